What follows belongs to an exercise in optimizing a design on an open flow for small area, a short achievable clock period and few clock cycles per item; a production flow would make more cautious choices. Where RTL was checked, it was by simulation tests only, not by an equivalence proof against the original. Order is by start time. A run may have started before the one above it ended, and the first run may already hold edits. The series may have gaps, and a smaller design here may also do less where the tests do not look. No functional check of the RTL was part of runs 3 to 5, 7 to 20, 23 to 37, 48 to 50, 52, 57, 58, 61 and 62.

`flow/config.mk`:
```
export PLATFORM = sky130hd
export DESIGN_NAME = top
export DESIGN_NICKNAME = top
export VERILOG_FILES = /design/flow/design.v
export SDC_FILE = /design/flow/constraint.sdc
export NUM_CORES = 4
export LEC_CHECK = 0
export CAP_MARGIN = 20
export CORE_MARGIN = 2
export CORE_UTILIZATION = 40
export PLACE_DENSITY = 0.6
export SLEW_MARGIN = 20
```
`flow/constraint.sdc`:
```
create_clock -name core_clock -period 5.0 [get_ports {clk}]
set_input_delay 1.0000 -clock core_clock [delete_from_list [all_inputs] [get_ports {clk}]]
set_output_delay 1.0000 -clock core_clock [all_outputs]
set_load 0.01 [all_outputs]
```
`flow/design.v`:
```
module top(clk, rst, start,i, socin1
  ,socin2
  ,socin3
  ,socin4,
  socout1
  ,socout2
  ,socout3
  ,socout4
  ,outReady);
  input i;
  input start;
  input clk;
  input rst;
  input socin1;
  input socin2;
  input socin3;
  input socin4;
  output socout1;
  output socout2;
  output socout3;
  output socout4;
  output outReady;
wire loadOut1
  ,loadOut2
  ,loadOut3
  ,loadOut4
  ,shft
  ,clrCount1
  ,loadDivide1
  ,loadDivide2
  ,loadMultiply
  ,divideDone1
  ,divideDone2
  ,multiplyDone
  ,ngtv
  ,loaded
  ,outDone;
  wire [1:0] sel2;
  CONTROLPATH z0 (
   loadOut1
  ,loadOut2
  ,loadOut3
  ,loadOut4
  ,shft
  ,clrCount1
  ,sel2
  ,loadDivide1
  ,loadDivide2
  ,loadMultiply
  ,divideDone1
  ,divideDone2
  ,multiplyDone
  ,ngtv
  ,loaded
  ,start
  ,clk
  ,rst
  ,outDone
);
 DATAPATH z1 (
   i
  ,clk
  ,rst
  ,socin1
  ,socin2
  ,socin3
  ,socin4
  ,shft
  ,loadOut1
  ,loadOut2
  ,loadOut3
  ,loadOut4
  ,clrCount1
  ,sel2
  ,loadDivide1
  ,loadDivide2
  ,loadMultiply
  ,socout1
  ,socout2
  ,socout3
  ,socout4
  ,divideDone1
  ,divideDone2
  ,multiplyDone
  ,outDone
  ,outReady
  ,loaded
  ,ngtv
);
endmodule
module CONTROLPATH(
   loadOut1
  ,loadOut2
  ,loadOut3
  ,loadOut4
  ,shft
  ,clrCount1
  ,sel2
  ,loadDivide1
  ,loadDivide2
  ,loadMultiply
  ,divideDone1
  ,divideDone2
  ,multiplyDone
  ,ngtv
  ,loaded
  ,start
  ,clk
  ,rst
  ,outDone
);
  input clk;
  input rst;
  input divideDone1;
  input divideDone2;
  input loaded;
  input multiplyDone;
  input ngtv;
  input start;
  input outDone;
  output reg loadOut1;
  output reg loadOut2;
  output reg loadOut3;
  output reg loadOut4;
  output reg clrCount1;
  output reg [1:0] sel2;
  output reg shft;
  output reg loadDivide1;
  output reg loadDivide2;
  output reg loadMultiply;
  reg [4:0] state;
  parameter S0=5'b00000,S1=5'b00001,S2=5'b00010,S3=5'b00011,S4=5'b00100,S5=5'b00101,S6=5'b00110,S7=5'b00111,S8=5'b01000,S9=5'b01001, S10=5'b01010,S11=5'b01011,S12=5'b01100,S13=5'b01101,S14=5'b01110,S15=5'b01111,S16=5'b10000,S17=5'b10001,S18=5'b10010,S19=5'b10011, S20=5'b10100,S21=5'b10101,S22=5'b10110,S23=5'b10111,S24=5'b11000,S25=5'b11001;
  always@(posedge clk)
    if(rst) state <= S0;
    else
    case(state)
      S0: if(start == 1) state <= S1;
      S1: state <= S2;  
      S2: if(loaded) begin if(!ngtv) state <= S3; else state <= S24; end  
      S3: state <= S4;  
      S4: if(divideDone2) state <= S5;  
      S5: state <= S6;  
      S6: if(multiplyDone) state <= S7;  
      S7: state <= S8;  
      S8: state <= S9;  
      S9: if(divideDone2) state <= S10;  
      S10: state <= S11;  
      S11: if(multiplyDone) state <= S12;  
      S12: state <= S13;  
      S13: state <= S14;  
      S14: if(divideDone2) state <= S15;  
      S15: state <= S16;  
      S16: if(multiplyDone) state <= S17;  
      S17: state <= S18;  
      S18: state <= S19;  
      S19: if(divideDone2) state <= S20;  
      S20: state <= S21;  
      S21: if(multiplyDone) state <= S22;  
      S22: state <= S23;  
      S23: if(outDone) state <= S0;
      S24: state <= S25;  
      S25: if(divideDone1) state <= S3;
  default: state <= S0;
    endcase
  always@(*)
    begin
      clrCount1    = (state==S1);
      loadDivide2  = (state==S3)|(state==S8)|(state==S13)|(state==S18);
      loadMultiply = (state==S5)|(state==S10)|(state==S15)|(state==S20);
      loadOut1     = (state==S7);
      loadOut2     = (state==S12);
      loadOut3     = (state==S17);
      loadOut4     = (state==S22);
      shft         = (state==S23);
      loadDivide1  = (state==S24);
      if(state>=S8 && state<=S12) sel2 = 2'd1;
      else if(state>=S13 && state<=S17) sel2 = 2'd2;
      else if(state>=S18 && state<=S23) sel2 = 2'd3;
      else sel2 = 2'd0;
    end
endmodule
module DATAPATH(
   i
  ,clk
  ,rst
  ,socin1
  ,socin2
  ,socin3
  ,socin4
  ,shft
  ,loadOut1
  ,loadOut2
  ,loadOut3
  ,loadOut4
  ,clrCount1
  ,sel2
  ,loadDivide1
  ,loadDivide2
  ,loadMultiply
  ,socout1
  ,socout2
  ,socout3
  ,socout4
  ,divideDone1
  ,divideDone2
  ,multiplyDone
  ,outDone
  ,outReady
  ,loaded
  ,ngtv
);
  input i;
  input clk;
  input rst;
  input socin1;
  input socin2;
  input socin3;
  input socin4;
  input loadOut1;
  input loadOut2;
  input loadOut3;
  input loadOut4;
  input shft;
  input clrCount1;
  input loadMultiply;
  input loadDivide1;
  input loadDivide2;
  input [1:0] sel2;
  output socout1;
  output ngtv;
  output loaded;
  output socout2;
  output socout3;
  output socout4;
  output divideDone1;
  output divideDone2;
  output outDone;
  output outReady;
  output multiplyDone;
  wire ld1;
  wire ld2;
  wire [12:0] current;
  wire [9:0] soc1;
  wire [9:0] soc2;
  wire [9:0] soc3;
  wire [9:0] soc4;
  wire [3:0] count;
  wire [10:0] soc_1;
  wire [10:0] soc_2;
  wire [10:0] soc_3;
  wire [10:0] soc_4;
  wire [43:0] mux_out;
  wire [12:0] sum_out;
  wire [25:0] multiplyOut;
  wire outDone1;
  wire outDone2;
  wire outDone3;
  wire outDone4;
  wire outReady1;
  wire outReady2;
  wire outReady3;
  wire outReady4;
  assign outReady = outReady1&outReady2&outReady3&outReady4;
  assign outDone  = outDone1&outDone2&outDone3&outDone4;
  assign loaded = !ld1;
  wire sel;
  assign sel = current[12];
  assign ngtv = current[12];
  wire [12:0] divideOut;
  wire [12:0] divideIn;
  wire divideDone11;
  wire divideDone12;
  wire divideDone13;
  wire divideDone14;
  wire s1;
  wire s2;
  wire s3;
  wire s4;
  wire [10:0] soc_11;
  wire [10:0] soc_22;
  wire [10:0] soc_33;
  wire [10:0] soc_44;
  assign s1 = |{1'b0,soc1};
  assign s2 = |{1'b0,soc2};
  assign s3 = |{1'b0,soc3};
  assign s4 = |{1'b0,soc4};
  assign divideDone1 = divideDone11&divideDone12&divideDone13&divideDone14;
  SIPO13     S1(current,i,clk,ld1);
  SIPO10     S2(soc1,socin1,clk,ld2);
  SIPO10     S3(soc2,socin2,clk,ld2);
  SIPO10     S4(soc3,socin3,clk,ld2);
  SIPO10     S5(soc4,socin4,clk,ld2);
  COUNTER1   A1(count,clk,clrCount1,rst);
  COMPARATOR C1(count,ld1,ld2);
  DIVIDER1    A2(soc_1,divideDone11,10'd1,soc1,loadDivide1,clk);
  DIVIDER1    A3(soc_2,divideDone12,10'd1,soc2,loadDivide1,clk);
  DIVIDER1    A4(soc_3,divideDone13,10'd1,soc3,loadDivide1,clk);
  DIVIDER1    A5(soc_4,divideDone14,10'd1,soc4,loadDivide1,clk);
  DIVIDER2    A6(divideIn,sum_out,divideOut,loadDivide2,clk,divideDone2);
  MUX1       M1({1'b0,soc1},{1'b0,soc2},{1'b0,soc3},{1'b0,soc4},soc_11,soc_22,soc_33,soc_44,mux_out,sel);
  MUX2       M2(mux_out[43:33],mux_out[32:22],mux_out[21:11],mux_out[10:0],divideIn[10:0],sel2);
  assign divideIn[12:11] = 2'b00;
  MUX3       M3(11'b0,soc_1,s1,soc_11);
  MUX3       M4(11'b0,soc_2,s2,soc_22);
  MUX3       M5(11'b0,soc_3,s3,soc_33);
  MUX3       M6(11'b0,soc_4,s4,soc_44);
  ADDER      W1(mux_out[43:33],mux_out[32:22],mux_out[21:11],mux_out[10:0],sum_out);
  BOOTH      B1(current,{1'b0,divideOut[12:1]},multiplyOut,loadMultiply,clk,multiplyDone);
  PISO       P1(multiplyOut[23:11],socout1,clk,rst,loadOut1,outDone1,outReady1,shft);
  PISO       P2(multiplyOut[23:11],socout2,clk,rst,loadOut2,outDone2,outReady2,shft);
  PISO       P3(multiplyOut[23:11],socout3,clk,rst,loadOut3,outDone3,outReady3,shft);
  PISO       P4(multiplyOut[23:11],socout4,clk,rst,loadOut4,outDone4,outReady4,shft);
endmodule
module SIPO13(d_out,d_in,clk,en);
  input d_in,clk,en;
  output [12:0] d_out;
  reg [12:0] out;
  assign d_out = out;
  always@(posedge clk)
    if(en)
    begin
      out[12] <= d_in;
      out[11:0] <= out[12:1];
    end
endmodule
module SIPO10(d_out,d_in,clk,en);  
  input d_in,clk,en;
  output [9:0] d_out;
  reg [9:0] out;
  assign d_out = out;
  always@(posedge clk)
    if(en)
    begin
      out[9] <= d_in;
      out[8:0] <= out[9:1];
    end
endmodule
module COUNTER1(d_out,clk,clr,rst);
  input clk,clr,rst;
  output reg [3:0] d_out;
  always@(posedge clk)
    begin
      if(rst)
        d_out <= 13;
      else if(clr)
        d_out <= 0;
      else if(d_out < 13)
        d_out <= d_out + 1;
    end
endmodule
module COMPARATOR(din,ld1,ld2);
  input [3:0] din;
  output ld1,ld2;
  assign ld1 = din<13;
  assign ld2 = din<10;
endmodule
module DIVIDER1(d_out,divideDone,numerator,denominator,load,clk);
  input [9:0] numerator,denominator;
  input load,clk;
  output divideDone;
  output [10:0] d_out;  
  reg [3:0] count;  
  reg [10:0] A;  
  reg [10:0] Q; 
  reg [9:0] M;  
  wire [10:0]AM;
  assign AM = A-M;
  assign d_out = Q;
  assign divideDone = (count==10);
  always@(posedge clk)
    begin
      if(load==1)
        begin
          count <= 0;
          A <= {1'b0,numerator};
          M <= denominator;
          Q <= 0;
        end
      else if(count < 11)
        begin
          count <= count +1 ;
          if(A<M)
            begin 
             Q <= Q << 1;
             A <= A << 1;
            end
          else
            begin
              Q <= {Q[9:0],1'b1};
              A <= {AM[9:0],1'b0};
            end
        end
    end
endmodule
module DIVIDER2(numerator,denominator,d_out,load,clk,divideDone);
  input [12:0] numerator,denominator;
  input load,clk;
  output [12:0] d_out;
  output divideDone;
  reg [12:0] Q;
  reg[13:0] A;
  reg [12:0] M;
  reg [3:0] count;
  wire [13:0] AM;
  assign AM = A-M;
  assign d_out = Q;
  assign divideDone = (count==13);
  always@(posedge clk)
    begin
      if(load)
        begin
          count <= 0;
          Q <= 0;
          M <= denominator;
          A <= {1'b0,numerator};
        end
      else if(count < 13)
        begin
          count <= count+1;
          if(A < M)
            begin
              Q <= Q << 1;
              A <= A << 1;
            end
          else 
            begin
              A <= {AM[12:0],1'b0};
              Q <= {Q[12:0],1'b1};
            end
         end
    end
endmodule
module ADDER(in1,in2,in3,in4,out);
  input [10:0] in1;
  input [10:0] in2;
  input [10:0] in3;
  input [10:0] in4;
  output reg [12:0] out;
  always@(*)
    out = {2'b00,in1}+{2'b00,in2}+{2'b00,in3}+{2'b00,in4};
endmodule
module MUX1(in1,in2,in3,in4,in5,in6,in7,in8,out,sel);
  input [10:0] in1;
  input [10:0] in2;
  input [10:0] in3;
  input [10:0] in4;
  input [10:0] in5;
  input [10:0] in6;
  input [10:0] in7;
  input [10:0] in8;
  input sel;
  output reg [43:0] out;
  always@(*)
    out = sel ? {in5,in6,in7,in8}:{in1,in2,in3,in4};
endmodule
module MUX2(in1,in2,in3,in4,out,sel);
  input [10:0] in1;
  input [10:0] in2;
  input [10:0] in3;
  input [10:0] in4;
  input [1:0] sel;
  output reg [10:0] out;
  always@(*)
    case(sel)
      2'b00: out[10:0] = in1[10:0];
      2'b01: out[10:0] = in2[10:0];
      2'b10: out[10:0] = in3[10:0];
      2'b11: out[10:0] = in4[10:0];
    endcase
endmodule
module MUX3(in1,in2,sel,out);
  input [10:0] in1;
  input [10:0] in2;
  input sel;
  output reg [10:0] out;
  always@(*)
    out = sel ? in2:in1;
endmodule
module BOOTH(in1,in2,out,load,clk,done);
  input [12:0] in1,in2;
  input clk,load;
  output [25:0] out;
  output done;
  reg [12:0] A;
  reg [12:0] Q;
  reg [12:0] M;
  wire [13:0] AM1;
  wire [13:0] AM2;
  assign AM1 = {A[12],A}+{M[12],M};
  assign AM2 = {A[12],A}-{M[12],M};
  assign out = {A,Q};
  reg [3:0] count;
  reg Q_1;
  assign done = (count==13);
  always@(posedge clk)
    begin
      if(load)
        begin
          count <= 0;
          A <= 0;
          M <= in1;
          Q <= in2;
          Q_1 <= 0;
        end
      else if(count < 13)
        begin
          count <= count + 1;
          if(in2 == 4096)
            begin
            A<= 0;
          	Q <= in1;
            end
          else if({Q[0],Q_1} == 2'b00 | {Q[0],Q_1} == 2'b11)
             begin
               A <= {A[12],A[12:1]};
               Q <= {A[0],Q[12:1]};
               Q_1 <= Q[0];
             end
          else if({Q[0],Q_1} == 2'b01)
            begin
              A <= AM1[13:1];
              Q <= {AM1[0],Q[12:1]};
              Q_1 <= Q[0];
            end
          else
            begin
              A <= AM2[13:1];
              Q <= {AM2[0],Q[12:1]};
              Q_1 <= Q[0];
            end
        end 
    end
endmodule
module PISO(d_in,d_out,clk,rst,load,done,ready,shft);
  input [12:0] d_in;
  input clk;
  input rst;
  input load;
  input shft;
  output d_out;
  output done;
  output ready;
  reg [12:0] out;
  reg [4:0] count;
  assign d_out = out[0];
  assign done = count==13;
  assign ready = !done;
  always@(posedge clk)
    begin
      if(rst)
        count <= 13;
      else if(load)
        begin
          out <= d_in;
          count <= 1;
        end
      else if(count < 13 & shft)
        begin
        count <= count+1;
          out <= out >>1;
        end
    end
endmodule
```
`flow/run.sh`:
```
#!/bin/bash
# synth_recipe.tcl (not shown) runs the flow's synth.tcl, then flattens the netlist and writes it again
# the make line also repeats each setting of config.mk as NAME=value (left out here)
make -C /OpenROAD-flow-scripts/flow DESIGN_CONFIG=/design/flow/config.mk WORK_HOME=/design/flow/orfs CLKGATE_MAP_FILE= SYNTH_SCRIPT=/design/flow/synth_recipe.tcl finish
```
==> out/results.txt, run 1 <==
Total negative slack - 0 ns
1st-pass router iterations - 5
Clock latency on the worst-skew pair - 0.57 ns
Port buffer count - 12
Final WS setup - 0.160 ns
Crit start category - register
Layout cells sized above 1 - 0.109
Final Critical Period - 4.84 ns
Syn avg cell area - 9.69 µm²
Setup crit end kind - register
Pre-CTS setup slack - -0.0734 ns
Boundary Pins - 13
Die Width - 228 µm
Critical Path AT - 5.13 ns
Antenna viol nets, final - 0
Cell variety after synth - 82
First-pass GRT wire length - 73.2 mm
Maxcap violations - 0
Worst slew margin relative to its limit - 0.276
Worst Setup Path Type - register to register
Number of synthesized flops with an enable pin - 194
Worst Path Required - 5.29 ns
Worst Hold Launch - z1.S1.out[0]
Vias in the first global route - 14539
P&R area growth vs syn - 13.6%
Layout Utilization - 0.457
YS warnings - 12
DP HPWL - 30.2 mm
Worst min-delay path class - register to register
Worst r2r src - z1.S2.out[7]
Worst path max stage delay - 0.54 ns
Routed wire length - 43.6 mm
Clock skew - 0.0294 ns
Worst path bufs/invs - 2
WL per Instance - 15.7 µm
Slowest cell on the critical path - fa_1
CTS Buffer Depth - 3
Die height - 228 µm
Clk root buf - clkbuf_16
Fin nets - 2233
DRC Markers - 0
Full die area - 0.0519 mm²
Status - complete, no violations
Cell family with most CP delay - adder cells
Yosys reg bits - 366
Initial drt markers - 1108
Initial Util - 0.402
GP Congestion - 0.927
Cell Rows - 82
Crit-path max FO - 5
Final count of pins violating max slew - 0
H-tree depth - 2
CP cell instances - nor4_2, nand4_1, buf_4, nand3_1, o21ai_1, ha_2, fa_2, a21o_1, a21oi_2, o21bai_1, a2111o_1, nand2_1, xor2_1, fa_1, inv_1, ha_1, and3_1, a2111oi_2, xnor2_1
Post-DR vias/cell - 5.34
Sequential area share after synthesis - 0.462
Antenna violations before repair - 0
Most used DFF post-synth - edfxtp_1
Gr usage total - 0.168
Post-Syn Instances - 2069
Via count - 14887
CTS tree - built
Clock transition at the registers of the reported paths - 0.06 ns
Hold Violations, Final - 0
Ys async rst share - 0
Max Clk Rate - 207 MHz
Final Setup Violations - 0
Synth Cell Area - 0.0200 mm²
N_diodes - 0
Crit share post-route - 0.968
GRT overflow - 0
Core Region - 0.0499 mm²
CTS Sinks - 366
Num CTS Buffers - 44
Slew @ Worst Pin - 1.09 ns
Critical Path Source - z1.S2.out[7]
Largest net degree at the start of global routing - 62
worst paths after layout:
path	to	slack, ns	cells after the start
max	z1.A6.M[10]	0.16	19
min	z1.B1.M[0]	0.42	0
max reg2reg	z1.A6.M[10]	0.16	19
min reg2reg	z1.B1.M[0]	0.42	0
final cells by class:
type	count	area, µm²
clock inverter	24	368
fill	4729	27100
clock buffer	58	1280
timing repair buffer	57	474
sequential	366	9270
inverter	163	613
multi-input combinational	1447	9920
tap	672	841
worst register-to-register path: cells and delay by family, from the launching register on:
family | cells | cell delay (ns)
xor+xnor | 2 | 0.20
buf+inv | 2 | 0.25
compound gates | 6 | 1.32
simple gates | 5 | 0.93
fa+ha+maj | 4 | 1.47
flops | 1 | 0.40
synthesized netlist by cell type (8+ instances only):
library cell  instances  share of area
nand3_1              48          0.012
a2111oi_0            11         0.0048
mux2i_1              32          0.016
or2_2                12         0.0037
a31oi_1              26         0.0081
o22ai_1              14         0.0044
a211oi_1             19         0.0071
and3_1               14         0.0044
nand2_1             236          0.044
nor4_1               14         0.0044
xnor2_1              57          0.025
nor2b_1              46          0.014
mux2_2               55          0.031
edfxtp_1            194           0.29
clkbuf_1             65          0.012
or3_1                 8         0.0025
xor2_1               22         0.0096
buf_2                24         0.0060
a21o_1               23         0.0086
nor3b_1               8         0.0030
a21oi_1             167          0.042
o21bai_1             14         0.0052
nor3_1               30         0.0075
inv_1               159          0.030
o21a_1               17         0.0064
dfxtp_1             172           0.17
o21ai_0             125          0.031
a41oi_1               8         0.0035
nand2b_1             23         0.0072
fa_1                 20          0.020
nor2_1              139          0.026
ha_1                126          0.079
kinds of logic (layout without fill, tap and decap cells):
| logic type | after synthesis | after routing | synth area share |
|---|---|---|---|
| multiplexers | 87 | 87 | 0.0469 |
| AO/OA/AOI/OAI | 516 | 516 | 0.163 |
| adder cells (fa/ha/maj) | 146 | 146 | 0.0986 |
| AND/OR/NAND/NOR | 619 | 619 | 0.145 |
| buffers and inverters | 256 | 302 | 0.0494 |
| flip-flops | 366 | 366 | 0.462 |
| XOR/XNOR | 79 | 79 | 0.0345 |
registers in the layout, summed over array words and instances, names as in the netlist, 13 cells and up:
name / count
z1.B1.Q: 13
z1.A6.A: 14
z1.P4.out: 13
z1.P3.out: 13
z1.A6.Q: 13
z1.B1.A: 13
z1.P1.out: 13
z1.B1.M: 13
z1.S1.out: 13
z1.A6.M: 13
z1.P2.out: 13
layout by cell type (no fill, tap or decap), types with 21 or more instances in the layout:
| cell | netlist | final |
|---|---|---|
| mux2_2 | 55 | 55 |
| nand2_1 | 236 | 236 |
| nor3_1 | 30 | 30 |
| buf_4 | 0 | 43 |
| dfxtp_1 | 172 | 172 |
| nor2b_1 | 46 | 46 |
| nor2_1 | 139 | 139 |
| o21ai_0 | 125 | 117 |
| ha_1 | 126 | 123 |
| xor2_1 | 22 | 21 |
| xnor2_1 | 57 | 57 |
| a21oi_1 | 167 | 163 |
| a31oi_1 | 26 | 26 |
| mux2i_1 | 32 | 32 |
| clkbuf_16 | 0 | 47 |
| edfxtp_1 | 194 | 194 |
| inv_1 | 159 | 158 |
| nand3_1 | 48 | 48 |
| a21o_1 | 23 | 23 |
| nand2b_1 | 23 | 23 |
repair_timing:
| action | in CTS | in global routing |
|---|---|---|
| setup endpoints to repair | 2 | 4 |
| pin swaps | 1 | 7 |
| hold buffers | 0 | 0 |
| gates resized for setup | 3 | 16 |
| setup buffers | 0 | 1 |
through the flow:
step                      hold slack [ns]  cells  cell area, µm²
after CTS                           0.426   2785           22700
after detailed placement            0.412   2703           21000
after global routing                0.453   2787           22800
final                               0.425   2787           22800
after floorplan                     0.400   2069           20000
after global placement              0.407   2703           21000
layer usage:
metal,routed length [µm],part of all wire,global-route usage
met1,21000,0.48,0.231
met3,1680,0.038,0.0226
met5,0,0,0
met4,867,0.020,0.0492
met2,20100,0.46,0.275
Testbench counts, summed over its fixed seeds: cycles 80,824, items 512.
Power of run 1 is not shown: the default activity estimate is doubtful for this run.
==> run 2, diff against run 1 <==
==> flow/design.v (replaced) <==
module top(clk, rst, start, i, socin1, socin2, socin3, socin4,
           socout1, socout2, socout3, socout4, outReady);
  input clk, rst, start, i;
  input socin1, socin2, socin3, socin4;
  output socout1, socout2, socout3, socout4;
  output reg outReady;
  localparam IDLE = 2'd0, INP = 2'd1, REC = 2'd2, MAIN = 2'd3;
  reg [1:0] state;
  reg       outp;           
  reg [4:0] cnt;
  reg [12:0] c;             
  reg [9:0]  tpos_lo;       
  reg [1:0]  tpos_hi;
  reg [1:0]  tcar;
  reg [12:0] tneg;          
  wire ng = c[12];
  wire inp       = (state == INP);
  wire sh_c      = inp & (cnt >= 5'd2) & (cnt <= 5'd14);
  wire sh_s      = inp & (cnt >= 5'd2) & (cnt <= 5'd11);
  wire tpos_acc  = inp & (cnt >= 5'd3) & (cnt <= 5'd12);
  wire a_pre     = inp & (cnt <= 5'd11);
  wire rec_it    = (inp & (cnt >= 5'd12) & ((cnt != 5'd15) | ng)) |
                   ((state == REC) & (cnt <= 5'd22));
  wire tneg_acc  = (inp & (cnt >= 5'd13)) | (state == REC);
  wire main_init = (inp & (cnt == 5'd15) & !ng) | ((state == REC) & (cnt == 5'd23));
  wire main_run  = (state == MAIN) & !outp;
  wire main_it   = main_run & (cnt <= 5'd11);
  wire out_sh    = (state == MAIN) & outp & (cnt <= 5'd11);
  always @(posedge clk) begin
    if (rst) begin
      state <= IDLE;
      outp <= 1'b0;
      outReady <= 1'b0;
      cnt <= 5'd0;
    end else begin
      case (state)
        IDLE: if (start) begin state <= INP; cnt <= 5'd1; end
        INP: begin
          cnt <= cnt + 5'd1;
          if (cnt == 5'd15) begin
            if (!ng) begin state <= MAIN; cnt <= 5'd0; end
            else state <= REC;
          end
        end
        REC: begin
          cnt <= cnt + 5'd1;
          if (cnt == 5'd23) begin state <= MAIN; cnt <= 5'd0; end
        end
        MAIN: begin
          cnt <= cnt + 5'd1;
          if (!outp) begin
            if (cnt == 5'd12) begin outp <= 1'b1; outReady <= 1'b1; cnt <= 5'd0; end
          end else begin
            if (cnt == 5'd11) outReady <= 1'b0;
            if (cnt == 5'd12) begin state <= IDLE; outp <= 1'b0; end
          end
        end
      endcase
    end
  end
  always @(posedge clk) begin
    if (sh_c) c <= {i, c[12:1]};
  end
  wire [24:0] P1, P2, P3, P4;
  wire q1, q2, q3, q4;    
  assign q1 = P1[0]; assign q2 = P2[0]; assign q3 = P3[0]; assign q4 = P4[0];
  wire [2:0] ssum = P1[24] + P2[24] + P3[24] + P4[24] + tcar;
  always @(posedge clk) begin
    if (inp & (cnt <= 5'd2)) tcar <= 2'd0;
    else if (tpos_acc) begin
      tcar <= ssum[2:1];
      tpos_lo <= {ssum[0], tpos_lo[9:1]};
      if (cnt == 5'd12) tpos_hi <= ssum[2:1];
    end
  end
  wire [2:0] pc = q1 + q2 + q3 + q4;
  always @(posedge clk) begin
    if (inp & (cnt == 5'd12)) tneg <= 13'd0;
    else if (tneg_acc) tneg <= {tneg[11:0], 1'b0} + pc;
  end
  wire [12:0] T = ng ? tneg : {1'b0, tpos_hi, tpos_lo};
  UNIT u1(clk, socin1, sh_s, a_pre, rec_it, main_init, main_it, main_run, out_sh, ng, c, T, P1);
  UNIT u2(clk, socin2, sh_s, a_pre, rec_it, main_init, main_it, main_run, out_sh, ng, c, T, P2);
  UNIT u3(clk, socin3, sh_s, a_pre, rec_it, main_init, main_it, main_run, out_sh, ng, c, T, P3);
  UNIT u4(clk, socin4, sh_s, a_pre, rec_it, main_init, main_it, main_run, out_sh, ng, c, T, P4);
  assign socout1 = P1[11];
  assign socout2 = P2[11];
  assign socout3 = P3[11];
  assign socout4 = P4[11];
endmodule
module UNIT(clk, sin, sh_s, a_pre, rec_it, main_init, main_it, main_run, out_sh, ng, c, T, P);
  input clk, sin, sh_s, a_pre, rec_it, main_init, main_it, main_run, out_sh, ng;
  input [12:0] c;
  input [12:0] T;
  output reg [24:0] P;
  reg [12:0] A;
  reg        qd;
  wire [9:0] s  = P[24:15];
  wire       nz = |s;
  wire [12:0] M = rec_it ? {3'b000, s} : T;
  wire [13:0] D = {1'b0, A} - {1'b0, M};
  wire ge = !D[13];
  always @(posedge clk) begin
    if (a_pre) A <= 13'd1;
    else if (main_init) A <= ng ? {2'b00, P[10:0]} : {3'b000, s};
    else if (rec_it | main_it) A <= ge ? {D[11:0], 1'b0} : {A[11:0], 1'b0};
  end
  always @(posedge clk) begin
    if (main_init) qd <= 1'b0;
    else if (main_it) qd <= ge;
    else qd <= 1'b0;
  end
  always @(posedge clk) begin
    if (sh_s) P[24:15] <= {sin, P[24:16]};
    else if (rec_it) P[10:0] <= {P[9:0], ge & nz};
    else if (main_init) P <= 25'd0;
    else if (main_run) P <= {P[23:0], 1'b0} + (qd ? {{12{c[12]}}, c} : 25'd0);
    else if (out_sh) P <= {P[24], P[24:1]};
  end
endmodule
==> run 2 against run 1 <==
Critical path type unchanged. Hold slack better by 0.029 ns. Global-route usage is 7.7 points higher. First-iteration DRC count is 37% higher. Still clean. Maximum frequency is 3.9% higher. Area after synthesis is 13% lower. Die area is 12% lower.
==> out/results.txt, run 2 <==
Cell family with most CP delay - compound AO/OA/AOI/OAI gates
Antenna violations before repair - 0 (unchanged)
Full die area - 0.0455 mm² (-12%)
R2r worst-path depth - 17 (-2)
Setup Fix Bufs, Post-CTS - 0 (unchanged)
GP Congestion - 0.930 (+0.35%)
Gr usage total - 0.245 (+0.0772)
Num CTS Buffers - 26 (-41%)
Worst Hold Launch - tpos_lo[7]
Crit start category - register
Worst r2r src - cnt[0]
Post-Syn Instances - 2020 (-2.4%)
Port buffer count - 12 (unchanged)
DRC Markers - 0 (unchanged)
Die Width - 213 µm (-6.4%)
Max Clk Rate - 215 MHz (+3.9%)
H-tree depth - 1 (-1)
YS warnings - 2 (-10)
Worst Setup Path Type - register to register
Worst Path Required - 5.39 ns (+0.10 ns)
Die height - 213 µm (-6.4%)
Final Setup Violations - 0 (unchanged)
Via count - 15961 (+7.2%)
Ys async rst share - 0 (unchanged)
Final instance area - 0.0192 mm² (-16%)
Clock skew - 0.0174 ns (-0.0119 ns)
P&R area growth vs syn - 9.46%
Worst slew margin relative to its limit - 0.318 (+0.0417)
DP HPWL - 40.7 mm (+35%)
Vias in the first global route - 15281 (+5.1%)
Fin nets - 2185 (-2.1%)
Post-synth top area share - 0.214 (-0.0762)
Clk root buf - clkbuf_16
Initial drt markers - 1523 (+37%)
Number of synthesized flops with an enable pin - 125 (-36%)
Commonest non-fill, non-tap cell in the layout - a21oi_1
Synth Cell Area - 0.0175 mm² (-13%)
Largest net degree at the start of global routing - 76 (+23%)
Synth cell count leaders - a21oi_1, nand2_1, ha_1, nor2_1, edfxtp_1
Crit-path max FO - 17 (+12)
Total negative slack - 0 ns (unchanged)
Critical path depth - 17 (-2)
Top cells by area, synth - edfxtp_1, ha_1, dfxtp_1, mux2i_1, a21oi_1
Worst path bufs/invs - 2 (unchanged)
CP cell instances - ha_1, and3_1, ha_1, inv_1, o21ai_1, o21a_4, nand2_1, o21ai_0, ha_1, nor2b_1, o31a_1, nor3_2, o41ai_2, o41ai_4, buf_4, mux2i_1, o22ai_1
CTS Sinks - 205 (-44%)
CTS tree - built
Status - complete, no violations
Worst path max stage delay - 0.45 ns (-0.09 ns)
CTS Buffer Depth - 3 (unchanged)
Cell Rows - 76 (-7.3%)
Yosys reg bits - 205 (-44%)
Most used DFF post-synth - edfxtp_1
Slowest cell on the critical path - o41ai_4
Initial Util - 0.405 (+0.00345)
Boundary Pins - 13 (unchanged)
Slew @ Worst Pin - 1.02 ns (-0.0671 ns)
Final count of pins violating max slew - 0 (unchanged)
Final Critical Period - 4.66 ns (-0.183 ns)
Critical Path Sink - u3.A[4]
Sequential area share after synthesis - 0.306 (-0.156)
Syn avg cell area - 8.67 µm² (-11%)
Routed wire length - 55.8 mm (+28%)
Clock latency on the worst-skew pair - 0.55 ns (-0.02 ns)
Post-DR vias/cell - 6.11 (+14%)
Cell variety after synth - 77 (-6.1%)
Setup slack, reg-to-reg - 0.34 ns (+0.18 ns)
1st-pass router iterations - 6 (+1)
GRT overflow - 0 (unchanged)
Critical Path Source - cnt[0]
DP Area - 0.0184 mm² (-13%)
-- run 2: cell families (layout without fill, tap and decap cells) --
group / after synthesis / count (layout) / share of synthesized area
flops: 205 / 205 / 0.306
simple gates: 578 / 578 / 0.159
xor+xnor: 114 / 114 / 0.0570
buf+inv: 150 / 158 / 0.0337
mux: 106 / 106 / 0.0615
other cells: 0 / 1 / 0
compound gates: 698 / 698 / 0.257
fa+ha+maj: 169 / 169 / 0.126
-- run 2: through the flow --
step	setup WS [ns]	cells	hold slack (ns)	utilization
5_1_grt	-0.0198	2613	0.461	0.444
2_1_floorplan	0.611	2020	0.426	-
3_5_place_dp	0.346	2565	0.437	0.426
6_report	0.343	2614	0.454	0.444
3_3_place_gp	0.561	2565	0.436	0.426
4_1_cts	0.306	2613	0.446	0.444
-- run 2: worst min path at each step --
| stage | cells past startpoint | endpoint | slack, ns |
|---|---|---|---|
| final | 0 | tpos_lo[6] | 0.45 |
| after global routing | 0 | tpos_lo[6] | 0.46 |
| after CTS | 0 | tpos_lo[6] | 0.45 |
| after detailed placement | 0 | tpos_lo[6] | 0.44 |
| after global placement | 0 | tpos_lo[2] | 0.44 |
| after floorplan | 0 | tpos_lo[0] | 0.43 |
-- run 2: metal layers --
layer	vias up	track usage	share of wire	wire (µm)
li1	7573	-	-	-
met1	7747	0.335	0.46	25400
met2	543	0.407	0.46	25600
met3	98	0.0234	0.056	3140
met4	0	0.0797	0.030	1670
met5	-	0	0	0
-- run 2: cell type report --
type / count / area [µm²]
sequential: 205 / 5360
clock inverter: 18 / 91.3
fill: 4230 / 24000
clock buffer: 30 / 687
tap: 585 / 732
multi-input combinational: 1665 / 11600
antenna: 1 / 2.50
inverter: 58 / 218
timing repair buffer: 52 / 445
-- run 2: repair_timing --
item / in CTS / in global routing
gates resized for setup: 0 / 2
hold endpoints to repair: 0 / 0
hold buffers: 0 / 0
setup endpoints to repair: 0 / 11
Testbench counts for the RTL of run 2, summed over its fixed seeds: cycles 22,992, items 512.
Power of run 2 is not shown: the default activity estimate is doubtful for this run.
==> run 3, diff against run 2 <==
==> flow/design.v (replaced) <==
module top(clk, rst, start, i, socin1, socin2, socin3, socin4,
           socout1, socout2, socout3, socout4, outReady);
  input clk, rst, start, i;
  input socin1, socin2, socin3, socin4;
  output socout1, socout2, socout3, socout4;
  output reg outReady;
  reg [5:0] cnt;            
  reg [12:0] c;             
  reg [9:0]  tpos_lo;       
  reg [1:0]  tpos_hi;
  reg [1:0]  tcar;
  reg [12:0] tneg;          
  wire ng = c[12];
  reg sh_c, sh_s, tpos_acc, tpos_fin, a_pre, rec, tneg_clr, tneg_acc;
  reg at15, at23, main_it, horner, out_sh;
  wire main_init = at23 | (at15 & !ng);
  wire [12:0] c_n = sh_c ? {i, c[12:1]} : c;
  wire [5:0] cnt_n = rst ? 6'd0 :
                     (cnt == 6'd0) ? {5'd0, start} :
                     (cnt == 6'd15 && !ng) ? 6'd24 :
                     (cnt == 6'd49) ? 6'd0 : cnt + 6'd1;
  always @(posedge clk) begin
    cnt      <= cnt_n;
    sh_c     <= (cnt_n >= 6'd2)  & (cnt_n <= 6'd14);
    sh_s     <= (cnt_n >= 6'd2)  & (cnt_n <= 6'd11);
    tpos_acc <= (cnt_n >= 6'd3)  & (cnt_n <= 6'd12);
    tpos_fin <= (cnt_n == 6'd12);
    a_pre    <= (cnt_n >= 6'd1)  & (cnt_n <= 6'd11);
    rec      <= (cnt_n >= 6'd12) & (cnt_n <= 6'd22);
    tneg_clr <= (cnt_n == 6'd12);
    tneg_acc <= (cnt_n >= 6'd13) & (cnt_n <= 6'd23);
    at15     <= (cnt_n == 6'd15);
    at23     <= (cnt_n == 6'd23);
    main_it  <= (cnt_n >= 6'd24) & (cnt_n <= 6'd35);
    horner   <= (cnt_n >= 6'd24) & (cnt_n <= 6'd36);
    out_sh   <= (cnt_n >= 6'd37) & (cnt_n <= 6'd48);
    outReady <= (cnt_n >= 6'd37) & (cnt_n <= 6'd48);
  end
  always @(posedge clk) c <= c_n;
  wire [24:0] P1, P2, P3, P4;
  wire [2:0] ssum = P1[24] + P2[24] + P3[24] + P4[24] + tcar;
  always @(posedge clk) begin
    if (a_pre & !tpos_acc) tcar <= 2'd0;
    else if (tpos_acc) begin
      tcar <= ssum[2:1];
      tpos_lo <= {ssum[0], tpos_lo[9:1]};
      if (tpos_fin) tpos_hi <= ssum[2:1];
    end
  end
  wire [2:0] pc = P1[0] + P2[0] + P3[0] + P4[0];
  always @(posedge clk) begin
    if (tneg_clr) tneg <= 13'd0;
    else if (tneg_acc) tneg <= {tneg[11:0], 1'b0} + pc;
  end
  wire [12:0] T = ng ? tneg : {1'b0, tpos_hi, tpos_lo};
  UNIT u1(clk, socin1, sh_s, a_pre, rec, main_init, main_it, horner, out_sh, ng, c, T, P1);
  UNIT u2(clk, socin2, sh_s, a_pre, rec, main_init, main_it, horner, out_sh, ng, c, T, P2);
  UNIT u3(clk, socin3, sh_s, a_pre, rec, main_init, main_it, horner, out_sh, ng, c, T, P3);
  UNIT u4(clk, socin4, sh_s, a_pre, rec, main_init, main_it, horner, out_sh, ng, c, T, P4);
  assign socout1 = P1[11];
  assign socout2 = P2[11];
  assign socout3 = P3[11];
  assign socout4 = P4[11];
endmodule
module UNIT(clk, sin, sh_s, a_pre, rec, main_init, main_it, horner, out_sh, ng, c, T, P);
  input clk, sin, sh_s, a_pre, rec, main_init, main_it, horner, out_sh, ng;
  input [12:0] c;
  input [12:0] T;
  output reg [24:0] P;
  reg [12:0] A;
  reg        qd;
  wire [9:0] s  = P[24:15];
  wire       nz = |s;
  wire [12:0] M = rec ? {3'b000, s} : T;
  wire [13:0] D = {1'b0, A} - {1'b0, M};
  wire ge = !D[13];
  always @(posedge clk) begin
    if (a_pre) A <= 13'd1;
    else if (main_init) A <= ng ? {2'b00, P[10:0]} : {3'b000, s};
    else if (rec | main_it) A <= ge ? {D[11:0], 1'b0} : {A[11:0], 1'b0};
  end
  always @(posedge clk) qd <= main_it & ge;
  always @(posedge clk) begin
    if (sh_s) P[24:15] <= {sin, P[24:16]};
    else if (main_init) P <= 25'd0;
    else if (rec) P[10:0] <= {P[9:0], ge & nz};
    else if (horner) P <= {P[23:0], 1'b0} + (qd ? {{12{c[12]}}, c} : 25'd0);
    else if (out_sh) P <= {P[24], P[24:1]};
  end
endmodule
==> run 3 against run 2 <==
Clock skew is 0.0016 ns lower. Cell count increased by 1.2%. Synthesized cell count increased by 4.0%. Cell area shrank 0.44%. Global-route usage up 0.38 points. Maximum frequency is 4.3% higher. Hold slack worse by 0.0046 ns. Sequential cell count increased by 9. Sequential share of layout area up 1.1 points. Area after synthesis is 0.62% higher.
==> out/results.txt, run 3 <==
Most used DFF post-synth - edfxtp_1
DRC Markers - 0 (unchanged)
Largest net degree at the start of global routing - 64 (-16%)
Worst Path Required - 5.39 ns (about the same)
GRT overflow - 0 (unchanged)
Gr usage total - 0.249 (+0.00378)
Routed wire length - 56.9 mm (+1.8%)
Met3 usage in global routing - 0.0376 (+0.0143)
Commonest non-fill, non-tap cell in the layout - nand2_1
Final Setup Violations - 0 (unchanged)
Clock latency on the worst-skew pair - 0.58 ns (+0.03 ns)
Clock skew - 0.0158 ns (-0.00161 ns)
Hold buffers post-CTS - 0 (unchanged)
CTS Buffer Depth - 3 (unchanged)
Dpl cells - 2596 (+1.2%)
H-tree depth - 1 (unchanged)
Port buffer count - 12 (unchanged)
Clk root buf - clkbuf_16
Syn avg cell area - 8.38 µm² (-3.3%)
YS warnings - 2 (unchanged)
Synth Cell Area - 0.0176 mm² (+0.62%)
Status - complete, no violations
Boundary Pins - 13 (unchanged)
Sequential area share after synthesis - 0.314 (+0.00834)
Antenna violations before repair - 1 (+1)
Total negative slack - 0 ns (unchanged)
Full die area - 0.0457 mm² (+0.61%)
Final count of pins violating max slew - 0 (unchanged)
Met2 GRT Util - 0.405 (-0.00155)
CTS Sinks - 214 (+4.4%)
Via count - 16237 (+1.7%)
Count leader, synth - nand2_1
Ys async rst share - 0 (unchanged)
Post-DR vias/cell - 6.14 (+0.50%)
Synth Area in XOR/XNOR - 0.0537 (-0.00334)
Yosys reg bits - 214 (+4.4%)
Layout filler cell count - 4330 (+2.4%)
Num CTS Buffers - 27 (+3.8%)
Crit start category - register
Compound-Gate Fraction of Synth Area - 0.232 (-0.0245)
1st-pass router iterations - 7 (+1)
N_diodes - 0 (-1)
Sequential Area - 0.00554 mm² (+3.4%)
WL met2 - 26.0 mm (+1.4%)
Initial Util - 0.407 (+0.00162)
Max Clk Rate - 224 MHz (+4.3%)
Cell variety after synth - 99 (+29%)
P&R area growth vs syn - 8.30%
Number of synthesized flops with an enable pin - 125 (unchanged)
Final Non-Filler Cells - 2646 (+1.2%)
Top Metal Used - met5
GP Congestion - 0.936 (+0.68%)
Global routing's busiest layer - met2
Setup Fix Bufs, Post-CTS - 0 (unchanged)
Main combinational cell family by area after synthesis - compound AO/OA/AOI/OAI gates
CTS tree - built
Initial drt markers - 1403 (-7.9%)
Final Critical Period - 4.46 ns (-0.193 ns)
Met1 usage - 0.335 (about the same)
Die height - 214 µm (+0.30%)
CTS resizes - 0 (unchanged)
Multi-input logic area - 0.0113 mm² (-2.6%)
Adder-cell area share of the yosys netlist - 0.0877 (-0.0387)
Synth cell count leaders - nand2_1, nor2_1, o21ai_0, a21oi_1, edfxtp_1
Post-synth top area share - 0.213 (-0.00133)
WL met3 - 3.63 mm (+16%)
DP HPWL - 40.8 mm (+0.27%)
Fin nets - 2162 (-1.1%)
Worst Setup Path Type - register to register
Vias in the first global route - 15599 (+2.1%)
Die Width - 214 µm (+0.30%)
## run 3: cell count changes after synthesis, moves of 21 or more
cell,before,now
o21ai_0,113,168
clkbuf_1,62,97
a21o_1,54,27
a21oi_1,182,160
o21ai_1,82,9
nor3_1,33,54
a211oi_1,26,52
nor2_1,144,170
a22o_1,29,5
ha_1,156,101
## run 3: critical path: stages, from the launching register on
cell	delay (ns)
edfxtp_1	0.89
inv_1	0.24
a211oi_1	0.60
a21oi_1	0.09
ha_1	0.25
nor2b_1	0.16
o2111ai_1	0.18
a311oi_1	0.39
a41oi_1	0.24
a21oi_2	0.78
o31ai_1	0.17
a211oi_1	0.28
## run 3: layout make-up
class,instances,share of cell area
Clock buffer,40,0.0422
Clock inverter,10,0.00361
Inverter,72,0.0142
Multi-Input combinational cell,1684,0.594
Sequential cell,214,0.290
Tap cell,585,0.0384
Timing Repair Buffer,41,0.0177
## run 3: stage by stage
stage               setup slack (ns)  hold WS (ns)  cell area [µm²]   util
floorplan                       1.38         0.418            17600      -
global placement               0.815         0.435            18200  0.421
detailed placement             0.610         0.439            18200  0.421
CTS                            0.561         0.454            19100  0.441
global route                   0.340         0.456            19100  0.441
finish                         0.536         0.449            19100  0.441
## run 3: worst paths after layout
kind                    from         end  slack, ns  cells past startpoint
setup / recovery       c[12]     u3.P[0]       0.54                     11
hold / removal    tpos_lo[1]  tpos_lo[0]       0.45                      0
hold reg to reg   tpos_lo[1]  tpos_lo[0]       0.45                      0
setup reg to reg       c[12]     u3.P[0]       0.54                     11
## run 3: cells by family (layout without fill, tap and decap cells)
kind of cell | Yosys count | in the layout
buffers and inverters | 203 | 163
adders and majority gates | 116 | 116
muxes | 111 | 111
AOI/OAI and AO/OA | 635 | 635
DFF | 214 | 214
xor gates and xnor gates | 108 | 108
and+or+nand+nor | 714 | 714
Power of run 3 is not shown: the default activity estimate is doubtful for this run.
==> run 4, diff against run 3 <==
--- a/flow/config.mk
+++ b/flow/config.mk
@@ -5,8 +5,10 @@
 export SDC_FILE = /design/flow/constraint.sdc
 export NUM_CORES = 4
 export LEC_CHECK = 0
+export ABC_CLOCK_PERIOD_IN_PS = 2500
 export CAP_MARGIN = 20
 export CORE_MARGIN = 2
 export CORE_UTILIZATION = 40
 export PLACE_DENSITY = 0.6
+export SETUP_SLACK_MARGIN = 2.2
 export SLEW_MARGIN = 20
==> run 4 against run 3 <==
Synthesized cell count unchanged. Critical path type unchanged. Wire length up 13%. Non-clock buffer count up 195. Cell count up 7.4%. Critical path depth down 1. Global-route usage up 2.2 points. Hold slack better by 0.011 ns. Die area unchanged. Register-to-register slack better by 1.3 ns.
==> out/results.txt, run 4 <==
Hold slack - 0.461 ns (+0.0113 ns)
Clock transition at the registers of the reported paths - 0.06 ns
1st-pass router iterations - 5 (-2)
Via count - 17575 (+8.2%)
Final Setup Violations - 0 (unchanged)
Synth Cell Area - 0.0176 mm² (unchanged)
Clock skew - 0.0202 ns (+0.00437 ns)
Boundary Pins - 13 (unchanged)
Most frequent cells in the layout - nand2_1, nor2_1, buf_4, a21oi_1, edfxtp_1
GP Congestion - 0.951 (+1.6%)
Critical Path AT - 3.64 ns
Synth area leader - edfxtp_1
Sequential area share after synthesis - 0.314 (unchanged)
Initial drt markers - 1705 (+22%)
Fin nets - 2359 (+9.1%)
CTS Sinks - 214 (unchanged)
GRT overflow - 0 (unchanged)
Hold Violations, Final - 0
Die Width - 214 µm (unchanged)
Total negative slack - 0 ns (unchanged)
DRC Markers - 0 (unchanged)
Slew @ Worst Pin - 0.908 ns
Yosys reg bits - 214 (unchanged)
Setup crit end kind - register
Worst slew margin relative to its limit - 0.391
DP HPWL - 41.2 mm (+1.0%)
Max Clk Rate - 315 MHz (+41%)
Worst min-delay path class - register to register
Final WS setup - 1.83 ns (+1.29 ns)
Number of synthesized flops with an enable pin - 125 (unchanged)
Worst Path Required - 5.47 ns (+0.08 ns)
Antenna violations before repair - 0 (-1)
Crit share post-route - 0.634
Gr usage total - 0.271 (+0.0221)
Vias in the first global route - 16882 (+8.2%)
Crit-path max FO - 10
Post-Syn Instances - 2101
Cell variety after synth - 99 (unchanged)
Full die area - 0.0457 mm² (unchanged)
Most used DFF post-synth - edfxtp_1
P&R area growth vs syn - 29.0%
CTS tree - built
Crit start category - register
Count leader, synth - nand2_1
Initial Util - 0.407 (unchanged)
Clock latency on the worst-skew pair - 0.58 ns (about the same)
Post-DR vias/cell - 6.18 (+0.74%)
Final count of pins violating max slew - 0 (unchanged)
RSZ-0062 raised after global routing - true
Cell Rows - 76
Layout cells sized above 1 - 0.250
Maxcap violations - 0
Post-synth top area share - 0.213 (unchanged)
Largest net degree at the start of global routing - 47 (-27%)
WL per Instance - 22.6 µm
Port buffer count - 12 (unchanged)
Routed wire length - 64.3 mm (+13%)
N_diodes - 0 (unchanged)
Clk root buf - clkbuf_16
Antenna viol nets, final - 0
Core Region - 0.0433 mm²
Commonest non-fill, non-tap cell in the layout - nand2_1
Worst Setup Path Type - register to register
Die height - 214 µm (unchanged)
H-tree depth - 1 (unchanged)
Num CTS Buffers - 27 (unchanged)
CTS Buffer Depth - 3 (unchanged)
DP Area - 0.0184 mm² (+1.1%)
Status - complete, no violations
Final Critical Period - 3.17 ns (-1.29 ns)
Top cells by area, synth - edfxtp_1, dfxtp_1, ha_1, mux2i_1, o21ai_0
First-pass GRT wire length - 96.7 mm
Synth cell count leaders - nand2_1, nor2_1, o21ai_0, a21oi_1, edfxtp_1
Final instance area - 0.0227 mm² (+19%)
Syn avg cell area - 8.38 µm² (unchanged)
Ys async rst share - 0 (unchanged)
Pre-CTS setup slack - 1.16 ns (+0.552 ns)
Setup slack, reg-to-reg - 1.83 ns (+1.29 ns)
YS warnings - 2 (unchanged)
run 4: path summary, 6_finish.rpt:
kind,start,end,cells after the start
worst min register to register,tpos_lo[5],tpos_lo[4],0
worst max register to register,c[12],u4.A[4],10
worst min-delay path,tpos_lo[5],tpos_lo[4],0
worst max-delay path,c[12],u4.A[4],10
run 4: timing repair:
item	CTS	global route
setup endpoints to repair	202	125
pin swaps	102	98
setup buffers	120	64
gates resized for setup	241	186
gates cloned	3	3
hold buffers	0	0
run 4: area by class of cell:
cell class | instances | area (µm²)
Tap cell | 585 | 732
Inverter | 72 | 278
Sequential cell | 214 | 5550
Timing Repair Buffer | 236 | 2190
Multi-Input combinational cell | 1686 | 13000
Clock inverter | 10 | 131
Fill cell | 3859 | 20600
Clock buffer | 40 | 787
run 4: logic make-up after synthesis:
logic type / share of synthesized area
and+or+nand+nor: 0.203
AOI/OAI and AO/OA: 0.232
DFF: 0.314
buffers and inverters: 0.0450
adders and majority gates: 0.0877
muxes: 0.0641
xor gates and xnor gates: 0.0537
run 4: worst max-delay path, stage by stage, from the launching register on:
cell and delay [ns]:
edfxtp_1 0.48, buf_6 0.18, buf_4 0.14, mux2_2 0.21, nand2_1 0.22, ha_1 0.40
nor3_1 0.06, nor2_1 0.64, and2_4 0.33, o211ai_1 0.10, a32o_1 0.30
run 4: through the flow:
step                      utilization  cells
final                           0.525   2843
after global routing            0.525   2843
after CTS                       0.494   2776
after detailed placement        0.425   2603
after global placement          0.425   2603
after floorplan                     -   2101
run 4: per-layer routing:
metal | wire length, µm | track usage
met3 | 4960 | 0.0422
met2 | 29500 | 0.442
met5 | 0 | 0
met1 | 27200 | 0.358
met4 | 2670 | 0.112
Power of run 4 is not shown: the default activity estimate is doubtful for this run.
==> run 5, diff against run 4 <==
==> flow/config.mk (replaced) <==
export PLATFORM = sky130hd
export DESIGN_NAME = top
export DESIGN_NICKNAME = top
export VERILOG_FILES = /design/flow/design.v
export SDC_FILE = /design/flow/constraint.sdc
export NUM_CORES = 4
export LEC_CHECK = 0
export ABC_CLOCK_PERIOD_IN_PS = 2000
export CAP_MARGIN = 20
export CORE_MARGIN = 2
export CORE_UTILIZATION = 40
export PLACE_DENSITY = 0.6
export SLEW_MARGIN = 20
==> run 5 against run 4 <==
Still clean on timing, DRC and antenna. Critical path depth is 1 higher. Global-route usage is 2.2 points lower. Count of clock-buffer cells in the layout stayed put. Maximum frequency is 29% lower. Wire length is 12% lower. First-iteration DRC count is 18% lower. Cell count is 6.9% lower. Die area stayed put. Non-clock buffer count is 195 lower. Synthesized cell count stayed put. Largest cell class unchanged. Highest routed layer is now met5.
==> out/results.txt, run 5 <==
Routed wire length - 56.9 mm (-12%)
YS warnings - 2 (unchanged)
GRT overflow - 0 (unchanged)
GP Congestion - 0.936 (-1.6%)
Top cells by area, synth - edfxtp_1, dfxtp_1, ha_1, mux2i_1, o21ai_0
Cell variety after synth - 99 (unchanged)
First-pass GRT wire length - 88.7 mm (-8.3%)
Die Width - 214 µm (unchanged)
Final count of pins violating max slew - 0 (unchanged)
Synth Cell Area - 0.0176 mm² (unchanged)
Number of synthesized flops with an enable pin - 125 (unchanged)
Count leader, synth - nand2_1
Most used DFF post-synth - edfxtp_1
Worst r2r src - c[12]
Layout Utilization - 0.441 (-0.0841)
Crit start category - register
Largest net degree at the start of global routing - 64 (+36%)
Pre-CTS setup slack - 0.610 ns (-0.552 ns)
Gr usage total - 0.249 (-0.0221)
Worst Setup Path Type - register to register
N_diodes - 0 (unchanged)
Via count - 16237 (-7.6%)
Boundary Pins - 13 (unchanged)
Clock transition at the registers of the reported paths - 0.06 ns (about the same)
Worst Hold End - tpos_lo[0]
Fin nets - 2162 (-8.4%)
Clk root buf - clkbuf_16
Final Critical Period - 4.46 ns (+1.29 ns)
Synth area leader - edfxtp_1
P&R area growth vs syn - 8.30%
Antenna violations before repair - 1 (+1)
Post-DR vias/cell - 6.14 (-0.73%)
Slew @ Worst Pin - 1.04 ns (+0.127 ns)
Critical Path AT - 4.86 ns (+1.22 ns)
Hold Path Depth - 0 (unchanged)
Max Clk Rate - 224 MHz (-29%)
Full die area - 0.0457 mm² (unchanged)
DRC Markers - 0 (unchanged)
CTS Sinks - 214 (unchanged)
Dpl cells - 2596 (-0.27%)
Worst slew margin relative to its limit - 0.310 (-0.0815)
WL per Instance - 21.5 µm (-5.0%)
Setup slack, reg-to-reg - 0.54 ns (-1.29 ns)
Commonest non-fill, non-tap cell in the layout - nand2_1
Worst min-delay path class - register to register
Worst Hold Launch - tpos_lo[1]
Setup crit end kind - register
CTS tree - built
Hold Violations, Final - 0 (unchanged)
Core Region - 0.0433 mm² (unchanged)
Status - complete, no violations
Num CTS Buffers - 27 (unchanged)
DP HPWL - 40.8 mm (-1.0%)
Crit-path max FO - 19 (+9)
Most frequent cells in the layout - nand2_1, nor2_1, o21ai_0, a21oi_1, edfxtp_1
Synth cell count leaders - nand2_1, nor2_1, o21ai_0, a21oi_1, edfxtp_1
Hold buffers post-CTS - 0 (unchanged)
Initial Util - 0.407 (unchanged)
RSZ-0062 raised after global routing - false
Final WS setup - 0.536 ns (-1.29 ns)
Ys async rst share - 0 (unchanged)
Post-synth top area share - 0.213 (unchanged)
Port buffer count - 12 (unchanged)
Crit share post-route - 0.893 (+0.258)
Worst Path Required - 5.39 ns (-0.08 ns)
H-tree depth - 1 (unchanged)
Sequential area share after synthesis - 0.314 (unchanged)
Reg-to-Reg End - u3.P[0]
Clock skew - 0.0158 ns (-0.00437 ns)
Final Setup Violations - 0 (unchanged)
Maxcap violations - 0 (unchanged)
run 5: critical path, cell delays in order (launching register included):
cell and delay, ns:
edfxtp_1 0.89, inv_1 0.24, a211oi_1 0.60, a21oi_1 0.09
ha_1 0.25, nor2b_1 0.16, o2111ai_1 0.18, a311oi_1 0.39
a41oi_1 0.24, a21oi_2 0.78, o31ai_1 0.17, a211oi_1 0.28
run 5: per-layer routing:
| layer | share of wire | GRT usage |
|---|---|---|
| met5 | 0.00019 | 0 |
| met4 | 0.037 | 0.0886 |
| met3 | 0.064 | 0.0376 |
| met2 | 0.46 | 0.405 |
| met1 | 0.44 | 0.335 |
run 5: how the worst max path moves through the flow:
stage,startpoint,endpoint,slack (ns),cells after the start
after floorplan,rec,u1.P[0],1.38,4
after global routing,c[12],u3.A[1],0.34,11
after global placement,c[12],u3.A[1],0.82,11
after detailed placement,c[12],u3.P[0],0.61,11
final,c[12],u3.P[0],0.54,11
after CTS,c[12],u3.P[0],0.56,11
run 5: cells by family after synthesis:
family,count (synthesis),share of synthesized area
AOI/OAI and AO/OA,635,0.232
xor gates and xnor gates,108,0.0537
adders and majority gates,116,0.0877
buffers and inverters,203,0.0450
DFF,214,0.314
muxes,111,0.0641
and+or+nand+nor,714,0.203
run 5: final cells by class:
type	instances	area (µm²)
inverters	72	270
clock inverters	10	68.8
multi-input cells	1684	11300
flip-flops and latches	214	5540
repair buffers	41	338
fillers	4330	24200
well taps	585	732
clock buffers	40	806
run 5: metrics by stage:
step                instance area (µm²)  hold WS [ns]
finish                            19100         0.449
global route                      19100         0.456
CTS                               19100         0.454
detailed placement                18200         0.439
global placement                  18200         0.435
floorplan                         17600         0.418
Power of run 5 is not shown: the default activity estimate is doubtful for this run.
==> run 6, diff against run 5 <==
--- a/flow/design.v
+++ b/flow/design.v
@@ -9,7 +9,7 @@
   reg [9:0]  tpos_lo;       
   reg [1:0]  tpos_hi;
   reg [1:0]  tcar;
-  reg [12:0] tneg;          
+  reg [12:0] T;             
   wire ng = c[12];
   reg sh_c, sh_s, tpos_acc, tpos_fin, a_pre, rec, tneg_clr, tneg_acc;
   reg at15, at23, main_it, horner, out_sh;
@@ -49,10 +49,10 @@
   end
   wire [2:0] pc = P1[0] + P2[0] + P3[0] + P4[0];
   always @(posedge clk) begin
-    if (tneg_clr) tneg <= 13'd0;
-    else if (tneg_acc) tneg <= {tneg[11:0], 1'b0} + pc;
+    if (tneg_clr) T <= 13'd0;
+    else if (at15 & !ng) T <= {1'b0, tpos_hi, tpos_lo};
+    else if (tneg_acc) T <= {T[11:0], 1'b0} + pc;
   end
-  wire [12:0] T = ng ? tneg : {1'b0, tpos_hi, tpos_lo};
   UNIT u1(clk, socin1, sh_s, a_pre, rec, main_init, main_it, horner, out_sh, ng, c, T, P1);
   UNIT u2(clk, socin2, sh_s, a_pre, rec, main_init, main_it, horner, out_sh, ng, c, T, P2);
   UNIT u3(clk, socin3, sh_s, a_pre, rec, main_init, main_it, horner, out_sh, ng, c, T, P3);
--- a/flow/config.mk
+++ b/flow/config.mk
@@ -5,9 +5,9 @@
 export SDC_FILE = /design/flow/constraint.sdc
 export NUM_CORES = 4
 export LEC_CHECK = 0
-export ABC_CLOCK_PERIOD_IN_PS = 2000
 export CAP_MARGIN = 20
 export CORE_MARGIN = 2
 export CORE_UTILIZATION = 40
 export PLACE_DENSITY = 0.6
+export SETUP_SLACK_MARGIN = 2.7
 export SLEW_MARGIN = 20
==> run 6 against run 5 <==
Still clean. Global-route usage grew 1.9 points. Sequential share of layout area shrank 5.4 points. Hold slack gained 0.0094 ns. Die area shrank 3.4%. Cell count grew 5.7%. Area after synthesis shrank 3.5%. Count of clock-buffer cells in the layout grew 5. Wire length grew 11%. Sequential cell count is the same. Cell area grew 23%. First-iteration DRC count grew 27%. Worst setup slack gained 1.3 ns. Critical path type unchanged. Critical endpoint is now u3.A[10]. Highest routed layer is now met4.
==> out/results.txt, run 6 <==
YS warnings - 2 (unchanged)
Worst Hold End - tpos_lo[4]
Antenna violations before repair - 1 (unchanged)
Via count - 17152 (+5.6%)
Critical Path Sink - u3.A[10]
Largest net degree at the start of global routing - 72 (+13%)
Met1 usage - 0.365 (+0.0304)
Crit start category - register
Final instance area - 0.0235 mm² (+23%)
RSZ-0062 raised after global routing - true
Worst Setup Path Type - register to register
Worst Path Required - 5.41 ns (+0.02 ns)
Sequential area share after synthesis - 0.325 (+0.0112)
Pre-CTS setup slack - 0.934 ns (+0.324 ns)
Synth cell count leaders - a21oi_1, nor2_1, nand2_1, o21ai_0, edfxtp_1
Setup slack, reg-to-reg - 1.86 ns (+1.32 ns)
Count leader, synth - a21oi_1
Max Clk Rate - 318 MHz (+42%)
Synth area leader - edfxtp_1
Yosys reg bits - 214
Ys async rst share - 0 (unchanged)
Final Critical Period - 3.14 ns (-1.32 ns)
Gr usage total - 0.268 (+0.0191)
H-tree depth - 1 (unchanged)
DRC Markers - 0 (unchanged)
Final WS setup - 1.86 ns (+1.32 ns)
Die Width - 210 µm (-1.7%)
Most frequent cells in the layout - a21oi_1, nor2_1, buf_4, nand2_1, edfxtp_1
Clock skew - 0.0212 ns (+0.00531 ns)
GP Congestion - 0.880 (-6.0%)
Worst min-delay path class - register to register
P&R area growth vs syn - 38.2%
Met3 usage in global routing - 0.0398 (+0.00214)
Maxcap violations - 0 (unchanged)
Cell variety after synth - 89 (-10%)
Worst slew margin relative to its limit - 0.345 (+0.0353)
Synth Cell Area - 0.0170 mm² (-3.5%)
Worst Hold Launch - tpos_lo[5]
Boundary Pins - 13 (unchanged)
Layout filler cell count - 3589 (-17%)
Post-synth top area share - 0.221 (+0.00762)
Setup crit end kind - register
Hold Violations, Final - 0 (unchanged)
Initial Util - 0.405 (-0.00169)
WL met3 - 4.99 mm (+38%)
Worst r2r src - rec
Num CTS Buffers - 28 (+3.7%)
Met2 GRT Util - 0.427 (+0.0214)
Top Metal Used - met4
Slew @ Worst Pin - 0.981 ns (-0.0544 ns)
Crit-path max FO - 8 (-11)
Fin nets - 2358 (+9.1%)
Full die area - 0.0442 mm² (-3.4%)
First-pass GRT wire length - 93.2 mm (+5.0%)
Core Region - 0.0419 mm² (-3.1%)
Most used DFF post-synth - edfxtp_1
CTS Sinks - 214 (unchanged)
Post-DR vias/cell - 6.13 (about the same)
Hold Path Depth - 0 (unchanged)
Clk root buf - clkbuf_16
Critical Path AT - 3.56 ns (-1.30 ns)
WL met2 - 28.7 mm (+11%)
DP HPWL - 37.5 mm (-8.1%)
Reg-to-Reg End - u3.A[10]
DP Area - 0.0181 mm² (-0.56%)
Number of synthesized flops with an enable pin - 125 (unchanged)
Crit share post-route - 0.629 (-0.264)
CTS tree - built
Critical Path Source - rec
Status - complete, no violations
Met1 wire length - 26.7 mm (+6.2%)
[run 6: cell count changes in the layout (fill, tap and decap cells not counted), sizes merged, moves of 15 or more]
| cell | change |
|---|---|
| buf | +248 |
| a21oi | +72 |
| nor2 | +28 |
| nand3 | -21 |
| inv | -18 |
| xor2 | +18 |
| a211oi | -17 |
| mux2i | -15 |
[run 6: metrics by stage]
stage	hold slack [ns]	cells	util
after floorplan	0.427	2042	-
after global placement	0.436	2489	0.431
after detailed placement	0.448	2489	0.431
after CTS	0.460	2734	0.527
after global routing	0.482	2797	0.560
final	0.459	2797	0.560
[run 6: worst max-delay path, cell delays in order (launching register included)]
cell and delay [ns]:
dfxtp_4 0.37, buf_12 0.15, buf_12 0.14, buf_12 0.15, nor2b_4 0.24, a21oi_2 0.06
ha_1 0.33, nand2_2 0.09, a211oi_4 0.27, nor4_2 0.06, buf_4 0.15, o31ai_4 0.27
buf_12 0.17, mux2_4 0.30, a32oi_2 0.16, a211oi_2 0.08
[run 6: area by class of cell]
type,instances,area (µm²),share of cell area
Clock buffer,45,908,0.0386
Clock inverter,7,82.6,0.00351
Inverter,56,220,0.00937
Multi-Input combinational cell,1642,13100,0.555
Sequential cell,214,5560,0.237
Tap cell,539,674,0.0287
Timing Repair Buffer,294,3000,0.128
[run 6: repair_timing]
item | in CTS | in global routing
cloned | 6 | 3
gates resized for setup | 311 | 198
pin swaps | 165 | 136
endpoints found under the setup margin | 262 | 249
buffers inserted | 187 | 60
[run 6: cell families after synthesis]
| group | count (synthesis) | synth area share |
|---|---|---|
| AO/OA/AOI/OAI | 614 | 0.222 |
| XOR/XNOR | 119 | 0.0613 |
| adder cells (fa/ha/maj) | 114 | 0.0896 |
| buffers and inverters | 188 | 0.0426 |
| flip-flops | 214 | 0.325 |
| multiplexers | 104 | 0.0625 |
| AND/OR/NAND/NOR | 689 | 0.196 |
Testbench counts for the RTL of run 6, summed over its fixed seeds: cycles 22,992, items 512.
Power of run 6 is not shown: the default activity estimate is doubtful for this run.
==> run 7, diff against run 6 <==
==> flow/design.v (replaced) <==
module top(clk, rst, start, i, socin1, socin2, socin3, socin4,
           socout1, socout2, socout3, socout4, outReady);
  input clk, rst, start, i;
  input socin1, socin2, socin3, socin4;
  output socout1, socout2, socout3, socout4;
  output reg outReady;
  reg [5:0] cnt;            
  reg [12:0] c;             
  reg [9:0]  tpos_lo;       
  reg [1:0]  tpos_hi;
  reg [1:0]  tcar;
  reg [12:0] T;             
  wire ng = c[12];
  reg sh_c, sh_s, tpos_acc, tpos_fin, a_pre, rec, t_init, t_acc;
  reg at15, at22, main_it, horner, ser, res;
  wire main_init = at22 | (at15 & !ng);
  wire [5:0] cnt_n = rst ? 6'd0 :
                     (cnt == 6'd0) ? {5'd0, start} :
                     (cnt == 6'd15 && !ng) ? 6'd23 :
                     (cnt == 6'd49) ? 6'd0 : cnt + 6'd1;
  always @(posedge clk) begin
    cnt      <= cnt_n;
    sh_c     <= (cnt_n >= 6'd2)  & (cnt_n <= 6'd14);
    sh_s     <= (cnt_n >= 6'd2)  & (cnt_n <= 6'd11);
    tpos_acc <= (cnt_n >= 6'd3)  & (cnt_n <= 6'd12);
    tpos_fin <= (cnt_n == 6'd12);
    a_pre    <= (cnt_n >= 6'd1)  & (cnt_n <= 6'd11);
    rec      <= (cnt_n >= 6'd12) & (cnt_n <= 6'd21);
    t_init   <= (cnt_n == 6'd12);
    t_acc    <= (cnt_n >= 6'd13) & (cnt_n <= 6'd22);
    at15     <= (cnt_n == 6'd15);
    at22     <= (cnt_n == 6'd22);
    main_it  <= (cnt_n >= 6'd23) & (cnt_n <= 6'd34);
    horner   <= (cnt_n >= 6'd23) & (cnt_n <= 6'd35);
    res      <= (cnt_n == 6'd36);
    ser      <= (cnt_n >= 6'd36) & (cnt_n <= 6'd48);
    outReady <= (cnt_n >= 6'd37) & (cnt_n <= 6'd48);
  end
  always @(posedge clk) if (sh_c) c <= {i, c[12:1]};
  wire s24_1, s24_2, s24_3, s24_4;    
  wire q1, q2, q3, q4;                
  wire o1, o2, o3, o4;                
  wire [2:0] ssum = s24_1 + s24_2 + s24_3 + s24_4 + tcar;
  always @(posedge clk) begin
    if (a_pre & !tpos_acc) tcar <= 2'd0;
    else if (tpos_acc) begin
      tcar <= ssum[2:1];
      tpos_lo <= {ssum[0], tpos_lo[9:1]};
      if (tpos_fin) tpos_hi <= ssum[2:1];
    end
  end
  wire [2:0] pc  = q1 + q2 + q3 + q4;
  wire [2:0] pco = o1 + o2 + o3 + o4;
  always @(posedge clk) begin
    if (t_init) T <= {10'd0, pco};
    else if (at15 & !ng) T <= {1'b0, tpos_hi, tpos_lo};
    else if (t_acc) T <= {T[11:0], 1'b0} + pc;
  end
  UNIT u1(clk, socin1, sh_s, a_pre, rec, main_init, main_it, horner, ser, res, ng, c, T, s24_1, q1, o1, socout1);
  UNIT u2(clk, socin2, sh_s, a_pre, rec, main_init, main_it, horner, ser, res, ng, c, T, s24_2, q2, o2, socout2);
  UNIT u3(clk, socin3, sh_s, a_pre, rec, main_init, main_it, horner, ser, res, ng, c, T, s24_3, q3, o3, socout3);
  UNIT u4(clk, socin4, sh_s, a_pre, rec, main_init, main_it, horner, ser, res, ng, c, T, s24_4, q4, o4, socout4);
endmodule
module UNIT(clk, sin, sh_s, a_pre, rec, main_init, main_it, horner, ser, res, ng, c, T,
            s24, q0, one, out);
  input clk, sin, sh_s, a_pre, rec, main_init, main_it, horner, ser, res, ng;
  input [12:0] c;
  input [12:0] T;
  output s24, q0, one;
  output reg out;
  reg [24:0] S;             
  reg [24:0] C;             
  reg [12:0] A;             
  reg        qd;            
  reg        cy;            
  wire [9:0] s  = S[24:15];
  wire       nz = |s;
  assign one = (s == 10'd1);
  assign s24 = S[24];
  assign q0  = S[0];
  wire [12:0] M = rec ? {3'b000, s} : T;
  wire [13:0] D = {1'b0, A} - {1'b0, M};
  wire ge = !D[13];
  always @(posedge clk) begin
    if (a_pre) A <= 13'd2;
    else if (main_init) A <= ng ? {2'b00, one, S[9:0]} : {3'b000, s};
    else if (rec | main_it) A <= ge ? {D[11:0], 1'b0} : {A[11:0], 1'b0};
  end
  always @(posedge clk) qd <= main_it & ge;
  wire [24:0] y  = qd ? {{12{c[12]}}, c} : 25'd0;
  wire [24:0] S2 = {S[23:0], 1'b0};
  wire [24:0] C2 = {C[23:0], 1'b0};
  wire [24:0] hs = S2 ^ C2 ^ y;
  wire [24:0] hc = (S2 & C2) | (S2 & y) | (C2 & y);
  wire [11:0] lo = {1'b0, S[10:0]} + {1'b0, C[10:0]};
  wire cyin = res ? lo[11] : cy;
  always @(posedge clk) begin
    if (sh_s) S[24:15] <= {sin, S[24:16]};
    else if (main_init) S <= 25'd0;
    else if (rec) S[9:0] <= {S[8:0], ge & nz & !one};
    else if (horner) S <= hs;
    else if (ser) S <= {1'b0, S[24:1]};
  end
  always @(posedge clk) begin
    if (main_init) C <= 25'd0;
    else if (horner) C <= {hc[23:0], 1'b0};
    else if (ser) C <= {1'b0, C[24:1]};
  end
  always @(posedge clk) begin
    if (ser) begin
      out <= S[11] ^ C[11] ^ cyin;
      cy  <= (S[11] & C[11]) | (S[11] & cyin) | (C[11] & cyin);
    end
  end
endmodule
--- a/flow/config.mk
+++ b/flow/config.mk
@@ -9,5 +9,5 @@
 export CORE_MARGIN = 2
 export CORE_UTILIZATION = 40
 export PLACE_DENSITY = 0.6
-export SETUP_SLACK_MARGIN = 2.7
+export SETUP_SLACK_MARGIN = 2.6
 export SLEW_MARGIN = 20
==> run 7 against run 6 <==
Count of clock-buffer cells in the layout rose by 10. Global-route usage fell by 3.1 points. Sequential share of layout area rose by 6.3 points. Register-to-register slack improved by 0.28 ns. Wire length rose by 6.1%. Clock skew rose by 0.018 ns. Hold slack got worse by 0.010 ns. Synthesized cell count rose by 15%. Core utilization fell by 6.3 points. First-iteration DRC count fell by 19%. Worst setup slack improved by 0.28 ns. Area after synthesis rose by 26%. Still clean.
==> out/results.txt, run 7 <==
Initial Util - 0.406 (+0.000875)
First-pass GRT wire length - 104 mm (+11%)
Gr usage total - 0.237 (-0.0311)
Worst path bufs/invs - 3 (-2)
Post-DR vias/cell - 5.87 (-4.4%)
Worst Hold Launch - tpos_lo[7]
Yosys reg bits - 324 (+51%)
DRC Markers - 0 (unchanged)
Layout Utilization - 0.497 (-0.0630)
DP HPWL - 43.2 mm (+15%)
Die Width - 236 µm (+12%)
Status - complete, no violations
Layout filler cell count - 4864 (+36%)
Crit share post-route - 0.573 (-0.0556)
Post-synth top area share - 0.191 (-0.0302)
Worst Setup Path Type - register to register
H-tree depth - 2 (+1)
Hold Path Depth - 0 (unchanged)
Final instance area - 0.0262 mm² (+12%)
Crit-path max FO - 7 (-1)
Cell variety after synth - 79 (-11%)
Critical Path Source - T[1]
Most used DFF post-synth - dfxtp_1
Synth Cell Area - 0.0214 mm² (+26%)
Worst Path Required - 5.42 ns (about the same)
Cell family with most CP delay - compound AO/OA/AOI/OAI gates
Largest net degree at the start of global routing - 218 (+200%)
Num CTS Buffers - 40 (+43%)
Ys async rst share - 0 (unchanged)
Clock skew - 0.0396 ns (+0.0184 ns)
Crit start category - register
Worst min-delay path class - register to register
Core Region - 0.0528 mm² (+26%)
Sequential area share after synthesis - 0.366 (+0.0406)
DP Area - 0.0222 mm² (+23%)
Critical Path AT - 3.29 ns (-0.27 ns)
Clock transition at the registers of the reported paths - 0.06 ns
Worst path max stage delay - 0.48 ns (+0.11 ns)
YS warnings - 2 (unchanged)
Setup slack, reg-to-reg - 2.13 ns (+0.28 ns)
Synth area leader - edfxtp_1
WL per Instance - 21.4 µm
Worst r2r src - T[1]
CTS Sinks - 324 (+51%)
Via count - 18406 (+7.3%)
Synth cell count leaders - nor2_1, a211oi_1, inv_1, dfxtp_1, a21oi_1
Fin nets - 2636 (+12%)
1st-pass router iterations - 5
Hold Violations, Final - 0 (unchanged)
Full die area - 0.0555 mm² (+26%)
CTS tree - built
Number of synthesized flops with an enable pin - 136 (+8.8%)
Reg-to-Reg End - u3.A[9]
GP Congestion - 0.898 (+2.1%)
Antenna violations before repair - 0 (-1)
Setup crit end kind - register
Worst Hold End - tpos_lo[6]
Clk root buf - clkbuf_16
Worst slew margin relative to its limit - 0.164 (-0.181)
Post-Syn Instances - 2340
Slowest cell on the critical path - edfxtp_1
RSZ-0062 raised after global routing - true
Max Clk Rate - 349 MHz (+9.7%)
Boundary Pins - 13 (unchanged)
N_diodes - 0
Most frequent cells in the layout - nor2_1, inv_1, a211oi_1, dfxtp_1, nand2_1
Final Critical Period - 2.87 ns (-0.278 ns)
CP cell instances - nor2b_4, a21oi_2, ha_1, nor2b_4, o31a_1, o31a_1, o41ai_4, buf_4, buf_12, buf_6, mux2i_1, a21oi_1
Count leader, synth - nor2_1
Slew @ Worst Pin - 1.25 ns (+0.271 ns)
Maxcap violations - 0 (unchanged)
-- run 7: cell type report --
class	count	area, µm²	area share
Multi-Input combinational cell	1679	13700	0.520
Clock inverter	18	278	0.0106
Clock buffer	55	1130	0.0430
Tap cell	688	861	0.0328
Inverter	199	759	0.0289
Sequential cell	324	7870	0.300
Timing Repair Buffer	175	1690	0.0646
-- run 7: worst max path at each step --
stage	endpoint	slack (ns)	cells past startpoint
after detailed placement	u2.A[2]	1.09	10
after global routing	u3.A[9]	2.03	12
after floorplan	u3.S[0]	2.28	12
after CTS	u3.A[1]	2.13	11
final	u3.A[9]	2.13	12
after global placement	u2.A[2]	1.20	10
-- run 7: cells by family (layout without fill, tap and decap cells) --
logic type,count (synthesis),count (layout),synth area share
AOI/OAI and AO/OA,654,655,0.204
xor gates and xnor gates,37,37,0.0151
adders and majority gates,209,209,0.159
buffers and inverters,343,447,0.0617
DFF,324,324,0.366
muxes,118,118,0.0559
and+or+nand+nor,655,660,0.138
-- run 7: routing by layer --
layer  global-route usage  routed length, µm  vias to the layer above
met2                0.371              29900                      630
met5                    0                  0                        -
met4               0.0766               2300                        0
li1                     -                  -                     8544
met3               0.0359               4360                      142
met1                0.335              30600                     9090
-- run 7: repair_timing --
item / 4_1_cts / 5_1_grt
resized for setup: 223 / 80
setup buffers: 114 / 29
pin swaps: 90 / 55
hold buffers: 0 / 0
cloned: 8 / 1
setup endpoints to repair: 342 / 124
-- run 7: per-stage QoR --
stage | setup WS (ns) | instances | hold WS [ns]
final | 2.13 | 3138 | 0.448
after global routing | 2.03 | 3138 | 0.457
after CTS | 2.13 | 3108 | 0.448
after detailed placement | 1.09 | 2913 | 0.437
after global placement | 1.20 | 2913 | 0.432
after floorplan | 2.28 | 2340 | 0.421
Power of run 7 is not shown: the default activity estimate is doubtful for this run.
==> run 8, diff against run 7 <==
--- a/flow/config.mk
+++ b/flow/config.mk
@@ -9,5 +9,5 @@
 export CORE_MARGIN = 2
 export CORE_UTILIZATION = 40
 export PLACE_DENSITY = 0.6
-export SETUP_SLACK_MARGIN = 2.6
+export SETUP_SLACK_MARGIN = 2.3
 export SLEW_MARGIN = 20
==> run 8 against run 7 <==
Sequential share of layout area increased by 1.3 points. Core utilization decreased by 2.1 points. Register-to-register slack got worse by 0.03 ns. Hold slack improved by 0.00053 ns. Sequential cell count unchanged. Wire length decreased by 3.7%. Maximum frequency decreased by 1.1%. Die area unchanged. Area after synthesis unchanged. Non-clock buffer count decreased by 36. Still clean on timing, DRC and antenna.
==> out/results.txt, run 8 <==
Post-DR vias/cell - 5.81 (-0.99%)
N_diodes - 0 (unchanged)
Hold Violations, Final - 0 (unchanged)
DRC Markers - 0 (unchanged)
Ys async rst share - 0 (unchanged)
Hold slack - 0.449 ns (+0.000527 ns)
Gr usage total - 0.230 (-0.00628)
Multi-input logic area - 0.0131 mm² (-4.3%)
H-tree depth - 2 (unchanged)
Core Region - 0.0528 mm² (unchanged)
Critical path depth - 12 (unchanged)
WL per Instance - 20.9 µm (-2.3%)
Sequential Area - 0.00786 mm² (about the same)
Worst Path Required - 5.27 ns (-0.15 ns)
GP Congestion - 0.917 (+2.0%)
Largest net degree at the start of global routing - 113 (-48%)
Count leader, synth - nor2_1
Clk root buf - clkbuf_16
Yosys reg bits - 324 (unchanged)
Worst path max stage delay - 0.51 ns (+0.03 ns)
Critical Path Source - T[1]
Post-synth top area share - 0.191 (unchanged)
YS warnings - 2 (unchanged)
Hold Path Depth - 0 (unchanged)
Most used DFF post-synth - dfxtp_1
Setup slack, reg-to-reg - 2.10 ns (-0.03 ns)
CTS Sinks - 324 (unchanged)
Number of synthesized flops with an enable pin - 136 (unchanged)
Worst slew margin relative to its limit - 0.233 (+0.0688)
Slowest cell on the critical path - edfxtp_1
Initial Util - 0.406 (unchanged)
WL met3 - 3.61 mm (-17%)
Full die area - 0.0555 mm² (unchanged)
Met1 wire length - 29.7 mm (-3.0%)
Via count - 17963 (-2.4%)
Fin nets - 2596 (-1.5%)
Die Width - 236 µm (unchanged)
Most frequent cells in the layout - nor2_1, inv_1, a211oi_1, dfxtp_1, nand2_1
Clock transition at the registers of the reported paths - 0.06 ns (about the same)
Synth area leader - edfxtp_1
Crit share post-route - 0.579 (+0.00624)
Crit-path max FO - 8 (+1)
1st-pass router iterations - 5 (unchanged)
Status - complete, no violations
Critical Path AT - 3.17 ns (-0.12 ns)
Num CTS Buffers - 40 (unchanged)
First-pass GRT wire length - 101 mm (-2.5%)
Worst r2r src - T[1]
Setup crit end kind - register
Critical Path Sink - u1.S[0]
Final Critical Period - 2.90 ns (+0.0312 ns)
Antenna violations before repair - 0 (unchanged)
Boundary Pins - 13 (unchanged)
Sequential area share after synthesis - 0.366 (unchanged)
Crit start category - register
Slew @ Worst Pin - 1.14 ns (-0.111 ns)
Cell family with most CP delay - compound AO/OA/AOI/OAI gates
Worst Setup Path Type - register to register
Cell variety after synth - 79 (unchanged)
CP cell instances - nor2b_4, buf_4, a21oi_2, ha_1, nor2b_4, o311a_4, o32ai_4, o21ai_4, buf_12, buf_12, a31oi_1, nor2_1
Clock skew - 0.0189 ns (-0.0207 ns)
Synth Cell Area - 0.0214 mm² (unchanged)
RSZ-0062 raised after global routing - true
Max Clk Rate - 345 MHz (-1.1%)
Layout filler cell count - 4995 (+2.7%)
Worst min-delay path class - register to register
Reg-to-Reg End - u1.S[0]
Maxcap violations - 0 (unchanged)
Post-Syn Instances - 2340 (unchanged)
DP HPWL - 42.6 mm (-1.4%)
Top Metal Used - met4
==> run 8: worst min path at each step <==
stage          startpoint          to  slack, ns
6_report       tpos_lo[8]  tpos_lo[7]       0.45
5_1_grt        tpos_lo[8]  tpos_lo[7]       0.46
2_1_floorplan       c[12]       c[11]       0.42
3_3_place_gp   tpos_lo[8]  tpos_lo[7]       0.43
3_5_place_dp   tpos_lo[8]  tpos_lo[7]       0.43
4_1_cts        tpos_lo[8]  tpos_lo[7]       0.45
==> run 8: repair_timing <==
action / 4_1_cts / 5_1_grt
setup buffers: 78 / 23
hold buffers: 0 / 0
gates resized for setup: 124 / 64
cloned: 6 / 0
endpoints found under the setup margin: 171 / 80
pin swaps: 44 / 34
==> run 8: kinds of logic after synthesis <==
group                    after synthesis  synth area share
AO/OA/AOI/OAI                        654             0.204
XOR/XNOR                              37            0.0151
adder cells (fa/ha/maj)              209             0.159
buffers and inverters                343            0.0617
flip-flops                           324             0.366
multiplexers                         118            0.0559
AND/OR/NAND/NOR                      655             0.138
==> run 8: cell type report <==
| cell class | count | area share |
|---|---|---|
| multi-input combinational | 1675 | 0.519 |
| tap | 688 | 0.0342 |
| timing repair buffer | 139 | 0.0559 |
| clock inverter | 8 | 0.00144 |
| inverter | 199 | 0.0300 |
| clock buffer | 60 | 0.0464 |
| sequential | 324 | 0.313 |
==> run 8: through the flow <==
step / utilization / instance area (µm²) / setup slack (ns) / instances
finish: 0.477 / 25200 / 2.10 / 3093
global placement: 0.419 / 22100 / 1.21 / 2918
global route: 0.477 / 25200 / 2.05 / 3093
floorplan: - / 21600 / 2.23 / 2340
CTS: 0.468 / 24700 / 2.10 / 3070
detailed placement: 0.419 / 22100 / 1.13 / 2918
==> run 8: per-layer routing <==
layer / track usage / up-vias
met5: 0 / -
met4: 0.0903 / 0
met3: 0.0328 / 133
met2: 0.358 / 541
met1: 0.324 / 8829
li1: - / 8460
Power of run 8 is not shown: the default activity estimate is doubtful for this run.
==> run 9, diff against run 8 <==
==> flow/design.v (replaced) <==
module top(clk, rst, start, i, socin1, socin2, socin3, socin4,
           socout1, socout2, socout3, socout4, outReady);
  input clk, rst, start, i;
  input socin1, socin2, socin3, socin4;
  output socout1, socout2, socout3, socout4;
  output reg outReady;
  reg [5:0] cnt;            
  reg [12:0] c;             
  reg [9:0]  tpos_lo;       
  reg [1:0]  tpos_hi;
  reg [1:0]  tcar;
  reg [12:0] tneg;          
  reg sh_c, sh_s, tpos_acc, tpos_fin, r_pre, r_it, r_init, qcol, t_init, t_acc;
  reg m_s, m_n, m_p, p_clr, horner, out_sh;
  wire [12:0] c_n  = sh_c ? {i, c[12:1]} : c;
  wire        ng   = c[12];
  wire        ng_n = c_n[12];
  wire [5:0] cnt_n = rst ? 6'd0 :
                     (cnt == 6'd0) ? {5'd0, start} :
                     (cnt == 6'd15 && !ng) ? 6'd24 :
                     (cnt == 6'd48) ? 6'd0 : cnt + 6'd1;
  wire pos15_n = (cnt_n == 6'd15) & !ng_n;
  always @(posedge clk) begin
    cnt      <= cnt_n;
    sh_c     <= (cnt_n >= 6'd2)  & (cnt_n <= 6'd14);
    sh_s     <= (cnt_n >= 6'd2)  & (cnt_n <= 6'd11);
    tpos_acc <= (cnt_n >= 6'd3)  & (cnt_n <= 6'd12);
    tpos_fin <= (cnt_n == 6'd12);
    r_pre    <= (cnt_n >= 6'd1)  & (cnt_n <= 6'd11);
    r_it     <= (((cnt_n >= 6'd12) & (cnt_n <= 6'd21)) & !pos15_n) |
                ((cnt_n >= 6'd24) & (cnt_n <= 6'd34));
    r_init   <= pos15_n | (cnt_n == 6'd23);
    qcol     <= (cnt_n >= 6'd13) & (cnt_n <= 6'd22);
    t_init   <= (cnt_n == 6'd12);
    t_acc    <= (cnt_n >= 6'd13) & (cnt_n <= 6'd22);
    m_s      <= (cnt_n >= 6'd12) & (cnt_n <= 6'd22) & !pos15_n;
    m_n      <= ng_n & (cnt_n >= 6'd23);
    m_p      <= !ng_n & (cnt_n >= 6'd15);
    p_clr    <= pos15_n | (cnt_n == 6'd23);
    horner   <= (cnt_n >= 6'd24) & (cnt_n <= 6'd35);
    out_sh   <= (cnt_n >= 6'd36) & (cnt_n <= 6'd47);
    outReady <= (cnt_n >= 6'd36) & (cnt_n <= 6'd47);
  end
  always @(posedge clk) c <= c_n;
  wire s24_1, s24_2, s24_3, s24_4;    
  wire q1, q2, q3, q4;                
  wire o1, o2, o3, o4;                
  wire [2:0] ssum = s24_1 + s24_2 + s24_3 + s24_4 + tcar;
  always @(posedge clk) begin
    if (r_pre & !tpos_acc) tcar <= 2'd0;
    else if (tpos_acc) begin
      tcar <= ssum[2:1];
      tpos_lo <= {ssum[0], tpos_lo[9:1]};
      if (tpos_fin) tpos_hi <= ssum[2:1];
    end
  end
  wire [2:0] pc  = q1 + q2 + q3 + q4;
  wire [2:0] pco = o1 + o2 + o3 + o4;
  always @(posedge clk) begin
    if (t_init) tneg <= {10'd0, pco};
    else if (t_acc) tneg <= {tneg[11:0], 1'b0} + pc;
  end
  wire [12:0] T = ({13{m_n}} & tneg) | ({13{m_p}} & {1'b0, tpos_hi, tpos_lo});
  UNIT u1(clk, socin1, sh_s, r_pre, r_it, r_init, qcol, m_s, p_clr, horner, out_sh, ng, c, T, s24_1, q1, o1, socout1);
  UNIT u2(clk, socin2, sh_s, r_pre, r_it, r_init, qcol, m_s, p_clr, horner, out_sh, ng, c, T, s24_2, q2, o2, socout2);
  UNIT u3(clk, socin3, sh_s, r_pre, r_it, r_init, qcol, m_s, p_clr, horner, out_sh, ng, c, T, s24_3, q3, o3, socout3);
  UNIT u4(clk, socin4, sh_s, r_pre, r_it, r_init, qcol, m_s, p_clr, horner, out_sh, ng, c, T, s24_4, q4, o4, socout4);
endmodule
module UNIT(clk, sin, sh_s, r_pre, r_it, r_init, qcol, m_s, p_clr, horner, out_sh, ng, c, T,
            s24, qr, one, out);
  input clk, sin, sh_s, r_pre, r_it, r_init, qcol, m_s, p_clr, horner, out_sh, ng;
  input [12:0] c;
  input [12:0] T;
  output s24, qr, one, out;
  reg [24:0] S;             
  reg [13:0] R;             
  wire [9:0] s  = S[24:15];
  wire       nz = |s;
  assign one = (s == 10'd1);
  assign s24 = S[24];
  assign out = S[11];
  wire q  = !R[13];                   
  assign qr = q & nz & !one;
  wire [12:0] M   = m_s ? {3'b000, s} : T;
  wire [10:0] w   = ng ? {one, S[9:0]} : {1'b0, s};
  wire [13:0] X   = r_init ? {3'b000, w} : {R[12:0], 1'b0};
  wire        sub = r_init | q;
  wire [13:0] Rn  = X + ({1'b0, M} ^ {14{sub}}) + sub;
  always @(posedge clk) begin
    if (r_pre) R <= 14'd1;
    else if (r_it | r_init) R <= Rn;
  end
  wire [13:0] lo = {1'b0, S[11:0], 1'b0} + (q ? {1'b0, c} : 14'd0);
  wire        sc = q & c[12];
  wire [11:0] hi = S[23:12] + {{11{sc & !lo[13]}}, sc ^ lo[13]};
  always @(posedge clk) begin
    if (sh_s) S[24:15] <= {sin, S[24:16]};
    else if (p_clr) S <= 25'd0;
    else if (qcol) S[9:0] <= {S[8:0], qr};
    else if (horner) S <= {hi, lo[12:0]};
    else if (out_sh) S <= {S[24], S[24:1]};
  end
endmodule
--- a/flow/config.mk
+++ b/flow/config.mk
@@ -9,5 +9,5 @@
 export CORE_MARGIN = 2
 export CORE_UTILIZATION = 40
 export PLACE_DENSITY = 0.6
-export SETUP_SLACK_MARGIN = 2.3
+export SETUP_SLACK_MARGIN = 2.8
 export SLEW_MARGIN = 20
==> run 9 against run 8 <==
Now fails the layout checks on negative setup slack. Register-to-register slack worse by 2.2 ns. Sequential share of layout area shrank 8.0 points. Global-route usage increased by 1.7 points. Die area down 20%. Highest routed layer unchanged.
==> out/results.txt, run 9 <==
GP Congestion - 0.880 (-3.9%)
Slew @ Worst Pin - 1.07 ns (-0.0703 ns)
Clock transition at the registers of the reported paths - 0.06 ns (about the same)
First-pass GRT wire length - 87.1 mm (-14%)
Initial Util - 0.406 (about the same)
Crit share post-route - 1.02 (+0.444)
Failed Checks - negative setup slack
Worst Setup Path Type - register to register
Met1 wire length - 24.8 mm (-16%)
Synth Cell Area - 0.0171 mm² (-20%)
Worst slew margin relative to its limit - 0.285 (+0.0516)
Crit start category - register
Syn avg cell area - 8.52 µm²
Number of synthesized flops with an enable pin - 127 (-6.6%)
Maxcap violations - 0 (unchanged)
Post-DR vias/cell - 5.69 (-2.1%)
1st-pass router iterations - 5 (unchanged)
Compound-Gate Fraction of Synth Area - 0.198 (-0.00690)
Top Metal Used - met4
Synth cell count leaders - a21oi_1, nor2_1, nand2_1, ha_1, edfxtp_1
Mux share of post-synthesis cell area - 0.0433 (-0.0126)
Clock skew - 0.0127 ns (-0.00620 ns)
Die Width - 211 µm (-11%)
DRC Markers - 0 (unchanged)
Cell variety after synth - 77 (-2.5%)
Crit-path max FO - 2 (-6)
Final WS setup - -0.117 ns (-2.22 ns)
Gr usage total - 0.248 (+0.0173)
Final Critical Period - 5.12 ns (+2.22 ns)
Status - complete, but fails checks
Post-synthesis simple-gate area fraction - 0.173 (+0.0355)
Largest net degree at the start of global routing - 93 (-18%)
Adder-cell area share of the yosys netlist - 0.131 (-0.0282)
Hold Violations, Final - 0 (unchanged)
Critical Path Source - c[1]
Die height - 211 µm
Sequential area share after synthesis - 0.326 (-0.0398)
Synth Area in XOR/XNOR - 0.0810 (+0.0659)
WL met3 - 2.83 mm (-22%)
CTS Sinks - 215 (-34%)
Num CTS Buffers - 28 (-30%)
Setup Fix Bufs, Post-CTS - 219 (+180%)
Count leader, synth - a21oi_1
Final Setup Violations - 9
GRT overflow - 0
Clk root buf - clkbuf_16
Yosys reg bits - 215 (-34%)
Worst path max stage delay - 0.41 ns (-0.10 ns)
Hold Path Depth - 2 (+2)
Hold buffers post-CTS - 0 (unchanged)
Worst r2r src - c[1]
RSZ-0062 raised after global routing - true
Max Clk Rate - 195 MHz (-43%)
Synth area leader - edfxtp_1
Post-Syn Instances - 2005 (-14%)
Worst min-delay path class - register to register
Ys async rst share - 0 (unchanged)
Slowest cell on the critical path - edfxtp_1
Most frequent cells in the layout - buf_4, nor2_1, nand2_1, a21oi_1, edfxtp_1
WL per Instance - 20.1 µm (-3.8%)
Worst Hold Launch - u2.R[10]
Most used DFF post-synth - edfxtp_1
YS warnings - 2 (unchanged)
CTS resizes - 192 (+55%)
Critical Path AT - 5.39 ns (+2.22 ns)
Cell Rows - 75
Worst Path Required - 5.27 ns (about the same)
Antenna violations before repair - 1 (+1)
Layout Utilization - 0.576 (+0.0989)
H-tree depth - 1 (-1)
Via count - 16480 (-8.3%)
## run 9: cell types whose count changed after synthesis, sizes merged, moves of 31 or more
cell	change
a21oi	+75
ha	+47
nor2b	+31
nor2	-56
fa	-88
mux2i	-44
clkbuf	-42
dfxtp	-100
xnor2	+99
inv	-80
a211oi	-174
## run 9: through the flow
step	setup TNS [ns]	area, µm²	worst slack, ns	std cells	hold slack [ns]
after floorplan	0	18000	0.316	2005	0.427
after global placement	-0.0103	18700	-0.0103	2516	0.436
after detailed placement	-0.258	18700	-0.132	2516	0.439
after CTS	-0.00594	22300	-0.00594	2787	0.446
after global routing	-4.54	24200	-0.448	2897	0.469
final	-0.621	24200	-0.117	2898	0.456
## run 9: layout make-up
class	count	area [µm²]
Sequential cell	215	5620
Timing Repair Buffer	397	3740
Antenna cell	2	5.00
Clock buffer	46	851
Tap cell	539	674
Multi-Input combinational cell	1575	12800
Inverter	120	454
Fill cell	3529	17800
Clock inverter	4	18.8
## run 9: worst max-delay path: cells and delay by family (launching register included)
family / cells / cell delay, ns
buffers and inverters: 13 / 1.27
AND/OR/NAND/NOR: 3 / 0.32
adder cells (fa/ha/maj): 5 / 1.16
AO/OA/AOI/OAI: 12 / 1.66
flip-flops: 1 / 0.41
## run 9: cell families after synthesis
family,after synthesis
fa+ha+maj,168
compound gates,543
buf+inv,215
mux,72
flops,215
xor+xnor,158
simple gates,634
## run 9: metal layers
layer	up-vias	GRT usage
met4	0	0.0884
met3	133	0.0297
met1	8090	0.313
met5	-	0
li1	7745	-
met2	512	0.436
## run 9: worst paths after layout
check,end,slack (ns)
min reg2reg,u2.R[10],0.46
max reg2reg,u3.S[17],-0.12
max,u3.S[17],-0.12
min,u2.R[10],0.46
Power of run 9 is not shown: the default activity estimate is doubtful for this run.
==> run 10, diff against run 9 <==
--- a/flow/config.mk
+++ b/flow/config.mk
@@ -9,5 +9,5 @@
 export CORE_MARGIN = 2
 export CORE_UTILIZATION = 40
 export PLACE_DENSITY = 0.6
-export SETUP_SLACK_MARGIN = 2.8
+export SETUP_SLACK_MARGIN = 2.4
 export SLEW_MARGIN = 20
==> run 10 against run 9 <==
The layout still fails its checks (negative setup slack). Maximum frequency rose by 0.71%. Hold slack got worse by 0.0036 ns. Cell count up 0.28%. Synthesized cell count is the same. Register-to-register slack better by 0.04 ns. Area after synthesis unchanged. Count of clock-buffer cells in the layout shrank 11. Critical path depth shrank 3. Cell area grew 0.37%. Worst setup slack better by 0.036 ns. Die area unchanged. Highest routed layer unchanged.
==> out/results.txt, run 10 <==
Status - complete, but fails checks
Failed Checks - negative setup slack
Yosys reg bits - 215 (unchanged)
WL met2 - 27.7 mm
RSZ-0062 raised after global routing - true
Post-synth top area share - 0.223
Final Critical Period - 5.08 ns (-0.0361 ns)
Met1 wire length - 25.1 mm (+1.2%)
Crit-path max FO - 3 (+1)
Worst path max stage delay - 0.42 ns (about the same)
Cell variety after synth - 77 (unchanged)
Die height - 211 µm (unchanged)
CTS Buffer Depth - 3
Worst Path Required - 5.38 ns (+0.11 ns)
Top Metal Used - met4
Clk root buf - clkbuf_16
DP HPWL - 35.7 mm
Slew @ Worst Pin - 1.10 ns (+0.0268 ns)
GRT overflow - 0 (unchanged)
Syn avg cell area - 8.52 µm² (unchanged)
Hold buffers post-CTS - 0 (unchanged)
Die Width - 211 µm (unchanged)
Post-synthesis simple-gate area fraction - 0.173 (unchanged)
Antenna viol nets, final - 0
Final Setup Violations - 3 (-6)
Count leader, synth - a21oi_1
H-tree depth - 1 (unchanged)
GP Congestion - 0.874 (-0.72%)
Hold slack - 0.452 ns (-0.00364 ns)
Worst slew margin relative to its limit - 0.264 (-0.0212)
Adder-cell area share of the yosys netlist - 0.131 (unchanged)
CTS Sinks - 215 (unchanged)
Final WS setup - -0.0814 ns (+0.0361 ns)
Synth Area in XOR/XNOR - 0.0810 (unchanged)
First-pass GRT wire length - 86.0 mm (-1.3%)
Worst path bufs/invs - 7 (-6)
Clock skew - 0.0237 ns (+0.0110 ns)
Cell Rows - 75 (unchanged)
Mux share of post-synthesis cell area - 0.0433 (unchanged)
Synth Cell Area - 0.0171 mm² (unchanged)
Worst Setup Path Type - register to register
Sequential area share after synthesis - 0.326 (unchanged)
Via count - 16453 (-0.16%)
Largest net degree at the start of global routing - 76 (-18%)
Worst min-delay path class - register to register
N_diodes - 0 (-2)
Crit share post-route - 1.02 (-0.00723)
Antenna violations before repair - 0 (-1)
Maxcap violations - 0 (unchanged)
WL per Instance - 20.0 µm (-0.30%)
Most frequent cells in the layout - buf_4, nor2_1, nand2_1, a21oi_1, buf_6
Post-DR vias/cell - 5.66 (-0.44%)
Most used DFF post-synth - edfxtp_1
Crit start category - register
Synth area leader - edfxtp_1
Cell family with most CP delay - compound AO/OA/AOI/OAI gates
DRC Markers - 0 (unchanged)
Initial Util - 0.406 (unchanged)
Num CTS Buffers - 27 (-3.6%)
1st-pass router iterations - 5 (unchanged)
Gr usage total - 0.244 (-0.00377)
Hold Violations, Final - 0 (unchanged)
P&R area growth vs syn - 42.1%
Pre-CTS setup slack - -0.159 ns (-0.0275 ns)
Synth cell count leaders - a21oi_1, nor2_1, nand2_1, ha_1, edfxtp_1
Post-Syn Instances - 2005 (unchanged)
Compound-Gate Fraction of Synth Area - 0.198 (unchanged)
Number of synthesized flops with an enable pin - 127 (unchanged)
Clock transition at the registers of the reported paths - 0.06 ns (about the same)
Slowest cell on the critical path - edfxtp_1
YS warnings - 2 (unchanged)
==> run 10: cell types whose count changed in the layout (fill, tap and decap cells not counted), moves of 5 or more <==
cell,delta
buf_6,+34
buf_4,-14
a21oi_2,+8
a21oi_4,-7
buf_12,-7
buf_8,-6
clkbuf_1,-6
ha_1,+6
nor2_1,+6
ha_4,-5
mux2i_1,-5
nor2_2,-5
==> run 10: area by class of cell <==
cell class | count | area [µm²]
Fill cell | 3398 | 17800
Multi-Input combinational cell | 1575 | 12700
Tap cell | 539 | 674
Sequential cell | 215 | 5610
Clock inverter | 15 | 180
Timing Repair Buffer | 407 | 3900
Inverter | 120 | 454
Clock buffer | 35 | 737
==> run 10: routing by layer <==
metal,global-route usage,vias up
met5,0,-
met2,0.411,506
met1,0.325,8038
li1,-,7772
met3,0.0287,137
met4,0.0847,0
==> run 10: worst paths after layout <==
check | startpoint | to | slack [ns] | depth (start not counted)
setup / recovery | c[1] | u4.S[19] | -0.08 | 30
hold / removal | u2.R[10] | u2.R[10] | 0.45 | 2
setup reg to reg | c[1] | u4.S[19] | -0.08 | 30
hold reg to reg | u2.R[10] | u2.R[10] | 0.45 | 2
==> run 10: metrics by stage <==
step / instances / TNS (ns) / cell area [µm²]
detailed placement: 2509 / -0.240 / 18600
global placement: 2509 / 0 / 18600
global route: 2906 / -2.05 / 24300
finish: 2906 / -0.227 / 24300
floorplan: 2005 / 0 / 18000
CTS: 2809 / -0.0858 / 22400
==> run 10: worst reg2reg max path: cells and delay by family, from the launching register on <==
kind	cells	cell delay [ns]
DFF	1	0.42
buffers and inverters	7	0.71
AOI/OAI and AO/OA	13	1.96
adders and majority gates	5	1.32
and+or+nand+nor	5	0.49
==> run 10: repair_timing <==
item | in CTS | in global routing
endpoints found under the setup margin | 229 | 161
buffers inserted | 247 | 96
pin swaps | 164 | 222
resized for setup | 178 | 262
gates cloned | 3 | 0
Power of run 10 is not shown: the default activity estimate is doubtful for this run.
==> run 11, diff against run 10 <==
--- a/flow/design.v
+++ b/flow/design.v
@@ -90,14 +90,12 @@
     if (r_pre) R <= 14'd1;
     else if (r_it | r_init) R <= Rn;
   end
-  wire [13:0] lo = {1'b0, S[11:0], 1'b0} + (q ? {1'b0, c} : 14'd0);
-  wire        sc = q & c[12];
-  wire [11:0] hi = S[23:12] + {{11{sc & !lo[13]}}, sc ^ lo[13]};
+  wire [24:0] H = {S[23:0], 1'b0} + (q ? {{12{c[12]}}, c} : 25'd0);
   always @(posedge clk) begin
     if (sh_s) S[24:15] <= {sin, S[24:16]};
     else if (p_clr) S <= 25'd0;
     else if (qcol) S[9:0] <= {S[8:0], qr};
-    else if (horner) S <= {hi, lo[12:0]};
+    else if (horner) S <= H;
     else if (out_sh) S <= {S[24], S[24:1]};
   end
 endmodule
==> run 11 against run 10 <==
The run now finishes clean. Sequential cell count unchanged. Area after synthesis increased by 6.1%. Maximum frequency increased by 51%. Count of clock-buffer cells in the layout unchanged. Critical path depth decreased by 15. Hold slack got worse by 0.0032 ns. First-iteration DRC count increased by 14%. Non-clock buffer count decreased by 136. Cell area decreased by 1.5%. Via count increased by 5.3%. Clock skew increased by 0.0061 ns. Worst setup slack improved by 1.7 ns. Largest cell class unchanged.
==> out/results.txt, run 11 <==
Compound-Gate Fraction of Synth Area - 0.222 (+0.0246)
Clock transition at the registers of the reported paths - 0.06 ns (about the same)
Mux share of post-synthesis cell area - 0.0411 (-0.00221)
Final instance area - 0.0239 mm² (-1.5%)
Pre-CTS setup slack - 1.21 ns (+1.37 ns)
Die Width - 217 µm (+2.9%)
YS warnings - 2 (unchanged)
CTS Sinks - 215 (unchanged)
Synth area leader - edfxtp_1
Final WS setup - 1.64 ns (+1.72 ns)
Crit-path max FO - 8 (+5)
RSZ-0062 raised after global routing - true
Hold Violations, Final - 0 (unchanged)
Met1 usage - 0.322 (-0.00278)
Synth Area in XOR/XNOR - 0.0797 (-0.00127)
Antenna viol nets, final - 0 (unchanged)
Synth Cell Area - 0.0181 mm² (+6.1%)
Synth cell count leaders - a21oi_1, nor2_1, nand2_1, ha_1, edfxtp_1
GRT overflow - 0 (unchanged)
Crit share post-route - 0.672 (-0.344)
Largest net degree at the start of global routing - 84 (+11%)
Sequential area share after synthesis - 0.308 (-0.0187)
Syn avg cell area - 8.36 µm² (-1.9%)
Most frequent cells in the layout - nor2_1, a21oi_1, buf_4, nand2_1, edfxtp_1
Antenna violations before repair - 1 (+1)
Crit start category - register
Die height - 217 µm (+2.9%)
Boundary Pins - 13
Worst Path Required - 5.49 ns (+0.11 ns)
Cell variety after synth - 86 (+12%)
Initial Util - 0.402 (-0.00439)
Final Setup Violations - 0 (-3)
Status - complete, no violations
Worst min-delay path class - register to register
Post-DR vias/cell - 5.80 (+2.4%)
CTS resizes - 190 (+6.7%)
CTS Buffer Depth - 3 (unchanged)
Total negative slack - 0 ns (+0.227 ns)
Worst Hold Launch - u2.R[11]
First-pass GRT wire length - 90.7 mm (+5.6%)
DP HPWL - 39.0 mm (+9.2%)
Clk root buf - clkbuf_16
Setup Fix Bufs, Post-CTS - 156 (-37%)
Met3 usage in global routing - 0.0277 (-0.00102)
WL per Instance - 20.2 µm (+0.79%)
Slew @ Worst Pin - 1.22 ns (+0.120 ns)
Maxcap violations - 0 (unchanged)
Count leader, synth - a21oi_1
GP Congestion - 0.880 (+0.65%)
Global routing's busiest layer - met2
DP Area - 0.0194 mm² (+4.5%)
Post-synthesis simple-gate area fraction - 0.190 (+0.0166)
Adder-cell area share of the yosys netlist - 0.116 (-0.0147)
Via count - 17327 (+5.3%)
Clock skew - 0.0298 ns (+0.00611 ns)
Post-Syn Instances - 2168 (+8.1%)
Cell Rows - 78 (+4.0%)
Post-synth top area share - 0.210 (-0.0128)
Critical Path Source - m_n
Layout filler cell count - 4077 (+20%)
Most used DFF post-synth - edfxtp_1
Worst slew margin relative to its limit - 0.188 (-0.0752)
P&R area growth vs syn - 31.9%
Worst Setup Path Type - register to register
Num CTS Buffers - 28 (+3.7%)
Final Critical Period - 3.36 ns (-1.72 ns)
Gr usage total - 0.243 (-0.00112)
Worst r2r src - m_n
Hold slack - 0.449 ns (-0.00319 ns)
Met2 GRT Util - 0.409 (-0.00143)
Number of synthesized flops with an enable pin - 127 (unchanged)
run 11: area by class of cell:
cell class                      count  area [µm²]  area share
Clock inverter                     17         241      0.0101
Antenna cell                        1        2.50    0.000105
Timing Repair Buffer              271        2500       0.105
Sequential cell                   215        5620       0.235
Tap cell                          600         751      0.0314
Multi-Input combinational cell   1746       13600       0.570
Inverter                          104         393      0.0164
Clock buffer                       35         790      0.0330
run 11: cell families (layout without fill, tap and decap cells):
kind of cell / Yosys count / count (layout)
muxes: 74 / 74
and+or+nand+nor: 714 / 714
AOI/OAI and AO/OA: 632 / 633
buffers and inverters: 208 / 427
other: 0 / 1
adders and majority gates: 160 / 160
DFF: 215 / 215
xor gates and xnor gates: 165 / 165
run 11: worst max-delay path, cell delays in order, from the launching register on:
cell	delay (ns)
dfxtp_4	0.41
buf_6	0.16
a221oi_4	0.38
a21oi_1	0.09
xnor2_1	0.14
ha_1	0.27
a21o_1	0.20
a21o_1	0.19
a32o_1	0.21
a311oi_2	0.23
o41ai_2	0.11
a21o_1	0.21
a21oi_4	0.21
nand3b_1	0.11
a21o_1	0.21
a41oi_2	0.11
run 11: per-layer routing:
metal	up-vias	wire, µm	part of all wire
met3	145	3510	0.058
met2	558	28400	0.47
met5	-	0	0
met4	0	2530	0.042
li1	8190	-	-
met1	8434	25900	0.43
run 11: per-stage QoR:
stage / util / std cells
floorplan: - / 2168
global placement: 0.431 / 2709
detailed placement: 0.431 / 2709
CTS: 0.501 / 2920
global route: 0.530 / 2989
finish: 0.530 / 2989
run 11: final timing paths:
kind | slack, ns | cells past startpoint | endpoint
max | 1.64 | 15 | u3.R[13]
min | 0.45 | 2 | u2.R[11]
max reg2reg | 1.64 | 15 | u3.R[13]
min reg2reg | 0.45 | 2 | u2.R[11]
Power of run 11 is not shown: the default activity estimate is doubtful for this run.
==> run 12, diff against run 11 <==
--- a/flow/config.mk
+++ b/flow/config.mk
@@ -9,5 +9,5 @@
 export CORE_MARGIN = 2
 export CORE_UTILIZATION = 40
 export PLACE_DENSITY = 0.6
-export SETUP_SLACK_MARGIN = 2.4
+export SETUP_SLACK_MARGIN = 2.8
 export SLEW_MARGIN = 20
==> run 12 against run 11 <==
Area after synthesis did not move. Worst setup slack worse by 0.024 ns. Non-clock buffer count up 25. Count of clock-buffer cells in the layout down 2. Critical path depth down 1. Cell area rose by 3.2%. Cell count grew 0.84%. Sequential share of layout area fell by 0.74 points. Core utilization grew 1.7 points. Hold slack improved by 0.0010 ns. Critical endpoint unchanged.
==> out/results.txt, run 12 <==
Top Metal Used - met4
Boundary Pins - 13 (unchanged)
RSZ-0062 raised after global routing - true
Num CTS Buffers - 29 (+3.6%)
Crit start category - register
Clock skew - 0.0283 ns (-0.00154 ns)
Hold Violations, Final - 0 (unchanged)
Cell Rows - 78 (unchanged)
Clk root buf - clkbuf_16
R2r worst-path depth - 14 (-1)
Sequential area share after synthesis - 0.308 (unchanged)
Cell family with most CP delay - compound AO/OA/AOI/OAI gates
Antenna viol nets, final - 0 (unchanged)
Die Width - 217 µm (unchanged)
Worst path bufs/invs - 1 (unchanged)
Hold Path Depth - 2 (unchanged)
Status - complete, no violations
Synth area leader - edfxtp_1
Worst slew margin relative to its limit - 0.335 (+0.146)
Met1 wire length - 25.6 mm (-1.4%)
Antenna violations before repair - 0 (-1)
Cell variety after synth - 86 (unchanged)
GRT overflow - 0 (unchanged)
Slew @ Worst Pin - 0.996 ns (-0.221 ns)
Worst path max stage delay - 0.41 ns (about the same)
GP Congestion - 0.862 (-2.1%)
Worst Path Required - 5.43 ns (-0.06 ns)
WL met2 - 29.8 mm (+5.2%)
Final WS setup - 1.62 ns (-0.0242 ns)
Post-Syn Instances - 2168 (unchanged)
Worst r2r src - m_n
Critical Path Source - m_n
Core Region - 0.0451 mm²
CP cell instances - buf_4, a221oi_4, a21oi_2, xnor2_1, ha_1, a21o_1, a21o_1, a32o_1, a311oi_2, o41ai_2, a21o_1, a21oi_4, mux2i_1, a41oi_2
Crit-path max FO - 6 (-2)
Final instance area - 0.0247 mm² (+3.2%)
Maxcap violations - 0 (unchanged)
Reg-to-Reg End - u3.R[13]
Critical Path Sink - u3.R[13]
Setup slack, reg-to-reg - 1.62 ns (-0.02 ns)
Worst Setup Path Type - register to register
Layout Utilization - 0.548 (+0.0171)
Initial Util - 0.402 (unchanged)
Worst Hold Launch - u4.R[10]
Synth Cell Area - 0.0181 mm² (unchanged)
Syn avg cell area - 8.36 µm² (unchanged)
Clock transition at the registers of the reported paths - 0.06 ns (about the same)
N_diodes - 0 (-1)
P&R area growth vs syn - 36.2%
Total negative slack - 0 ns (unchanged)
Slowest cell on the critical path - a221oi_4
Post-DR vias/cell - 5.82 (+0.48%)
Critical path depth - 14 (-1)
DP Area - 0.0193 mm² (-0.75%)
Worst Hold End - u4.R[10]
Number of synthesized flops with an enable pin - 127 (unchanged)
Final Setup Violations - 0 (unchanged)
Most frequent cells in the layout - nor2_1, a21oi_1, buf_4, nand2_1, edfxtp_1
Crit share post-route - 0.677 (+0.00485)
Via count - 17555 (+1.3%)
Count leader, synth - a21oi_1
YS warnings - 2 (unchanged)
DRC Markers - 0
WL met3 - 3.69 mm (+5.0%)
Die height - 217 µm (unchanged)
Gr usage total - 0.250 (+0.00702)
CTS Buffer Depth - 3 (unchanged)
First-pass GRT wire length - 93.8 mm (+3.4%)
Most used DFF post-synth - edfxtp_1
Synth cell count leaders - a21oi_1, nor2_1, nand2_1, ha_1, edfxtp_1
Worst min-delay path class - register to register
==> run 12: cell counts after synthesis <==
Identical to the previous run, type by type.
==> run 12: repair_timing <==
| item | 4_1_cts | 5_1_grt |
|---|---|---|
| resized for setup | 307 | 215 |
| pin swaps | 220 | 163 |
| hold buffers | 0 | 0 |
| buffers inserted | 198 | 63 |
| cloned | 2 | 0 |
| endpoints found under the setup margin | 260 | 178 |
==> run 12: layer usage <==
metal | global-route usage | vias up
met4 | 0.0900 | 0
met3 | 0.0363 | 167
met2 | 0.433 | 593
met5 | 0 | -
met1 | 0.316 | 8557
li1 | - | 8238
==> run 12: final cells by class <==
| cell class | count | area (µm²) |
|---|---|---|
| Fill cell | 3865 | 20400 |
| Sequential cell | 215 | 5620 |
| Tap cell | 600 | 751 |
| Clock inverter | 21 | 253 |
| Inverter | 104 | 390 |
| Timing Repair Buffer | 296 | 2810 |
| Multi-Input combinational cell | 1745 | 14100 |
| Clock buffer | 33 | 741 |
==> run 12: cell families after synthesis <==
group           after synthesis  share of synthesized area
fa+ha+maj                   160                      0.116
xor+xnor                    165                     0.0797
simple gates                714                      0.190
compound gates              632                      0.222
flops                       215                      0.308
mux                          74                     0.0411
buf+inv                     208                     0.0435
==> run 12: worst register-to-register path: stages (launching register included) <==
cell and delay (ns):
dfxtp_4 0.39, buf_4 0.16, a221oi_4 0.41, a21oi_2 0.07, xnor2_1 0.15, ha_1 0.36
a21o_1 0.19, a21o_1 0.19, a32o_1 0.22, a311oi_2 0.26, o41ai_2 0.11, a21o_1 0.19
a21oi_4 0.18, mux2i_1 0.24, a41oi_2 0.12
==> run 12: through the flow <==
step,hold slack (ns),std cells
after detailed placement,0.441,2697
after global routing,0.477,3014
after floorplan,0.427,2168
after CTS,0.453,2951
after global placement,0.436,2697
final,0.450,3014
Power of run 12 is not shown: the default activity estimate is doubtful for this run.
==> run 13, diff against run 12 <==
==> flow/design.v (replaced) <==
module top(clk, rst, start, i, socin1, socin2, socin3, socin4,
           socout1, socout2, socout3, socout4, outReady);
  input clk, rst, start, i;
  input socin1, socin2, socin3, socin4;
  output socout1, socout2, socout3, socout4;
  output reg outReady;
  reg [5:0] cnt;            
  reg [3:0] rc;             
  reg       colf;           
  reg [12:0] c;             
  reg [9:0]  tpos_lo;       
  reg [1:0]  tpos_hi;
  reg [1:0]  tcar;
  reg [12:0] tneg;          
  reg sh_c, sh_s, tpos_acc, tpos_fin, jcalc, r_it, r_init, t_last;
  reg m_s, m_n, m_p, horner, out_sh;
  wire [12:0] c_n  = sh_c ? {i, c[12:1]} : c;
  wire        ng   = c[12];
  wire        ng_n = c_n[12];
  wire [9:0] sv1, sv2, sv3, sv4;      
  wire q1, q2, q3, q4;                
  wire o1, o2, o3, o4;                
  wire [9:0] all_m;
  genvar m;
  generate for (m = 0; m < 10; m = m + 1) begin : th
    assign all_m[m] = (sv1 < 10'd2 || sv1 > (10'd1 << m)) &&
                      (sv2 < 10'd2 || sv2 > (10'd1 << m)) &&
                      (sv3 < 10'd2 || sv3 > (10'd1 << m)) &&
                      (sv4 < 10'd2 || sv4 > (10'd1 << m));
  end endgenerate
  wire [3:0] jn = all_m[1] + all_m[2] + all_m[3] + all_m[4] + all_m[5] +
                  all_m[6] + all_m[7] + all_m[8] + all_m[9];
  wire [9:0] r0 = all_m & ~{1'b0, all_m[9:1]};    
  wire in_rec = (cnt >= 6'd13) & (cnt <= 6'd15);
  wire init   = (cnt == 6'd15) & (!ng | ((rc == 4'd0) & !colf));
  wire itf    = in_rec & (rc != 4'd0) & !init;
  wire [5:0] cnt_n = rst ? 6'd0 :
                     (cnt == 6'd0) ? {5'd0, start} :
                     (cnt == 6'd15) ? (init ? 6'd24 : 6'd15) :
                     (cnt == 6'd48) ? 6'd0 : cnt + 6'd1;
  wire [3:0] rc_n = jcalc ? 4'd10 - jn : rc - {3'd0, itf};
  wire colf_n = itf;
  wire in_rec_n = (cnt_n >= 6'd13) & (cnt_n <= 6'd15);
  wire init_n   = (cnt_n == 6'd15) & (!ng_n | ((rc_n == 4'd0) & !colf_n));
  wire itf_n    = in_rec_n & (rc_n != 4'd0) & !init_n;
  always @(posedge clk) begin
    cnt      <= cnt_n;
    rc       <= rc_n;
    colf     <= colf_n;
    sh_c     <= (cnt_n >= 6'd2)  & (cnt_n <= 6'd14);
    sh_s     <= (cnt_n >= 6'd2)  & (cnt_n <= 6'd11);
    tpos_acc <= (cnt_n >= 6'd3)  & (cnt_n <= 6'd12);
    tpos_fin <= (cnt_n == 6'd12);
    jcalc    <= (cnt_n == 6'd12);
    r_it     <= itf_n | ((cnt_n >= 6'd24) & (cnt_n <= 6'd34));
    r_init   <= init_n;
    t_last   <= colf_n & !itf_n;
    m_s      <= itf_n;
    m_n      <= ng_n & (cnt_n >= 6'd15) & !itf_n;
    m_p      <= !ng_n & (cnt_n >= 6'd15);
    horner   <= (cnt_n >= 6'd24) & (cnt_n <= 6'd35);
    out_sh   <= (cnt_n >= 6'd36) & (cnt_n <= 6'd47);
    outReady <= (cnt_n >= 6'd36) & (cnt_n <= 6'd47);
  end
  always @(posedge clk) c <= c_n;
  wire [2:0] ssum = sv1[9] + sv2[9] + sv3[9] + sv4[9] + tcar;
  always @(posedge clk) begin
    if (sh_c & !tpos_acc) tcar <= 2'd0;
    else if (tpos_acc) begin
      tcar <= ssum[2:1];
      tpos_lo <= {ssum[0], tpos_lo[9:1]};
      if (tpos_fin) tpos_hi <= ssum[2:1];
    end
  end
  wire [2:0] pc  = q1 + q2 + q3 + q4;
  wire [2:0] pco = o1 + o2 + o3 + o4;
  always @(posedge clk) begin
    if (jcalc) tneg <= 13'd0;
    else if (colf) tneg <= {tneg[11:0], 1'b0} + pc + (t_last ? {pco, 10'd0} : 13'd0);
  end
  wire [12:0] T = ({13{m_n}} & tneg) | ({13{m_p}} & {1'b0, tpos_hi, tpos_lo});
  UNIT u1(clk, socin1, sh_s, jcalc, r0, r_it, r_init, colf, m_s, horner, out_sh, ng, c, T, sv1, q1, o1, socout1);
  UNIT u2(clk, socin2, sh_s, jcalc, r0, r_it, r_init, colf, m_s, horner, out_sh, ng, c, T, sv2, q2, o2, socout2);
  UNIT u3(clk, socin3, sh_s, jcalc, r0, r_it, r_init, colf, m_s, horner, out_sh, ng, c, T, sv3, q3, o3, socout3);
  UNIT u4(clk, socin4, sh_s, jcalc, r0, r_it, r_init, colf, m_s, horner, out_sh, ng, c, T, sv4, q4, o4, socout4);
endmodule
module UNIT(clk, sin, sh_s, jcalc, r0, r_it, r_init, qcol, m_s, horner, out_sh, ng, c, T,
            s, qr, one, out);
  input clk, sin, sh_s, jcalc, r_it, r_init, qcol, m_s, horner, out_sh, ng;
  input [9:0] r0;
  input [12:0] c;
  input [12:0] T;
  output [9:0] s;
  output qr, one, out;
  reg [24:0] S;             
  reg [13:0] R;             
  assign s = S[24:15];
  wire   nz = |s;
  assign one = (s == 10'd1);
  assign out = S[11];
  wire q  = !R[13];                   
  assign qr = q & nz & !one;
  wire [12:0] M   = m_s ? {3'b000, s} : T;
  wire [10:0] w   = ng ? {one, S[9:0]} : {1'b0, s};
  wire [13:0] X   = r_init ? {3'b000, w} : {R[12:0], 1'b0};
  wire        sub = r_init | q;
  wire [14:0] Rs  = {X, 1'b1} + {{1'b0, M} ^ {14{sub}}, sub};    
  wire [13:0] Rn  = Rs[14:1];
  always @(posedge clk) begin
    if (jcalc) R <= {4'd0, r0};
    else if (r_it | r_init) R <= Rn;
  end
  wire [24:0] H = {S[23:0], 1'b0} + (q ? {{12{c[12]}}, c} : 25'd0);
  always @(posedge clk) begin
    if (sh_s) S[24:15] <= {sin, S[24:16]};
    else if (r_init) S <= 25'd0;
    else if (jcalc) S[9:0] <= 10'd0;
    else if (qcol) S[9:0] <= {S[8:0], qr};
    else if (horner) S <= H;
    else if (out_sh) S <= {S[24], S[24:1]};
  end
endmodule
--- a/flow/config.mk
+++ b/flow/config.mk
@@ -9,5 +9,5 @@
 export CORE_MARGIN = 2
 export CORE_UTILIZATION = 40
 export PLACE_DENSITY = 0.6
-export SETUP_SLACK_MARGIN = 2.8
+export SETUP_SLACK_MARGIN = 2.6
 export SLEW_MARGIN = 20
==> run 13 against run 12 <==
Synthesized cell count rose by 4.1%. Cell count rose by 5.5%. Sequential cell count increased by 4. Count of clock-buffer cells in the layout rose by 7. Register-to-register slack got worse by 1.6 ns. Critical path depth rose by 2. Core utilization grew 0.96 points. Cell area up 7.5%. Hold slack lost 0.0056 ns. Still clean on timing, DRC and antenna. Worst setup slack got worse by 1.6 ns. Maximum frequency is 31% lower.
==> out/results.txt, run 13 <==
Status - complete, no violations
Die height - 223 µm (+3.0%)
DP Area - 0.0213 mm² (+11%)
Post-Syn Instances - 2256 (+4.1%)
Worst Path Required - 5.46 ns (+0.03 ns)
Commonest non-fill, non-tap cell in the layout - buf_4
Sequential area share after synthesis - 0.313 (+0.00563)
Max Clk Rate - 203 MHz
Crit-path max FO - 3 (-3)
Most used DFF post-synth - edfxtp_1
Clk root buf - clkbuf_16
P&R area growth vs syn - 38.0%
Via count - 18572 (+5.8%)
Clock skew - 0.0154 ns (-0.0129 ns)
First-pass GRT wire length - 102 mm (+9.2%)
Cell variety after synth - 74 (-14%)
Count leader, synth - a21oi_1
DP HPWL - 47.4 mm
Fin nets - 2732
Largest net degree at the start of global routing - 86
Maxcap violations - 0 (unchanged)
Most frequent cells in the layout - buf_4, nor2_1, edfxtp_1, a21oi_1, nand2_1
N_diodes - 0 (unchanged)
Crit share post-route - 0.987 (+0.310)
Antenna viol nets, final - 0 (unchanged)
Clock latency on the worst-skew pair - 0.58 ns
Port buffer count - 12
CTS Buffer Depth - 3 (unchanged)
Setup crit end kind - register
Critical Path AT - 5.39 ns
Slew @ Worst Pin - 1.05 ns (+0.0536 ns)
Hold Violations, Final - 0 (unchanged)
Boundary Pins - 13 (unchanged)
Final Critical Period - 4.94 ns
GRT overflow - 0 (unchanged)
Worst Setup Path Type - register to register
1st-pass router iterations - 5
Ys async rst share - 0
Top cells by area, synth - edfxtp_1, ha_1, xnor2_1, a21oi_1, dfxtp_1
Gr usage total - 0.264 (+0.0139)
WL per Instance - 21.9 µm
Layout filler cell count - 4163 (+7.7%)
Initial Util - 0.404 (+0.00176)
Worst min-delay path class - register to register
Crit start category - register
Met2 GRT Util - 0.440 (+0.00649)
Synth cell count leaders - a21oi_1, nor2_1, ha_1, edfxtp_1, o21ai_0
DRC Markers - 0 (unchanged)
Final Setup Violations - 0 (unchanged)
Core Region - 0.0476 mm² (+5.7%)
RSZ-0062 raised after global routing - true
Met1 usage - 0.352 (+0.0366)
Post-synth top area share - 0.256
Routed wire length - 69.7 mm
Met3 usage in global routing - 0.0300 (-0.00631)
Post-DR vias/cell - 5.84 (+0.30%)
Yosys reg bits - 219
Synth area leader - edfxtp_1
Antenna violations before repair - 3 (+3)
GP Congestion - 0.976 (+13%)
Full die area - 0.0499 mm²
Initial drt markers - 1334
CTS tree - built
Layout Utilization - 0.557 (+0.00958)
Global routing's busiest layer - met2
CTS Sinks - 219
Layout cells sized above 1 - 0.323
Die Width - 223 µm (+3.0%)
Number of synthesized flops with an enable pin - 164 (+29%)
H-tree depth - 1
Vias in the first global route - 17746
Syn avg cell area - 8.53 µm² (+2.0%)
Final instance area - 0.0265 mm² (+7.5%)
Hold buffers post-CTS - 0 (unchanged)
Clock transition at the registers of the reported paths - 0.06 ns (about the same)
YS warnings - 2 (unchanged)
Cell Rows - 80 (+2.6%)
Num CTS Buffers - 29 (unchanged)
Final count of pins violating max slew - 0
Synth Cell Area - 0.0192 mm² (+6.1%)
Worst slew margin relative to its limit - 0.299 (-0.0364)
[run 13: cell type report]
type	count	area, µm²	share of cell area
Inverter	123	473	0.0178
Timing Repair Buffer	359	3290	0.124
Tap cell	615	769	0.0290
Clock buffer	40	841	0.0317
Clock inverter	12	90.1	0.00339
Sequential cell	219	6080	0.229
Multi-Input combinational cell	1811	15000	0.565
[run 13: final timing paths]
check	from	endpoint	slack [ns]	cells past startpoint
setup / recovery	u4.S[17]	r_it	0.06	16
hold / removal	u1.R[11]	u1.R[11]	0.44	2
setup reg to reg	u4.S[17]	r_it	0.06	16
hold reg to reg	u1.R[11]	u1.R[11]	0.44	2
[run 13: what timing repair did]
action                     CTS  global route
setup buffers              162           103
resized for setup          194           274
setup endpoints to repair  206           291
cloned                       2             0
pin swaps                  161           257
[run 13: per-layer routing]
metal  wire, µm  part of all wire
met1      29700              0.43
met2      32900              0.47
met3       4150             0.059
met4       2870             0.041
met5          0                 0
[run 13: through the flow]
step,worst slack (ns),TNS (ns),std cells,hold WS [ns]
finish,0.0632,0,3179,0.445
global route,-0.0517,-0.0517,3179,0.465
CTS,0.0476,0,3076,0.444
detailed placement,-0.105,-0.157,2860,0.436
global placement,-0.0393,-0.0393,2860,0.429
floorplan,0.262,0,2256,0.417
[run 13: worst max-delay path: stages, from the launching register on]
cell	delay, ns
edfxtp_1	0.38
or4_4	0.56
or3_4	0.38
nor4b_4	0.30
a2111o_1	0.19
nor2_4	0.06
fa_2	0.38
ha_4	0.25
fa_1	0.53
inv_2	0.04
fa_2	0.35
ha_4	0.23
nand2_2	0.06
o21ai_2	0.07
or4_4	0.58
o211a_1	0.16
a311o_1	0.28
[run 13: cell families after synthesis]
logic type / share of synthesized area
AOI/OAI and AO/OA: 0.217
xor gates and xnor gates: 0.0842
adders and majority gates: 0.124
buffers and inverters: 0.0445
DFF: 0.313
muxes: 0.0442
and+or+nand+nor: 0.174
Power of run 13 is not shown: the default activity estimate is doubtful for this run.
==> run 14, diff against run 13 <==
--- a/flow/config.mk
+++ b/flow/config.mk
@@ -9,5 +9,5 @@
 export CORE_MARGIN = 2
 export CORE_UTILIZATION = 40
 export PLACE_DENSITY = 0.6
-export SETUP_SLACK_MARGIN = 2.6
+export SETUP_SLACK_MARGIN = 2.2
 export SLEW_MARGIN = 20
==> run 14 against run 13 <==
Sequential cell count unchanged. Via count fell by 0.59%. Count of clock-buffer cells in the layout increased by 1. Register-to-register slack better by 0.096 ns. Maximum frequency rose by 2.0%. Critical path depth up 3. Wire length fell by 0.87%. Synthesized cell count stayed put. Hold slack about the same. Core utilization down 2.0 points. Cell area shrank 3.6%. Worst setup slack improved by 0.096 ns. Critical endpoint unchanged.
==> out/results.txt, run 14 <==
Most frequent cells in the layout - nor2_1, buf_4, a21oi_1, edfxtp_1, nand2_1
Worst path max stage delay - 0.58 ns (about the same)
Cell family with most CP delay - simple AND/OR/NAND/NOR gates
Hold Violations, Final - 0 (unchanged)
Via count - 18462 (-0.59%)
Worst Path Required - 5.46 ns (about the same)
Clk root buf - clkbuf_16
First-pass GRT wire length - 95.9 mm (-6.3%)
Crit-path max FO - 4 (+1)
Full die area - 0.0499 mm² (unchanged)
Yosys reg bits - 219 (unchanged)
Worst Hold End - u3.R[11]
Num CTS Buffers - 29 (unchanged)
Crit start category - register
Status - complete, no violations
Antenna violations before repair - 2 (-1)
Final Setup Violations - 0 (unchanged)
Cell variety after synth - 74 (unchanged)
DRC Markers - 0 (unchanged)
Slew @ Worst Pin - 0.997 ns (-0.0527 ns)
Crit share post-route - 0.968 (-0.0191)
P&R area growth vs syn - 33.1%
Synth Cell Area - 0.0192 mm² (unchanged)
Reg-to-Reg End - r_it
1st-pass router iterations - 5 (unchanged)
Most used DFF post-synth - edfxtp_1
Fin nets - 2670 (-2.3%)
Slowest cell on the critical path - or4_4
Worst path bufs/invs - 1 (unchanged)
Clock skew - 0.00955 ns (-0.00580 ns)
Met2 GRT Util - 0.411 (-0.0291)
RSZ-0062 raised after global routing - true
Global routing's busiest layer - met2
Core Region - 0.0476 mm² (unchanged)
CTS Buffer Depth - 3 (unchanged)
CP cell instances - or4_4, nor2_4, nand2_4, or2_4, nor3_2, nor3_1, o221ai_2, a21oi_2, fa_2, ha_4, fa_1, inv_2, fa_2, ha_4, nand2_1, o21ai_1, or4_4, o211a_1, a311o_1
Worst min-delay path class - register to register
Setup slack, reg-to-reg - 0.16 ns (+0.10 ns)
Layout Utilization - 0.537 (-0.0199)
Worst Hold Launch - u3.R[11]
Final count of pins violating max slew - 0 (unchanged)
Clock latency on the worst-skew pair - 0.58 ns (about the same)
Routed wire length - 69.1 mm (-0.87%)
Critical Path AT - 5.30 ns (-0.09 ns)
Layout cells sized above 1 - 0.280 (-0.0437)
Met3 usage in global routing - 0.0241 (-0.00593)
CTS Sinks - 219 (unchanged)
Clock transition at the registers of the reported paths - 0.06 ns (about the same)
Number of synthesized flops with an enable pin - 164 (unchanged)
Die Width - 223 µm (unchanged)
Die height - 223 µm (unchanged)
Synth area leader - edfxtp_1
Initial drt markers - 1416 (+6.1%)
Final instance area - 0.0256 mm² (-3.6%)
Synth cell count leaders - a21oi_1, nor2_1, ha_1, edfxtp_1, o21ai_0
Worst slew margin relative to its limit - 0.334 (+0.0352)
DP Area - 0.0210 mm² (-1.7%)
Gr usage total - 0.247 (-0.0164)
Boundary Pins - 13 (unchanged)
Largest net degree at the start of global routing - 86 (unchanged)
Maxcap violations - 0 (unchanged)
Post-DR vias/cell - 5.92 (+1.3%)
Post-synth top area share - 0.256 (unchanged)
R2r worst-path depth - 19 (+3)
Commonest non-fill, non-tap cell in the layout - nor2_1
Final Critical Period - 4.84 ns (-0.0957 ns)
Hold Path Depth - 2 (unchanged)
Worst r2r src - u2.S[20]
Count leader, synth - a21oi_1
DP HPWL - 46.8 mm (-1.3%)
Worst Setup Path Type - register to register
## run 14: changes by cell type in the layout (fill, tap and decap cells not counted), moves of 10 or more
| cell | delta |
|---|---|
| ha_4 | -10 |
| buf_6 | -27 |
| a21oi_1 | +14 |
| ha_1 | +14 |
| a21oi_2 | -20 |
| buf_4 | -36 |
## run 14: layout make-up
cell class	count	area share
multi-input combinational	1812	0.570
sequential	219	0.237
clock inverter	12	0.00430
tap	615	0.0301
clock buffer	41	0.0337
inverter	123	0.0180
timing repair buffer	296	0.106
antenna	1	0.0000977
## run 14: kinds of logic after synthesis
family	share of synthesized area
adders and majority gates	0.124
xor gates and xnor gates	0.0842
muxes	0.0442
buffers and inverters	0.0445
and+or+nand+nor	0.174
DFF	0.313
AOI/OAI and AO/OA	0.217
## run 14: routing by layer
layer | vias up | share of wire
met1 | 9033 | 0.43
met2 | 681 | 0.47
met5 | - | 0
li1 | 8606 | -
met3 | 142 | 0.061
met4 | 0 | 0.035
## run 14: per-stage QoR
stage | setup WS (ns) | TNS, ns | instances
after floorplan | 0.262 | 0 | 2256
after global placement | -0.0184 | -0.0184 | 2856
after detailed placement | -0.0859 | -0.149 | 2857
after CTS | 0.170 | 0 | 2918
after global routing | 0.0323 | 0 | 3118
final | 0.159 | 0 | 3119
## run 14: worst max path at each step
stage               depth (start not counted)  startpoint  endpoint  slack [ns]
finish                                     19    u2.S[20]      r_it        0.16
global route                               20    u2.S[20]      r_it        0.03
CTS                                        19    u2.S[19]      r_it        0.17
detailed placement                         19    u2.S[19]      r_it       -0.09
global placement                           19    u2.S[19]      r_it       -0.02
floorplan                                  16    u4.S[16]      r_it        0.26
## run 14: timing repair
item	in CTS	in global routing
setup endpoints to repair	137	180
setup buffers	8	195
pin swaps	9	249
gates cloned	0	5
resized for setup	20	439
Power of run 14 is not shown: the default activity estimate is doubtful for this run.
==> run 15, diff against run 14 <==
--- a/flow/design.v
+++ b/flow/design.v
@@ -41,8 +41,9 @@
   wire [3:0] rc_n = jcalc ? 4'd10 - jn : rc - {3'd0, itf};
   wire colf_n = itf;
   wire in_rec_n = (cnt_n >= 6'd13) & (cnt_n <= 6'd15);
-  wire init_n   = (cnt_n == 6'd15) & (!ng_n | ((rc_n == 4'd0) & !colf_n));
-  wire itf_n    = in_rec_n & (rc_n != 4'd0) & !init_n;
+  wire rcnz_n   = jcalc | (rc != {3'd0, itf});
+  wire init_n   = (cnt_n == 6'd15) & (!ng_n | (!rcnz_n & !colf_n));
+  wire itf_n    = in_rec_n & rcnz_n & !init_n;
   always @(posedge clk) begin
     cnt      <= cnt_n;
     rc       <= rc_n;
--- a/flow/config.mk
+++ b/flow/config.mk
@@ -9,5 +9,5 @@
 export CORE_MARGIN = 2
 export CORE_UTILIZATION = 40
 export PLACE_DENSITY = 0.6
-export SETUP_SLACK_MARGIN = 2.2
+export SETUP_SLACK_MARGIN = 2.0
 export SLEW_MARGIN = 20
==> run 15 against run 14 <==
Highest routed layer unchanged. Still clean. Core utilization is 0.15 points lower. Area after synthesis is 0.96% higher. Critical endpoint is now rc[3]. Register-to-register slack better by 0.88 ns. Global-route usage is 2.5 points higher. Synthesized cell count is 1.5% higher. Critical path type unchanged. Cell area is 0.14% higher. Non-clock buffer count is 25 higher.
==> out/results.txt, run 15 <==
Reg-to-Reg End - rc[3]
Clock skew - 0.0105 ns (+0.000900 ns)
Final Non-Filler Cells - 3177 (+1.9%)
Setup crit end kind - register
Final Setup Violations - 0 (unchanged)
Gr usage total - 0.273 (+0.0252)
Worst path max stage delay - 0.49 ns (-0.09 ns)
Worst Path Required - 5.44 ns (-0.02 ns)
Via count - 18902 (+2.4%)
Worst Hold Launch - u1.R[11]
Slowest cell on the critical path - fa_1
Yosys reg bits - 219 (unchanged)
Layout cells sized above 1 - 0.270 (-0.0100)
Num CTS Buffers - 29 (unchanged)
First-pass GRT wire length - 106 mm (+11%)
Full die area - 0.0503 mm² (+0.95%)
RSZ-0062 raised after global routing - true
Setup slack, reg-to-reg - 1.04 ns (+0.88 ns)
N_diodes - 3 (+2)
DP HPWL - 47.6 mm (+1.8%)
Crit share post-route - 0.792 (-0.176)
Clock latency on the worst-skew pair - 0.58 ns (about the same)
Most frequent cells in the layout - nor2_1, buf_4, a21oi_1, edfxtp_1, ha_1
Dpl cells - 2839 (-0.63%)
Number of synthesized flops with an enable pin - 164 (unchanged)
Leading cell kind - multi-input combinational cells
Synth area leader - edfxtp_1
Antenna violations before repair - 0 (-2)
Clock buffer count - 36 (-12%)
Routed wire length - 71.4 mm (+3.4%)
Final count of pins violating max slew - 0 (unchanged)
Signal buffers - 321 (+8.4%)
Multi-input gates - 1853 (+2.3%)
Die height - 224 µm (+0.47%)
CTS Buffer Depth - 3 (unchanged)
Die Width - 224 µm (+0.47%)
Status - complete, no violations
Non-clk invs - 114 (-7.3%)
Cell family with most CP delay - adder cells
Non-clock buffer share - 0.113 (+0.00639)
Clock transition at the registers of the reported paths - 0.06 ns (about the same)
DRC Markers - 0 (unchanged)
Hold Violations, Final - 0 (unchanged)
CP cell instances - nor3_4, nand2_2, buf_4, or3_4, o22ai_2, a221oi_2, o31ai_2, fa_1, buf_4, fa_1, ha_4, fa_2, ha_2, xor2_1, nand2_1, o21ai_1
Clk root buf - clkbuf_16
Most used DFF post-synth - edfxtp_1
Commonest non-fill, non-tap cell in the layout - nor2_1
Fin nets - 2726 (+2.1%)
Cell variety after synth - 81 (+9.5%)
Synth cell count leaders - nor2_1, a21oi_1, ha_1, edfxtp_1, xnor2_1
Total negative slack - 0 ns (unchanged)
Worst path bufs/invs - 2 (+1)
Core Region - 0.0478 mm² (+0.42%)
P&R area growth vs syn - 32.0%
Worst Hold End - u1.R[11]
Final clock-cell share - 0.0357 (-0.00230)
Sequential share of cell area - 0.237 (-0.000433)
Sequential cells - 219 (unchanged)
1st-pass router iterations - 5 (unchanged)
Worst Setup Path Type - register to register
Post-synth top area share - 0.254 (-0.00244)
Boundary Pins - 13 (unchanged)
Worst min-delay path class - register to register
Worst slew margin relative to its limit - 0.307 (-0.0272)
Count leader, synth - nor2_1
Final Critical Period - 3.96 ns (-0.881 ns)
Synth Cell Area - 0.0194 mm² (+0.96%)
Worst r2r src - u3.S[17]
Post-DR vias/cell - 5.95 (+0.51%)
Slew @ Worst Pin - 1.04 ns (+0.0430 ns)
CTS Sinks - 219 (unchanged)
==> run 15: changes by cell type after synthesis, sizes merged, moves of 7 or more <==
cell	delta
nor3	+8
o21bai	+11
nor2b	-9
a31oi	+11
xor2	+7
nand2	-8
a211oi	-11
inv	-10
o21ai	+9
nor2	+32
==> run 15: per-stage QoR <==
step	setup WS (ns)	util	hold WS (ns)	instance area [µm²]
after floorplan	1.36	-	0.413	20000
after global placement	0.909	0.428	0.430	20500
after detailed placement	0.842	0.428	0.435	20500
after CTS	1.13	0.501	0.445	24000
after global routing	0.942	0.536	0.475	25600
final	1.04	0.536	0.444	25600
==> run 15: cells by family (layout without fill, tap and decap cells) <==
family,Yosys count,in the layout,synth area share
AND/OR/NAND/NOR,708,708,0.174
adder cells (fa/ha/maj),180,180,0.122
XOR/XNOR,191,191,0.0861
other,0,3,0
multiplexers,86,86,0.0446
AO/OA/AOI/OAI,688,688,0.220
buffers and inverters,218,487,0.0432
flip-flops,219,219,0.310
==> run 15: worst max path at each step <==
stage	startpoint	endpoint	slack [ns]	depth (start not counted)
floorplan	u4.S[22]	rc[3]	1.36	15
global placement	u4.S[24]	rc[3]	0.91	13
detailed placement	u4.S[24]	rc[3]	0.84	13
CTS	u1.S[23]	rc[3]	1.13	17
global route	u3.S[16]	rc[3]	0.94	16
finish	u3.S[17]	rc[3]	1.04	16
==> run 15: timing repair <==
| action | 4_1_cts | 5_1_grt |
|---|---|---|
| resized for setup | 233 | 201 |
| setup buffers | 196 | 85 |
| gates cloned | 2 | 0 |
| setup endpoints to repair | 110 | 102 |
| pin swaps | 183 | 174 |
==> run 15: metal layers <==
layer / global-route usage / up-vias / part of all wire
li1: - / 8818 / -
met1: 0.356 / 9206 / 0.43
met2: 0.455 / 693 / 0.46
met3: 0.0306 / 185 / 0.060
met4: 0.122 / 0 / 0.050
met5: 0 / - / 0
Power of run 15 is not shown: the default activity estimate is doubtful for this run.
==> run 16, diff against run 15 <==
--- a/flow/config.mk
+++ b/flow/config.mk
@@ -9,5 +9,5 @@
 export CORE_MARGIN = 2
 export CORE_UTILIZATION = 40
 export PLACE_DENSITY = 0.6
-export SETUP_SLACK_MARGIN = 2.0
+export SETUP_SLACK_MARGIN = 2.4
 export SLEW_MARGIN = 20
==> run 16 against run 15 <==
Still clean on timing, DRC and antenna. Sequential share of layout area fell by 0.80 points. First-iteration DRC count fell by 5.5%. Cell area rose by 3.5%. Hold slack improved by 0.0010 ns. Wire length rose by 1.1%. Synthesized cell count did not move. Sequential cell count did not move. Critical path type unchanged. Largest cell class unchanged.
==> out/results.txt, run 16 <==
Synth Cell Area - 0.0194 mm² (unchanged)
Fin nets - 2776 (+1.8%)
Synth area leader - edfxtp_1
Number of synthesized flops with an enable pin - 164 (unchanged)
Die Width - 224 µm (unchanged)
Via count - 19195 (+1.6%)
Final Critical Period - 3.89 ns (-0.0750 ns)
Compound-Gate Fraction of Synth Area - 0.220 (unchanged)
CP cell instances - nor2_1, a21boi_2, nand2_1, a2111oi_1, or3_1, fa_1, fa_1, ha_1, fa_2, ha_2, xor2_1, nand2_1, o21ai_1
P&R area growth vs syn - 36.6%
Clk root buf - clkbuf_16
Layout cells sized above 1 - 0.310 (+0.0407)
Synth Area in XOR/XNOR - 0.0861 (unchanged)
Clock skew - 0.0191 ns (+0.00861 ns)
Cell variety after synth - 81 (unchanged)
Final instance area - 0.0265 mm² (+3.5%)
CTS Sinks - 219 (unchanged)
Setup crit end kind - register
Yosys reg bits - 219 (unchanged)
Commonest non-fill, non-tap cell in the layout - buf_4
Post-synthesis simple-gate area fraction - 0.174 (unchanged)
Critical Path AT - 4.33 ns
Status - complete, no violations
Mux share of post-synthesis cell area - 0.0446 (unchanged)
Most frequent cells in the layout - buf_4, nor2_1, edfxtp_1, a21oi_1, ha_1
Pre-CTS setup slack - 0.927 ns (+0.0855 ns)
Total negative slack - 0 ns (unchanged)
DP HPWL - 47.2 mm (-0.92%)
Worst path max stage delay - 0.51 ns (+0.02 ns)
GP Congestion - 0.915
Hold Violations, Final - 0 (unchanged)
Worst Path Required - 5.44 ns (about the same)
Main combinational cell family by area after synthesis - compound AO/OA/AOI/OAI gates
CTS Buffer Depth - 3 (unchanged)
Final count of pins violating max slew - 0 (unchanged)
Die height - 224 µm (unchanged)
Most used DFF post-synth - edfxtp_1
Final Non-Filler Cells - 3226 (+1.5%)
Slew @ Worst Pin - 1.12 ns (+0.0777 ns)
Final WS setup - 1.11 ns (+0.0750 ns)
Dpl cells - 2847 (+0.28%)
Vias in the first global route - 18373
Adder-cell area share of the yosys netlist - 0.122 (unchanged)
Gr usage total - 0.275 (+0.00249)
Post-DR vias/cell - 5.95 (about the same)
Clock transition at the registers of the reported paths - 0.06 ns (about the same)
DRC Markers - 0 (unchanged)
Cell family with most CP delay - adder cells
Num CTS Buffers - 28 (-3.4%)
Slowest cell on the critical path - edfxtp_1
Antenna violations before repair - 1 (+1)
Post-synth top area share - 0.254 (unchanged)
Setup slack, reg-to-reg - 1.11 ns (+0.07 ns)
Worst Setup Path Type - register to register
Count leader, synth - nor2_1
Max Clk Rate - 257 MHz
Worst min-delay path class - register to register
Crit share post-route - 0.777 (-0.0150)
Worst slew margin relative to its limit - 0.253 (-0.0536)
Hold slack - 0.445 ns (+0.00105 ns)
RSZ-0062 raised after global routing - true
Synth cell count leaders - nor2_1, a21oi_1, ha_1, edfxtp_1, xnor2_1
Final Setup Violations - 0 (unchanged)
Full die area - 0.0503 mm² (unchanged)
DP Area - 0.0209 mm² (+2.2%)
Worst path bufs/invs - 0 (-2)
Crit start category - register
1st-pass router iterations - 6 (+1)
Boundary Pins - 13 (unchanged)
Layout Utilization - 0.554 (+0.0187)
First-pass GRT wire length - 107 mm (+1.2%)
-- run 16: changes by cell type in the layout (fill, tap and decap cells not counted), moves of 7 or more --
cell,delta
a21oi_1,-15
a21oi_2,+16
nand2_2,+8
buf_4,+38
nor2_2,+8
o21ai_0,-13
xnor2_1,-7
o21ai_1,+9
nand2_1,-11
ha_1,-10
-- run 16: final timing paths --
path | start | end | cells past startpoint
setup / recovery | u4.S[23] | rc[3] | 13
hold / removal | u4.R[11] | u4.R[11] | 2
setup reg to reg | u4.S[23] | rc[3] | 13
hold reg to reg | u4.R[11] | u4.R[11] | 2
-- run 16: cell type report --
class / instances / area (µm²)
diodes: 1 / 2.50
clock buffers: 36 / 772
clock inverters: 16 / 168
fillers: 4158 / 21300
inverters: 114 / 433
multi-input cells: 1854 / 14900
flip-flops and latches: 219 / 6070
well taps: 615 / 769
repair buffers: 371 / 3400
-- run 16: logic make-up after synthesis --
| kind of cell | after synthesis |
|---|---|
| simple gates | 708 |
| compound gates | 688 |
| flops | 219 |
| buf+inv | 218 |
| xor+xnor | 191 |
| fa+ha+maj | 180 |
| mux | 86 |
-- run 16: worst register-to-register path: cells and delay by family (launching register included) --
kind,cells,cell delay (ns)
flops,1,0.51
compound gates,3,0.76
fa+ha+maj,5,1.74
xor+xnor,1,0.13
simple gates,4,0.61
-- run 16: what timing repair did --
item / 4_1_cts / 5_1_grt
endpoints found under the setup margin: 207 / 185
resized for setup: 260 / 201
buffers inserted: 218 / 102
gates cloned: 5 / 1
endpoints found under the hold margin: 0 / 0
pin swaps: 197 / 184
-- run 16: routing by layer --
metal  vias to the layer above  global-route usage  routed length, µm
met1                      9345               0.362              30000
met4                         0               0.111               3510
met3                       165              0.0261               4700
li1                       8918                   -                  -
met2                       767               0.464              34000
met5                         -                   0                  0
Power of run 16 is not shown: the default activity estimate is doubtful for this run.
==> run 17, diff against run 16 <==
--- a/flow/design.v
+++ b/flow/design.v
@@ -5,7 +5,7 @@
   output socout1, socout2, socout3, socout4;
   output reg outReady;
   reg [5:0] cnt;            
-  reg [3:0] rc;             
+  reg [9:0] rt;             
   reg       colf;           
   reg [12:0] c;             
   reg [9:0]  tpos_lo;       
@@ -20,33 +20,40 @@
   wire [9:0] sv1, sv2, sv3, sv4;      
   wire q1, q2, q3, q4;                
   wire o1, o2, o3, o4;                
-  wire [9:0] all_m;
+  wire [9:0] all_m, g1, g2, g3, g4;
   genvar m;
   generate for (m = 0; m < 10; m = m + 1) begin : th
-    assign all_m[m] = (sv1 < 10'd2 || sv1 > (10'd1 << m)) &&
-                      (sv2 < 10'd2 || sv2 > (10'd1 << m)) &&
-                      (sv3 < 10'd2 || sv3 > (10'd1 << m)) &&
-                      (sv4 < 10'd2 || sv4 > (10'd1 << m));
+    if (m == 0) begin : m0
+      assign g1[0] = |sv1[9:1]; assign g2[0] = |sv2[9:1];
+      assign g3[0] = |sv3[9:1]; assign g4[0] = |sv4[9:1];
+    end else if (m == 9) begin : m9
+      assign g1[9] = sv1[9] & |sv1[8:0]; assign g2[9] = sv2[9] & |sv2[8:0];
+      assign g3[9] = sv3[9] & |sv3[8:0]; assign g4[9] = sv4[9] & |sv4[8:0];
+    end else begin : mm
+      assign g1[m] = |sv1[9:m+1] | (sv1[m] & |sv1[m-1:0]);
+      assign g2[m] = |sv2[9:m+1] | (sv2[m] & |sv2[m-1:0]);
+      assign g3[m] = |sv3[9:m+1] | (sv3[m] & |sv3[m-1:0]);
+      assign g4[m] = |sv4[9:m+1] | (sv4[m] & |sv4[m-1:0]);
+    end
+    assign all_m[m] = (g1[m] | !g1[0]) & (g2[m] | !g2[0]) & (g3[m] | !g3[0]) & (g4[m] | !g4[0]);
   end endgenerate
-  wire [3:0] jn = all_m[1] + all_m[2] + all_m[3] + all_m[4] + all_m[5] +
-                  all_m[6] + all_m[7] + all_m[8] + all_m[9];
   wire [9:0] r0 = all_m & ~{1'b0, all_m[9:1]};    
   wire in_rec = (cnt >= 6'd13) & (cnt <= 6'd15);
-  wire init   = (cnt == 6'd15) & (!ng | ((rc == 4'd0) & !colf));
-  wire itf    = in_rec & (rc != 4'd0) & !init;
+  wire init   = (cnt == 6'd15) & (!ng | ((rt == 10'd0) & !colf));
+  wire itf    = in_rec & (rt != 10'd0) & !init;
   wire [5:0] cnt_n = rst ? 6'd0 :
                      (cnt == 6'd0) ? {5'd0, start} :
                      (cnt == 6'd15) ? (init ? 6'd24 : 6'd15) :
                      (cnt == 6'd48) ? 6'd0 : cnt + 6'd1;
-  wire [3:0] rc_n = jcalc ? 4'd10 - jn : rc - {3'd0, itf};
+  wire [9:0] rt_n = jcalc ? {1'b1, ~all_m[9:1]} : itf ? {rt[8:0], 1'b0} : rt;
   wire colf_n = itf;
   wire in_rec_n = (cnt_n >= 6'd13) & (cnt_n <= 6'd15);
-  wire rcnz_n   = jcalc | (rc != {3'd0, itf});
+  wire rcnz_n   = jcalc | (itf ? |rt[8:0] : |rt);
   wire init_n   = (cnt_n == 6'd15) & (!ng_n | (!rcnz_n & !colf_n));
   wire itf_n    = in_rec_n & rcnz_n & !init_n;
   always @(posedge clk) begin
     cnt      <= cnt_n;
-    rc       <= rc_n;
+    rt       <= rt_n;
     colf     <= colf_n;
     sh_c     <= (cnt_n >= 6'd2)  & (cnt_n <= 6'd14);
     sh_s     <= (cnt_n >= 6'd2)  & (cnt_n <= 6'd11);
@@ -107,11 +114,22 @@
   wire        sub = r_init | q;
   wire [14:0] Rs  = {X, 1'b1} + {{1'b0, M} ^ {14{sub}}, sub};    
   wire [13:0] Rn  = Rs[14:1];
-  always @(posedge clk) begin
-    if (jcalc) R <= {4'd0, r0};
-    else if (r_it | r_init) R <= Rn;
-  end
-  wire [24:0] H = {S[23:0], 1'b0} + (q ? {{12{c[12]}}, c} : 25'd0);
+  always @(posedge clk) R <= jcalc ? {4'd0, r0} : Rn;
+  wire [13:0] lo  = {1'b0, S[11:0], 1'b0} + (q ? {1'b0, c} : 14'd0);
+  wire        sc  = q & c[12];
+  wire        inc = lo[13] & !sc;
+  wire        dec = !lo[13] & sc;
+  wire [11:0] x   = S[23:12];
+  wire [11:0] hi;
+  genvar b;
+  generate for (b = 0; b < 12; b = b + 1) begin : hb
+    if (b == 0) begin : b0
+      assign hi[0] = x[0] ^ (inc | dec);
+    end else begin : bb
+      assign hi[b] = x[b] ^ ((inc & (&x[b-1:0])) | (dec & ~(|x[b-1:0])));
+    end
+  end endgenerate
+  wire [24:0] H = {hi, lo[12:0]};
   always @(posedge clk) begin
     if (sh_s) S[24:15] <= {sin, S[24:16]};
     else if (r_init) S <= 25'd0;
==> run 17 against run 16 <==
Still clean. Maximum frequency fell by 4.9%. Core utilization grew 0.63 points. Sequential share of layout area increased by 0.79 points. First-iteration DRC count fell by 7.6%. Critical endpoint is now u4.S[22]. Largest cell class unchanged. Highest routed layer unchanged.
==> out/results.txt, run 17 <==
Full die area - 0.0463 mm² (-8.1%)
Layout filler cell count - 3822 (-8.1%)
Layout cells sized above 1 - 0.341 (+0.0302)
Met2 GRT Util - 0.432 (-0.0325)
P&R area growth vs syn - 38.8%
Crit start category - register
Worst slew margin relative to its limit - 0.372 (+0.119)
First-pass GRT wire length - 96.4 mm (-10%)
Final Setup Violations - 0 (unchanged)
Synth Cell Area - 0.0178 mm² (-8.2%)
Met3 usage in global routing - 0.0301 (+0.00402)
Post-synth top area share - 0.224 (-0.0294)
Hold Violations, Final - 0 (unchanged)
WL met2 - 30.6 mm (-10%)
RSZ-0062 raised after global routing - true
Via count - 17367 (-9.5%)
DP HPWL - 41.2 mm (-13%)
CP cell instances - buf_6, nor2b_4, ha_4, fa_2, a21o_1, a21oi_2, o21bai_1, a21oi_2, o21ai_2, a31oi_2, nor2b_4, o21a_1, ha_2, nor3b_4, nand2b_1, buf_6, or2_4, mux2i_1, xnor2_1, a22o_1
Boundary Pins - 13 (unchanged)
Met1 wire length - 27.5 mm (-8.1%)
WL met3 - 4.44 mm (-5.6%)
Clock latency on the worst-skew pair - 0.58 ns
1st-pass router iterations - 5 (-1)
Multi-input logic area - 0.0136 mm² (-8.6%)
Clock transition at the registers of the reported paths - 0.06 ns (about the same)
Fin nets - 2481 (-11%)
Sequential Area - 0.00586 mm² (-3.5%)
Hold slack - 0.492 ns (+0.0472 ns)
Die height - 215 µm (-4.1%)
Gr usage total - 0.265 (-0.00955)
Die Width - 215 µm (-4.1%)
Clk root buf - clkbuf_16
Commonest non-fill, non-tap cell in the layout - buf_4
Met1 usage - 0.359 (-0.00386)
Worst path bufs/invs - 2 (+2)
Crit share post-route - 0.817 (+0.0397)
CTS Sinks - 224 (+2.3%)
YS warnings - 2
Most used DFF post-synth - edfxtp_1
CTS Buffer Depth - 3 (unchanged)
Clock skew - 0.0143 ns (-0.00476 ns)
Setup crit end kind - register
Cell variety after synth - 86 (+6.2%)
Vias in the first global route - 16404 (-11%)
Status - complete, no violations
N_diodes - 0 (-1)
GP Congestion - 0.933 (+2.0%)
Final Critical Period - 4.08 ns (+0.199 ns)
Antenna violations before repair - 0 (-1)
Count leader, synth - nor2_1
Synth area leader - edfxtp_1
Num CTS Buffers - 29 (+3.6%)
Final count of pins violating max slew - 0 (unchanged)
Number of synthesized flops with an enable pin - 133 (-19%)
Worst path max stage delay - 0.42 ns (-0.09 ns)
Global routing's busiest layer - met2
DRC Markers - 0 (unchanged)
Critical Path AT - 4.41 ns (+0.08 ns)
Top Metal Used - met4
Cell family with most CP delay - compound AO/OA/AOI/OAI gates
Slew @ Worst Pin - 0.940 ns (-0.178 ns)
Worst min-delay path class - register to register
GRT overflow - 0
Post-DR vias/cell - 5.87 (-1.4%)
Synth cell count leaders - nor2_1, a21oi_1, xnor2_1, edfxtp_1, nand2_1
Most frequent cells in the layout - buf_4, nor2_1, a21oi_1, edfxtp_1, xnor2_1
Yosys reg bits - 224 (+2.3%)
Slowest cell on the critical path - edfxtp_1
Port buffer count - 12
Worst Setup Path Type - register to register
Worst Path Required - 5.32 ns (-0.12 ns)
==> run 17: cell count changes after synthesis, moves of 14 or more <==
cell      previous run  this run
ha_1               165       118
a22o_1               6        34
o21bai_1            32        15
a21o_1              72        32
a31oi_1             31        17
xor2_1              56        42
dfxtp_1             55        91
a21oi_1            230       196
inv_1              111        76
nor2_1             265       216
o21ai_1             62         7
edfxtp_1           164       133
nor2b_1             71       107
==> run 17: path summary, 6_finish.rpt <==
kind	start	slack (ns)	end	cells past startpoint
worst max-delay path	c[1]	0.92	u4.S[22]	20
worst min-delay path	tpos_lo[7]	0.49	tpos_lo[6]	0
worst max register to register	c[1]	0.92	u4.S[22]	20
worst min register to register	tpos_lo[7]	0.49	tpos_lo[6]	0
==> run 17: repair_timing <==
| action | CTS | global route |
|---|---|---|
| gates cloned | 1 | 0 |
| pin swaps | 197 | 176 |
| endpoints found under the hold margin | 0 | 0 |
| endpoints found under the setup margin | 150 | 154 |
| buffers inserted | 235 | 82 |
| resized for setup | 282 | 248 |
==> run 17: layout make-up <==
type                    instances  share of cell area
flip-flops and latches        224               0.237
repair buffers                359               0.133
inverters                      76              0.0117
clock buffers                  38              0.0315
well taps                     592              0.0299
clock inverters                15             0.00587
multi-input cells            1655               0.551
==> run 17: cells by family after synthesis <==
kind of cell / share of synthesized area
buffers and inverters: 0.0431
and+or+nand+nor: 0.195
adders and majority gates: 0.0941
xor gates and xnor gates: 0.0909
AOI/OAI and AO/OA: 0.201
DFF: 0.326
muxes: 0.0496
==> run 17: per-stage QoR <==
step,util,instances,area (µm²),worst slack [ns]
5_1_grt,0.561,2959,24700,0.723
3_3_place_gp,0.427,2587,18800,0.858
6_report,0.561,2959,24700,0.916
3_5_place_dp,0.428,2588,18900,0.812
4_1_cts,0.520,2877,22900,0.982
2_1_floorplan,-,2078,18400,1.16
Power of run 17 is not shown: the default activity estimate is doubtful for this run.
==> run 18, diff against run 17 <==
--- a/flow/config.mk
+++ b/flow/config.mk
@@ -9,5 +9,5 @@
 export CORE_MARGIN = 2
 export CORE_UTILIZATION = 40
 export PLACE_DENSITY = 0.6
-export SETUP_SLACK_MARGIN = 2.4
+export SETUP_SLACK_MARGIN = 2.0
 export SLEW_MARGIN = 20
==> run 18 against run 17 <==
Cell count is 3.2% lower. Die area unchanged. Critical endpoint is now u2.S[24]. Wire length down 5.0%. Maximum frequency grew 1.2%. Worst setup slack gained 0.050 ns. Area after synthesis unchanged. Register-to-register slack improved by 0.05 ns. Via count decreased by 3.3%. Still clean on timing, DRC and antenna.
==> out/results.txt, run 18 <==
Hold slack - 0.478 ns (-0.0149 ns)
Worst Setup Path Type - register to register
RSZ-0062 raised after global routing - true
Setup slack, reg-to-reg - 0.97 ns (+0.05 ns)
Boundary Pins - 13 (unchanged)
YS warnings - 2 (unchanged)
Met3 usage in global routing - 0.0389 (+0.00878)
Number of synthesized flops with an enable pin - 133 (unchanged)
Count leader, synth - nor2_1
Critical path depth - 19 (-5.0%)
Dpl cells - 2595 (+0.27%)
Reg-to-Reg End - u2.S[24]
Critical Path Sink - u2.S[24]
CTS Buffer Depth - 3 (unchanged)
Worst Hold End - tpos_lo[6]
Post-synth top area share - 0.224 (unchanged)
Global routing's busiest layer - met2
WL met2 - 28.0 mm (-8.5%)
Most frequent cells in the layout - nor2_1, buf_4, a21oi_1, edfxtp_1, xnor2_1
Clock transition at the registers of the reported paths - 0.06 ns (about the same)
Post-synthesis simple-gate area fraction - 0.195 (unchanged)
Cell variety after synth - 86 (unchanged)
Status - complete, no violations
Hold Violations, Final - 0 (unchanged)
WL met3 - 4.35 mm (-1.8%)
Antenna violations before repair - 1 (+1)
Final instance area - 0.0231 mm² (-6.8%)
Met1 usage - 0.353 (-0.00592)
CP cell instances - nor2b_4, ha_4, fa_2, a21o_1, a21oi_2, o21bai_1, a21oi_2, o21a_1, o21ai_2, nor2_2, o21a_1, ha_2, nor3b_4, nand2b_1, or3_4, nor4b_2, a41oi_1, xnor2_1, a22o_1
Top Metal Used - met4
Synth Cell Area - 0.0178 mm² (unchanged)
Full die area - 0.0463 mm² (unchanged)
Num CTS Buffers - 29 (unchanged)
1st-pass router iterations - 5 (unchanged)
Worst min-delay path class - register to register
Clock skew - 0.0125 ns (-0.00177 ns)
Layout cells sized above 1 - 0.265 (-0.0752)
R2r worst-path depth - 19 (-5.0%)
DP HPWL - 41.5 mm (+0.55%)
Final Critical Period - 4.03 ns (-0.0498 ns)
Slowest cell on the critical path - edfxtp_1
Hold Path Depth - 0 (unchanged)
Final WS setup - 0.966 ns (+0.0498 ns)
Post-DR vias/cell - 5.86 (-0.13%)
Main combinational cell family by area after synthesis - compound AO/OA/AOI/OAI gates
Die Width - 215 µm (unchanged)
Die height - 215 µm (unchanged)
Worst path max stage delay - 0.44 ns (+0.02 ns)
Synth cell count leaders - nor2_1, a21oi_1, xnor2_1, edfxtp_1, nand2_1
Final count of pins violating max slew - 0 (unchanged)
DP Area - 0.0188 mm² (-0.47%)
GRT overflow - 0 (unchanged)
N_diodes - 0 (unchanged)
Pre-CTS setup slack - 0.762 ns (-0.0499 ns)
Worst path bufs/invs - 0 (-2)
Layout Utilization - 0.523 (-0.0380)
Adder-cell area share of the yosys netlist - 0.0941 (unchanged)
Worst slew margin relative to its limit - 0.355 (-0.0165)
Critical Path AT - 4.35 ns (-0.06 ns)
Cell family with most CP delay - simple AND/OR/NAND/NOR gates
Met2 GRT Util - 0.400 (-0.0320)
Setup crit end kind - register
Final Setup Violations - 0 (unchanged)
Critical Path Source - c[1]
Clk root buf - clkbuf_16
Mux share of post-synthesis cell area - 0.0496 (unchanged)
Worst Path Required - 5.32 ns (about the same)
Port buffer count - 12 (unchanged)
Worst r2r src - c[1]
Met1 wire length - 27.2 mm (-1.1%)
Slew @ Worst Pin - 0.965 ns (+0.0249 ns)
==> run 18: cell count changes in the layout (fill, tap and decap cells not counted), moves of 7 or more <==
| cell | previous run | this run |
|---|---|---|
| xnor2_1 | 121 | 131 |
| a21oi_1 | 136 | 163 |
| a211oi_1 | 30 | 37 |
| nor2_2 | 24 | 14 |
| a21oi_2 | 46 | 25 |
| o21ai_0 | 46 | 67 |
| nor2_1 | 184 | 195 |
| o21ai_1 | 35 | 20 |
| buf_4 | 231 | 187 |
| nor2b_1 | 88 | 95 |
| xnor2_2 | 22 | 12 |
| buf_6 | 99 | 50 |
==> run 18: repair_timing <==
| action | 4_1_cts | 5_1_grt |
|---|---|---|
| pin swaps | 106 | 152 |
| gates resized for setup | 175 | 166 |
| setup buffers | 139 | 75 |
| cloned | 2 | 0 |
| setup endpoints to repair | 95 | 91 |
==> run 18: worst reg2reg max path, cell delays in order (launching register included) <==
cell and delay (ns):
edfxtp_1 0.44, nor2b_4 0.17, ha_4 0.17, fa_2 0.35, a21o_1 0.18, a21oi_2 0.13
o21bai_1 0.09, a21oi_2 0.16, o21a_1 0.17, o21ai_2 0.09, nor2_2 0.12, o21a_1 0.14
ha_2 0.17, nor3b_4 0.19, nand2b_1 0.13, or3_4 0.40, nor4b_2 0.26, a41oi_1 0.09
xnor2_1 0.16, a22o_1 0.20
==> run 18: cell families after synthesis <==
family,Yosys count
AOI/OAI and AO/OA,555
xor gates and xnor gates,185
adders and majority gates,128
buffers and inverters,199
DFF,224
muxes,87
and+or+nand+nor,700
==> run 18: layout make-up <==
class / instances / area [µm²]
Inverter: 76 / 289
Timing Repair Buffer: 265 / 2430
Clock buffer: 33 / 751
Clock inverter: 20 / 224
Sequential cell: 224 / 5850
Fill cell: 4074 / 21100
Multi-Input combinational cell: 1655 / 12800
Tap cell: 592 / 741
Power of run 18 is not shown: the default activity estimate is doubtful for this run.
==> run 19, diff against run 18 <==
--- a/flow/design.v
+++ b/flow/design.v
@@ -41,8 +41,7 @@
   wire in_rec = (cnt >= 6'd13) & (cnt <= 6'd15);
   wire init   = (cnt == 6'd15) & (!ng | ((rt == 10'd0) & !colf));
   wire itf    = in_rec & (rt != 10'd0) & !init;
-  wire [5:0] cnt_n = rst ? 6'd0 :
-                     (cnt == 6'd0) ? {5'd0, start} :
+  wire [5:0] cnt_n = (cnt == 6'd0) ? {5'd0, start} :
                      (cnt == 6'd15) ? (init ? 6'd24 : 6'd15) :
                      (cnt == 6'd48) ? 6'd0 : cnt + 6'd1;
   wire [9:0] rt_n = jcalc ? {1'b1, ~all_m[9:1]} : itf ? {rt[8:0], 1'b0} : rt;
@@ -52,9 +51,16 @@
   wire init_n   = (cnt_n == 6'd15) & (!ng_n | (!rcnz_n & !colf_n));
   wire itf_n    = in_rec_n & rcnz_n & !init_n;
   always @(posedge clk) begin
-    cnt      <= cnt_n;
     rt       <= rt_n;
     colf     <= colf_n;
+  end
+  always @(posedge clk) begin
+    if (rst) begin
+      cnt <= 6'd0;
+      {sh_c, sh_s, tpos_acc, tpos_fin, jcalc, r_it, r_init, t_last} <= 8'd0;
+      {m_s, m_n, m_p, horner, out_sh, outReady} <= 6'd0;
+    end else begin
+    cnt      <= cnt_n;
     sh_c     <= (cnt_n >= 6'd2)  & (cnt_n <= 6'd14);
     sh_s     <= (cnt_n >= 6'd2)  & (cnt_n <= 6'd11);
     tpos_acc <= (cnt_n >= 6'd3)  & (cnt_n <= 6'd12);
@@ -69,6 +75,7 @@
     horner   <= (cnt_n >= 6'd24) & (cnt_n <= 6'd35);
     out_sh   <= (cnt_n >= 6'd36) & (cnt_n <= 6'd47);
     outReady <= (cnt_n >= 6'd36) & (cnt_n <= 6'd47);
+    end
   end
   always @(posedge clk) c <= c_n;
   wire [2:0] ssum = sv1[9] + sv2[9] + sv3[9] + sv4[9] + tcar;
@@ -115,21 +122,7 @@
   wire [14:0] Rs  = {X, 1'b1} + {{1'b0, M} ^ {14{sub}}, sub};    
   wire [13:0] Rn  = Rs[14:1];
   always @(posedge clk) R <= jcalc ? {4'd0, r0} : Rn;
-  wire [13:0] lo  = {1'b0, S[11:0], 1'b0} + (q ? {1'b0, c} : 14'd0);
-  wire        sc  = q & c[12];
-  wire        inc = lo[13] & !sc;
-  wire        dec = !lo[13] & sc;
-  wire [11:0] x   = S[23:12];
-  wire [11:0] hi;
-  genvar b;
-  generate for (b = 0; b < 12; b = b + 1) begin : hb
-    if (b == 0) begin : b0
-      assign hi[0] = x[0] ^ (inc | dec);
-    end else begin : bb
-      assign hi[b] = x[b] ^ ((inc & (&x[b-1:0])) | (dec & ~(|x[b-1:0])));
-    end
-  end endgenerate
-  wire [24:0] H = {hi, lo[12:0]};
+  wire [24:0] H = {S[23:0], 1'b0} + (q ? {{12{c[12]}}, c} : 25'd0);
   always @(posedge clk) begin
     if (sh_s) S[24:15] <= {sin, S[24:16]};
     else if (r_init) S <= 25'd0;
--- a/flow/config.mk
+++ b/flow/config.mk
@@ -9,5 +9,5 @@
 export CORE_MARGIN = 2
 export CORE_UTILIZATION = 40
 export PLACE_DENSITY = 0.6
-export SETUP_SLACK_MARGIN = 2.0
+export SETUP_SLACK_MARGIN = 2.2
 export SLEW_MARGIN = 20
==> run 19 against run 18 <==
Wire length rose by 21%. Clock skew rose by 0.0032 ns. Count of clock-buffer cells in the layout grew 8. Sequential share of layout area shrank 3.4 points. Area after synthesis is 8.5% higher. Critical path depth is 6 lower. Still clean on timing, DRC and antenna. First-iteration DRC count rose by 29%. Worst setup slack gained 0.64 ns. Critical endpoint is now u1.S[23]. Core utilization grew 3.5 points. Sequential cell count did not move.
==> out/results.txt, run 19 <==
Status - complete, no violations
Post-Syn Instances - 2306
Multi-input logic area - 0.0153 mm² (+20%)
Fin nets - 2753
Most frequent cells in the layout - nor2_1, buf_4, a21oi_1, edfxtp_1, nand2_1
Cell variety after synth - 82 (-4.7%)
Via count - 19638
Synth Cell Area - 0.0193 mm² (+8.5%)
Syn avg cell area - 8.39 µm²
DP Area - 0.0204 mm² (+8.4%)
Post-synthesis simple-gate area fraction - 0.189 (-0.00632)
Worst min-delay path class - register to register
RSZ-0062 raised after global routing - true
Num CTS Buffers - 30 (+3.4%)
Final Setup Violations - 0 (unchanged)
Gr usage total - 0.280
Worst slew margin relative to its limit - 0.186 (-0.169)
Final count of pins violating max slew - 0 (unchanged)
Top Metal Used - met5
Slew @ Worst Pin - 1.22 ns (+0.253 ns)
Sequential Area - 0.00586 mm² (+0.11%)
YS warnings - 2 (unchanged)
Mux share of post-synthesis cell area - 0.0496 (about the same)
Clock transition at the registers of the reported paths - 0.06 ns (about the same)
Slowest cell on the critical path - edfxtp_1
Post-DR vias/cell - 6.10 (+4.0%)
Reg-to-Reg End - u1.S[23]
WL met3 - 6.79 mm (+56%)
Clock skew - 0.0157 ns (+0.00320 ns)
Setup crit end kind - register
Full die area - 0.0501 mm² (+8.4%)
Cell family with most CP delay - compound AO/OA/AOI/OAI gates
Die height - 224 µm (+4.1%)
Worst path max stage delay - 0.46 ns (+0.02 ns)
CTS Buffer Depth - 3 (unchanged)
1st-pass router iterations - 6 (+1)
Setup slack, reg-to-reg - 1.61 ns (+0.64 ns)
Critical Path AT - 3.68 ns (-0.67 ns)
Layout filler cell count - 4041 (-0.81%)
Worst path bufs/invs - 2 (+2)
Synth cell count leaders - nor2_1, a21oi_1, ha_1, edfxtp_1, nand2_1
R2r worst-path depth - 13 (-6)
Worst r2r src - c[1]
Die Width - 224 µm (+4.1%)
Hold Violations, Final - 0 (unchanged)
Hold Path Depth - 0 (unchanged)
Main combinational cell family by area after synthesis - compound AO/OA/AOI/OAI gates
Clk root buf - clkbuf_16
Hold slack - 0.482 ns (+0.00453 ns)
Crit-path max FO - 3
Count leader, synth - nor2_1
Antenna violations before repair - 6 (+5)
CP cell instances - buf_6, buf_6, nor2b_4, ha_4, fa_2, a211oi_2, o211ai_1, a31o_1, a31oi_4, o21ai_2, o31ai_2, mux2i_1, o211ai_1
Core Region - 0.0477 mm²
DP HPWL - 48.4 mm (+17%)
Met1 wire length - 30.5 mm (+12%)
Setup Fix Bufs, Post-CTS - 188 (+35%)
Worst Setup Path Type - register to register
Worst Path Required - 5.29 ns (-0.03 ns)
Ys async rst share - 0
Post-synth top area share - 0.206 (-0.0176)
Final Critical Period - 3.39 ns (-0.643 ns)
Boundary Pins - 13 (unchanged)
Final instance area - 0.0266 mm² (+15%)
Dpl cells - 2854 (+10%)
GRT overflow - 0 (unchanged)
Worst Hold End - tpos_lo[3]
Most used DFF post-synth - edfxtp_1
Layout cells sized above 1 - 0.298 (+0.0323)
Number of synthesized flops with an enable pin - 133 (unchanged)
Adder-cell area share of the yosys netlist - 0.110 (+0.0162)
[run 19: cell count changes in the layout (fill, tap and decap cells not counted), sizes merged, moves of 12 or more]
cell / delta
o211ai: +14
mux2i: +12
nor3b: +12
o21ai: +38
a21oi: +30
xor2: +16
buf: +90
nor2b: -38
a21o: +35
a22o: -31
nor2: +46
nand3: +17
ha: +38
xnor2: -14
[run 19: layout make-up]
type,count,share of cell area
Clock buffer,41,0.0320
Multi-Input combinational cell,1883,0.576
Antenna cell,1,0.0000940
Clock inverter,15,0.00512
Timing Repair Buffer,355,0.125
Tap cell,615,0.0289
Inverter,86,0.0123
Sequential cell,224,0.220
[run 19: per-stage QoR]
step	setup WS (ns)	util
6_report	1.61	0.558
5_1_grt	1.54	0.558
4_1_cts	1.69	0.507
3_5_place_dp	1.30	0.426
3_3_place_gp	1.42	0.426
2_1_floorplan	1.71	-
[run 19: worst max path at each step]
| stage | startpoint | endpoint | slack, ns | cells past startpoint |
|---|---|---|---|---|
| 3_5_place_dp | u3.R[13] | u3.R[12] | 1.30 | 13 |
| 3_3_place_gp | u3.R[13] | u3.R[12] | 1.42 | 13 |
| 2_1_floorplan | u1.S[21] | tneg[12] | 1.71 | 14 |
| 5_1_grt | u4.S[22] | tneg[12] | 1.54 | 12 |
| 6_report | c[1] | u1.S[23] | 1.61 | 13 |
| 4_1_cts | c[1] | u3.S[23] | 1.69 | 11 |
[run 19: logic make-up (layout without fill, tap and decap cells)]
logic type	after synthesis	count (layout)
AO/OA/AOI/OAI	692	692
XOR/XNOR	187	187
multiplexers	95	95
AND/OR/NAND/NOR	744	744
buffers and inverters	199	497
other	0	1
adder cells (fa/ha/maj)	165	165
flip-flops	224	224
[run 19: metal layers]
layer	track usage	up-vias
li1	-	8982
met5	0	-
met1	0.365	9510
met4	0.125	2
met2	0.454	926
met3	0.0470	218
Power of run 19 is not shown: the default activity estimate is doubtful for this run.
==> run 20, diff against run 19 <==
--- a/flow/config.mk
+++ b/flow/config.mk
@@ -9,5 +9,5 @@
 export CORE_MARGIN = 2
 export CORE_UTILIZATION = 40
 export PLACE_DENSITY = 0.6
-export SETUP_SLACK_MARGIN = 2.2
+export SETUP_SLACK_MARGIN = 2.6
 export SLEW_MARGIN = 20
==> run 20 against run 19 <==
Hold slack improved by 0.0011 ns. Register-to-register slack got worse by 0.02 ns. Sequential cell count did not move. First-iteration DRC count shrank 8.8%. Synthesized cell count unchanged. Wire length decreased by 1.4%. Die area unchanged. Count of clock-buffer cells in the layout fell by 3. Cell area up 2.1%. Maximum frequency down 0.69%. Largest cell class unchanged.
==> out/results.txt, run 20 <==
Worst slew margin relative to its limit - 0.380 (+0.193)
Setup slack, reg-to-reg - 1.58 ns (-0.02 ns)
Critical Path Source - u1.S[17]
Sequential area share after synthesis - 0.301
Post-DR vias/cell - 6.07 (-0.45%)
DP HPWL - 47.6 mm (-1.7%)
Number of synthesized flops with an enable pin - 133 (unchanged)
Most frequent cells in the layout - nor2_1, buf_4, a21oi_1, edfxtp_1, nand2_1
YS warnings - 2 (unchanged)
Worst Setup Path Type - register to register
Clock latency on the worst-skew pair - 0.60 ns
Fin nets - 2768 (+0.54%)
Initial Util - 0.405
Final instance area - 0.0272 mm² (+2.1%)
N_diodes - 0 (-1)
RSZ-0062 raised after global routing - true
Slew @ Worst Pin - 0.929 ns (-0.288 ns)
Worst path max stage delay - 0.58 ns (+0.12 ns)
Synth cell count leaders - nor2_1, a21oi_1, ha_1, edfxtp_1, nand2_1
GP Congestion - 0.936
Worst min-delay path class - register to register
Worst Path Required - 5.45 ns (+0.16 ns)
Setup crit end kind - register
Gr usage total - 0.278 (-0.00135)
Hold Violations, Final - 0 (unchanged)
Most used DFF post-synth - edfxtp_1
Post-synth top area share - 0.206 (unchanged)
DP Area - 0.0207 mm² (+1.5%)
Final Critical Period - 3.42 ns (+0.0235 ns)
CTS Buffer Depth - 3 (unchanged)
Count leader, synth - nor2_1
Clock skew - 0.0200 ns (+0.00431 ns)
Final Setup Violations - 0 (unchanged)
Post-Syn Instances - 2306 (unchanged)
1st-pass router iterations - 5 (-1)
Die Width - 224 µm (unchanged)
Sequential Area - 0.00586 mm² (about the same)
Via count - 19629 (-0.046%)
Boundary Pins - 13 (unchanged)
Final count of pins violating max slew - 0 (unchanged)
R2r worst-path depth - 15 (+2)
WL per Instance - 23.0 µm
Synth Cell Area - 0.0193 mm² (unchanged)
Status - complete, no violations
Full die area - 0.0501 mm² (unchanged)
Num CTS Buffers - 29 (-3.3%)
Largest net degree at the start of global routing - 64
Crit-path max FO - 8 (+5)
Dpl cells - 2847 (-0.25%)
Layout filler cell count - 3961 (-2.0%)
H-tree depth - 1
CP cell instances - or3_1, nor3_4, buf_4, buf_6, buf_6, nor2_4, fa_2, ha_4, fa_2, nand3_2, nor2_4, a31oi_4, xnor2_1, mux2i_1, nor2_1
Critical Path Sink - tneg[12]
Slowest cell on the critical path - fa_2
Antenna violations before repair - 3 (-3)
Clk root buf - clkbuf_16
Cell variety after synth - 82 (unchanged)
Total negative slack - 0 ns
Reg-to-Reg End - tneg[12]
Top cells by area, synth - edfxtp_1, ha_1, dfxtp_1, a21oi_1, xnor2_1
Core Region - 0.0477 mm² (unchanged)
Critical Path AT - 3.87 ns (+0.19 ns)
Worst r2r src - u1.S[17]
DRC Markers - 0
Multi-input logic area - 0.0158 mm² (+2.7%)
Layout cells sized above 1 - 0.329 (+0.0313)
Syn avg cell area - 8.39 µm² (unchanged)
Die height - 224 µm (unchanged)
Clock transition at the registers of the reported paths - 0.06 ns (about the same)
Ys async rst share - 0 (unchanged)
GRT overflow - 0 (unchanged)
## run 20: through the flow
stage / util / setup slack, ns / hold WS [ns]
finish: 0.569 / 1.58 / 0.483
global route: 0.569 / 1.49 / 0.524
CTS: 0.528 / 1.65 / 0.485
detailed placement: 0.433 / 1.36 / 0.442
global placement: 0.433 / 1.38 / 0.447
floorplan: - / 1.72 / 0.413
## run 20: kinds of logic after synthesis
family | synth area share
and+or+nand+nor | 0.189
AOI/OAI and AO/OA | 0.227
DFF | 0.301
buffers and inverters | 0.0388
xor gates and xnor gates | 0.0847
adders and majority gates | 0.110
muxes | 0.0496
## run 20: timing repair
item                       in CTS  in global routing
setup endpoints to repair     231                189
gates cloned                    4                  1
pin swaps                     223                211
setup buffers                 227                100
resized for setup             359                244
## run 20: routing by layer
metal  wire length, µm  global-route usage
met5                13                   0
met4              4060               0.118
met3              5700              0.0429
met2             34100               0.459
met1             30700               0.362
## run 20: layout make-up
type / count / share of cell area
flip-flops and latches: 224 / 0.216
multi-input cells: 1883 / 0.580
well taps: 615 / 0.0283
inverters: 86 / 0.0122
clock buffers: 38 / 0.0302
repair buffers: 371 / 0.128
clock inverters: 16 / 0.00552
## run 20: worst min path at each step
stage	from	cells after the start	end	slack (ns)
final	rt[9]	2	rt[9]	0.48
after global routing	tpos_lo[1]	0	tpos_lo[0]	0.52
after CTS	rt[9]	2	rt[9]	0.49
after detailed placement	tpos_lo[8]	0	tpos_lo[7]	0.44
after global placement	tpos_lo[8]	0	tpos_lo[7]	0.45
after floorplan	c[12]	0	c[11]	0.41
## run 20: worst max-delay path: cells and delay by family (launching register included)
family / cells / cell delay, ns
muxes: 1 / 0.14
xor gates and xnor gates: 1 / 0.13
and+or+nand+nor: 6 / 1.06
adders and majority gates: 3 / 0.96
DFF: 1 / 0.56
buffers and inverters: 3 / 0.34
AOI/OAI and AO/OA: 1 / 0.10
Power of run 20 is not shown: the default activity estimate is doubtful for this run.
==> run 21, diff against run 20 <==
==> flow/design.v: back to that of run 6 <==
--- a/flow/config.mk
+++ b/flow/config.mk
@@ -9,5 +9,5 @@
 export CORE_MARGIN = 2
 export CORE_UTILIZATION = 40
 export PLACE_DENSITY = 0.6
-export SETUP_SLACK_MARGIN = 2.6
+export SETUP_SLACK_MARGIN = 2.0
 export SLEW_MARGIN = 20
==> run 21 against run 20 <==
Worst setup slack improved by 0.33 ns. Maximum frequency increased by 11%. Critical endpoint is now u1.P[21]. Register-to-register slack improved by 0.33 ns. Hold slack got worse by 0.025 ns. Area after synthesis decreased by 12%. First-iteration DRC count decreased by 5.6%. Die area decreased by 12%. Via count decreased by 16%. Sequential cell count decreased by 10. Critical path depth unchanged.
==> out/results.txt, run 21 <==
Hold Path Depth - 0 (-2)
R2r worst-path depth - 15 (unchanged)
Worst min-delay path class - register to register
Clk root buf - clkbuf_16
Number of synthesized flops with an enable pin - 125 (-6.0%)
Global routing's busiest layer - met2
RSZ-0062 raised after global routing - true
1st-pass router iterations - 6 (+1)
YS warnings - 2 (unchanged)
Reg-to-Reg End - u1.P[21]
Core Region - 0.0419 mm² (-12%)
Setup slack, reg-to-reg - 1.91 ns (+0.33 ns)
Cell variety after synth - 89 (+8.5%)
Largest net degree at the start of global routing - 65 (+1.6%)
Gr usage total - 0.247 (-0.0312)
Final count of pins violating max slew - 0 (unchanged)
Post-DR vias/cell - 6.13 (+1.0%)
Full die area - 0.0442 mm² (-12%)
Status - complete, no violations
Sequential area share after synthesis - 0.325 (+0.0248)
Synth cell count leaders - a21oi_1, nor2_1, nand2_1, o21ai_0, edfxtp_1
Boundary Pins - 13 (unchanged)
Crit-path max FO - 3 (-5)
Die height - 210 µm (-6.1%)
Most frequent cells in the layout - a21oi_1, nor2_1, nand2_1, buf_4, o21ai_0
Syn avg cell area - 8.33 µm² (-0.72%)
Layout cells sized above 1 - 0.222 (-0.106)
Final Setup Violations - 0 (unchanged)
Worst path bufs/invs - 3 (unchanged)
CTS resizes - 154 (-57%)
Slew @ Worst Pin - 0.895 ns (-0.0345 ns)
Worst path max stage delay - 0.38 ns (-0.20 ns)
Total negative slack - 0 ns (unchanged)
Met2 GRT Util - 0.410 (-0.0488)
Met1 usage - 0.333 (-0.0294)
Post-synth top area share - 0.221 (+0.0142)
Most used DFF post-synth - edfxtp_1
N_diodes - 0 (unchanged)
Clock transition at the registers of the reported paths - 0.06 ns (about the same)
Num CTS Buffers - 26 (-10%)
CTS Buffer Depth - 3 (unchanged)
DRC Markers - 0 (unchanged)
Worst slew margin relative to its limit - 0.403 (+0.0230)
Met1 wire length - 24.6 mm (-20%)
Met3 usage in global routing - 0.0262 (-0.0167)
Ys async rst share - 0 (unchanged)
WL per Instance - 21.5 µm (-6.8%)
Worst Hold Launch - tpos_lo[7]
Layout filler cell count - 3769 (-4.8%)
Fin nets - 2255 (-19%)
Synth Cell Area - 0.0170 mm² (-12%)
Clock latency on the worst-skew pair - 0.56 ns (-0.04 ns)
Worst Path Required - 5.26 ns (-0.19 ns)
Critical Path AT - 3.35 ns (-0.52 ns)
WL met3 - 3.89 mm (-32%)
Top Metal Used - met4
Top cells by area, synth - edfxtp_1, dfxtp_1, ha_1, a21oi_1, mux2i_1
GP Congestion - 0.892 (-4.7%)
Clock skew - 0.0338 ns (+0.0138 ns)
Worst Hold End - tpos_lo[6]
H-tree depth - 1 (unchanged)
Initial Util - 0.405 (about the same)
Antenna violations before repair - 1 (-2)
Via count - 16515 (-16%)
Setup crit end kind - register
WL met2 - 27.1 mm (-20%)
Hold Violations, Final - 0 (unchanged)
Count leader, synth - a21oi_1
Cell family with most CP delay - compound AO/OA/AOI/OAI gates
DP HPWL - 36.9 mm (-22%)
Die Width - 210 µm (-6.1%)
run 21: kinds of logic (layout without fill, tap and decap cells):
logic type | count (synthesis) | after routing | share of synthesized area
adder cells (fa/ha/maj) | 114 | 114 | 0.0896
AND/OR/NAND/NOR | 689 | 689 | 0.196
flip-flops | 214 | 214 | 0.325
AO/OA/AOI/OAI | 614 | 614 | 0.222
buffers and inverters | 188 | 299 | 0.0426
XOR/XNOR | 119 | 119 | 0.0613
multiplexers | 104 | 104 | 0.0625
run 21: worst reg2reg max path, cell delays in order (launching register included):
cell and delay [ns]:
edfxtp_1 0.38, buf_6 0.15, and2_4 0.15, ha_4 0.14, inv_2 0.04, fa_2 0.37, nor2b_2 0.17, o31ai_2 0.11
a211o_1 0.33, nand3b_1 0.18, nand3_2 0.14, buf_6 0.16, a22oi_2 0.19, nor2_4 0.05, xnor2_2 0.15, o21ai_1 0.07
run 21: stage by stage:
stage               std cells  area, µm²   util  worst slack (ns)  hold WS, ns
global route             2692      21300  0.508              1.78        0.472
finish                   2692      21300  0.508              1.91        0.458
CTS                      2645      20000  0.478              1.93        0.456
global placement         2488      17500  0.418              1.11        0.441
detailed placement       2488      17600  0.419              1.11        0.443
floorplan                2042      17100      -              1.99        0.427
run 21: layout make-up:
type,instances,area [µm²],share of cell area
multi-input cells,1640,12200,0.571
flip-flops and latches,214,5550,0.261
repair buffers,195,1780,0.0835
clock buffers,36,785,0.0368
well taps,539,674,0.0317
inverters,56,216,0.0102
clock inverters,12,119,0.00558
run 21: worst max-delay path by stage:
stage                     start        to  slack, ns  depth (start not counted)
after floorplan             rec   u2.A[4]       1.99                         12
after global placement      rec   u2.A[8]       1.11                         13
after detailed placement    rec   u2.A[8]       1.11                         13
after global routing       c[3]  u3.P[24]       1.78                         12
after CTS                   rec   u2.A[8]       1.93                         16
final                      c[1]  u1.P[21]       1.91                         15
Testbench counts for the RTL of run 21, summed over its fixed seeds: cycles 22,992, items 512.
Power of run 21 is not shown: the default activity estimate is doubtful for this run.
==> run 22, diff against run 21 <==
--- a/flow/config.mk
+++ b/flow/config.mk
@@ -9,5 +9,5 @@
 export CORE_MARGIN = 2
 export CORE_UTILIZATION = 40
 export PLACE_DENSITY = 0.6
-export SETUP_SLACK_MARGIN = 2.0
+export SETUP_SLACK_MARGIN = 2.4
 export SLEW_MARGIN = 20
==> run 22 against run 21 <==
Wire length up 3.7%. Worst setup slack worse by 0.13 ns. Global-route usage up 1.4 points. Critical path type unchanged. Still clean on timing, DRC and antenna.
==> out/results.txt, run 22 <==
CTS resizes - 291 (+89%)
P&R area growth vs syn - 33.3%
First-pass GRT wire length - 91.2 mm
Dpl cells - 2485 (-0.12%)
Initial drt markers - 1476
Compound-Gate Fraction of Synth Area - 0.222 (unchanged)
Status - complete, no violations
Commonest non-fill, non-tap cell in the layout - nor2_1
Ys async rst share - 0 (unchanged)
Final Non-Filler Cells - 2745 (+2.0%)
Worst Path Required - 5.31 ns (+0.05 ns)
Port buffer count - 12
Sequential area share after synthesis - 0.325 (unchanged)
Critical Path AT - 3.52 ns (+0.17 ns)
Mux share of post-synthesis cell area - 0.0625 (unchanged)
DRC Markers - 0 (unchanged)
Fin nets - 2307 (+2.3%)
Boundary Pins - 13 (unchanged)
CTS Sinks - 214
RSZ-0062 raised after global routing - true
Routed wire length - 60.0 mm
Maxcap violations - 0
Hold buffers post-CTS - 0
Cell variety after synth - 89 (unchanged)
Via count - 16727 (+1.3%)
Yosys reg bits - 214
GRT overflow - 0
Crit-path max FO - 4 (+1)
H-tree depth - 1 (unchanged)
Cell Rows - 75
Count leader, synth - a21oi_1
Slew @ Worst Pin - 1.06 ns (+0.162 ns)
Total negative slack - 0 ns (unchanged)
Layout cells sized above 1 - 0.293 (+0.0700)
Adder-cell area share of the yosys netlist - 0.0896 (unchanged)
Final Setup Violations - 0 (unchanged)
Crit start category - register
Post-synth top area share - 0.221 (unchanged)
CTS tree - built
Synth Area in XOR/XNOR - 0.0613 (unchanged)
Hold Violations, Final - 0 (unchanged)
1st-pass router iterations - 6 (unchanged)
Setup crit end kind - register
Core Region - 0.0419 mm² (unchanged)
Hold slack - 0.440 ns (-0.0177 ns)
Clock skew - 0.0214 ns (-0.0124 ns)
Final count of pins violating max slew - 0 (unchanged)
Clk root buf - clkbuf_16
Post-synthesis simple-gate area fraction - 0.196 (unchanged)
Most frequent cells in the layout - nor2_1, a21oi_1, nand2_1, buf_4, edfxtp_1
Synth cell count leaders - a21oi_1, nor2_1, nand2_1, o21ai_0, edfxtp_1
Initial Util - 0.405 (unchanged)
Max Clk Rate - 311 MHz
Full die area - 0.0442 mm² (unchanged)
Vias in the first global route - 16221
Worst min-delay path class - register to register
Antenna violations before repair - 3 (+2)
Die height - 210 µm (unchanged)
Post-DR vias/cell - 6.09 (-0.67%)
Crit share post-route - 0.643
Syn avg cell area - 8.33 µm² (unchanged)
Setup Fix Bufs, Post-CTS - 156
Synth area leader - edfxtp_1
Worst slew margin relative to its limit - 0.291 (-0.112)
WL per Instance - 21.8 µm (+1.7%)
Worst Setup Path Type - register to register
CTS Buffer Depth - 3 (unchanged)
YS warnings - 2 (unchanged)
DP HPWL - 37.3 mm (+1.0%)
Clock transition at the registers of the reported paths - 0.07 ns (about the same)
Final Critical Period - 3.21 ns
Pre-CTS setup slack - 0.850 ns (-0.262 ns)
Main combinational cell family by area after synthesis - compound AO/OA/AOI/OAI gates
Num CTS Buffers - 26 (unchanged)
Number of synthesized flops with an enable pin - 125 (unchanged)
Largest net degree at the start of global routing - 57 (-12%)
Most used DFF post-synth - edfxtp_1
Die Width - 210 µm (unchanged)
Top cells by area, synth - edfxtp_1, dfxtp_1, ha_1, a21oi_1, mux2i_1
Antenna viol nets, final - 0
Setup slack, reg-to-reg - 1.79 ns (-0.13 ns)
Post-Syn Instances - 2042
Clock latency on the worst-skew pair - 0.57 ns (about the same)
Final WS setup - 1.79 ns (-0.127 ns)
GP Congestion - 0.907 (+1.6%)
Synth Cell Area - 0.0170 mm² (unchanged)
Gr usage total - 0.261 (+0.0136)
==> run 22: cell counts after synthesis <==
Identical to the previous run, type by type.
==> run 22: area by class of cell <==
| cell class | instances | area [µm²] |
|---|---|---|
| antenna | 1 | 2.50 |
| clock buffer | 34 | 817 |
| clock inverter | 14 | 189 |
| fill | 3678 | 19300 |
| inverter | 56 | 213 |
| multi-input combinational | 1641 | 12700 |
| sequential | 214 | 5550 |
| tap | 539 | 674 |
| timing repair buffer | 246 | 2490 |
==> run 22: worst paths after layout <==
path	from	endpoint	depth (start not counted)
worst max-delay path	c[1]	u4.P[17]	14
worst min register to register	tpos_lo[4]	tpos_lo[3]	0
worst max register to register	c[1]	u4.P[17]	14
worst min-delay path	tpos_lo[4]	tpos_lo[3]	0
==> run 22: kinds of logic (layout without fill, tap and decap cells) <==
group / count (synthesis) / after routing
and+or+nand+nor: 689 / 690
AOI/OAI and AO/OA: 614 / 614
DFF: 214 / 214
buffers and inverters: 188 / 350
xor gates and xnor gates: 119 / 119
adders and majority gates: 114 / 114
muxes: 104 / 104
other: 0 / 1
==> run 22: worst max-delay path: stages, from the launching register on <==
cell	delay, ns
edfxtp_1	0.52
buf_4	0.17
and2_4	0.14
ha_4	0.13
inv_2	0.04
fa_2	0.34
nor2b_2	0.14
o31a_1	0.24
o31ai_4	0.08
a21oi_2	0.19
a21o_1	0.20
a21o_1	0.25
mux2i_1	0.26
xor2_1	0.16
o21ai_1	0.09
==> run 22: routing by layer <==
metal,routed length (µm),GRT usage
met1,24700,0.339
met2,28500,0.437
met3,4580,0.0460
met4,2150,0.0893
met5,12,0
==> run 22: through the flow <==
stage | utilization | cell area (µm²)
after floorplan | - | 17500
after global placement | 0.426 | 17900
after detailed placement | 0.426 | 17900
after CTS | 0.513 | 21500
after global routing | 0.540 | 22700
final | 0.540 | 22700
Power of run 22 is not shown: the default activity estimate is doubtful for this run.
==> run 23, diff against run 22 <==
==> flow/design.v: back to that of run 19 <==
--- a/flow/config.mk
+++ b/flow/config.mk
@@ -9,5 +9,5 @@
 export CORE_MARGIN = 2
 export CORE_UTILIZATION = 40
 export PLACE_DENSITY = 0.6
-export SETUP_SLACK_MARGIN = 2.4
+export SETUP_SLACK_MARGIN = 1.6
 export SLEW_MARGIN = 20
==> run 23 against run 22 <==
Sequential share of layout area is 2.0 points higher. Clock skew is 0.011 ns lower. Critical path depth is 2 lower. Maximum frequency is 7.2% lower. First-iteration DRC count is 2.2% higher. Cell area is 2.8% lower. Die area is 13% higher. Synthesized cell count is 13% higher. Largest cell class unchanged.
==> out/results.txt, run 23 <==
1st-pass router iterations - 6 (unchanged)
N_diodes - 0 (-1)
Layout cells sized above 1 - 0.0996 (-0.193)
Post-DR vias/cell - 5.99 (-1.6%)
Hold buffers post-CTS - 0 (unchanged)
Cell variety after synth - 82 (-7.9%)
Final Critical Period - 3.46 ns (+0.251 ns)
Final count of pins violating max slew - 0 (unchanged)
Slowest cell on the critical path - a2111oi_1
First-pass GRT wire length - 96.0 mm (+5.2%)
DRC Markers - 0 (unchanged)
Clock transition at the registers of the reported paths - 0.06 ns (about the same)
GRT overflow - 0 (unchanged)
Via count - 17828 (+6.6%)
Die height - 224 µm (+6.5%)
Initial drt markers - 1508 (+2.2%)
Crit start category - register
WL per Instance - 21.3 µm (-2.5%)
Most used DFF post-synth - edfxtp_1
CP cell instances - buf_12, mux2_1, nand2_1, inv_1, ha_1, a21o_1, a21oi_1, o21bai_1, a211o_1, a2111oi_1, or4_1, nand3_1
Synth area leader - edfxtp_1
Die Width - 224 µm (+6.5%)
Routed wire length - 63.3 mm (+5.6%)
Clock skew - 0.0102 ns (-0.0112 ns)
Sequential area share after synthesis - 0.301 (-0.0248)
Commonest non-fill, non-tap cell in the layout - nor2_1
Full die area - 0.0501 mm² (+13%)
Worst Setup Path Type - register to register
Antenna violations before repair - 0 (-3)
DP HPWL - 45.9 mm (+23%)
Number of synthesized flops with an enable pin - 133 (+6.4%)
Hold slack - 0.449 ns (+0.00854 ns)
Max Clk Rate - 289 MHz (-7.2%)
Cell Rows - 80 (+6.7%)
Core Region - 0.0477 mm² (+14%)
Worst slew margin relative to its limit - 0.414 (+0.123)
Worst min-delay path class - register to register
Num CTS Buffers - 29 (+12%)
Synth cell count leaders - nor2_1, a21oi_1, ha_1, edfxtp_1, nand2_1
CTS tree - built
GP Congestion - 0.953 (+5.1%)
Post-synth top area share - 0.206 (-0.0142)
Port buffer count - 12 (unchanged)
Boundary Pins - 13 (unchanged)
Worst Path Required - 5.43 ns (+0.12 ns)
Syn avg cell area - 8.39 µm² (+0.72%)
Layout Utilization - 0.461 (-0.0789)
Hold Violations, Final - 0 (unchanged)
Clock latency on the worst-skew pair - 0.57 ns (about the same)
RSZ-0062 raised after global routing - true
Yosys reg bits - 224 (+4.7%)
Clk root buf - clkbuf_16
Top cells by area, synth - edfxtp_1, ha_1, dfxtp_1, a21oi_1, xnor2_1
Setup crit end kind - register
Status - complete, no violations
Crit share post-route - 0.693 (+0.0502)
Synth Cell Area - 0.0193 mm² (+14%)
Final Setup Violations - 0 (unchanged)
Dpl cells - 2857 (+15%)
Slew @ Worst Pin - 0.879 ns (-0.177 ns)
Initial Util - 0.405 (about the same)
H-tree depth - 1 (unchanged)
YS warnings - 2 (unchanged)
P&R area growth vs syn - 13.9%
Most frequent cells in the layout - nor2_1, a21oi_1, ha_1, edfxtp_1, nand2_1
Crit-path max FO - 45 (+41)
Gr usage total - 0.245 (-0.0161)
CTS Buffer Depth - 3 (unchanged)
Maxcap violations - 0 (unchanged)
Count leader, synth - nor2_1
Worst path max stage delay - 0.61 ns (+0.09 ns)
## run 23: kinds of logic (layout without fill, tap and decap cells)
logic type                 count (synthesis)  count (layout)  synth area share
and+or+nand+nor                          744             744             0.189
adders and majority gates                165             165             0.110
muxes                                     95              95            0.0496
xor gates and xnor gates                 187             187            0.0847
buffers and inverters                    199             252            0.0388
DFF                                      224             224             0.301
AOI/OAI and AO/OA                        692             692             0.227
## run 23: metal layers
layer  global-route usage  vias to the layer above  share of wire
met2                0.389                      694           0.45
met3               0.0437                      141          0.080
met1                0.330                     8467           0.43
met4               0.0940                        0          0.042
li1                     -                     8526              -
met5                    0                        -              0
## run 23: worst max-delay path, delay by kind of cell, from the launching register on
family	cells	cell delay [ns]
compound gates	5	1.48
simple gates	3	0.41
flops	1	0.38
buf+inv	2	0.38
mux	1	0.36
fa+ha+maj	1	0.30
## run 23: final timing paths
kind	startpoint	endpoint	slack, ns	cells past startpoint
hold / removal	tpos_lo[6]	tpos_lo[5]	0.45	0
setup / recovery	c[12]	u4.R[8]	1.54	12
hold reg to reg	tpos_lo[6]	tpos_lo[5]	0.45	0
setup reg to reg	c[12]	u4.R[8]	1.54	12
## run 23: per-stage QoR
step / instance area (µm²) / setup WS [ns]
after floorplan: 19400 / 1.54
after global placement: 20200 / 1.14
after detailed placement: 20200 / 1.06
after CTS: 21500 / 1.45
after global routing: 22000 / 1.36
final: 22000 / 1.54
## run 23: area by class of cell
class	count	area (µm²)	area share
Clock inverter	20	216	0.00983
Timing Repair Buffer	113	935	0.0424
Clock buffer	33	751	0.0341
Sequential cell	224	5840	0.265
Tap cell	615	769	0.0349
Inverter	86	327	0.0148
Multi-Input combinational cell	1883	13200	0.599
## run 23: timing repair
item | 4_1_cts | 5_1_grt
endpoints found under the setup margin | 49 | 43
pin swaps | 14 | 16
buffers inserted | 27 | 37
gates resized for setup | 34 | 54
Power of run 23 is not shown: the default activity estimate is doubtful for this run.
==> run 24, diff against run 23 <==
--- a/flow/design.v
+++ b/flow/design.v
@@ -13,7 +13,7 @@
   reg [1:0]  tcar;
   reg [12:0] tneg;          
   reg sh_c, sh_s, tpos_acc, tpos_fin, jcalc, r_it, r_init, t_last;
-  reg m_s, m_n, m_p, horner, out_sh;
+  reg m_s, m_n, m_p, horner, out_fix, out_sh;
   wire [12:0] c_n  = sh_c ? {i, c[12:1]} : c;
   wire        ng   = c[12];
   wire        ng_n = c_n[12];
@@ -58,7 +58,7 @@
     if (rst) begin
       cnt <= 6'd0;
       {sh_c, sh_s, tpos_acc, tpos_fin, jcalc, r_it, r_init, t_last} <= 8'd0;
-      {m_s, m_n, m_p, horner, out_sh, outReady} <= 6'd0;
+      {m_s, m_n, m_p, horner, out_fix, out_sh, outReady} <= 7'd0;
     end else begin
     cnt      <= cnt_n;
     sh_c     <= (cnt_n >= 6'd2)  & (cnt_n <= 6'd14);
@@ -73,7 +73,8 @@
     m_n      <= ng_n & (cnt_n >= 6'd15) & !itf_n;
     m_p      <= !ng_n & (cnt_n >= 6'd15);
     horner   <= (cnt_n >= 6'd24) & (cnt_n <= 6'd35);
-    out_sh   <= (cnt_n >= 6'd36) & (cnt_n <= 6'd47);
+    out_fix  <= (cnt_n == 6'd36);
+    out_sh   <= (cnt_n >= 6'd37) & (cnt_n <= 6'd47);
     outReady <= (cnt_n >= 6'd36) & (cnt_n <= 6'd47);
     end
   end
@@ -91,17 +92,17 @@
   wire [2:0] pco = o1 + o2 + o3 + o4;
   always @(posedge clk) begin
     if (jcalc) tneg <= 13'd0;
-    else if (colf) tneg <= {tneg[11:0], 1'b0} + pc + (t_last ? {pco, 10'd0} : 13'd0);
+    else if (colf) tneg <= {tneg[11:0], 1'b0} + {pco & {3{t_last}}, 7'd0, pc};
   end
   wire [12:0] T = ({13{m_n}} & tneg) | ({13{m_p}} & {1'b0, tpos_hi, tpos_lo});
-  UNIT u1(clk, socin1, sh_s, jcalc, r0, r_it, r_init, colf, m_s, horner, out_sh, ng, c, T, sv1, q1, o1, socout1);
-  UNIT u2(clk, socin2, sh_s, jcalc, r0, r_it, r_init, colf, m_s, horner, out_sh, ng, c, T, sv2, q2, o2, socout2);
-  UNIT u3(clk, socin3, sh_s, jcalc, r0, r_it, r_init, colf, m_s, horner, out_sh, ng, c, T, sv3, q3, o3, socout3);
-  UNIT u4(clk, socin4, sh_s, jcalc, r0, r_it, r_init, colf, m_s, horner, out_sh, ng, c, T, sv4, q4, o4, socout4);
+  UNIT u1(clk, socin1, sh_s, jcalc, r0, r_it, r_init, colf, m_s, horner, out_fix, out_sh, ng, c, T, sv1, q1, o1, socout1);
+  UNIT u2(clk, socin2, sh_s, jcalc, r0, r_it, r_init, colf, m_s, horner, out_fix, out_sh, ng, c, T, sv2, q2, o2, socout2);
+  UNIT u3(clk, socin3, sh_s, jcalc, r0, r_it, r_init, colf, m_s, horner, out_fix, out_sh, ng, c, T, sv3, q3, o3, socout3);
+  UNIT u4(clk, socin4, sh_s, jcalc, r0, r_it, r_init, colf, m_s, horner, out_fix, out_sh, ng, c, T, sv4, q4, o4, socout4);
 endmodule
-module UNIT(clk, sin, sh_s, jcalc, r0, r_it, r_init, qcol, m_s, horner, out_sh, ng, c, T,
+module UNIT(clk, sin, sh_s, jcalc, r0, r_it, r_init, qcol, m_s, horner, out_fix, out_sh, ng, c, T,
             s, qr, one, out);
-  input clk, sin, sh_s, jcalc, r_it, r_init, qcol, m_s, horner, out_sh, ng;
+  input clk, sin, sh_s, jcalc, r_it, r_init, qcol, m_s, horner, out_fix, out_sh, ng;
   input [9:0] r0;
   input [12:0] c;
   input [12:0] T;
@@ -122,13 +123,23 @@
   wire [14:0] Rs  = {X, 1'b1} + {{1'b0, M} ^ {14{sub}}, sub};    
   wire [13:0] Rn  = Rs[14:1];
   always @(posedge clk) R <= jcalc ? {4'd0, r0} : Rn;
-  wire [24:0] H = {S[23:0], 1'b0} + (q ? {{12{c[12]}}, c} : 25'd0);
+  reg  [1:0]  d;
+  wire [14:0] lo  = {1'b0, S[12:0], 1'b0} + {2'b00, c & {13{q}}};
+  wire        sc  = q & c[12];
+  wire [11:0] dh  = {9'd0, d, 1'b0} - {11'd0, sc};    
+  wire [11:0] hi  = {S[23:13], 1'b0} + dh;
+  wire [11:0] hf  = S[24:13] + {10'd0, d};
+  always @(posedge clk) begin
+    if (r_init) d <= 2'd0;
+    else if (horner) d <= lo[14:13];
+  end
   always @(posedge clk) begin
     if (sh_s) S[24:15] <= {sin, S[24:16]};
     else if (r_init) S <= 25'd0;
     else if (jcalc) S[9:0] <= 10'd0;
     else if (qcol) S[9:0] <= {S[8:0], qr};
-    else if (horner) S <= H;
+    else if (horner) S <= {hi, lo[12:0]};
+    else if (out_fix) S <= {hf[11], hf, S[12:1]};
     else if (out_sh) S <= {S[24], S[24:1]};
   end
 endmodule
--- a/flow/config.mk
+++ b/flow/config.mk
@@ -9,5 +9,5 @@
 export CORE_MARGIN = 2
 export CORE_UTILIZATION = 40
 export PLACE_DENSITY = 0.6
-export SETUP_SLACK_MARGIN = 1.6
+export SETUP_SLACK_MARGIN = 2.4
 export SLEW_MARGIN = 20
==> run 24 against run 23 <==
Cell count increased by 12%. Core utilization is 4.8 points higher. Hold slack gained 0.020 ns. Die area rose by 6.9%. Non-clock buffer count rose by 138. Wire length rose by 26%.
==> out/results.txt, run 24 <==
Status - complete, no violations
N_diodes - 0 (unchanged)
Post-synth top area share - 0.193 (-0.0136)
Worst slew margin relative to its limit - 0.297 (-0.117)
Num CTS Buffers - 31 (+6.9%)
Synth Cell Area - 0.0207 mm² (+7.0%)
Compound-Gate Fraction of Synth Area - 0.242 (+0.0151)
GRT overflow - 0 (unchanged)
Full die area - 0.0536 mm² (+6.9%)
Cell family with most CP delay - adder cells
Setup crit end kind - register
Final count of pins violating max slew - 0 (unchanged)
WL met3 - 6.76 mm (+33%)
DP HPWL - 55.2 mm (+20%)
Adder-cell area share of the yosys netlist - 0.116 (+0.00570)
Post-DR vias/cell - 6.18 (+3.1%)
Hold Path Depth - 0 (unchanged)
Multi-input logic area - 0.0154 mm² (+16%)
P&R area growth vs syn - 26.0%
Crit start category - register
CTS Buffer Depth - 3 (unchanged)
Via count - 20530 (+15%)
Number of synthesized flops with an enable pin - 133 (unchanged)
Synth cell count leaders - a21oi_1, nor2_1, ha_1, o21ai_0, inv_1
Cell Rows - 83 (+3.8%)
Top Metal Used - met5
Layout cells sized above 1 - 0.221 (+0.122)
Clk root buf - clkbuf_16
Die Width - 232 µm (+3.4%)
Syn avg cell area - 8.36 µm² (-0.36%)
Worst r2r src - u2.S[21]
Pre-CTS setup slack - 1.05 ns (-0.0123 ns)
Synth Area in XOR/XNOR - 0.0694 (-0.0153)
Max Clk Rate - 276 MHz (-4.5%)
Yosys reg bits - 234 (+4.5%)
H-tree depth - 1 (unchanged)
Synth area leader - edfxtp_1
WL per Instance - 24.1 µm (+13%)
Final Critical Period - 3.63 ns (+0.163 ns)
Worst Setup Path Type - register to register
Clock skew - 0.0170 ns (+0.00686 ns)
Most frequent cells in the layout - nor2_1, a21oi_1, buf_4, ha_1, edfxtp_1
Final Setup Violations - 0 (unchanged)
Initial drt markers - 1916 (+27%)
CP cell instances - nor4_4, nand3_2, nor3_4, nor2_2, fa_1, ha_4, ha_4, ha_4, inv_2, fa_2, nor2b_4, nor2b_4, a41oi_2, xnor2_1, mux2i_1, nor2_1
Mux share of post-synthesis cell area - 0.0424 (-0.00725)
Boundary Pins - 13 (unchanged)
Worst Hold Launch - tpos_lo[7]
Slew @ Worst Pin - 1.05 ns (+0.175 ns)
1st-pass router iterations - 5 (-1)
Cell variety after synth - 96 (+17%)
Critical Path Source - u2.S[21]
Final WS setup - 1.37 ns (-0.163 ns)
CTS tree - built
WL met2 - 35.4 mm (+25%)
Sequential Area - 0.00605 mm² (+3.6%)
Sequential area share after synthesis - 0.291 (-0.0101)
Setup slack, reg-to-reg - 1.37 ns (-0.16 ns)
First-pass GRT wire length - 118 mm (+23%)
Crit share post-route - 0.725 (+0.0325)
Count leader, synth - a21oi_1
Post-synthesis simple-gate area fraction - 0.187 (-0.00144)
Maxcap violations - 0 (unchanged)
Die height - 232 µm (+3.4%)
Worst path bufs/invs - 1 (-1)
Crit-path max FO - 2 (-96%)
Reg-to-Reg End - tneg[11]
Worst min-delay path class - register to register
Worst Path Required - 5.44 ns (about the same)
GP Congestion - 0.970 (+1.8%)
Routed wire length - 79.9 mm (+26%)
[run 24: stage by stage]
stage / util / hold slack [ns] / instances / instance area [µm²]
2_1_floorplan: - / 0.428 / 2477 / 21300
3_3_place_gp: 0.427 / 0.441 / 3067 / 21900
3_5_place_dp: 0.427 / 0.454 / 3067 / 21900
4_1_cts: 0.482 / 0.465 / 3246 / 24700
5_1_grt: 0.510 / 0.484 / 3323 / 26100
6_report: 0.510 / 0.469 / 3323 / 26100
[run 24: layout make-up]
cell class / count / area share
clock buffers: 40 / 0.0318
clock inverters: 18 / 0.00628
inverters: 136 / 0.0200
multi-input cells: 1964 / 0.588
flip-flops and latches: 234 / 0.232
well taps: 680 / 0.0326
repair buffers: 251 / 0.0888
[run 24: how the worst max path moves through the flow]
stage                to  depth (start not counted)
2_1_floorplan  tneg[11]                         17
3_3_place_gp   tneg[11]                         15
3_5_place_dp   tneg[11]                         16
4_1_cts        tneg[11]                         16
5_1_grt        tneg[11]                         16
6_report       tneg[11]                         16
[run 24: layer usage]
| layer | global-route usage | vias to the layer above |
|---|---|---|
| met5 | 0 | - |
| met4 | 0.131 | 2 |
| met3 | 0.0404 | 202 |
| met2 | 0.447 | 955 |
| met1 | 0.393 | 9970 |
| li1 | - | 9401 |
[run 24: repair_timing]
item                                    4_1_cts  5_1_grt
endpoints found under the setup margin      235      209
pin swaps                                    91      108
resized for setup                           176      160
buffers inserted                            120       77
hold buffers                                  0        0
cloned                                        1        0
[run 24: kinds of logic (layout without fill, tap and decap cells)]
family	after synthesis	after routing
compound gates	774	774
simple gates	762	762
buf+inv	279	445
flops	234	234
fa+ha+maj	181	181
xor+xnor	164	164
mux	83	83
Power of run 24 is not shown: the default activity estimate is doubtful for this run.
==> run 25, diff against run 24 <==
--- a/flow/config.mk
+++ b/flow/config.mk
@@ -9,5 +9,5 @@
 export CORE_MARGIN = 2
 export CORE_UTILIZATION = 40
 export PLACE_DENSITY = 0.6
-export SETUP_SLACK_MARGIN = 2.4
+export SETUP_SLACK_MARGIN = 2.0
 export SLEW_MARGIN = 20
==> run 25 against run 24 <==
Still clean. Die area stayed put. Hold slack worse by 0.0091 ns. Wire length is 0.20% lower. Clock skew is 0.012 ns higher. First-iteration DRC count is 20% higher. Count of clock-buffer cells in the layout is 3 higher. Largest cell class unchanged.
==> out/results.txt, run 25 <==
Status - complete, no violations
Syn avg cell area - 8.36 µm² (unchanged)
Yosys reg bits - 234 (unchanged)
DP Area - 0.0217 mm² (-0.97%)
Multi-input logic area - 0.0149 mm² (-2.9%)
Crit share post-route - 0.744 (+0.0189)
Setup crit end kind - register
Clock buffer count - 43 (+7.5%)
Sequential cells - 234 (unchanged)
CTS tree - built
Multi-input gates - 1965 (+0.051%)
Die Width - 232 µm (unchanged)
Setup slack, reg-to-reg - 1.28 ns (-0.09 ns)
Full die area - 0.0536 mm² (unchanged)
Die height - 232 µm (unchanged)
Final instance area - 0.0253 mm² (-2.9%)
Leading cell kind - multi-input combinational cells
Crit-path max FO - 2 (unchanged)
Final Critical Period - 3.72 ns (+0.0943 ns)
Cell Rows - 83 (unchanged)
Number of synthesized flops with an enable pin - 133 (unchanged)
Worst Path Required - 5.45 ns (about the same)
WL per Instance - 24.2 µm (+0.71%)
Core Region - 0.0512 mm²
Final Setup Violations - 0 (unchanged)
Cell variety after synth - 96 (unchanged)
Via count - 20483 (-0.23%)
GRT overflow - 0 (unchanged)
Worst slew margin relative to its limit - 0.296 (-0.000548)
N_diodes - 2 (+2)
First-pass GRT wire length - 117 mm (-0.96%)
CP cell instances - nor4_4, nand3_2, nor3_4, nor2_2, fa_1, ha_4, ha_4, ha_4, inv_2, fa_2, nor2b_4, nor2b_4, a41oi_2, xnor2_1, mux2i_1, nor2_1
Count leader, synth - a21oi_1
Sequential Area - 0.00605 mm² (about the same)
Hold slack - 0.460 ns (-0.00909 ns)
Worst Setup Path Type - register to register
Maxcap violations - 0 (unchanged)
Post-DR vias/cell - 6.22 (+0.68%)
Final WS setup - 1.28 ns (-0.0943 ns)
Reg-to-Reg End - tneg[11]
Max Clk Rate - 269 MHz (-2.5%)
Critical Path Source - u2.S[20]
Routed wire length - 79.8 mm (-0.20%)
Critical Path AT - 4.17 ns
Signal buffers - 220 (-12%)
Final count of pins violating max slew - 0 (unchanged)
CTS Buffer Depth - 3 (unchanged)
Final Non-Filler Cells - 3293 (-0.90%)
Num CTS Buffers - 30 (-3.2%)
Synth area leader - edfxtp_1
Pre-CTS setup slack - 1.10 ns (+0.0469 ns)
Crit start category - register
Post-synth top area share - 0.193 (unchanged)
Sequential share of cell area - 0.239 (+0.00700)
DP HPWL - 54.9 mm (-0.61%)
Synth Cell Area - 0.0207 mm² (unchanged)
Worst r2r src - u2.S[20]
Hold Violations, Final - 0
GP Congestion - 0.961 (-0.93%)
Layout Utilization - 0.495 (-0.0150)
Clock skew - 0.0286 ns (+0.0115 ns)
Sequential area share after synthesis - 0.291 (unchanged)
Non-clock buffer share - 0.0749 (-0.0139)
H-tree depth - 1 (unchanged)
P&R area growth vs syn - 22.3%
Critical Path Sink - tneg[11]
Initial drt markers - 2302 (+20%)
Hold buffers post-CTS - 0 (unchanged)
Tap cells - 680 (unchanged)
Synth cell count leaders - a21oi_1, nor2_1, ha_1, o21ai_0, inv_1
Boundary Pins - 13 (unchanged)
run 25: cell count changes in the layout (fill, tap and decap cells not counted), moves of 7 or more:
cell / previous run / this run
o21ai_0: 115 / 135
buf_6: 36 / 20
o21ai_1: 31 / 17
a21oi_1: 207 / 217
mux2i_1: 64 / 54
a211oi_1: 40 / 49
nor2b_1: 71 / 79
nor2b_4: 13 / 5
mux2i_4: 7 / 14
nor3_2: 12 / 5
run 25: repair_timing:
action	in CTS	in global routing
buffers inserted	90	70
pin swaps	55	93
gates resized for setup	128	138
setup endpoints to repair	86	104
gates cloned	1	2
run 25: how the worst min path moves through the flow:
stage | start | endpoint | depth (start not counted)
CTS | tpos_lo[7] | tpos_lo[6] | 0
finish | tpos_lo[7] | tpos_lo[6] | 0
floorplan | tpos_lo[1] | tpos_lo[0] | 0
global route | tpos_lo[6] | tpos_lo[5] | 0
global placement | tpos_lo[5] | tpos_lo[4] | 0
detailed placement | tpos_lo[9] | tpos_lo[8] | 0
run 25: logic make-up after synthesis:
group / count (synthesis) / share of synthesized area
AOI/OAI and AO/OA: 774 / 0.242
and+or+nand+nor: 762 / 0.187
buffers and inverters: 279 / 0.0521
DFF: 234 / 0.291
adders and majority gates: 181 / 0.116
xor gates and xnor gates: 164 / 0.0694
muxes: 83 / 0.0424
run 25: metal layers:
layer,vias to the layer above,share of wire,global-route usage,wire length [µm]
li1,9337,-,-,-
met1,9851,0.41,0.379,32900
met2,1066,0.44,0.442,35000
met4,0,0.055,0.131,4350
met5,-,0,0,0
met3,229,0.094,0.0534,7470
run 25: worst max-delay path: cells and delay by family (launching register included):
family | cells | cell delay (ns)
and+or+nand+nor | 7 | 1.18
AOI/OAI and AO/OA | 1 | 0.14
xor gates and xnor gates | 1 | 0.16
buffers and inverters | 1 | 0.03
adders and majority gates | 5 | 1.42
DFF | 1 | 0.47
muxes | 1 | 0.15
Power of run 25 is not shown: the default activity estimate is doubtful for this run.
==> run 26, diff against run 25 <==
--- a/flow/design.v
+++ b/flow/design.v
@@ -38,6 +38,9 @@
     assign all_m[m] = (g1[m] | !g1[0]) & (g2[m] | !g2[0]) & (g3[m] | !g3[0]) & (g4[m] | !g4[0]);
   end endgenerate
   wire [9:0] r0 = all_m & ~{1'b0, all_m[9:1]};    
+  reg  [9:0] r0q;           
+  reg  [2:0] pcoq;          
+  always @(posedge clk) r0q <= jcalc ? r0 : 10'd0;
   wire in_rec = (cnt >= 6'd13) & (cnt <= 6'd15);
   wire init   = (cnt == 6'd15) & (!ng | ((rt == 10'd0) & !colf));
   wire itf    = in_rec & (rt != 10'd0) & !init;
@@ -91,14 +94,17 @@
   wire [2:0] pc  = q1 + q2 + q3 + q4;
   wire [2:0] pco = o1 + o2 + o3 + o4;
   always @(posedge clk) begin
+    if (jcalc) pcoq <= pco;
+  end
+  always @(posedge clk) begin
     if (jcalc) tneg <= 13'd0;
-    else if (colf) tneg <= {tneg[11:0], 1'b0} + {pco & {3{t_last}}, 7'd0, pc};
+    else if (colf) tneg <= {tneg[11:0], 1'b0} + {pcoq & {3{t_last}}, 7'd0, pc};
   end
   wire [12:0] T = ({13{m_n}} & tneg) | ({13{m_p}} & {1'b0, tpos_hi, tpos_lo});
-  UNIT u1(clk, socin1, sh_s, jcalc, r0, r_it, r_init, colf, m_s, horner, out_fix, out_sh, ng, c, T, sv1, q1, o1, socout1);
-  UNIT u2(clk, socin2, sh_s, jcalc, r0, r_it, r_init, colf, m_s, horner, out_fix, out_sh, ng, c, T, sv2, q2, o2, socout2);
-  UNIT u3(clk, socin3, sh_s, jcalc, r0, r_it, r_init, colf, m_s, horner, out_fix, out_sh, ng, c, T, sv3, q3, o3, socout3);
-  UNIT u4(clk, socin4, sh_s, jcalc, r0, r_it, r_init, colf, m_s, horner, out_fix, out_sh, ng, c, T, sv4, q4, o4, socout4);
+  UNIT u1(clk, socin1, sh_s, jcalc, r0q, r_it, r_init, colf, m_s, horner, out_fix, out_sh, ng, c, T, sv1, q1, o1, socout1);
+  UNIT u2(clk, socin2, sh_s, jcalc, r0q, r_it, r_init, colf, m_s, horner, out_fix, out_sh, ng, c, T, sv2, q2, o2, socout2);
+  UNIT u3(clk, socin3, sh_s, jcalc, r0q, r_it, r_init, colf, m_s, horner, out_fix, out_sh, ng, c, T, sv3, q3, o3, socout3);
+  UNIT u4(clk, socin4, sh_s, jcalc, r0q, r_it, r_init, colf, m_s, horner, out_fix, out_sh, ng, c, T, sv4, q4, o4, socout4);
 endmodule
 module UNIT(clk, sin, sh_s, jcalc, r0, r_it, r_init, qcol, m_s, horner, out_fix, out_sh, ng, c, T,
             s, qr, one, out);
@@ -111,18 +117,19 @@
   reg [24:0] S;             
   reg [13:0] R;             
   assign s = S[24:15];
-  wire   nz = |s;
   assign one = (s == 10'd1);
+  reg    oneq, valq;        
+  always @(posedge clk) if (jcalc) begin oneq <= one; valq <= |s[9:1]; end
   assign out = S[11];
   wire q  = !R[13];                   
-  assign qr = q & nz & !one;
+  assign qr = q & valq;
   wire [12:0] M   = m_s ? {3'b000, s} : T;
-  wire [10:0] w   = ng ? {one, S[9:0]} : {1'b0, s};
-  wire [13:0] X   = r_init ? {3'b000, w} : {R[12:0], 1'b0};
+  wire [10:0] w   = ng ? {oneq, S[9:0]} : {1'b0, s};
+  wire [13:0] X   = r_init ? {3'b000, w} : {R[12:0] | {3'b000, r0}, 1'b0};
   wire        sub = r_init | q;
   wire [14:0] Rs  = {X, 1'b1} + {{1'b0, M} ^ {14{sub}}, sub};    
   wire [13:0] Rn  = Rs[14:1];
-  always @(posedge clk) R <= jcalc ? {4'd0, r0} : Rn;
+  always @(posedge clk) R <= jcalc ? 14'd0 : Rn;
   reg  [1:0]  d;
   wire [14:0] lo  = {1'b0, S[12:0], 1'b0} + {2'b00, c & {13{q}}};
   wire        sc  = q & c[12];
@@ -134,11 +141,11 @@
     else if (horner) d <= lo[14:13];
   end
   always @(posedge clk) begin
-    if (sh_s) S[24:15] <= {sin, S[24:16]};
+    if (horner) S <= {hi, lo[12:0]};
+    else if (sh_s) S[24:15] <= {sin, S[24:16]};
     else if (r_init) S <= 25'd0;
     else if (jcalc) S[9:0] <= 10'd0;
     else if (qcol) S[9:0] <= {S[8:0], qr};
-    else if (horner) S <= {hi, lo[12:0]};
     else if (out_fix) S <= {hf[11], hf, S[12:1]};
     else if (out_sh) S <= {S[24], S[24:1]};
   end
==> run 26 against run 25 <==
Sequential cell count is 21 higher. Cell count is 7.6% lower. First-iteration DRC count shrank 28%. Worst setup slack gained 0.67 ns. Cell area shrank 5.7%. Area after synthesis fell by 3.6%. Hold slack better by 0.040 ns. Global-route usage shrank 3.7 points. Synthesized cell count shrank 8.8%. Count of clock-buffer cells in the layout up 4. Largest cell class unchanged. Highest routed layer unchanged.
==> out/results.txt, run 26 <==
Clock transition at the registers of the reported paths - 0.06 ns
Setup crit end kind - register
Count leader, synth - a21oi_1
Critical Path Source - u4.S[24]
Vias in the first global route - 16665
Die Width - 227 µm (-1.8%)
DRC Markers - 0
Synth cell count leaders - a21oi_1, nor2_1, ha_1, xnor2_1, edfxtp_1
H-tree depth - 1 (unchanged)
Synth Cell Area - 0.0200 mm² (-3.6%)
Pre-CTS setup slack - 1.39 ns (+0.295 ns)
WL per Instance - 21.8 µm (-10%)
Hold Violations, Final - 0 (unchanged)
Maxcap violations - 0 (unchanged)
Final instance area - 0.0239 mm² (-5.7%)
DP Area - 0.0207 mm² (-4.2%)
Syn avg cell area - 8.83 µm² (+5.6%)
Layout Utilization - 0.487 (-0.00782)
Synth Area in XOR/XNOR - 0.100 (+0.0307)
CP cell instances - inv_1, and3_1, nand4_1, or3b_2, fa_1, inv_1, ha_1, ha_1
Hold buffers post-CTS - 0 (unchanged)
Worst slew margin relative to its limit - 0.335 (+0.0385)
Crit-path max FO - 9 (+7)
Main combinational cell family by area after synthesis - compound AO/OA/AOI/OAI gates
Post-synth top area share - 0.217 (+0.0238)
Die height - 227 µm (-1.8%)
Mux share of post-synthesis cell area - 0.0520 (+0.00962)
Post-DR vias/cell - 5.89 (-5.4%)
Initial drt markers - 1651 (-28%)
Post-synthesis simple-gate area fraction - 0.169 (-0.0186)
N_diodes - 0 (-2)
Hold slack - 0.500 ns (+0.0404 ns)
Yosys reg bits - 255 (+9.0%)
Reg-to-Reg End - pcoq[1]
Worst Path Required - 5.33 ns (-0.12 ns)
Status - complete, no violations
Setup slack, reg-to-reg - 1.95 ns (+0.67 ns)
Hold Path Depth - 2 (+2)
GP Congestion - 0.930 (-3.2%)
Worst Hold End - tcar[0]
Via count - 17914 (-13%)
Port buffer count - 12
Num CTS Buffers - 30 (unchanged)
P&R area growth vs syn - 19.7%
Routed wire length - 66.3 mm (-17%)
First-pass GRT wire length - 97.4 mm (-17%)
Critical Path Sink - pcoq[1]
Boundary Pins - 13 (unchanged)
Final WS setup - 1.95 ns (+0.675 ns)
Full die area - 0.0517 mm² (-3.6%)
CTS tree - built
Crit share post-route - 0.609 (-0.135)
Compound-Gate Fraction of Synth Area - 0.187 (-0.0555)
DP HPWL - 46.1 mm (-16%)
Clock skew - 0.0109 ns (-0.0177 ns)
Core Region - 0.0491 mm² (-4.2%)
Final Setup Violations - 0 (unchanged)
Adder-cell area share of the yosys netlist - 0.120 (+0.00437)
Crit start category - register
Number of synthesized flops with an enable pin - 144 (+8.3%)
Cell variety after synth - 85 (-11%)
Sequential area share after synthesis - 0.328 (+0.0375)
Final Non-Filler Cells - 3044 (-7.6%)
Worst Hold Launch - tcar[0]
GRT overflow - 0 (unchanged)
Worst r2r src - u4.S[24]
R2r worst-path depth - 8
Dpl cells - 2847
Final count of pins violating max slew - 0 (unchanged)
Final Critical Period - 3.05 ns (-0.675 ns)
Max Clk Rate - 328 MHz (+22%)
==> run 26: cell count changes after synthesis, sizes merged, moves of 22 or more <==
| cell | previous run | this run |
|---|---|---|
| inv | 136 | 111 |
| clkbuf | 104 | 80 |
| o22ai | 24 | 61 |
| nor2 | 238 | 179 |
| a21oi | 248 | 207 |
| xor2 | 30 | 72 |
| xnor2 | 134 | 156 |
| mux2i | 76 | 98 |
| a211oi | 56 | 28 |
| o21ai | 160 | 94 |
==> run 26: logic make-up after synthesis <==
kind of cell	after synthesis
xor gates and xnor gates	228
muxes	103
adders and majority gates	181
AOI/OAI and AO/OA	596
and+or+nand+nor	669
buffers and inverters	228
DFF	255
==> run 26: layout make-up <==
class / instances / area, µm² / area share
Inverter: 111 / 429 / 0.0180
Multi-Input combinational cell: 1777 / 13400 / 0.560
Timing Repair Buffer: 181 / 1660 / 0.0695
Clock buffer: 47 / 907 / 0.0380
Tap cell: 664 / 831 / 0.0348
Sequential cell: 255 / 6590 / 0.276
Clock inverter: 9 / 100 / 0.00419
==> run 26: critical path, delay by kind of cell, from the launching register on <==
kind,cells,cell delay (ns)
adder cells (fa/ha/maj),3,1.06
AND/OR/NAND/NOR,3,0.89
flip-flops,1,0.59
buffers and inverters,2,0.25
==> run 26: per-layer routing <==
layer,wire length [µm],vias to the layer above,track usage
li1,-,8369,-
met1,27900,8692,0.327
met2,30000,691,0.393
met3,5060,162,0.0383
met4,3280,0,0.116
met5,0,-,0
==> run 26: timing repair <==
action | 4_1_cts | 5_1_grt
gates resized for setup | 92 | 97
pin swaps | 12 | 65
buffers inserted | 31 | 106
cloned | 2 | 2
setup endpoints to repair | 143 | 65
endpoints found under the hold margin | 0 | 0
Power of run 26 is not shown: the default activity estimate is doubtful for this run.
==> run 27, diff against run 26 <==
--- a/flow/config.mk
+++ b/flow/config.mk
@@ -9,5 +9,5 @@
 export CORE_MARGIN = 2
 export CORE_UTILIZATION = 40
 export PLACE_DENSITY = 0.6
-export SETUP_SLACK_MARGIN = 2.0
+export SETUP_SLACK_MARGIN = 2.4
 export SLEW_MARGIN = 20
==> run 27 against run 26 <==
First-iteration DRC count grew 8.4%. Register-to-register slack about the same. Global-route usage rose by 3.1 points. Die area did not move. Sequential share of layout area shrank 3.6 points. Worst setup slack got worse by 0.0046 ns. Still clean. Synthesized cell count unchanged. Highest routed layer is now met5. Core utilization rose by 7.5 points. Hold slack got worse by 0.0032 ns.
==> out/results.txt, run 27 <==
Final WS setup - 1.95 ns (-0.00460 ns)
Critical path depth - 14 (+6)
Synth Cell Area - 0.0200 mm² (unchanged)
Yosys reg bits - 255 (unchanged)
CP cell instances - buf_4, a221oi_4, buf_6, a21oi_1, xnor2_1, ha_1, a21o_1, nand2_2, inv_2, a211oi_2, o21bai_2, o31ai_2, xnor2_1, nor2_1
GP Congestion - 0.991 (+6.6%)
Final Setup Violations - 0 (unchanged)
Via count - 19492 (+8.8%)
Pre-CTS setup slack - 1.32 ns (-0.0684 ns)
R2r worst-path depth - 14 (+6)
Setup crit end kind - register
Port buffer count - 12 (unchanged)
DP Area - 0.0210 mm² (+1.2%)
Core Region - 0.0491 mm² (unchanged)
Initial Util - 0.407
Slew @ Worst Pin - 1.12 ns
Worst path bufs/invs - 3 (+1)
Crit share post-route - 0.610 (+0.000920)
Post-synth top area share - 0.217 (unchanged)
P&R area growth vs syn - 38.0%
Critical Path Sink - u4.R[13]
Ys async rst share - 0
Critical Path AT - 3.44 ns
Reg-to-Reg End - u4.R[13]
Num CTS Buffers - 34 (+13%)
Post-DR vias/cell - 5.96 (+1.2%)
Syn avg cell area - 8.83 µm² (unchanged)
Clk root buf - clkbuf_16
Hold slack - 0.497 ns (-0.00317 ns)
Status - complete, no violations
Final Critical Period - 3.05 ns (+0.00460 ns)
GRT overflow - 0 (unchanged)
CTS tree - built
Boundary Pins - 13 (unchanged)
Number of synthesized flops with an enable pin - 144 (unchanged)
Final instance area - 0.0275 mm² (+15%)
WL per Instance - 23.0 µm (+5.4%)
Die height - 227 µm (unchanged)
Setup slack, reg-to-reg - 1.95 ns (about the same)
Hold Violations, Final - 0 (unchanged)
Full die area - 0.0517 mm² (unchanged)
Maxcap violations - 0 (unchanged)
Cell variety after synth - 85 (unchanged)
Final Non-Filler Cells - 3272 (+7.5%)
Die Width - 227 µm (unchanged)
Layout Utilization - 0.561 (+0.0746)
Final count of pins violating max slew - 0 (unchanged)
Count leader, synth - a21oi_1
Crit start category - register
Clock skew - 0.0261 ns (+0.0152 ns)
Synth cell count leaders - a21oi_1, nor2_1, ha_1, xnor2_1, edfxtp_1
Worst slew margin relative to its limit - 0.252 (-0.0832)
Critical Path Source - m_p
Vias in the first global route - 18790 (+13%)
Slowest cell on the critical path - dfxtp_4
Worst r2r src - m_p
Worst Path Required - 5.38 ns (+0.05 ns)
Crit-path max FO - 13 (+4)
Clock transition at the registers of the reported paths - 0.06 ns (about the same)
Dpl cells - 2847 (unchanged)
Hold buffers post-CTS - 0 (unchanged)
H-tree depth - 2 (+1)
Max Clk Rate - 328 MHz (-0.15%)
Routed wire length - 75.2 mm (+13%)
Cell family with most CP delay - compound AO/OA/AOI/OAI gates
Initial drt markers - 1790 (+8.4%)
Sequential area share after synthesis - 0.328 (unchanged)
DP HPWL - 47.7 mm (+3.6%)
DRC Markers - 0 (unchanged)
Worst min-delay path class - register to register
Worst path max stage delay - 0.51 ns
-- run 27: cell counts after synthesis --
Identical to the previous run, type by type.
-- run 27: tightest hold or removal path, cell delays in order, from the launching register on --
cell and delay [ns]:
dfxtp_1 0.32, a21oi_1 0.07, o21ai_0 0.07
-- run 27: worst min-delay path by stage --
| stage | start | endpoint | slack [ns] | cells after the start |
|---|---|---|---|---|
| floorplan | tpos_lo[5] | tpos_lo[4] | 0.43 | 0 |
| global placement | tpos_lo[5] | tpos_lo[4] | 0.45 | 0 |
| detailed placement | tpos_lo[5] | tpos_lo[4] | 0.44 | 0 |
| CTS | rt[9] | rt[9] | 0.50 | 2 |
| global route | tpos_lo[2] | tpos_lo[1] | 0.53 | 0 |
| finish | rt[9] | rt[9] | 0.50 | 2 |
-- run 27: cells by family after synthesis --
kind of cell | Yosys count | synth area share
AOI/OAI and AO/OA | 596 | 0.187
DFF | 255 | 0.328
muxes | 103 | 0.0520
buffers and inverters | 228 | 0.0439
adders and majority gates | 181 | 0.120
and+or+nand+nor | 669 | 0.169
xor gates and xnor gates | 228 | 0.100
-- run 27: cell type report --
class / count / area (µm²)
Fill cell: 4196 / 21500
Multi-Input combinational cell: 1778 / 14900
Clock buffer: 52 / 1030
Sequential cell: 255 / 6600
Clock inverter: 9 / 98.8
Inverter: 111 / 439
Timing Repair Buffer: 401 / 3610
Antenna cell: 2 / 5.00
Tap cell: 664 / 831
-- run 27: layer usage --
metal	track usage	part of all wire	up-vias	wire [µm]
met4	0.155	0.058	4	4380
li1	-	-	8821	-
met2	0.455	0.46	922	34700
met5	0	0.00033	-	25
met3	0.0534	0.087	265	6550
met1	0.343	0.39	9480	29500
-- run 27: timing repair --
action                     4_1_cts  5_1_grt
pin swaps                      195      223
gates cloned                     3        0
setup endpoints to repair      196      117
resized for setup              299      239
buffers inserted               257      102
Power of run 27 is not shown: the default activity estimate is doubtful for this run.
==> run 28, diff against run 27 <==
==> flow/design.v (replaced) <==
module top(clk, rst, start, i, socin1, socin2, socin3, socin4,
           socout1, socout2, socout3, socout4, outReady);
  input clk, rst, start, i;
  input socin1, socin2, socin3, socin4;
  output socout1, socout2, socout3, socout4;
  output reg outReady;
  reg [5:0] cnt;            
  reg [12:0] c;             
  reg [9:0]  tpos_lo;       
  reg [1:0]  tpos_hi;
  reg [1:0]  tcar;
  reg [12:0] T;             
  wire ng = c[12];
  reg sh_c, sh_s, tpos_acc, tpos_fin, a_pre, rec, tneg_clr, tneg_acc;
  reg at15, at23, main_it, horner, out_sh;
  wire main_init = at23 | (at15 & !ng);
  wire [12:0] c_n = sh_c ? {i, c[12:1]} : c;
  wire [5:0] cnt_n = rst ? 6'd0 :
                     (cnt == 6'd0) ? {5'd0, start} :
                     (cnt == 6'd15 && !ng) ? 6'd24 :
                     (cnt == 6'd49) ? 6'd0 : cnt + 6'd1;
  always @(posedge clk) begin
    cnt      <= cnt_n;
    sh_c     <= (cnt_n >= 6'd2)  & (cnt_n <= 6'd14);
    sh_s     <= (cnt_n >= 6'd2)  & (cnt_n <= 6'd11);
    tpos_acc <= (cnt_n >= 6'd3)  & (cnt_n <= 6'd12);
    tpos_fin <= (cnt_n == 6'd12);
    a_pre    <= (cnt_n >= 6'd1)  & (cnt_n <= 6'd11);
    rec      <= (cnt_n >= 6'd12) & (cnt_n <= 6'd22);
    tneg_clr <= (cnt_n == 6'd12);
    tneg_acc <= (cnt_n >= 6'd13) & (cnt_n <= 6'd23);
    at15     <= (cnt_n == 6'd15);
    at23     <= (cnt_n == 6'd23);
    main_it  <= (cnt_n >= 6'd24) & (cnt_n <= 6'd35);
    horner   <= (cnt_n >= 6'd24) & (cnt_n <= 6'd36);
    out_sh   <= (cnt_n >= 6'd37) & (cnt_n <= 6'd48);
    outReady <= (cnt_n >= 6'd37) & (cnt_n <= 6'd48);
  end
  always @(posedge clk) c <= c_n;
  wire [24:0] P1, P2, P3, P4;
  wire [2:0] ssum = P1[24] + P2[24] + P3[24] + P4[24] + tcar;
  always @(posedge clk) begin
    if (a_pre & !tpos_acc) tcar <= 2'd0;
    else if (tpos_acc) begin
      tcar <= ssum[2:1];
      tpos_lo <= {ssum[0], tpos_lo[9:1]};
      if (tpos_fin) tpos_hi <= ssum[2:1];
    end
  end
  wire [2:0] pc = P1[0] + P2[0] + P3[0] + P4[0];
  always @(posedge clk) begin
    if (tneg_clr) T <= 13'd0;
    else if (at15 & !ng) T <= {1'b0, tpos_hi, tpos_lo};
    else if (tneg_acc) T <= {T[11:0], 1'b0} + pc;
  end
  UNIT u1(clk, socin1, sh_s, a_pre, rec, main_init, main_it, horner, out_sh, ng, c, T, P1);
  UNIT u2(clk, socin2, sh_s, a_pre, rec, main_init, main_it, horner, out_sh, ng, c, T, P2);
  UNIT u3(clk, socin3, sh_s, a_pre, rec, main_init, main_it, horner, out_sh, ng, c, T, P3);
  UNIT u4(clk, socin4, sh_s, a_pre, rec, main_init, main_it, horner, out_sh, ng, c, T, P4);
  assign socout1 = P1[11];
  assign socout2 = P2[11];
  assign socout3 = P3[11];
  assign socout4 = P4[11];
endmodule
module UNIT(clk, sin, sh_s, a_pre, rec, main_init, main_it, horner, out_sh, ng, c, T, P);
  input clk, sin, sh_s, a_pre, rec, main_init, main_it, horner, out_sh, ng;
  input [12:0] c;
  input [12:0] T;
  output reg [24:0] P;
  reg [12:0] A;
  reg        qd;
  wire [9:0] s  = P[24:15];
  wire       nz = |s;
  wire [12:0] M = rec ? {3'b000, s} : T;
  wire [13:0] D = {1'b0, A} - {1'b0, M};
  wire ge = !D[13];
  always @(posedge clk) begin
    if (main_init) A <= ng ? {2'b00, P[10:0]} : {3'b000, s};
    else if (rec | main_it) A <= ge ? {D[11:0], 1'b0} : {A[11:0], 1'b0};
    else if (a_pre) A <= 13'd1;
  end
  always @(posedge clk) qd <= main_it & ge;
  always @(posedge clk) begin
    if (horner) P <= {P[23:0], 1'b0} + (qd ? {{12{c[12]}}, c} : 25'd0);
    else if (sh_s) P[24:15] <= {sin, P[24:16]};
    else if (main_init) P <= 25'd0;
    else if (rec) P[10:0] <= {P[9:0], ge & nz};
    else if (out_sh) P <= {P[24], P[24:1]};
  end
endmodule
--- a/flow/config.mk
+++ b/flow/config.mk
@@ -9,5 +9,5 @@
 export CORE_MARGIN = 2
 export CORE_UTILIZATION = 40
 export PLACE_DENSITY = 0.6
-export SETUP_SLACK_MARGIN = 2.4
+export SETUP_SLACK_MARGIN = 2.0
 export SLEW_MARGIN = 20
==> run 28 against run 27 <==
Critical path depth fell by 4. Cell count down 21%. Register-to-register slack lost 0.13 ns. Via count fell by 19%. Area after synthesis down 14%. Wire length decreased by 24%. Core utilization shrank 4.0 points. Synthesized cell count shrank 17%. Cell area decreased by 20%. Hold slack got worse by 0.043 ns.
==> out/results.txt, run 28 <==
Clk root buf - clkbuf_16
Core Region - 0.0421 mm² (-14%)
Leading cell kind - multi-input combinational cells
Sequential cells - 214 (-16%)
Synth cell count leaders - edfxtp_1, a21oi_1, ha_1, nand2_1, nor2_1
Clock skew - 0.0250 ns (-0.00111 ns)
Crit share post-route - 0.636 (+0.0259)
Initial drt markers - 1286 (-28%)
Fraction of area in multi-input gates - 0.550 (+0.00828)
H-tree depth - 1 (-1)
Setup crit end kind - register
Hold slack - 0.454 ns (-0.0434 ns)
GP Congestion - 0.882 (-11%)
Die Width - 211 µm (-7.1%)
Reg-to-Reg End - u1.P[17]
Boundary Pins - 13 (unchanged)
Hold Violations, Final - 0 (unchanged)
Cell Rows - 75
Worst Hold Launch - tpos_lo[9]
Final count of pins violating max slew - 0 (unchanged)
Cell variety after synth - 74 (-13%)
Setup slack, reg-to-reg - 1.82 ns (-0.13 ns)
Num CTS Buffers - 29 (-15%)
Worst min-delay path class - register to register
Port buffer count - 12 (unchanged)
N_diodes - 5 (+3)
DP Area - 0.0180 mm² (-14%)
Post-synth top area share - 0.309 (+0.0925)
Status - complete, no violations
Count leader, synth - edfxtp_1
Synth Cell Area - 0.0172 mm² (-14%)
Antenna viol nets, final - 0
Non-clock buffer share - 0.0845 (-0.0466)
Max Clk Rate - 314 MHz (-4.1%)
Vias in the first global route - 14970 (-20%)
Die height - 211 µm (-7.1%)
Tap cells - 539 (-19%)
Syn avg cell area - 9.11 µm² (+3.2%)
Slew @ Worst Pin - 0.920 ns (-0.203 ns)
Ys async rst share - 0 (unchanged)
Final Setup Violations - 0 (unchanged)
CTS tree - built
GRT overflow - 0 (unchanged)
Clock transition at the registers of the reported paths - 0.06 ns (about the same)
Clock buffer count - 41 (-21%)
P&R area growth vs syn - 27.8%
WL per Instance - 21.9 µm (-4.6%)
Worst Hold End - tpos_lo[8]
Signal buffers - 187 (-53%)
Multi-input gates - 1545 (-13%)
Routed wire length - 57.0 mm (-24%)
Sequential Area - 0.00607 mm² (-7.9%)
Initial Util - 0.408 (+0.00118)
Layout filler cell count - 3685 (-12%)
Worst Path Required - 5.31 ns (-0.07 ns)
Largest net degree at the start of global routing - 82
Crit-path max FO - 4 (-9)
Hold Path Depth - 0 (-2)
Multi-input logic area - 0.0121 mm² (-19%)
DRC Markers - 0 (unchanged)
Maxcap violations - 0 (unchanged)
Yosys reg bits - 214 (-16%)
Critical Path AT - 3.49 ns (+0.05 ns)
Sequential area share after synthesis - 0.352 (+0.0242)
Worst r2r src - c[8]
Via count - 15830 (-19%)
Non-clk invs - 56 (-50%)
R2r worst-path depth - 10 (-4)
DP HPWL - 35.5 mm (-26%)
Number of synthesized flops with an enable pin - 177 (+23%)
Final instance area - 0.0220 mm² (-20%)
-- run 28: routing by layer --
metal / up-vias / wire length, µm / track usage
met2: 591 / 26800 / 0.401
met3: 143 / 3780 / 0.0354
li1: 7390 / - / -
met1: 7706 / 24000 / 0.314
met5: - / 0 / 0
met4: 0 / 2420 / 0.0981
-- run 28: timing repair --
item / CTS / global route
resized for setup: 133 / 211
pin swaps: 47 / 122
setup endpoints to repair: 181 / 156
gates cloned: 3 / 9
hold endpoints to repair: 0 / 0
setup buffers: 61 / 80
-- run 28: cell families after synthesis --
family | after synthesis | synth area share
AND/OR/NAND/NOR | 594 | 0.167
buffers and inverters | 133 | 0.0298
flip-flops | 214 | 0.352
AO/OA/AOI/OAI | 570 | 0.210
adder cells (fa/ha/maj) | 162 | 0.124
XOR/XNOR | 114 | 0.0581
multiplexers | 100 | 0.0596
-- run 28: per-stage QoR --
stage | cells | worst slack, ns
after CTS | 2506 | 1.87
after detailed placement | 2388 | 0.946
after floorplan | 1887 | 1.92
after global routing | 2595 | 1.76
final | 2600 | 1.82
after global placement | 2388 | 1.06
-- run 28: worst max path at each step --
stage | start | slack, ns | depth (start not counted) | endpoint
after floorplan | rec | 1.92 | 15 | u1.A[5]
after global placement | rec | 1.06 | 10 | u2.P[0]
after detailed placement | rec | 0.95 | 10 | u2.A[2]
after CTS | c[1] | 1.87 | 13 | u4.P[24]
after global routing | c[8] | 1.76 | 10 | u1.P[17]
final | c[8] | 1.82 | 10 | u1.P[17]
-- run 28: critical path, cell delays in order, from the launching register on --
cell and delay [ns]:
edfxtp_1 0.52, and2_1 0.20, ha_1 0.33, and3_1 0.26, nor2b_1 0.17, nor4_2 0.24, a21oi_4 0.12, o211ai_1 0.31
a21boi_1 0.14, or3_1 0.35, a32o_1 0.26
Power of run 28 is not shown: the default activity estimate is doubtful for this run.
==> run 29, diff against run 28 <==
==> flow/design.v: back to that of run 26 <==
--- a/flow/config.mk
+++ b/flow/config.mk
@@ -9,5 +9,5 @@
 export CORE_MARGIN = 2
 export CORE_UTILIZATION = 40
 export PLACE_DENSITY = 0.6
-export SETUP_SLACK_MARGIN = 2.0
+export SETUP_SLACK_MARGIN = 1.6
 export SLEW_MARGIN = 20
==> run 29 against run 28 <==
Non-clock buffer count fell by 139. Die area increased by 16%. First-iteration DRC count increased by 36%. Worst setup slack got worse by 0.093 ns. Register-to-register slack worse by 0.09 ns. Critical path depth fell by 2. Area after synthesis is 16% higher. Hold slack better by 0.034 ns. Highest routed layer unchanged. Sequential cell count grew 41. Via count increased by 8.8%. Sequential share of layout area is 2.1 points higher. Still clean on timing, DRC and antenna.
==> out/results.txt, run 29 <==
Status - complete, no violations
Clock latency on the worst-skew pair - 0.56 ns
Final Setup Violations - 0 (unchanged)
Slowest cell on the critical path - fa_1
1st-pass router iterations - 6
DRC Markers - 0 (unchanged)
Initial drt markers - 1748 (+36%)
Crit-path max FO - 12 (+8)
Synth area leader - edfxtp_1
Synth Cell Area - 0.0200 mm² (+16%)
Num CTS Buffers - 34 (+17%)
Antenna violations before repair - 1
Count leader, synth - a21oi_1
Yosys reg bits - 255 (+19%)
Most used DFF post-synth - edfxtp_1
Worst path max stage delay - 0.70 ns (+0.18 ns)
CTS tree - built
P&R area growth vs syn - 10.6%
Post-Syn Instances - 2260
Sequential area share after synthesis - 0.328 (-0.0242)
Max Clk Rate - 305 MHz (-2.8%)
Final count of pins violating max slew - 0 (unchanged)
Top cells by area, synth - edfxtp_1, dfxtp_1, ha_1, xnor2_1, a21oi_1
Worst min-delay path class - register to register
Ys async rst share - 0 (unchanged)
CTS Buffer Depth - 3
Hold Violations, Final - 0 (unchanged)
Cell family with most CP delay - adder cells
Setup crit end kind - register
Syn avg cell area - 8.83 µm² (-3.1%)
Post-synth top area share - 0.217 (-0.0925)
First-pass GRT wire length - 99.2 mm
Hold buffers post-CTS - 0
Number of synthesized flops with an enable pin - 144 (-19%)
N_diodes - 0 (-5)
YS warnings - 2
RSZ-0062 raised after global routing - true
Full die area - 0.0517 mm²
Critical Path AT - 3.58 ns (+0.09 ns)
GRT overflow - 0 (unchanged)
Worst path bufs/invs - 2 (+2)
Worst Path Required - 5.31 ns (about the same)
Maxcap violations - 0 (unchanged)
Antenna viol nets, final - 0 (unchanged)
Die height - 227 µm (+7.6%)
Routed wire length - 64.8 mm (+14%)
Worst Setup Path Type - register to register
Final Critical Period - 3.27 ns
Cell variety after synth - 85 (+15%)
Synth cell count leaders - a21oi_1, nor2_1, ha_1, xnor2_1, edfxtp_1
DP HPWL - 47.5 mm (+34%)
Post-DR vias/cell - 5.91
Clock skew - 0.0402 ns (+0.0152 ns)
WL per Instance - 22.2 µm (+1.5%)
Core Region - 0.0491 mm² (+16%)
Gr usage total - 0.254
Total negative slack - 0 ns
Worst slew margin relative to its limit - 0.291
H-tree depth - 2 (+1)
Clock transition at the registers of the reported paths - 0.06 ns (about the same)
Clk root buf - clkbuf_16
CP cell instances - inv_1, nand3_1, nor4_1, nand3_1, fa_1, inv_1, ha_1, ha_1
Layout cells sized above 1 - 0.0662
Most frequent cells in the layout - a21oi_1, nor2_1, ha_1, xnor2_1, edfxtp_1
Port buffer count - 12 (unchanged)
Crit share post-route - 0.655 (+0.0187)
Commonest non-fill, non-tap cell in the layout - a21oi_1
Largest net degree at the start of global routing - 71 (-13%)
GP Congestion - 0.946 (+7.2%)
Vias in the first global route - 16815 (+12%)
Initial Util - 0.407 (-0.00118)
Die Width - 227 µm (+7.6%)
Crit start category - register
Cell Rows - 81 (+8.0%)
Boundary Pins - 13 (unchanged)
Via count - 17219 (+8.8%)
Fin nets - 2416
Slew @ Worst Pin - 1.06 ns (+0.140 ns)
CTS Sinks - 255
[run 29: worst paths after layout]
path	start	to	slack [ns]	cells after the start
min reg2reg	tpos_lo[4]	tpos_lo[3]	0.49	0
max reg2reg	u1.S[24]	pcoq[1]	1.73	8
min	tpos_lo[4]	tpos_lo[3]	0.49	0
max	u1.S[24]	pcoq[1]	1.73	8
[run 29: logic make-up after synthesis]
group | share of synthesized area
AO/OA/AOI/OAI | 0.187
XOR/XNOR | 0.100
adder cells (fa/ha/maj) | 0.120
buffers and inverters | 0.0439
flip-flops | 0.328
multiplexers | 0.0520
AND/OR/NAND/NOR | 0.169
[run 29: layout make-up]
class	count	area, µm²
Clock inverter	15	183
Fill cell	4741	27000
Tap cell	664	831
Inverter	111	419
Clock buffer	45	943
Timing Repair Buffer	48	433
Multi-Input combinational cell	1777	12700
Sequential cell	255	6570
[run 29: through the flow]
step	hold slack, ns	utilization	instances	setup WS (ns)	instance area [µm²]
2_1_floorplan	0.428	-	2260	1.55	20000
3_3_place_gp	0.439	0.423	2854	1.59	20700
3_5_place_dp	0.437	0.423	2854	1.51	20700
4_1_cts	0.454	0.447	2915	1.60	21900
5_1_grt	0.503	0.450	2915	1.53	22100
6_report	0.487	0.450	2915	1.73	22100
[run 29: timing repair]
item | CTS | global route
buffers inserted | 1 | 0
endpoints found under the setup margin | 9 | 42
gates resized for setup | 5 | 34
pin swaps | 0 | 2
endpoints found under the hold margin | 0 | 0
[run 29: per-layer routing]
metal,vias up,routed length (µm),GRT usage
met3,137,4740,0.0408
met4,0,3050,0.114
met2,607,28700,0.398
li1,8113,-,-
met1,8362,28400,0.344
met5,-,0,0
Power of run 29 is not shown: the default activity estimate is doubtful for this run.
==> run 30, diff against run 29 <==
--- a/flow/design.v
+++ b/flow/design.v
@@ -12,7 +12,7 @@
   reg [1:0]  tpos_hi;
   reg [1:0]  tcar;
   reg [12:0] tneg;          
-  reg sh_c, sh_s, tpos_acc, tpos_fin, jcalc, r_it, r_init, t_last;
+  reg sh_c, sh_s, tpos_acc, tpos_fin, jcalc, first, r_it, r_init;
   reg m_s, m_n, m_p, horner, out_fix, out_sh;
   wire [12:0] c_n  = sh_c ? {i, c[12:1]} : c;
   wire        ng   = c[12];
@@ -39,7 +39,6 @@
   end endgenerate
   wire [9:0] r0 = all_m & ~{1'b0, all_m[9:1]};    
   reg  [9:0] r0q;           
-  reg  [2:0] pcoq;          
   always @(posedge clk) r0q <= jcalc ? r0 : 10'd0;
   wire in_rec = (cnt >= 6'd13) & (cnt <= 6'd15);
   wire init   = (cnt == 6'd15) & (!ng | ((rt == 10'd0) & !colf));
@@ -60,7 +59,7 @@
   always @(posedge clk) begin
     if (rst) begin
       cnt <= 6'd0;
-      {sh_c, sh_s, tpos_acc, tpos_fin, jcalc, r_it, r_init, t_last} <= 8'd0;
+      {sh_c, sh_s, tpos_acc, tpos_fin, jcalc, first, r_it, r_init} <= 8'd0;
       {m_s, m_n, m_p, horner, out_fix, out_sh, outReady} <= 7'd0;
     end else begin
     cnt      <= cnt_n;
@@ -71,7 +70,7 @@
     jcalc    <= (cnt_n == 6'd12);
     r_it     <= itf_n | ((cnt_n >= 6'd24) & (cnt_n <= 6'd34));
     r_init   <= init_n;
-    t_last   <= colf_n & !itf_n;
+    first    <= jcalc;
     m_s      <= itf_n;
     m_n      <= ng_n & (cnt_n >= 6'd15) & !itf_n;
     m_p      <= !ng_n & (cnt_n >= 6'd15);
@@ -93,12 +92,16 @@
   end
   wire [2:0] pc  = q1 + q2 + q3 + q4;
   wire [2:0] pco = o1 + o2 + o3 + o4;
-  always @(posedge clk) begin
-    if (jcalc) pcoq <= pco;
+  reg [12:0] tinit;         
+  integer b;
+  always @(*) begin
+    tinit = 13'd0;
+    for (b = 0; b < 10; b = b + 1)
+      tinit = tinit | (({10'd0, pco} << b) & {13{r0q[b]}});
   end
   always @(posedge clk) begin
-    if (jcalc) tneg <= 13'd0;
-    else if (colf) tneg <= {tneg[11:0], 1'b0} + {pcoq & {3{t_last}}, 7'd0, pc};
+    if (first) tneg <= tinit;
+    else if (colf) tneg <= {tneg[11:0], 1'b0} + {10'd0, pc};
   end
   wire [12:0] T = ({13{m_n}} & tneg) | ({13{m_p}} & {1'b0, tpos_hi, tpos_lo});
   UNIT u1(clk, socin1, sh_s, jcalc, r0q, r_it, r_init, colf, m_s, horner, out_fix, out_sh, ng, c, T, sv1, q1, o1, socout1);
@@ -113,18 +116,18 @@
   input [12:0] c;
   input [12:0] T;
   output [9:0] s;
-  output qr, one, out;
+  output qr, out;
+  output reg one;           
   reg [24:0] S;             
   reg [13:0] R;             
   assign s = S[24:15];
-  assign one = (s == 10'd1);
-  reg    oneq, valq;        
-  always @(posedge clk) if (jcalc) begin oneq <= one; valq <= |s[9:1]; end
+  reg    valq;              
+  always @(posedge clk) if (jcalc) begin one <= (s == 10'd1); valq <= |s[9:1]; end
   assign out = S[11];
   wire q  = !R[13];                   
   assign qr = q & valq;
   wire [12:0] M   = m_s ? {3'b000, s} : T;
-  wire [10:0] w   = ng ? {oneq, S[9:0]} : {1'b0, s};
+  wire [10:0] w   = ng ? {one, S[9:0]} : {1'b0, s};
   wire [13:0] X   = r_init ? {3'b000, w} : {R[12:0] | {3'b000, r0}, 1'b0};
   wire        sub = r_init | q;
   wire [14:0] Rs  = {X, 1'b1} + {{1'b0, M} ^ {14{sub}}, sub};    
--- a/flow/config.mk
+++ b/flow/config.mk
@@ -8,6 +8,8 @@
 export CAP_MARGIN = 20
 export CORE_MARGIN = 2
 export CORE_UTILIZATION = 40
+export CTS_BUF_LIST = sky130_fd_sc_hd__clkbuf_4 sky130_fd_sc_hd__clkbuf_8
+export CTS_CLUSTER_SIZE = 30
 export PLACE_DENSITY = 0.6
-export SETUP_SLACK_MARGIN = 1.6
+export SETUP_SLACK_MARGIN = 2.0
 export SLEW_MARGIN = 20
==> run 30 against run 29 <==
Sequential share of layout area is 1.7 points lower. First-iteration DRC count is 3.3% higher. Critical path depth is 9 higher. Synthesized cell count is 0.71% lower. Via count is 5.3% higher. Critical path type unchanged. Largest cell class unchanged. Highest routed layer unchanged.
==> out/results.txt, run 30 <==
Critical Path AT - 3.51 ns (-0.07 ns)
Post-synth top area share - 0.234 (+0.0169)
Initial Util - 0.405 (-0.00162)
Worst Hold Launch - tpos_lo[7]
YS warnings - 2 (unchanged)
WL per Instance - 22.8 µm (+2.6%)
Worst min-delay path class - register to register
Layout cells sized above 1 - 0.171 (+0.105)
Cell variety after synth - 70 (-18%)
Pre-CTS setup slack - 1.11 ns (-0.400 ns)
Gr usage total - 0.263 (+0.00970)
Max Clk Rate - 319 MHz (+4.5%)
Clock skew - 0.0374 ns (-0.00285 ns)
R2r worst-path depth - 17 (+9)
Synth Cell Area - 0.0198 mm² (-0.81%)
CTS Sinks - 252 (-1.2%)
Final Critical Period - 3.13 ns (-0.140 ns)
Final instance area - 0.0236 mm² (+7.0%)
Via count - 18134 (+5.3%)
Worst Hold End - tpos_lo[6]
1st-pass router iterations - 5 (-1)
Crit share post-route - 0.627 (-0.0280)
Maxcap violations - 0 (unchanged)
P&R area growth vs syn - 19.3%
Sequential area share after synthesis - 0.333 (+0.00470)
Worst Setup Path Type - register to register
Final Non-Filler Cells - 3045 (+4.5%)
GRT overflow - 0 (unchanged)
Dpl cells - 2836 (-0.63%)
Worst slew margin relative to its limit - 0.247 (-0.0439)
Count leader, synth - a21oi_1
Layout Utilization - 0.483 (+0.0335)
Largest net degree at the start of global routing - 86 (+21%)
DP Area - 0.0206 mm² (-0.71%)
Initial drt markers - 1806 (+3.3%)
Antenna violations before repair - 0 (-1)
Layout filler cell count - 4645 (-2.0%)
First-pass GRT wire length - 102 mm (+3.1%)
Clock transition at the registers of the reported paths - 0.07 ns (about the same)
Crit-path max FO - 8 (-4)
Vias in the first global route - 17609 (+4.7%)
Full die area - 0.0513 mm² (-0.79%)
Clock latency on the worst-skew pair - 0.67 ns (+0.11 ns)
Synth cell count leaders - a21oi_1, nor2_1, ha_1, edfxtp_1, xnor2_1
GP Congestion - 0.960 (+1.5%)
Antenna viol nets, final - 0 (unchanged)
Routed wire length - 69.4 mm (+7.1%)
Cell Rows - 81 (unchanged)
Die Width - 226 µm (-0.40%)
Ys async rst share - 0 (unchanged)
Yosys reg bits - 252 (-1.2%)
Synth area leader - edfxtp_1
Crit start category - register
Final WS setup - 1.87 ns (+0.140 ns)
Most frequent cells in the layout - nor2_1, a21oi_1, edfxtp_1, xnor2_1, ha_1
Commonest non-fill, non-tap cell in the layout - nor2_1
Hold Violations, Final - 0 (unchanged)
DRC Markers - 0 (unchanged)
Top cells by area, synth - edfxtp_1, ha_1, dfxtp_1, xnor2_1, a21oi_1
H-tree depth - 2 (unchanged)
Slew @ Worst Pin - 1.13 ns (+0.0682 ns)
DP HPWL - 47.9 mm (+0.93%)
Num CTS Buffers - 47 (+38%)
Final Setup Violations - 0 (unchanged)
RSZ-0062 raised after global routing - true
Boundary Pins - 13 (unchanged)
Critical Path Sink - u2.S[18]
Status - complete, no violations
Total negative slack - 0 ns (unchanged)
Worst r2r src - c[12]
Post-Syn Instances - 2244 (-0.71%)
## run 30: cell types whose count changed after synthesis, sizes merged, moves of 12 or more
cell,delta
nor3,+14
a21oi,-12
a211oi,-19
buf,-19
or3,+13
clkbuf,+16
nand3b,-14
dfxtp,-13
## run 30: worst max-delay path, cell delays in order (launching register included)
cell and delay [ns]:
dfxtp_4 0.48, nor2b_4 0.30, ha_4 0.23, inv_1 0.08, ha_4 0.14, fa_2 0.22, a21o_1 0.16, a21oi_2 0.08
buf_4 0.13, buf_4 0.13, buf_6 0.11, buf_4 0.12, buf_6 0.10, buf_6 0.10, buf_6 0.11, buf_6 0.11
xnor2_2 0.15, o22ai_1 0.10
## run 30: cells by family after synthesis
group,count (synthesis),share of synthesized area
buffers and inverters,231,0.0446
flip-flops,252,0.333
AO/OA/AOI/OAI,565,0.181
AND/OR/NAND/NOR,695,0.173
XOR/XNOR,227,0.100
adder cells (fa/ha/maj),177,0.119
multiplexers,97,0.0493
## run 30: layout make-up
type | instances | area (µm²) | area share
clock buffers | 73 | 867 | 0.0367
clock inverters | 14 | 124 | 0.00525
inverters | 117 | 442 | 0.0187
multi-input cells | 1762 | 13200 | 0.560
flip-flops and latches | 252 | 6630 | 0.281
well taps | 664 | 831 | 0.0352
repair buffers | 163 | 1490 | 0.0630
## run 30: what timing repair did
action	4_1_cts	5_1_grt
resized for setup	94	114
pin swaps	18	88
setup endpoints to repair	81	68
gates cloned	1	2
setup buffers	41	78
## run 30: metal layers
| layer | share of wire | track usage | routed length [µm] | vias up |
|---|---|---|---|---|
| met3 | 0.079 | 0.0358 | 5500 | 194 |
| met4 | 0.051 | 0.133 | 3530 | 0 |
| met2 | 0.45 | 0.423 | 31600 | 762 |
| li1 | - | - | - | 8349 |
| met5 | 0 | 0 | 0 | - |
| met1 | 0.42 | 0.347 | 28800 | 8829 |
Power of run 30 is not shown: the default activity estimate is doubtful for this run.
==> run 31, diff against run 30 <==
--- a/flow/config.mk
+++ b/flow/config.mk
@@ -8,8 +8,6 @@
 export CAP_MARGIN = 20
 export CORE_MARGIN = 2
 export CORE_UTILIZATION = 40
-export CTS_BUF_LIST = sky130_fd_sc_hd__clkbuf_4 sky130_fd_sc_hd__clkbuf_8
-export CTS_CLUSTER_SIZE = 30
 export PLACE_DENSITY = 0.6
 export SETUP_SLACK_MARGIN = 2.0
 export SLEW_MARGIN = 20
==> run 31 against run 30 <==
Critical endpoint is now u2.S[24]. Clock skew down 0.021 ns. Largest cell class unchanged. Worst setup slack better by 0.015 ns. Critical path depth down 4. Hold slack about the same. Via count down 1.1%. Cell count down 1.3%.
==> out/results.txt, run 31 <==
Slew @ Worst Pin - 1.09 ns (-0.0353 ns)
Worst slew margin relative to its limit - 0.272 (+0.0245)
1st-pass router iterations - 6 (+1)
DP Area - 0.0206 mm² (unchanged)
Antenna viol nets, final - 0 (unchanged)
Routed wire length - 69.2 mm (-0.36%)
Cell variety after synth - 70 (unchanged)
Sequential area share after synthesis - 0.333 (unchanged)
Slowest cell on the critical path - dfxtp_4
Via count - 17934 (-1.1%)
GRT overflow - 0 (unchanged)
Critical path depth - 13 (-4)
Final Critical Period - 3.12 ns (-0.0155 ns)
Critical Path AT - 3.44 ns (-0.07 ns)
Initial Util - 0.405 (unchanged)
Layout Utilization - 0.481 (-0.00197)
GP Congestion - 0.960 (unchanged)
Cell Rows - 81 (unchanged)
Vias in the first global route - 17380 (-1.3%)
Syn avg cell area - 8.82 µm²
H-tree depth - 1 (-1)
Ys async rst share - 0 (unchanged)
Worst Hold End - tpos_lo[6]
Crit share post-route - 0.624 (-0.00310)
Crit start category - register
Clock transition at the registers of the reported paths - 0.06 ns (about the same)
Worst path max stage delay - 0.47 ns (about the same)
RSZ-0062 raised after global routing - true
Synth cell count leaders - a21oi_1, nor2_1, ha_1, edfxtp_1, xnor2_1
Post-Syn Instances - 2244 (unchanged)
Final Non-Filler Cells - 3006 (-1.3%)
Status - complete, no violations
Synth Cell Area - 0.0198 mm² (unchanged)
Post-synth top area share - 0.234 (unchanged)
Full die area - 0.0513 mm² (unchanged)
Boundary Pins - 13 (unchanged)
CTS Sinks - 252 (unchanged)
Worst min-delay path class - register to register
CP cell instances - nor2b_4, ha_4, inv_2, ha_4, fa_2, a21o_1, a21oi_2, o21bai_1, a21oi_2, o21bai_1, a31oi_1, mux2i_1, o211ai_1
YS warnings - 2 (unchanged)
Largest net degree at the start of global routing - 86 (unchanged)
Crit-path max FO - 8 (unchanged)
Layout cells sized above 1 - 0.152 (-0.0193)
R2r worst-path depth - 13 (-4)
P&R area growth vs syn - 18.8%
Pre-CTS setup slack - 1.11 ns (unchanged)
Commonest non-fill, non-tap cell in the layout - nor2_1
Die Width - 226 µm (unchanged)
Maxcap violations - 0 (unchanged)
Yosys reg bits - 252 (unchanged)
Antenna violations before repair - 3 (+3)
Worst r2r src - c[12]
Clock skew - 0.0159 ns (-0.0215 ns)
Dpl cells - 2836 (unchanged)
WL per Instance - 23.0 µm (+0.94%)
DRC Markers - 0 (unchanged)
Worst Setup Path Type - register to register
First-pass GRT wire length - 102 mm (-0.69%)
Layout filler cell count - 4634 (-0.24%)
Top cells by area, synth - edfxtp_1, ha_1, dfxtp_1, xnor2_1, a21oi_1
Max Clk Rate - 321 MHz (+0.50%)
Most frequent cells in the layout - nor2_1, a21oi_1, edfxtp_1, ha_1, xnor2_1
Clock latency on the worst-skew pair - 0.61 ns (-0.06 ns)
Hold Violations, Final - 0 (unchanged)
Synth area leader - edfxtp_1
Worst path bufs/invs - 1 (-8)
Cell family with most CP delay - compound AO/OA/AOI/OAI gates
Count leader, synth - a21oi_1
Total negative slack - 0 ns (unchanged)
Initial drt markers - 1626 (-10%)
Num CTS Buffers - 31 (-34%)
run 31: cell types whose count changed in the layout (fill, tap and decap cells not counted), sizes merged:
cell,previous run,this run
bufbuf,1,0
clkbuf,74,45
clkinv,11,12
diode,0,1
buf,149,138
run 31: how the worst max path moves through the flow:
stage | start | to | slack [ns]
final | c[12] | u2.S[24] | 1.88
after CTS | tneg[1] | u3.R[9] | 1.95
after floorplan | c[12] | u4.S[24] | 1.81
after detailed placement | m_s | u3.R[9] | 1.11
after global routing | c[12] | u1.R[13] | 1.79
after global placement | m_s | u3.R[9] | 1.18
run 31: layout make-up:
type                            instances  area [µm²]  area share
Multi-Input combinational cell       1762       13200       0.560
Antenna cell                            1        2.50    0.000106
Inverter                              117         439      0.0187
Timing Repair Buffer                  152        1390      0.0591
Clock inverter                         15         134     0.00570
Tap cell                              664         831      0.0353
Sequential cell                       252        6630       0.282
Clock buffer                           43         915      0.0389
run 31: logic make-up (layout without fill, tap and decap cells):
logic type      after synthesis  in the layout  share of synthesized area
compound gates              565            566                      0.181
xor+xnor                    227            227                      0.100
fa+ha+maj                   177            177                      0.119
buf+inv                     231            327                     0.0446
flops                       252            252                      0.333
mux                          97             97                     0.0493
other cells                   0              1                          0
simple gates                695            695                      0.173
run 31: what timing repair did:
item                                    4_1_cts  5_1_grt
cloned                                        1        3
gates resized for setup                      86      118
hold buffers                                  0        0
pin swaps                                    18       75
buffers inserted                             37       70
endpoints found under the setup margin       79       67
run 31: metal layers:
metal | wire (µm) | up-vias | GRT usage | share of wire
li1 | - | 8284 | - | -
met1 | 29000 | 8779 | 0.347 | 0.42
met2 | 31800 | 690 | 0.425 | 0.46
met3 | 5200 | 179 | 0.0321 | 0.075
met4 | 3210 | 2 | 0.111 | 0.046
met5 | 11 | - | 0 | 0.00016
Power of run 31 is not shown: the default activity estimate is doubtful for this run.
==> run 32, diff against run 31 <==
--- a/flow/design.v
+++ b/flow/design.v
@@ -126,7 +126,7 @@
   assign out = S[11];
   wire q  = !R[13];                   
   assign qr = q & valq;
-  wire [12:0] M   = m_s ? {3'b000, s} : T;
+  wire [12:0] M   = ({13{m_s}} & {3'b000, s}) | T;
   wire [10:0] w   = ng ? {one, S[9:0]} : {1'b0, s};
   wire [13:0] X   = r_init ? {3'b000, w} : {R[12:0] | {3'b000, r0}, 1'b0};
   wire        sub = r_init | q;
@@ -134,22 +134,21 @@
   wire [13:0] Rn  = Rs[14:1];
   always @(posedge clk) R <= jcalc ? 14'd0 : Rn;
   reg  [1:0]  d;
+  reg         sp;
   wire [14:0] lo  = {1'b0, S[12:0], 1'b0} + {2'b00, c & {13{q}}};
-  wire        sc  = q & c[12];
-  wire [11:0] dh  = {9'd0, d, 1'b0} - {11'd0, sc};    
-  wire [11:0] hi  = {S[23:13], 1'b0} + dh;
-  wire [11:0] hf  = S[24:13] + {10'd0, d};
+  wire [11:0] e   = sp ? ((d == 2'd0) ? 12'hfff : {10'd0, d - 2'd1}) : {10'd0, d};
+  wire [11:0] hx  = S[24:13] + e;
   always @(posedge clk) begin
-    if (r_init) d <= 2'd0;
-    else if (horner) d <= lo[14:13];
+    if (r_init) begin d <= 2'd0; sp <= 1'b0; end
+    else if (horner) begin d <= lo[14:13]; sp <= q & c[12]; end
   end
   always @(posedge clk) begin
-    if (horner) S <= {hi, lo[12:0]};
+    if (horner) S <= {hx[10:0], 1'b0, lo[12:0]};
     else if (sh_s) S[24:15] <= {sin, S[24:16]};
     else if (r_init) S <= 25'd0;
     else if (jcalc) S[9:0] <= 10'd0;
     else if (qcol) S[9:0] <= {S[8:0], qr};
-    else if (out_fix) S <= {hf[11], hf, S[12:1]};
+    else if (out_fix) S <= {hx[11], hx, S[12:1]};
     else if (out_sh) S <= {S[24], S[24:1]};
   end
 endmodule
==> run 32 against run 31 <==
Cell area is 3.2% lower. Cell count is 1.4% lower. Critical endpoint is now u1.S[22]. Wire length is 6.1% lower. Sequential cell count is 4 higher. Register-to-register slack worse by 0.09 ns. Core utilization is 1.6 points lower. Clock skew hardly changed. Non-clock buffer count is 42 lower. Critical path depth is 1 higher. First-iteration DRC count is 12% higher. Hold slack worse by 0.012 ns. Largest cell class unchanged. Area after synthesis is 0.20% higher. Still clean on timing, DRC and antenna.
==> out/results.txt, run 32 <==
Largest net degree at the start of global routing - 52 (-40%)
Worst path max stage delay - 0.44 ns (-0.03 ns)
Via count - 17773 (-0.90%)
WL met3 - 5.17 mm (-0.71%)
Global routing's busiest layer - met2
Met3 usage in global routing - 0.0428 (+0.0106)
DRC Markers - 0 (unchanged)
Met2 GRT Util - 0.394 (-0.0306)
Boundary Pins - 13 (unchanged)
GP Congestion - 0.922 (-3.9%)
Post-synth top area share - 0.227 (-0.00652)
Commonest non-fill, non-tap cell in the layout - nor2_1
Synth area leader - edfxtp_1
Clock skew - 0.0155 ns (-0.000417 ns)
Layout cells sized above 1 - 0.127 (-0.0246)
Cell family with most CP delay - compound AO/OA/AOI/OAI gates
WL per Instance - 21.9 µm (-4.8%)
Max Clk Rate - 312 MHz (-2.7%)
First-pass GRT wire length - 97.7 mm (-3.8%)
DP HPWL - 46.3 mm
Routed wire length - 64.9 mm (-6.1%)
P&R area growth vs syn - 14.7%
Cell variety after synth - 87 (+24%)
Worst path bufs/invs - 1 (unchanged)
CP cell instances - inv_2, ha_4, nor2_2, nor2_1, ha_2, fa_2, a21o_1, a21oi_2, nor2_1, o31a_1, or4_4, a31oi_4, xnor2_2, a221o_1
Status - complete, no violations
Die Width - 227 µm (about the same)
Top Metal Used - met5
CTS resizes - 56 (-35%)
Met1 wire length - 27.9 mm (-3.9%)
Worst slew margin relative to its limit - 0.374 (+0.102)
Final Critical Period - 3.20 ns (+0.0852 ns)
Initial drt markers - 1813 (+12%)
Clock transition at the registers of the reported paths - 0.06 ns (about the same)
Synth cell count leaders - a21oi_1, nor2_1, nand2_1, ha_1, edfxtp_1
Crit share post-route - 0.641 (+0.0170)
Setup Fix Bufs, Post-CTS - 29 (-22%)
Initial Util - 0.405 (about the same)
Num CTS Buffers - 34 (+9.7%)
Antenna violations before repair - 4 (+1)
WL met2 - 29.2 mm (-7.9%)
Post-Syn Instances - 2247 (+0.13%)
Met1 usage - 0.333 (-0.0140)
CTS Sinks - 256 (+1.6%)
Slowest cell on the critical path - or4_4
Crit-path max FO - 2 (-6)
Ys async rst share - 0 (unchanged)
Maxcap violations - 0 (unchanged)
Syn avg cell area - 8.82 µm² (about the same)
Clock latency on the worst-skew pair - 0.56 ns (-0.05 ns)
Worst Setup Path Type - register to register
Vias in the first global route - 16741 (-3.7%)
Cell Rows - 81 (unchanged)
Full die area - 0.0514 mm² (+0.19%)
Crit start category - register
H-tree depth - 2 (+1)
Most frequent cells in the layout - nor2_1, a21oi_1, nand2_1, edfxtp_1, ha_1
Top cells by area, synth - edfxtp_1, dfxtp_1, ha_1, mux2i_1, xnor2_1
Synth Cell Area - 0.0198 mm² (+0.20%)
Hold buffers post-CTS - 0 (unchanged)
Antenna viol nets, final - 0 (unchanged)
GRT overflow - 0 (unchanged)
Sequential area share after synthesis - 0.334 (+0.00137)
Final Setup Violations - 0
1st-pass router iterations - 8 (+2)
Hold Violations, Final - 0 (unchanged)
YS warnings - 2 (unchanged)
Count leader, synth - a21oi_1
Yosys reg bits - 256 (+1.6%)
Critical Path AT - 3.51 ns (+0.07 ns)
Slew @ Worst Pin - 0.939 ns (-0.153 ns)
-- run 32: changes by cell type after synthesis, moves of 14 or more --
cell,delta
a22o_1,+14
a22oi_1,+32
inv_1,-55
nand2_1,+32
nand2b_1,+14
nor2_1,+18
nor3_1,-31
o21ai_0,+33
o21bai_1,-16
o22ai_1,-38
or3_1,-16
xnor2_1,-31
-- run 32: area by class of cell --
type	count	area, µm²
antenna	2	5.00
clock buffer	50	1000
sequential	256	6670
fill	4693	26200
tap	664	831
multi-input combinational	1809	13000
clock inverter	11	72.6
inverter	63	239
timing repair buffer	110	965
-- run 32: kinds of logic (layout without fill, tap and decap cells) --
kind of cell / after synthesis / in the layout / share of synthesized area
and+or+nand+nor: 708 / 708 / 0.176
DFF: 256 / 256 / 0.334
muxes: 110 / 110 / 0.0558
other: 0 / 2 / 0
AOI/OAI and AO/OA: 634 / 634 / 0.204
adders and majority gates: 170 / 170 / 0.113
buffers and inverters: 182 / 234 / 0.0351
xor gates and xnor gates: 187 / 187 / 0.0826
-- run 32: final timing paths --
kind	start	to	slack [ns]	cells past startpoint
worst max-delay path	u1.d[0]	u1.S[22]	1.80	14
worst min-delay path	tpos_lo[8]	tpos_lo[7]	0.45	0
worst max register to register	u1.d[0]	u1.S[22]	1.80	14
worst min register to register	tpos_lo[8]	tpos_lo[7]	0.45	0
-- run 32: stage by stage --
| stage | hold slack [ns] | cell area (µm²) | util | cells | worst slack, ns |
|---|---|---|---|---|---|
| 4_1_cts | 0.451 | 22100 | 0.452 | 2925 | 1.78 |
| 2_1_floorplan | 0.403 | 19900 | - | 2247 | 1.94 |
| 3_5_place_dp | 0.436 | 20600 | 0.421 | 2835 | 1.39 |
| 5_1_grt | 0.454 | 22700 | 0.465 | 2963 | 1.67 |
| 6_report | 0.447 | 22700 | 0.465 | 2965 | 1.80 |
| 3_3_place_gp | 0.429 | 20600 | 0.421 | 2835 | 1.43 |
Power of run 32 is not shown: the default activity estimate is doubtful for this run.
==> run 33, diff against run 32 <==
--- a/flow/config.mk
+++ b/flow/config.mk
@@ -9,5 +9,5 @@
 export CORE_MARGIN = 2
 export CORE_UTILIZATION = 40
 export PLACE_DENSITY = 0.6
-export SETUP_SLACK_MARGIN = 2.0
+export SETUP_SLACK_MARGIN = 2.4
 export SLEW_MARGIN = 20
==> run 33 against run 32 <==
Non-clock buffer count is 174 higher. Cell area is 13% higher. Sequential cell count stayed put. Wire length is 8.3% higher. First-iteration DRC count is 9.4% lower. Critical path depth stayed put. Area after synthesis stayed put. Maximum frequency is 2.0% higher. Register-to-register slack better by 0.06 ns. Die area stayed put. Worst setup slack better by 0.063 ns. Highest routed layer is now met4.
==> out/results.txt, run 33 <==
Status - complete, no violations
Hold Violations, Final - 0 (unchanged)
Antenna viol nets, final - 0 (unchanged)
Synth area leader - edfxtp_1
Synth cell count leaders - a21oi_1, nor2_1, nand2_1, ha_1, edfxtp_1
Vias in the first global route - 17511 (+4.6%)
Yosys reg bits - 256 (unchanged)
Cell variety after synth - 87 (unchanged)
Critical Path Sink - u1.S[22]
Full die area - 0.0514 mm² (unchanged)
P&R area growth vs syn - 30.0%
Crit share post-route - 0.628 (-0.0126)
Syn avg cell area - 8.82 µm² (unchanged)
Critical Path AT - 3.45 ns (-0.06 ns)
Clock skew - 0.0307 ns (+0.0152 ns)
CTS Sinks - 256 (unchanged)
H-tree depth - 2 (unchanged)
Routed wire length - 70.3 mm (+8.3%)
N_diodes - 0 (-2)
Global routing's busiest layer - met2
Commonest non-fill, non-tap cell in the layout - buf_4
YS warnings - 2 (unchanged)
Die Width - 227 µm (unchanged)
Via count - 18619 (+4.8%)
Top cells by area, synth - edfxtp_1, dfxtp_1, ha_1, mux2i_1, xnor2_1
Worst Setup Path Type - register to register
Met1 wire length - 29.7 mm (+6.5%)
Most frequent cells in the layout - buf_4, nor2_1, nand2_1, edfxtp_1, a21oi_1
WL met2 - 32.5 mm (+11%)
DP HPWL - 46.6 mm (+0.64%)
First-pass GRT wire length - 102 mm (+4.8%)
Maxcap violations - 0 (unchanged)
Met1 usage - 0.351 (+0.0182)
DP Area - 0.0207 mm² (+0.53%)
Hold buffers post-CTS - 0 (unchanged)
Layout cells sized above 1 - 0.276 (+0.149)
Boundary Pins - 13 (unchanged)
Antenna violations before repair - 0 (-4)
GP Congestion - 0.883 (-4.3%)
1st-pass router iterations - 8 (unchanged)
Num CTS Buffers - 35 (+2.9%)
GRT overflow - 0 (unchanged)
Slew @ Worst Pin - 0.951 ns (+0.0129 ns)
Setup Fix Bufs, Post-CTS - 129 (+340%)
Worst slew margin relative to its limit - 0.365 (-0.00944)
Worst r2r src - u1.d[0]
CTS resizes - 211 (+280%)
Cell Rows - 81 (unchanged)
Final Critical Period - 3.14 ns (-0.0632 ns)
Setup slack, reg-to-reg - 1.86 ns (+0.06 ns)
DRC Markers - 0 (unchanged)
WL per Instance - 22.4 µm (+2.3%)
Synth Cell Area - 0.0198 mm² (unchanged)
Post-synth top area share - 0.227 (unchanged)
Ys async rst share - 0 (unchanged)
Top Metal Used - met4
Critical Path Source - u1.d[0]
Sequential area share after synthesis - 0.334 (unchanged)
Met3 usage in global routing - 0.0350 (-0.00778)
Reg-to-Reg End - u1.S[22]
Initial Util - 0.405 (unchanged)
Max Clk Rate - 318 MHz (+2.0%)
WL met3 - 5.10 mm (-1.2%)
Clock latency on the worst-skew pair - 0.56 ns (about the same)
Crit start category - register
Largest net degree at the start of global routing - 65 (+25%)
Final instance area - 0.0258 mm² (+13%)
R2r worst-path depth - 14 (unchanged)
Crit-path max FO - 2 (unchanged)
Initial drt markers - 1643 (-9.4%)
Final Setup Violations - 0 (unchanged)
-- run 33: cell counts after synthesis --
Identical to the previous run, type by type.
-- run 33: critical path, stage by stage, from the launching register on --
cell     delay, ns
dfxtp_2       0.34
inv_2         0.05
ha_4          0.15
nor2_2        0.09
nor2_1        0.05
ha_2          0.18
fa_2          0.34
a21o_1        0.17
a21oi_2       0.16
nor2_2        0.06
o31a_1        0.25
or4_4         0.44
a31oi_4       0.20
xnor2_2       0.09
a221o_1       0.34
-- run 33: stage by stage --
step,setup WS [ns],hold WS [ns],utilization,instances
after global placement,1.28,0.431,0.423,2832
after CTS,1.84,0.447,0.485,3025
after global routing,1.75,0.463,0.527,3139
final,1.86,0.456,0.527,3139
after floorplan,1.94,0.409,-,2247
after detailed placement,1.23,0.438,0.423,2832
-- run 33: kinds of logic after synthesis --
family,Yosys count,synth area share
adders and majority gates,170,0.113
and+or+nand+nor,708,0.176
muxes,110,0.0558
buffers and inverters,182,0.0351
DFF,256,0.334
xor gates and xnor gates,187,0.0826
AOI/OAI and AO/OA,634,0.204
-- run 33: area by class of cell --
type | count | area (µm²)
fillers | 4353 | 23200
multi-input cells | 1809 | 14400
flip-flops and latches | 256 | 6690
repair buffers | 284 | 2480
clock buffers | 54 | 1080
well taps | 664 | 831
inverters | 63 | 244
clock inverters | 9 | 51.3
-- run 33: how the worst min path moves through the flow --
| stage | endpoint | start | depth (start not counted) |
|---|---|---|---|
| finish | tpos_lo[6] | tpos_lo[7] | 0 |
| global route | tpos_lo[6] | tpos_lo[7] | 0 |
| CTS | tpos_lo[6] | tpos_lo[7] | 0 |
| detailed placement | tpos_lo[1] | tpos_lo[2] | 0 |
| global placement | tpos_lo[6] | tpos_lo[7] | 0 |
| floorplan | c[11] | c[12] | 0 |
Power of run 33 is not shown: the default activity estimate is doubtful for this run.
==> run 34, diff against run 33 <==
--- a/flow/design.v
+++ b/flow/design.v
@@ -99,9 +99,12 @@
     for (b = 0; b < 10; b = b + 1)
       tinit = tinit | (({10'd0, pco} << b) & {13{r0q[b]}});
   end
+  wire [12:0] tsum;
+  PADD #(12) tadd(.a(tneg[11:0]), .b({10'd0, pc[2:1]}), .ci(1'b0), .s(tsum[12:1]), .co());
+  assign tsum[0] = pc[0];
   always @(posedge clk) begin
     if (first) tneg <= tinit;
-    else if (colf) tneg <= {tneg[11:0], 1'b0} + {10'd0, pc};
+    else if (colf) tneg <= tsum;
   end
   wire [12:0] T = ({13{m_n}} & tneg) | ({13{m_p}} & {1'b0, tpos_hi, tpos_lo});
   UNIT u1(clk, socin1, sh_s, jcalc, r0q, r_it, r_init, colf, m_s, horner, out_fix, out_sh, ng, c, T, sv1, q1, o1, socout1);
@@ -130,14 +133,17 @@
   wire [10:0] w   = ng ? {one, S[9:0]} : {1'b0, s};
   wire [13:0] X   = r_init ? {3'b000, w} : {R[12:0] | {3'b000, r0}, 1'b0};
   wire        sub = r_init | q;
-  wire [14:0] Rs  = {X, 1'b1} + {{1'b0, M} ^ {14{sub}}, sub};    
-  wire [13:0] Rn  = Rs[14:1];
+  wire [13:0] Rn;
+  PADD #(14) radd(.a(X), .b({1'b0, M} ^ {14{sub}}), .ci(sub), .s(Rn), .co());
   always @(posedge clk) R <= jcalc ? 14'd0 : Rn;
   reg  [1:0]  d;
   reg         sp;
-  wire [14:0] lo  = {1'b0, S[12:0], 1'b0} + {2'b00, c & {13{q}}};
+  wire [14:0] lo;
+  PADD #(14) ladd(.a({1'b0, S[12:0]}), .b({2'b00, c[12:1] & {12{q}}}), .ci(1'b0), .s(lo[14:1]), .co());
+  assign lo[0] = c[0] & q;
   wire [11:0] e   = sp ? ((d == 2'd0) ? 12'hfff : {10'd0, d - 2'd1}) : {10'd0, d};
-  wire [11:0] hx  = S[24:13] + e;
+  wire [11:0] hx;
+  PADD #(12) hadd(.a(S[24:13]), .b(e), .ci(1'b0), .s(hx), .co());
   always @(posedge clk) begin
     if (r_init) begin d <= 2'd0; sp <= 1'b0; end
     else if (horner) begin d <= lo[14:13]; sp <= q & c[12]; end
@@ -152,3 +158,46 @@
     else if (out_sh) S <= {S[24], S[24:1]};
   end
 endmodule
+module PADD #(parameter N = 8) (a, b, ci, s, co);
+  input  [N-1:0] a, b;
+  input  ci;
+  output [N-1:0] s;
+  output co;
+  localparam L = $clog2(N + 1);
+  wire [N:0] g [0:L];
+  wire [N:0] p [0:L];
+  assign g[0][0] = ci;
+  assign p[0][0] = 1'b0;
+  assign g[0][N:1] = a & b;
+  assign p[0][N:1] = a ^ b;
+  genvar l, i;
+  generate for (l = 0; l < L; l = l + 1) begin : lv
+    for (i = 0; i <= N; i = i + 1) begin : cl
+      if (((i >> l) & 1) == 1) begin : mrg
+        localparam J = ((i >> l) << l) - 1;
+        if (J < (1 << l)) begin : gray
+          PG_G u(.gh(g[l][i]), .ph(p[l][i]), .gl(g[l][J]), .g(g[l+1][i]));
+          assign p[l+1][i] = 1'b0;
+        end else begin : black
+          PG_B u(.gh(g[l][i]), .ph(p[l][i]), .gl(g[l][J]), .pl(p[l][J]), .g(g[l+1][i]), .p(p[l+1][i]));
+        end
+      end else begin : pass
+        assign g[l+1][i] = g[l][i];
+        assign p[l+1][i] = p[l][i];
+      end
+    end
+  end endgenerate
+  assign s  = p[0][N:1] ^ g[L][N-1:0];
+  assign co = g[L][N];
+endmodule
+module PG_G(gh, ph, gl, g);
+  input gh, ph, gl;
+  output g;
+  assign g = gh | (ph & gl);
+endmodule
+module PG_B(gh, ph, gl, pl, g, p);
+  input gh, ph, gl, pl;
+  output g, p;
+  assign g = gh | (ph & gl);
+  assign p = ph & pl;
+endmodule
--- a/flow/config.mk
+++ b/flow/config.mk
@@ -9,5 +9,5 @@
 export CORE_MARGIN = 2
 export CORE_UTILIZATION = 40
 export PLACE_DENSITY = 0.6
-export SETUP_SLACK_MARGIN = 2.4
+export SETUP_SLACK_MARGIN = 2.0
 export SLEW_MARGIN = 20
==> run 34 against run 33 <==
Critical path depth decreased by 1. Largest cell class unchanged. Cell area decreased by 13%. Via count decreased by 11%.
==> out/results.txt, run 34 <==
Status - complete, no violations
Post-DR vias/cell - 5.91
Crit start category - register
Most frequent cells in the layout - nor2_1, edfxtp_1, nand2_1, a21oi_1, ha_1
Die height - 222 µm
Maxcap violations - 0 (unchanged)
Initial drt markers - 1495 (-9.0%)
Synth Cell Area - 0.0191 mm² (-3.8%)
Slowest cell on the critical path - fa_1
Core Region - 0.0474 mm²
Clock transition at the registers of the reported paths - 0.06 ns
GP Congestion - 0.917 (+4.0%)
H-tree depth - 1 (-1)
Via count - 16591 (-11%)
Worst path bufs/invs - 0 (-1)
CTS tree - built
Syn avg cell area - 9.03 µm² (+2.3%)
Pre-CTS setup slack - 1.42 ns (+0.199 ns)
Crit-path most repeated cell - and3_4
Post-synth top area share - 0.236 (+0.00892)
Final WS setup - 1.91 ns (+0.0544 ns)
Initial Util - 0.402 (-0.00295)
DRC Markers - 0 (unchanged)
Boundary Pins - 13 (unchanged)
RSZ-0062 raised after global routing - true
Cell family with most CP delay - adder cells
Clk root buf - clkbuf_16
Crit-path max FO - 3 (+1)
First-pass GRT wire length - 94.2 mm (-8.1%)
Ys async rst share - 0 (unchanged)
Antenna viol nets, final - 0 (unchanged)
CTS Sinks - 256 (unchanged)
Full die area - 0.0495 mm² (-3.7%)
Slew @ Worst Pin - 0.937 ns (-0.0147 ns)
Setup crit end kind - register
Die Width - 222 µm (-1.9%)
Final Critical Period - 3.09 ns (-0.0544 ns)
Cell variety after synth - 76 (-13%)
Layout cells sized above 1 - 0.162 (-0.114)
1st-pass router iterations - 7 (-1)
Cell Rows - 80 (-1.2%)
Routed wire length - 63.0 mm (-10%)
Vias in the first global route - 16286 (-7.0%)
YS warnings - 4 (+2)
Worst path max stage delay - 0.49 ns (+0.05 ns)
CTS Buffer Depth - 3
Hold Violations, Final - 0 (unchanged)
Gr usage total - 0.246
Synth area leader - edfxtp_1
P&R area growth vs syn - 18.1%
Sequential area share after synthesis - 0.347 (+0.0131)
Worst Setup Path Type - register to register
Largest net degree at the start of global routing - 47 (-28%)
Clock skew - 0.0235 ns (-0.00719 ns)
Top cells by area, synth - edfxtp_1, dfxtp_1, ha_1, xnor2_1, mux2i_1
Num CTS Buffers - 31 (-11%)
Crit share post-route - 0.617 (-0.0109)
Commonest non-fill, non-tap cell in the layout - nor2_1
Fin nets - 2373
CP cell instances - nor2b_4, fa_1, ha_2, ha_4, ha_4, a21oi_2, nor2b_2, and3_4, and3_4, and3_4, nand3_2, xor2_1, nor2_1
Number of synthesized flops with an enable pin - 150
Antenna violations before repair - 1 (+1)
Final Setup Violations - 0 (unchanged)
Count leader, synth - nor2_1
Final count of pins violating max slew - 0
Yosys reg bits - 256 (unchanged)
GRT overflow - 0 (unchanged)
Hold buffers post-CTS - 0 (unchanged)
Critical Path AT - 3.40 ns (-0.05 ns)
Worst min-delay path class - register to register
Most used DFF post-synth - edfxtp_1
Clock latency on the worst-skew pair - 0.60 ns (+0.04 ns)
DP HPWL - 43.4 mm (-6.9%)
Max Clk Rate - 324 MHz (+1.8%)
Post-Syn Instances - 2113
Synth cell count leaders - nor2_1, a21oi_1, ha_1, nand2_1, edfxtp_1
Worst slew margin relative to its limit - 0.375 (+0.00984)
Worst Path Required - 5.32 ns
Port buffer count - 12
WL per Instance - 22.4 µm (+0.10%)
Total negative slack - 0 ns
run 34: layout make-up:
type | instances | area, µm²
fillers | 4470 | 24900
multi-input cells | 1652 | 12500
flip-flops and latches | 256 | 6670
repair buffers | 136 | 1170
clock buffers | 45 | 931
well taps | 615 | 769
inverters | 91 | 349
clock inverters | 13 | 98.8
diodes | 1 | 2.50
run 34: cells by family (layout without fill, tap and decap cells):
group	count (synthesis)	in the layout	synth area share
AND/OR/NAND/NOR	711	711	0.180
other	0	1	0
multiplexers	94	94	0.0496
AO/OA/AOI/OAI	498	499	0.167
XOR/XNOR	151	151	0.0693
flip-flops	256	256	0.347
buffers and inverters	206	285	0.0412
adder cells (fa/ha/maj)	197	197	0.146
run 34: repair_timing:
| action | CTS | global route |
|---|---|---|
| buffers inserted | 49 | 48 |
| gates cloned | 0 | 2 |
| pin swaps | 24 | 54 |
| resized for setup | 86 | 114 |
| endpoints found under the setup margin | 103 | 81 |
run 34: path summary, 6_finish.rpt:
path	startpoint	end	slack, ns	cells past startpoint
hold reg to reg	tpos_lo[8]	tpos_lo[7]	0.48	0
hold / removal	tpos_lo[8]	tpos_lo[7]	0.48	0
setup / recovery	u2.valq	tneg[12]	1.91	13
setup reg to reg	u2.valq	tneg[12]	1.91	13
run 34: per-layer routing:
metal,wire [µm],GRT usage,vias up
li1,-,-,7737
met5,0,0,-
met1,26600,0.327,8047
met4,3150,0.117,0
met3,4940,0.0409,143
met2,28300,0.389,664
run 34: per-stage QoR:
step	instance area, µm²	hold slack, ns	std cells	util
floorplan	19100	0.427	2113	-
global placement	19800	0.446	2651	0.417
detailed placement	19800	0.451	2651	0.417
CTS	21500	0.478	2758	0.454
global route	22500	0.496	2808	0.475
finish	22500	0.477	2809	0.475
Power of run 34 is not shown: the default activity estimate is doubtful for this run.
==> run 35, diff against run 34 <==
--- a/flow/config.mk
+++ b/flow/config.mk
@@ -9,5 +9,7 @@
 export CORE_MARGIN = 2
 export CORE_UTILIZATION = 40
 export PLACE_DENSITY = 0.6
-export SETUP_SLACK_MARGIN = 2.0
+export SETUP_SLACK_MARGIN = 2.2
 export SLEW_MARGIN = 20
+export SYNTH_HIERARCHICAL = 1
+export SYNTH_MINIMUM_KEEP_SIZE = 0
==> run 35 against run 34 <==
Still clean. Sequential share of layout area down 2.0 points. Clock skew increased by 0.0092 ns. Critical path depth increased by 1. Maximum frequency increased by 2.0%. Critical endpoint is now tneg[10]. Highest routed layer unchanged.
==> out/results.txt, run 35 <==
Status - complete, no violations
Commonest non-fill, non-tap cell in the layout - a21o_1
Synth Cell Area - 0.0218 mm² (+15%)
Cell Rows - 85 (+6.3%)
Setup crit end kind - register
Worst Setup Path Type - register to register
Slowest cell on the critical path - fa_1
Final count of pins violating max slew - 0 (unchanged)
YS warnings - 10 (+6)
Largest net degree at the start of global routing - 49 (+4.3%)
GP Congestion - 0.897 (-2.2%)
Worst min-delay path class - register to register
DP HPWL - 42.8 mm (-1.3%)
Port buffer count - 12 (unchanged)
Initial drt markers - 1235 (-17%)
Post-Syn Instances - 2298 (+8.8%)
Gr usage total - 0.212 (-0.0337)
Die height - 238 µm (+6.9%)
Via count - 17199 (+3.7%)
Routed wire length - 61.4 mm (-2.6%)
Vias in the first global route - 16668 (+2.3%)
Core Region - 0.0539 mm² (+14%)
H-tree depth - 1 (unchanged)
Post-DR vias/cell - 5.71 (-3.3%)
Worst path bufs/invs - 2 (+2)
Worst Path Required - 5.29 ns (-0.03 ns)
Clock transition at the registers of the reported paths - 0.06 ns (about the same)
Maxcap violations - 0 (unchanged)
GRT overflow - 0 (unchanged)
Final Setup Violations - 0 (unchanged)
CTS Buffer Depth - 3 (unchanged)
RSZ-0062 raised after global routing - true
CP cell instances - nor2b_4, inv_2, fa_1, inv_2, ha_4, ha_4, ha_4, a21o_1, a21o_1, a21o_1, a21o_1, xor2_1, nor2_1, a21oi_1
Worst path max stage delay - 0.50 ns (about the same)
Clock skew - 0.0326 ns (+0.00915 ns)
Max Clk Rate - 330 MHz (+2.0%)
Fin nets - 2485 (+4.7%)
DRC Markers - 0 (unchanged)
Layout cells sized above 1 - 0.123 (-0.0391)
Crit start category - register
P&R area growth vs syn - 10.9%
Antenna viol nets, final - 0 (unchanged)
Full die area - 0.0565 mm² (+14%)
Syn avg cell area - 9.51 µm² (+5.3%)
Clk root buf - clkbuf_16
Crit share post-route - 0.605 (-0.0120)
CTS tree - built
Die Width - 238 µm (+6.9%)
First-pass GRT wire length - 94.9 mm (+0.78%)
Critical Path AT - 3.31 ns (-0.09 ns)
Most frequent cells in the layout - a21o_1, xor2_1, ha_1, edfxtp_1, and2_1
Slew @ Worst Pin - 0.901 ns (-0.0356 ns)
Hold buffers post-CTS - 0 (unchanged)
Antenna violations before repair - 3 (+2)
Final Critical Period - 3.03 ns (-0.0601 ns)
Worst slew margin relative to its limit - 0.398 (+0.0238)
Hold Violations, Final - 0 (unchanged)
1st-pass router iterations - 5 (-2)
WL per Instance - 20.4 µm (-9.1%)
Layout filler cell count - 4958 (+11%)
Crit-path most repeated cell - a21o_1
Boundary Pins - 13 (unchanged)
Initial Util - 0.405 (+0.00304)
Total negative slack - 0 ns (unchanged)
Cell family with most CP delay - adder cells
Crit-path max FO - 15 (+12)
CTS Sinks - 256 (unchanged)
Num CTS Buffers - 31 (unchanged)
N_diodes - 0 (-1)
Clock latency on the worst-skew pair - 0.60 ns (about the same)
==> run 35: stage by stage <==
step	cell area, µm²	hold WS, ns	utilization	worst slack (ns)	instances
after detailed placement	22300	0.442	0.413	1.56	2917
after global routing	24200	0.463	0.449	1.79	3010
after global placement	22300	0.431	0.413	1.63	2916
after CTS	23600	0.442	0.438	1.93	2988
after floorplan	22000	0.428	-	2.10	2333
final	24200	0.443	0.449	1.97	3010
==> run 35: what timing repair did <==
item,in CTS,in global routing
endpoints found under the setup margin,88,59
hold endpoints to repair,0,0
buffers inserted,13,22
pin swaps,14,18
gates resized for setup,59,56
==> run 35: final timing paths <==
check / from / end / slack (ns) / cells after the start
worst max-delay path: u4.R[13] / tneg[10] / 1.97 / 14
worst min-delay path: tpos_lo[2] / tpos_lo[1] / 0.44 / 0
worst max register to register: u4.R[13] / tneg[10] / 1.97 / 14
worst min register to register: tpos_lo[2] / tpos_lo[1] / 0.44 / 0
==> run 35: final cells by class <==
cell class                      instances  area (µm²)  area share
Tap cell                              696         871      0.0359
Sequential cell                       256        6680       0.276
Inverter                               37         139     0.00573
Multi-Input combinational cell       1900       14900       0.614
Clock buffer                           40         870      0.0359
Clock inverter                         18         185     0.00764
Timing Repair Buffer                   63         614      0.0254
==> run 35: per-layer routing <==
| metal | part of all wire | up-vias | track usage |
|---|---|---|---|
| li1 | - | 8265 | - |
| met1 | 0.46 | 8407 | 0.291 |
| met2 | 0.46 | 421 | 0.345 |
| met3 | 0.049 | 106 | 0.0239 |
| met4 | 0.033 | 0 | 0.0745 |
| met5 | 0 | - | 0 |
Power of run 35 is not shown: the default activity estimate is doubtful for this run.
==> run 36, diff against run 35 <==
--- a/flow/design.v
+++ b/flow/design.v
@@ -7,6 +7,7 @@
   reg [5:0] cnt;            
   reg [9:0] rt;             
   reg       colf;           
+  reg       colf2;          
   reg [12:0] c;             
   reg [9:0]  tpos_lo;       
   reg [1:0]  tpos_hi;
@@ -41,7 +42,7 @@
   reg  [9:0] r0q;           
   always @(posedge clk) r0q <= jcalc ? r0 : 10'd0;
   wire in_rec = (cnt >= 6'd13) & (cnt <= 6'd15);
-  wire init   = (cnt == 6'd15) & (!ng | ((rt == 10'd0) & !colf));
+  wire init   = (cnt == 6'd15) & (!ng | ((rt == 10'd0) & !colf & !colf2));
   wire itf    = in_rec & (rt != 10'd0) & !init;
   wire [5:0] cnt_n = (cnt == 6'd0) ? {5'd0, start} :
                      (cnt == 6'd15) ? (init ? 6'd24 : 6'd15) :
@@ -50,11 +51,12 @@
   wire colf_n = itf;
   wire in_rec_n = (cnt_n >= 6'd13) & (cnt_n <= 6'd15);
   wire rcnz_n   = jcalc | (itf ? |rt[8:0] : |rt);
-  wire init_n   = (cnt_n == 6'd15) & (!ng_n | (!rcnz_n & !colf_n));
+  wire init_n   = (cnt_n == 6'd15) & (!ng_n | (!rcnz_n & !colf_n & !colf));
   wire itf_n    = in_rec_n & rcnz_n & !init_n;
   always @(posedge clk) begin
     rt       <= rt_n;
     colf     <= colf_n;
+    colf2    <= colf;
   end
   always @(posedge clk) begin
     if (rst) begin
@@ -90,7 +92,9 @@
       if (tpos_fin) tpos_hi <= ssum[2:1];
     end
   end
-  wire [2:0] pc  = q1 + q2 + q3 + q4;
+  wire [2:0] pcn = q1 + q2 + q3 + q4;
+  reg  [2:0] pc;            
+  always @(posedge clk) pc <= pcn;
   wire [2:0] pco = o1 + o2 + o3 + o4;
   reg [12:0] tinit;         
   integer b;
@@ -104,7 +108,7 @@
   assign tsum[0] = pc[0];
   always @(posedge clk) begin
     if (first) tneg <= tinit;
-    else if (colf) tneg <= tsum;
+    else if (colf2) tneg <= tsum;
   end
   wire [12:0] T = ({13{m_n}} & tneg) | ({13{m_p}} & {1'b0, tpos_hi, tpos_lo});
   UNIT u1(clk, socin1, sh_s, jcalc, r0q, r_it, r_init, colf, m_s, horner, out_fix, out_sh, ng, c, T, sv1, q1, o1, socout1);
--- a/flow/config.mk
+++ b/flow/config.mk
@@ -9,7 +9,7 @@
 export CORE_MARGIN = 2
 export CORE_UTILIZATION = 40
 export PLACE_DENSITY = 0.6
-export SETUP_SLACK_MARGIN = 2.2
+export SETUP_SLACK_MARGIN = 2.6
 export SLEW_MARGIN = 20
 export SYNTH_HIERARCHICAL = 1
 export SYNTH_MINIMUM_KEEP_SIZE = 0
==> run 36 against run 35 <==
First-iteration DRC count rose by 11%. Register-to-register slack improved by 0.39 ns. Non-clock buffer count increased by 272. Count of clock-buffer cells in the layout is 1 lower. Hold slack improved by 0.030 ns. Core utilization increased by 7.7 points. Worst setup slack improved by 0.39 ns. Largest cell class unchanged.
==> out/results.txt, run 36 <==
Status - complete, no violations
Core Region - 0.0539 mm² (unchanged)
P&R area growth vs syn - 30.1%
Post-DR vias/cell - 5.75 (+0.67%)
Gr usage total - 0.243 (+0.0315)
Final count of pins violating max slew - 0 (unchanged)
Worst Setup Path Type - register to register
Worst path max stage delay - 0.55 ns (+0.05 ns)
Antenna violations before repair - 1 (-2)
GRT overflow - 0 (unchanged)
Boundary Pins - 13 (unchanged)
Port buffer count - 12 (unchanged)
CTS tree - built
Most frequent cells in the layout - a21o_1, buf_4, xor2_1, edfxtp_1, and2_1
Clock latency on the worst-skew pair - 0.59 ns (about the same)
Vias in the first global route - 18598 (+12%)
Worst path bufs/invs - 1 (-1)
Synth Cell Area - 0.0218 mm² (about the same)
Post-Syn Instances - 2297 (-0.044%)
Full die area - 0.0564 mm² (about the same)
RSZ-0062 raised after global routing - true
Critical Path AT - 3.11 ns (-0.20 ns)
First-pass GRT wire length - 108 mm (+13%)
Setup crit end kind - register
Largest net degree at the start of global routing - 46 (-6.1%)
Layout cells sized above 1 - 0.293 (+0.170)
Initial drt markers - 1372 (+11%)
Hold Violations, Final - 0 (unchanged)
Antenna viol nets, final - 0 (unchanged)
Initial Util - 0.405 (about the same)
DRC Markers - 0 (unchanged)
Crit-path max FO - 7 (-8)
WL per Instance - 21.9 µm (+7.2%)
Die height - 238 µm (about the same)
GP Congestion - 0.912 (+1.6%)
Layout filler cell count - 4623 (-6.8%)
Commonest non-fill, non-tap cell in the layout - a21o_1
Syn avg cell area - 9.50 µm² (about the same)
CTS Sinks - 260 (+1.6%)
H-tree depth - 1 (unchanged)
Die Width - 238 µm (about the same)
Cell family with most CP delay - compound AO/OA/AOI/OAI gates
Crit share post-route - 0.528 (-0.0777)
Via count - 18873 (+9.7%)
Routed wire length - 71.7 mm (+17%)
1st-pass router iterations - 5 (unchanged)
Final Setup Violations - 0 (unchanged)
Clk root buf - clkbuf_16
Worst Path Required - 5.47 ns (+0.18 ns)
Fin nets - 2755 (+11%)
Maxcap violations - 0 (unchanged)
Num CTS Buffers - 31 (unchanged)
Max Clk Rate - 379 MHz (+15%)
Worst min-delay path class - register to register
Worst slew margin relative to its limit - 0.240 (-0.159)
Crit start category - register
CP cell instances - buf_4, a21oi_1, xnor2_2, ha_4, a21o_1, a21o_1, a21o_4, a21o_1, xor2_1, nor2b_1
Cell Rows - 85 (unchanged)
Clock skew - 0.0111 ns (-0.0215 ns)
CTS Buffer Depth - 3 (unchanged)
YS warnings - 10 (unchanged)
Total negative slack - 0 ns (unchanged)
Slew @ Worst Pin - 1.14 ns (+0.239 ns)
DP HPWL - 44.0 mm (+2.9%)
Final Critical Period - 2.64 ns (-0.388 ns)
Final WS setup - 2.36 ns (+0.388 ns)
Crit-path most repeated cell - a21o_1
Pre-CTS setup slack - 1.51 ns (-0.0492 ns)
Slowest cell on the critical path - edfxtp_1
Clock transition at the registers of the reported paths - 0.06 ns (about the same)
run 36: worst paths after layout:
kind / endpoint / start / slack (ns) / cells after the start
max: u1.R[9] / u1.S[17] / 2.36 / 10
min: tpos_lo[3] / tpos_lo[4] / 0.47 / 0
min reg2reg: tpos_lo[3] / tpos_lo[4] / 0.47 / 0
max reg2reg: u1.R[9] / u1.S[17] / 2.36 / 10
run 36: repair_timing:
action	4_1_cts	5_1_grt
endpoints found under the setup margin	175	151
setup buffers	212	88
gates cloned	9	0
gates resized for setup	222	197
hold buffers	0	0
endpoints found under the hold margin	0	0
pin swaps	126	150
run 36: layout make-up:
type,instances,area [µm²],area share
Timing Repair Buffer,335,3250,0.114
Sequential cell,260,6780,0.239
Clock inverter,19,229,0.00806
Inverter,34,128,0.00449
Clock buffer,39,857,0.0302
Tap cell,696,871,0.0307
Multi-Input combinational cell,1897,16300,0.574
Antenna cell,1,2.50,0.0000881
run 36: per-stage QoR:
stage	std cells	util	cell area, µm²	hold slack (ns)
after detailed placement	2913	0.415	22400	0.437
after CTS	3192	0.494	26700	0.470
after global placement	2913	0.415	22400	0.442
after global routing	3280	0.527	28400	0.494
after floorplan	2332	-	22300	0.428
final	3281	0.527	28400	0.473
run 36: routing by layer:
layer,vias up,track usage,routed length [µm]
met5,-,0,0
met2,624,0.397,33000
met4,0,0.125,3790
met3,191,0.0383,4410
li1,8818,-,-
met1,9240,0.312,30500
run 36: worst register-to-register path, stage by stage (launching register included):
cell,delay (ns)
edfxtp_1,0.55
buf_4,0.24
a21oi_1,0.25
xnor2_2,0.18
ha_4,0.25
a21o_1,0.17
a21o_1,0.20
a21o_4,0.25
a21o_1,0.17
xor2_1,0.14
nor2b_1,0.13
Power of run 36 is not shown: the default activity estimate is doubtful for this run.
==> run 37, diff against run 36 <==
--- a/flow/config.mk
+++ b/flow/config.mk
@@ -9,7 +9,5 @@
 export CORE_MARGIN = 2
 export CORE_UTILIZATION = 40
 export PLACE_DENSITY = 0.6
-export SETUP_SLACK_MARGIN = 2.6
+export SETUP_SLACK_MARGIN = 2.2
 export SLEW_MARGIN = 20
-export SYNTH_HIERARCHICAL = 1
-export SYNTH_MINIMUM_KEEP_SIZE = 0
==> run 37 against run 36 <==
Worst setup slack got worse by 0.52 ns. Hold slack got worse by 0.048 ns. Cell count decreased by 14%. Count of clock-buffer cells in the layout increased by 11. Wire length decreased by 12%. Critical path depth increased by 2. Area after synthesis decreased by 12%. Synthesized cell count decreased by 9.5%. Still clean on timing, DRC and antenna. Cell area decreased by 17%. Clock skew increased by 0.013 ns.
==> out/results.txt, run 37 <==
DP HPWL - 41.9 mm (-4.8%)
Cell Rows - 80 (-5.9%)
Worst r2r src - u1.d[0]
Core Region - 0.0474 mm² (-12%)
Final instance area - 0.0236 mm² (-17%)
Die Width - 223 µm (-6.3%)
Hold Violations, Final - 0 (unchanged)
Vias in the first global route - 16413 (-12%)
Antenna violations before repair - 0 (-1)
Critical Path AT - 3.42 ns (+0.31 ns)
Via count - 16763 (-11%)
Layout cells sized above 1 - 0.216 (-0.0774)
Post-DR vias/cell - 5.93 (+3.0%)
Global routing's busiest layer - met2
Crit-path max FO - 2 (-5)
Pre-CTS setup slack - 1.40 ns (-0.102 ns)
Die height - 223 µm (-6.3%)
GRT overflow - 0 (unchanged)
Initial Util - 0.403 (-0.00223)
WL per Instance - 22.3 µm (+1.9%)
Max Clk Rate - 317 MHz (-16%)
P&R area growth vs syn - 23.6%
Met2 GRT Util - 0.390 (-0.00657)
Layout filler cell count - 4381 (-5.2%)
Fin nets - 2392 (-13%)
WL met2 - 28.8 mm (-13%)
DRC Markers - 0 (unchanged)
Full die area - 0.0495 mm² (-12%)
Clk root buf - clkbuf_16
R2r worst-path depth - 12 (+2)
Crit start category - register
Most frequent cells in the layout - nor2_1, edfxtp_1, nand2_1, buf_4, ha_1
Antenna viol nets, final - 0 (unchanged)
Reg-to-Reg End - u1.S[24]
Synth Cell Area - 0.0191 mm² (-12%)
Clock skew - 0.0238 ns (+0.0126 ns)
Maxcap violations - 0 (unchanged)
Met1 wire length - 26.2 mm (-14%)
Commonest non-fill, non-tap cell in the layout - nor2_1
Final Critical Period - 3.16 ns (+0.520 ns)
Critical Path Sink - u1.S[24]
YS warnings - 4 (-6)
CTS Sinks - 260 (unchanged)
CTS Buffer Depth - 3 (unchanged)
RSZ-0062 raised after global routing - true
Largest net degree at the start of global routing - 67 (+46%)
First-pass GRT wire length - 93.6 mm (-13%)
Clock transition at the registers of the reported paths - 0.06 ns (about the same)
Number of synthesized flops with an enable pin - 150
Critical Path Source - u1.d[0]
DP Area - 0.0200 mm² (-11%)
Worst Setup Path Type - register to register
N_diodes - 0 (-1)
Final WS setup - 1.84 ns (-0.520 ns)
Hold slack - 0.425 ns (-0.0483 ns)
Initial drt markers - 1448 (+5.5%)
H-tree depth - 2 (+1)
CTS tree - built
Boundary Pins - 13 (unchanged)
Setup slack, reg-to-reg - 1.84 ns (-0.52 ns)
Status - complete, no violations
Worst Path Required - 5.27 ns (-0.20 ns)
Worst slew margin relative to its limit - 0.325 (+0.0855)
GP Congestion - 0.910 (-0.21%)
Met3 usage in global routing - 0.0325 (-0.00579)
Slew @ Worst Pin - 1.01 ns (-0.129 ns)
Clock latency on the worst-skew pair - 0.54 ns (-0.05 ns)
Final Setup Violations - 0 (unchanged)
1st-pass router iterations - 7 (+2)
Crit share post-route - 0.632 (+0.104)
Synth area leader - edfxtp_1
run 37: logic make-up (layout without fill, tap and decap cells):
kind of cell,count (synthesis),count (layout),share of synthesized area
simple gates,690,690,0.173
compound gates,475,475,0.162
flops,260,260,0.351
fa+ha+maj,197,197,0.146
buf+inv,189,323,0.0376
xor+xnor,152,152,0.0697
mux,116,116,0.0613
run 37: worst max-delay path, stage by stage, from the launching register on:
cell and delay (ns):
dfxtp_2 0.33, inv_2 0.05, ha_4 0.23, a21oi_4 0.15, ha_4 0.22, a21o_1 0.17
a21o_1 0.20, a2111oi_4 0.32, nor3_2 0.10, a211o_1 0.31, o31a_1 0.35, xnor2_2 0.16
a221o_1 0.32
run 37: per-stage QoR:
step | utilization | std cells
finish | 0.498 | 2828
global route | 0.498 | 2828
CTS | 0.473 | 2770
detailed placement | 0.421 | 2624
global placement | 0.421 | 2624
floorplan | - | 2079
run 37: what timing repair did:
action                                  CTS  global route
buffers inserted                         84            58
endpoints found under the setup margin  136            84
resized for setup                       139           148
pin swaps                               101            91
hold buffers                              0             0
run 37: how the worst min path moves through the flow:
stage	startpoint	endpoint	depth (start not counted)
2_1_floorplan	colf	colf2	0
3_3_place_gp	colf	colf2	0
3_5_place_dp	colf	colf2	0
4_1_cts	colf	colf2	0
5_1_grt	colf	colf2	0
6_report	colf	colf2	0
run 37: area by class of cell:
class,count,area (µm²),share of cell area
Multi-Input combinational cell,1630,13000,0.552
Sequential cell,260,6750,0.286
Timing Repair Buffer,180,1600,0.0679
Clock buffer,50,1040,0.0442
Tap cell,615,769,0.0326
Inverter,81,318,0.0135
Clock inverter,12,95.1,0.00403
Power of run 37 is not shown: the default activity estimate is doubtful for this run.
==> run 38, diff against run 37 <==
--- a/flow/design.v
+++ b/flow/design.v
@@ -7,7 +7,6 @@
   reg [5:0] cnt;            
   reg [9:0] rt;             
   reg       colf;           
-  reg       colf2;          
   reg [12:0] c;             
   reg [9:0]  tpos_lo;       
   reg [1:0]  tpos_hi;
@@ -42,7 +41,7 @@
   reg  [9:0] r0q;           
   always @(posedge clk) r0q <= jcalc ? r0 : 10'd0;
   wire in_rec = (cnt >= 6'd13) & (cnt <= 6'd15);
-  wire init   = (cnt == 6'd15) & (!ng | ((rt == 10'd0) & !colf & !colf2));
+  wire init   = (cnt == 6'd15) & (!ng | ((rt == 10'd0) & !colf));
   wire itf    = in_rec & (rt != 10'd0) & !init;
   wire [5:0] cnt_n = (cnt == 6'd0) ? {5'd0, start} :
                      (cnt == 6'd15) ? (init ? 6'd24 : 6'd15) :
@@ -51,12 +50,11 @@
   wire colf_n = itf;
   wire in_rec_n = (cnt_n >= 6'd13) & (cnt_n <= 6'd15);
   wire rcnz_n   = jcalc | (itf ? |rt[8:0] : |rt);
-  wire init_n   = (cnt_n == 6'd15) & (!ng_n | (!rcnz_n & !colf_n & !colf));
+  wire init_n   = (cnt_n == 6'd15) & (!ng_n | (!rcnz_n & !colf_n));
   wire itf_n    = in_rec_n & rcnz_n & !init_n;
   always @(posedge clk) begin
     rt       <= rt_n;
     colf     <= colf_n;
-    colf2    <= colf;
   end
   always @(posedge clk) begin
     if (rst) begin
@@ -92,9 +90,7 @@
       if (tpos_fin) tpos_hi <= ssum[2:1];
     end
   end
-  wire [2:0] pcn = q1 + q2 + q3 + q4;
-  reg  [2:0] pc;            
-  always @(posedge clk) pc <= pcn;
+  wire [2:0] pc  = q1 + q2 + q3 + q4;
   wire [2:0] pco = o1 + o2 + o3 + o4;
   reg [12:0] tinit;         
   integer b;
@@ -108,7 +104,7 @@
   assign tsum[0] = pc[0];
   always @(posedge clk) begin
     if (first) tneg <= tinit;
-    else if (colf2) tneg <= tsum;
+    else if (colf) tneg <= tsum;
   end
   wire [12:0] T = ({13{m_n}} & tneg) | ({13{m_p}} & {1'b0, tpos_hi, tpos_lo});
   UNIT u1(clk, socin1, sh_s, jcalc, r0q, r_it, r_init, colf, m_s, horner, out_fix, out_sh, ng, c, T, sv1, q1, o1, socout1);
@@ -162,12 +158,11 @@
     else if (out_sh) S <= {S[24], S[24:1]};
   end
 endmodule
-module PADD #(parameter N = 8) (a, b, ci, s, co);
+module PADD #(parameter N = 8, parameter L = 4) (a, b, ci, s, co);    
   input  [N-1:0] a, b;
   input  ci;
   output [N-1:0] s;
   output co;
-  localparam L = $clog2(N + 1);
   wire [N:0] g [0:L];
   wire [N:0] p [0:L];
   assign g[0][0] = ci;
--- a/flow/config.mk
+++ b/flow/config.mk
@@ -9,5 +9,5 @@
 export CORE_MARGIN = 2
 export CORE_UTILIZATION = 40
 export PLACE_DENSITY = 0.6
-export SETUP_SLACK_MARGIN = 2.2
+export SETUP_SLACK_MARGIN = 2.0
 export SLEW_MARGIN = 20
==> run 38 against run 37 <==
Synthesized cell count is 1.6% higher. First-iteration DRC count is 3.2% higher. Cell area is 4.6% lower. Maximum frequency is 2.3% higher. Core utilization is 2.3 points lower. Critical path depth is 1 higher. Non-clock buffer count is 44 lower. Count of clock-buffer cells in the layout is 5 lower. Register-to-register slack better by 0.07 ns. Cell count is 0.67% lower. Critical path type unchanged. Critical endpoint is now tneg[12].
==> out/results.txt, run 38 <==
Global routing's busiest layer - met2
Commonest non-fill, non-tap cell in the layout - nor2_1
Pre-CTS setup slack - 1.42 ns (+0.0208 ns)
Crit start category - register
Cell Rows - 80 (unchanged)
Met2 GRT Util - 0.389 (-0.00120)
Top cells by area, synth - edfxtp_1, dfxtp_1, ha_1, xnor2_1, mux2i_1
Largest net degree at the start of global routing - 47 (-30%)
Crit-path max FO - 3 (+1)
Layout cells sized above 1 - 0.162 (-0.0537)
Crit share post-route - 0.617 (-0.0143)
Hold buffers post-CTS - 0 (unchanged)
WL met2 - 28.3 mm (-1.7%)
Full die area - 0.0495 mm² (-0.10%)
Die height - 222 µm (about the same)
DP HPWL - 43.4 mm (+3.5%)
RSZ-0062 raised after global routing - true
Hold Violations, Final - 0 (unchanged)
Clock transition at the registers of the reported paths - 0.06 ns (about the same)
Core Region - 0.0474 mm² (unchanged)
Initial drt markers - 1495 (+3.2%)
Antenna viol nets, final - 0 (unchanged)
Worst Path Required - 5.32 ns (+0.05 ns)
Boundary Pins - 13 (unchanged)
Status - complete, no violations
Worst path max stage delay - 0.49 ns (+0.14 ns)
Crit-path most repeated cell - and3_4
Dpl cells - 2651 (+1.0%)
Max Clk Rate - 324 MHz (+2.3%)
WL per Instance - 22.4 µm (+0.72%)
P&R area growth vs syn - 18.1%
YS warnings - 4 (unchanged)
1st-pass router iterations - 7 (unchanged)
Maxcap violations - 0 (unchanged)
Post-DR vias/cell - 5.91 (-0.36%)
Die Width - 222 µm (about the same)
Clock skew - 0.0235 ns (-0.000313 ns)
GRT overflow - 0 (unchanged)
First-pass GRT wire length - 94.2 mm (+0.59%)
Slowest cell on the critical path - fa_1
Synth Cell Area - 0.0191 mm² (-0.10%)
Final WS setup - 1.91 ns (+0.0716 ns)
Clock latency on the worst-skew pair - 0.60 ns (+0.06 ns)
DRC Markers - 0 (unchanged)
CTS Buffer Depth - 3 (unchanged)
Initial Util - 0.402 (-0.000422)
Fin nets - 2373 (-0.79%)
CTS tree - built
Critical Path AT - 3.40 ns (-0.02 ns)
H-tree depth - 1 (-1)
CP cell instances - nor2b_4, fa_1, ha_2, ha_4, ha_4, a21oi_2, nor2b_2, and3_4, and3_4, and3_4, nand3_2, xor2_1, nor2_1
Via count - 16591 (-1.0%)
Worst Setup Path Type - register to register
Final Setup Violations - 0 (unchanged)
Clk root buf - clkbuf_16
Met3 usage in global routing - 0.0409 (+0.00833)
Slew @ Worst Pin - 0.937 ns (-0.0741 ns)
Ys async rst share - 0
Final Critical Period - 3.09 ns (-0.0716 ns)
Most frequent cells in the layout - nor2_1, edfxtp_1, nand2_1, a21oi_1, ha_1
Number of synthesized flops with an enable pin - 150 (unchanged)
CTS Sinks - 256 (-1.5%)
Worst slew margin relative to its limit - 0.375 (+0.0492)
Synth area leader - edfxtp_1
Setup crit end kind - register
Worst path bufs/invs - 0 (-1)
Met1 wire length - 26.6 mm (+1.6%)
Cell family with most CP delay - adder cells
Antenna violations before repair - 1 (+1)
GP Congestion - 0.917 (+0.86%)
Final Non-Filler Cells - 2809 (-0.67%)
==> run 38: cell type report <==
type,instances,area [µm²]
clock buffer,45,931
inverter,91,349
multi-input combinational,1652,12500
antenna,1,2.50
fill,4470,24900
sequential,256,6670
timing repair buffer,136,1170
tap,615,769
clock inverter,13,98.8
==> run 38: worst reg2reg max path, stage by stage, from the launching register on <==
cell      delay (ns)
edfxtp_1        0.44
nor2b_4         0.16
fa_1            0.49
ha_2            0.20
ha_4            0.17
ha_4            0.26
a21oi_2         0.05
nor2b_2         0.16
and3_4          0.20
and3_4          0.18
and3_4          0.22
nand3_2         0.09
xor2_1          0.14
nor2_1          0.05
==> run 38: through the flow <==
stage	util	hold slack [ns]	cell area, µm²
6_report	0.475	0.477	22500
5_1_grt	0.475	0.496	22500
4_1_cts	0.454	0.478	21500
3_5_place_dp	0.417	0.451	19800
3_3_place_gp	0.417	0.446	19800
2_1_floorplan	-	0.427	19100
==> run 38: worst paths after layout <==
path	startpoint	to	slack [ns]	cells after the start
min reg2reg	tpos_lo[8]	tpos_lo[7]	0.48	0
max reg2reg	u2.valq	tneg[12]	1.91	13
max	u2.valq	tneg[12]	1.91	13
min	tpos_lo[8]	tpos_lo[7]	0.48	0
==> run 38: logic make-up (layout without fill, tap and decap cells) <==
group                    Yosys count  after routing  synth area share
flip-flops                       256            256             0.347
XOR/XNOR                         151            151            0.0693
AO/OA/AOI/OAI                    498            499             0.167
multiplexers                      94             94            0.0496
other                              0              1                 0
buffers and inverters            206            285            0.0412
adder cells (fa/ha/maj)          197            197             0.146
AND/OR/NAND/NOR                  711            711             0.180
==> run 38: repair_timing <==
action | in CTS | in global routing
setup endpoints to repair | 103 | 81
setup buffers | 49 | 48
pin swaps | 24 | 54
gates cloned | 0 | 2
gates resized for setup | 86 | 114
Testbench counts for the RTL of run 38, summed over its fixed seeds: cycles 21,091, items 512.
Power of run 38 is not shown: the default activity estimate is doubtful for this run.
==> run 39, diff against run 38 <==
--- a/flow/config.mk
+++ b/flow/config.mk
@@ -9,5 +9,5 @@
 export CORE_MARGIN = 2
 export CORE_UTILIZATION = 40
 export PLACE_DENSITY = 0.6
-export SETUP_SLACK_MARGIN = 2.0
+export SETUP_SLACK_MARGIN = 1.8
 export SLEW_MARGIN = 20
==> run 39 against run 38 <==
Register-to-register slack lost 0.04 ns. First-iteration DRC count grew 5.1%. Wire length shrank 3.6%. Critical endpoint is now u3.R[12]. Still clean on timing, DRC and antenna. Count of clock-buffer cells in the layout grew 1. Sequential cell count is the same. Clock skew grew 0.0063 ns. Synthesized cell count is the same. Maximum frequency shrank 1.3%. Cell area shrank 3.9%. Hold slack lost 0.0085 ns.
==> out/results.txt, run 39 <==
H-tree depth - 1 (unchanged)
Clock transition at the registers of the reported paths - 0.06 ns (about the same)
Slew @ Worst Pin - 1.09 ns (+0.156 ns)
Worst Setup Path Type - register to register
Antenna violations before repair - 0 (-1)
Setup crit end kind - register
CTS Buffer Depth - 3 (unchanged)
Syn avg cell area - 9.03 µm²
Fin nets - 2322 (-2.1%)
Core Region - 0.0474 mm² (unchanged)
Ys async rst share - 0 (unchanged)
Initial Util - 0.402 (unchanged)
Routed wire length - 60.8 mm
Hold Violations, Final - 0 (unchanged)
Vias in the first global route - 16084
Most used DFF post-synth - edfxtp_1
Maxcap violations - 0 (unchanged)
Most frequent cells in the layout - nor2_1, a21oi_1, ha_1, edfxtp_1, nand2_1
Worst Path Required - 5.47 ns (+0.15 ns)
Final instance area - 0.0216 mm² (-3.9%)
P&R area growth vs syn - 13.5%
Met1 wire length - 26.1 mm (-2.1%)
Count leader, synth - nor2_1
Num CTS Buffers - 31
WL per Instance - 22.0 µm (-1.7%)
Commonest non-fill, non-tap cell in the layout - nor2_1
Clk root buf - clkbuf_16
Die height - 222 µm (unchanged)
Largest net degree at the start of global routing - 56 (+19%)
Top cells by area, synth - edfxtp_1, dfxtp_1, ha_1, xnor2_1, mux2i_1
Boundary Pins - 13 (unchanged)
WL met2 - 27.7 mm (-2.3%)
Crit share post-route - 0.625 (+0.00813)
Global routing's busiest layer - met2
Max Clk Rate - 320 MHz (-1.3%)
Synth area leader - edfxtp_1
Worst slew margin relative to its limit - 0.272 (-0.103)
Synth cell count leaders - nor2_1, a21oi_1, ha_1, nand2_1, edfxtp_1
Sequential area share after synthesis - 0.347
Die Width - 222 µm (unchanged)
Met3 usage in global routing - 0.0274 (-0.0135)
YS warnings - 4 (unchanged)
Cell Rows - 80 (unchanged)
DP HPWL - 42.7 mm (-1.7%)
N_diodes - 0 (-1)
CTS Sinks - 256 (unchanged)
First-pass GRT wire length - 93.3 mm (-0.91%)
Final Non-Filler Cells - 2757 (-1.9%)
Post-synth top area share - 0.236
Port buffer count - 12
GP Congestion - 0.963 (+5.0%)
Met2 GRT Util - 0.393 (+0.00384)
WL met3 - 4.14 mm
Clock latency on the worst-skew pair - 0.60 ns (about the same)
R2r worst-path depth - 13 (unchanged)
Final Setup Violations - 0 (unchanged)
Setup slack, reg-to-reg - 1.87 ns (-0.04 ns)
Top Metal Used - met4
Via count - 16358 (-1.4%)
Crit start category - register
Final count of pins violating max slew - 0
Yosys reg bits - 256
GRT overflow - 0 (unchanged)
Gr usage total - 0.242
Hold Path Depth - 0 (unchanged)
CTS tree - built
Critical Path AT - 3.60 ns (+0.20 ns)
DRC Markers - 0 (unchanged)
Total negative slack - 0 ns
Clock skew - 0.0298 ns (+0.00633 ns)
Full die area - 0.0495 mm² (unchanged)
DP Area - 0.0197 mm² (-0.22%)
Number of synthesized flops with an enable pin - 150 (unchanged)
Post-Syn Instances - 2113
Cell variety after synth - 76
Antenna viol nets, final - 0 (unchanged)
Status - complete, no violations
Met1 usage - 0.324
Post-DR vias/cell - 5.93 (+0.46%)
Dpl cells - 2648 (-0.11%)
Final Critical Period - 3.13 ns (+0.0407 ns)
Initial drt markers - 1571 (+5.1%)
RSZ-0062 raised after global routing - true
Synth Cell Area - 0.0191 mm² (unchanged)
Crit-path max FO - 5 (+2)
Worst min-delay path class - register to register
1st-pass router iterations - 8 (+1)
Layout cells sized above 1 - 0.109 (-0.0531)
## run 39: cell counts after synthesis
Identical to the previous run, type by type.
## run 39: stage by stage
stage           util  hold slack [ns]  setup WS [ns]
6_report       0.456            0.469           1.87
3_3_place_gp   0.416            0.445           1.31
3_5_place_dp   0.416            0.454           1.24
5_1_grt        0.456            0.475           1.74
4_1_cts        0.446            0.474           1.81
2_1_floorplan      -            0.427           1.82
## run 39: area by class of cell
class,instances,area (µm²)
clock inverters,12,103
repair buffers,86,742
inverters,91,353
multi-input cells,1651,12000
fillers,4607,25800
flip-flops and latches,256,6660
well taps,615,769
clock buffers,46,998
## run 39: path summary, 6_finish.rpt
kind,from,end
max,tneg[1],u3.R[12]
min reg2reg,tpos_lo[8],tpos_lo[7]
min,tpos_lo[8],tpos_lo[7]
max reg2reg,tneg[1],u3.R[12]
## run 39: worst max-delay path, stage by stage, from the launching register on
cell      delay, ns
edfxtp_1       0.47
a22oi_2        0.22
buf_4          0.19
nand2_1        0.09
xnor2_2        0.15
ha_1           0.25
o21a_1         0.22
o31ai_2        0.23
a211oi_1       0.11
nor2_1         0.19
a21oi_2        0.11
a41o_1         0.31
or3_1          0.31
and3_1         0.17
## run 39: timing repair
| action | in CTS | in global routing |
|---|---|---|
| setup buffers | 24 | 27 |
| pin swaps | 4 | 16 |
| endpoints found under the setup margin | 62 | 56 |
| gates resized for setup | 40 | 64 |
| hold buffers | 0 | 0 |
## run 39: cells by family after synthesis
group | after synthesis | synth area share
xor gates and xnor gates | 151 | 0.0693
adders and majority gates | 197 | 0.146
and+or+nand+nor | 711 | 0.180
muxes | 94 | 0.0496
DFF | 256 | 0.347
buffers and inverters | 206 | 0.0412
AOI/OAI and AO/OA | 498 | 0.167
Power of run 39 is not shown: the default activity estimate is doubtful for this run.
==> run 40, diff against run 39 <==
--- a/flow/config.mk
+++ b/flow/config.mk
@@ -9,5 +9,5 @@
 export CORE_MARGIN = 2
 export CORE_UTILIZATION = 40
 export PLACE_DENSITY = 0.6
-export SETUP_SLACK_MARGIN = 1.8
+export SETUP_SLACK_MARGIN = 2.2
 export SLEW_MARGIN = 20
==> run 40 against run 39 <==
Via count increased by 3.3%. Global-route usage increased by 0.96 points. Synthesized cell count unchanged. Non-clock buffer count increased by 90. Maximum frequency increased by 5.0%. First-iteration DRC count decreased by 3.9%. Register-to-register slack improved by 0.15 ns. Clock skew increased by 0.0041 ns. Area after synthesis unchanged. Die area unchanged. Highest routed layer unchanged.
==> out/results.txt, run 40 <==
Status - complete, no violations
Maxcap violations - 0 (unchanged)
Clk root buf - clkbuf_16
Clock transition at the registers of the reported paths - 0.07 ns (about the same)
DRC Markers - 0 (unchanged)
N_diodes - 0 (unchanged)
Via count - 16895 (+3.3%)
Post-Syn Instances - 2113 (unchanged)
Ys async rst share - 0 (unchanged)
CP cell instances - nor2b_4, fa_1, ha_2, ha_4, ha_4, a21oi_2, nor2b_2, and3_4, and3_4, and3_4, nand2_2, xor2_1, o21ai_1
Vias in the first global route - 16409 (+2.0%)
Port buffer count - 12 (unchanged)
Top cells by area, synth - edfxtp_1, dfxtp_1, ha_1, xnor2_1, mux2i_1
Reg-to-Reg End - tneg[11]
Worst Path Required - 5.32 ns (-0.15 ns)
Post-DR vias/cell - 5.94 (about the same)
Num CTS Buffers - 31 (unchanged)
Most used DFF post-synth - edfxtp_1
Hold slack - 0.469 ns (+0.000196 ns)
Cell Rows - 80 (unchanged)
Commonest non-fill, non-tap cell in the layout - nor2_1
R2r worst-path depth - 13 (unchanged)
Count leader, synth - nor2_1
Compound-Gate Fraction of Synth Area - 0.167 (unchanged)
Final Setup Violations - 0 (unchanged)
RSZ-0062 raised after global routing - true
Yosys reg bits - 256 (unchanged)
Total negative slack - 0 ns (unchanged)
Synth area leader - edfxtp_1
Synth Cell Area - 0.0191 mm² (unchanged)
Final Non-Filler Cells - 2846 (+3.2%)
Initial drt markers - 1509 (-3.9%)
WL per Instance - 22.5 µm (+2.3%)
Setup slack, reg-to-reg - 2.02 ns (+0.15 ns)
Full die area - 0.0495 mm² (unchanged)
CTS Sinks - 256 (unchanged)
H-tree depth - 1 (unchanged)
Final count of pins violating max slew - 0 (unchanged)
Slowest cell on the critical path - fa_1
Synth cell count leaders - nor2_1, a21oi_1, ha_1, nand2_1, edfxtp_1
Syn avg cell area - 9.03 µm² (unchanged)
Worst slew margin relative to its limit - 0.349 (+0.0769)
Final Critical Period - 2.98 ns (-0.148 ns)
Worst path bufs/invs - 0 (-1)
Clock latency on the worst-skew pair - 0.60 ns (about the same)
Post-synthesis simple-gate area fraction - 0.180 (unchanged)
Core Region - 0.0474 mm² (unchanged)
Main combinational cell family by area after synthesis - simple AND/OR/NAND/NOR gates
Max Clk Rate - 336 MHz (+5.0%)
Worst Hold End - u2.d[1]
Worst path max stage delay - 0.45 ns (-0.02 ns)
Gr usage total - 0.252 (+0.00958)
Setup crit end kind - register
First-pass GRT wire length - 96.5 mm (+3.4%)
Worst Setup Path Type - register to register
Slew @ Worst Pin - 0.976 ns (-0.117 ns)
Worst Hold Launch - u2.d[1]
Crit-path most repeated cell - and3_4
DP Area - 0.0199 mm² (+0.82%)
YS warnings - 4 (unchanged)
Die height - 222 µm (unchanged)
Boundary Pins - 13 (unchanged)
Crit-path max FO - 3 (-2)
Mux share of post-synthesis cell area - 0.0496 (unchanged)
Final instance area - 0.0236 mm² (+9.1%)
DP HPWL - 43.0 mm (+0.73%)
Crit start category - register
Initial Util - 0.402 (unchanged)
GRT overflow - 0 (unchanged)
1st-pass router iterations - 8 (unchanged)
Dpl cells - 2644 (-0.15%)
-- run 40: cell counts after synthesis --
Identical to the previous run, type by type.
-- run 40: worst reg2reg max path: stages (launching register included) --
cell and delay [ns]:
edfxtp_1 0.42, nor2b_4 0.17, fa_1 0.45, ha_2 0.20, ha_4 0.16, ha_4 0.26, a21oi_2 0.05, nor2b_2 0.13
and3_4 0.20, and3_4 0.18, and3_4 0.19, nand2_2 0.06, xor2_1 0.16, o21ai_1 0.07
-- run 40: metrics by stage --
stage	worst slack, ns	utilization
after global placement	1.27	0.419
after floorplan	2.07	-
after detailed placement	1.24	0.419
after global routing	1.88	0.498
after CTS	2.03	0.471
final	2.02	0.498
-- run 40: layout make-up --
type	instances	area, µm²
timing repair buffer	176	1660
fill	4374	23800
tap	615	769
clock inverter	21	198
sequential	256	6680
multi-input combinational	1651	13100
clock buffer	36	826
inverter	91	352
-- run 40: worst max path at each step --
stage	to	cells after the start	startpoint	slack [ns]
6_report	tneg[11]	13	u4.valq	2.02
4_1_cts	tneg[11]	13	u2.valq	2.03
5_1_grt	tneg[11]	13	u2.valq	1.88
2_1_floorplan	tneg[12]	14	u4.R[13]	2.07
3_5_place_dp	u2.R[13]	11	u2.R[13]	1.24
3_3_place_gp	u2.R[13]	11	u2.R[13]	1.27
-- run 40: layer usage --
layer	wire (µm)	vias up	track usage	part of all wire
met5	0	-	0	0
met4	3990	0	0.143	0.062
met3	4470	193	0.0317	0.070
met2	28500	673	0.394	0.44
met1	27200	8195	0.337	0.42
li1	-	7834	-	-
-- run 40: timing repair --
action / 4_1_cts / 5_1_grt
buffers inserted: 78 / 62
resized for setup: 162 / 144
setup endpoints to repair: 130 / 86
pin swaps: 72 / 115
gates cloned: 4 / 0
Power of run 40 is not shown: the default activity estimate is doubtful for this run.
==> run 41, diff against run 40 <==
--- a/flow/design.v
+++ b/flow/design.v
@@ -12,7 +12,7 @@
   reg [1:0]  tpos_hi;
   reg [1:0]  tcar;
   reg [12:0] tneg;          
-  reg sh_c, sh_s, tpos_acc, tpos_fin, jcalc, first, r_it, r_init;
+  reg sh_c, sh_s, tpos_acc, tpos_fin, jcalc, first, r_init;
   reg m_s, m_n, m_p, horner, out_fix, out_sh;
   wire [12:0] c_n  = sh_c ? {i, c[12:1]} : c;
   wire        ng   = c[12];
@@ -37,9 +37,7 @@
     end
     assign all_m[m] = (g1[m] | !g1[0]) & (g2[m] | !g2[0]) & (g3[m] | !g3[0]) & (g4[m] | !g4[0]);
   end endgenerate
-  wire [9:0] r0 = all_m & ~{1'b0, all_m[9:1]};    
-  reg  [9:0] r0q;           
-  always @(posedge clk) r0q <= jcalc ? r0 : 10'd0;
+  wire [9:0] r0q = {10{first}} & rt & ~{rt[8:0], 1'b0};
   wire in_rec = (cnt >= 6'd13) & (cnt <= 6'd15);
   wire init   = (cnt == 6'd15) & (!ng | ((rt == 10'd0) & !colf));
   wire itf    = in_rec & (rt != 10'd0) & !init;
@@ -59,7 +57,7 @@
   always @(posedge clk) begin
     if (rst) begin
       cnt <= 6'd0;
-      {sh_c, sh_s, tpos_acc, tpos_fin, jcalc, first, r_it, r_init} <= 8'd0;
+      {sh_c, sh_s, tpos_acc, tpos_fin, jcalc, first, r_init} <= 7'd0;
       {m_s, m_n, m_p, horner, out_fix, out_sh, outReady} <= 7'd0;
     end else begin
     cnt      <= cnt_n;
@@ -68,7 +66,6 @@
     tpos_acc <= (cnt_n >= 6'd3)  & (cnt_n <= 6'd12);
     tpos_fin <= (cnt_n == 6'd12);
     jcalc    <= (cnt_n == 6'd12);
-    r_it     <= itf_n | ((cnt_n >= 6'd24) & (cnt_n <= 6'd34));
     r_init   <= init_n;
     first    <= jcalc;
     m_s      <= itf_n;
@@ -107,14 +104,14 @@
     else if (colf) tneg <= tsum;
   end
   wire [12:0] T = ({13{m_n}} & tneg) | ({13{m_p}} & {1'b0, tpos_hi, tpos_lo});
-  UNIT u1(clk, socin1, sh_s, jcalc, r0q, r_it, r_init, colf, m_s, horner, out_fix, out_sh, ng, c, T, sv1, q1, o1, socout1);
-  UNIT u2(clk, socin2, sh_s, jcalc, r0q, r_it, r_init, colf, m_s, horner, out_fix, out_sh, ng, c, T, sv2, q2, o2, socout2);
-  UNIT u3(clk, socin3, sh_s, jcalc, r0q, r_it, r_init, colf, m_s, horner, out_fix, out_sh, ng, c, T, sv3, q3, o3, socout3);
-  UNIT u4(clk, socin4, sh_s, jcalc, r0q, r_it, r_init, colf, m_s, horner, out_fix, out_sh, ng, c, T, sv4, q4, o4, socout4);
-endmodule
-module UNIT(clk, sin, sh_s, jcalc, r0, r_it, r_init, qcol, m_s, horner, out_fix, out_sh, ng, c, T,
+  UNIT u1(clk, socin1, sh_s, jcalc, first, r0q, r_init, colf, m_s, horner, out_fix, out_sh, ng, c, T, sv1, q1, o1, socout1);
+  UNIT u2(clk, socin2, sh_s, jcalc, first, r0q, r_init, colf, m_s, horner, out_fix, out_sh, ng, c, T, sv2, q2, o2, socout2);
+  UNIT u3(clk, socin3, sh_s, jcalc, first, r0q, r_init, colf, m_s, horner, out_fix, out_sh, ng, c, T, sv3, q3, o3, socout3);
+  UNIT u4(clk, socin4, sh_s, jcalc, first, r0q, r_init, colf, m_s, horner, out_fix, out_sh, ng, c, T, sv4, q4, o4, socout4);
+endmodule
+module UNIT(clk, sin, sh_s, jcalc, first, r0, r_init, qcol, m_s, horner, out_fix, out_sh, ng, c, T,
             s, qr, one, out);
-  input clk, sin, sh_s, jcalc, r_it, r_init, qcol, m_s, horner, out_fix, out_sh, ng;
+  input clk, sin, sh_s, jcalc, first, r_init, qcol, m_s, horner, out_fix, out_sh, ng;
   input [9:0] r0;
   input [12:0] c;
   input [12:0] T;
@@ -149,13 +146,19 @@
     else if (horner) begin d <= lo[14:13]; sp <= q & c[12]; end
   end
   always @(posedge clk) begin
-    if (horner) S <= {hx[10:0], 1'b0, lo[12:0]};
+    if (horner) S[24:15] <= hx[10:1];
     else if (sh_s) S[24:15] <= {sin, S[24:16]};
-    else if (r_init) S <= 25'd0;
-    else if (jcalc) S[9:0] <= 10'd0;
-    else if (qcol) S[9:0] <= {S[8:0], qr};
-    else if (out_fix) S <= {hx[11], hx, S[12:1]};
-    else if (out_sh) S <= {S[24], S[24:1]};
+    else if (r_init) S[24:15] <= 10'd0;
+    else if (out_fix) S[24:15] <= {hx[11], hx[11:3]};
+    else if (out_sh) S[24:15] <= {S[24], S[24:16]};
+  end
+  always @(posedge clk) begin
+    if (horner) S[14:0] <= {hx[0], 1'b0, lo[12:0]};
+    else if (r_init) S[14:0] <= 15'd0;
+    else if (first) S[14:0] <= {S[15:11], 10'd0};
+    else if (qcol) S[14:0] <= {S[15:11], S[8:0], qr};
+    else if (out_fix) S[14:0] <= {hx[2:0], S[12:1]};
+    else S[14:0] <= S[15:1];
   end
 endmodule
 module PADD #(parameter N = 8, parameter L = 4) (a, b, ci, s, co);    
--- a/flow/config.mk
+++ b/flow/config.mk
@@ -9,5 +9,5 @@
 export CORE_MARGIN = 2
 export CORE_UTILIZATION = 40
 export PLACE_DENSITY = 0.6
-export SETUP_SLACK_MARGIN = 2.2
+export SETUP_SLACK_MARGIN = 2.0
 export SLEW_MARGIN = 20
==> run 41 against run 40 <==
Still clean. Sequential share of layout area fell by 2.3 points. Die area fell by 3.5%. Count of clock-buffer cells in the layout rose by 10. Critical path depth fell by 1. Area after synthesis fell by 3.6%. Non-clock buffer count rose by 22. Register-to-register slack got worse by 0.10 ns. Synthesized cell count fell by 0.19%. Global-route usage fell by 0.33 points. Cell count rose by 0.39%. First-iteration DRC count fell by 15%. Largest cell class unchanged.
==> out/results.txt, run 41 <==
Status - complete, no violations
Clock transition at the registers of the reported paths - 0.06 ns (about the same)
Sequential Area - 0.00591 mm² (-12%)
First-pass GRT wire length - 92.1 mm (-4.6%)
CTS resizes - 132 (-19%)
Setup slack, reg-to-reg - 1.92 ns (-0.10 ns)
Die height - 218 µm (-1.8%)
Most used DFF post-synth - dfxtp_1
Clk root buf - clkbuf_16
Final Critical Period - 3.08 ns (+0.104 ns)
Critical Path Source - u2.d[1]
Final Setup Violations - 0 (unchanged)
Layout Utilization - 0.502 (+0.00439)
RSZ-0062 raised after global routing - true
Hold slack - 0.488 ns (+0.0188 ns)
Setup Fix Bufs, Post-CTS - 76 (-2.6%)
Worst Path Required - 5.33 ns (about the same)
Final WS setup - 1.92 ns (-0.104 ns)
Final Non-Filler Cells - 2857 (+0.39%)
Worst slew margin relative to its limit - 0.300 (-0.0488)
Yosys reg bits - 246 (-3.9%)
Core Region - 0.0454 mm² (-4.4%)
YS warnings - 4 (unchanged)
Num CTS Buffers - 31 (unchanged)
Top cells by area, synth - dfxtp_1, edfxtp_1, ha_1, nor2_1, mux2i_1
Synth Cell Area - 0.0184 mm² (-3.6%)
Initial drt markers - 1285 (-15%)
Max Clk Rate - 324 MHz (-3.4%)
Worst Hold Launch - tpos_lo[9]
Slew @ Worst Pin - 1.05 ns (+0.0745 ns)
Total negative slack - 0 ns (unchanged)
GRT overflow - 0 (unchanged)
N_diodes - 0 (unchanged)
Post-Syn Instances - 2109 (-0.19%)
CTS Sinks - 246 (-3.9%)
Crit start category - register
Ys async rst share - 0 (unchanged)
1st-pass router iterations - 5 (-3)
Maxcap violations - 0 (unchanged)
Vias in the first global route - 16235 (-1.1%)
DP Area - 0.0191 mm² (-3.9%)
Layout filler cell count - 4213 (-3.7%)
Setup crit end kind - register
Port buffer count - 12 (unchanged)
Post-synth top area share - 0.165
Layout cells sized above 1 - 0.218
Dpl cells - 2638 (-0.23%)
Boundary Pins - 13 (unchanged)
Syn avg cell area - 8.72 µm² (-3.4%)
Count leader, synth - nor2_1
Post-DR vias/cell - 5.85 (-1.4%)
R2r worst-path depth - 12 (-1)
DRC Markers - 0 (unchanged)
WL per Instance - 21.5 µm (-4.7%)
Final instance area - 0.0228 mm² (-3.5%)
Cell Rows - 78 (-2.5%)
Via count - 16722 (-1.0%)
Initial Util - 0.405 (+0.00321)
Cell variety after synth - 77
Synth cell count leaders - nor2_1, nand2_1, a21oi_1, ha_1, dfxtp_1
DP HPWL - 41.6 mm (-3.3%)
Full die area - 0.0477 mm² (-3.5%)
Synth area leader - dfxtp_1
Crit-path max FO - 2 (-1)
Worst Setup Path Type - register to register
Pre-CTS setup slack - 1.34 ns (+0.0926 ns)
Multi-input logic area - 0.0129 mm² (-1.6%)
Clock latency on the worst-skew pair - 0.58 ns (-0.02 ns)
Final count of pins violating max slew - 0 (unchanged)
Commonest non-fill, non-tap cell in the layout - nor2_1
Gr usage total - 0.249 (-0.00330)
==> run 41: cell count changes in the layout (fill, tap and decap cells not counted), moves of 11 or more <==
cell | previous run | this run
edfxtp_1 | 150 | 94
dfxtp_1 | 80 | 129
nor3_1 | 74 | 32
nor2_1 | 204 | 244
nand3_1 | 44 | 28
xnor2_1 | 90 | 74
a21o_1 | 16 | 30
ha_1 | 124 | 138
buf_4 | 134 | 146
buf_6 | 15 | 26
ha_4 | 25 | 14
==> run 41: cell families after synthesis <==
group | count (synthesis) | synth area share
fa+ha+maj | 197 | 0.151
buf+inv | 198 | 0.0409
flops | 246 | 0.319
simple gates | 713 | 0.184
xor+xnor | 141 | 0.0671
mux | 90 | 0.0492
compound gates | 524 | 0.188
==> run 41: layout make-up <==
class	count	share of cell area
Inverter	91	0.0157
Clock inverter	11	0.00461
Multi-Input combinational cell	1665	0.567
Tap cell	600	0.0329
Sequential cell	246	0.259
Timing Repair Buffer	198	0.0781
Clock buffer	46	0.0423
==> run 41: worst paths after layout <==
kind | to
worst max-delay path | u2.S[23]
worst min-delay path | tpos_lo[8]
worst max register to register | u2.S[23]
worst min register to register | tpos_lo[8]
==> run 41: critical path: stages, from the launching register on <==
cell and delay (ns):
dfxtp_2 0.33, inv_2 0.04, ha_4 0.23, a21oi_4 0.17, ha_4 0.22, a21o_1 0.16, a21o_1 0.18, a2111o_1 0.40
and3_4 0.18, or2_4 0.23, o211ai_1 0.26, mux2i_1 0.15, a221o_1 0.27
==> run 41: metal layers <==
metal  wire [µm]  global-route usage  up-vias  part of all wire
met1       25900               0.325     8188              0.42
li1            -                   -     7802                 -
met5           0                   0        -                 0
met3        4370              0.0347      148             0.071
met2       28500               0.411      584              0.46
met4        2640               0.104        0             0.043
Testbench counts for the RTL of run 41, summed over its fixed seeds: cycles 21,091, items 512.
Power of run 41 is not shown: the default activity estimate is doubtful for this run.
==> run 42, diff against run 41 <==
--- a/flow/config.mk
+++ b/flow/config.mk
@@ -9,5 +9,5 @@
 export CORE_MARGIN = 2
 export CORE_UTILIZATION = 40
 export PLACE_DENSITY = 0.6
-export SETUP_SLACK_MARGIN = 2.0
+export SETUP_SLACK_MARGIN = 1.4
 export SLEW_MARGIN = 20
==> run 42 against run 41 <==
Die area is the same. Critical path depth rose by 2. Global-route usage shrank 1.2 points. First-iteration DRC count shrank 8.5%. Wire length decreased by 7.5%. Sequential cell count unchanged. Core utilization fell by 5.6 points. Register-to-register slack worse by 0.39 ns. Hold slack got worse by 0.016 ns.
==> out/results.txt, run 42 <==
YS warnings - 4 (unchanged)
Post-Syn Instances - 2109 (unchanged)
Count leader, synth - nor2_1
Initial Util - 0.405 (unchanged)
DP HPWL - 41.0 mm (-1.4%)
Post-DR vias/cell - 5.81 (-0.72%)
Sequential share of cell area - 0.291 (+0.0313)
Slew @ Worst Pin - 1.08 ns (+0.0290 ns)
Core Region - 0.0454 mm² (unchanged)
Synth Cell Area - 0.0184 mm² (unchanged)
Crit-path max FO - 16 (+14)
Yosys reg bits - 246 (unchanged)
Clock latency on the worst-skew pair - 0.58 ns (about the same)
DP Area - 0.0190 mm² (-0.34%)
Most used DFF post-synth - dfxtp_1
Worst slew margin relative to its limit - 0.280 (-0.0193)
Final Non-Filler Cells - 2704 (-5.4%)
Vias in the first global route - 15411 (-5.1%)
Cell variety after synth - 77 (unchanged)
Worst Setup Path Type - register to register
Max Clk Rate - 288 MHz (-11%)
Maxcap violations - 0 (unchanged)
GRT overflow - 0 (unchanged)
Cell Rows - 78 (unchanged)
Multi-input logic area - 0.0119 mm² (-8.2%)
Worst Path Required - 5.31 ns (-0.02 ns)
Initial drt markers - 1176 (-8.5%)
Setup slack, reg-to-reg - 1.53 ns (-0.39 ns)
CP cell instances - buf_4, nor2b_2, fa_1, ha_1, ha_1, ha_1, a21oi_1, nor2b_1, and3_1, and3_1, and3_1, nand2_1, xor2_1, o21ai_0
Port buffer count - 12 (unchanged)
Layout filler cell count - 4426 (+5.1%)
Fraction of area in multi-input gates - 0.585 (+0.0185)
Ys async rst share - 0 (unchanged)
1st-pass router iterations - 5 (unchanged)
Die height - 218 µm (unchanged)
Synth cell count leaders - nor2_1, nand2_1, a21oi_1, ha_1, dfxtp_1
Final instance area - 0.0203 mm² (-11%)
Final WS setup - 1.53 ns (-0.387 ns)
Clk root buf - clkbuf_16
Worst path max stage delay - 0.47 ns (+0.07 ns)
Synth area leader - dfxtp_1
Non-clock buffer share - 0.0197 (-0.0584)
Tap cells - 600 (unchanged)
Leading cell kind - multi-input combinational cells
Critical Path Sink - tneg[11]
Crit start category - register
Critical Path Source - u4.R[13]
Setup crit end kind - register
WL per Instance - 21.0 µm (-2.3%)
R2r worst-path depth - 14 (+2)
CTS Sinks - 246 (unchanged)
Num CTS Buffers - 30 (-3.2%)
Sequential Area - 0.00589 mm² (-0.40%)
Final clock-cell share - 0.0493 (+0.00241)
Slowest cell on the critical path - fa_1
Status - complete, no violations
Full die area - 0.0477 mm² (unchanged)
Top cells by area, synth - dfxtp_1, edfxtp_1, ha_1, nor2_1, mux2i_1
Via count - 15712 (-6.0%)
Layout cells sized above 1 - 0.0728 (-0.145)
Multi-input gates - 1665 (unchanged)
Reg-to-Reg End - tneg[11]
DRC Markers - 0 (unchanged)
N_diodes - 1 (+1)
Pre-CTS setup slack - 1.03 ns (-0.311 ns)
First-pass GRT wire length - 87.4 mm (-5.1%)
Syn avg cell area - 8.72 µm² (unchanged)
Total negative slack - 0 ns (unchanged)
Gr usage total - 0.237 (-0.0119)
Signal buffers - 45 (-77%)
Sequential cells - 246 (unchanged)
[run 42: cell count changes in the layout (fill, tap and decap cells not counted), sizes merged]
cell,before,now
clkinvlp,3,5
bufbuf,1,0
buf,185,33
clkinv,9,13
clkbuf,46,40
inv,88,87
diode,0,1
[run 42: cells by family after synthesis]
group | share of synthesized area
muxes | 0.0492
adders and majority gates | 0.151
AOI/OAI and AO/OA | 0.188
buffers and inverters | 0.0409
xor gates and xnor gates | 0.0671
and+or+nand+nor | 0.184
DFF | 0.319
[run 42: worst min-delay path by stage]
stage                           from          to  slack (ns)  cells after the start
after global routing      tpos_lo[5]  tpos_lo[4]        0.49                      0
final                     tpos_lo[6]  tpos_lo[5]        0.47                      0
after detailed placement  tpos_lo[6]  tpos_lo[5]        0.44                      0
after CTS                 tpos_lo[8]  tpos_lo[7]        0.47                      0
after floorplan                c[12]       c[11]        0.40                      0
after global placement    tpos_lo[3]  tpos_lo[2]        0.45                      0
[run 42: timing repair]
item | in CTS | in global routing
gates resized for setup | 10 | 19
buffers inserted | 2 | 9
endpoints found under the setup margin | 17 | 42
[run 42: through the flow]
step / utilization / hold slack (ns)
2_1_floorplan: - / 0.403
3_3_place_gp: 0.420 / 0.448
3_5_place_dp: 0.420 / 0.442
4_1_cts: 0.443 / 0.470
5_1_grt: 0.446 / 0.486
6_report: 0.446 / 0.471
[run 42: worst max-delay path, delay by kind of cell, from the launching register on]
kind            cells  cell delay, ns
xor+xnor            1            0.14
flops               1            0.30
fa+ha+maj           4            1.18
buf+inv             1            0.21
simple gates        6            1.09
compound gates      2            0.27
[run 42: metal layers]
| metal | GRT usage | wire, µm |
|---|---|---|
| met1 | 0.312 | 24600 |
| met2 | 0.378 | 25400 |
| met3 | 0.0388 | 4020 |
| met4 | 0.111 | 2700 |
| met5 | 0 | 0 |
Power of run 42 is not shown: the default activity estimate is doubtful for this run.
==> run 43, diff against run 42 <==
--- a/flow/config.mk
+++ b/flow/config.mk
@@ -9,5 +9,5 @@
 export CORE_MARGIN = 2
 export CORE_UTILIZATION = 40
 export PLACE_DENSITY = 0.6
-export SETUP_SLACK_MARGIN = 1.4
+export SETUP_SLACK_MARGIN = 1.6
 export SLEW_MARGIN = 20
==> run 43 against run 42 <==
Still clean. Via count up 0.37%. Highest routed layer unchanged. Clock skew about the same. Count of clock-buffer cells in the layout up 3. First-iteration DRC count up 0.94%. Core utilization up 0.69 points. Non-clock buffer count up 10. Synthesized cell count unchanged. Die area unchanged. Cell area up 1.5%. Maximum frequency up 4.6%. Area after synthesis unchanged. Hold slack worse by 0.0051 ns.
==> out/results.txt, run 43 <==
Status - complete, no violations
YS warnings - 4 (unchanged)
Multi-input logic area - 0.0120 mm² (+1.1%)
N_diodes - 0 (-1)
Sequential Area - 0.00589 mm² (about the same)
Cell Rows - 78 (unchanged)
WL per Instance - 21.4 µm (+1.9%)
Final count of pins violating max slew - 0
CTS Buffer Depth - 3
DRC Markers - 0 (unchanged)
Routed wire length - 58.1 mm
First-pass GRT wire length - 88.9 mm (+1.7%)
Top cells by area, synth - dfxtp_1, edfxtp_1, ha_1, nor2_1, mux2i_1
Compound-Gate Fraction of Synth Area - 0.188 (unchanged)
Antenna violations before repair - 0
Final Setup Violations - 0
Crit-path max FO - 6 (-10)
CTS Sinks - 246 (unchanged)
Boundary Pins - 13
Hold Violations, Final - 0
Antenna viol nets, final - 0
GRT overflow - 0 (unchanged)
Gr usage total - 0.242 (+0.00539)
Crit start category - register
Slew @ Worst Pin - 1.11 ns (+0.0270 ns)
Synth area leader - dfxtp_1
Critical Path AT - 3.76 ns
Worst slew margin relative to its limit - 0.262 (-0.0180)
Final Critical Period - 3.32 ns
Post-synth top area share - 0.165
Post-DR vias/cell - 5.81 (about the same)
Via count - 15770 (+0.37%)
Critical Path Source - rt[2]
Post-Syn Instances - 2109 (unchanged)
Layout filler cell count - 4372 (-1.2%)
Full die area - 0.0477 mm² (unchanged)
RSZ-0062 raised after global routing - true
P&R area growth vs syn - 11.8%
Commonest non-fill, non-tap cell in the layout - nor2_1
Count leader, synth - nor2_1
Port buffer count - 12 (unchanged)
Max Clk Rate - 302 MHz (+4.6%)
Worst Hold Launch - tpos_lo[2]
Clock transition at the registers of the reported paths - 0.06 ns
Sequential area share after synthesis - 0.319
Synth cell count leaders - nor2_1, nand2_1, a21oi_1, ha_1, dfxtp_1
Most frequent cells in the layout - nor2_1, nand2_1, a21oi_1, ha_1, dfxtp_1
Mux share of post-synthesis cell area - 0.0492 (unchanged)
GP Congestion - 0.928
Worst min-delay path class - register to register
Setup crit end kind - register
Largest net degree at the start of global routing - 62
Die Width - 218 µm
Total negative slack - 0 ns (unchanged)
Clock latency on the worst-skew pair - 0.59 ns (about the same)
DP HPWL - 42.2 mm (+2.9%)
Syn avg cell area - 8.72 µm² (unchanged)
Clock skew - 0.0107 ns
Synth Cell Area - 0.0184 mm² (unchanged)
Ys async rst share - 0 (unchanged)
Main combinational cell family by area after synthesis - compound AO/OA/AOI/OAI gates
Post-synthesis simple-gate area fraction - 0.184 (unchanged)
CTS tree - built
Yosys reg bits - 246 (unchanged)
Synth Area in XOR/XNOR - 0.0671 (unchanged)
Worst Setup Path Type - register to register
Num CTS Buffers - 31 (+3.3%)
Hold buffers post-CTS - 0
Initial drt markers - 1187 (+0.94%)
Most used DFF post-synth - dfxtp_1
1st-pass router iterations - 6 (+1)
Worst Path Required - 5.45 ns (+0.14 ns)
H-tree depth - 1
Die height - 218 µm (unchanged)
Adder-cell area share of the yosys netlist - 0.151 (unchanged)
Setup slack, reg-to-reg - 1.68 ns (+0.15 ns)
Fin nets - 2295
Crit share post-route - 0.663
Maxcap violations - 0 (unchanged)
Core Region - 0.0454 mm² (unchanged)
Vias in the first global route - 15401 (-0.065%)
Cell variety after synth - 77 (unchanged)
Layout cells sized above 1 - 0.0903 (+0.0176)
Clk root buf - clkbuf_16
Initial Util - 0.405 (unchanged)
Worst r2r src - rt[2]
Number of synthesized flops with an enable pin - 94
run 43: cell counts after synthesis:
No cell type changed its count.
run 43: area by class of cell:
cell class	instances	share of cell area
Clock buffer	43	0.0449
Clock inverter	15	0.00791
Inverter	91	0.0173
Multi-Input combinational cell	1665	0.583
Sequential cell	246	0.287
Tap cell	600	0.0365
Timing Repair Buffer	55	0.0241
run 43: worst max-delay path, cell delays in order (launching register included):
cell and delay [ns]:
edfxtp_1 0.47, nor2b_1 0.20, a21o_2 0.32, o21a_1 0.23
ha_1 0.23, a21oi_1 0.32, nand4_1 0.21, a2111oi_2 0.54
o31ai_2 0.19, o31ai_2 0.26, xnor2_1 0.14, nor2_1 0.05
run 43: metal layers:
metal / vias up / track usage / share of wire
met4: 0 / 0.109 / 0.048
li1: 7539 / - / -
met3: 122 / 0.0262 / 0.062
met2: 470 / 0.400 / 0.46
met1: 7639 / 0.318 / 0.43
met5: - / 0 / 0
run 43: timing repair:
action | CTS | global route
setup endpoints to repair | 47 | 54
setup buffers | 6 | 13
gates resized for setup | 23 | 43
cloned | 0 | 0
pin swaps | 1 | 16
run 43: stage by stage:
step	instance area, µm²	cells	setup slack, ns	utilization	hold WS, ns
after floorplan	18400	2109	1.62	-	0.403
after global placement	19100	2638	1.25	0.420	0.437
after detailed placement	19100	2638	1.23	0.420	0.443
after CTS	20300	2702	1.60	0.447	0.464
after global routing	20600	2715	1.55	0.453	0.486
final	20600	2715	1.68	0.453	0.466
run 43: worst paths after layout:
| check | end | cells past startpoint |
|---|---|---|
| worst max-delay path | u2.R[13] | 11 |
| worst min-delay path | tpos_lo[1] | 0 |
| worst max register to register | u2.R[13] | 11 |
| worst min register to register | tpos_lo[1] | 0 |
Power of run 43 is not shown: the default activity estimate is doubtful for this run.
==> run 44, diff against run 43 <==
--- a/flow/config.mk
+++ b/flow/config.mk
@@ -9,5 +9,5 @@
 export CORE_MARGIN = 2
 export CORE_UTILIZATION = 40
 export PLACE_DENSITY = 0.6
-export SETUP_SLACK_MARGIN = 1.6
+export SETUP_SLACK_MARGIN = 1.8
 export SLEW_MARGIN = 20
==> run 44 against run 43 <==
Non-clock buffer count grew 50. Global-route usage grew 0.28 points. Core utilization grew 1.9 points. Sequential cell count is the same. Cell area grew 4.1%. Area after synthesis is the same. Count of clock-buffer cells in the layout grew 6. Maximum frequency grew 6.0%. Critical path depth grew 1. Die area is the same. Register-to-register slack gained 0.19 ns. Via count grew 2.5%.
==> out/results.txt, run 44 <==
DP Area - 0.0191 mm² (+0.19%)
YS warnings - 4 (unchanged)
Boundary Pins - 13 (unchanged)
Critical Path Source - r_init
DRC Markers - 0 (unchanged)
Critical path depth - 12 (+1)
Top cells by area, synth - dfxtp_1, edfxtp_1, ha_1, nor2_1, mux2i_1
CP cell instances - buf_12, nor2b_1, buf_6, xor2_1, ha_1, a21oi_2, o311ai_2, a2111oi_4, o31ai_2, o41ai_2, xnor2_1, nor2_1
Largest net degree at the start of global routing - 55 (-11%)
First-pass GRT wire length - 90.0 mm (+1.2%)
Post-Syn Instances - 2109 (unchanged)
Worst Setup Path Type - register to register
Hold Path Depth - 2 (+2)
Commonest non-fill, non-tap cell in the layout - nor2_1
Die height - 218 µm (unchanged)
Vias in the first global route - 15765 (+2.4%)
Die Width - 218 µm (unchanged)
Post-DR vias/cell - 5.85 (+0.64%)
Post-synth top area share - 0.165 (unchanged)
1st-pass router iterations - 6 (unchanged)
Total negative slack - 0 ns (unchanged)
Setup crit end kind - register
CTS Sinks - 246 (unchanged)
Count leader, synth - nor2_1
Clk root buf - clkbuf_16
Synth Cell Area - 0.0184 mm² (unchanged)
Synth cell count leaders - nor2_1, nand2_1, a21oi_1, ha_1, dfxtp_1
GP Congestion - 0.934 (+0.61%)
Slowest cell on the critical path - dfxtp_4
Clock latency on the worst-skew pair - 0.58 ns (about the same)
Hold Violations, Final - 0 (unchanged)
Status - complete, no violations
Number of synthesized flops with an enable pin - 94 (unchanged)
Dpl cells - 2640 (+0.076%)
CTS Buffer Depth - 3 (unchanged)
GRT overflow - 0 (unchanged)
H-tree depth - 1 (unchanged)
Worst min-delay path class - register to register
Reg-to-Reg End - u3.R[13]
Final count of pins violating max slew - 0 (unchanged)
Antenna violations before repair - 1 (+1)
R2r worst-path depth - 12 (+1)
Most used DFF post-synth - dfxtp_1
Worst path bufs/invs - 2 (+2)
Worst path max stage delay - 0.48 ns (-0.06 ns)
WL per Instance - 21.4 µm (+0.20%)
Antenna viol nets, final - 0 (unchanged)
Gr usage total - 0.245 (+0.00276)
Routed wire length - 59.2 mm (+2.0%)
Num CTS Buffers - 31 (unchanged)
Core Region - 0.0454 mm² (unchanged)
Cell family with most CP delay - compound AO/OA/AOI/OAI gates
Port buffer count - 12 (unchanged)
Final Critical Period - 3.13 ns (-0.188 ns)
Yosys reg bits - 246 (unchanged)
Worst r2r src - r_init
Critical Path AT - 3.55 ns (-0.21 ns)
Final Non-Filler Cells - 2764 (+1.8%)
Cell variety after synth - 77 (unchanged)
Final Setup Violations - 0 (unchanged)
Max Clk Rate - 320 MHz (+6.0%)
Crit-path max FO - 25 (+19)
Full die area - 0.0477 mm² (unchanged)
Cell Rows - 78 (unchanged)
Hold slack - 0.466 ns (-0.000654 ns)
Worst Path Required - 5.43 ns (-0.02 ns)
Layout cells sized above 1 - 0.143 (+0.0525)
Initial Util - 0.405 (unchanged)
Hold buffers post-CTS - 0 (unchanged)
Critical Path Sink - u3.R[13]
Final instance area - 0.0214 mm² (+4.1%)
## run 44: cell type report
class / count / area (µm²)
Sequential cell: 246 / 5910
Fill cell: 4371 / 24000
Multi-Input combinational cell: 1665 / 12500
Tap cell: 600 / 751
Inverter: 91 / 355
Antenna cell: 1 / 2.50
Clock buffer: 49 / 935
Clock inverter: 7 / 63.8
Timing Repair Buffer: 105 / 931
## run 44: through the flow
stage               utilization  worst slack [ns]
floorplan                     -              1.81
global placement          0.421              1.32
detailed placement        0.421              1.28
CTS                       0.450              1.74
global route              0.472              1.74
finish                    0.472              1.87
## run 44: repair_timing
action                                  4_1_cts  5_1_grt
endpoints found under the setup margin       67       66
pin swaps                                    18       62
setup buffers                                16       51
gates resized for setup                      57      122
## run 44: how the worst min path moves through the flow
stage                             to  slack [ns]
after floorplan                c[11]        0.40
after global placement    tpos_lo[0]        0.46
after detailed placement  tpos_lo[1]        0.45
after CTS                 tpos_lo[1]        0.48
after global routing      tpos_lo[8]        0.49
final                        u3.d[1]        0.47
## run 44: layer usage
| layer | GRT usage | wire length (µm) | share of wire |
|---|---|---|---|
| met4 | 0.117 | 2750 | 0.046 |
| met2 | 0.390 | 26600 | 0.45 |
| met3 | 0.0347 | 4170 | 0.070 |
| met1 | 0.326 | 25700 | 0.43 |
| met5 | 0 | 0 | 0 |
## run 44: kinds of logic after synthesis
kind of cell | count (synthesis) | synth area share
xor+xnor | 141 | 0.0671
buf+inv | 198 | 0.0409
mux | 90 | 0.0492
fa+ha+maj | 197 | 0.151
compound gates | 524 | 0.188
simple gates | 713 | 0.184
flops | 246 | 0.319
## run 44: tightest hold or removal path, stage by stage (launching register included)
cell and delay [ns]:
dfxtp_2 0.32, nand2_1 0.05, a21oi_1 0.05
Power of run 44 is not shown: the default activity estimate is doubtful for this run.
==> run 45, diff against run 44 <==
--- a/flow/config.mk
+++ b/flow/config.mk
@@ -9,5 +9,5 @@
 export CORE_MARGIN = 2
 export CORE_UTILIZATION = 40
 export PLACE_DENSITY = 0.6
-export SETUP_SLACK_MARGIN = 1.8
+export SETUP_SLACK_MARGIN = 1.9
 export SLEW_MARGIN = 20
==> run 45 against run 44 <==
First-iteration DRC count shrank 6.3%. Global-route usage about the same. Worst setup slack got worse by 0.031 ns. Count of clock-buffer cells in the layout down 6. Cell count increased by 1.5%. Via count rose by 0.98%. Hold slack improved by 0.0066 ns. Critical path depth increased by 1. Sequential share of layout area fell by 0.61 points. Core utilization rose by 1.2 points. Critical path type unchanged.
==> out/results.txt, run 45 <==
Cell variety after synth - 77 (unchanged)
Antenna violations before repair - 1 (unchanged)
Reg-to-Reg End - tneg[10]
CTS Buffer Depth - 3 (unchanged)
Num CTS Buffers - 31 (unchanged)
Final Critical Period - 3.16 ns (+0.0310 ns)
Most frequent cells in the layout - nor2_1, nand2_1, ha_1, a21oi_1, dfxtp_1
Hold Path Depth - 0 (-2)
Top Metal Used - met4
Die height - 218 µm (unchanged)
GP Congestion - 0.923 (-1.2%)
Synth area leader - dfxtp_1
WL met3 - 3.32 mm (-20%)
Worst Path Required - 5.33 ns (-0.10 ns)
Routed wire length - 59.9 mm (+1.1%)
WL met2 - 27.7 mm (+4.0%)
First-pass GRT wire length - 90.5 mm (+0.58%)
Worst r2r src - u1.valq
YS warnings - 4 (unchanged)
Worst path max stage delay - 0.54 ns (+0.06 ns)
Synth cell count leaders - nor2_1, nand2_1, a21oi_1, ha_1, dfxtp_1
Port buffer count - 12 (unchanged)
Largest net degree at the start of global routing - 84 (+53%)
Critical Path Source - u1.valq
Clock latency on the worst-skew pair - 0.59 ns (about the same)
Yosys reg bits - 246 (unchanged)
Post-DR vias/cell - 5.82 (-0.50%)
Crit-path max FO - 3 (-88%)
Worst Setup Path Type - register to register
1st-pass router iterations - 5 (-1)
Post-synth top area share - 0.165 (unchanged)
Critical Path AT - 3.49 ns (-0.06 ns)
Setup crit end kind - register
Hold Violations, Final - 0 (unchanged)
P&R area growth vs syn - 19.2%
Status - complete, no violations
Boundary Pins - 13 (unchanged)
Worst min-delay path class - register to register
DRC Markers - 0 (unchanged)
Cell family with most CP delay - adder cells
Met1 wire length - 26.1 mm (+1.6%)
Max Clk Rate - 317 MHz (-0.98%)
Hold buffers post-CTS - 0 (unchanged)
Worst path bufs/invs - 1 (-1)
Worst Hold End - tpos_lo[1]
Slowest cell on the critical path - fa_2
Gr usage total - 0.244 (-0.000412)
Initial Util - 0.405 (unchanged)
RSZ-0062 raised after global routing - true
Final count of pins violating max slew - 0 (unchanged)
H-tree depth - 1 (unchanged)
Count leader, synth - nor2_1
Commonest non-fill, non-tap cell in the layout - nor2_1
GRT overflow - 0 (unchanged)
Cell Rows - 78 (unchanged)
Number of synthesized flops with an enable pin - 94 (unchanged)
Vias in the first global route - 15793 (+0.18%)
Final Setup Violations - 0 (unchanged)
Top cells by area, synth - dfxtp_1, edfxtp_1, ha_1, nor2_1, mux2i_1
N_diodes - 0 (-1)
Antenna viol nets, final - 0 (unchanged)
Total negative slack - 0 ns (unchanged)
Post-Syn Instances - 2109 (unchanged)
Full die area - 0.0477 mm² (unchanged)
Die Width - 218 µm (unchanged)
Layout cells sized above 1 - 0.175 (+0.0317)
Synth Cell Area - 0.0184 mm² (unchanged)
Initial drt markers - 1302
Clk root buf - clkbuf_16
Ys async rst share - 0
CP cell instances - nor2b_4, fa_2, ha_4, ha_4, ha_4, a21oi_2, nor2b_1, and3_4, and3_4, and3_4, buf_4, xnor2_1, o21ai_1
-- run 45: kinds of logic after synthesis --
logic type,share of synthesized area
buffers and inverters,0.0409
adders and majority gates,0.151
DFF,0.319
muxes,0.0492
and+or+nand+nor,0.184
xor gates and xnor gates,0.0671
AOI/OAI and AO/OA,0.188
-- run 45: layout make-up --
class | count | area (µm²)
timing repair buffer | 145 | 1230
sequential | 246 | 5920
clock inverter | 15 | 154
tap | 600 | 751
multi-input combinational | 1665 | 12600
inverter | 91 | 357
fill | 4288 | 23500
clock buffer | 43 | 871
-- run 45: worst max path at each step --
stage,to,slack [ns],depth (start not counted)
after global placement,u1.R[13],1.34,11
after detailed placement,u1.R[13],1.22,10
final,tneg[10],1.84,13
after global routing,tneg[11],1.76,13
after CTS,u1.S[24],1.78,12
after floorplan,u2.S[23],1.91,12
-- run 45: routing by layer --
layer  GRT usage  up-vias
met5           0        -
met4       0.104        0
met3      0.0238      137
met2       0.400      496
met1       0.328     7983
li1            -     7699
-- run 45: timing repair --
| action | 4_1_cts | 5_1_grt |
|---|---|---|
| setup endpoints to repair | 122 | 68 |
| gates cloned | 0 | 1 |
| setup buffers | 39 | 71 |
| gates resized for setup | 87 | 135 |
| pin swaps | 52 | 106 |
| hold endpoints to repair | 0 | 0 |
-- run 45: per-stage QoR --
stage	cell area [µm²]	setup slack [ns]	util	std cells	hold slack (ns)
floorplan	18500	1.91	-	2109	0.403
global placement	19100	1.34	0.420	2636	0.456
detailed placement	19100	1.22	0.420	2636	0.442
CTS	20700	1.78	0.457	2733	0.469
global route	21900	1.76	0.483	2805	0.477
finish	21900	1.84	0.483	2805	0.472
Power of run 45 is not shown: the default activity estimate is doubtful for this run.
==> run 46, diff against run 45 <==
==> flow/config.mk (replaced) <==
export PLATFORM = sky130hd
export DESIGN_NAME = top
export DESIGN_NICKNAME = top
export VERILOG_FILES = /design/flow/design.v
export SDC_FILE = /design/flow/constraint.sdc
export NUM_CORES = 4
export LEC_CHECK = 0
export CAP_MARGIN = 5
export CORE_MARGIN = 2
export CORE_UTILIZATION = 40
export PLACE_DENSITY = 0.6
export SETUP_SLACK_MARGIN = 1.8
export SLEW_MARGIN = 5
==> run 46 against run 45 <==
Cell count is 1.5% lower. Critical endpoint is now u3.R[13]. Highest routed layer unchanged. Clock skew is 0.0045 ns higher. First-iteration DRC count is 6.8% higher. Register-to-register slack better by 0.03 ns.
==> out/results.txt, run 46 <==
Synth cell count leaders - nor2_1, nand2_1, a21oi_1, ha_1, dfxtp_1
Slew @ Worst Pin - 1.05 ns
Count leader, synth - nor2_1
Commonest non-fill, non-tap cell in the layout - nor2_1
YS warnings - 4 (unchanged)
Reg-to-Reg End - u3.R[13]
Worst Hold End - u3.d[1]
Via count - 16157
Most frequent cells in the layout - nor2_1, nand2_1, ha_1, a21oi_1, dfxtp_1
Fin nets - 2345
Crit-path max FO - 25 (+22)
Core Region - 0.0454 mm²
Vias in the first global route - 15765 (-0.18%)
CP cell instances - buf_12, nor2b_1, buf_6, xor2_1, ha_1, a21oi_2, o311ai_2, a2111oi_4, o31ai_2, o41ai_2, xnor2_1, nor2_1
Worst r2r src - r_init
Worst Setup Path Type - register to register
Synth area leader - dfxtp_1
Post-DR vias/cell - 5.85 (+0.50%)
Final Critical Period - 3.13 ns (-0.0310 ns)
Initial Util - 0.405 (unchanged)
Full die area - 0.0477 mm² (unchanged)
P&R area growth vs syn - 16.4%
Hold buffers post-CTS - 0 (unchanged)
First-pass GRT wire length - 90.0 mm (-0.58%)
Worst Hold Launch - u3.d[1]
Clock skew - 0.0180 ns
Hold Path Depth - 2 (+2)
Antenna violations before repair - 1 (unchanged)
Clk root buf - clkbuf_16
Boundary Pins - 13 (unchanged)
Clock latency on the worst-skew pair - 0.58 ns (about the same)
Max Clk Rate - 320 MHz (+0.99%)
GRT overflow - 0 (unchanged)
GP Congestion - 0.934 (+1.2%)
DRC Markers - 0 (unchanged)
Critical Path AT - 3.55 ns (+0.06 ns)
Worst Path Required - 5.43 ns (+0.10 ns)
Worst path max stage delay - 0.48 ns (-0.06 ns)
R2r worst-path depth - 12
Number of synthesized flops with an enable pin - 94 (unchanged)
Slowest cell on the critical path - dfxtp_4
Crit start category - register
Post-synth top area share - 0.165 (unchanged)
Hold Violations, Final - 0 (unchanged)
CTS Sinks - 246
H-tree depth - 1 (unchanged)
Ys async rst share - 0 (unchanged)
Routed wire length - 59.2 mm (-1.1%)
Worst min-delay path class - register to register
Layout cells sized above 1 - 0.143 (-0.0317)
Setup crit end kind - register
Die Width - 218 µm (unchanged)
Final count of pins violating max slew - 0 (unchanged)
Antenna viol nets, final - 0 (unchanged)
CTS tree - built
Syn avg cell area - 8.72 µm²
WL per Instance - 21.4 µm
1st-pass router iterations - 6 (+1)
Critical Path Source - r_init
Cell Rows - 78 (unchanged)
Die height - 218 µm (unchanged)
Cell family with most CP delay - compound AO/OA/AOI/OAI gates
Most used DFF post-synth - dfxtp_1
Cell variety after synth - 77 (unchanged)
Synth Cell Area - 0.0184 mm² (unchanged)
Total negative slack - 0 ns (unchanged)
Maxcap violations - 0
Layout filler cell count - 4371 (+1.9%)
Sequential Area - 0.00591 mm² (-0.17%)
Clock transition at the registers of the reported paths - 0.06 ns
CTS Buffer Depth - 3 (unchanged)
Port buffer count - 12 (unchanged)
Top cells by area, synth - dfxtp_1, edfxtp_1, ha_1, nor2_1, mux2i_1
Initial drt markers - 1390 (+6.8%)
Multi-input logic area - 0.0125 mm² (-1.5%)
Sequential area share after synthesis - 0.319
RSZ-0062 raised after global routing - true
Final Setup Violations - 0 (unchanged)
Gr usage total - 0.245 (+0.000412)
Yosys reg bits - 246 (unchanged)
Num CTS Buffers - 31 (unchanged)
Status - complete, no violations
Worst slew margin relative to its limit - 0.300
Setup slack, reg-to-reg - 1.87 ns
Post-Syn Instances - 2109 (unchanged)
Crit share post-route - 0.626
DP HPWL - 42.3 mm
Worst path bufs/invs - 2 (+1)
Largest net degree at the start of global routing - 55 (-35%)
-- run 46: cell counts after synthesis --
No cell type changed its count.
-- run 46: worst max-delay path by stage --
stage | cells after the start | slack (ns) | end
2_1_floorplan | 12 | 1.81 | u1.S[24]
3_3_place_gp | 14 | 1.32 | u2.R[8]
3_5_place_dp | 14 | 1.28 | u2.R[8]
4_1_cts | 15 | 1.74 | u2.R[8]
5_1_grt | 13 | 1.74 | u2.R[10]
6_report | 12 | 1.87 | u3.R[13]
-- run 46: cell type report --
type                       instances  area share
antenna                            1    0.000117
clock buffer                      49      0.0437
clock inverter                     7     0.00298
inverter                          91      0.0166
multi-input combinational       1665       0.582
sequential                       246       0.276
tap                              600      0.0351
timing repair buffer             105      0.0435
-- run 46: cells by family after synthesis --
group,after synthesis,share of synthesized area
and+or+nand+nor,713,0.184
AOI/OAI and AO/OA,524,0.188
DFF,246,0.319
buffers and inverters,198,0.0409
adders and majority gates,197,0.151
xor gates and xnor gates,141,0.0671
muxes,90,0.0492
-- run 46: routing by layer --
layer / share of wire / track usage
met3: 0.070 / 0.0347
met4: 0.046 / 0.117
met5: 0 / 0
met1: 0.43 / 0.326
met2: 0.45 / 0.390
-- run 46: stage by stage --
step | instance area [µm²] | util | std cells | setup slack, ns | hold slack, ns
detailed placement | 19100 | 0.421 | 2640 | 1.28 | 0.448
floorplan | 18400 | - | 2109 | 1.81 | 0.403
finish | 21400 | 0.472 | 2764 | 1.87 | 0.466
global placement | 19100 | 0.421 | 2640 | 1.32 | 0.457
CTS | 20400 | 0.450 | 2712 | 1.74 | 0.478
global route | 21400 | 0.472 | 2763 | 1.74 | 0.487
-- run 46: what timing repair did --
item	in CTS	in global routing
setup buffers	16	51
gates resized for setup	57	122
endpoints found under the setup margin	67	66
pin swaps	18	62
Power of run 46 is not shown: the default activity estimate is doubtful for this run.
==> run 47, diff against run 46 <==
==> flow/config.mk (replaced) <==
export PLATFORM = sky130hd
export DESIGN_NAME = top
export DESIGN_NICKNAME = top
export VERILOG_FILES = /design/flow/design.v
export SDC_FILE = /design/flow/constraint.sdc
export NUM_CORES = 4
export LEC_CHECK = 0
export CAP_MARGIN = 20
export CORE_MARGIN = 2
export CORE_UTILIZATION = 55
export PLACE_DENSITY = 0.8
export SETUP_SLACK_MARGIN = 1.8
export SLEW_MARGIN = 20
==> run 47 against run 46 <==
Non-clock buffer count grew 5. Critical endpoint is now u1.S[24]. Core utilization rose by 18 points. Largest cell class unchanged. Die area down 27%.
==> out/results.txt, run 47 <==
Status - complete, no violations
Initial Util - 0.562 (+0.157)
DRC Markers - 0 (unchanged)
Die Width - 187 µm (-14%)
Hold slack - 0.453 ns (-0.0130 ns)
First-pass GRT wire length - 86.7 mm (-3.7%)
Crit-path max FO - 3 (-88%)
Largest net degree at the start of global routing - 79 (+44%)
Vias in the first global route - 16054 (+1.8%)
Worst path max stage delay - 0.42 ns (-0.06 ns)
Sequential Area - 0.00591 mm² (about the same)
CTS Buffer Depth - 3 (unchanged)
Most used DFF post-synth - dfxtp_1
P&R area growth vs syn - 16.2%
CP cell instances - inv_2, ha_4, a21oi_4, ha_1, a21o_1, a21o_1, a2111oi_4, nor3_2, buf_4, o211ai_1, o2111ai_4, xnor2_2, a21o_1
Clk root buf - clkbuf_16
Slew @ Worst Pin - 1.04 ns (-0.00587 ns)
Full die area - 0.0349 mm² (-27%)
Layout filler cell count - 2553 (-42%)
Post-DR vias/cell - 6.45 (+10%)
Clock skew - 0.0127 ns (-0.00535 ns)
Clock transition at the registers of the reported paths - 0.06 ns (about the same)
Hold Path Depth - 0 (-2)
Worst Setup Path Type - register to register
Final Critical Period - 3.24 ns (+0.115 ns)
Total negative slack - 0 ns (unchanged)
Routed wire length - 58.3 mm (-1.5%)
Num CTS Buffers - 30 (-3.2%)
Critical Path AT - 3.58 ns (+0.03 ns)
Sequential area share after synthesis - 0.319 (unchanged)
Max Clk Rate - 308 MHz (-3.5%)
Worst slew margin relative to its limit - 0.304 (+0.00391)
CTS Sinks - 246 (unchanged)
Boundary Pins - 13 (unchanged)
Via count - 16833 (+4.2%)
Synth area leader - dfxtp_1
Worst Hold Launch - tpos_lo[7]
H-tree depth - 1 (unchanged)
Worst r2r src - u1.d[1]
Gr usage total - 0.313 (+0.0679)
DP HPWL - 39.8 mm (-5.8%)
Clock latency on the worst-skew pair - 0.58 ns (about the same)
Crit start category - register
Port buffer count - 12 (unchanged)
Setup slack, reg-to-reg - 1.76 ns (-0.11 ns)
GP Congestion - 0.999 (+7.0%)
YS warnings - 4 (unchanged)
Reg-to-Reg End - u1.S[24]
Worst Path Required - 5.33 ns (-0.10 ns)
Cell Rows - 66 (-15%)
Syn avg cell area - 8.72 µm² (unchanged)
Post-Syn Instances - 2109 (unchanged)
Top cells by area, synth - dfxtp_1, edfxtp_1, ha_1, nor2_1, mux2i_1
Layout cells sized above 1 - 0.154 (+0.0107)
Final Setup Violations - 0 (unchanged)
Cell variety after synth - 77 (unchanged)
Synth Cell Area - 0.0184 mm² (unchanged)
Fin nets - 2349 (+0.17%)
Core Region - 0.0327 mm² (-28%)
Crit share post-route - 0.649 (+0.0230)
1st-pass router iterations - 8 (+2)
Antenna viol nets, final - 0 (unchanged)
Die height - 187 µm (-14%)
Worst min-delay path class - register to register
Count leader, synth - nor2_1
Multi-input logic area - 0.0126 mm² (+0.81%)
Final WS setup - 1.76 ns (-0.115 ns)
R2r worst-path depth - 13 (+1)
N_diodes - 0 (-1)
Yosys reg bits - 246 (unchanged)
Setup crit end kind - register
==> run 47: how the worst max path moves through the flow <==
stage,from,to,slack [ns],cells after the start
global route,rt[3],u3.R[10],1.63,15
CTS,r_init,u2.R[8],1.78,15
global placement,u2.R[13],u2.R[8],1.33,14
detailed placement,u2.R[13],u2.R[8],1.22,14
finish,u1.d[1],u1.S[24],1.76,13
floorplan,u1.d[0],u1.S[24],1.81,12
==> run 47: kinds of logic after synthesis <==
kind of cell | Yosys count | synth area share
compound gates | 524 | 0.188
xor+xnor | 141 | 0.0671
fa+ha+maj | 197 | 0.151
buf+inv | 198 | 0.0409
flops | 246 | 0.319
mux | 90 | 0.0492
simple gates | 713 | 0.184
==> run 47: timing repair <==
action                                  CTS  global route
endpoints found under the setup margin   81            65
pin swaps                                17            89
resized for setup                        59           135
hold buffers                              0             0
setup buffers                            17            58
==> run 47: through the flow <==
step / area, µm² / instances / util
2_1_floorplan: 18400 / 2109 / -
3_3_place_gp: 18900 / 2479 / 0.577
3_5_place_dp: 18900 / 2479 / 0.577
4_1_cts: 20300 / 2552 / 0.621
5_1_grt: 21400 / 2610 / 0.654
6_report: 21400 / 2610 / 0.654
==> run 47: routing by layer <==
layer | share of wire | track usage
met1 | 0.39 | 0.398
met2 | 0.45 | 0.501
met3 | 0.097 | 0.0492
met4 | 0.063 | 0.191
met5 | 0 | 0
==> run 47: cell type report <==
type                    instances  share of cell area
repair buffers                110              0.0425
well taps                     442              0.0259
multi-input cells            1665               0.588
flip-flops and latches        246               0.277
inverters                      91              0.0167
clock buffers                  39              0.0415
clock inverters                17             0.00896
==> run 47: worst register-to-register path: cells and delay by family (launching register included) <==
family          cells  cell delay [ns]
compound gates      7             1.64
buf+inv             2             0.21
xor+xnor            1             0.22
fa+ha+maj           2             0.46
simple gates        1             0.11
flops               1             0.35
Power of run 47 is not shown: the default activity estimate is doubtful for this run.
==> run 48, diff against run 47 <==
--- a/flow/design.v
+++ b/flow/design.v
@@ -43,7 +43,7 @@
   wire itf    = in_rec & (rt != 10'd0) & !init;
   wire [5:0] cnt_n = (cnt == 6'd0) ? {5'd0, start} :
                      (cnt == 6'd15) ? (init ? 6'd24 : 6'd15) :
-                     (cnt == 6'd48) ? 6'd0 : cnt + 6'd1;
+                     (cnt == 6'd47) ? 6'd0 : cnt + 6'd1;
   wire [9:0] rt_n = jcalc ? {1'b1, ~all_m[9:1]} : itf ? {rt[8:0], 1'b0} : rt;
   wire colf_n = itf;
   wire in_rec_n = (cnt_n >= 6'd13) & (cnt_n <= 6'd15);
@@ -71,10 +71,10 @@
     m_s      <= itf_n;
     m_n      <= ng_n & (cnt_n >= 6'd15) & !itf_n;
     m_p      <= !ng_n & (cnt_n >= 6'd15);
-    horner   <= (cnt_n >= 6'd24) & (cnt_n <= 6'd35);
-    out_fix  <= (cnt_n == 6'd36);
-    out_sh   <= (cnt_n >= 6'd37) & (cnt_n <= 6'd47);
-    outReady <= (cnt_n >= 6'd36) & (cnt_n <= 6'd47);
+    horner   <= (cnt_n >= 6'd24) & (cnt_n <= 6'd34);
+    out_fix  <= (cnt_n == 6'd35);
+    out_sh   <= (cnt_n >= 6'd36) & (cnt_n <= 6'd46);
+    outReady <= (cnt_n >= 6'd35) & (cnt_n <= 6'd46);
     end
   end
   always @(posedge clk) c <= c_n;
@@ -104,31 +104,38 @@
     else if (colf) tneg <= tsum;
   end
   wire [12:0] T = ({13{m_n}} & tneg) | ({13{m_p}} & {1'b0, tpos_hi, tpos_lo});
-  UNIT u1(clk, socin1, sh_s, jcalc, first, r0q, r_init, colf, m_s, horner, out_fix, out_sh, ng, c, T, sv1, q1, o1, socout1);
-  UNIT u2(clk, socin2, sh_s, jcalc, first, r0q, r_init, colf, m_s, horner, out_fix, out_sh, ng, c, T, sv2, q2, o2, socout2);
-  UNIT u3(clk, socin3, sh_s, jcalc, first, r0q, r_init, colf, m_s, horner, out_fix, out_sh, ng, c, T, sv3, q3, o3, socout3);
-  UNIT u4(clk, socin4, sh_s, jcalc, first, r0q, r_init, colf, m_s, horner, out_fix, out_sh, ng, c, T, sv4, q4, o4, socout4);
+  wire z1, z2, z3, z4;
+  UNIT u1(clk, socin1, sh_s, jcalc, first, r0q, r_init, colf, m_s, horner, out_fix, out_sh, ng, c, T,
+          z2 & z3 & z4, sv1, q1, o1, z1, socout1);
+  UNIT u2(clk, socin2, sh_s, jcalc, first, r0q, r_init, colf, m_s, horner, out_fix, out_sh, ng, c, T,
+          z1 & z3 & z4, sv2, q2, o2, z2, socout2);
+  UNIT u3(clk, socin3, sh_s, jcalc, first, r0q, r_init, colf, m_s, horner, out_fix, out_sh, ng, c, T,
+          z1 & z2 & z4, sv3, q3, o3, z3, socout3);
+  UNIT u4(clk, socin4, sh_s, jcalc, first, r0q, r_init, colf, m_s, horner, out_fix, out_sh, ng, c, T,
+          z1 & z2 & z3, sv4, q4, o4, z4, socout4);
 endmodule
 module UNIT(clk, sin, sh_s, jcalc, first, r0, r_init, qcol, m_s, horner, out_fix, out_sh, ng, c, T,
-            s, qr, one, out);
+            oz, s, qr, one, z, out);
   input clk, sin, sh_s, jcalc, first, r_init, qcol, m_s, horner, out_fix, out_sh, ng;
   input [9:0] r0;
   input [12:0] c;
   input [12:0] T;
   output [9:0] s;
-  output qr, out;
+  input oz;                 
+  output qr, z, out;
   output reg one;           
   reg [24:0] S;             
   reg [13:0] R;             
   assign s = S[24:15];
   reg    valq;              
   always @(posedge clk) if (jcalc) begin one <= (s == 10'd1); valq <= |s[9:1]; end
+  assign z = !(one | valq);   
   assign out = S[11];
   wire q  = !R[13];                   
   assign qr = q & valq;
   wire [12:0] M   = ({13{m_s}} & {3'b000, s}) | T;
   wire [10:0] w   = ng ? {one, S[9:0]} : {1'b0, s};
-  wire [13:0] X   = r_init ? {3'b000, w} : {R[12:0] | {3'b000, r0}, 1'b0};
+  wire [13:0] X   = r_init ? ({2'b00, w, 1'b0} & {14{!oz}}) : {R[12:0] | {3'b000, r0}, 1'b0};
   wire        sub = r_init | q;
   wire [13:0] Rn;
   PADD #(14) radd(.a(X), .b({1'b0, M} ^ {14{sub}}), .ci(sub), .s(Rn), .co());
@@ -142,7 +149,7 @@
   wire [11:0] hx;
   PADD #(12) hadd(.a(S[24:13]), .b(e), .ci(1'b0), .s(hx), .co());
   always @(posedge clk) begin
-    if (r_init) begin d <= 2'd0; sp <= 1'b0; end
+    if (r_init) begin d <= 2'd0; sp <= oz & c[12]; end
     else if (horner) begin d <= lo[14:13]; sp <= q & c[12]; end
   end
   always @(posedge clk) begin
@@ -154,7 +161,7 @@
   end
   always @(posedge clk) begin
     if (horner) S[14:0] <= {hx[0], 1'b0, lo[12:0]};
-    else if (r_init) S[14:0] <= 15'd0;
+    else if (r_init) S[14:0] <= {2'b00, c & {13{oz}}};
     else if (first) S[14:0] <= {S[15:11], 10'd0};
     else if (qcol) S[14:0] <= {S[15:11], S[8:0], qr};
     else if (out_fix) S[14:0] <= {hx[2:0], S[12:1]};
--- a/flow/config.mk
+++ b/flow/config.mk
@@ -7,7 +7,7 @@
 export LEC_CHECK = 0
 export CAP_MARGIN = 20
 export CORE_MARGIN = 2
-export CORE_UTILIZATION = 55
-export PLACE_DENSITY = 0.8
+export CORE_UTILIZATION = 40
+export PLACE_DENSITY = 0.6
 export SETUP_SLACK_MARGIN = 1.8
 export SLEW_MARGIN = 20
==> run 48 against run 47 <==
Sequential share of layout area shrank 0.70 points. Non-clock buffer count shrank 21. Cell count grew 10%. Area after synthesis grew 5.3%. Via count grew 3.7%. Core utilization shrank 19 points. Synthesized cell count grew 7.1%.
==> out/results.txt, run 48 <==
Status - complete, no violations
Synth Area in XOR/XNOR - 0.0732 (+0.00610)
Syn avg cell area - 8.58 µm² (-1.6%)
First-pass GRT wire length - 99.5 mm (+15%)
Max Clk Rate - 316 MHz (+2.6%)
Crit start category - register
Via count - 17464 (+3.7%)
Post-Syn Instances - 2258 (+7.1%)
Clk root buf - clkbuf_16
N_diodes - 0 (unchanged)
Largest net degree at the start of global routing - 67 (-15%)
Final instance area - 0.0220 mm² (+2.9%)
H-tree depth - 1 (unchanged)
Top cells by area, synth - dfxtp_1, edfxtp_1, ha_1, xnor2_1, a21oi_1
Worst path max stage delay - 0.59 ns (+0.17 ns)
Synth cell count leaders - nor2_1, a21oi_1, nand2_1, ha_1, dfxtp_1
Cell variety after synth - 77 (unchanged)
Slew @ Worst Pin - 0.982 ns (-0.0620 ns)
Vias in the first global route - 16614 (+3.5%)
Post-synthesis simple-gate area fraction - 0.172 (-0.0125)
Compound-Gate Fraction of Synth Area - 0.201 (+0.0122)
Initial Util - 0.406 (-0.157)
Cell Rows - 80 (+21%)
Worst slew margin relative to its limit - 0.345 (+0.0414)
DRC Markers - 0 (unchanged)
1st-pass router iterations - 5 (-3)
Worst Setup Path Type - register to register
CTS Sinks - 246 (unchanged)
Die Width - 224 µm (+20%)
Port buffer count - 12 (unchanged)
DP HPWL - 46.8 mm (+18%)
Yosys reg bits - 246 (unchanged)
CTS Buffer Depth - 3 (unchanged)
Worst Path Required - 5.34 ns (about the same)
Die height - 224 µm (+20%)
Final Setup Violations - 0 (unchanged)
CP cell instances - nor2b_2, fa_2, ha_2, ha_4, ha_2, a21oi_2, nand4bb_4, nor2_2, ha_2, xnor2_1, o21ai_1, a221o_1
Core Region - 0.0477 mm² (+46%)
Post-DR vias/cell - 6.06 (-6.0%)
Fin nets - 2453 (+4.4%)
Ys async rst share - 0
GP Congestion - 0.922 (-7.7%)
Crit-path max FO - 3 (unchanged)
Final Critical Period - 3.16 ns (-0.0809 ns)
Total negative slack - 0 ns (unchanged)
Synth Cell Area - 0.0194 mm² (+5.3%)
Num CTS Buffers - 30 (unchanged)
Crit share post-route - 0.632 (-0.0162)
Layout cells sized above 1 - 0.121 (-0.0327)
Critical Path AT - 3.50 ns (-0.08 ns)
DP Area - 0.0200 mm² (+6.1%)
Clock latency on the worst-skew pair - 0.58 ns (about the same)
Mux share of post-synthesis cell area - 0.0549 (+0.00565)
P&R area growth vs syn - 13.5%
Most used DFF post-synth - dfxtp_1
Adder-cell area share of the yosys netlist - 0.147 (-0.00440)
Worst min-delay path class - register to register
Routed wire length - 66.3 mm (+14%)
YS warnings - 4 (unchanged)
Full die area - 0.0502 mm² (+44%)
Gr usage total - 0.258 (-0.0543)
Antenna viol nets, final - 0 (unchanged)
Layout Utilization - 0.460 (-0.193)
Count leader, synth - nor2_1
Synth area leader - dfxtp_1
Clock skew - 0.00868 ns (-0.00399 ns)
Boundary Pins - 13 (unchanged)
Clock transition at the registers of the reported paths - 0.06 ns (about the same)
CTS tree - built
Hold slack - 0.460 ns (+0.00698 ns)
Main combinational cell family by area after synthesis - compound AO/OA/AOI/OAI gates
run 48: changes by cell type after synthesis, moves of 26 or more:
cell / before / now
clkbuf_1: 87 / 113
mux2_2: 4 / 34
nor2_1: 255 / 215
a21oi_1: 163 / 189
o21ai_0: 90 / 135
xnor2_1: 81 / 112
run 48: layer usage:
metal	up-vias	track usage	part of all wire
li1	8126	-	-
met1	8328	0.359	0.43
met2	843	0.385	0.42
met3	165	0.0502	0.094
met4	2	0.122	0.053
met5	-	0	0.00026
run 48: cell type report:
type | count | area (µm²) | area share
well taps | 615 | 769 | 0.0350
clock inverters | 18 | 267 | 0.0121
inverters | 106 | 413 | 0.0188
clock buffers | 38 | 928 | 0.0422
flip-flops and latches | 246 | 5930 | 0.270
repair buffers | 89 | 761 | 0.0346
multi-input cells | 1770 | 12900 | 0.588
run 48: through the flow:
| step | worst slack [ns] | instances |
|---|---|---|
| finish | 1.84 | 2882 |
| global route | 1.67 | 2882 |
| CTS | 1.75 | 2848 |
| detailed placement | 1.12 | 2782 |
| global placement | 1.23 | 2782 |
| floorplan | 1.81 | 2258 |
run 48: timing repair:
item,in CTS,in global routing
gates cloned,0,1
pin swaps,6,14
endpoints found under the setup margin,60,50
resized for setup,38,73
hold buffers,0,0
setup buffers,10,33
run 48: path summary, 6_finish.rpt:
path,from,slack (ns),to,cells after the start
max reg2reg,u1.valq,1.84,tneg[9],12
min,tpos_lo[2],0.46,tpos_lo[1],0
max,u1.valq,1.84,tneg[9],12
min reg2reg,tpos_lo[2],0.46,tpos_lo[1],0
run 48: worst register-to-register path: stages, from the launching register on:
cell and delay (ns):
edfxtp_1 0.46, nor2b_2 0.21, fa_2 0.59, ha_2 0.22, ha_4 0.20, ha_2 0.18, a21oi_2 0.17, nand4bb_4 0.20
nor2_2 0.05, ha_2 0.16, xnor2_1 0.14, o21ai_1 0.07, a221o_1 0.27
Power of run 48 is not shown: the default activity estimate is doubtful for this run.
==> run 49, diff against run 48 <==
--- a/flow/config.mk
+++ b/flow/config.mk
@@ -9,5 +9,5 @@
 export CORE_MARGIN = 2
 export CORE_UTILIZATION = 40
 export PLACE_DENSITY = 0.6
-export SETUP_SLACK_MARGIN = 1.8
+export SETUP_SLACK_MARGIN = 2.0
 export SLEW_MARGIN = 20
==> run 49 against run 48 <==
Wire length grew 3.1%. Critical endpoint is now u1.R[11]. Hold slack better by 0.0065 ns. Via count is 2.7% higher.
==> out/results.txt, run 49 <==
Critical Path Sink - u1.R[11]
Worst Hold End - tpos_lo[5]
Port buffer count - 12 (unchanged)
Cell Rows - 80 (unchanged)
Worst r2r src - u4.one
CTS tree - built
Antenna viol nets, final - 0 (unchanged)
Worst Setup Path Type - register to register
Crit share post-route - 0.612 (-0.0208)
Count leader, synth - nor2_1
Crit-path max FO - 4 (+1)
CTS Sinks - 246 (unchanged)
Status - complete, no violations
Post-Syn Instances - 2258 (unchanged)
Critical path depth - 14 (+2)
Layout cells sized above 1 - 0.187 (+0.0664)
Core Region - 0.0477 mm² (unchanged)
Final Setup Violations - 0 (unchanged)
Critical Path Source - u4.one
First-pass GRT wire length - 101 mm (+1.8%)
Cell variety after synth - 77 (unchanged)
Max Clk Rate - 327 MHz (+3.4%)
Clock transition at the registers of the reported paths - 0.06 ns (about the same)
Clock latency on the worst-skew pair - 0.59 ns (about the same)
Via count - 17931 (+2.7%)
Post-DR vias/cell - 6.09 (+0.55%)
Clock skew - 0.0114 ns (+0.00277 ns)
Num CTS Buffers - 30 (unchanged)
Full die area - 0.0502 mm² (unchanged)
Setup crit end kind - register
Synth area leader - dfxtp_1
Die height - 224 µm (unchanged)
Synth cell count leaders - nor2_1, a21oi_1, nand2_1, ha_1, dfxtp_1
Worst min-delay path class - register to register
Largest net degree at the start of global routing - 94 (+40%)
P&R area growth vs syn - 20.0%
Boundary Pins - 13 (unchanged)
Fin nets - 2514 (+2.5%)
DP HPWL - 46.6 mm (-0.47%)
Hold slack - 0.466 ns (+0.00645 ns)
Synth Cell Area - 0.0194 mm² (unchanged)
GP Congestion - 0.923 (+0.12%)
Gr usage total - 0.262 (+0.00390)
Yosys reg bits - 246 (unchanged)
1st-pass router iterations - 5 (unchanged)
Total negative slack - 0 ns (unchanged)
Crit start category - register
Setup slack, reg-to-reg - 1.94 ns (+0.10 ns)
Initial Util - 0.406 (unchanged)
R2r worst-path depth - 14 (+2)
Final Critical Period - 3.06 ns (-0.104 ns)
CTS Buffer Depth - 3 (unchanged)
Hold Path Depth - 0 (unchanged)
Syn avg cell area - 8.58 µm² (unchanged)
Slew @ Worst Pin - 1.09 ns (+0.109 ns)
DRC Markers - 0 (unchanged)
Die Width - 224 µm (unchanged)
CP cell instances - buf_4, nor4_4, buf_4, buf_6, nand2_4, nand3_4, o21ai_4, ha_4, a211oi_4, o21ai_4, a311oi_4, o21bai_1, xnor2_1, nor2_1
Routed wire length - 68.3 mm (+3.1%)
Worst path max stage delay - 0.50 ns (-0.09 ns)
Most used DFF post-synth - dfxtp_1
Clk root buf - clkbuf_16
Ys async rst share - 0 (unchanged)
Final count of pins violating max slew - 0
YS warnings - 4 (unchanged)
Reg-to-Reg End - u1.R[11]
Worst slew margin relative to its limit - 0.272 (-0.0733)
Worst path bufs/invs - 3
Vias in the first global route - 16848 (+1.4%)
H-tree depth - 1 (unchanged)
N_diodes - 0 (unchanged)
[run 49: cell counts after synthesis]
Identical to the previous run, type by type.
[run 49: cell type report]
| type | instances | area, µm² |
|---|---|---|
| Fill cell | 4429 | 24500 |
| Multi-Input combinational cell | 1770 | 13900 |
| Clock buffer | 38 | 812 |
| Timing Repair Buffer | 150 | 1300 |
| Inverter | 106 | 413 |
| Sequential cell | 246 | 5940 |
| Tap cell | 615 | 769 |
| Clock inverter | 18 | 141 |
[run 49: logic make-up after synthesis]
family,after synthesis,synth area share
AO/OA/AOI/OAI,611,0.201
XOR/XNOR,162,0.0732
adder cells (fa/ha/maj),202,0.147
buffers and inverters,242,0.0479
flip-flops,246,0.305
multiplexers,102,0.0549
AND/OR/NAND/NOR,693,0.172
[run 49: repair_timing]
item | 4_1_cts | 5_1_grt
setup endpoints to repair | 132 | 94
hold buffers | 0 | 0
pin swaps | 24 | 86
gates resized for setup | 114 | 204
setup buffers | 40 | 67
[run 49: routing by layer]
metal,vias up,global-route usage,share of wire
met2,790,0.402,0.44
met1,8740,0.367,0.43
li1,8237,-,-
met5,-,0,0
met3,164,0.0392,0.084
met4,0,0.111,0.050
[run 49: worst reg2reg max path, stage by stage, from the launching register on]
cell	delay (ns)
edfxtp_1	0.50
buf_4	0.20
nor4_4	0.30
buf_4	0.17
buf_6	0.09
nand2_4	0.06
nand3_4	0.09
o21ai_4	0.07
ha_4	0.23
a211oi_4	0.33
o21ai_4	0.11
a311oi_4	0.41
o21bai_1	0.14
xnor2_1	0.17
nor2_1	0.05
[run 49: per-stage QoR]
step           area (µm²)  instances  setup slack (ns)   util
6_report            23200       2943              1.94  0.487
5_1_grt             23200       2943              1.81  0.487
4_1_cts             21700       2876              1.99  0.454
3_5_place_dp        20000       2780              1.30  0.419
3_3_place_gp        20000       2780              1.34  0.419
2_1_floorplan       19400       2258              2.02      -
Power of run 49 is not shown: the default activity estimate is doubtful for this run.
==> run 50, diff against run 49 <==
--- a/flow/config.mk
+++ b/flow/config.mk
@@ -9,5 +9,5 @@
 export CORE_MARGIN = 2
 export CORE_UTILIZATION = 40
 export PLACE_DENSITY = 0.6
-export SETUP_SLACK_MARGIN = 2.0
+export SETUP_SLACK_MARGIN = 1.6
 export SLEW_MARGIN = 20
==> run 50 against run 49 <==
Die area unchanged. Core utilization is 3.9 points lower. Register-to-register slack got worse by 0.26 ns. Cell count decreased by 3.0%. Hold slack got worse by 0.0031 ns. Area after synthesis unchanged. Clock skew is 0.0034 ns higher. Synthesized cell count unchanged. Wire length is 5.8% lower. Sequential cell count is the same. Still clean on timing, DRC and antenna. First-iteration DRC count decreased by 0.92%. Global-route usage shrank 0.81 points.
==> out/results.txt, run 50 <==
Ys async rst share - 0 (unchanged)
Reg-to-Reg End - tneg[12]
Antenna viol nets, final - 0 (unchanged)
1st-pass router iterations - 6 (+1)
Worst r2r src - u4.valq
Core Region - 0.0477 mm² (unchanged)
Final count of pins violating max slew - 0 (unchanged)
Most used DFF post-synth - dfxtp_1
Worst path bufs/invs - 0 (-3)
Routed wire length - 64.4 mm (-5.8%)
CTS tree - built
Port buffer count - 12 (unchanged)
Synth cell count leaders - nor2_1, a21oi_1, nand2_1, ha_1, dfxtp_1
Cell variety after synth - 77 (unchanged)
Gr usage total - 0.254 (-0.00807)
Crit share post-route - 0.663 (+0.0512)
Slew @ Worst Pin - 1.10 ns (+0.00844 ns)
Max Clk Rate - 302 MHz (-7.7%)
Final Non-Filler Cells - 2855 (-3.0%)
Count leader, synth - nor2_1
Worst path max stage delay - 0.48 ns (-0.02 ns)
Clock transition at the registers of the reported paths - 0.06 ns (about the same)
Critical Path AT - 3.64 ns
GP Congestion - 0.916 (-0.80%)
Fin nets - 2426 (-3.5%)
Total negative slack - 0 ns (unchanged)
Final Critical Period - 3.31 ns (+0.256 ns)
Die height - 224 µm (unchanged)
Final Setup Violations - 0 (unchanged)
Num CTS Buffers - 31 (+3.3%)
YS warnings - 4 (unchanged)
Crit start category - register
Setup slack, reg-to-reg - 1.69 ns (-0.26 ns)
First-pass GRT wire length - 98.5 mm (-2.8%)
DP HPWL - 46.8 mm (+0.32%)
Boundary Pins - 13 (unchanged)
CP cell instances - nor2b_1, fa_1, ha_1, ha_1, ha_1, a21oi_1, nand4bb_2, nor3_1, nand3_1, xor2_1, nor2_1
H-tree depth - 1 (unchanged)
Dpl cells - 2784 (+0.14%)
Synth Cell Area - 0.0194 mm² (unchanged)
Clk root buf - clkbuf_16
Worst Setup Path Type - register to register
DP Area - 0.0200 mm² (about the same)
Via count - 17170 (-4.2%)
Syn avg cell area - 8.58 µm² (unchanged)
DRC Markers - 0 (unchanged)
Critical Path Sink - tneg[12]
Layout Utilization - 0.448 (-0.0393)
Cell Rows - 80 (unchanged)
Clock skew - 0.0149 ns (+0.00344 ns)
Critical Path Source - u4.valq
Crit-path max FO - 4 (unchanged)
Initial Util - 0.406 (unchanged)
R2r worst-path depth - 11 (-3)
Post-DR vias/cell - 6.01 (-1.3%)
Die Width - 224 µm (unchanged)
Pre-CTS setup slack - 0.975 ns (-0.323 ns)
N_diodes - 0 (unchanged)
Final WS setup - 1.69 ns (-0.256 ns)
Setup crit end kind - register
Worst slew margin relative to its limit - 0.266 (-0.00564)
WL per Instance - 22.6 µm
Layout cells sized above 1 - 0.0866 (-0.101)
Vias in the first global route - 16515 (-2.0%)
Clock latency on the worst-skew pair - 0.58 ns (about the same)
Largest net degree at the start of global routing - 87 (-7.4%)
Worst min-delay path class - register to register
Hold Path Depth - 0 (unchanged)
Hold slack - 0.463 ns (-0.00307 ns)
P&R area growth vs syn - 10.3%
Status - complete, no violations
-- run 50: cell types whose count changed in the layout (fill, tap and decap cells not counted), moves of 8 or more --
| cell | delta |
|---|---|
| nor2_2 | -8 |
| o21ai_2 | -9 |
| nand2_1 | +8 |
| a21oi_2 | -16 |
| o21ai_1 | -17 |
| ha_4 | -32 |
| o21ai_0 | +33 |
| buf_6 | -20 |
| nor2_1 | +13 |
| buf_4 | -66 |
| a21oi_1 | +21 |
| ha_1 | +37 |
-- run 50: timing repair --
| action | in CTS | in global routing |
|---|---|---|
| hold buffers | 0 | 0 |
| endpoints found under the setup margin | 70 | 78 |
| gates resized for setup | 15 | 31 |
| pin swaps | 1 | 3 |
| buffers inserted | 2 | 11 |
-- run 50: routing by layer --
metal,vias up,wire (µm),global-route usage
met4,0,2290,0.0882
met1,8301,28500,0.351
met5,-,0,0
met3,131,4930,0.0418
li1,8053,-,-
met2,685,28600,0.403
-- run 50: cell families (layout without fill, tap and decap cells) --
kind of cell | after synthesis | in the layout | share of synthesized area
AND/OR/NAND/NOR | 693 | 693 | 0.172
AO/OA/AOI/OAI | 611 | 611 | 0.201
flip-flops | 246 | 246 | 0.305
buffers and inverters | 242 | 224 | 0.0479
adder cells (fa/ha/maj) | 202 | 202 | 0.147
XOR/XNOR | 162 | 162 | 0.0732
multiplexers | 102 | 102 | 0.0549
-- run 50: area by class of cell --
type | count | area, µm²
flip-flops and latches | 246 | 5930
multi-input cells | 1770 | 12600
well taps | 615 | 769
repair buffers | 61 | 519
clock inverters | 19 | 246
fillers | 4649 | 26400
inverters | 106 | 409
clock buffers | 38 | 853
Power of run 50 is not shown: the default activity estimate is doubtful for this run.
==> run 51, diff against run 50 <==
==> flow/design.v: back to that of run 41 <==
--- a/flow/config.mk
+++ b/flow/config.mk
@@ -9,5 +9,5 @@
 export CORE_MARGIN = 2
 export CORE_UTILIZATION = 40
 export PLACE_DENSITY = 0.6
-export SETUP_SLACK_MARGIN = 1.6
+export SETUP_SLACK_MARGIN = 1.7
 export SLEW_MARGIN = 20
==> run 51 against run 50 <==
Cell count shrank 3.9%. Register-to-register slack gained 0.098 ns. Die area shrank 5.0%. Non-clock buffer count grew 21.
==> out/results.txt, run 51 <==
Status - complete, no violations
Met1 usage - 0.328 (-0.0225)
Core Region - 0.0454 mm² (-5.0%)
Most used DFF post-synth - dfxtp_1
DRC Markers - 0 (unchanged)
Via count - 15952 (-7.1%)
Post-DR vias/cell - 5.82 (-3.3%)
Syn avg cell area - 8.72 µm² (+1.7%)
Compound-Gate Fraction of Synth Area - 0.188 (-0.0122)
CP cell instances - inv_2, ha_4, a21oi_4, ha_4, a21o_1, a21o_1, a2111oi_4, nor3_2, o31a_1, or3_4, a31o_4, a21o_1
CTS Sinks - 246
1st-pass router iterations - 5 (-1)
Mux share of post-synthesis cell area - 0.0492 (-0.00565)
Post-synthesis simple-gate area fraction - 0.184 (+0.0125)
WL per Instance - 21.3 µm (-5.6%)
P&R area growth vs syn - 13.2%
Port buffer count - 12 (unchanged)
GP Congestion - 0.927 (+1.2%)
Boundary Pins - 13 (unchanged)
CTS tree - built
CTS resizes - 28 (+13)
Clock transition at the registers of the reported paths - 0.06 ns (about the same)
Worst path max stage delay - 0.40 ns (-0.08 ns)
Final count of pins violating max slew - 0 (unchanged)
Worst Setup Path Type - register to register
Worst path bufs/invs - 1 (+1)
First-pass GRT wire length - 89.5 mm (-9.2%)
Critical Path AT - 3.56 ns (-0.08 ns)
Final Setup Violations - 0 (unchanged)
Hold buffers post-CTS - 0 (unchanged)
Synth Cell Area - 0.0184 mm² (-5.1%)
Count leader, synth - nor2_1
Ys async rst share - 0 (unchanged)
Vias in the first global route - 15533 (-5.9%)
Full die area - 0.0477 mm²
Layout filler cell count - 4371 (-6.0%)
Die height - 218 µm (-2.5%)
Cell variety after synth - 77 (unchanged)
Slew @ Worst Pin - 1.07 ns (-0.0311 ns)
Main combinational cell family by area after synthesis - compound AO/OA/AOI/OAI gates
Crit-path max FO - 4 (unchanged)
H-tree depth - 1 (unchanged)
Layout cells sized above 1 - 0.109 (+0.0222)
Clock skew - 0.0130 ns (-0.00184 ns)
Die Width - 218 µm (-2.5%)
Setup Fix Bufs, Post-CTS - 9 (+7)
Routed wire length - 58.4 mm (-9.3%)
DP HPWL - 41.7 mm (-11%)
Gr usage total - 0.242 (-0.0125)
Clock latency on the worst-skew pair - 0.58 ns (about the same)
Synth Area in XOR/XNOR - 0.0671 (-0.00610)
Worst slew margin relative to its limit - 0.288 (+0.0217)
Antenna viol nets, final - 0 (unchanged)
Clk root buf - clkbuf_16
Hold slack - 0.476 ns (+0.0132 ns)
Adder-cell area share of the yosys netlist - 0.151 (+0.00440)
Total negative slack - 0 ns (unchanged)
Met2 GRT Util - 0.394 (-0.00842)
Global routing's busiest layer - met2
Final Critical Period - 3.22 ns (-0.0980 ns)
YS warnings - 4 (unchanged)
Max Clk Rate - 311 MHz (+3.0%)
Num CTS Buffers - 31 (unchanged)
Largest net degree at the start of global routing - 79 (-9.2%)
Crit share post-route - 0.643 (-0.0196)
Cell Rows - 78 (-2.5%)
Crit start category - register
Initial Util - 0.405 (-0.000418)
Met3 usage in global routing - 0.0315 (-0.0104)
Synth cell count leaders - nor2_1, nand2_1, a21oi_1, ha_1, dfxtp_1
Commonest non-fill, non-tap cell in the layout - nor2_1
[run 51: changes by cell type after synthesis, sizes merged, moves of 14 or more]
cell | previous run | this run
a21oi | 189 | 163
clkbuf | 114 | 87
mux2 | 34 | 4
mux2i | 68 | 86
nand3 | 51 | 29
nor2 | 216 | 255
o21ai | 135 | 93
o221ai | 15 | 1
o31a | 25 | 3
or2 | 5 | 23
xnor2 | 112 | 81
[run 51: metal layers]
layer / share of wire / routed length, µm
met1: 0.44 / 25900
met2: 0.46 / 26600
met3: 0.062 / 3640
met4: 0.037 / 2170
met5: 0 / 0
[run 51: per-stage QoR]
| stage | area, µm² | util | setup slack [ns] | cells |
|---|---|---|---|---|
| detailed placement | 19100 | 0.420 | 1.14 | 2637 |
| finish | 20800 | 0.459 | 1.78 | 2743 |
| global placement | 19100 | 0.420 | 1.22 | 2637 |
| floorplan | 18400 | - | 1.71 | 2109 |
| CTS | 20200 | 0.445 | 1.70 | 2704 |
| global route | 20800 | 0.459 | 1.61 | 2742 |
[run 51: final timing paths]
check | from | end | slack [ns] | cells past startpoint
worst max-delay path | u1.d[1] | u1.S[24] | 1.78 | 12
worst min-delay path | u2.d[1] | u2.d[1] | 0.48 | 2
worst max register to register | u1.d[1] | u1.S[24] | 1.78 | 12
worst min register to register | u2.d[1] | u2.d[1] | 0.48 | 2
[run 51: final cells by class]
| type | instances | area (µm²) | area share |
|---|---|---|---|
| diodes | 1 | 2.50 | 0.000120 |
| flip-flops and latches | 246 | 5900 | 0.283 |
| multi-input cells | 1665 | 12100 | 0.581 |
| clock buffers | 50 | 928 | 0.0446 |
| repair buffers | 82 | 739 | 0.0355 |
| inverters | 91 | 357 | 0.0171 |
| well taps | 600 | 751 | 0.0360 |
| clock inverters | 8 | 46.3 | 0.00222 |
Testbench counts for the RTL of run 51, summed over its fixed seeds: cycles 21,091, items 512.
Power of run 51 is not shown: the default activity estimate is doubtful for this run.
==> run 52, diff against run 51 <==
==> flow/design.v: back to that of run 48 <==
==> run 52 against run 51 <==
Via count is 10% higher. Worst setup slack worse by 0.015 ns. Non-clock buffer count is 2 higher. Area after synthesis is 5.3% higher. Sequential share of layout area is 0.95 points lower. Clock skew is 0.0022 ns lower. Cell area is 4.1% higher. Hold slack worse by 0.0093 ns. Maximum frequency is 0.48% lower. Wire length is 14% higher. Largest cell class unchanged.
==> out/results.txt, run 52 <==
Slew @ Worst Pin - 1.01 ns (-0.0543 ns)
YS warnings - 4 (unchanged)
CTS Buffer Depth - 3
GP Congestion - 0.953 (+2.8%)
Synth cell count leaders - nor2_1, a21oi_1, nand2_1, ha_1, dfxtp_1
Max Clk Rate - 309 MHz (-0.48%)
Cell family with most CP delay - simple AND/OR/NAND/NOR gates
Antenna viol nets, final - 0 (unchanged)
Cell variety after synth - 77 (unchanged)
Die Width - 224 µm (+2.6%)
P&R area growth vs syn - 11.9%
Via count - 17548 (+10%)
Crit share post-route - 0.646 (+0.00307)
Fin nets - 2447
Num CTS Buffers - 29 (-6.5%)
H-tree depth - 1 (unchanged)
Final Critical Period - 3.23 ns (+0.0154 ns)
Worst Path Required - 5.51 ns
Hold slack - 0.467 ns (-0.00929 ns)
Final count of pins violating max slew - 0 (unchanged)
Synth area leader - dfxtp_1
Antenna violations before repair - 1
Count leader, synth - nor2_1
Crit start category - register
Layout cells sized above 1 - 0.106 (-0.00254)
Routed wire length - 66.6 mm (+14%)
Gr usage total - 0.259 (+0.0176)
Largest net degree at the start of global routing - 84 (+6.3%)
RSZ-0062 raised after global routing - true
Worst path max stage delay - 0.50 ns (+0.10 ns)
Die height - 224 µm (+2.6%)
Hold Violations, Final - 0
Slowest cell on the critical path - edfxtp_1
Maxcap violations - 0
Vias in the first global route - 16800 (+8.2%)
GRT overflow - 0
First-pass GRT wire length - 101 mm (+12%)
Ys async rst share - 0 (unchanged)
1st-pass router iterations - 6 (+1)
CTS tree - built
Commonest non-fill, non-tap cell in the layout - nor2_1
N_diodes - 0 (-1)
Post-DR vias/cell - 6.11 (+5.0%)
Final WS setup - 1.77 ns (-0.0154 ns)
DP HPWL - 47.4 mm (+14%)
Critical Path AT - 3.74 ns (+0.18 ns)
CTS Sinks - 246 (unchanged)
Status - complete, no violations
Number of synthesized flops with an enable pin - 98
Clock latency on the worst-skew pair - 0.58 ns (about the same)
Sequential area share after synthesis - 0.305
Top cells by area, synth - dfxtp_1, edfxtp_1, ha_1, xnor2_1, a21oi_1
Syn avg cell area - 8.58 µm² (-1.6%)
Clk root buf - clkbuf_16
Boundary Pins - 13 (unchanged)
Most frequent cells in the layout - nor2_1, a21oi_1, nand2_1, ha_1, dfxtp_1
Final Setup Violations - 0 (unchanged)
Crit-path max FO - 8 (+4)
Pre-CTS setup slack - 1.10 ns (-0.0359 ns)
Clock transition at the registers of the reported paths - 0.07 ns (about the same)
Yosys reg bits - 246
Worst min-delay path class - register to register
Initial drt markers - 1976
Post-synth top area share - 0.153
Full die area - 0.0502 mm² (+5.2%)
Clock skew - 0.0109 ns (-0.00219 ns)
Worst path bufs/invs - 1 (unchanged)
Worst slew margin relative to its limit - 0.324 (+0.0362)
Initial Util - 0.406 (+0.000418)
Worst Setup Path Type - register to register
Core Region - 0.0477 mm² (+5.2%)
Setup crit end kind - register
Post-Syn Instances - 2258
Synth Cell Area - 0.0194 mm² (+5.3%)
Total negative slack - 0 ns (unchanged)
Port buffer count - 12 (unchanged)
Most used DFF post-synth - dfxtp_1
CP cell instances - nor2_2, nand2_2, nor3_4, buf_4, o21ai_0, o31a_1, ha_1, o21ai_0, nand2b_1, and3_1, nor2_1, fa_1, nor2_1
WL per Instance - 23.2 µm (+9.0%)
DRC Markers - 0 (unchanged)
Cell Rows - 80 (+2.6%)
[run 52: cell families (layout without fill, tap and decap cells)]
logic type      count (synthesis)  count (layout)  synth area share
simple gates                  693             693             0.172
compound gates                611             611             0.201
flops                         246             246             0.305
buf+inv                       242             243            0.0479
fa+ha+maj                     202             202             0.147
xor+xnor                      162             162            0.0732
mux                           102             102            0.0549
[run 52: what timing repair did]
item,CTS,global route
hold buffers,0,0
resized for setup,26,57
pin swaps,2,7
setup buffers,7,27
endpoints found under the setup margin,44,48
[run 52: per-layer routing]
layer / part of all wire / vias to the layer above / GRT usage
li1: - / 8087 / -
met1: 0.44 / 8461 / 0.371
met2: 0.43 / 843 / 0.399
met3: 0.089 / 157 / 0.0373
met4: 0.042 / 0 / 0.0890
met5: 0 / - / 0
[run 52: final cells by class]
| class | instances | area (µm²) |
|---|---|---|
| fillers | 4594 | 26100 |
| multi-input cells | 1770 | 12900 |
| flip-flops and latches | 246 | 5930 |
| clock buffers | 41 | 855 |
| well taps | 615 | 769 |
| repair buffers | 84 | 717 |
| inverters | 106 | 417 |
| clock inverters | 12 | 116 |
[run 52: worst paths after layout]
path,cells past startpoint,start,end,slack (ns)
worst max-delay path,13,u4.valq,u1.R[7],1.77
worst min-delay path,0,tpos_lo[8],tpos_lo[7],0.47
worst max register to register,13,u4.valq,u1.R[7],1.77
worst min register to register,0,tpos_lo[8],tpos_lo[7],0.47
[run 52: per-stage QoR]
stage / utilization / cell area [µm²] / std cells
floorplan: - / 19400 / 2258
global placement: 0.420 / 20100 / 2786
detailed placement: 0.420 / 20100 / 2787
CTS: 0.444 / 21200 / 2847
global route: 0.454 / 21700 / 2874
finish: 0.454 / 21700 / 2874
Power of run 52 is not shown: the default activity estimate is doubtful for this run.
==> run 53, diff against run 52 <==
==> flow/design.v: back to that of run 41 <==
--- a/flow/config.mk
+++ b/flow/config.mk
@@ -8,6 +8,8 @@
 export CAP_MARGIN = 20
 export CORE_MARGIN = 2
 export CORE_UTILIZATION = 40
+export CTS_CLUSTER_DIAMETER = 70
+export CTS_CLUSTER_SIZE = 25
 export PLACE_DENSITY = 0.6
 export SETUP_SLACK_MARGIN = 1.7
 export SLEW_MARGIN = 20
==> run 53 against run 52 <==
Global-route usage is 1.7 points lower. Still clean on timing, DRC and antenna. Largest cell class unchanged. Synthesized cell count is 6.6% lower. Critical endpoint is now u1.S[24]. Count of clock-buffer cells in the layout is 12 lower.
==> out/results.txt, run 53 <==
Status - complete, no violations
Total negative slack - 0 ns (unchanged)
Final count of pins violating max slew - 0 (unchanged)
Sequential area share after synthesis - 0.319 (+0.0140)
Port buffer count - 12 (unchanged)
R2r worst-path depth - 12 (-1)
Die height - 218 µm (-2.5%)
Yosys reg bits - 246 (unchanged)
CP cell instances - inv_2, ha_4, a21oi_4, ha_1, a21o_1, a21o_1, a2111oi_4, nor3_2, o31a_1, or3_4, a31o_4, a21o_1
Slew @ Worst Pin - 1.05 ns (+0.0381 ns)
Number of synthesized flops with an enable pin - 94 (-4.1%)
Setup crit end kind - register
Boundary Pins - 13 (unchanged)
DP HPWL - 41.7 mm (-12%)
Synth area leader - dfxtp_1
Synth Cell Area - 0.0184 mm² (-5.1%)
Pre-CTS setup slack - 1.14 ns (+0.0359 ns)
Slowest cell on the critical path - a2111oi_4
Commonest non-fill, non-tap cell in the layout - nor2_1
P&R area growth vs syn - 14.0%
Largest net degree at the start of global routing - 79 (-6.0%)
Cell family with most CP delay - compound AO/OA/AOI/OAI gates
Most used DFF post-synth - dfxtp_1
Reg-to-Reg End - u1.S[24]
Initial Util - 0.405 (-0.000418)
Cell variety after synth - 77 (unchanged)
YS warnings - 4 (unchanged)
1st-pass router iterations - 5 (-1)
Worst Setup Path Type - register to register
GP Congestion - 0.927 (-2.7%)
Crit-path max FO - 4 (-4)
Layout cells sized above 1 - 0.115 (+0.00830)
DRC Markers - 0 (unchanged)
Worst r2r src - u1.d[1]
Num CTS Buffers - 29 (unchanged)
Count leader, synth - nor2_1
Clock latency on the worst-skew pair - 0.60 ns (+0.02 ns)
N_diodes - 0 (unchanged)
Via count - 16050 (-8.5%)
Dpl cells - 2637 (-5.4%)
Top cells by area, synth - dfxtp_1, edfxtp_1, ha_1, nor2_1, mux2i_1
First-pass GRT wire length - 89.7 mm (-11%)
Syn avg cell area - 8.72 µm² (+1.7%)
Post-DR vias/cell - 5.86 (-4.0%)
Worst path bufs/invs - 1 (unchanged)
Worst Hold Launch - u2.d[1]
Clock transition at the registers of the reported paths - 0.08 ns (about the same)
Antenna violations before repair - 1 (unchanged)
Layout Utilization - 0.462 (+0.00803)
RSZ-0062 raised after global routing - true
Core Region - 0.0454 mm² (-5.0%)
WL per Instance - 21.4 µm (-7.6%)
Post-synth top area share - 0.165 (+0.0125)
Vias in the first global route - 15462 (-8.0%)
H-tree depth - 1 (unchanged)
Cell Rows - 78 (-2.5%)
CTS Sinks - 246 (unchanged)
Worst Hold End - u2.d[1]
Hold Path Depth - 2 (+2)
Most frequent cells in the layout - nor2_1, nand2_1, ha_1, a21oi_1, dfxtp_1
Full die area - 0.0477 mm² (-5.0%)
Worst slew margin relative to its limit - 0.299 (-0.0254)
Setup slack, reg-to-reg - 1.80 ns (+0.04 ns)
CTS Buffer Depth - 3 (unchanged)
Worst path max stage delay - 0.40 ns (-0.10 ns)
Max Clk Rate - 313 MHz (+1.1%)
Antenna viol nets, final - 0 (unchanged)
Synth cell count leaders - nor2_1, nand2_1, a21oi_1, ha_1, dfxtp_1
Post-Syn Instances - 2109 (-6.6%)
Routed wire length - 58.7 mm (-12%)
Ys async rst share - 0 (unchanged)
==> run 53: what timing repair did <==
action	CTS	global route
resized for setup	31	77
setup buffers	9	39
endpoints found under the setup margin	65	62
pin swaps	3	34
==> run 53: cell type report <==
class                   count  area (µm²)
clock inverters            25         367
repair buffers             83         767
clock buffers              29         726
flip-flops and latches    246        5900
well taps                 600         751
inverters                  91         357
fillers                  4361       24400
multi-input cells        1665       12100
==> run 53: how the worst max path moves through the flow <==
| stage | cells past startpoint | startpoint | slack (ns) | endpoint |
|---|---|---|---|---|
| floorplan | 12 | u1.d[0] | 1.71 | u1.S[24] |
| global placement | 11 | u4.R[13] | 1.22 | u4.R[13] |
| detailed placement | 11 | u4.R[13] | 1.14 | u4.R[13] |
| CTS | 12 | rt[1] | 1.70 | u3.R[13] |
| global route | 12 | rt[0] | 1.65 | u3.R[10] |
| finish | 12 | u1.d[1] | 1.80 | u1.S[24] |
==> run 53: per-layer routing <==
metal / wire, µm / track usage / vias to the layer above / share of wire
met5: 0 / 0 / - / 0
met1: 25700 / 0.327 / 7852 / 0.44
met2: 26900 / 0.398 / 483 / 0.46
met3: 3880 / 0.0342 / 118 / 0.066
met4: 2160 / 0.0812 / 0 / 0.037
li1: - / - / 7597 / -
==> run 53: kinds of logic after synthesis <==
group,count (synthesis),share of synthesized area
and+or+nand+nor,713,0.184
AOI/OAI and AO/OA,524,0.188
DFF,246,0.319
buffers and inverters,198,0.0409
adders and majority gates,197,0.151
xor gates and xnor gates,141,0.0671
muxes,90,0.0492
==> run 53: through the flow <==
| step | hold slack, ns | cell area, µm² |
|---|---|---|
| 2_1_floorplan | 0.403 | 18400 |
| 3_3_place_gp | 0.437 | 19100 |
| 3_5_place_dp | 0.442 | 19100 |
| 4_1_cts | 0.478 | 20300 |
| 5_1_grt | 0.496 | 21000 |
| 6_report | 0.479 | 21000 |
Testbench counts for the RTL of run 53, summed over its fixed seeds: cycles 21,091, items 512.
Power of run 53 is not shown: the default activity estimate is doubtful for this run.
==> run 54, diff against run 53 <==
--- a/flow/config.mk
+++ b/flow/config.mk
@@ -8,8 +8,8 @@
 export CAP_MARGIN = 20
 export CORE_MARGIN = 2
 export CORE_UTILIZATION = 40
-export CTS_CLUSTER_DIAMETER = 70
-export CTS_CLUSTER_SIZE = 25
+export CTS_CLUSTER_DIAMETER = 150
+export CTS_CLUSTER_SIZE = 20
 export PLACE_DENSITY = 0.6
 export SETUP_SLACK_MARGIN = 1.7
 export SLEW_MARGIN = 20
==> run 54 against run 53 <==
Still clean on timing, DRC and antenna. Clock skew increased by 0.0047 ns. Via count decreased by 1.5%. Wire length decreased by 0.91%. Register-to-register slack got worse by 0.07 ns. Non-clock buffer count decreased by 6. Cell count decreased by 1.2%. Count of clock-buffer cells in the layout decreased by 3. Highest routed layer unchanged.
==> out/results.txt, run 54 <==
Initial Util - 0.405 (unchanged)
Number of synthesized flops with an enable pin - 94 (unchanged)
Num CTS Buffers - 16 (-45%)
Cell Rows - 78 (unchanged)
Most frequent cells in the layout - nor2_1, nand2_1, ha_1, a21oi_1, dfxtp_1
Main combinational cell family by area after synthesis - compound AO/OA/AOI/OAI gates
Setup slack, reg-to-reg - 1.74 ns (-0.07 ns)
Core Region - 0.0454 mm² (unchanged)
First-pass GRT wire length - 89.2 mm (-0.55%)
Synth area leader - dfxtp_1
Crit-path max FO - 4 (unchanged)
Final instance area - 0.0203 mm² (-3.1%)
Syn avg cell area - 8.72 µm² (unchanged)
CP cell instances - inv_2, ha_4, a21oi_4, ha_4, a21o_1, a21o_1, a2111oi_4, nor3_2, o31a_1, or3_4, a31o_4, a21o_1
Worst slew margin relative to its limit - 0.247 (-0.0516)
Via count - 15816 (-1.5%)
DP Area - 0.0191 mm² (unchanged)
Final count of pins violating max slew - 0 (unchanged)
Maxcap violations - 0
Worst r2r src - u1.d[1]
Cell variety after synth - 77 (unchanged)
WL per Instance - 21.5 µm (+0.26%)
Total negative slack - 0 ns (unchanged)
Global routing's busiest layer - met2
Worst Setup Path Type - register to register
Commonest non-fill, non-tap cell in the layout - nor2_1
Setup crit end kind - register
Met3 usage in global routing - 0.0298 (-0.00445)
Status - complete, no violations
Ys async rst share - 0 (unchanged)
Met2 GRT Util - 0.393 (-0.00496)
Top cells by area, synth - dfxtp_1, edfxtp_1, ha_1, nor2_1, mux2i_1
Largest net degree at the start of global routing - 79 (unchanged)
Post-DR vias/cell - 5.84 (-0.29%)
Boundary Pins - 13 (unchanged)
DP HPWL - 41.7 mm (unchanged)
Most used DFF post-synth - dfxtp_1
Vias in the first global route - 15358 (-0.67%)
N_diodes - 0 (unchanged)
Slowest cell on the critical path - a2111oi_4
Crit share post-route - 0.652
YS warnings - 4 (unchanged)
Post-synthesis simple-gate area fraction - 0.184 (unchanged)
DRC Markers - 0 (unchanged)
GP Congestion - 0.927 (unchanged)
Synth Area in XOR/XNOR - 0.0671 (unchanged)
RSZ-0062 raised after global routing - true
Antenna viol nets, final - 0 (unchanged)
H-tree depth - 1 (unchanged)
Die height - 218 µm (unchanged)
Full die area - 0.0477 mm² (unchanged)
Yosys reg bits - 246 (unchanged)
CTS Buffer Depth - 3 (unchanged)
Adder-cell area share of the yosys netlist - 0.151 (unchanged)
Mux share of post-synthesis cell area - 0.0492 (unchanged)
Critical Path Sink - u1.S[24]
Max Clk Rate - 307 MHz (-2.0%)
CTS Sinks - 246 (unchanged)
Port buffer count - 12 (unchanged)
Reg-to-Reg End - u1.S[24]
Post-Syn Instances - 2109 (unchanged)
Met1 usage - 0.329 (+0.00163)
Post-synth top area share - 0.165 (unchanged)
Clock latency on the worst-skew pair - 0.54 ns (-0.06 ns)
Critical Path Source - u1.d[1]
Count leader, synth - nor2_1
Layout cells sized above 1 - 0.0997 (-0.0149)
Compound-Gate Fraction of Synth Area - 0.188 (unchanged)
R2r worst-path depth - 12 (unchanged)
Routed wire length - 58.2 mm (-0.91%)
Synth Cell Area - 0.0184 mm² (unchanged)
-- run 54: changes by cell type in the layout (fill, tap and decap cells not counted), moves of 4 or more --
cell       change
clkbuf_16     -13
inv_16         -5
clkinv_8       -4
clkbuf_1      +10
-- run 54: cell type report --
cell class	count	area, µm²
fillers	4424	25100
flip-flops and latches	246	5900
well taps	600	751
inverters	91	357
repair buffers	77	696
clock buffers	26	438
clock inverters	2	32.5
multi-input cells	1665	12100
-- run 54: critical path, delay by kind of cell (launching register included) --
kind            cells  cell delay [ns]
buf+inv             1             0.06
flops               1             0.35
compound gates      7             1.62
fa+ha+maj           2             0.46
simple gates        2             0.52
-- run 54: worst min path at each step --
stage,start,end,slack [ns],cells past startpoint
2_1_floorplan,c[12],c[11],0.40,0
3_3_place_gp,tpos_lo[3],tpos_lo[2],0.44,0
3_5_place_dp,tpos_lo[4],tpos_lo[3],0.44,0
4_1_cts,tpos_lo[4],tpos_lo[3],0.48,0
5_1_grt,tpos_lo[3],tpos_lo[2],0.49,0
6_report,u2.d[1],u2.d[1],0.48,2
-- run 54: metrics by stage --
stage	worst slack, ns	instances	hold slack (ns)	utilization
detailed placement	1.14	2637	0.442	0.420
floorplan	1.71	2109	0.403	-
finish	1.74	2707	0.481	0.448
CTS	1.70	2674	0.480	0.435
global route	1.63	2707	0.492	0.448
global placement	1.22	2637	0.437	0.420
-- run 54: routing by layer --
layer | wire length [µm] | vias up
met1 | 25800 | 7696
met5 | 0 | -
met4 | 2010 | 0
met3 | 3820 | 90
li1 | - | 7525
met2 | 26600 | 505
-- run 54: repair_timing --
item	CTS	global route
endpoints found under the setup margin	68	60
cloned	0	0
setup buffers	9	33
resized for setup	35	80
pin swaps	5	36
Power of run 54 is not shown: the default activity estimate is doubtful for this run.
==> run 55, diff against run 54 <==
--- a/flow/config.mk
+++ b/flow/config.mk
@@ -8,8 +8,8 @@
 export CAP_MARGIN = 20
 export CORE_MARGIN = 2
 export CORE_UTILIZATION = 40
-export CTS_CLUSTER_DIAMETER = 150
-export CTS_CLUSTER_SIZE = 20
+export CTS_CLUSTER_DIAMETER = 100
+export CTS_CLUSTER_SIZE = 25
 export PLACE_DENSITY = 0.6
 export SETUP_SLACK_MARGIN = 1.7
 export SLEW_MARGIN = 20
==> run 55 against run 54 <==
Critical endpoint unchanged. Wire length rose by 0.23%. Hold slack improved by 0.0011 ns. Still clean on timing, DRC and antenna. Critical path type unchanged. Via count fell by 0.12%. Highest routed layer unchanged.
==> out/results.txt, run 55 <==
Die Width - 218 µm
Synth Cell Area - 0.0184 mm² (unchanged)
Hold Violations, Final - 0
Number of synthesized flops with an enable pin - 94 (unchanged)
Max Clk Rate - 311 MHz (+1.3%)
N_diodes - 0 (unchanged)
GP Congestion - 0.927 (unchanged)
Boundary Pins - 13 (unchanged)
Layout cells sized above 1 - 0.100 (+0.000427)
Worst min-delay path class - register to register
Fin nets - 2305
Most frequent cells in the layout - nor2_1, nand2_1, ha_1, a21oi_1, dfxtp_1
Num CTS Buffers - 15 (-1)
Synth cell count leaders - nor2_1, nand2_1, a21oi_1, ha_1, dfxtp_1
Crit-path most repeated cell - a21o_1
Worst r2r src - u1.d[1]
Synth area leader - dfxtp_1
Cell family with most CP delay - compound AO/OA/AOI/OAI gates
Die height - 218 µm (unchanged)
Gr usage total - 0.241
Final Critical Period - 3.22 ns
Final Setup Violations - 0
Worst Hold Launch - u3.d[1]
Ys async rst share - 0 (unchanged)
First-pass GRT wire length - 89.2 mm (about the same)
P&R area growth vs syn - 10.3%
Worst path bufs/invs - 1 (unchanged)
Via count - 15797 (-0.12%)
Worst slew margin relative to its limit - 0.300 (+0.0529)
Sequential area share after synthesis - 0.319
Clock transition at the registers of the reported paths - 0.09 ns
Initial drt markers - 1265
YS warnings - 4 (unchanged)
RSZ-0062 raised after global routing - true
Initial Util - 0.405 (unchanged)
Slew @ Worst Pin - 1.05 ns
Antenna viol nets, final - 0 (unchanged)
Layout filler cell count - 4434 (+0.23%)
Post-DR vias/cell - 5.83 (-0.16%)
Pre-CTS setup slack - 1.14 ns (unchanged)
GRT overflow - 0
Maxcap violations - 0 (unchanged)
Clock skew - 0.0453 ns
Crit start category - register
Vias in the first global route - 15385 (+0.18%)
Port buffer count - 12 (unchanged)
H-tree depth - 1 (unchanged)
Count leader, synth - nor2_1
Cell variety after synth - 77 (unchanged)
CTS Sinks - 246 (unchanged)
DRC Markers - 0 (unchanged)
Post-synth top area share - 0.165 (unchanged)
Routed wire length - 58.3 mm (+0.23%)
Yosys reg bits - 246 (unchanged)
Antenna violations before repair - 1
Hold buffers post-CTS - 0
Final WS setup - 1.78 ns (+0.0419 ns)
1st-pass router iterations - 5
Worst Setup Path Type - register to register
Critical Path AT - 3.50 ns
Crit share post-route - 0.644 (-0.00839)
Post-Syn Instances - 2109 (unchanged)
CTS tree - built
WL per Instance - 21.5 µm (+0.19%)
Final count of pins violating max slew - 0 (unchanged)
Setup crit end kind - register
Commonest non-fill, non-tap cell in the layout - nor2_1
Worst Path Required - 5.28 ns
DP HPWL - 41.7 mm (unchanged)
Clk root buf - clkbuf_16
CTS Buffer Depth - 3 (unchanged)
Core Region - 0.0454 mm² (unchanged)
CP cell instances - inv_1, ha_4, a21oi_4, ha_1, a21o_1, a21o_1, a2111oi_4, nor3_2, o31a_1, or3_4, a31o_2, a21o_1
Syn avg cell area - 8.72 µm² (unchanged)
Worst path max stage delay - 0.40 ns
Cell Rows - 78 (unchanged)
Full die area - 0.0477 mm² (unchanged)
Most used DFF post-synth - dfxtp_1
Slowest cell on the critical path - a2111oi_4
Critical Path Source - u1.d[1]
Clock latency on the worst-skew pair - 0.54 ns (about the same)
Total negative slack - 0 ns (unchanged)
Top cells by area, synth - dfxtp_1, edfxtp_1, ha_1, nor2_1, mux2i_1
Crit-path max FO - 4 (unchanged)
Status - complete, no violations
Largest net degree at the start of global routing - 79 (unchanged)
## run 55: metrics by stage
step,util,hold WS [ns],instances,cell area (µm²)
after floorplan,-,0.403,2109,18400
after global placement,0.420,0.437,2637,19100
after detailed placement,0.420,0.442,2637,19100
after CTS,0.434,0.485,2671,19700
after global routing,0.447,0.497,2708,20300
final,0.447,0.482,2708,20300
## run 55: path summary, 6_finish.rpt
kind              depth (start not counted)       end  slack (ns)
hold reg to reg                           2   u3.d[1]        0.48
setup / recovery                         12  u1.S[24]        1.78
setup reg to reg                         12  u1.S[24]        1.78
hold / removal                            2   u3.d[1]        0.48
## run 55: per-layer routing
metal,part of all wire,up-vias,track usage
met5,0,-,0
met4,0.037,0,0.0821
met2,0.46,472,0.394
met1,0.44,7693,0.330
met3,0.060,95,0.0274
li1,-,7537,-
## run 55: cell type report
class / instances / area [µm²] / share of cell area
Multi-Input combinational cell: 1665 / 12100 / 0.597
Timing Repair Buffer: 81 / 726 / 0.0358
Clock inverter: 7 / 63.8 / 0.00314
Clock buffer: 18 / 387 / 0.0191
Inverter: 91 / 357 / 0.0176
Tap cell: 600 / 751 / 0.0370
Sequential cell: 246 / 5900 / 0.291
## run 55: kinds of logic after synthesis
logic type      count (synthesis)  synth area share
xor+xnor                      141            0.0671
simple gates                  713             0.184
flops                         246             0.319
buf+inv                       198            0.0409
mux                            90            0.0492
fa+ha+maj                     197             0.151
compound gates                524             0.188
## run 55: timing repair
| item | 4_1_cts | 5_1_grt |
|---|---|---|
| pin swaps | 4 | 32 |
| cloned | 0 | 0 |
| buffers inserted | 9 | 37 |
| resized for setup | 32 | 77 |
| setup endpoints to repair | 67 | 62 |
Power of run 55 is not shown: the default activity estimate is doubtful for this run.
==> run 56, diff against run 55 <==
--- a/flow/config.mk
+++ b/flow/config.mk
@@ -9,7 +9,7 @@
 export CORE_MARGIN = 2
 export CORE_UTILIZATION = 40
 export CTS_CLUSTER_DIAMETER = 100
-export CTS_CLUSTER_SIZE = 25
+export CTS_CLUSTER_SIZE = 20
 export PLACE_DENSITY = 0.6
 export SETUP_SLACK_MARGIN = 1.7
 export SLEW_MARGIN = 20
==> run 56 against run 55 <==
Still clean on timing, DRC and antenna. Synthesized cell count unchanged. Register-to-register slack better by 0.02 ns. Maximum frequency increased by 0.59%. Via count down 0.23%. Wire length about the same. First-iteration DRC count shrank 12%. Area after synthesis unchanged. Sequential share of layout area fell by 0.070 points. Critical path depth unchanged. Core utilization is 0.13 points higher. Sequential cell count is the same. Cell area grew 0.28%. Critical path type unchanged.
==> out/results.txt, run 56 <==
Hold slack - 0.482 ns (-0.000212 ns)
Syn avg cell area - 8.72 µm² (unchanged)
N_diodes - 0 (unchanged)
CTS tree - built
Met2 GRT Util - 0.394 (unchanged)
Num CTS Buffers - 17 (+2)
Synth Area in XOR/XNOR - 0.0671 (unchanged)
Post-Syn Instances - 2109 (unchanged)
Compound-Gate Fraction of Synth Area - 0.188 (unchanged)
YS warnings - 4 (unchanged)
Post-DR vias/cell - 5.81 (-0.45%)
Most used DFF post-synth - dfxtp_1
DRC Markers - 0 (unchanged)
Max Clk Rate - 312 MHz (+0.59%)
Mux share of post-synthesis cell area - 0.0492 (unchanged)
Clock transition at the registers of the reported paths - 0.10 ns (about the same)
Most frequent cells in the layout - nor2_1, nand2_1, ha_1, a21oi_1, dfxtp_1
Crit share post-route - 0.640 (-0.00375)
1st-pass router iterations - 7 (+2)
Yosys reg bits - 246 (unchanged)
Clock latency on the worst-skew pair - 0.54 ns (about the same)
Layout cells sized above 1 - 0.101 (+0.000662)
Largest net degree at the start of global routing - 79 (unchanged)
Worst slew margin relative to its limit - 0.307 (+0.00741)
Layout filler cell count - 4408 (-0.59%)
Initial drt markers - 1110 (-12%)
Main combinational cell family by area after synthesis - compound AO/OA/AOI/OAI gates
Antenna violations before repair - 0 (-1)
Final Setup Violations - 0 (unchanged)
Gr usage total - 0.241 (+0.000485)
Maxcap violations - 0 (unchanged)
Final WS setup - 1.80 ns (+0.0187 ns)
Status - complete, no violations
Clk root buf - clkbuf_16
Full die area - 0.0477 mm² (unchanged)
Pre-CTS setup slack - 1.14 ns (unchanged)
DP HPWL - 41.7 mm (unchanged)
WL per Instance - 21.5 µm (-0.27%)
Met1 usage - 0.328 (-0.00145)
Critical Path AT - 3.48 ns (-0.02 ns)
CTS Sinks - 246 (unchanged)
Hold Violations, Final - 0 (unchanged)
Final Critical Period - 3.20 ns (-0.0187 ns)
Total negative slack - 0 ns (unchanged)
Post-synthesis simple-gate area fraction - 0.184 (unchanged)
Clock skew - 0.0279 ns (-0.0174 ns)
Cell variety after synth - 77 (unchanged)
Boundary Pins - 13 (unchanged)
Vias in the first global route - 15409 (+0.16%)
Ys async rst share - 0 (unchanged)
Die Width - 218 µm (unchanged)
Setup crit end kind - register
Adder-cell area share of the yosys netlist - 0.151 (unchanged)
Global routing's busiest layer - met2
Count leader, synth - nor2_1
Die height - 218 µm (unchanged)
Post-synth top area share - 0.165 (unchanged)
Synth area leader - dfxtp_1
Worst Path Required - 5.28 ns (about the same)
Synth Cell Area - 0.0184 mm² (unchanged)
GRT overflow - 0 (unchanged)
Cell Rows - 78 (unchanged)
First-pass GRT wire length - 89.3 mm (about the same)
Crit-path max FO - 4 (unchanged)
GP Congestion - 0.927 (unchanged)
RSZ-0062 raised after global routing - true
CTS Buffer Depth - 3 (unchanged)
Crit start category - register
Commonest non-fill, non-tap cell in the layout - nor2_1
Slew @ Worst Pin - 1.04 ns (-0.0111 ns)
P&R area growth vs syn - 10.6%
run 56: layer usage:
metal / up-vias / part of all wire / wire, µm
met4: 0 / 0.037 / 2140
li1: 7549 / - / -
met5: - / 0 / 0
met2: 462 / 0.46 / 26600
met1: 7647 / 0.44 / 25900
met3: 103 / 0.061 / 3580
run 56: final cells by class:
class	instances	area, µm²	share of cell area
timing repair buffer	83	749	0.0368
sequential	246	5900	0.290
clock buffer	25	455	0.0224
tap	600	751	0.0369
inverter	91	353	0.0173
multi-input combinational	1665	12100	0.594
clock inverter	4	42.5	0.00209
run 56: logic make-up after synthesis:
family / after synthesis
xor gates and xnor gates: 141
adders and majority gates: 197
AOI/OAI and AO/OA: 524
muxes: 90
buffers and inverters: 198
and+or+nand+nor: 713
DFF: 246
run 56: per-stage QoR:
stage,std cells,area (µm²)
finish,2714,20300
global route,2714,20300
CTS,2675,19700
detailed placement,2637,19100
global placement,2637,19100
floorplan,2109,18400
run 56: worst max-delay path: stages (launching register included):
cell and delay, ns:
dfxtp_2 0.36, inv_2 0.05, ha_4 0.22, a21oi_4 0.16, ha_1 0.24, a21o_1 0.18
a21o_1 0.19, a2111oi_4 0.42, nor3_2 0.12, o31a_1 0.28, or3_4 0.34, a31o_2 0.25
a21o_1 0.14
run 56: repair_timing:
item | in CTS | in global routing
endpoints found under the setup margin | 67 | 62
pin swaps | 4 | 33
buffers inserted | 9 | 39
gates cloned | 0 | 0
resized for setup | 33 | 74
run 56: path summary, 6_finish.rpt:
| kind | start | end | slack (ns) | cells past startpoint |
|---|---|---|---|---|
| max | u1.d[0] | u1.S[24] | 1.80 | 12 |
| min | u2.d[1] | u2.d[1] | 0.48 | 2 |
| max reg2reg | u1.d[0] | u1.S[24] | 1.80 | 12 |
| min reg2reg | u2.d[1] | u2.d[1] | 0.48 | 2 |
Power of run 56 is not shown: the default activity estimate is doubtful for this run.
==> run 57, diff against run 56 <==
==> flow/design.v: back to that of run 48 <==
--- a/flow/config.mk
+++ b/flow/config.mk
@@ -11,5 +11,5 @@
 export CTS_CLUSTER_DIAMETER = 100
 export CTS_CLUSTER_SIZE = 20
 export PLACE_DENSITY = 0.6
-export SETUP_SLACK_MARGIN = 1.7
+export SETUP_SLACK_MARGIN = 1.8
 export SLEW_MARGIN = 20
==> run 57 against run 56 <==
Non-clock buffer count rose by 9. Register-to-register slack improved by 0.05 ns. Via count rose by 9.8%.
==> out/results.txt, run 57 <==
Status - complete, no violations
Mux share of post-synthesis cell area - 0.0549 (+0.00565)
Count leader, synth - nor2_1
Cell family with most CP delay - adder cells
Post-synthesis simple-gate area fraction - 0.172 (-0.0125)
Antenna viol nets, final - 0
Most used DFF post-synth - dfxtp_1
Boundary Pins - 13 (unchanged)
Setup crit end kind - register
WL per Instance - 23.0 µm (+7.1%)
1st-pass router iterations - 6 (-1)
Antenna violations before repair - 1 (+1)
CP cell instances - nor2b_4, fa_2, ha_4, ha_4, ha_2, a21oi_2, nand4bb_4, nor2_2, ha_2, xnor2_1, o21ai_1, a221o_1
GRT overflow - 0 (unchanged)
Slew @ Worst Pin - 0.992 ns (-0.0471 ns)
Full die area - 0.0502 mm² (+5.2%)
Synth Cell Area - 0.0194 mm² (+5.3%)
Gr usage total - 0.257 (+0.0157)
Worst path bufs/invs - 0 (-1)
CTS Buffer Depth - 3 (unchanged)
Dpl cells - 2782 (+5.5%)
Main combinational cell family by area after synthesis - compound AO/OA/AOI/OAI gates
Adder-cell area share of the yosys netlist - 0.147 (-0.00440)
Maxcap violations - 0 (unchanged)
Number of synthesized flops with an enable pin - 98
CTS Sinks - 246 (unchanged)
Syn avg cell area - 8.58 µm² (-1.6%)
YS warnings - 4 (unchanged)
Vias in the first global route - 16403 (+6.5%)
DRC Markers - 0 (unchanged)
Total negative slack - 0 ns (unchanged)
First-pass GRT wire length - 99.0 mm (+11%)
GP Congestion - 0.922 (-0.53%)
Synth area leader - dfxtp_1
Die Width - 224 µm (+2.6%)
Clock transition at the registers of the reported paths - 0.10 ns (about the same)
Crit-path max FO - 4 (unchanged)
Synth Area in XOR/XNOR - 0.0732 (+0.00610)
Max Clk Rate - 317 MHz (+1.5%)
Ys async rst share - 0 (unchanged)
Clk root buf - clkbuf_16
Cell Rows - 80 (+2.6%)
CTS tree - built
P&R area growth vs syn - 9.98%
Critical Path AT - 3.42 ns (-0.06 ns)
Final Setup Violations - 0 (unchanged)
Clock latency on the worst-skew pair - 0.54 ns (about the same)
Final Critical Period - 3.15 ns (-0.0471 ns)
Crit start category - register
Crit share post-route - 0.631 (-0.00943)
Post-DR vias/cell - 6.05 (+4.3%)
Num CTS Buffers - 16 (-1)
Slowest cell on the critical path - fa_2
Worst Path Required - 5.27 ns (about the same)
DP HPWL - 46.8 mm (+12%)
Worst min-delay path class - register to register
Largest net degree at the start of global routing - 67 (-15%)
RSZ-0062 raised after global routing - true
Commonest non-fill, non-tap cell in the layout - nor2_1
Clock skew - 0.0344 ns (+0.00655 ns)
Initial drt markers - 1853 (+67%)
Compound-Gate Fraction of Synth Area - 0.201 (+0.0122)
Worst path max stage delay - 0.64 ns (+0.22 ns)
Hold Violations, Final - 0 (unchanged)
Worst slew margin relative to its limit - 0.339 (+0.0314)
Post-synth top area share - 0.153 (-0.0125)
Yosys reg bits - 246 (unchanged)
Most frequent cells in the layout - nor2_1, a21oi_1, nand2_1, ha_1, dfxtp_1
Die height - 224 µm (+2.6%)
Cell variety after synth - 77 (unchanged)
Layout cells sized above 1 - 0.107 (+0.00584)
[run 57: cells by family (layout without fill, tap and decap cells)]
family / after synthesis / in the layout
buf+inv: 242 / 226
compound gates: 611 / 611
mux: 102 / 102
other cells: 0 / 1
simple gates: 693 / 693
flops: 246 / 246
fa+ha+maj: 202 / 202
xor+xnor: 162 / 162
[run 57: final cells by class]
type	count	area [µm²]
flip-flops and latches	246	5930
well taps	615	769
diodes	1	2.50
multi-input cells	1770	12900
clock inverters	2	16.3
fillers	4619	26400
repair buffers	92	783
inverters	106	418
clock buffers	26	469
[run 57: worst paths after layout]
| path | start | to | slack (ns) | depth (start not counted) |
|---|---|---|---|---|
| setup / recovery | u4.valq | tneg[9] | 1.85 | 12 |
| hold / removal | tpos_lo[2] | tpos_lo[1] | 0.47 | 0 |
| setup reg to reg | u4.valq | tneg[9] | 1.85 | 12 |
| hold reg to reg | tpos_lo[2] | tpos_lo[1] | 0.47 | 0 |
[run 57: metal layers]
layer	wire [µm]	vias to the layer above	share of wire	global-route usage
met5	0	-	0	0
met4	2950	0	0.045	0.114
met3	6240	129	0.095	0.0479
met2	28200	834	0.43	0.385
met1	28400	8290	0.43	0.360
li1	-	8050	-	-
[run 57: what timing repair did]
item	in CTS	in global routing
setup endpoints to repair	61	49
pin swaps	7	14
resized for setup	46	64
setup buffers	17	30
[run 57: through the flow]
stage               hold slack [ns]  setup WS (ns)  area (µm²)
floorplan                     0.406           1.81       19400
global placement              0.444           1.23       20000
detailed placement            0.451           1.12       20000
CTS                           0.465           1.75       20800
global route                  0.476           1.73       21300
finish                        0.466           1.85       21300
[run 57: worst reg2reg max path, delay by kind of cell (launching register included)]
family,cells,cell delay [ns]
DFF,1,0.48
xor gates and xnor gates,1,0.14
AOI/OAI and AO/OA,3,0.51
adders and majority gates,5,1.33
and+or+nand+nor,3,0.42
Power of run 57 is not shown: the default activity estimate is doubtful for this run.
==> run 58, diff against run 57 <==
--- a/flow/config.mk
+++ b/flow/config.mk
@@ -11,5 +11,5 @@
 export CTS_CLUSTER_DIAMETER = 100
 export CTS_CLUSTER_SIZE = 20
 export PLACE_DENSITY = 0.6
-export SETUP_SLACK_MARGIN = 1.8
+export SETUP_SLACK_MARGIN = 1.7
 export SLEW_MARGIN = 20
==> run 58 against run 57 <==
Still clean on timing, DRC and antenna. First-iteration DRC count down 5.1%. Hold slack better by 0.0053 ns. Clock skew up 0.0033 ns. Global-route usage up 0.073 points. Wire length up 0.50%. Critical path type unchanged. Largest cell class unchanged. Highest routed layer is now met5.
==> out/results.txt, run 58 <==
Synth area leader - dfxtp_1
Vias in the first global route - 16625 (+1.4%)
Layout cells sized above 1 - 0.0939 (-0.0127)
Largest net degree at the start of global routing - 84 (+25%)
Initial drt markers - 1759 (-5.1%)
Cell Rows - 80 (unchanged)
Post-synth top area share - 0.153 (unchanged)
Post-DR vias/cell - 6.11 (+0.88%)
Crit-path max FO - 4 (unchanged)
Synth Cell Area - 0.0194 mm² (unchanged)
GRT overflow - 0 (unchanged)
Clock latency on the worst-skew pair - 0.54 ns (about the same)
Slew @ Worst Pin - 1.04 ns (+0.0488 ns)
Boundary Pins - 13 (unchanged)
Sequential Area - 0.00593 mm² (about the same)
Clock skew - 0.0377 ns (+0.00326 ns)
Non-clk invs - 106 (unchanged)
CTS tree - built
Num CTS Buffers - 16 (unchanged)
Setup crit end kind - register
Worst r2r src - u1.valq
DRC Markers - 0 (unchanged)
Total negative slack - 0 ns (unchanged)
Full die area - 0.0502 mm² (unchanged)
Layout filler cell count - 4650 (+0.67%)
Gr usage total - 0.258 (+0.000728)
Sequential cells - 246 (unchanged)
Signal buffers - 86 (-6.5%)
P&R area growth vs syn - 9.11%
Final clock-cell share - 0.0234 (+0.000595)
Sequential share of cell area - 0.281 (+0.00238)
Tap cells - 615 (unchanged)
Crit start category - register
CTS Sinks - 246 (unchanged)
Status - complete, no violations
Critical Path Source - u1.valq
Cell variety after synth - 77 (unchanged)
Clock transition at the registers of the reported paths - 0.09 ns (about the same)
CTS Buffer Depth - 3 (unchanged)
Critical Path AT - 3.60 ns (+0.18 ns)
DP HPWL - 47.4 mm (+1.3%)
Ys async rst share - 0 (unchanged)
Worst min-delay path class - register to register
GP Congestion - 0.953 (+3.3%)
N_diodes - 0 (-1)
Max Clk Rate - 302 MHz (-4.8%)
Final Critical Period - 3.31 ns (+0.158 ns)
Antenna violations before repair - 1 (unchanged)
Most used DFF post-synth - dfxtp_1
Worst slew margin relative to its limit - 0.306 (-0.0325)
Fin nets - 2436
Multi-input gates - 1770 (unchanged)
Final Setup Violations - 0 (unchanged)
Clk root buf - clkbuf_16
RSZ-0062 raised after global routing - true
Syn avg cell area - 8.58 µm² (unchanged)
Die Width - 224 µm (unchanged)
Yosys reg bits - 246 (unchanged)
Worst Path Required - 5.29 ns (+0.02 ns)
Worst Hold Launch - tpos_lo[8]
Multi-input logic area - 0.0128 mm² (-0.97%)
Fraction of area in multi-input gates - 0.605 (-0.00111)
Clock buffer count - 26 (unchanged)
Hold Violations, Final - 0 (unchanged)
Commonest non-fill, non-tap cell in the layout - nor2_1
Non-clock buffer share - 0.0346 (-0.00214)
First-pass GRT wire length - 99.4 mm (+0.40%)
Number of synthesized flops with an enable pin - 98 (unchanged)
Leading cell kind - multi-input combinational cells
YS warnings - 4 (unchanged)
1st-pass router iterations - 5 (-1)
-- run 58: cell counts after synthesis --
Identical to the previous run, type by type.
-- run 58: repair_timing --
| action | 4_1_cts | 5_1_grt |
|---|---|---|
| buffers inserted | 9 | 27 |
| pin swaps | 2 | 7 |
| gates resized for setup | 29 | 44 |
| endpoints found under the setup margin | 44 | 49 |
| cloned | 0 | 0 |
-- run 58: worst max-delay path, stage by stage, from the launching register on --
cell and delay (ns):
edfxtp_1 0.49, nor2b_2 0.22, fa_1 0.53, ha_1 0.24
ha_1 0.21, ha_1 0.29, a21oi_2 0.19, nand4bb_4 0.18
nor2_1 0.06, ha_1 0.19, xnor2_1 0.13, o21ai_0 0.08
a221o_1 0.26
-- run 58: path summary, 6_finish.rpt --
path,end,slack [ns],cells past startpoint
min reg2reg,tpos_lo[7],0.47,0
max,tneg[9],1.69,12
max reg2reg,tneg[9],1.69,12
min,tpos_lo[7],0.47,0
-- run 58: cell families after synthesis --
| logic type | share of synthesized area |
|---|---|
| mux | 0.0549 |
| xor+xnor | 0.0732 |
| buf+inv | 0.0479 |
| flops | 0.305 |
| simple gates | 0.172 |
| fa+ha+maj | 0.147 |
| compound gates | 0.201 |
-- run 58: layer usage --
metal,global-route usage,share of wire,up-vias
met3,0.0480,0.092,158
met4,0.107,0.048,2
li1,-,-,8052
met2,0.387,0.42,807
met5,0.00782,0.00077,-
met1,0.362,0.44,8394
-- run 58: stage by stage --
stage               cell area [µm²]  hold slack, ns  setup WS [ns]  instances   util
floorplan                     19400           0.406           1.64       2258      -
global placement              20100           0.450           1.34       2786  0.420
detailed placement            20100           0.445           1.10       2787  0.420
CTS                           20700           0.471           1.59       2824  0.434
global route                  21100           0.486           1.55       2851  0.443
finish                        21100           0.471           1.69       2851  0.443
Power of run 58 is not shown: the default activity estimate is doubtful for this run.
==> run 59, diff against run 58 <==
==> flow/design.v: back to that of run 41 <==
--- a/flow/config.mk
+++ b/flow/config.mk
@@ -11,5 +11,5 @@
 export CTS_CLUSTER_DIAMETER = 100
 export CTS_CLUSTER_SIZE = 20
 export PLACE_DENSITY = 0.6
-export SETUP_SLACK_MARGIN = 1.7
+export SETUP_SLACK_MARGIN = 1.75
 export SLEW_MARGIN = 20
==> run 59 against run 58 <==
Still clean. Global-route usage fell by 1.6 points. Count of clock-buffer cells in the layout fell by 1. Critical path depth did not move. Core utilization rose by 1.3 points. Hold slack got worse by 0.0042 ns. First-iteration DRC count fell by 24%. Cell area fell by 2.1%. Wire length fell by 11%. Critical path type unchanged.
==> out/results.txt, run 59 <==
Ys async rst share - 0 (unchanged)
Worst path max stage delay - 0.41 ns (-0.12 ns)
Fraction of area in multi-input gates - 0.590 (-0.0150)
Multi-input logic area - 0.0122 mm² (-4.5%)
Initial drt markers - 1330 (-24%)
Worst slew margin relative to its limit - 0.296 (-0.0100)
CTS tree - built
CTS Buffer Depth - 3 (unchanged)
CP cell instances - inv_2, ha_4, a21oi_4, ha_4, a21o_1, a21o_1, a2111oi_4, nor3_2, o31a_1, or3_4, a31o_4, a21o_1
1st-pass router iterations - 9 (+4)
Synth Cell Area - 0.0184 mm² (-5.1%)
GP Congestion - 0.932 (-2.2%)
Worst Setup Path Type - register to register
Cell family with most CP delay - compound AO/OA/AOI/OAI gates
Worst Path Required - 5.30 ns (about the same)
Non-clock buffer share - 0.0461 (+0.0114)
Port buffer count - 12
Crit-path most repeated cell - a21o_1
First-pass GRT wire length - 89.2 mm (-10%)
Number of synthesized flops with an enable pin - 94 (-4.1%)
Status - complete, no violations
RSZ-0062 raised after global routing - true
Boundary Pins - 13 (unchanged)
Layout filler cell count - 4392 (-5.5%)
Sequential cells - 246 (unchanged)
Crit-path max FO - 3 (-1)
Final WS setup - 1.82 ns (+0.136 ns)
Pre-CTS setup slack - 1.18 ns (+0.0733 ns)
Largest net degree at the start of global routing - 80 (-4.8%)
Fin nets - 2335 (-4.1%)
Crit start category - register
Synth area leader - dfxtp_1
GRT overflow - 0 (unchanged)
DP HPWL - 42.0 mm (-11%)
Max Clk Rate - 315 MHz (+4.3%)
Clock latency on the worst-skew pair - 0.53 ns (about the same)
Num CTS Buffers - 17 (+1)
Clock skew - 0.0315 ns (-0.00621 ns)
Sequential Area - 0.00590 mm² (-0.46%)
P&R area growth vs syn - 12.5%
Final clock-cell share - 0.0248 (+0.00140)
YS warnings - 4 (unchanged)
Yosys reg bits - 246 (unchanged)
Final Critical Period - 3.18 ns (-0.136 ns)
Slew @ Worst Pin - 1.06 ns (+0.0150 ns)
Sequential share of cell area - 0.285 (+0.00459)
DRC Markers - 0 (unchanged)
Leading cell kind - multi-input combinational cells
Multi-input gates - 1665 (-5.9%)
Non-clk invs - 91 (-14%)
Tap cells - 600 (-2.4%)
Cell variety after synth - 77 (unchanged)
Gr usage total - 0.242 (-0.0161)
Post-DR vias/cell - 5.82 (-4.8%)
Final Setup Violations - 0 (unchanged)
Post-synth top area share - 0.165 (+0.0125)
N_diodes - 0 (unchanged)
Signal buffers - 109 (+27%)
Hold Violations, Final - 0 (unchanged)
Syn avg cell area - 8.72 µm² (+1.7%)
Die Width - 218 µm (-2.5%)
Commonest non-fill, non-tap cell in the layout - nor2_1
Clk root buf - clkbuf_16
Most used DFF post-synth - dfxtp_1
Full die area - 0.0477 mm² (-5.0%)
Total negative slack - 0 ns (unchanged)
Setup crit end kind - register
Layout cells sized above 1 - 0.119 (+0.0248)
Cell Rows - 78 (-2.5%)
Critical Path AT - 3.48 ns (-0.12 ns)
Worst min-delay path class - register to register
[run 59: cells by family (layout without fill, tap and decap cells)]
| group | count (synthesis) | count (layout) | synth area share |
|---|---|---|---|
| AOI/OAI and AO/OA | 524 | 524 | 0.188 |
| DFF | 246 | 246 | 0.319 |
| muxes | 90 | 90 | 0.0492 |
| and+or+nand+nor | 713 | 713 | 0.184 |
| adders and majority gates | 197 | 197 | 0.151 |
| buffers and inverters | 198 | 229 | 0.0409 |
| xor gates and xnor gates | 141 | 141 | 0.0671 |
[run 59: metrics by stage]
stage          instance area, µm²  utilization  hold slack (ns)  instances
3_5_place_dp                19100        0.420            0.443       2639
5_1_grt                     20700        0.456            0.484       2740
6_report                    20700        0.456            0.467       2740
2_1_floorplan               18400            -            0.403       2109
4_1_cts                     19900        0.439            0.468       2690
3_3_place_gp                19100        0.420            0.452       2639
[run 59: final timing paths]
path	from	to	slack (ns)	cells after the start
min reg2reg	tpos_lo[8]	tpos_lo[7]	0.47	0
max	u1.d[1]	u1.S[24]	1.82	12
max reg2reg	u1.d[1]	u1.S[24]	1.82	12
min	tpos_lo[8]	tpos_lo[7]	0.47	0
[run 59: routing by layer]
| layer | part of all wire | up-vias | track usage | wire [µm] |
|---|---|---|---|---|
| met3 | 0.063 | 108 | 0.0296 | 3700 |
| met2 | 0.46 | 494 | 0.394 | 26700 |
| met1 | 0.44 | 7746 | 0.328 | 25900 |
| met4 | 0.037 | 0 | 0.0898 | 2140 |
| li1 | - | 7591 | - | - |
| met5 | 0 | - | 0 | 0 |
[run 59: repair_timing]
action	in CTS	in global routing
pin swaps	14	40
cloned	0	1
buffers inserted	22	49
endpoints found under the setup margin	102	63
gates resized for setup	49	88
Testbench counts for the RTL of run 59, summed over its fixed seeds: cycles 21,091, items 512.
Power of run 59 is not shown: the default activity estimate is doubtful for this run.
==> run 60, diff against run 59 <==
--- a/flow/config.mk
+++ b/flow/config.mk
@@ -11,5 +11,5 @@
 export CTS_CLUSTER_DIAMETER = 100
 export CTS_CLUSTER_SIZE = 20
 export PLACE_DENSITY = 0.6
-export SETUP_SLACK_MARGIN = 1.75
+export SETUP_SLACK_MARGIN = 1.6
 export SLEW_MARGIN = 20
==> run 60 against run 59 <==
Still clean. Non-clock buffer count down 43. Cell area down 2.8%. Worst setup slack worse by 0.15 ns. Die area unchanged. Maximum frequency down 4.6%. Global-route usage down 0.071 points. Critical path depth down 4. Sequential cell count unchanged. Cell count down 1.6%. Area after synthesis unchanged. Via count down 1.7%.
==> out/results.txt, run 60 <==
Status - complete, no violations
DRC Markers - 0 (unchanged)
Commonest non-fill, non-tap cell in the layout - nor2_1
Layout filler cell count - 4392 (unchanged)
Critical Path AT - 3.71 ns (+0.23 ns)
Sequential Area - 0.00589 mm² (-0.21%)
Boundary Pins - 13 (unchanged)
Worst Hold End - tpos_lo[7]
First-pass GRT wire length - 88.9 mm (-0.40%)
Clk root buf - clkbuf_16
Max Clk Rate - 300 MHz (-4.6%)
Critical path depth - 8 (-4)
Worst Path Required - 5.39 ns (+0.09 ns)
Cell Rows - 78 (unchanged)
Worst r2r src - u3.S[15]
Setup crit end kind - register
Most used DFF post-synth - dfxtp_1
Initial drt markers - 1313 (-1.3%)
Die height - 218 µm
Worst Setup Path Type - register to register
Worst Hold Launch - tpos_lo[8]
Synth Cell Area - 0.0184 mm² (unchanged)
Multi-input logic area - 0.0120 mm² (-2.0%)
Worst path max stage delay - 0.72 ns (+0.31 ns)
Worst min-delay path class - register to register
Final Critical Period - 3.33 ns (+0.153 ns)
Crit start category - register
Slew @ Worst Pin - 1.07 ns (+0.0138 ns)
Sequential area share after synthesis - 0.319
GP Congestion - 0.928 (-0.40%)
Worst slew margin relative to its limit - 0.287 (-0.00921)
Synth area leader - dfxtp_1
Clock latency on the worst-skew pair - 0.55 ns (+0.02 ns)
YS warnings - 4 (unchanged)
Crit-path max FO - 7 (+4)
Post-synth top area share - 0.165 (unchanged)
Largest net degree at the start of global routing - 62 (-23%)
CTS Buffer Depth - 3 (unchanged)
Clock skew - 0.0329 ns (+0.00142 ns)
GRT overflow - 0 (unchanged)
DP HPWL - 42.2 mm (+0.32%)
H-tree depth - 1
Final Setup Violations - 0 (unchanged)
Yosys reg bits - 246 (unchanged)
Setup slack, reg-to-reg - 1.67 ns (-0.15 ns)
Port buffer count - 12 (unchanged)
Number of synthesized flops with an enable pin - 94 (unchanged)
Cell variety after synth - 77 (unchanged)
Post-DR vias/cell - 5.81 (-0.10%)
Gr usage total - 0.241 (-0.000709)
Total negative slack - 0 ns (unchanged)
P&R area growth vs syn - 9.43%
Cell family with most CP delay - compound AO/OA/AOI/OAI gates
Hold Violations, Final - 0 (unchanged)
CTS Sinks - 246
RSZ-0062 raised after global routing - false
Fin nets - 2292 (-1.8%)
Num CTS Buffers - 17 (unchanged)
Syn avg cell area - 8.72 µm² (unchanged)
Reg-to-Reg End - u3.R[12]
1st-pass router iterations - 5 (-4)
CP cell instances - a222oi_1, a21oi_1, o311ai_1, a2111oi_4, o31ai_2, o22ai_1, xor2_1, nor2_1
Layout cells sized above 1 - 0.0820 (-0.0367)
Die Width - 218 µm (unchanged)
Hold Path Depth - 0 (unchanged)
Most frequent cells in the layout - nor2_1, nand2_1, a21oi_1, ha_1, dfxtp_1
N_diodes - 0 (unchanged)
Full die area - 0.0477 mm² (unchanged)
R2r worst-path depth - 8 (-4)
CTS tree - built
Ys async rst share - 0 (unchanged)
[run 60: kinds of logic after synthesis]
kind of cell	synth area share
AO/OA/AOI/OAI	0.188
XOR/XNOR	0.0671
adder cells (fa/ha/maj)	0.151
buffers and inverters	0.0409
flip-flops	0.319
multiplexers	0.0492
AND/OR/NAND/NOR	0.184
[run 60: what timing repair did]
action                     in CTS  in global routing
setup endpoints to repair      47                 54
cloned                          0                  0
buffers inserted                6                 24
pin swaps                       1                 14
resized for setup              23                 45
[run 60: routing by layer]
layer  track usage  share of wire
met4        0.0805          0.038
met3        0.0242          0.055
met2         0.407           0.46
met5             0              0
met1         0.322           0.44
[run 60: cell type report]
cell class | count | share of cell area
timing repair buffer | 66 | 0.0293
clock buffer | 24 | 0.0246
tap | 600 | 0.0373
sequential | 246 | 0.293
inverter | 91 | 0.0177
clock inverter | 5 | 0.00323
multi-input combinational | 1665 | 0.595
[run 60: through the flow]
stage                     std cells  hold slack [ns]  worst slack (ns)  utilization  cell area, µm²
final                          2697            0.470              1.67        0.444           20100
after global routing           2697            0.483              1.59        0.444           20100
after CTS                      2673            0.475              1.60        0.435           19800
after detailed placement       2638            0.443              1.23        0.420           19100
after global placement         2638            0.437              1.25        0.420           19100
after floorplan                2109            0.403              1.62            -           18400
[run 60: worst max-delay path by stage]
stage              from  endpoint  slack [ns]
4_1_cts          r_init   u2.R[8]        1.60
3_5_place_dp   u4.R[13]   u4.R[7]        1.23
5_1_grt        u1.R[13]  tneg[11]        1.59
6_report       u3.S[15]  u3.R[12]        1.67
2_1_floorplan     c[12]  u2.R[13]        1.62
3_3_place_gp   u4.R[13]  u4.R[13]        1.25
[run 60: worst register-to-register path: cells and delay by family, from the launching register on]
family / cells / cell delay, ns
AOI/OAI and AO/OA: 6 / 2.40
DFF: 1 / 0.55
xor gates and xnor gates: 1 / 0.16
and+or+nand+nor: 1 / 0.06
Power of run 60 is not shown: the default activity estimate is doubtful for this run.
==> run 61, diff against run 60 <==
==> flow/design.v: back to that of run 48 <==
--- a/flow/config.mk
+++ b/flow/config.mk
@@ -9,7 +9,7 @@
 export CORE_MARGIN = 2
 export CORE_UTILIZATION = 40
 export CTS_CLUSTER_DIAMETER = 100
-export CTS_CLUSTER_SIZE = 20
+export CTS_CLUSTER_SIZE = 25
 export PLACE_DENSITY = 0.6
-export SETUP_SLACK_MARGIN = 1.6
+export SETUP_SLACK_MARGIN = 1.8
 export SLEW_MARGIN = 20
==> run 61 against run 60 <==
Still clean on timing, DRC and antenna. Synthesized cell count grew 7.1%. Area after synthesis grew 5.3%. First-iteration DRC count increased by 44%. Global-route usage grew 1.6 points. Non-clock buffer count rose by 29. Maximum frequency increased by 5.5%. Critical path depth grew 5. Hold slack worse by 0.0020 ns. Highest routed layer is now met5.
==> out/results.txt, run 61 <==
H-tree depth - 1 (unchanged)
Gr usage total - 0.257 (+0.0159)
First-pass GRT wire length - 99.0 mm (+11%)
Hold buffers post-CTS - 0
1st-pass router iterations - 7 (+2)
DP Area - 0.0200 mm² (+5.1%)
N_diodes - 0 (unchanged)
YS warnings - 4 (unchanged)
Cell variety after synth - 77 (unchanged)
Crit share post-route - 0.631
DP HPWL - 46.8 mm (+11%)
Initial Util - 0.406
Most frequent cells in the layout - nor2_1, a21oi_1, nand2_1, ha_1, dfxtp_1
Layout cells sized above 1 - 0.111 (+0.0290)
CP cell instances - buf_8, nor2b_4, fa_2, ha_4, ha_4, ha_4, a21oi_2, nand4bb_4, nor2_2, ha_2, xnor2_1, o21ai_1, a221o_1
Commonest non-fill, non-tap cell in the layout - nor2_1
Critical path depth - 13 (+5)
CTS tree - built
Num CTS Buffers - 15 (-2)
Synth Cell Area - 0.0194 mm² (+5.3%)
Post-synth top area share - 0.153 (-0.0125)
Sequential area share after synthesis - 0.305 (-0.0140)
Critical Path AT - 3.43 ns (-0.28 ns)
Via count - 17251
Routed wire length - 65.7 mm
Worst min-delay path class - register to register
Slowest cell on the critical path - fa_2
Layout Utilization - 0.447 (+0.00363)
CTS Sinks - 246 (unchanged)
Crit-path most repeated cell - ha_4
Clk root buf - clkbuf_16
GRT overflow - 0 (unchanged)
Hold Path Depth - 0 (unchanged)
Hold slack - 0.468 ns (-0.00196 ns)
Cell family with most CP delay - adder cells
Slew @ Worst Pin - 0.994 ns (-0.0753 ns)
Synth cell count leaders - nor2_1, a21oi_1, nand2_1, ha_1, dfxtp_1
DRC Markers - 0 (unchanged)
Cell Rows - 80 (+2.6%)
Post-Syn Instances - 2258
Clock transition at the registers of the reported paths - 0.10 ns
Count leader, synth - nor2_1
Boundary Pins - 13 (unchanged)
Final Critical Period - 3.15 ns (-0.175 ns)
Crit-path max FO - 15 (+8)
Die height - 224 µm (+2.6%)
Port buffer count - 12 (unchanged)
Worst Path Required - 5.28 ns (-0.11 ns)
Fin nets - 2444 (+6.6%)
CTS Buffer Depth - 3 (unchanged)
Worst Setup Path Type - register to register
Max Clk Rate - 317 MHz (+5.5%)
Final instance area - 0.0214 mm² (+6.1%)
Final count of pins violating max slew - 0
Antenna viol nets, final - 0
Die Width - 224 µm (+2.6%)
Most used DFF post-synth - dfxtp_1
P&R area growth vs syn - 10.2%
Full die area - 0.0502 mm² (+5.2%)
Maxcap violations - 0
RSZ-0062 raised after global routing - true
Post-DR vias/cell - 6.04 (+3.9%)
Total negative slack - 0 ns (unchanged)
Syn avg cell area - 8.58 µm² (-1.6%)
Worst path max stage delay - 0.65 ns (-0.07 ns)
GP Congestion - 0.922 (-0.66%)
Vias in the first global route - 16442
Core Region - 0.0477 mm²
Synth area leader - dfxtp_1
Crit start category - register
Worst slew margin relative to its limit - 0.337 (+0.0502)
Number of synthesized flops with an enable pin - 98 (+4.3%)
Initial drt markers - 1894 (+44%)
WL per Instance - 23.0 µm
Setup crit end kind - register
Clock latency on the worst-skew pair - 0.53 ns (-0.02 ns)
Yosys reg bits - 246 (unchanged)
Final Setup Violations - 0 (unchanged)
Antenna violations before repair - 2
Hold Violations, Final - 0 (unchanged)
Status - complete, no violations
Clock skew - 0.0186 ns (-0.0143 ns)
Ys async rst share - 0 (unchanged)
Top cells by area, synth - dfxtp_1, edfxtp_1, ha_1, xnor2_1, a21oi_1
Largest net degree at the start of global routing - 67 (+8.1%)
R2r worst-path depth - 13 (+5)
Worst path bufs/invs - 1
## run 61: path summary, 6_finish.rpt
| check | start | slack [ns] | endpoint |
|---|---|---|---|
| worst max register to register | u4.R[13] | 1.85 | tneg[9] |
| worst min register to register | tpos_lo[2] | 0.47 | tpos_lo[1] |
| worst max-delay path | u4.R[13] | 1.85 | tneg[9] |
| worst min-delay path | tpos_lo[2] | 0.47 | tpos_lo[1] |
## run 61: per-stage QoR
stage | setup slack [ns] | std cells
finish | 1.85 | 2857
global route | 1.70 | 2857
CTS | 1.79 | 2821
detailed placement | 1.12 | 2782
global placement | 1.23 | 2782
floorplan | 1.81 | 2258
## run 61: logic make-up (layout without fill, tap and decap cells)
| group | after synthesis | count (layout) | synth area share |
|---|---|---|---|
| xor gates and xnor gates | 162 | 162 | 0.0732 |
| muxes | 102 | 102 | 0.0549 |
| adders and majority gates | 202 | 202 | 0.147 |
| DFF | 246 | 246 | 0.305 |
| AOI/OAI and AO/OA | 611 | 611 | 0.201 |
| and+or+nand+nor | 693 | 693 | 0.172 |
| buffers and inverters | 242 | 226 | 0.0479 |
## run 61: layout make-up
type	instances	area, µm²
inverter	106	418
clock inverter	8	82.6
tap	615	769
sequential	246	5930
timing repair buffer	95	790
clock buffer	17	404
multi-input combinational	1770	13000
fill	4600	26400
## run 61: repair_timing
item	4_1_cts	5_1_grt
buffers inserted	14	36
pin swaps	5	18
setup endpoints to repair	61	50
gates cloned	0	0
gates resized for setup	45	71
## run 61: layer usage
metal	GRT usage	vias up	part of all wire
met1	0.357	8252	0.43
met5	0	-	0.00017
met2	0.384	788	0.43
li1	-	8071	-
met4	0.116	2	0.048
met3	0.0517	138	0.096
Power of run 61 is not shown: the default activity estimate is doubtful for this run.
==> run 62, diff against run 61 <==
--- a/flow/config.mk
+++ b/flow/config.mk
@@ -9,7 +9,7 @@
 export CORE_MARGIN = 2
 export CORE_UTILIZATION = 40
 export CTS_CLUSTER_DIAMETER = 100
-export CTS_CLUSTER_SIZE = 25
+export CTS_CLUSTER_SIZE = 20
 export PLACE_DENSITY = 0.6
-export SETUP_SLACK_MARGIN = 1.8
+export SETUP_SLACK_MARGIN = 1.9
 export SLEW_MARGIN = 20
==> run 62 against run 61 <==
Critical path depth rose by 1. Register-to-register slack worse by 0.02 ns. Core utilization grew 1.2 points. Via count grew 2.2%. Critical endpoint is now u3.R[7]. Cell area increased by 2.6%. Cell count grew 0.77%. Count of clock-buffer cells in the layout increased by 9. Area after synthesis did not move. Synthesized cell count unchanged.
==> out/results.txt, run 62 <==
Status - complete, no violations
Initial Util - 0.406 (unchanged)
Layout cells sized above 1 - 0.142 (+0.0307)
Count leader, synth - nor2_1
Post-synth top area share - 0.153 (unchanged)
CTS Sinks - 246 (unchanged)
H-tree depth - 1 (unchanged)
CTS tree - built
Core Region - 0.0477 mm² (unchanged)
Maxcap violations - 0 (unchanged)
Slew @ Worst Pin - 1.15 ns (+0.159 ns)
Port buffer count - 12 (unchanged)
Top cells by area, synth - dfxtp_1, edfxtp_1, ha_1, xnor2_1, a21oi_1
Final Setup Violations - 0 (unchanged)
Die Width - 224 µm (unchanged)
Top Metal Used - met5
Setup slack, reg-to-reg - 1.82 ns (-0.02 ns)
Hold Violations, Final - 0 (unchanged)
Critical Path AT - 3.64 ns (+0.21 ns)
Reg-to-Reg End - u3.R[7]
CTS Buffer Depth - 3 (unchanged)
Worst Setup Path Type - register to register
Most used DFF post-synth - dfxtp_1
CP cell instances - buf_4, nor2_2, nand2_2, nor3_1, buf_4, o21ai_1, o31a_1, ha_1, o21ai_0, nand2b_1, and3_1, nor2_1, fa_1, nor2_1
Met3 usage in global routing - 0.0450 (-0.00669)
Full die area - 0.0502 mm² (unchanged)
Total negative slack - 0 ns (unchanged)
Clock skew - 0.0284 ns (+0.00979 ns)
YS warnings - 4 (unchanged)
Vias in the first global route - 16972 (+3.2%)
Sequential area share after synthesis - 0.305 (unchanged)
Antenna viol nets, final - 0 (unchanged)
Clk root buf - clkbuf_16
Cell variety after synth - 77 (unchanged)
Synth area leader - dfxtp_1
Worst slew margin relative to its limit - 0.231 (-0.106)
Worst min-delay path class - register to register
Gr usage total - 0.263 (+0.00639)
First-pass GRT wire length - 102 mm (+2.9%)
WL per Instance - 23.4 µm (+2.0%)
Antenna violations before repair - 2 (unchanged)
Met2 GRT Util - 0.413 (+0.0284)
Hold Path Depth - 0 (unchanged)
Setup crit end kind - register
Largest net degree at the start of global routing - 82 (+22%)
Crit share post-route - 0.635 (+0.00426)
Hold buffers post-CTS - 0 (unchanged)
Boundary Pins - 13 (unchanged)
Slowest cell on the critical path - edfxtp_1
Crit start category - register
Die height - 224 µm (unchanged)
Final count of pins violating max slew - 0 (unchanged)
Cell Rows - 80 (unchanged)
P&R area growth vs syn - 13.1%
Clock transition at the registers of the reported paths - 0.10 ns (about the same)
Worst Path Required - 5.46 ns (+0.18 ns)
DP HPWL - 47.9 mm (+2.2%)
DRC Markers - 0 (unchanged)
Syn avg cell area - 8.58 µm² (unchanged)
Num CTS Buffers - 16 (+1)
WL met3 - 5.99 mm (-5.3%)
Post-DR vias/cell - 6.12 (+1.4%)
Met1 wire length - 28.5 mm (+1.4%)
Fin nets - 2465 (+0.86%)
N_diodes - 0 (unchanged)
WL met2 - 30.2 mm (+7.5%)
GP Congestion - 0.956 (+3.7%)
Routed wire length - 67.5 mm (+2.8%)
Clock latency on the worst-skew pair - 0.54 ns (about the same)
Post-Syn Instances - 2258 (unchanged)
Via count - 17631 (+2.2%)
[run 62: cell counts after synthesis]
Identical to the previous run, type by type.
[run 62: cell families after synthesis]
group	synth area share
AO/OA/AOI/OAI	0.201
XOR/XNOR	0.0732
adder cells (fa/ha/maj)	0.147
buffers and inverters	0.0479
flip-flops	0.305
multiplexers	0.0549
AND/OR/NAND/NOR	0.172
[run 62: area by class of cell]
class / count / area [µm²]
Clock buffer: 26 / 512
Clock inverter: 1 / 5.00
Fill cell: 4583 / 25800
Inverter: 106 / 415
Multi-Input combinational cell: 1770 / 13300
Sequential cell: 246 / 5930
Tap cell: 615 / 769
Timing Repair Buffer: 115 / 975
[run 62: timing repair]
item | in CTS | in global routing
endpoints found under the setup margin | 66 | 53
resized for setup | 91 | 109
setup buffers | 33 | 35
pin swaps | 20 | 34
gates cloned | 0 | 0
[run 62: worst max-delay path, delay by kind of cell, from the launching register on]
family	cells	cell delay (ns)
AOI/OAI and AO/OA	3	0.49
DFF	1	0.44
and+or+nand+nor	7	1.01
adders and majority gates	2	0.76
buffers and inverters	2	0.40
[run 62: per-stage QoR]
step	util	hold WS, ns	setup WS (ns)	instance area (µm²)
after floorplan	-	0.406	1.92	19400
after global placement	0.420	0.441	1.37	20000
after detailed placement	0.420	0.447	1.21	20000
after CTS	0.443	0.469	1.88	21100
after global routing	0.459	0.476	1.70	21900
final	0.459	0.463	1.82	21900
[run 62: worst max-delay path by stage]
stage                  from  cells past startpoint  slack (ns)        to
global placement     u3.one                     12        1.37   u2.R[8]
CTS                   c[12]                     11        1.88   u2.R[7]
global route        u1.valq                     14        1.70   u3.R[7]
finish              u1.valq                     14        1.82   u3.R[7]
floorplan             c[12]                     13        1.92   u1.R[7]
detailed placement   u3.one                     11        1.21  u2.R[12]
Power of run 62 is not shown: the default activity estimate is doubtful for this run.
==> run 63, diff against run 62 <==
==> flow/design.v: back to that of run 41 <==
--- a/flow/config.mk
+++ b/flow/config.mk
@@ -11,5 +11,6 @@
 export CTS_CLUSTER_DIAMETER = 100
 export CTS_CLUSTER_SIZE = 20
 export PLACE_DENSITY = 0.6
-export SETUP_SLACK_MARGIN = 1.9
+export SETUP_SLACK_MARGIN = 1.7
 export SLEW_MARGIN = 20
+export TNS_END_PERCENT = 50
==> run 63 against run 62 <==
Still clean. Global-route usage shrank 2.2 points. Critical path depth shrank 2. Worst setup slack worse by 0.073 ns. Sequential share of layout area grew 2.0 points. Critical path type unchanged.
==> out/results.txt, run 63 <==
Setup crit end kind - register
Most used DFF post-synth - dfxtp_1
Synth area leader - dfxtp_1
DP HPWL - 41.7 mm (-13%)
Worst min-delay path class - register to register
Final count of pins violating max slew - 0 (unchanged)
Met3 usage in global routing - 0.0310 (-0.0140)
Maxcap violations - 0 (unchanged)
Crit start category - register
Reg-to-Reg End - u1.S[24]
Multi-input logic area - 0.0121 mm² (-9.1%)
Setup Fix Bufs, Post-CTS - 8 (-76%)
CTS resizes - 31 (-66%)
Setup slack, reg-to-reg - 1.75 ns (-0.07 ns)
CTS tree - built
Critical Path AT - 3.53 ns (-0.11 ns)
Sequential Area - 0.00590 mm² (-0.42%)
Hold Violations, Final - 0 (unchanged)
Hold buffers post-CTS - 0 (unchanged)
Final Setup Violations - 0 (unchanged)
Fin nets - 2309 (-6.3%)
H-tree depth - 1 (unchanged)
Clock latency on the worst-skew pair - 0.54 ns (about the same)
Met2 GRT Util - 0.394 (-0.0188)
Slew @ Worst Pin - 1.05 ns (-0.0991 ns)
Layout filler cell count - 4415 (-3.7%)
Initial Util - 0.405 (-0.000418)
Num CTS Buffers - 17 (+1)
Antenna viol nets, final - 0 (unchanged)
Top cells by area, synth - dfxtp_1, edfxtp_1, ha_1, nor2_1, mux2i_1
Syn avg cell area - 8.72 µm² (+1.7%)
Post-Syn Instances - 2109 (-6.6%)
CTS Sinks - 246 (unchanged)
WL met2 - 26.7 mm (-11%)
Clock transition at the registers of the reported paths - 0.11 ns (about the same)
Layout cells sized above 1 - 0.0998 (-0.0420)
P&R area growth vs syn - 10.6%
Max Clk Rate - 308 MHz
Worst slew margin relative to its limit - 0.297 (+0.0660)
Core Region - 0.0454 mm² (-5.0%)
WL per Instance - 21.5 µm (-8.4%)
DRC Markers - 0 (unchanged)
Crit share post-route - 0.650 (+0.0147)
Clock skew - 0.0273 ns (-0.00115 ns)
Status - complete, no violations
Largest net degree at the start of global routing - 79 (-3.7%)
Post-DR vias/cell - 5.83 (-4.8%)
Cell variety after synth - 77 (unchanged)
First-pass GRT wire length - 89.3 mm (-12%)
GP Congestion - 0.927 (-3.1%)
Boundary Pins - 13 (unchanged)
Met1 wire length - 25.9 mm (-9.4%)
YS warnings - 4 (unchanged)
Count leader, synth - nor2_1
Post-synth top area share - 0.165 (+0.0125)
Top Metal Used - met4
Via count - 15831 (-10%)
Full die area - 0.0477 mm² (-5.0%)
Routed wire length - 58.3 mm (-14%)
Clk root buf - clkbuf_16
Cell Rows - 78 (-2.5%)
N_diodes - 0 (unchanged)
Worst Setup Path Type - register to register
Sequential area share after synthesis - 0.319 (+0.0140)
Gr usage total - 0.241 (-0.0220)
Hold Path Depth - 2 (+2)
Worst Path Required - 5.28 ns (-0.18 ns)
Port buffer count - 12 (unchanged)
Antenna violations before repair - 0 (-2)
Layout Utilization - 0.448 (-0.0106)
Total negative slack - 0 ns (unchanged)
## run 63: cell type report
| class | count | area share |
|---|---|---|
| clock buffers | 25 | 0.0224 |
| well taps | 600 | 0.0369 |
| inverters | 91 | 0.0173 |
| multi-input cells | 1665 | 0.594 |
| clock inverters | 4 | 0.00209 |
| repair buffers | 83 | 0.0367 |
| flip-flops and latches | 246 | 0.290 |
## run 63: critical path, stage by stage (launching register included)
cell and delay (ns):
dfxtp_2 0.34, inv_1 0.10, ha_4 0.21, a21oi_2 0.18, ha_1 0.25, a21o_1 0.18
a21o_1 0.19, a2111oi_4 0.42, nor3_2 0.12, o31a_1 0.28, or3_4 0.34, a31o_2 0.25
a21o_1 0.14
## run 63: how the worst max path moves through the flow
stage / endpoint / slack [ns] / cells past startpoint
floorplan: u1.S[24] / 1.71 / 12
global placement: u4.R[13] / 1.22 / 11
detailed placement: u4.R[13] / 1.14 / 11
CTS: u2.S[23] / 1.67 / 12
global route: u3.R[10] / 1.62 / 12
finish: u1.S[24] / 1.75 / 12
## run 63: through the flow
stage	instance area, µm²	hold WS [ns]	cells	setup WS (ns)
2_1_floorplan	18400	0.403	2109	1.71
3_3_place_gp	19100	0.437	2637	1.22
3_5_place_dp	19100	0.442	2637	1.14
4_1_cts	19700	0.481	2674	1.67
5_1_grt	20300	0.493	2714	1.62
6_report	20300	0.482	2714	1.75
## run 63: cell families (layout without fill, tap and decap cells)
group                      Yosys count  in the layout  synth area share
xor gates and xnor gates           141            141            0.0671
muxes                               90             90            0.0492
adders and majority gates          197            197             0.151
DFF                                246            246             0.319
and+or+nand+nor                    713            713             0.184
AOI/OAI and AO/OA                  524            524             0.188
buffers and inverters              198            203            0.0409
Testbench counts for the RTL of run 63, summed over its fixed seeds: cycles 21,091, items 512.
Power of run 63 is not shown: the default activity estimate is doubtful for this run.
==> run 64, diff against run 63 <==
--- a/flow/config.mk
+++ b/flow/config.mk
@@ -10,7 +10,7 @@
 export CORE_UTILIZATION = 40
 export CTS_CLUSTER_DIAMETER = 100
 export CTS_CLUSTER_SIZE = 20
+export GPL_TIMING_DRIVEN = 0
 export PLACE_DENSITY = 0.6
 export SETUP_SLACK_MARGIN = 1.7
 export SLEW_MARGIN = 20
-export TNS_END_PERCENT = 50
==> run 64 against run 63 <==
Global-route usage is 3.0 points higher. Die area stayed put. Still clean on timing, DRC and antenna. Wire length is 12% higher. Hold slack worse by 0.020 ns. Critical endpoint unchanged.
==> out/results.txt, run 64 <==
Maxcap violations - 0 (unchanged)
Ys async rst share - 0
Layout Utilization - 0.464 (+0.0161)
Crit start category - register
Hold buffers post-CTS - 0 (unchanged)
Initial drt markers - 1447
Boundary Pins - 13 (unchanged)
Synth cell count leaders - nor2_1, nand2_1, a21oi_1, ha_1, dfxtp_1
Setup crit end kind - register
Cell variety after synth - 77 (unchanged)
Number of synthesized flops with an enable pin - 94
Core Region - 0.0454 mm² (unchanged)
Max Clk Rate - 303 MHz (-1.7%)
Compound-Gate Fraction of Synth Area - 0.188 (unchanged)
Main combinational cell family by area after synthesis - compound AO/OA/AOI/OAI gates
Worst Path Required - 5.30 ns (+0.02 ns)
Clk root buf - clkbuf_16
RSZ-0062 raised after global routing - true
Synth Cell Area - 0.0184 mm²
Crit-path most repeated cell - a21o_1
Sequential area share after synthesis - 0.319 (unchanged)
Slowest cell on the critical path - a2111oi_4
Full die area - 0.0477 mm² (unchanged)
Cell Rows - 78 (unchanged)
H-tree depth - 1 (unchanged)
Most used DFF post-synth - dfxtp_1
Slew @ Worst Pin - 1.13 ns (+0.0804 ns)
Final instance area - 0.0211 mm² (+3.6%)
Largest net degree at the start of global routing - 37 (-53%)
WL per Instance - 23.3 µm (+8.6%)
Layout cells sized above 1 - 0.121 (+0.0209)
Hold slack - 0.462 ns (-0.0204 ns)
Syn avg cell area - 8.72 µm² (unchanged)
Worst slew margin relative to its limit - 0.243 (-0.0546)
Post-Syn Instances - 2109 (unchanged)
1st-pass router iterations - 7
DP HPWL - 49.6 mm (+19%)
Post-DR vias/cell - 5.93 (+1.6%)
Total negative slack - 0 ns (unchanged)
First-pass GRT wire length - 98.0 mm (+9.7%)
Final Critical Period - 3.30 ns
Status - complete, no violations
Worst Setup Path Type - register to register
Via count - 16579 (+4.7%)
DRC Markers - 0 (unchanged)
Port buffer count - 12 (unchanged)
CP cell instances - inv_2, ha_4, a21oi_4, ha_4, a21o_1, a21o_1, a2111oi_4, nor3_4, o31a_1, or3_4, a31o_4, a21o_1
Worst path bufs/invs - 1 (unchanged)
DP Area - 0.0193 mm² (+1.2%)
Adder-cell area share of the yosys netlist - 0.151 (unchanged)
GRT overflow - 0
Routed wire length - 65.2 mm (+12%)
CTS tree - built
Hold Violations, Final - 0 (unchanged)
Commonest non-fill, non-tap cell in the layout - nor2_1
Worst path max stage delay - 0.47 ns (+0.05 ns)
Initial Util - 0.405 (unchanged)
Cell family with most CP delay - compound AO/OA/AOI/OAI gates
Die height - 218 µm
Post-synth top area share - 0.165 (unchanged)
Clock latency on the worst-skew pair - 0.54 ns (about the same)
Top cells by area, synth - dfxtp_1, edfxtp_1, ha_1, nor2_1, mux2i_1
Crit share post-route - 0.661 (+0.0110)
Worst min-delay path class - register to register
GP Congestion - 0.959 (+3.5%)
Synth area leader - dfxtp_1
Most frequent cells in the layout - nor2_1, nand2_1, ha_1, a21oi_1, dfxtp_1
Count leader, synth - nor2_1
Crit-path max FO - 3
CTS Sinks - 246 (unchanged)
Synth Area in XOR/XNOR - 0.0671 (unchanged)
Clock skew - 0.0300 ns (+0.00273 ns)
Clock transition at the registers of the reported paths - 0.10 ns (about the same)
Antenna viol nets, final - 0 (unchanged)
Die Width - 218 µm
Vias in the first global route - 16213
Critical Path AT - 3.61 ns (+0.08 ns)
Yosys reg bits - 246
Post-synthesis simple-gate area fraction - 0.184 (unchanged)
Final count of pins violating max slew - 0 (unchanged)
P&R area growth vs syn - 14.6%
Final Setup Violations - 0 (unchanged)
Num CTS Buffers - 16 (-1)
CTS Buffer Depth - 3
Gr usage total - 0.271 (+0.0297)
Fin nets - 2391 (+3.6%)
Antenna violations before repair - 1 (+1)
Mux share of post-synthesis cell area - 0.0492 (unchanged)
YS warnings - 4 (unchanged)
-- run 64: final cells by class --
class	instances	area [µm²]
well taps	600	751
diodes	1	2.50
clock inverters	1	16.3
plain buffers	107	666
inverters	91	357
clock buffers	27	464
flip-flops and latches	246	5900
repair buffers	59	480
fillers	4378	24300
multi-input cells	1665	12400
-- run 64: per-stage QoR --
| step | setup slack (ns) | std cells |
|---|---|---|
| 2_1_floorplan | 1.71 | 2109 |
| 3_3_place_gp | 0.361 | 2721 |
| 3_5_place_dp | 0.298 | 2721 |
| 4_1_cts | 1.67 | 2762 |
| 5_1_grt | 1.62 | 2796 |
| 6_report | 1.70 | 2797 |
-- run 64: path summary, 6_finish.rpt --
check                                   to  slack, ns  depth (start not counted)       start
worst min-delay path            tpos_lo[7]       0.46                          0  tpos_lo[8]
worst max register to register    u1.S[24]       1.70                         12     u1.d[1]
worst min register to register  tpos_lo[7]       0.46                          0  tpos_lo[8]
worst max-delay path              u1.S[24]       1.70                         12     u1.d[1]
-- run 64: what timing repair did --
item                                    4_1_cts  5_1_grt
gates cloned                                  0        2
setup buffers                                13       32
endpoints found under the setup margin       90       60
pin swaps                                    16       57
gates resized for setup                     125      131
-- run 64: routing by layer --
metal	routed length, µm	track usage	vias to the layer above
li1	-	-	7715
met1	27200	0.353	8067
met2	29800	0.447	647
met3	5040	0.0408	148
met4	3210	0.115	2
met5	11	0	-
-- run 64: kinds of logic after synthesis --
kind of cell	after synthesis
XOR/XNOR	141
AO/OA/AOI/OAI	524
adder cells (fa/ha/maj)	197
multiplexers	90
buffers and inverters	198
AND/OR/NAND/NOR	713
flip-flops	246
Power of run 64 is not shown: the default activity estimate is doubtful for this run.

-- separate check: timing with driven ports --
No port has a modelled driver above. Below, the same layouts with a new extraction and two added sets of constraints. Step 1, drivers: a clkbuf_16 drives clk and a buf_2 each remaining input, both assumed. Step 2 times the ports against the registers' clock, not the clock port: input delays grow and output delays shrink by t, the midpoint of the rising clock arrivals with the driver on. a / b / c = ideal / step 1 / step 2; a / b = the first two.
| run | t (ns) | setup WS [ns] | pins driven straight from the clock port |
|---|---|---|---|
| run 1 | 0.613 | 0.160 / 0.160 / 0.160 | 1 |
| run 2 | 0.596 | 0.343 / 0.343 / 0.343 | 1 |
| run 3 | 0.626 | 0.536 / 0.536 / 0.536 | 1 |
| run 4 | 0.623 | 1.828 / 1.828 / 1.828 | 1 |
| run 5 | 0.626 | 0.536 / 0.536 / 0.536 | 1 |
| run 6 | 0.621 | 1.856 / 1.856 / 1.856 | 1 |
| run 7 | 0.636 | 2.134 / 2.134 / 2.087 | 1 |
| run 8 | 0.615 | 2.103 / 2.103 / 1.881 | 1 |
| run 9 | 0.611 | -0.117 / -0.117 / -0.117 | 1 |
| run 10 | 0.609 | -0.081 / -0.081 / -0.081 | 1 |
| run 11 | 0.639 | 1.639 / 1.639 / 1.639 | 1 |
| run 12 | 0.638 | 1.615 / 1.615 / 1.615 | 1 |
| run 13 | 0.633 | 0.063 / 0.063 / 0.063 | 1 |
| run 14 | 0.639 | 0.159 / 0.159 / 0.159 | 1 |
| run 15 | 0.632 | 1.040 / 1.040 / 1.040 | 1 |
| run 16 | 0.635 | 1.115 / 1.115 / 1.115 | 1 |
| run 17 | 0.626 | 0.916 / 0.916 / 0.916 | 1 |
| run 18 | 0.623 | 0.966 / 0.966 / 0.966 | 1 |
| run 19 | 0.642 | 1.608 / 1.608 / 1.608 | 1 |
| run 20 | 0.644 | 1.585 / 1.585 / 1.585 | 1 |
| run 21 | 0.602 | 1.914 / 1.914 / 1.856 | 1 |
| run 22 | 0.619 | 1.787 / 1.787 / 1.787 | 1 |
| run 23 | 0.625 | 1.536 / 1.536 / 1.536 | 1 |
| run 24 | 0.647 | 1.373 / 1.373 / 1.373 | 1 |
| run 25 | 0.662 | 1.279 / 1.279 / 1.279 | 1 |
| run 26 | 0.637 | 1.953 / 1.953 / 1.953 | 1 |
| run 27 | 0.604 | 1.949 / 1.949 / 1.949 | 1 |
| run 28 | 0.629 | 1.819 / 1.819 / 1.819 | 1 |
| run 29 | 0.599 | 1.726 / 1.726 / 1.726 | 1 |
| run 30 | 0.701 | 1.866 / 1.866 / 1.866 | 1 |
| run 31 | 0.660 | 1.881 / 1.881 / 1.881 | 1 |
| run 32 | 0.603 | 1.796 / 1.796 / 1.796 | 1 |
| run 33 | 0.605 | 1.859 / 1.859 / 1.859 | 1 |
| run 34 | 0.645 | 1.914 / 1.914 / 1.914 | 1 |
| run 35 | 0.647 | 1.974 / 1.974 / 1.974 | 1 |
| run 36 | 0.647 | 2.362 / 2.362 / 2.316 | 1 |
| run 37 | 0.583 | 1.842 / 1.842 / 1.842 | 1 |
| run 38 | 0.645 | 1.914 / 1.914 / 1.914 | 1 |
| run 39 | 0.647 | 1.873 / 1.873 / 1.873 | 1 |
| run 40 | 0.640 | 2.021 / 2.021 / 2.021 | 1 |
| run 41 | 0.637 | 1.916 / 1.916 / 1.916 | 1 |
| run 42 | 0.635 | 1.529 / 1.529 / 1.529 | 1 |
| run 43 | 0.641 | 1.684 / 1.684 / 1.684 | 1 |
| run 44 | 0.629 | 1.872 / 1.872 / 1.872 | 1 |
| run 45 | 0.637 | 1.841 / 1.841 / 1.841 | 1 |
| run 46 | 0.629 | 1.872 / 1.872 / 1.872 | 1 |
| run 47 | 0.621 | 1.757 / 1.757 / 1.757 | 1 |
| run 48 | 0.635 | 1.838 / 1.838 / 1.838 | 1 |
| run 49 | 0.636 | 1.942 / 1.942 / 1.942 | 1 |
| run 50 | 0.631 | 1.686 / 1.686 / 1.686 | 1 |
| run 51 | 0.635 | 1.784 / 1.784 / 1.784 | 1 |
| run 52 | 0.635 | 1.768 / 1.768 / 1.768 | 1 |
| run 53 | 0.640 | 1.805 / 1.805 / 1.805 | 1 |
| run 54 | 0.579 | 1.738 / 1.738 / 1.738 | 1 |
| run 55 | 0.577 | 1.780 / 1.780 / 1.780 | 1 |
| run 56 | 0.582 | 1.799 / 1.799 / 1.799 | 1 |
| run 57 | 0.579 | 1.846 / 1.846 / 1.846 | 1 |
| run 58 | 0.581 | 1.688 / 1.688 / 1.688 | 1 |
| run 59 | 0.576 | 1.824 / 1.824 / 1.824 | 1 |
| run 60 | 0.591 | 1.671 / 1.671 / 1.671 | 1 |
| run 61 | 0.585 | 1.845 / 1.845 / 1.845 | 1 |
| run 62 | 0.583 | 1.824 / 1.824 / 1.824 | 1 |
| run 63 | 0.581 | 1.751 / 1.751 / 1.751 | 1 |
| run 64 | 0.579 | 1.696 / 1.696 / 1.696 | 1 |
The setup slack of run 8, which loses most, moves by 0.000 ns with the drivers and by -0.222 ns with both steps.
